This design comes from an exercise in tuning for small area on the open sky130 flow, not from production work. At most, simulation tests tie the RTL to the original design; equivalence was not proved. Runs are listed by start time; runs that overlapped did not see each other's results, and the first one shown may already differ from the original design. Some runs may be left out. An edit can pass the tests and still lose a function that they never use. Only the layout flow was run in runs 3 to 6, 15, 16 and 21; the RTL was not checked for function there.

--- design/flow/config.mk ---
export PLATFORM = sky130hd
export DESIGN_NAME = MX_MAC_hybrid_BPE
export DESIGN_NICKNAME = MX_MAC_hybrid_BPE
export VERILOG_FILES = /design/flow/design.v
export SDC_FILE = /design/flow/constraint.sdc
export NUM_CORES = 4
export LEC_CHECK = 0
export CAP_MARGIN = 20
export CORE_MARGIN = 2
export CORE_UTILIZATION = 40
export SLEW_MARGIN = 20
--- design/flow/constraint.sdc ---
create_clock -name core_clock -period 30.0 [get_ports {clk_i}]
set_input_delay 6.0000 -clock core_clock [delete_from_list [all_inputs] [get_ports {clk_i}]]
set_output_delay 6.0000 -clock core_clock [all_outputs]
set_load 0.01 [all_outputs]
--- design/flow/design.v ---
module mul_2bit #()
(
  input  logic [1:0] in1,
  input  logic [1:0] in2,
  output logic [3:0] out
);
assign out = in1*in2;
endmodule
module L1 (
	input logic [3:0] mant0,
	input logic [5:0] exp0,
	input logic sign0,
	input logic [3:0] mant1,
	input logic [5:0] exp1,
	input logic sign1,
	input logic [3:0] mant2,
	input logic [5:0] exp2,
	input logic sign2,
	input logic [3:0] mant3,
	input logic [5:0] exp3,
	input logic sign3,
	input logic [1:0] prec_mode,
	output logic [9:0] added_mant,  
	output logic [5:0] added_exp,  
	output logic added_sign
);
logic [10:0] added_mant_signed;
logic signed [8:0] mant0_signed_shifted;
logic signed [8:0] mant1_signed_shifted;
logic signed [8:0] mant2_signed_shifted;
logic signed [8:0] mant3_signed_shifted;
logic [0:3][2:0] exp_shift;
assign exp_shift[0] = exp0[2:0]-2;
assign exp_shift[1] = exp1[2:0]-2;
assign exp_shift[2] = exp2[2:0]-2;
assign exp_shift[3] = exp3[2:0]-2;  
logic [0:3][4:0] mant_shift;
assign mant_shift[0] = {1'b0,mant0};
assign mant_shift[1] = {1'b0,mant1};
assign mant_shift[2] = {1'b0,mant2};
assign mant_shift[3] = {1'b0,mant3};
always_comb begin
mant0_signed_shifted = '0; mant1_signed_shifted = '0; mant2_signed_shifted = '0; mant3_signed_shifted = '0; added_mant_signed = '0;
if (prec_mode == 2'b11) begin  
	mant0_signed_shifted = (sign0) ? (-(mant_shift[0] << exp_shift[0])):(mant_shift[0] << exp_shift[0]);
	mant1_signed_shifted = (sign1) ? (-(mant_shift[1] << exp_shift[1])):(mant_shift[1] << exp_shift[1]);
	mant2_signed_shifted = (sign2) ? (-(mant_shift[2] << exp_shift[2])):(mant_shift[2] << exp_shift[2]);
	mant3_signed_shifted = (sign3) ? (-(mant_shift[3] << exp_shift[3])):(mant_shift[3] << exp_shift[3]);
	added_mant_signed = mant0_signed_shifted + mant1_signed_shifted + mant2_signed_shifted + mant3_signed_shifted;
	added_mant = (added_mant_signed[10]) ? (-added_mant_signed):(added_mant_signed);
	added_sign = added_mant_signed[10];
	added_exp = '0;  
end else begin  
	added_mant = mant0 + (mant1 << 2) + (mant2 << 2) + (mant3 << 4);
	added_exp  = exp0;
	added_sign = sign0;  
end
end
endmodule
module L2_hybrid #(
	parameter M_out_width = 16
)
(
	input  logic [9:0] mant0,
	input  logic [5:0]  exp0,
	input  logic        sign0,
	input  logic [9:0] mant1,
	input  logic [5:0]  exp1,
	input  logic        sign1,
	input  logic [9:0] mant2,
	input  logic [5:0]  exp2,
	input  logic        sign2,
	input  logic [9:0] mant3,
	input  logic [5:0]  exp3,
	input  logic        sign3,
	input  logic [1:0]  prec_mode,
	input  logic [1:0]  FP_mode,
	input  logic [M_out_width-1+9:0] accum_FP32,
	input  logic [7:0] shared_exp_added,
	output logic [M_out_width-1:0] out_mant,
	output logic [7:0]  out_exp,
	output logic        out_sign
);
logic [0:3][9:0] mants;
always_comb begin
if ((prec_mode == 2'b01) & (FP_mode == 2'b11)) begin
	mants[0] = mant0 << 4; mants[1] = mant1 << 4; mants[2] = mant2 << 4; mants[3] = mant3 << 4; 
end
else begin
	mants[0] = mant0; mants[1] = mant1; mants[2] = mant2; mants[3] = mant3; 
end
end
logic [M_out_width+2:0] mant0_ext, mant1_ext, mant2_ext, mant3_ext;
extend_v1_EA #(.M_out_width(M_out_width)) extend0 (.mant0(mants[0]), .mant1(mants[1]), .mant2(mants[2]), .mant3(mants[3]), .sign0(sign0), .sign1(sign1), .sign2(sign2), .sign3(sign3), .prec_mode(prec_mode), .mant0_ext(mant0_ext), .mant1_ext(mant1_ext), .mant2_ext(mant2_ext), .mant3_ext(mant3_ext));
logic [7:0] big_exp;
logic [7:0] exp_diff0, exp_diff1, exp_diff2, exp_diff3;
high_exp_v1_EA #(.M_out_width(M_out_width)) high_exp0 (.exp0_e(exp0), .exp1(exp1), .exp2(exp2), .exp3(exp3), .big_exp(big_exp), .exp_diff0(exp_diff0), .exp_diff1(exp_diff1), .exp_diff2(exp_diff2), .exp_diff3(exp_diff3));
logic signed [M_out_width+4:0] mant_to_FP_add;
logic sign_to_FP_add;
mant_add_v1_EA #(.M_out_width(M_out_width)) mant_add0 (.mant0_ext(mant0_ext), .mant1_ext(mant1_ext), .mant2_ext(mant2_ext), .mant3_ext(mant3_ext), .exp_diff0(exp_diff0), .exp_diff1(exp_diff1), .exp_diff2(exp_diff2), .exp_diff3(exp_diff3), .sign0(sign0), .prec_mode(prec_mode), .mant_to_FP_add(mant_to_FP_add), .sign_to_FP_add(sign_to_FP_add));
logic [7:0] exp_fp32;
exp_bias_v5_EA #(.M_out_width(M_out_width)) exp_bias0 (.big_exp(big_exp), .prec_mode(prec_mode), .FP_mode(FP_mode), .exp_fp32(exp_fp32));
logic [M_out_width+4+1+M_out_width+1:0] mant_to_normalize;  
logic [7:0]  exp_to_normalize;
logic        sign_to_normalize;
logic        accum_is_out;
accum_add_EA #(.M_out_width(M_out_width)) accum_add_EA0 (.mant_in(mant_to_FP_add), .exp_in(exp_fp32), .sign_in(sign_to_FP_add), .mant_accum(accum_FP32[M_out_width-1:0]), .exp_accum(accum_FP32[M_out_width+7:M_out_width]), .sign_accum(accum_FP32[M_out_width+8]), 
.shared_exp_added(shared_exp_added), .mant_to_normalize(mant_to_normalize), .exp_to_normalize(exp_to_normalize), .sign_to_normalize(sign_to_normalize), .accum_is_out(accum_is_out));
logic [M_out_width-1:0] normalized_mant;
logic [7:0] output_exp;
normalize_v1_EA #(.M_out_width(M_out_width)) normalize0 (.mant_to_normalize(mant_to_normalize), .exp_to_normalize(exp_to_normalize), .normalized_mant_out(normalized_mant), .output_exp(output_exp));
assign out_exp = output_exp;  
assign out_mant = (accum_is_out) ? accum_FP32[M_out_width-1:0]:normalized_mant;
assign out_sign = sign_to_normalize;
endmodule
module extend_v1_EA #(
	parameter M_out_width = 16
)
(
	input  logic [9:0] mant0,
	input  logic [9:0] mant1,
	input  logic [9:0] mant2,
	input  logic [9:0] mant3,
	input  logic sign0,
	input  logic sign1,
	input  logic sign2,
	input  logic sign3,
	input  logic [1:0] prec_mode,
	output logic [M_out_width+2:0] mant0_ext,
	output logic [M_out_width+2:0] mant1_ext,
	output logic [M_out_width+2:0] mant2_ext,
	output logic [M_out_width+2:0] mant3_ext
);
always_comb begin
if (prec_mode == 2'b00) begin
	mant0_ext = {1'b0,mant0, {(M_out_width-8){1'b0}}} >> 8;
	mant1_ext = {1'b0,mant1, {(M_out_width-8){1'b0}}} >> 4;
	mant2_ext = {1'b0,mant2, {(M_out_width-8){1'b0}}} >> 4;
	mant3_ext = {1'b0,mant3, {(M_out_width-8){1'b0}}};
end else begin
	mant0_ext = (sign0) ? (-({1'b0,mant0, {(M_out_width-8){1'b0}}})):({1'b0,mant0, {(M_out_width-8){1'b0}}});
	mant1_ext = (sign1) ? (-({1'b0,mant1, {(M_out_width-8){1'b0}}})):({1'b0,mant1, {(M_out_width-8){1'b0}}});
	mant2_ext = (sign2) ? (-({1'b0,mant2, {(M_out_width-8){1'b0}}})):({1'b0,mant2, {(M_out_width-8){1'b0}}});
	mant3_ext = (sign3) ? (-({1'b0,mant3, {(M_out_width-8){1'b0}}})):({1'b0,mant3, {(M_out_width-8){1'b0}}});
end
end
endmodule
module high_exp_v1_EA #(
	parameter M_out_width = 16
)
(
	input logic [5:0] exp0_e,
	input logic [5:0] exp1,
	input logic [5:0] exp2,
	input logic [5:0] exp3,
	output logic [7:0] big_exp,
	output logic [7:0] exp_diff0,
	output logic [7:0] exp_diff1,
	output logic [7:0] exp_diff2,
	output logic [7:0] exp_diff3
);
always_comb begin
if ((exp0_e >= exp1) & (exp0_e >= exp2) & (exp0_e >= exp3)) begin
	big_exp = exp0_e;
end else if ((exp1 >= exp0_e) & (exp1 >= exp2) & (exp1 >= exp3)) begin
	big_exp = exp1;
end else if ((exp2 >= exp0_e) & (exp2 >= exp1) & (exp2 >= exp3)) begin
	big_exp = exp2;
end else begin
	big_exp = exp3;
end
exp_diff0 = big_exp - exp0_e;
exp_diff1 = big_exp - exp1;
exp_diff2 = big_exp - exp2;
exp_diff3 = big_exp - exp3;
end
endmodule
module mant_add_v1_EA #(
	parameter M_out_width = 16
)
(
	input logic signed [M_out_width+2:0] mant0_ext,
	input logic signed [M_out_width+2:0] mant1_ext,
	input logic signed [M_out_width+2:0] mant2_ext,
	input logic signed [M_out_width+2:0] mant3_ext,
	input logic signed [7:0] exp_diff0, 
	input logic signed [7:0] exp_diff1,
	input logic signed [7:0] exp_diff2,
	input logic signed [7:0] exp_diff3,
	input logic sign0,
	input logic [1:0] prec_mode,
	output logic [M_out_width+4:0] mant_to_FP_add,
	output logic sign_to_FP_add
);
logic [M_out_width+4:0] added_mant;  
logic signed [M_out_width+2:0] shifted_mant0, shifted_mant1, shifted_mant2, shifted_mant3;
assign shifted_mant0 = mant0_ext >>> exp_diff0;
assign shifted_mant1 = mant1_ext >>> exp_diff1;
assign shifted_mant2 = mant2_ext >>> exp_diff2;
assign shifted_mant3 = mant3_ext >>> exp_diff3;
assign added_mant = shifted_mant0 + shifted_mant1 + shifted_mant2 + shifted_mant3;
assign mant_to_FP_add = ((prec_mode==2'b00) & (sign0)) ? -added_mant:added_mant;
assign sign_to_FP_add = (prec_mode==2'b00) ? sign0:added_mant[M_out_width+4];
endmodule
module exp_bias_v5_EA #(
	parameter M_out_width = 16
)
(
	input logic [7:0] big_exp,
	input logic [1:0] prec_mode,
	input logic [1:0] FP_mode,
	output logic [7:0] exp_fp32
);
always_comb begin
casez({prec_mode,FP_mode})
	4'b00??: begin  
		exp_fp32 = 127-1+8;
	end
	4'b0110: begin  
		exp_fp32 = big_exp + 119-1;
	end
	4'b0101: begin  
		exp_fp32 = big_exp + 129-1;
	end
	4'b0111: begin  
		exp_fp32 = big_exp + 101-1;
	end
	4'b0100: begin  
		exp_fp32 = big_exp + 127-1;
	end
	4'b11??: begin  
		exp_fp32 = 135-1+2;
	end
	default: begin
		exp_fp32 = 127;
	end
endcase
end
endmodule
module accum_add_EA #(
	parameter M_out_width = 16
)
(
	input  logic signed [M_out_width+4:0] mant_in,
	input  logic [7:0]  exp_in,
	input  logic        sign_in,
	input  logic [M_out_width-1:0] mant_accum,
	input  logic [7:0]  exp_accum,
	input  logic        sign_accum,
	input  logic [7:0] shared_exp_added,
	output logic [M_out_width+4+1+M_out_width+1:0] mant_to_normalize,
	output logic [7:0]  exp_to_normalize,
	output logic        sign_to_normalize,
	output logic        accum_is_out
);
logic [7:0] exp_tot_in;
assign exp_tot_in = exp_in + shared_exp_added - 127;
logic [M_out_width:0] mant_accum_full;
logic signed [M_out_width+4:0] mant_accum_2_comp;
assign mant_accum_full = (exp_accum == '0) ? {1'b0, mant_accum}:{1'b1, mant_accum};
assign mant_accum_2_comp = (sign_accum) ? -{1'b0, mant_accum_full, 3'd0}:{1'b0, mant_accum_full, 3'd0};
logic signed [M_out_width+4+1+M_out_width+1:0] mant_accum_ext;
logic signed [M_out_width+4+1+M_out_width+1:0] mant_in_ext;
logic signed [M_out_width+4+1+M_out_width+1:0] added_mants;
logic signed [8:0] exp_diff;
assign exp_diff = exp_accum - exp_tot_in;
localparam int signed MAX = M_out_width+1;  
localparam int signed MIN = M_out_width+1+4 + M_out_width+2;
localparam int PADD = M_out_width+2;
logic signed [M_out_width+4+1+M_out_width+1:0] temp;
always_comb begin
  accum_is_out = 1'b0;
  mant_in_ext = '0;
  mant_accum_ext = '0;
  added_mants = '0;
  temp = '0;
  if ((~exp_diff[8]) & (exp_diff < MAX)) begin
    mant_in_ext = (sign_in) ? {{PADD{1'b1}}, mant_in}:{{PADD{1'b0}}, mant_in};
    mant_accum_ext = mant_accum_2_comp << exp_diff;
    added_mants = mant_in_ext + mant_accum_ext;
    mant_to_normalize = (added_mants[M_out_width+4+1+M_out_width+1]) ? -added_mants:added_mants;
    exp_to_normalize = exp_accum;  
    sign_to_normalize = added_mants[M_out_width+4+1+M_out_width+1];
  end
  else if ((~exp_diff[8]) & (exp_diff >= MAX)) begin
    accum_is_out = 1'b1;
    mant_to_normalize = '0;
    exp_to_normalize = '0;
    sign_to_normalize = '0;
  end
  else if ((exp_diff[8]) & ((-exp_diff) < MIN)) begin
    mant_in_ext = {mant_in, {PADD{1'b0}}};  
    temp = {mant_accum_2_comp, {PADD{1'b0}}};
    mant_accum_ext = temp >>> (-exp_diff);  
    added_mants = mant_in_ext + mant_accum_ext;
    mant_to_normalize = (added_mants[M_out_width+4+1+M_out_width+1]) ? -added_mants:added_mants;
    exp_to_normalize = exp_tot_in;
    sign_to_normalize = added_mants[M_out_width+4+1+M_out_width+1];
  end
  else begin  
    mant_to_normalize = (sign_in) ? ({-mant_in, {PADD{1'b0}}}):{mant_in, {PADD{1'b0}}};
    exp_to_normalize = exp_tot_in;
    sign_to_normalize = sign_in;
  end
end
endmodule
module normalize_v1_EA #(
	parameter M_out_width = 16
)
(
	input logic [M_out_width+4+1+M_out_width+1:0] mant_to_normalize,
	input logic [7:0] exp_to_normalize,
	output logic [M_out_width-1:0] normalized_mant_out,
	output logic [7:0] output_exp
);
logic [M_out_width+4+1+M_out_width+1:0] normalized_mant;
assign normalized_mant_out = normalized_mant[M_out_width+4+1+M_out_width+1:M_out_width+4+1+M_out_width+1 - M_out_width + 1];
logic [$clog2(M_out_width+4+1+M_out_width+1 - 2)-1:0] leading_zeros;
always_comb begin
	leading_zeros = 0;
	for (int i=0; i<=(M_out_width+4+1+M_out_width+1); i++) begin
		if (mant_to_normalize[i]==1'b1) begin
			leading_zeros = (M_out_width+4+1+M_out_width+1)-i;
		end
	end
	normalized_mant = mant_to_normalize << (leading_zeros+1);
	output_exp = exp_to_normalize-leading_zeros+1;
end
endmodule
module normalize_v5_EA #(
	parameter M_out_width = 16
)
(
	input logic [52:0] mant_to_normalize,
	input logic [7:0] exp_to_normalize,
	output logic [22:0] normalized_mant_out,
	output logic [7:0] output_exp
);
logic [52:0] normalized_mant;
assign normalized_mant_out = normalized_mant[52:30];
always_comb begin
casez(mant_to_normalize)
	    53'b1????????????????????????????????????????????????????: begin 
			normalized_mant = mant_to_normalize << 1;
			output_exp = exp_to_normalize+1;
	    end
	    53'b01???????????????????????????????????????????????????: begin 
			normalized_mant = mant_to_normalize << 2;
			output_exp = exp_to_normalize-1+1;
	    end
	    53'b001??????????????????????????????????????????????????: begin 
			normalized_mant = mant_to_normalize << 3;
			output_exp = exp_to_normalize-2+1;
	    end
	    53'b0001?????????????????????????????????????????????????: begin 
			normalized_mant = mant_to_normalize << 4;
			output_exp = exp_to_normalize-3+1;
	    end
	    53'b00001????????????????????????????????????????????????: begin 
			normalized_mant = mant_to_normalize << 5;
			output_exp = exp_to_normalize-4+1;
	    end
	    53'b000001???????????????????????????????????????????????: begin 
			normalized_mant = mant_to_normalize << 6;
			output_exp = exp_to_normalize-5+1;
	    end
	    53'b0000001??????????????????????????????????????????????: begin 
			normalized_mant = mant_to_normalize << 7;
			output_exp = exp_to_normalize-6+1;
	    end
	    53'b00000001?????????????????????????????????????????????: begin 
			normalized_mant = mant_to_normalize << 8;
			output_exp = exp_to_normalize-7+1;
	    end
	    53'b000000001????????????????????????????????????????????: begin 
			normalized_mant = mant_to_normalize << 9;
			output_exp = exp_to_normalize-8+1;
	    end
	    53'b0000000001???????????????????????????????????????????: begin 
			normalized_mant = mant_to_normalize << 10;
			output_exp = exp_to_normalize-9+1;
	    end
	    53'b00000000001??????????????????????????????????????????: begin 
			normalized_mant = mant_to_normalize << 11;
			output_exp = exp_to_normalize-10+1;
	    end
	    53'b000000000001?????????????????????????????????????????: begin 
			normalized_mant = mant_to_normalize << 12;
			output_exp = exp_to_normalize-11+1;
	    end
	    53'b0000000000001????????????????????????????????????????: begin 
			normalized_mant = mant_to_normalize << 13;
			output_exp = exp_to_normalize-12+1;
	    end
	    53'b00000000000001???????????????????????????????????????: begin 
			normalized_mant = mant_to_normalize << 14;
			output_exp = exp_to_normalize-13+1;
	    end
	    53'b000000000000001??????????????????????????????????????: begin 
			normalized_mant = mant_to_normalize << 15;
			output_exp = exp_to_normalize-14+1;
	    end
	    53'b0000000000000001?????????????????????????????????????: begin 
			normalized_mant = mant_to_normalize << 16;
			output_exp = exp_to_normalize-15+1;
	    end
	    53'b00000000000000001????????????????????????????????????: begin 
			normalized_mant = mant_to_normalize << 17;
			output_exp = exp_to_normalize-16+1;
	    end
	    53'b000000000000000001???????????????????????????????????: begin 
			normalized_mant = mant_to_normalize << 18;
			output_exp = exp_to_normalize-17+1;
	    end
	    53'b0000000000000000001??????????????????????????????????: begin 
			normalized_mant = mant_to_normalize << 19;
			output_exp = exp_to_normalize-18+1;
	    end
	    53'b00000000000000000001?????????????????????????????????: begin 
			normalized_mant = mant_to_normalize << 20;
			output_exp = exp_to_normalize-19+1;
	    end
	    53'b000000000000000000001????????????????????????????????: begin 
			normalized_mant = mant_to_normalize << 21;
			output_exp = exp_to_normalize-20+1;
	    end
	    53'b0000000000000000000001???????????????????????????????: begin 
			normalized_mant = mant_to_normalize << 22;
			output_exp = exp_to_normalize-21+1;
	    end
	    53'b00000000000000000000001??????????????????????????????: begin 
			normalized_mant = mant_to_normalize << 23;
			output_exp = exp_to_normalize-22+1;
	    end
	    53'b000000000000000000000001?????????????????????????????: begin 
			normalized_mant = mant_to_normalize << 24;
			output_exp = exp_to_normalize-23+1;
	    end
	    53'b0000000000000000000000001????????????????????????????: begin 
			normalized_mant = mant_to_normalize << 25;
			output_exp = exp_to_normalize-24+1;
	    end
	    53'b00000000000000000000000001???????????????????????????: begin 
			normalized_mant = mant_to_normalize << 26;
			output_exp = exp_to_normalize-25+1;
	    end
	    53'b000000000000000000000000001??????????????????????????: begin 
			normalized_mant = mant_to_normalize << 27;
			output_exp = exp_to_normalize-26+1;
	    end
	    53'b0000000000000000000000000001?????????????????????????: begin 
			normalized_mant = mant_to_normalize << 28;
			output_exp = exp_to_normalize-27+1;
	    end
	    53'b00000000000000000000000000001????????????????????????: begin 
			normalized_mant = mant_to_normalize << 29;
			output_exp = exp_to_normalize-28+1;
	    end
	    53'b000000000000000000000000000001???????????????????????: begin 
			normalized_mant = mant_to_normalize << 30;
			output_exp = exp_to_normalize-29+1;
	    end
	    53'b0000000000000000000000000000001??????????????????????: begin 
			normalized_mant = mant_to_normalize << 31;
			output_exp = exp_to_normalize-30+1;
	    end
	    53'b00000000000000000000000000000001?????????????????????: begin 
			normalized_mant = mant_to_normalize << 32;
			output_exp = exp_to_normalize-31+1;
	    end
	    53'b000000000000000000000000000000001????????????????????: begin 
			normalized_mant = mant_to_normalize << 33;
			output_exp = exp_to_normalize-32+1;
	    end
	    53'b0000000000000000000000000000000001???????????????????: begin 
			normalized_mant = mant_to_normalize << 34;
			output_exp = exp_to_normalize-33+1;
	    end
	    53'b00000000000000000000000000000000001??????????????????: begin 
			normalized_mant = mant_to_normalize << 35;
			output_exp = exp_to_normalize-34+1;
	    end
	    53'b000000000000000000000000000000000001?????????????????: begin 
			normalized_mant = mant_to_normalize << 36;
			output_exp = exp_to_normalize-35+1;
	    end
	    53'b0000000000000000000000000000000000001????????????????: begin 
			normalized_mant = mant_to_normalize << 37;
			output_exp = exp_to_normalize-36+1;
	    end
	    53'b00000000000000000000000000000000000001???????????????: begin 
			normalized_mant = mant_to_normalize << 38;
			output_exp = exp_to_normalize-37+1;
	    end
	    53'b000000000000000000000000000000000000001??????????????: begin 
			normalized_mant = mant_to_normalize << 39;
			output_exp = exp_to_normalize-38+1;
	    end
	    53'b0000000000000000000000000000000000000001?????????????: begin 
			normalized_mant = mant_to_normalize << 40;
			output_exp = exp_to_normalize-39+1;
	    end
	    53'b00000000000000000000000000000000000000001????????????: begin 
			normalized_mant = mant_to_normalize << 41;
			output_exp = exp_to_normalize-40+1;
	    end
	    53'b000000000000000000000000000000000000000001???????????: begin 
			normalized_mant = mant_to_normalize << 42;
			output_exp = exp_to_normalize-41+1;
	    end
	    53'b0000000000000000000000000000000000000000001??????????: begin 
			normalized_mant = mant_to_normalize << 43;
			output_exp = exp_to_normalize-42+1;
	    end
	    53'b00000000000000000000000000000000000000000001?????????: begin 
			normalized_mant = mant_to_normalize << 44;
			output_exp = exp_to_normalize-43+1;
	    end
	    53'b000000000000000000000000000000000000000000001???????: begin 
			normalized_mant = mant_to_normalize << 45;
			output_exp = exp_to_normalize-44+1;
	    end
	    53'b0000000000000000000000000000000000000000000001??????: begin 
			normalized_mant = mant_to_normalize << 46;
			output_exp = exp_to_normalize-45+1;
	    end
	    53'b00000000000000000000000000000000000000000000001?????: begin 
			normalized_mant = mant_to_normalize << 47;
			output_exp = exp_to_normalize-46+1;
	    end
	    53'b000000000000000000000000000000000000000000000001????: begin 
			normalized_mant = mant_to_normalize << 48;
			output_exp = exp_to_normalize-47+1;
	    end
	    53'b0000000000000000000000000000000000000000000000001???: begin 
			normalized_mant = mant_to_normalize << 49;
			output_exp = exp_to_normalize-48+1;
	    end
	    53'b00000000000000000000000000000000000000000000000001??: begin 
			normalized_mant = mant_to_normalize << 50;
			output_exp = exp_to_normalize-49+1;
	    end
	    53'b000000000000000000000000000000000000000000000000001?: begin 
			normalized_mant = mant_to_normalize << 51;
			output_exp = exp_to_normalize-50+1;
	    end
	    53'b0000000000000000000000000000000000000000000000000001: begin 
			normalized_mant = mant_to_normalize << 52;
			output_exp = exp_to_normalize-51+1;
	    end
	    default: begin
		normalized_mant = '0;
		output_exp = '0;
	    end
endcase
end
endmodule
module ST_mul_hybrid #(
  parameter M_out_width = 16
)
(
  input  logic [7:0]  a_mant0,
  input  logic [7:0]  a_mant1,
  input  logic [7:0]  a_mant2,
  input  logic [7:0]  a_mant3,
  input  logic [7:0]  b_mant0,
  input  logic [7:0]  b_mant1,
  input  logic [7:0]  b_mant2,
  input  logic [7:0]  b_mant3,
  input  logic [9:0]  a_exp_in0,  
  input  logic [9:0]  a_exp_in1,
  input  logic [9:0]  a_exp_in2,
  input  logic [9:0]  a_exp_in3,
  input  logic [9:0]  b_exp_in0,
  input  logic [9:0]  b_exp_in1,
  input  logic [9:0]  b_exp_in2,
  input  logic [9:0]  b_exp_in3,
  input  logic [3:0]  a_sign_in0,  
  input  logic [3:0]  a_sign_in1,
  input  logic [3:0]  a_sign_in2,
  input  logic [3:0]  a_sign_in3,
  input  logic [3:0]  b_sign_in0,
  input  logic [3:0]  b_sign_in1,
  input  logic [3:0]  b_sign_in2,
  input  logic [3:0]  b_sign_in3,
  input  logic [1:0]  prec_mode,  
  input  logic [1:0]  FP_mode,  
  input  logic [7:0] shared_exp_added,
  input  logic [M_out_width-1+9:0] accum_FP32,
  output logic [M_out_width-1:0] out_mant,
  output logic [7:0]  out_exp,
  output logic        out_sign
);
logic [0:3][0:3][1:0] a;
logic [0:3][0:3][1:0] b;
logic [0:3][0:3][4:0] a_exp;
logic [0:3][0:3][4:0] b_exp;
logic [0:3][0:3] a_sign;
logic [0:3][0:3] b_sign;
preprocessing preprocessing0 (.a_mant0(a_mant0), .a_mant1(a_mant1), .a_mant2(a_mant2), .a_mant3(a_mant3), .b_mant0(b_mant0), .b_mant1(b_mant1), .b_mant2(b_mant2), .b_mant3(b_mant3), .a_exp_in0(a_exp_in0), .a_exp_in1(a_exp_in1), 
.a_exp_in2(a_exp_in2), .a_exp_in3(a_exp_in3), .b_exp_in0(b_exp_in0), .b_exp_in1(b_exp_in1), .b_exp_in2(b_exp_in2), .b_exp_in3(b_exp_in3), .a_sign_in0(a_sign_in0), .a_sign_in1(a_sign_in1), .a_sign_in2(a_sign_in2), .a_sign_in3(a_sign_in3), 
.b_sign_in0(b_sign_in0), .b_sign_in1(b_sign_in1), .b_sign_in2(b_sign_in2), .b_sign_in3(b_sign_in3), .prec_mode(prec_mode), .FP_mode(FP_mode), .a(a), .b(b), .a_exp(a_exp), .b_exp(b_exp), .a_sign(a_sign), .b_sign(b_sign));
logic [3:0] m00_o, m01_o, m02_o, m03_o, m10_o, m11_o, m12_o, m13_o, m20_o, m21_o, m22_o, m23_o, m30_o, m31_o, m32_o, m33_o; 
logic [0:3][0:3][5:0] exp_interm;
logic [0:3][0:3] sign_interm;
multiplication multiplication0 (.a(a), .b(b), .m00_o(m00_o), .m01_o(m01_o), .m02_o(m02_o), .m03_o(m03_o), .m10_o(m10_o), .m11_o(m11_o), .m12_o(m12_o), .m13_o(m13_o), .m20_o(m20_o), .m21_o(m21_o), .m22_o(m22_o), .m23_o(m23_o), .m30_o(m30_o), .m31_o(m31_o), .m32_o(m32_o), .m33_o(m33_o), .a_exp(a_exp), .b_exp(b_exp), .a_sign(a_sign), .b_sign(b_sign), .exp_interm(exp_interm), .sign_interm(sign_interm));
logic [9:0] added_mant0, added_mant1, added_mant2, added_mant3;
logic [5:0] added_exp0, added_exp1, added_exp2, added_exp3;
logic added_sign0, added_sign1, added_sign2, added_sign3;
lvl1_adders lvl1_adders0 (.m00_o(m00_o), .m01_o(m01_o), .m02_o(m02_o), .m03_o(m03_o), .m10_o(m10_o), .m11_o(m11_o), .m12_o(m12_o), .m13_o(m13_o), .m20_o(m20_o), .m21_o(m21_o), .m22_o(m22_o), .m23_o(m23_o), .m30_o(m30_o), .m31_o(m31_o), .m32_o(m32_o), .m33_o(m33_o), .exp_interm(exp_interm), .sign_interm(sign_interm), .prec_mode(prec_mode), 
.added_mant0(added_mant0), .added_mant1(added_mant1), .added_mant2(added_mant2), .added_mant3(added_mant3), .added_exp0(added_exp0), .added_exp1(added_exp1), .added_exp2(added_exp2), .added_exp3(added_exp3), .added_sign0(added_sign0), .added_sign1(added_sign1), .added_sign2(added_sign2), .added_sign3(added_sign3));
L2_hybrid #(.M_out_width(M_out_width)) L2_EA_0 (.mant0(added_mant0), .exp0(added_exp0), .sign0(added_sign0), .mant1(added_mant1), .exp1(added_exp1), .sign1(added_sign1), .mant2(added_mant2), .exp2(added_exp2), .sign2(added_sign2), .mant3(added_mant3), .exp3(added_exp3), .sign3(added_sign3), .prec_mode(prec_mode), .FP_mode(FP_mode), .out_mant(out_mant), .out_exp(out_exp), .out_sign(out_sign), .accum_FP32(accum_FP32), .shared_exp_added(shared_exp_added));
endmodule
module preprocessing (
	input logic [7:0] a_mant0,
	input logic [7:0] a_mant1,
	input logic [7:0] a_mant2,
	input logic [7:0] a_mant3,
	input logic [7:0] b_mant0,
	input logic [7:0] b_mant1,
	input logic [7:0] b_mant2,
	input logic [7:0] b_mant3,
	input logic [9:0] a_exp_in0,
	input logic [9:0] a_exp_in1,
	input logic [9:0] a_exp_in2,
	input logic [9:0] a_exp_in3,
	input logic [9:0] b_exp_in0,
	input logic [9:0] b_exp_in1,
	input logic [9:0] b_exp_in2,
	input logic [9:0] b_exp_in3,
	input logic [3:0] a_sign_in0,
	input logic [3:0] a_sign_in1,
	input logic [3:0] a_sign_in2,
	input logic [3:0] a_sign_in3,
	input logic [3:0] b_sign_in0,
	input logic [3:0] b_sign_in1,
	input logic [3:0] b_sign_in2,
	input logic [3:0] b_sign_in3,
	input logic [1:0] prec_mode,
	input logic [1:0] FP_mode,
	output logic [0:3][0:3][1:0] a,
	output logic [0:3][0:3][1:0] b,
	output logic [0:3][0:3][4:0] a_exp,
	output logic [0:3][0:3][4:0] b_exp,
	output logic [0:3][0:3] a_sign,
	output logic [0:3][0:3] b_sign
);		
logic [0:3][7:0] a_mant;
assign a_mant[0] = a_mant0; assign a_mant[1] = a_mant1; assign a_mant[2] = a_mant2; assign a_mant[3] = a_mant3;
logic [0:3][7:0] b_mant;
assign b_mant[0] = b_mant0; assign b_mant[1] = b_mant1; assign b_mant[2] = b_mant2; assign b_mant[3] = b_mant3;
logic [0:3][9:0] a_exp_in;
assign a_exp_in[0] = a_exp_in0; assign a_exp_in[1] = a_exp_in1; assign a_exp_in[2] = a_exp_in2; assign a_exp_in[3] = a_exp_in3; 
logic [0:3][9:0] b_exp_in;
assign b_exp_in[0] = b_exp_in0; assign b_exp_in[1] = b_exp_in1; assign b_exp_in[2] = b_exp_in2; assign b_exp_in[3] = b_exp_in3; 
logic [0:3][3:0] a_sign_in;
assign a_sign_in[0] = a_sign_in0; assign a_sign_in[1] = a_sign_in1; assign a_sign_in[2] = a_sign_in2; assign a_sign_in[3] = a_sign_in3; 
logic [0:3][3:0] b_sign_in;
assign b_sign_in[0] = b_sign_in0; assign b_sign_in[1] = b_sign_in1; assign b_sign_in[2] = b_sign_in2; assign b_sign_in[3] = b_sign_in3;
logic [0:3][7:0] a_mant_;
logic [0:3][7:0] b_mant_;
logic [0:3][9:0] a_exp_in_;
logic [0:3][9:0] b_exp_in_;
logic [0:3][3:0] a_sign_in_;
logic [0:3][3:0] b_sign_in_;
always_comb begin
  case (prec_mode)
    2'b00: begin  
	a_mant_ = a_mant;
	b_mant_ = b_mant;
	a_exp_in_ = a_exp_in;
	b_exp_in_ = b_exp_in;
	a_sign_in_ = a_sign_in;
	b_sign_in_ = b_sign_in;
    end
    2'b01: begin  
	a_mant_ = a_mant;
	b_mant_ = b_mant;
	a_exp_in_ = a_exp_in;
	b_exp_in_ = b_exp_in;
	a_sign_in_ = a_sign_in;
	b_sign_in_ = b_sign_in;
    end
    2'b11: begin  
	a_mant_[0] = {4'd0,a_mant[0][3:0]}; a_exp_in_[0] = {6'd0,a_exp_in[0][3:0]}; a_sign_in_[0] = a_sign_in[0];
	a_mant_[1] = {4'd0,a_mant[1][3:0]}; a_exp_in_[1] = {6'd0,a_exp_in[1][3:0]}; a_sign_in_[1] = a_sign_in[1];
	a_mant_[2] = {a_mant[2][7:4],4'd0}; a_exp_in_[2] = {a_exp_in[2][9:4],4'd0}; a_sign_in_[2] = a_sign_in[2];
	a_mant_[3] = {a_mant[3][7:4],4'd0}; a_exp_in_[3] = {a_exp_in[3][9:4],4'd0}; a_sign_in_[3] = a_sign_in[3];
	b_mant_[0] = {4'd0,b_mant[0][3:0]}; b_exp_in_[0] = {6'd0,b_exp_in[0][3:0]}; b_sign_in_[0] = b_sign_in[0];
	b_mant_[1] = {4'd0,b_mant[1][3:0]}; b_exp_in_[1] = {6'd0,b_exp_in[1][3:0]}; b_sign_in_[1] = b_sign_in[1];
	b_mant_[2] = {b_mant[2][7:4],4'd0}; b_exp_in_[2] = {b_exp_in[2][9:4],4'd0}; b_sign_in_[2] = b_sign_in[2];
	b_mant_[3] = {b_mant[3][7:4],4'd0}; b_exp_in_[3] = {b_exp_in[3][9:4],4'd0}; b_sign_in_[3] = b_sign_in[3];
    end
    default: begin
	a_mant_[0] = '0; a_exp_in_[0] = '0; a_sign_in_[0] = '0;
	a_mant_[1] = '0; a_exp_in_[1] = '0; a_sign_in_[1] = '0;
	a_mant_[2] = '0; a_exp_in_[2] = '0; a_sign_in_[2] = '0;
	a_mant_[3] = '0; a_exp_in_[3] = '0; a_sign_in_[3] = '0;
	b_mant_[0] = '0; b_exp_in_[0] = '0; b_sign_in_[0] = '0;
	b_mant_[1] = '0; b_exp_in_[1] = '0; b_sign_in_[1] = '0;
	b_mant_[2] = '0; b_exp_in_[2] = '0; b_sign_in_[2] = '0;
	b_mant_[3] = '0; b_exp_in_[3] = '0; b_sign_in_[3] = '0;
    end
  endcase
end
integer i,j;
always_comb begin
	j = 0;
	if (prec_mode == 2'b00) begin  
		{a[0][3],a[0][2],a[0][1],a[0][0]} = (a_mant_[0][7]) ? (~a_mant_[0])+1:a_mant_[0];
		{a[1][3],a[1][2],a[1][1],a[1][0]} = (a_mant_[0][7]) ? (~a_mant_[0])+1:a_mant_[0];
		{a[2][3],a[2][2],a[2][1],a[2][0]} = (a_mant_[0][7]) ? (~a_mant_[0])+1:a_mant_[0];
		{a[3][3],a[3][2],a[3][1],a[3][0]} = (a_mant_[0][7]) ? (~a_mant_[0])+1:a_mant_[0];
		{b[0][3],b[0][2],b[0][1],b[0][0]} = (b_mant_[0][7]) ? (~b_mant_[0])+1:b_mant_[0];
		{b[1][3],b[1][2],b[1][1],b[1][0]} = (b_mant_[0][7]) ? (~b_mant_[0])+1:b_mant_[0];
		{b[2][3],b[2][2],b[2][1],b[2][0]} = (b_mant_[0][7]) ? (~b_mant_[0])+1:b_mant_[0];
		{b[3][3],b[3][2],b[3][1],b[3][0]} = (b_mant_[0][7]) ? (~b_mant_[0])+1:b_mant_[0];
		for (i=0;i<4;i=i+1) begin
		for (j=0;j<4;j=j+1) begin
			a_exp[i][j] = '0;
			b_exp[i][j] = '0;
			a_sign[i][j] = a_mant_[0][7];
			b_sign[i][j] = b_mant_[0][7];
		end
		end
	end else if (prec_mode == 2'b01) begin
    		if (FP_mode[0]) begin  
			for (i=0;i<2;i=i+1) begin
			for (j=0;j<2;j=j+1) begin
				{a[i][3],a[i][2]} = (a_exp_in_[0][9:5] == 0) ? {2'b00,a_mant_[0][5:4]}:{2'b01,a_mant_[0][5:4]};
				{a[i][1],a[i][0]} = (a_exp_in_[0][4:0] == 0) ? {2'b00,a_mant_[0][1:0]}:{2'b01,a_mant_[0][1:0]};
      				a_exp[i][j+2] = (a_exp_in_[0][9:5] == 0) ? 5'd1:a_exp_in_[0][9:5];
      				a_exp[i][j] = (a_exp_in_[0][4:0] == 0) ? 5'd1:a_exp_in_[0][4:0];
				a_sign[i][j+2] = a_sign_in_[0][1];
				a_sign[i][j] = a_sign_in_[0][0];
				{a[i+2][3],a[i+2][2]} = (a_exp_in_[1][9:5] == 0) ? {2'b00,a_mant_[1][5:4]}:{2'b01,a_mant_[1][5:4]};
				{a[i+2][1],a[i+2][0]} = (a_exp_in_[1][4:0] == 0) ? {2'b00,a_mant_[1][1:0]}:{2'b01,a_mant_[1][1:0]};
      				a_exp[i+2][j+2] = (a_exp_in_[1][9:5] == 0) ? 5'd1:a_exp_in_[1][9:5];
      				a_exp[i+2][j] = (a_exp_in_[1][4:0] == 0) ? 5'd1:a_exp_in_[1][4:0];
				a_sign[i+2][j+2] = a_sign_in_[1][1];
				a_sign[i+2][j] = a_sign_in_[1][0];
				{b[i][3],b[i][2]} = (b_exp_in_[0][9:5] == 0) ? {2'b00,b_mant_[0][5:4]}:{2'b01,b_mant_[0][5:4]};
				{b[i][1],b[i][0]} = (b_exp_in_[0][4:0] == 0) ? {2'b00,b_mant_[0][1:0]}:{2'b01,b_mant_[0][1:0]};
      				b_exp[i][j+2] = (b_exp_in_[0][9:5] == 0) ? 5'd1:b_exp_in_[0][9:5];
      				b_exp[i][j] = (b_exp_in_[0][4:0] == 0) ? 5'd1:b_exp_in_[0][4:0];
				b_sign[i][j+2] = b_sign_in_[0][1];
				b_sign[i][j] = b_sign_in_[0][0];
				{b[i+2][3],b[i+2][2]} = (b_exp_in_[1][9:5] == 0) ? {2'b00,b_mant_[1][5:4]}:{2'b01,b_mant_[1][5:4]};
				{b[i+2][1],b[i+2][0]} = (b_exp_in_[1][4:0] == 0) ? {2'b00,b_mant_[1][1:0]}:{2'b01,b_mant_[1][1:0]};
      				b_exp[i+2][j+2] = (b_exp_in_[1][9:5] == 0) ? 5'd1:b_exp_in_[1][9:5];
      				b_exp[i+2][j] = (b_exp_in_[1][4:0] == 0) ? 5'd1:b_exp_in_[1][4:0];
				b_sign[i+2][j+2] = b_sign_in_[1][1];
				b_sign[i+2][j] = b_sign_in_[1][0];
			end
			end
    		end else begin  
			for (i=0;i<2;i=i+1) begin
			for (j=0;j<2;j=j+1) begin
				{a[i][3],a[i][2]} = (a_exp_in_[0][9:5] == 0) ? {1'b0,a_mant_[0][6:4]}:{1'b1,a_mant_[0][6:4]};
				{a[i][1],a[i][0]} = (a_exp_in_[0][4:0] == 0) ? {1'b0,a_mant_[0][2:0]}:{1'b1,a_mant_[0][2:0]};
      				a_exp[i][j+2] = (a_exp_in_[0][9:5] == 0) ? 5'd1:a_exp_in_[0][9:5];
      				a_exp[i][j] = (a_exp_in_[0][4:0] == 0) ? 5'd1:a_exp_in_[0][4:0];
				a_sign[i][j+2] = a_sign_in_[0][1];
				a_sign[i][j] = a_sign_in_[0][0];
				{a[i+2][3],a[i+2][2]} = (a_exp_in_[1][9:5] == 0) ? {1'b0,a_mant_[1][6:4]}:{1'b1,a_mant_[1][6:4]};
				{a[i+2][1],a[i+2][0]} = (a_exp_in_[1][4:0] == 0) ? {1'b0,a_mant_[1][2:0]}:{1'b1,a_mant_[1][2:0]};
      				a_exp[i+2][j+2] = (a_exp_in_[1][9:5] == 0) ? 5'd1:a_exp_in_[1][9:5];
      				a_exp[i+2][j] = (a_exp_in_[1][4:0] == 0) ? 5'd1:a_exp_in_[1][4:0];
				a_sign[i+2][j+2] = a_sign_in_[1][1];
				a_sign[i+2][j] = a_sign_in_[1][0];
				{b[i][3],b[i][2]} = (b_exp_in_[0][9:5] == 0) ? {1'b0,b_mant_[0][6:4]}:{1'b1,b_mant_[0][6:4]};
				{b[i][1],b[i][0]} = (b_exp_in_[0][4:0] == 0) ? {1'b0,b_mant_[0][2:0]}:{1'b1,b_mant_[0][2:0]};
      				b_exp[i][j+2] = (b_exp_in_[0][9:5] == 0) ? 5'd1:b_exp_in_[0][9:5];
      				b_exp[i][j] = (b_exp_in_[0][4:0] == 0) ? 5'd1:b_exp_in_[0][4:0];
				b_sign[i][j+2] = b_sign_in_[0][1];
				b_sign[i][j] = b_sign_in_[0][0];
				{b[i+2][3],b[i+2][2]} = (b_exp_in_[1][9:5] == 0) ? {1'b0,b_mant_[1][6:4]}:{1'b1,b_mant_[1][6:4]};
				{b[i+2][1],b[i+2][0]} = (b_exp_in_[1][4:0] == 0) ? {1'b0,b_mant_[1][2:0]}:{1'b1,b_mant_[1][2:0]};
      				b_exp[i+2][j+2] = (b_exp_in_[1][9:5] == 0) ? 5'd1:b_exp_in_[1][9:5];
      				b_exp[i+2][j] = (b_exp_in_[1][4:0] == 0) ? 5'd1:b_exp_in_[1][4:0];
				b_sign[i+2][j+2] = b_sign_in_[1][1];
				b_sign[i+2][j] = b_sign_in_[1][0];
			end
			end
		end
	end else if (prec_mode == 2'b11) begin
		for (i=0;i<2;i=i+1) begin
    			a[i][3] = '0;
    			a[i][2] = '0;
    			a[i][1] = (a_exp_in_[i][3:2] == 0) ? {1'b0,a_mant_[i][2]}:{1'b1,a_mant_[i][2]};
    			a[i][0] = (a_exp_in_[i][1:0] == 0) ? {1'b0,a_mant_[i][0]}:{1'b1,a_mant_[i][0]};
    			a_exp[i][3] = '0;
    			a_exp[i][2] = '0;
    			a_exp[i][1] = (a_exp_in_[i][3:2] == 0) ? 2'd1:a_exp_in_[i][3:2];
    			a_exp[i][0] = (a_exp_in_[i][1:0] == 0) ? 2'd1:a_exp_in_[i][1:0];
			a_sign[i][3] = a_sign_in_[i][3]; 
			a_sign[i][2] = a_sign_in_[i][2]; 
			a_sign[i][1] = a_sign_in_[i][1];
			a_sign[i][0] = a_sign_in_[i][0];
    			a[i+2][3] = (a_exp_in_[i+2][7:6] == 0) ? {1'b0,a_mant_[i+2][6]}:{1'b1,a_mant_[i+2][6]};
    			a[i+2][2] = (a_exp_in_[i+2][5:4] == 0) ? {1'b0,a_mant_[i+2][4]}:{1'b1,a_mant_[i+2][4]};
    			a[i+2][1] = '0;
    			a[i+2][0] = '0;
    			a_exp[i+2][3] = (a_exp_in_[i+2][7:6] == 0) ? 2'd1:a_exp_in_[i+2][7:6];
    			a_exp[i+2][2] = (a_exp_in_[i+2][5:4] == 0) ? 2'd1:a_exp_in_[i+2][5:4];
    			a_exp[i+2][1] = '0;
    			a_exp[i+2][0] = '0;
			a_sign[i+2][3] = a_sign_in_[i+2][3];
			a_sign[i+2][2] = a_sign_in_[i+2][2];
			a_sign[i+2][1] = a_sign_in_[i+2][1]; 
			a_sign[i+2][0] = a_sign_in_[i+2][0]; 
    			b[i][3] = '0;
    			b[i][2] = '0;
    			b[i][1] = (b_exp_in_[i][3:2] == 0) ? {1'b0,b_mant_[i][2]}:{1'b1,b_mant_[i][2]};
    			b[i][0] = (b_exp_in_[i][1:0] == 0) ? {1'b0,b_mant_[i][0]}:{1'b1,b_mant_[i][0]};
    			b_exp[i][3] = '0;
    			b_exp[i][2] = '0;
    			b_exp[i][1] = (b_exp_in_[i][3:2] == 0) ? 2'd1:b_exp_in_[i][3:2];
    			b_exp[i][0] = (b_exp_in_[i][1:0] == 0) ? 2'd1:b_exp_in_[i][1:0];
			b_sign[i][3] = b_sign_in_[i][3]; 
			b_sign[i][2] = b_sign_in_[i][2]; 
			b_sign[i][1] = b_sign_in_[i][1];
			b_sign[i][0] = b_sign_in_[i][0];
    			b[i+2][3] = (b_exp_in_[i+2][7:6] == 0) ? {1'b0,b_mant_[i+2][6]}:{1'b1,b_mant_[i+2][6]};
    			b[i+2][2] = (b_exp_in_[i+2][5:4] == 0) ? {1'b0,b_mant_[i+2][4]}:{1'b1,b_mant_[i+2][4]};
    			b[i+2][1] = '0;
    			b[i+2][0] = '0;
    			b_exp[i+2][3] = (b_exp_in_[i+2][7:6] == 0) ? 2'd1:b_exp_in_[i+2][7:6];
    			b_exp[i+2][2] = (b_exp_in_[i+2][5:4] == 0) ? 2'd1:b_exp_in_[i+2][5:4];
    			b_exp[i+2][1] = '0;
    			b_exp[i+2][0] = '0;
			b_sign[i+2][3] = b_sign_in_[i+2][3];
			b_sign[i+2][2] = b_sign_in_[i+2][2];
			b_sign[i+2][1] = b_sign_in_[i+2][1]; 
			b_sign[i+2][0] = b_sign_in_[i+2][0]; 
		end
	end else begin  
		for (i=0;i<4;i=i+1) begin
		for (j=0;j<4;j=j+1) begin
			a[i][j] = '0;
			b[i][j] = '0;
			a_exp[i][j] = '0;
			b_exp[i][j] = '0;
			a_sign[i][j] = '0;
			b_sign[i][j] = '0;
		end
		end
	end
end
endmodule
module multiplication (
	input wire [0:3][0:3][1:0] a,
	input wire [0:3][0:3][1:0] b,
	output logic [3:0] m00_o,
	output logic [3:0] m01_o,
	output logic [3:0] m02_o,
	output logic [3:0] m03_o,
	output logic [3:0] m10_o,
	output logic [3:0] m11_o,
	output logic [3:0] m12_o,
	output logic [3:0] m13_o,
	output logic [3:0] m20_o,
	output logic [3:0] m21_o,
	output logic [3:0] m22_o,
	output logic [3:0] m23_o,
	output logic [3:0] m30_o,
	output logic [3:0] m31_o,
	output logic [3:0] m32_o,
	output logic [3:0] m33_o,
	input  wire [0:3][0:3][4:0] a_exp,
	input  wire [0:3][0:3][4:0] b_exp,
	input  wire [0:3][0:3] a_sign,
	input  wire [0:3][0:3] b_sign,
	output logic [0:3][0:3][5:0] exp_interm,
	output logic [0:3][0:3] sign_interm
);
mul_2bit m00 (.in1(a[0][0]), .in2(b[0][0]), .out(m00_o));
mul_2bit m01 (.in1(a[1][0]), .in2(b[0][1]), .out(m01_o));
mul_2bit m02 (.in1(a[2][0]), .in2(b[0][2]), .out(m02_o));
mul_2bit m03 (.in1(a[3][0]), .in2(b[0][3]), .out(m03_o));
mul_2bit m10 (.in1(a[0][1]), .in2(b[1][0]), .out(m10_o));
mul_2bit m11 (.in1(a[1][1]), .in2(b[1][1]), .out(m11_o));
mul_2bit m12 (.in1(a[2][1]), .in2(b[1][2]), .out(m12_o));
mul_2bit m13 (.in1(a[3][1]), .in2(b[1][3]), .out(m13_o));
mul_2bit m20 (.in1(a[0][2]), .in2(b[2][0]), .out(m20_o));
mul_2bit m21 (.in1(a[1][2]), .in2(b[2][1]), .out(m21_o));
mul_2bit m22 (.in1(a[2][2]), .in2(b[2][2]), .out(m22_o));
mul_2bit m23 (.in1(a[3][2]), .in2(b[2][3]), .out(m23_o));
mul_2bit m30 (.in1(a[0][3]), .in2(b[3][0]), .out(m30_o));
mul_2bit m31 (.in1(a[1][3]), .in2(b[3][1]), .out(m31_o));
mul_2bit m32 (.in1(a[2][3]), .in2(b[3][2]), .out(m32_o));
mul_2bit m33 (.in1(a[3][3]), .in2(b[3][3]), .out(m33_o));
integer i1,j1;
always_comb begin
	for (i1=0;i1<4;i1=i1+1) begin
	for (j1=0;j1<4;j1=j1+1) begin
		exp_interm[i1][j1] = a_exp[j1][i1]+b_exp[i1][j1];
		sign_interm[i1][j1] = a_sign[j1][i1]+b_sign[i1][j1];
	end
	end
end
endmodule
module lvl1_adders (
	input logic [3:0] m00_o, 
	input logic [3:0] m01_o, 
	input logic [3:0] m02_o, 
	input logic [3:0] m03_o, 
	input logic [3:0] m10_o, 
	input logic [3:0] m11_o, 
	input logic [3:0] m12_o, 
	input logic [3:0] m13_o, 
	input logic [3:0] m20_o, 
	input logic [3:0] m21_o, 
	input logic [3:0] m22_o, 
	input logic [3:0] m23_o, 
	input logic [3:0] m30_o, 
	input logic [3:0] m31_o, 
	input logic [3:0] m32_o, 
	input logic [3:0] m33_o,
	input wire [0:3][0:3][5:0] exp_interm,
	input wire [0:3][0:3] sign_interm,
	input logic [1:0] prec_mode,
	output logic [9:0] added_mant0,
	output logic [9:0] added_mant1,
	output logic [9:0] added_mant2,
	output logic [9:0] added_mant3,
	output logic [5:0] added_exp0,
	output logic [5:0] added_exp1,
	output logic [5:0] added_exp2,
	output logic [5:0] added_exp3,
	output logic       added_sign0,
	output logic       added_sign1,
	output logic       added_sign2,
	output logic       added_sign3
);
L1 L1_0 (.mant0(m00_o), .exp0(exp_interm[0][0]), .sign0(sign_interm[0][0]), .mant1(m01_o), .exp1(exp_interm[0][1]), .sign1(sign_interm[0][1]), 
		      .mant2(m10_o), .exp2(exp_interm[1][0]), .sign2(sign_interm[1][0]), .mant3(m11_o), .exp3(exp_interm[1][1]), .sign3(sign_interm[1][1]), 
		      .prec_mode(prec_mode), .added_mant(added_mant0), .added_exp(added_exp0), .added_sign(added_sign0));
L1 L1_1 (.mant0(m20_o), .exp0(exp_interm[2][0]), .sign0(sign_interm[2][0]), .mant1(m21_o), .exp1(exp_interm[2][1]), .sign1(sign_interm[2][1]), 
		      .mant2(m30_o), .exp2(exp_interm[3][0]), .sign2(sign_interm[3][0]), .mant3(m31_o), .exp3(exp_interm[3][1]), .sign3(sign_interm[3][1]), 
		      .prec_mode(prec_mode), .added_mant(added_mant1), .added_exp(added_exp1), .added_sign(added_sign1));
L1 L1_2 (.mant0(m02_o), .exp0(exp_interm[0][2]), .sign0(sign_interm[0][2]), .mant1(m03_o), .exp1(exp_interm[0][3]), .sign1(sign_interm[0][3]), 
		      .mant2(m12_o), .exp2(exp_interm[1][2]), .sign2(sign_interm[1][2]), .mant3(m13_o), .exp3(exp_interm[1][3]), .sign3(sign_interm[1][3]), 
		      .prec_mode(prec_mode), .added_mant(added_mant2), .added_exp(added_exp2), .added_sign(added_sign2));
L1 L1_3 (.mant0(m22_o), .exp0(exp_interm[2][2]), .sign0(sign_interm[2][2]), .mant1(m23_o), .exp1(exp_interm[2][3]), .sign1(sign_interm[2][3]), 
		      .mant2(m32_o), .exp2(exp_interm[3][2]), .sign2(sign_interm[3][2]), .mant3(m33_o), .exp3(exp_interm[3][3]), .sign3(sign_interm[3][3]), 
		      .prec_mode(prec_mode), .added_mant(added_mant3), .added_exp(added_exp3), .added_sign(added_sign3));
endmodule
module MX_MAC_hybrid_BPE #(
	parameter M_out_width = 16
)
(
  	input  logic        clk_i,
  	input  logic        rstn,
  	input  logic [7:0]  a_mant0,
  	input  logic [7:0]  a_mant1,
  	input  logic [7:0]  a_mant2,
 	input  logic [7:0]  a_mant3,
  	input  logic [7:0]  b_mant0,
  	input  logic [7:0]  b_mant1,
  	input  logic [7:0]  b_mant2,
  	input  logic [7:0]  b_mant3,
  	input  logic [9:0]  a_exp_in0,  
  	input  logic [9:0]  a_exp_in1,
  	input  logic [9:0]  a_exp_in2,
  	input  logic [9:0]  a_exp_in3,
  	input  logic [9:0]  b_exp_in0,
  	input  logic [9:0]  b_exp_in1,
  	input  logic [9:0]  b_exp_in2,
	input  logic [9:0]  b_exp_in3,
  	input  logic [3:0]  a_sign_in0,  
	input  logic [3:0]  a_sign_in1,
	input  logic [3:0]  a_sign_in2,
	input  logic [3:0]  a_sign_in3,
  	input  logic [3:0]  b_sign_in0,
	input  logic [3:0]  b_sign_in1,
	input  logic [3:0]  b_sign_in2,
	input  logic [3:0]  b_sign_in3,
	input  logic [1:0]  prec_mode,  
	input  logic [1:0]  FP_mode,
	input  logic [7:0]  shared_exp_added,
	input  logic        A_valid,
	input  logic        B_valid,
	output logic [M_out_width-1:0] MAC_mant_out,
	output logic [7:0] MAC_exp_out,
	output logic MAC_sign_out
);
logic [M_out_width-1:0] out_mant;
logic [7:0]  out_exp;
logic        out_sign;
logic [M_out_width-1:0] accum_mant;
logic [7:0]  accum_exp;
logic        accum_sign;
logic [M_out_width-1+9:0] accum_FP32;
assign accum_FP32 = {accum_sign, accum_exp, accum_mant};
ST_mul_hybrid #(.M_out_width(M_out_width)) ST_mul_EA_0 (.a_mant0(a_mant0), .a_mant1(a_mant1), .a_mant2(a_mant2), .a_mant3(a_mant3), .b_mant0(b_mant0), .b_mant1(b_mant1), .b_mant2(b_mant2), .b_mant3(b_mant3), 
.a_exp_in0(a_exp_in0), .a_exp_in1(a_exp_in1), .a_exp_in2(a_exp_in2), .a_exp_in3(a_exp_in3), .b_exp_in0(b_exp_in0), .b_exp_in1(b_exp_in1), .b_exp_in2(b_exp_in2), .b_exp_in3(b_exp_in3), 
.a_sign_in0(a_sign_in0), .a_sign_in1(a_sign_in1), .a_sign_in2(a_sign_in2), .a_sign_in3(a_sign_in3), .b_sign_in0(b_sign_in0), .b_sign_in1(b_sign_in1), .b_sign_in2(b_sign_in2), .b_sign_in3(b_sign_in3), 
.prec_mode(prec_mode), .FP_mode(FP_mode), .shared_exp_added(shared_exp_added), .accum_FP32(accum_FP32), .out_mant(out_mant), .out_exp(out_exp), .out_sign(out_sign));
assign MAC_mant_out = accum_mant;
assign MAC_exp_out = accum_exp;
assign MAC_sign_out = accum_sign;
register #(.M_out_width(M_out_width)) reg0 (.clk_i(clk_i), .rstn(rstn), .output_mant(out_mant), .output_exp(out_exp), .output_sign(out_sign), .accum_mant(accum_mant), .accum_exp(accum_exp), .accum_sign(accum_sign), .A_valid(A_valid), .B_valid(B_valid));
endmodule
module register #(
	parameter M_out_width = 16
)
(
	input logic clk_i,
	input logic rstn,
	input logic [M_out_width-1:0] output_mant,
	input logic [7:0] output_exp,
	input logic output_sign,
	input logic A_valid,
	input logic B_valid,
	output logic [M_out_width-1:0] accum_mant,
	output logic [7:0] accum_exp,
	output logic accum_sign
);
always @(posedge clk_i or negedge rstn) begin
	if (~rstn) begin
		accum_mant <= '0; accum_exp <= '0; accum_sign <= '0;
	end else if (A_valid & B_valid) begin
		accum_mant <= output_mant; accum_exp <= output_exp; accum_sign <= output_sign;
	end else begin
		accum_mant <= accum_mant; accum_exp <= accum_exp; accum_sign <= accum_sign;
	end
end
endmodule
--- design/flow/run.sh ---
#!/bin/bash
# synth_recipe.tcl (not shown) runs the flow's synth.tcl, then flattens the netlist and writes it again
# the make line also repeats each setting of config.mk as NAME=value (left out here)
make -C /OpenROAD-flow-scripts/flow DESIGN_CONFIG=/design/flow/config.mk WORK_HOME=/design/flow/orfs CLKGATE_MAP_FILE= SYNTH_SCRIPT=/design/flow/synth_recipe.tcl finish
==> results.cfg, run 1 <==
[routing]
drt_wl_total_um = 182900
via_per_inst = 6.314
total_via_count_in_the_routed_design = 50630
wl_per_cell_um = 22.81
first_iter_violations = 5357
drt_first_pass_iters = 6
ant_nets = 0
route.detailed.drc = 0

[job]
drv_cap = 0

[floorplan]
row_count = 121
floorplan.initialDensity_pct = 40.15
chipHeight_um = 333.8
floorplan.io_pins = 217
core-area_sq_um = 108400
die-area_sq_um = 111400
die_width_um = 333.8

[timing]
period_share_pct = 94.78
setup_repair_after_global_routing_missed_its_margin = no
final-max-slew-violation-count = 0
hold_violations = 0
final_setup_skew_ns = 0.004361
worst_pin_slew_ns = 1.263
max_slew_margin_pct = 15.33
setup_viol = 0
fmaxAchievable_ghz = 0.03517
finalWorstPathRequiredPeriod_ns = 28.43

[global_routing]
grt-busiest-layer = met2
gr-usage-all-layers_pct = 31.30
grt_remaining_overflow = 0
grtUsageMet1_pct = 46.02
largest_net_degree_at_the_start_of_global_routing = 98
grt_pass1_wl_um = 277600
globalRouteMet2Util_pct = 47.59
global_route.usage.met3_pct = 4.036
antenna_found_initial = 2
via_count_of_the_first_global_routing_pass = 46160

[synth]
synthDistinctLibCells = 119
mappedNetlistArea_sq_um = 43520
synth_largest_area_cell = sky130_fd_sc_hd__ha_1
yosysWarningCount = 10
synth_fp_nets = 7308
post-synth-top-area-fraction_pct = 12.10
post_synth_main_area_contributors = sky130_fd_sc_hd__ha_1 12%, sky130_fd_sc_hd__xnor2_1 6.7%, sky130_fd_sc_hd__a21oi_1 6.4%, sky130_fd_sc_hd__nor2_1 6.0%, sky130_fd_sc_hd__nand2_1 5.6%
syn_avg_cell_area_sq_um = 6.602
postSynthRegisterBits = 25
synth_cells = 6592
synth_top_flop_cell = sky130_fd_sc_hd__dfrtp_1
synth-seq-area-share_pct = 1.438
synth_async_sr_flop_share_pct = 100.0
synth-edff-count = 0

[worst_setup_path]
slowest_delay_ns = 0.55
rr_worst_depth = 47
crit_arrival_ns = 28.58
timing.critical_path.slowest_stage_cell = sky130_fd_sc_hd__fa_1
end_kind = register
timing.rr.end = reg0.accum_exp[7]
cpLargestDelayFamily = compound AO/OA/AOI/OAI gates
crit_type = input port to register
rrSetupSlack_ns = 15.74
cpMostUsedCell = sky130_fd_sc_hd__a21oi_1
required_ns = 30.15
path_buf_inv = 9
maximum_fanout_encountered_on_the_critical_timing_path = 16
worst_setup_path_startpoint = b_exp_in0[1]
worstReg2RegStart = reg0.accum_exp[0]
startpoint_type = input port

[placement]
gp_routability_congestion = 1.033
placedInstanceArea_sq_um = 47010
detailed_place_hpwl_um = 152300
buffer_ports.inserted = 164

[clocking]
cts-root-buf = sky130_fd_sc_hd__clkbuf_16
cts_made_buffers = 3
cts.reportedPaths.clkPinSlew_ns = 0.07
cts.path.max_buffers = 2
clock_insertion_delay_worst_skew_ns = 0.26
cts_tree = done
cts.htree.levels = 1
numClockSinks = 25
cts_hold_buffers = 0

[run_status]
status = timing/DRC/antenna clean

[final_layout]
final_cell_area_sq_um = 47650
post_layout_nets = 7320
flow.area_growth_from_synthesis_pct = 9.500
final.fill_count = 11510
layout_cell_share_with_drive_strength_beyond_1_pct = 7.481

[hold_path]
end_point_of_the_most_critical_hold_path = reg0.accum_mant[7]
min-delay-start = reg0.accum_mant[7]
timing.hold.worst.class = register to register
min_delay_path_depth = 2
-- worst reg2reg max path, delay by kind of cell (launching register included) --
kind / cells / cell delay (ns)
AOI/OAI and AO/OA: 21 / 6.45
and+or+nand+nor: 10 / 2.81
adders and majority gates: 7 / 2.64
buffers and inverters: 4 / 0.76
xor gates and xnor gates: 3 / 0.55
DFF: 1 / 0.46
muxes: 2 / 0.46
-- through the flow --
stage / setup WS [ns] / utilization [%] / std cells / hold slack (ns) / setup TNS, ns
global placement: 0.1117 / 43.37 / 7998 / 0.5960 / 0
finish: 1.567 / 43.96 / 8019 / 0.6373 / 0
global route: 0.009290 / 43.96 / 8019 / 0.6792 / 0
detailed placement: -0.1949 / 43.37 / 7998 / 0.6064 / -1.305
CTS: 0.002327 / 43.45 / 8002 / 0.6186 / 0
floorplan: 1.485 / - / 6592 / 0.5746 / 0
-- final cells by class --
type	count	area, sq um	share of cell area (%)
diodes	2	5.005	0.01050
well taps	1414	1769	3.713
inverters	384	1449	3.041
flip-flops and latches	25	625.6	1.313
repair buffers	365	3174	6.661
clock inverters	1	7.507	0.01575
multi-input cells	5825	40550	85.09
clock buffers	3	75.07	0.1575
-- cells in the mapped netlist (35+ instances only) --
cell type / number
sky130_fd_sc_hd__nor3_1: 195
sky130_fd_sc_hd__ha_1: 421
sky130_fd_sc_hd__a211oi_1: 81
sky130_fd_sc_hd__o21a_1: 54
sky130_fd_sc_hd__nand3_1: 160
sky130_fd_sc_hd__a31oi_1: 135
sky130_fd_sc_hd__nor2_1: 697
sky130_fd_sc_hd__inv_1: 377
sky130_fd_sc_hd__a22oi_1: 39
sky130_fd_sc_hd__o22ai_1: 54
sky130_fd_sc_hd__and2_1: 85
sky130_fd_sc_hd__mux2_2: 71
sky130_fd_sc_hd__xnor2_1: 334
sky130_fd_sc_hd__and3_1: 68
sky130_fd_sc_hd__o211ai_1: 80
sky130_fd_sc_hd__nand4_1: 49
sky130_fd_sc_hd__nand2_1: 652
sky130_fd_sc_hd__a21oi_1: 559
sky130_fd_sc_hd__nand2b_1: 83
sky130_fd_sc_hd__o21bai_1: 56
sky130_fd_sc_hd__o21ai_0: 469
sky130_fd_sc_hd__buf_2: 45
sky130_fd_sc_hd__nor2b_1: 103
sky130_fd_sc_hd__a21o_1: 128
sky130_fd_sc_hd__clkbuf_1: 271
sky130_fd_sc_hd__xor2_1: 155
sky130_fd_sc_hd__fa_1: 103
sky130_fd_sc_hd__or2_2: 44
sky130_fd_sc_hd__mux2i_1: 179
sky130_fd_sc_hd__buf_1: 35
sky130_fd_sc_hd__or3_1: 80
sky130_fd_sc_hd__o31ai_1: 70
sky130_fd_sc_hd__nor4_1: 45
-- state kept, by name, indices dropped and copies added, names as in the netlist --
name             flops
reg0.accum_sign      1
reg0.accum_mant     16
reg0.accum_exp       8
-- layer usage --
metal	vias up	wire length, um
met3	237	15720
li1	24110	-
met5	-	0
met1	24080	85040
met2	2204	76630
met4	0	5549
-- kinds of logic after synthesis --
kind of cell	share of synthesized area, %
and+or+nand+nor	26.64
buffers and inverters	6.624
DFF	1.438
muxes	6.765
xor gates and xnor gates	9.934
adders and majority gates	16.84
AOI/OAI and AO/OA	31.76
-- worst max-delay path by stage --
| stage | end | cells after the start |
|---|---|---|
| after floorplan | reg0.accum_mant[4] | 111 |
| after global placement | reg0.accum_mant[14] | 99 |
| after detailed placement | reg0.accum_mant[14] | 99 |
| after CTS | reg0.accum_mant[14] | 99 |
| after global routing | reg0.accum_mant[15] | 103 |
| final | reg0.accum_mant[5] | 97 |
-- placed cells by master, fill, tap and decap left out, drive strengths merged, types with 54 or more instances in the layout --
master and count:
a21o 128, a211oi 87, o21ai 494, and3 68, nand2 652, nor2 699
fa 103, inv 379, nand3 161, a21oi 561, clkdlybuf4s50 162, buf 203
ha 421, o21a 54, or3 81, nor3 199, nor2b 104, mux2i 179
nand2b 83, o211ai 80, o31ai 72, xor2 156, o21bai 56, and2 88
o22ai 55, xnor2 334, a31oi 135, mux2 72
-- timing repair --
action / 4_1_cts / 5_1_grt
setup buffers: 0 / 15
endpoints found under the setup margin: 0 / 23
resized for setup: 0 / 85
hold endpoints to repair: 0 / 0
Power of run 1 is not shown: default switching activity piles up to over one toggle a cycle in this logic, so the estimate is an artifact.
==> inputs of run 2 (changes only) <==
==> design/flow/design.v (replaced) <==
module fp_lane (
	input  logic [3:0]  x,
	input  logic [3:0]  y,
	input  logic        s,
	input  logic [5:0]  d,
	input  logic        e5m2,
	output logic [20:0] term,
	output logic        cin
);
logic [7:0] p;
logic [17:0] v, mag;
logic sticky;
assign p = x * y;
assign v = e5m2 ? {p[5:0], 12'd0} : {2'b00, p, 8'd0};
assign mag = v >> d;
assign sticky = |(v & ~({18{1'b1}} << d));
assign term = {3'b000, mag} ^ {21{s}};
assign cin = s & ~sticky;
endmodule
module fp4_dot (
	input  logic        en,
	input  logic [7:0]  a_mant0, a_mant1, a_mant2, a_mant3,
	input  logic [7:0]  b_mant0, b_mant1, b_mant2, b_mant3,
	input  logic [9:0]  a_exp_in0, a_exp_in1, a_exp_in2, a_exp_in3,
	input  logic [9:0]  b_exp_in0, b_exp_in1, b_exp_in2, b_exp_in3,
	input  logic [3:0]  a_sign_in0, a_sign_in1, a_sign_in2, a_sign_in3,
	input  logic [3:0]  b_sign_in0, b_sign_in1, b_sign_in2, b_sign_in3,
	output logic signed [11:0] sum
);
function automatic [3:0] f4v(input m, input [1:0] ef);
	case (ef)
		2'd0: f4v = {3'b000, m};
		2'd1: f4v = {2'b00, 1'b1, m};
		2'd2: f4v = {1'b0, 1'b1, m, 1'b0};
		default: f4v = {1'b1, m, 2'b00};
	endcase
endfunction
function automatic signed [8:0] term(input en_, input ma, input [1:0] ea, input sa, input mb, input [1:0] eb, input sb);
	logic [7:0] pu;
	logic signed [8:0] p;
	pu = f4v(ma, ea) * f4v(mb, eb);
	p = {1'b0, pu};
	term = (en_ & (sa ^ sb)) ? -p : (en_ ? p : 9'sd0);
endfunction
assign sum = term(en, a_mant0[0], a_exp_in0[1:0], a_sign_in0[0], b_mant0[0], b_exp_in0[1:0], b_sign_in0[0])
           + term(en, a_mant1[0], a_exp_in1[1:0], a_sign_in1[0], b_mant0[2], b_exp_in0[3:2], b_sign_in0[1])
           + term(en, a_mant0[2], a_exp_in0[3:2], a_sign_in0[1], b_mant1[0], b_exp_in1[1:0], b_sign_in1[0])
           + term(en, a_mant1[2], a_exp_in1[3:2], a_sign_in1[1], b_mant1[2], b_exp_in1[3:2], b_sign_in1[1])
           + term(en, a_mant2[4], a_exp_in2[5:4], a_sign_in2[2], b_mant2[4], b_exp_in2[5:4], b_sign_in2[2])
           + term(en, a_mant3[4], a_exp_in3[5:4], a_sign_in3[2], b_mant2[6], b_exp_in2[7:6], b_sign_in2[3])
           + term(en, a_mant2[6], a_exp_in2[7:6], a_sign_in2[3], b_mant3[4], b_exp_in3[5:4], b_sign_in3[2])
           + term(en, a_mant3[6], a_exp_in3[7:6], a_sign_in3[3], b_mant3[6], b_exp_in3[7:6], b_sign_in3[3]);
endmodule
module front_end (
	input  logic [7:0]  a_mant0, a_mant1, a_mant2, a_mant3,
	input  logic [7:0]  b_mant0, b_mant1, b_mant2, b_mant3,
	input  logic [9:0]  a_exp_in0, a_exp_in1, a_exp_in2, a_exp_in3,
	input  logic [9:0]  b_exp_in0, b_exp_in1, b_exp_in2, b_exp_in3,
	input  logic [3:0]  a_sign_in0, a_sign_in1, a_sign_in2, a_sign_in3,
	input  logic [3:0]  b_sign_in0, b_sign_in1, b_sign_in2, b_sign_in3,
	input  logic [1:0]  prec_mode,
	input  logic [1:0]  FP_mode,
	output logic signed [20:0] x_sum,
	output logic        x_sign,
	output logic [7:0]  x_exp
);
logic int8, fp8, fp4, m3, e5m2;
assign int8 = (prec_mode == 2'b00);
assign fp8  = (prec_mode == 2'b01);
assign fp4  = (prec_mode == 2'b11);
assign m3   = ~FP_mode[0];
assign e5m2 = fp8 & (FP_mode == 2'b11);
logic [7:0] a_abs, b_abs;
logic s_int;
assign a_abs = a_mant0[7] ? (~a_mant0 + 8'd1) : a_mant0;
assign b_abs = b_mant0[7] ? (~b_mant0 + 8'd1) : b_mant0;
assign s_int = a_mant0[7] ^ b_mant0[7];
function automatic [3:0] f8m(input [2:0] bits, input [4:0] ef, input m3_);
	f8m = m3_ ? {|ef, bits} : {1'b0, |ef, bits[1:0]};
endfunction
function automatic [4:0] f8e(input [4:0] ef);
	f8e = (ef == 5'd0) ? 5'd1 : ef;
endfunction
logic [3:0] mA0l, mA0h, mA1l, mA1h, mB0l, mB0h, mB1l, mB1h;
assign mA0l = f8m(a_mant0[2:0], a_exp_in0[4:0], m3);
assign mA0h = f8m(a_mant0[6:4], a_exp_in0[9:5], m3);
assign mA1l = f8m(a_mant1[2:0], a_exp_in1[4:0], m3);
assign mA1h = f8m(a_mant1[6:4], a_exp_in1[9:5], m3);
assign mB0l = f8m(b_mant0[2:0], b_exp_in0[4:0], m3);
assign mB0h = f8m(b_mant0[6:4], b_exp_in0[9:5], m3);
assign mB1l = f8m(b_mant1[2:0], b_exp_in1[4:0], m3);
assign mB1h = f8m(b_mant1[6:4], b_exp_in1[9:5], m3);
logic [5:0] e0, e1, e2, e3;
assign e0 = f8e(a_exp_in0[4:0]) + f8e(b_exp_in0[4:0]);
assign e1 = f8e(a_exp_in0[9:5]) + f8e(b_exp_in1[4:0]);
assign e2 = f8e(a_exp_in1[4:0]) + f8e(b_exp_in0[9:5]);
assign e3 = f8e(a_exp_in1[9:5]) + f8e(b_exp_in1[9:5]);
logic [5:0] big01, big23, big;
assign big01 = (e0 >= e1) ? e0 : e1;
assign big23 = (e2 >= e3) ? e2 : e3;
assign big   = (big01 >= big23) ? big01 : big23;
logic [3:0] x0, x1, x2, x3, y0, y1, y2, y3;
logic s0, s1, s2, s3;
logic [5:0] d0, d1, d2, d3;
always_comb begin
	x0 = '0; x1 = '0; x2 = '0; x3 = '0; y0 = '0; y1 = '0; y2 = '0; y3 = '0;
	s0 = 1'b0; s1 = 1'b0; s2 = 1'b0; s3 = 1'b0;
	d0 = big - e0; d1 = big - e1; d2 = big - e2; d3 = big - e3;
	if (int8) begin
		x0 = a_abs[3:0]; y0 = b_abs[3:0];
		x1 = a_abs[7:4]; y1 = b_abs[3:0];
		x2 = a_abs[3:0]; y2 = b_abs[7:4];
		x3 = a_abs[7:4]; y3 = b_abs[7:4];
		s0 = s_int; s1 = s_int; s2 = s_int; s3 = s_int;
		d0 = 6'd8; d1 = 6'd4; d2 = 6'd4; d3 = 6'd0;
	end else if (fp8) begin
		x0 = mA0l; y0 = mB0l; s0 = a_sign_in0[0] ^ b_sign_in0[0];
		x1 = mA0h; y1 = mB1l; s1 = a_sign_in0[1] ^ b_sign_in1[0];
		x2 = mA1l; y2 = mB0h; s2 = a_sign_in1[0] ^ b_sign_in0[1];
		x3 = mA1h; y3 = mB1h; s3 = a_sign_in1[1] ^ b_sign_in1[1];
	end
end
logic [20:0] t0, t1, t2, t3;
logic c0, c1, c2, c3;
fp_lane ln0 (.x(x0), .y(y0), .s(s0), .d(d0), .e5m2(e5m2), .term(t0), .cin(c0));
fp_lane ln1 (.x(x1), .y(y1), .s(s1), .d(d1), .e5m2(e5m2), .term(t1), .cin(c1));
fp_lane ln2 (.x(x2), .y(y2), .s(s2), .d(d2), .e5m2(e5m2), .term(t2), .cin(c2));
fp_lane ln3 (.x(x3), .y(y3), .s(s3), .d(d3), .e5m2(e5m2), .term(t3), .cin(c3));
logic signed [11:0] f4sum;
fp4_dot f4 (.en(fp4),
	.a_mant0(a_mant0), .a_mant1(a_mant1), .a_mant2(a_mant2), .a_mant3(a_mant3),
	.b_mant0(b_mant0), .b_mant1(b_mant1), .b_mant2(b_mant2), .b_mant3(b_mant3),
	.a_exp_in0(a_exp_in0), .a_exp_in1(a_exp_in1), .a_exp_in2(a_exp_in2), .a_exp_in3(a_exp_in3),
	.b_exp_in0(b_exp_in0), .b_exp_in1(b_exp_in1), .b_exp_in2(b_exp_in2), .b_exp_in3(b_exp_in3),
	.a_sign_in0(a_sign_in0), .a_sign_in1(a_sign_in1), .a_sign_in2(a_sign_in2), .a_sign_in3(a_sign_in3),
	.b_sign_in0(b_sign_in0), .b_sign_in1(b_sign_in1), .b_sign_in2(b_sign_in2), .b_sign_in3(b_sign_in3),
	.sum(f4sum));
assign x_sum = t0 + t1 + t2 + t3 + {f4sum[11], f4sum, 8'd0} + c0 + c1 + c2 + c3;
assign x_sign = int8 ? s_int : x_sum[20];
always_comb begin
	case (prec_mode)
		2'b00: x_exp = 8'd134;
		2'b11: x_exp = 8'd136;
		2'b10: x_exp = 8'd127;
		default: case (FP_mode)
			2'b11: x_exp = {2'b00, big} + 8'd100;
			2'b10: x_exp = {2'b00, big} + 8'd118;
			2'b01: x_exp = {2'b00, big} + 8'd128;
			default: x_exp = {2'b00, big} + 8'd126;
		endcase
	endcase
end
endmodule
module accum_norm (
	input  logic signed [20:0] x_sum,
	input  logic        x_sign,
	input  logic [7:0]  x_exp,
	input  logic [7:0]  shared_exp_added,
	input  logic [24:0] accum_FP32,
	output logic [15:0] out_mant,
	output logic [7:0]  out_exp,
	output logic        out_sign
);
logic [15:0] ma;
logic [7:0]  ea;
logic        sa;
assign ma = accum_FP32[15:0];
assign ea = accum_FP32[23:16];
assign sa = accum_FP32[24];
logic [7:0] e_in;
assign e_in = x_exp + shared_exp_added - 8'd127;
logic [8:0] d;           
assign d = {1'b0, ea} - {1'b0, e_in};
logic dneg, case1, case2, case4;
assign dneg  = d[8];
assign case1 = ~dneg & (d < 9'd17);
assign case2 = ~dneg & ~case1;
logic signed [8:0] ds;
assign ds = d;
assign case4 = dneg & (ds <= -9'sd39);
logic [17:0] a18;
assign a18 = sa ? -{1'b0, |ea, ma} : {1'b0, |ea, ma};
logic [5:0] r;
assign r = (dneg ? 6'd2 : 6'd20) - d[5:0];
logic signed [40:0] qw;
logic signed [40:0] aw;
assign aw = {a18, 23'd0};
assign qw = aw >>> r;
logic [38:0] q;
assign q = case4 ? 39'd0 : qw[38:0];
logic [38:0] p;
assign p = case1 ? {{18{x_sign}}, x_sum} : {x_sum, 18'd0};
logic [38:0] y, m;
assign y = p + q;
assign m = y[38] ? -y : y;
logic [38:0] n0, n1, n2, n3, n4, n5;
logic [5:0] lz;
always_comb begin
	n0 = m; lz = 6'd0;
	if (n0[38:7]  == '0) begin n1 = n0 << 32; lz[5] = 1'b1; end else n1 = n0;
	if (n1[38:23] == '0) begin n2 = n1 << 16; lz[4] = 1'b1; end else n2 = n1;
	if (n2[38:31] == '0) begin n3 = n2 << 8;  lz[3] = 1'b1; end else n3 = n2;
	if (n3[38:35] == '0) begin n4 = n3 << 4;  lz[2] = 1'b1; end else n4 = n3;
	if (n4[38:37] == '0) begin n5 = n4 << 2;  lz[1] = 1'b1; end else n5 = n4;
	if (n5[38] == 1'b0)  begin lz[0] = 1'b1; end
end
logic [15:0] nm;
assign nm = lz[0] ? n5[36:21] : n5[37:22];
logic zero;
assign zero = (m == '0);
logic [7:0] en;
assign en = case1 ? ea : e_in;
always_comb begin
	if (case2) begin
		out_mant = ma; out_exp = 8'd1; out_sign = 1'b0;
	end else begin
		out_mant = nm;
		out_exp  = zero ? en + 8'd1 : en - {2'b00, lz} + 8'd1;
		out_sign = case4 ? x_sign : y[38];
	end
end
endmodule
module mac_core (
	input  logic [7:0]  a_mant0, a_mant1, a_mant2, a_mant3,
	input  logic [7:0]  b_mant0, b_mant1, b_mant2, b_mant3,
	input  logic [9:0]  a_exp_in0, a_exp_in1, a_exp_in2, a_exp_in3,
	input  logic [9:0]  b_exp_in0, b_exp_in1, b_exp_in2, b_exp_in3,
	input  logic [3:0]  a_sign_in0, a_sign_in1, a_sign_in2, a_sign_in3,
	input  logic [3:0]  b_sign_in0, b_sign_in1, b_sign_in2, b_sign_in3,
	input  logic [1:0]  prec_mode,
	input  logic [1:0]  FP_mode,
	input  logic [7:0]  shared_exp_added,
	input  logic [24:0] accum_FP32,
	output logic [15:0] out_mant,
	output logic [7:0]  out_exp,
	output logic        out_sign
);
logic signed [20:0] x_sum;    
logic               x_sign;   
logic [7:0]         x_exp;    
front_end fe0 (.a_mant0(a_mant0), .a_mant1(a_mant1), .a_mant2(a_mant2), .a_mant3(a_mant3),
	.b_mant0(b_mant0), .b_mant1(b_mant1), .b_mant2(b_mant2), .b_mant3(b_mant3),
	.a_exp_in0(a_exp_in0), .a_exp_in1(a_exp_in1), .a_exp_in2(a_exp_in2), .a_exp_in3(a_exp_in3),
	.b_exp_in0(b_exp_in0), .b_exp_in1(b_exp_in1), .b_exp_in2(b_exp_in2), .b_exp_in3(b_exp_in3),
	.a_sign_in0(a_sign_in0), .a_sign_in1(a_sign_in1), .a_sign_in2(a_sign_in2), .a_sign_in3(a_sign_in3),
	.b_sign_in0(b_sign_in0), .b_sign_in1(b_sign_in1), .b_sign_in2(b_sign_in2), .b_sign_in3(b_sign_in3),
	.prec_mode(prec_mode), .FP_mode(FP_mode), .x_sum(x_sum), .x_sign(x_sign), .x_exp(x_exp));
accum_norm an0 (.x_sum(x_sum), .x_sign(x_sign), .x_exp(x_exp), .shared_exp_added(shared_exp_added),
	.accum_FP32(accum_FP32), .out_mant(out_mant), .out_exp(out_exp), .out_sign(out_sign));
endmodule
module MX_MAC_hybrid_BPE #(
	parameter M_out_width = 16
)
(
	input  logic        clk_i,
	input  logic        rstn,
	input  logic [7:0]  a_mant0,
	input  logic [7:0]  a_mant1,
	input  logic [7:0]  a_mant2,
	input  logic [7:0]  a_mant3,
	input  logic [7:0]  b_mant0,
	input  logic [7:0]  b_mant1,
	input  logic [7:0]  b_mant2,
	input  logic [7:0]  b_mant3,
	input  logic [9:0]  a_exp_in0,
	input  logic [9:0]  a_exp_in1,
	input  logic [9:0]  a_exp_in2,
	input  logic [9:0]  a_exp_in3,
	input  logic [9:0]  b_exp_in0,
	input  logic [9:0]  b_exp_in1,
	input  logic [9:0]  b_exp_in2,
	input  logic [9:0]  b_exp_in3,
	input  logic [3:0]  a_sign_in0,
	input  logic [3:0]  a_sign_in1,
	input  logic [3:0]  a_sign_in2,
	input  logic [3:0]  a_sign_in3,
	input  logic [3:0]  b_sign_in0,
	input  logic [3:0]  b_sign_in1,
	input  logic [3:0]  b_sign_in2,
	input  logic [3:0]  b_sign_in3,
	input  logic [1:0]  prec_mode,
	input  logic [1:0]  FP_mode,
	input  logic [7:0]  shared_exp_added,
	input  logic        A_valid,
	input  logic        B_valid,
	output logic [M_out_width-1:0] MAC_mant_out,
	output logic [7:0] MAC_exp_out,
	output logic MAC_sign_out
);
logic [15:0] accum_mant;
logic [7:0]  accum_exp;
logic        accum_sign;
logic [15:0] out_mant;
logic [7:0]  out_exp;
logic        out_sign;
mac_core core0 (.a_mant0(a_mant0), .a_mant1(a_mant1), .a_mant2(a_mant2), .a_mant3(a_mant3),
	.b_mant0(b_mant0), .b_mant1(b_mant1), .b_mant2(b_mant2), .b_mant3(b_mant3),
	.a_exp_in0(a_exp_in0), .a_exp_in1(a_exp_in1), .a_exp_in2(a_exp_in2), .a_exp_in3(a_exp_in3),
	.b_exp_in0(b_exp_in0), .b_exp_in1(b_exp_in1), .b_exp_in2(b_exp_in2), .b_exp_in3(b_exp_in3),
	.a_sign_in0(a_sign_in0), .a_sign_in1(a_sign_in1), .a_sign_in2(a_sign_in2), .a_sign_in3(a_sign_in3),
	.b_sign_in0(b_sign_in0), .b_sign_in1(b_sign_in1), .b_sign_in2(b_sign_in2), .b_sign_in3(b_sign_in3),
	.prec_mode(prec_mode), .FP_mode(FP_mode), .shared_exp_added(shared_exp_added),
	.accum_FP32({accum_sign, accum_exp, accum_mant}),
	.out_mant(out_mant), .out_exp(out_exp), .out_sign(out_sign));
always @(posedge clk_i or negedge rstn) begin
	if (~rstn) begin
		accum_mant <= '0; accum_exp <= '0; accum_sign <= '0;
	end else if (A_valid & B_valid) begin
		accum_mant <= out_mant; accum_exp <= out_exp; accum_sign <= out_sign;
	end
end
assign MAC_mant_out = accum_mant;
assign MAC_exp_out = accum_exp;
assign MAC_sign_out = accum_sign;
endmodule
==> results.cfg, run 2 <==
[placement]
gp_routability_congestion = 0.9757
detailed_place_hpwl_um = 76370
post-place-ws_ns = 0.9954
buffer_ports.inserted = 148

[timing]
setup_repair_after_global_routing_missed_its_margin = no
fin_worst_hold_slack_ns = 0.5819
period_share_pct = 94.65
final-max-slew-violation-count = 0
hold_violations = 0
final_ws_setup_ns = 1.604
max_slew_margin_pct = 25.67
finalWorstPathRequiredPeriod_ns = 28.40
final_setup_skew_ns = 0.002462
setup_tns_ns = 0
setup_viol = 0
worst_pin_slew_ns = 1.114
fmaxAchievable_ghz = 0.03522

[run_status]
status = timing/DRC/antenna clean

[synth]
yosysWarningCount = 4
syn_avg_cell_area_sq_um = 6.943
postSynthRegisterBits = 25
synth-edff-count = 0
synth-seq-area-share_pct = 2.201
synth_top_flop_cell = sky130_fd_sc_hd__dfrtp_1
mappedNetlistArea_sq_um = 28420
synth_largest_area_cell = sky130_fd_sc_hd__ha_1
synth_async_sr_flop_share_pct = 100.0
post_synth_main_area_contributors = sky130_fd_sc_hd__ha_1 15%, sky130_fd_sc_hd__fa_1 12%, sky130_fd_sc_hd__xnor2_1 7.7%, sky130_fd_sc_hd__nor2_1 6.2%, sky130_fd_sc_hd__a21oi_1 6.0%
synthDistinctLibCells = 98
synth_cells = 4093
synth_fp_nets = 4791
post-synth-top-area-fraction_pct = 14.97
synth_common_cells = 471 x sky130_fd_sc_hd__nor2_1, 421 x sky130_fd_sc_hd__nand2_1, 343 x sky130_fd_sc_hd__a21oi_1
post-synth-top-count-cell = sky130_fd_sc_hd__nor2_1

[final_layout]
layout_commonest_cell = sky130_fd_sc_hd__nor2_1
registers_with_the_most_flip_flops = accum_mant (16), accum_exp (8), accum_sign (1)
number_of_flip_flops_in_the_largest_register = 16
most_flops_register = accum_mant
layout_cell_share_with_drive_strength_beyond_1_pct = 3.920
layout.cells.most_common_list = 469 x sky130_fd_sc_hd__nor2_1, 420 x sky130_fd_sc_hd__nand2_1, 338 x sky130_fd_sc_hd__ha_1, 337 x sky130_fd_sc_hd__a21oi_1, 318 x sky130_fd_sc_hd__inv_1
post_layout_nets = 4781
flow.area_growth_from_synthesis_pct = 8.079

[worst_setup_path]
end_kind = register
crit_arrival_ns = 28.59
required_ns = 30.19
slowest_delay_ns = 0.74
crit_type = input port to register
startpoint_type = input port
cpMostUsedCell = sky130_fd_sc_hd__a21oi_1
timing.critical_path.slowest_stage_cell = sky130_fd_sc_hd__or4_1
maximum_fanout_encountered_on_the_critical_timing_path = 22

[clocking]
cts-root-buf = sky130_fd_sc_hd__clkbuf_16
numClockSinks = 25
cts.reportedPaths.clkPinSlew_ns = 0.07
clock_insertion_delay_worst_skew_ns = 0.27
cts_made_buffers = 3
cts_tree = done
cts.htree.levels = 1
post_cts_repair_setup_buffers = 0
cts.path.max_buffers = 2

[job]
drv_cap = 0

[floorplan]
chipHeight_um = 270.5
row_count = 97
floorplan.initialDensity_pct = 40.51
die_width_um = 270.5
core-area_sq_um = 70150
floorplan.io_pins = 217
die-area_sq_um = 73190

[routing]
wl_per_cell_um = 17.84
ant_nets = 0
via_per_inst = 5.673
total_via_count_in_the_routed_design = 28490
drt_first_pass_iters = 6
drt_wl_total_um = 89630
route.detailed.drc = 0
first_iter_violations = 1934

[global_routing]
antenna_found_initial = 2
gr-usage-all-layers_pct = 23.80
via_count_of_the_first_global_routing_pass = 27290
grt_remaining_overflow = 0
largest_net_degree_at_the_start_of_global_routing = 74
grt_pass1_wl_um = 144100

[hold_path]
timing.hold.worst.class = register to register
## run 2: changes by cell type after synthesis, moves of 60 or more
cell	change
sky130_fd_sc_hd__clkbuf_1	-108
sky130_fd_sc_hd__o21ai_0	-219
sky130_fd_sc_hd__mux2i_1	-64
sky130_fd_sc_hd__fa_1	+63
sky130_fd_sc_hd__nand2_1	-231
sky130_fd_sc_hd__ha_1	-81
sky130_fd_sc_hd__xnor2_1	-85
sky130_fd_sc_hd__nor3_1	-111
sky130_fd_sc_hd__nand3_1	-60
sky130_fd_sc_hd__nor2_1	-226
sky130_fd_sc_hd__nor2b_1	-72
sky130_fd_sc_hd__a21oi_1	-216
sky130_fd_sc_hd__a31oi_1	-89
## run 2: layout make-up
type                       count  area (sq um)
clock buffer                   3         75.07
antenna                        1         2.502
timing repair buffer         191          1804
clock inverter                 1         7.507
inverter                     323          1217
fill                        7465         39440
tap                          940          1176
sequential                    25         625.6
multi-input combinational   3539         25800
## run 2: worst max-delay path: cells and delay by family
kind,cells,cell delay [ns]
compound gates,45,9.30
buf+inv,10,1.98
simple gates,22,4.79
xor+xnor,5,1.24
fa+ha+maj,14,4.71
mux,3,0.51
## run 2: worst paths after layout
check	startpoint	endpoint	slack (ns)	cells after the start
max reg2reg	accum_exp[0]	accum_exp[7]	16.36	52
max	a_exp_in1[2]	accum_exp[7]	1.60	99
min	accum_mant[11]	accum_mant[11]	0.58	2
min reg2reg	accum_mant[11]	accum_mant[11]	0.58	2
max in group asynchronous	rstn	accum_mant[1]	23.67	2
min in group asynchronous	rstn	accum_mant[8]	6.09	2
## run 2: per-layer routing
metal,part of all wire (%),GRT usage (%)
met5,0,0
met4,3.8,8.026
met3,4.1,1.065
met2,49,42.94
met1,44,30.19
## run 2: what timing repair did
item / CTS / global route
gates resized for setup: 0 / 3
endpoints found under the hold margin: 0 / 0
hold buffers: 0 / 0
endpoints found under the setup margin: 0 / 1
## run 2: cells by family (layout without fill, tap and decap cells)
logic type | Yosys count | in the layout | synth area share [%]
xor+xnor | 361 | 361 | 11.17
buf+inv | 529 | 518 | 7.159
compound gates | 1095 | 1095 | 24.34
fa+ha+maj | 508 | 508 | 26.73
simple gates | 1443 | 1443 | 23.67
other cells | 0 | 1 | 0
mux | 132 | 132 | 4.724
flops | 25 | 25 | 2.201
## run 2: metrics by stage
stage | util (%) | instance area [sq um] | std cells
finish | 43.78 | 30710 | 5023
global route | 43.78 | 30710 | 5022
CTS | 43.76 | 30700 | 5022
detailed placement | 43.65 | 30620 | 5018
global placement | 43.65 | 30620 | 5018
floorplan | - | 28420 | 4093
Power of run 2 is left out for the same reason.
==> inputs of run 3 (changes only) <==
==> design/flow/design.v (replaced) <==
module mul4x4 (
	input  logic [3:0] x,
	input  logic [3:0] y,
	output logic [7:0] p
);
logic [3:0] r0, r1, r2, r3;
assign r0 = x & {4{y[0]}};
assign r1 = x & {4{y[1]}};
assign r2 = x & {4{y[2]}};
assign r3 = x & {4{y[3]}};
logic [4:0] s1;
logic [3:0] c1;
assign s1[0] = r0[1] ^ r1[0];            assign c1[0] = r0[1] & r1[0];
assign s1[1] = r0[2] ^ r1[1] ^ c1[0];    assign c1[1] = (r0[2] & r1[1]) | (c1[0] & (r0[2] ^ r1[1]));
assign s1[2] = r0[3] ^ r1[2] ^ c1[1];    assign c1[2] = (r0[3] & r1[2]) | (c1[1] & (r0[3] ^ r1[2]));
assign s1[3] = r1[3] ^ c1[2];            assign c1[3] = r1[3] & c1[2];
assign s1[4] = c1[3];
logic [4:0] s2;
logic [3:0] c2;
assign s2[0] = s1[1] ^ r2[0];            assign c2[0] = s1[1] & r2[0];
assign s2[1] = s1[2] ^ r2[1] ^ c2[0];    assign c2[1] = (s1[2] & r2[1]) | (c2[0] & (s1[2] ^ r2[1]));
assign s2[2] = s1[3] ^ r2[2] ^ c2[1];    assign c2[2] = (s1[3] & r2[2]) | (c2[1] & (s1[3] ^ r2[2]));
assign s2[3] = s1[4] ^ r2[3] ^ c2[2];    assign c2[3] = (s1[4] & r2[3]) | (c2[2] & (s1[4] ^ r2[3]));
assign s2[4] = c2[3];
logic [4:0] s3;
logic [3:0] c3;
assign s3[0] = s2[1] ^ r3[0];            assign c3[0] = s2[1] & r3[0];
assign s3[1] = s2[2] ^ r3[1] ^ c3[0];    assign c3[1] = (s2[2] & r3[1]) | (c3[0] & (s2[2] ^ r3[1]));
assign s3[2] = s2[3] ^ r3[2] ^ c3[1];    assign c3[2] = (s2[3] & r3[2]) | (c3[1] & (s2[3] ^ r3[2]));
assign s3[3] = s2[4] ^ r3[3] ^ c3[2];    assign c3[3] = (s2[4] & r3[3]) | (c3[2] & (s2[4] ^ r3[3]));
assign s3[4] = c3[3];
assign p = {s3[4:0], s2[0], s1[0], r0[0]};
endmodule
module add_rc #(
	parameter W = 8
)
(
	input  logic [W-1:0] a,
	input  logic [W-1:0] b,
	input  logic         cin,
	output logic [W-1:0] s
);
logic [W:0] c;
assign c[0] = cin;
genvar i;
generate
	for (i = 0; i < W; i = i + 1) begin : g_bit
		assign s[i] = a[i] ^ b[i] ^ c[i];
		assign c[i+1] = (a[i] & b[i]) | (c[i] & (a[i] ^ b[i]));
	end
endgenerate
endmodule
module fp_lane (
	input  logic [3:0]  x,
	input  logic [3:0]  y,
	input  logic        s,
	input  logic [6:0]  d,
	output logic [18:0] term,
	output logic        cin
);
logic [7:0] p;
mul4x4 mul0 (.x(x), .y(y), .p(p));
logic [19:0] v, sh, mask;
assign v = {p, 12'd0};
assign sh = v >> d;
assign mask = ~({20{1'b1}} << d);
assign term = {~s, sh[17:0] ^ {18{s}}};
assign cin = s & ~(|(v & mask));
endmodule
module fp4_prod (
	input  logic       ma,
	input  logic [1:0] ea,
	input  logic       sa,
	input  logic       mb,
	input  logic [1:0] eb,
	input  logic       sb,
	output logic [7:0] mag,
	output logic       s
);
logic ha, hb;
assign ha = |ea;
assign hb = |eb;
logic [3:0] q;
assign q[0] = ma & mb;
assign q[1] = (ha & mb) ^ (ma & hb);
assign q[2] = (ha & hb) & ~(ma & mb);
assign q[3] = ha & hb & ma & mb;
logic [5:0] qa;
always_comb begin
	case (ea)
		2'd3: qa = {q, 2'b00};
		2'd2: qa = {1'b0, q, 1'b0};
		default: qa = {2'b00, q};
	endcase
	case (eb)
		2'd3: mag = {qa, 2'b00};
		2'd2: mag = {1'b0, qa, 1'b0};
		default: mag = {2'b00, qa};
	endcase
end
assign s = sa ^ sb;
endmodule
module front_end (
	input  logic [7:0]  a_mant0, a_mant1, a_mant2, a_mant3,
	input  logic [7:0]  b_mant0, b_mant1, b_mant2, b_mant3,
	input  logic [9:0]  a_exp_in0, a_exp_in1, a_exp_in2, a_exp_in3,
	input  logic [9:0]  b_exp_in0, b_exp_in1, b_exp_in2, b_exp_in3,
	input  logic [3:0]  a_sign_in0, a_sign_in1, a_sign_in2, a_sign_in3,
	input  logic [3:0]  b_sign_in0, b_sign_in1, b_sign_in2, b_sign_in3,
	input  logic [1:0]  prec_mode,
	input  logic [1:0]  FP_mode,
	input  logic [7:0]  shared_exp_added,
	output logic [20:0] x_sum,
	output logic        x_sign,
	output logic [7:0]  e_in
);
logic int8, fp8, fp4, m3, e5m2;
assign int8 = (prec_mode == 2'b00);
assign fp8  = (prec_mode == 2'b01);
assign fp4  = (prec_mode == 2'b11);
assign m3   = ~FP_mode[0];
assign e5m2 = (FP_mode == 2'b11);
logic [7:0] a_abs, b_abs;
logic s_int;
assign a_abs = a_mant0[7] ? (~a_mant0 + 8'd1) : a_mant0;
assign b_abs = b_mant0[7] ? (~b_mant0 + 8'd1) : b_mant0;
assign s_int = a_mant0[7] ^ b_mant0[7];
function automatic [3:0] f8m(input [2:0] bits, input [4:0] ef, input m3_);
	f8m = m3_ ? {|ef, bits} : {1'b0, |ef, bits[1:0]};
endfunction
function automatic [4:0] f8e(input [4:0] ef);
	f8e = {ef[4:1], ef[0] | ~(|ef[4:1])};
endfunction
function automatic [3:0] f4v(input m, input [1:0] ef);
	case (ef)
		2'd0: f4v = {3'b000, m};
		2'd1: f4v = {2'b00, 1'b1, m};
		2'd2: f4v = {1'b0, 1'b1, m, 1'b0};
		default: f4v = {1'b1, m, 2'b00};
	endcase
endfunction
logic [5:0] e0, e1, e2, e3;
assign e0 = f8e(a_exp_in0[4:0]) + f8e(b_exp_in0[4:0]);
assign e1 = f8e(a_exp_in0[9:5]) + f8e(b_exp_in1[4:0]);
assign e2 = f8e(a_exp_in1[4:0]) + f8e(b_exp_in0[9:5]);
assign e3 = f8e(a_exp_in1[9:5]) + f8e(b_exp_in1[9:5]);
logic [5:0] big01, big23, big;
assign big01 = (e0 >= e1) ? e0 : e1;
assign big23 = (e2 >= e3) ? e2 : e3;
assign big   = (big01 >= big23) ? big01 : big23;
logic [3:0] x0, x1, x2, x3, y0, y1, y2, y3;
logic s0, s1, s2, s3;
logic [6:0] d0, d1, d2, d3, bigp;
assign bigp = {1'b0, big} + {4'd0, ~e5m2, 2'b00};
always_comb begin
	x0 = '0; x1 = '0; x2 = '0; x3 = '0; y0 = '0; y1 = '0; y2 = '0; y3 = '0;
	s0 = 1'b0; s1 = 1'b0; s2 = 1'b0; s3 = 1'b0;
	d0 = 7'd4; d1 = 7'd4; d2 = 7'd4; d3 = 7'd4;
	if (int8) begin
		x0 = a_abs[3:0]; y0 = b_abs[3:0];
		x1 = a_abs[7:4]; y1 = b_abs[3:0];
		x2 = a_abs[3:0]; y2 = b_abs[7:4];
		x3 = a_abs[7:4]; y3 = b_abs[7:4];
		s0 = s_int; s1 = s_int; s2 = s_int; s3 = s_int;
		d0 = 7'd12; d1 = 7'd8; d2 = 7'd8; d3 = 7'd4;
	end else if (fp8) begin
		x0 = f8m(a_mant0[2:0], a_exp_in0[4:0], m3); y0 = f8m(b_mant0[2:0], b_exp_in0[4:0], m3);
		x1 = f8m(a_mant0[6:4], a_exp_in0[9:5], m3); y1 = f8m(b_mant1[2:0], b_exp_in1[4:0], m3);
		x2 = f8m(a_mant1[2:0], a_exp_in1[4:0], m3); y2 = f8m(b_mant0[6:4], b_exp_in0[9:5], m3);
		x3 = f8m(a_mant1[6:4], a_exp_in1[9:5], m3); y3 = f8m(b_mant1[6:4], b_exp_in1[9:5], m3);
		s0 = a_sign_in0[0] ^ b_sign_in0[0];
		s1 = a_sign_in0[1] ^ b_sign_in1[0];
		s2 = a_sign_in1[0] ^ b_sign_in0[1];
		s3 = a_sign_in1[1] ^ b_sign_in1[1];
		d0 = bigp - {1'b0, e0}; d1 = bigp - {1'b0, e1}; d2 = bigp - {1'b0, e2}; d3 = bigp - {1'b0, e3};
	end else if (fp4) begin
		x0 = f4v(a_mant0[0], a_exp_in0[1:0]); y0 = f4v(b_mant0[0], b_exp_in0[1:0]);
		x1 = f4v(a_mant1[0], a_exp_in1[1:0]); y1 = f4v(b_mant0[2], b_exp_in0[3:2]);
		x2 = f4v(a_mant0[2], a_exp_in0[3:2]); y2 = f4v(b_mant1[0], b_exp_in1[1:0]);
		x3 = f4v(a_mant1[2], a_exp_in1[3:2]); y3 = f4v(b_mant1[2], b_exp_in1[3:2]);
		s0 = a_sign_in0[0] ^ b_sign_in0[0];
		s1 = a_sign_in1[0] ^ b_sign_in0[1];
		s2 = a_sign_in0[1] ^ b_sign_in1[0];
		s3 = a_sign_in1[1] ^ b_sign_in1[1];
	end
end
logic [18:0] t0, t1, t2, t3;
logic c0, c1, c2, c3;
fp_lane ln0 (.x(x0), .y(y0), .s(s0), .d(d0), .term(t0), .cin(c0));
fp_lane ln1 (.x(x1), .y(y1), .s(s1), .d(d1), .term(t1), .cin(c1));
fp_lane ln2 (.x(x2), .y(y2), .s(s2), .d(d2), .term(t2), .cin(c2));
fp_lane ln3 (.x(x3), .y(y3), .s(s3), .d(d3), .term(t3), .cin(c3));
logic [7:0] u0, u1, u2, u3;
logic us0, us1, us2, us3;
fp4_prod fq0 (.ma(a_mant2[4]), .ea(a_exp_in2[5:4]), .sa(a_sign_in2[2]), .mb(b_mant2[4]), .eb(b_exp_in2[5:4]), .sb(b_sign_in2[2]), .mag(u0), .s(us0));
fp4_prod fq1 (.ma(a_mant3[4]), .ea(a_exp_in3[5:4]), .sa(a_sign_in3[2]), .mb(b_mant2[6]), .eb(b_exp_in2[7:6]), .sb(b_sign_in2[3]), .mag(u1), .s(us1));
fp4_prod fq2 (.ma(a_mant2[6]), .ea(a_exp_in2[7:6]), .sa(a_sign_in2[3]), .mb(b_mant3[4]), .eb(b_exp_in3[5:4]), .sb(b_sign_in3[2]), .mag(u2), .s(us2));
fp4_prod fq3 (.ma(a_mant3[6]), .ea(a_exp_in3[7:6]), .sa(a_sign_in3[3]), .mb(b_mant3[6]), .eb(b_exp_in3[7:6]), .sb(b_sign_in3[3]), .mag(u3), .s(us3));
logic [8:0] v0, v1, v2, v3;
assign v0 = {~(fp4 & us0), (u0 & {8{fp4}}) ^ {8{fp4 & us0}}};
assign v1 = {~(fp4 & us1), (u1 & {8{fp4}}) ^ {8{fp4 & us1}}};
assign v2 = {~(fp4 & us2), (u2 & {8{fp4}}) ^ {8{fp4 & us2}}};
assign v3 = {~(fp4 & us3), (u3 & {8{fp4}}) ^ {8{fp4 & us3}}};
logic [20:0] op [0:11];
assign op[0]  = {2'b00, t0};
assign op[1]  = {2'b00, t1};
assign op[2]  = {2'b00, t2};
assign op[3]  = {2'b00, t3};
assign op[4]  = {4'd0, v0, 8'd0};
assign op[5]  = {4'd0, v1, 8'd0};
assign op[6]  = {4'd0, v2, 8'd0};
assign op[7]  = {4'd0, v3, 8'd0};
assign op[8]  = {2'b01, 1'b1, 9'd0, fp4 & us0, 7'd0, c0};
assign op[9]  = {12'd0, fp4 & us1, 7'd0, c1};
assign op[10] = {12'd0, fp4 & us2, 7'd0, c2};
assign op[11] = {12'd0, fp4 & us3, 7'd0, c3};
function automatic [41:0] csa(input [20:0] a, input [20:0] b, input [20:0] c);
	logic [20:0] cy;
	cy = (a & b) | (a & c) | (b & c);
	csa = {a ^ b ^ c, cy[19:0], 1'b0};
endfunction
logic [20:0] l1 [0:7];
logic [20:0] l2 [0:5];
logic [20:0] l3 [0:3];
logic [20:0] l4 [0:2];
logic [20:0] l5 [0:1];
assign {l1[0], l1[1]} = csa(op[0], op[1], op[2]);
assign {l1[2], l1[3]} = csa(op[3], op[4], op[5]);
assign {l1[4], l1[5]} = csa(op[6], op[7], op[8]);
assign {l1[6], l1[7]} = csa(op[9], op[10], op[11]);
assign {l2[0], l2[1]} = csa(l1[0], l1[1], l1[2]);
assign {l2[2], l2[3]} = csa(l1[3], l1[4], l1[5]);
assign l2[4] = l1[6];
assign l2[5] = l1[7];
assign {l3[0], l3[1]} = csa(l2[0], l2[1], l2[2]);
assign {l3[2], l3[3]} = csa(l2[3], l2[4], l2[5]);
assign {l4[0], l4[1]} = csa(l3[0], l3[1], l3[2]);
assign l4[2] = l3[3];
assign {l5[0], l5[1]} = csa(l4[0], l4[1], l4[2]);
add_rc #(.W(21)) xadd (.a(l5[0]), .b(l5[1]), .cin(1'b0), .s(x_sum));
assign x_sign = int8 ? s_int : x_sum[20];
logic [7:0] ebias;
always_comb begin
	case (prec_mode)
		2'b00: ebias = 8'd7;
		2'b11: ebias = 8'd9;
		2'b10: ebias = 8'd0;
		default: case (FP_mode)
			2'b11: ebias = 8'd229;
			2'b10: ebias = 8'd247;
			2'b01: ebias = 8'd1;
			default: ebias = 8'd255;
		endcase
	endcase
end
assign e_in = shared_exp_added + ebias + (fp8 ? {2'b00, big} : 8'd0);
endmodule
module accum_norm (
	input  logic [20:0] x_sum,
	input  logic        x_sign,
	input  logic [7:0]  e_in,
	input  logic [24:0] accum_FP32,
	output logic [15:0] out_mant,
	output logic [7:0]  out_exp,
	output logic        out_sign
);
logic [15:0] ma;
logic [7:0]  ea;
logic        sa;
assign ma = accum_FP32[15:0];
assign ea = accum_FP32[23:16];
assign sa = accum_FP32[24];
logic [8:0] d;           
assign d = {1'b0, ea} - {1'b0, e_in};
logic dneg, case1, case2, case4;
assign dneg  = d[8];
assign case1 = ~dneg & (d[7:0] < 8'd17);
assign case2 = ~dneg & ~case1;
assign case4 = dneg & (d[7:0] <= 8'd217);    
logic [5:0] r;
assign r = (dneg ? 6'd2 : 6'd20) - d[5:0];
logic [39:0] fw, qs, qmask;
assign fw = {|ea, ma, 23'd0};
assign qs = fw >> r;
assign qmask = ~({40{1'b1}} << r);
logic q_sticky;
assign q_sticky = |(fw & qmask);
logic [38:0] q;
logic qcin;
assign q = case4 ? 39'd0 : (qs[38:0] ^ {39{sa}});
assign qcin = ~case4 & sa & ~q_sticky;
logic [38:0] p;
assign p = case1 ? {{18{x_sign}}, x_sum} : {x_sum, 18'd0};
logic [38:0] y, m;
add_rc #(.W(39)) yadd (.a(p), .b(q), .cin(qcin), .s(y));
assign m = (y ^ {39{y[38]}}) + {38'd0, y[38]};
logic [38:0] n1, n2, n3, n4, n5;
logic [5:0] lz;
always_comb begin
	lz = 6'd0;
	if (m[38:7]   == '0) begin n1 = m << 32;  lz[5] = 1'b1; end else n1 = m;
	if (n1[38:23] == '0) begin n2 = n1 << 16; lz[4] = 1'b1; end else n2 = n1;
	if (n2[38:31] == '0) begin n3 = n2 << 8;  lz[3] = 1'b1; end else n3 = n2;
	if (n3[38:35] == '0) begin n4 = n3 << 4;  lz[2] = 1'b1; end else n4 = n3;
	if (n4[38:37] == '0) begin n5 = n4 << 2;  lz[1] = 1'b1; end else n5 = n4;
	if (n5[38] == 1'b0)  begin lz[0] = 1'b1; end
end
logic [15:0] nm;
assign nm = lz[0] ? n5[36:21] : n5[37:22];
logic zero;
assign zero = ~(|m);
logic [7:0] en;
assign en = case1 ? ea : e_in;
always_comb begin
	if (case2) begin
		out_mant = ma; out_exp = 8'd1; out_sign = 1'b0;
	end else begin
		out_mant = nm;
		out_exp  = zero ? en + 8'd1 : en - {2'b00, lz} + 8'd1;
		out_sign = case4 ? x_sign : y[38];
	end
end
endmodule
module mac_core (
	input  logic [7:0]  a_mant0, a_mant1, a_mant2, a_mant3,
	input  logic [7:0]  b_mant0, b_mant1, b_mant2, b_mant3,
	input  logic [9:0]  a_exp_in0, a_exp_in1, a_exp_in2, a_exp_in3,
	input  logic [9:0]  b_exp_in0, b_exp_in1, b_exp_in2, b_exp_in3,
	input  logic [3:0]  a_sign_in0, a_sign_in1, a_sign_in2, a_sign_in3,
	input  logic [3:0]  b_sign_in0, b_sign_in1, b_sign_in2, b_sign_in3,
	input  logic [1:0]  prec_mode,
	input  logic [1:0]  FP_mode,
	input  logic [7:0]  shared_exp_added,
	input  logic [24:0] accum_FP32,
	output logic [15:0] out_mant,
	output logic [7:0]  out_exp,
	output logic        out_sign
);
logic [20:0] x_sum;    
logic        x_sign;   
logic [7:0]  e_in;     
front_end fe0 (.a_mant0(a_mant0), .a_mant1(a_mant1), .a_mant2(a_mant2), .a_mant3(a_mant3),
	.b_mant0(b_mant0), .b_mant1(b_mant1), .b_mant2(b_mant2), .b_mant3(b_mant3),
	.a_exp_in0(a_exp_in0), .a_exp_in1(a_exp_in1), .a_exp_in2(a_exp_in2), .a_exp_in3(a_exp_in3),
	.b_exp_in0(b_exp_in0), .b_exp_in1(b_exp_in1), .b_exp_in2(b_exp_in2), .b_exp_in3(b_exp_in3),
	.a_sign_in0(a_sign_in0), .a_sign_in1(a_sign_in1), .a_sign_in2(a_sign_in2), .a_sign_in3(a_sign_in3),
	.b_sign_in0(b_sign_in0), .b_sign_in1(b_sign_in1), .b_sign_in2(b_sign_in2), .b_sign_in3(b_sign_in3),
	.prec_mode(prec_mode), .FP_mode(FP_mode), .shared_exp_added(shared_exp_added),
	.x_sum(x_sum), .x_sign(x_sign), .e_in(e_in));
accum_norm an0 (.x_sum(x_sum), .x_sign(x_sign), .e_in(e_in),
	.accum_FP32(accum_FP32), .out_mant(out_mant), .out_exp(out_exp), .out_sign(out_sign));
endmodule
module MX_MAC_hybrid_BPE #(
	parameter M_out_width = 16
)
(
	input  logic        clk_i,
	input  logic        rstn,
	input  logic [7:0]  a_mant0,
	input  logic [7:0]  a_mant1,
	input  logic [7:0]  a_mant2,
	input  logic [7:0]  a_mant3,
	input  logic [7:0]  b_mant0,
	input  logic [7:0]  b_mant1,
	input  logic [7:0]  b_mant2,
	input  logic [7:0]  b_mant3,
	input  logic [9:0]  a_exp_in0,
	input  logic [9:0]  a_exp_in1,
	input  logic [9:0]  a_exp_in2,
	input  logic [9:0]  a_exp_in3,
	input  logic [9:0]  b_exp_in0,
	input  logic [9:0]  b_exp_in1,
	input  logic [9:0]  b_exp_in2,
	input  logic [9:0]  b_exp_in3,
	input  logic [3:0]  a_sign_in0,
	input  logic [3:0]  a_sign_in1,
	input  logic [3:0]  a_sign_in2,
	input  logic [3:0]  a_sign_in3,
	input  logic [3:0]  b_sign_in0,
	input  logic [3:0]  b_sign_in1,
	input  logic [3:0]  b_sign_in2,
	input  logic [3:0]  b_sign_in3,
	input  logic [1:0]  prec_mode,
	input  logic [1:0]  FP_mode,
	input  logic [7:0]  shared_exp_added,
	input  logic        A_valid,
	input  logic        B_valid,
	output logic [M_out_width-1:0] MAC_mant_out,
	output logic [7:0] MAC_exp_out,
	output logic MAC_sign_out
);
logic [15:0] accum_mant;
logic [7:0]  accum_exp;
logic        accum_sign;
logic [15:0] out_mant;
logic [7:0]  out_exp;
logic        out_sign;
mac_core core0 (.a_mant0(a_mant0), .a_mant1(a_mant1), .a_mant2(a_mant2), .a_mant3(a_mant3),
	.b_mant0(b_mant0), .b_mant1(b_mant1), .b_mant2(b_mant2), .b_mant3(b_mant3),
	.a_exp_in0(a_exp_in0), .a_exp_in1(a_exp_in1), .a_exp_in2(a_exp_in2), .a_exp_in3(a_exp_in3),
	.b_exp_in0(b_exp_in0), .b_exp_in1(b_exp_in1), .b_exp_in2(b_exp_in2), .b_exp_in3(b_exp_in3),
	.a_sign_in0(a_sign_in0), .a_sign_in1(a_sign_in1), .a_sign_in2(a_sign_in2), .a_sign_in3(a_sign_in3),
	.b_sign_in0(b_sign_in0), .b_sign_in1(b_sign_in1), .b_sign_in2(b_sign_in2), .b_sign_in3(b_sign_in3),
	.prec_mode(prec_mode), .FP_mode(FP_mode), .shared_exp_added(shared_exp_added),
	.accum_FP32({accum_sign, accum_exp, accum_mant}),
	.out_mant(out_mant), .out_exp(out_exp), .out_sign(out_sign));
always @(posedge clk_i or negedge rstn) begin
	if (~rstn) begin
		accum_mant <= '0; accum_exp <= '0; accum_sign <= '0;
	end else if (A_valid & B_valid) begin
		accum_mant <= out_mant; accum_exp <= out_exp; accum_sign <= out_sign;
	end
end
assign MAC_mant_out = accum_mant;
assign MAC_exp_out = accum_exp;
assign MAC_sign_out = accum_sign;
endmodule
==> results.cfg, run 3 <==
[final_layout]
layout_cell_share_with_drive_strength_beyond_1_pct = 31.34
final.fill_count = 5600
diodes = 0
layout_commonest_cell = sky130_fd_sc_hd__buf_4
registers_with_the_most_flip_flops = accum_mant (16), accum_exp (8), accum_sign (1)
layout.cells.most_common_list = 940 x sky130_fd_sc_hd__buf_4, 357 x sky130_fd_sc_hd__nor2_1, 323 x sky130_fd_sc_hd__nand2_1, 306 x sky130_fd_sc_hd__inv_1, 232 x sky130_fd_sc_hd__a21oi_1
flow.area_growth_from_synthesis_pct = 43.78
most_flops_register = accum_mant
post_layout_nets = 4828
number_of_flip_flops_in_the_largest_register = 16
final_cell_area_sq_um = 34060

[routing]
route.detailed.drc = 0
total_via_count_in_the_routed_design = 27870
drt_wl_total_um = 89520
wl_per_cell_um = 17.66
ant_nets = 0
drt_first_pass_iters = 6
first_iter_violations = 1965
via_per_inst = 5.500

[global_routing]
gr-usage-all-layers_pct = 28.46
via_count_of_the_first_global_routing_pass = 26750
grt_pass1_wl_um = 140700
grt_remaining_overflow = 0
antenna_found_initial = 1
largest_net_degree_at_the_start_of_global_routing = 43

[floorplan]
floorplan.io_pins = 217
core-area_sq_um = 58800
die-area_sq_um = 61180
row_count = 89
floorplan.initialDensity_pct = 40.29
chipHeight_um = 247.4
die_width_um = 247.4

[timing]
final_setup_skew_ns = 0.003058
period_share_pct = 116.0
setup_viol = 24
max_slew_margin_pct = 34.54
fmaxAchievable_ghz = 0.02873
final_ws_setup_ns = -4.809
final-max-slew-violation-count = 0
setup_repair_after_global_routing_missed_its_margin = yes
worst_pin_slew_ns = 0.9786
finalWorstPathRequiredPeriod_ns = 34.81
hold_violations = 0

[synth]
synth_area_in_xor_xnor_pct = 9.951
synthDistinctLibCells = 119
synth-edff-count = 0
synth_cells = 3388
synth_fa_ha_area_share_pct = 24.01
synth_largest_area_cell = sky130_fd_sc_hd__fa_1
post-synth-top-area-fraction_pct = 15.47
post_synth_main_area_contributors = sky130_fd_sc_hd__fa_1 15%, sky130_fd_sc_hd__ha_1 8.3%, sky130_fd_sc_hd__xnor2_1 7.2%, sky130_fd_sc_hd__nor2_1 5.9%, sky130_fd_sc_hd__a21oi_1 5.4%
synth_fp_nets = 3920
postSynthRegisterBits = 25
synth_compound_area_share_pct = 23.96
synth-seq-area-share_pct = 2.641
synth_common_cells = 370 x sky130_fd_sc_hd__nor2_1, 327 x sky130_fd_sc_hd__nand2_1, 321 x sky130_fd_sc_hd__inv_1
post-synth-top-count-cell = sky130_fd_sc_hd__nor2_1
synth.mux.area_fraction_pct = 5.255
synth_async_sr_flop_share_pct = 100.0
synthSimpleGateAreaFrac_pct = 24.72
largest_family_of_logic_cells_by_synthesized_area = simple AND/OR/NAND/NOR gates
syn_avg_cell_area_sq_um = 6.992
synth_top_flop_cell = sky130_fd_sc_hd__dfrtp_1
yosysWarningCount = 16
mappedNetlistArea_sq_um = 23690

[clocking]
clock_insertion_delay_worst_skew_ns = 0.26
cts.reportedPaths.clkPinSlew_ns = 0.06
cts_tree = done
cts.path.max_buffers = 2
cts_made_buffers = 3
cts-root-buf = sky130_fd_sc_hd__clkbuf_16
cts.htree.levels = 1
cts_hold_buffers = 0
numClockSinks = 25

[worst_setup_path]
end_kind = register
timing.critical_path.slowest_stage_cell = sky130_fd_sc_hd__or4b_4
crit_arrival_ns = 34.93
required_ns = 30.12
slowest_delay_ns = 0.58
crit_type = input port to register
startpoint_type = input port
maximum_fanout_encountered_on_the_critical_timing_path = 6
cpMostUsedCell = sky130_fd_sc_hd__fa_2

[placement]
buffer_ports.inserted = 148
placedInstanceArea_sq_um = 32360
gp_routability_congestion = 1.031
detailed_place_hpwl_um = 73870

[job]
drv_cap = 0

[run_status]
failing_layout_checks_criteria = negative setup slack
status = complete, but fails checks

[hold_path]
timing.hold.worst.class = register to register
run 3: changes by cell type after synthesis, moves of 38 or more:
cell                      change
sky130_fd_sc_hd__a21oi_1     -87
sky130_fd_sc_hd__ha_1       -183
sky130_fd_sc_hd__nand2_1     -94
sky130_fd_sc_hd__nor2_1     -101
sky130_fd_sc_hd__o21a_1      -38
sky130_fd_sc_hd__o21ai_0     -61
sky130_fd_sc_hd__xnor2_1     -53
sky130_fd_sc_hd__xor2_1      -46
run 3: layer usage:
metal | global-route usage [%] | part of all wire (%) | vias up
met1 | 37.18 | 43 | 13270
li1 | - | - | 13600
met5 | 0 | 0 | -
met4 | 8.647 | 3.4 | 0
met2 | 50.40 | 49 | 838
met3 | 1.503 | 4.7 | 169
run 3: critical path: cells and delay by family:
kind | cells | cell delay [ns]
buffers and inverters | 20 | 2.04
muxes | 2 | 0.58
AOI/OAI and AO/OA | 24 | 3.76
and+or+nand+nor | 18 | 4.01
adders and majority gates | 54 | 17.94
xor gates and xnor gates | 4 | 0.53
run 3: what timing repair did:
| item | in CTS | in global routing |
|---|---|---|
| pin swaps | 46 | 47 |
| setup endpoints to repair | 24 | 25 |
| resized for setup | 224 | 92 |
| endpoints found under the hold margin | 0 | 0 |
| buffers inserted | 65 | 23 |
run 3: path summary, 6_finish.rpt:
check	slack [ns]	depth (start not counted)	start	endpoint
worst min register to register	0.58	2	accum_exp[3]	accum_exp[3]
min in group asynchronous	5.72	1	rstn	accum_mant[11]
worst min-delay path	0.58	2	accum_exp[3]	accum_exp[3]
max in group asynchronous	23.91	1	rstn	accum_exp[0]
worst max-delay path	-4.81	122	b_exp_in0[1]	accum_exp[3]
worst max register to register	6.07	101	accum_exp[0]	accum_exp[3]
run 3: logic make-up after synthesis:
group | Yosys count
and+or+nand+nor | 1216
AOI/OAI and AO/OA | 866
buffers and inverters | 552
adders and majority gates | 346
xor gates and xnor gates | 265
muxes | 118
DFF | 25
run 3: layout make-up:
type	count	area, sq um	share of cell area (%)
multi-input cells	2811	22230	65.26
repair buffers	1124	8904	26.14
inverters	331	1255	3.685
well taps	773	967.2	2.840
flip-flops and latches	25	625.6	1.837
clock buffers	3	75.07	0.2204
clock inverters	1	7.507	0.02204
run 3: stage by stage:
| step | setup slack, ns | setup TNS (ns) | utilization, % | hold WS (ns) | std cells |
|---|---|---|---|---|---|
| 6_report | -4.809 | -98.15 | 57.93 | 0.5753 | 5068 |
| 5_1_grt | -5.755 | -120.15 | 57.93 | 0.6379 | 5068 |
| 4_1_cts | -4.496 | -88.48 | 57.11 | 0.5761 | 5048 |
| 3_5_place_dp | -5.993 | -119.38 | 55.03 | 0.5624 | 4980 |
| 3_3_place_gp | -5.640 | -111.52 | 55.04 | 0.5600 | 4980 |
| 2_1_floorplan | -4.835 | -86.24 | - | 0.5663 | 3388 |
Power of run 3 is left out for the same reason.
==> inputs of run 4 (changes only) <==
--- a/design/flow/design.v
+++ b/design/flow/design.v
@@ -202,41 +202,7 @@
 assign v2 = {~(fp4 & us2), (u2 & {8{fp4}}) ^ {8{fp4 & us2}}};
 assign v3 = {~(fp4 & us3), (u3 & {8{fp4}}) ^ {8{fp4 & us3}}};
-logic [20:0] op [0:11];
-assign op[0]  = {2'b00, t0};
-assign op[1]  = {2'b00, t1};
-assign op[2]  = {2'b00, t2};
-assign op[3]  = {2'b00, t3};
-assign op[4]  = {4'd0, v0, 8'd0};
-assign op[5]  = {4'd0, v1, 8'd0};
-assign op[6]  = {4'd0, v2, 8'd0};
-assign op[7]  = {4'd0, v3, 8'd0};
-assign op[8]  = {2'b01, 1'b1, 9'd0, fp4 & us0, 7'd0, c0};
-assign op[9]  = {12'd0, fp4 & us1, 7'd0, c1};
-assign op[10] = {12'd0, fp4 & us2, 7'd0, c2};
-assign op[11] = {12'd0, fp4 & us3, 7'd0, c3};
-function automatic [41:0] csa(input [20:0] a, input [20:0] b, input [20:0] c);
-	logic [20:0] cy;
-	cy = (a & b) | (a & c) | (b & c);
-	csa = {a ^ b ^ c, cy[19:0], 1'b0};
-endfunction
-logic [20:0] l1 [0:7];
-logic [20:0] l2 [0:5];
-logic [20:0] l3 [0:3];
-logic [20:0] l4 [0:2];
-logic [20:0] l5 [0:1];
-assign {l1[0], l1[1]} = csa(op[0], op[1], op[2]);
-assign {l1[2], l1[3]} = csa(op[3], op[4], op[5]);
-assign {l1[4], l1[5]} = csa(op[6], op[7], op[8]);
-assign {l1[6], l1[7]} = csa(op[9], op[10], op[11]);
-assign {l2[0], l2[1]} = csa(l1[0], l1[1], l1[2]);
-assign {l2[2], l2[3]} = csa(l1[3], l1[4], l1[5]);
-assign l2[4] = l1[6];
-assign l2[5] = l1[7];
-assign {l3[0], l3[1]} = csa(l2[0], l2[1], l2[2]);
-assign {l3[2], l3[3]} = csa(l2[3], l2[4], l2[5]);
-assign {l4[0], l4[1]} = csa(l3[0], l3[1], l3[2]);
-assign l4[2] = l3[3];
-assign {l5[0], l5[1]} = csa(l4[0], l4[1], l4[2]);
-add_rc #(.W(21)) xadd (.a(l5[0]), .b(l5[1]), .cin(1'b0), .s(x_sum));
+xsum xs0 (.t0(t0), .t1(t1), .t2(t2), .t3(t3), .v0(v0), .v1(v1), .v2(v2), .v3(v3),
+	.c0(c0), .c1(c1), .c2(c2), .c3(c3),
+	.u0(fp4 & us0), .u1(fp4 & us1), .u2(fp4 & us2), .u3(fp4 & us3), .s(x_sum));
 assign x_sign = int8 ? s_int : x_sum[20];
 logic [7:0] ebias;
@@ -256,4 +222,259 @@
 assign e_in = shared_exp_added + ebias + (fp8 ? {2'b00, big} : 8'd0);
 endmodule
+module xsum (
+	input  logic [18:0] t0, t1, t2, t3,
+	input  logic [8:0]  v0, v1, v2, v3,
+	input  logic        c0, c1, c2, c3,
+	input  logic        u0, u1, u2, u3,
+	output logic [20:0] s
+);
+logic n1, n2, n3, n4, n5, n6, n7, n8, n9, n10, n11, n12, n13, n14, n15, n16, n17, n18, n19, n20, n21, n22, n23, n24, n25, n26, n27, n28, n29, n30, n31, n32, n33, n34, n35, n36, n37, n38, n39, n40, n41, n42, n43, n44, n45, n46, n47, n48, n49, n50, n51, n52, n53, n54, n55, n56, n57, n58, n59, n60, n61, n62, n63, n64, n65, n66, n67, n68, n69, n70, n71, n72, n73, n74, n75, n76, n77, n78, n79, n80, n81, n82, n83, n84, n85, n86, n87, n88, n89, n90, n91, n92, n93, n94, n95, n96, n97, n98, n99, n100, n101, n102, n103, n104, n105, n106, n107, n108, n109, n110, n111, n112, n113, n114, n115, n116, n117, n118, n119, n120, n121, n122, n123, n124, n125, n126, n127, n128, n129, n130, n131, n132, n133, n134, n135, n136, n137, n138, n139, n140, n141, n142, n143, n144, n145, n146, n147, n148, n149, n150, n151, n152, n153, n154, n155, n156, n157, n158, n159, n160, n161, n162, n163, n164, n165, n166, n167, n168, n169, n170, n171, n172, n173, n174, n175, n176, n177, n178, n179, n180, n181, n182, n183, n184, n185, n186, n187, n188, n189, n190, n191, n192, n193, n194, n195, n196, n197, n198, n199, n200, n201, n202;
+assign n1 = t0[8] ^ v0[0] ^ u0;
+assign n2 = (t0[8] & v0[0]) | (u0 & (t0[8] ^ v0[0]));
+assign n3 = t1[8] ^ v1[0];
+assign n4 = t1[8] & v1[0];
+assign n5 = t0[9] ^ v0[1];
+assign n6 = t0[9] & v0[1];
+assign n7 = t0[0] ^ c0 ^ t1[0];
+assign n8 = (t0[0] & c0) | (t1[0] & (t0[0] ^ c0));
+assign n9 = u1 ^ t2[8] ^ v2[0];
+assign n10 = (u1 & t2[8]) | (v2[0] & (u1 ^ t2[8]));
+assign n11 = u2 ^ t3[8];
+assign n12 = u2 & t3[8];
+assign n13 = t1[9] ^ v1[1] ^ t2[9];
+assign n14 = (t1[9] & v1[1]) | (t2[9] & (t1[9] ^ v1[1]));
+assign n15 = v2[1] ^ t3[9] ^ v3[1];
+assign n16 = (v2[1] & t3[9]) | (v3[1] & (v2[1] ^ t3[9]));
+assign n17 = n5 ^ n2;
+assign n18 = n5 & n2;
+assign n19 = t0[10] ^ v0[2] ^ t1[10];
+assign n20 = (t0[10] & v0[2]) | (t1[10] & (t0[10] ^ v0[2]));
+assign n21 = v1[2] ^ t2[10] ^ v2[2];
+assign n22 = (v1[2] & t2[10]) | (v2[2] & (v1[2] ^ t2[10]));
+assign n23 = t3[10] ^ v3[2] ^ n6;
+assign n24 = (t3[10] & v3[2]) | (n6 & (t3[10] ^ v3[2]));
+assign n25 = t0[11] ^ v0[3] ^ t1[11];
+assign n26 = (t0[11] & v0[3]) | (t1[11] & (t0[11] ^ v0[3]));
+assign n27 = v1[3] ^ t2[11] ^ v2[3];
+assign n28 = (v1[3] & t2[11]) | (v2[3] & (v1[3] ^ t2[11]));
+assign n29 = t3[11] ^ v3[3];
+assign n30 = t3[11] & v3[3];
+assign n31 = t0[12] ^ v0[4] ^ t1[12];
+assign n32 = (t0[12] & v0[4]) | (t1[12] & (t0[12] ^ v0[4]));
+assign n33 = v1[4] ^ t2[12] ^ v2[4];
+assign n34 = (v1[4] & t2[12]) | (v2[4] & (v1[4] ^ t2[12]));
+assign n35 = t3[12] ^ v3[4];
+assign n36 = t3[12] & v3[4];
+assign n37 = t0[13] ^ v0[5] ^ t1[13];
+assign n38 = (t0[13] & v0[5]) | (t1[13] & (t0[13] ^ v0[5]));
+assign n39 = v1[5] ^ t2[13] ^ v2[5];
+assign n40 = (v1[5] & t2[13]) | (v2[5] & (v1[5] ^ t2[13]));
+assign n41 = t3[13] ^ v3[5];
+assign n42 = t3[13] & v3[5];
+assign n43 = t0[14] ^ v0[6] ^ t1[14];
+assign n44 = (t0[14] & v0[6]) | (t1[14] & (t0[14] ^ v0[6]));
+assign n45 = v1[6] ^ t2[14] ^ v2[6];
+assign n46 = (v1[6] & t2[14]) | (v2[6] & (v1[6] ^ t2[14]));
+assign n47 = t3[14] ^ v3[6];
+assign n48 = t3[14] & v3[6];
+assign n49 = t0[15] ^ v0[7] ^ t1[15];
+assign n50 = (t0[15] & v0[7]) | (t1[15] & (t0[15] ^ v0[7]));
+assign n51 = v1[7] ^ t2[15] ^ v2[7];
+assign n52 = (v1[7] & t2[15]) | (v2[7] & (v1[7] ^ t2[15]));
+assign n53 = t3[15] ^ v3[7];
+assign n54 = t3[15] & v3[7];
+assign n55 = t0[16] ^ v0[8] ^ t1[16];
+assign n56 = (t0[16] & v0[8]) | (t1[16] & (t0[16] ^ v0[8]));
+assign n57 = v1[8] ^ t2[16] ^ v2[8];
+assign n58 = (v1[8] & t2[16]) | (v2[8] & (v1[8] ^ t2[16]));
+assign n59 = t3[16] ^ v3[8];
+assign n60 = t3[16] & v3[8];
+assign n61 = t0[17] ^ t1[17];
+assign n62 = t0[17] & t1[17];
+assign n63 = c1 ^ t2[0] ^ c2;
+assign n64 = (c1 & t2[0]) | (c2 & (c1 ^ t2[0]));
+assign n65 = t0[1] ^ t1[1] ^ t2[1];
+assign n66 = (t0[1] & t1[1]) | (t2[1] & (t0[1] ^ t1[1]));
+assign n67 = t0[2] ^ t1[2];
+assign n68 = t0[2] & t1[2];
+assign n69 = t0[3] ^ t1[3];
+assign n70 = t0[3] & t1[3];
+assign n71 = t0[4] ^ t1[4];
+assign n72 = t0[4] & t1[4];
+assign n73 = t0[5] ^ t1[5];
+assign n74 = t0[5] & t1[5];
+assign n75 = t0[6] ^ t1[6];
+assign n76 = t0[6] & t1[6];
+assign n77 = t0[7] ^ t1[7];
+assign n78 = t0[7] & t1[7];
+assign n79 = v3[0] ^ u3 ^ n1;
+assign n80 = (v3[0] & u3) | (n1 & (v3[0] ^ u3));
+assign n81 = n3 ^ n9;
+assign n82 = n3 & n9;
+assign n83 = n4 ^ n13 ^ n15;
+assign n84 = (n4 & n13) | (n15 & (n4 ^ n13));
+assign n85 = n17 ^ n10 ^ n12;
+assign n86 = (n17 & n10) | (n12 & (n17 ^ n10));
+assign n87 = n19 ^ n21 ^ n23;
+assign n88 = (n19 & n21) | (n23 & (n19 ^ n21));
+assign n89 = n14 ^ n16 ^ n18;
+assign n90 = (n14 & n16) | (n18 & (n14 ^ n16));
+assign n91 = n25 ^ n27 ^ n29;
+assign n92 = (n25 & n27) | (n29 & (n25 ^ n27));
+assign n93 = n20 ^ n22 ^ n24;
+assign n94 = (n20 & n22) | (n24 & (n20 ^ n22));
+assign n95 = n31 ^ n33 ^ n35;
+assign n96 = (n31 & n33) | (n35 & (n31 ^ n33));
+assign n97 = n26 ^ n28 ^ n30;
+assign n98 = (n26 & n28) | (n30 & (n26 ^ n28));
+assign n99 = n37 ^ n39 ^ n41;
+assign n100 = (n37 & n39) | (n41 & (n37 ^ n39));
+assign n101 = n32 ^ n34 ^ n36;
+assign n102 = (n32 & n34) | (n36 & (n32 ^ n34));
+assign n103 = n43 ^ n45 ^ n47;
+assign n104 = (n43 & n45) | (n47 & (n43 ^ n45));
+assign n105 = n38 ^ n40 ^ n42;
+assign n106 = (n38 & n40) | (n42 & (n38 ^ n40));
+assign n107 = n49 ^ n51 ^ n53;
+assign n108 = (n49 & n51) | (n53 & (n49 ^ n51));
+assign n109 = n44 ^ n46 ^ n48;
+assign n110 = (n44 & n46) | (n48 & (n44 ^ n46));
+assign n111 = n55 ^ n57 ^ n59;
+assign n112 = (n55 & n57) | (n59 & (n55 ^ n57));
+assign n113 = n50 ^ n52 ^ n54;
+assign n114 = (n50 & n52) | (n54 & (n50 ^ n52));
+assign n115 = t2[17] ^ t3[17] ^ n61;
+assign n116 = (t2[17] & t3[17]) | (n61 & (t2[17] ^ t3[17]));
+assign n117 = n56 ^ n58 ^ n60;
+assign n118 = (n56 & n58) | (n60 & (n56 ^ n58));
+assign n119 = t0[18] ^ t1[18] ^ t2[18];
+assign n120 = (t0[18] & t1[18]) | (t2[18] & (t0[18] ^ t1[18]));
+assign n121 = t3[18] ^ 1'b1 ^ n62;
+assign n122 = (t3[18] & 1'b1) | (n62 & (t3[18] ^ 1'b1));
+assign n123 = t3[0] ^ c3;
+assign n124 = t3[0] & c3;
+assign n125 = t3[1] ^ n8 ^ n65;
+assign n126 = (t3[1] & n8) | (n65 & (t3[1] ^ n8));
+assign n127 = t2[2] ^ t3[2] ^ n67;
+assign n128 = (t2[2] & t3[2]) | (n67 & (t2[2] ^ t3[2]));
+assign n129 = t2[3] ^ t3[3] ^ n69;
+assign n130 = (t2[3] & t3[3]) | (n69 & (t2[3] ^ t3[3]));
+assign n131 = t2[4] ^ t3[4] ^ n71;
+assign n132 = (t2[4] & t3[4]) | (n71 & (t2[4] ^ t3[4]));
+assign n133 = t2[5] ^ t3[5] ^ n73;
+assign n134 = (t2[5] & t3[5]) | (n73 & (t2[5] ^ t3[5]));
+assign n135 = t2[6] ^ t3[6] ^ n75;
+assign n136 = (t2[6] & t3[6]) | (n75 & (t2[6] ^ t3[6]));
+assign n137 = t2[7] ^ t3[7] ^ n77;
+assign n138 = (t2[7] & t3[7]) | (n77 & (t2[7] ^ t3[7]));
+assign n139 = n11 ^ n79 ^ n81;
+assign n140 = (n11 & n79) | (n81 & (n11 ^ n79));
+assign n141 = n83 ^ n85 ^ n80;
+assign n142 = (n83 & n85) | (n80 & (n83 ^ n85));
+assign n143 = n87 ^ n89 ^ n84;
+assign n144 = (n87 & n89) | (n84 & (n87 ^ n89));
+assign n145 = n91 ^ n93 ^ n88;
+assign n146 = (n91 & n93) | (n88 & (n91 ^ n93));
+assign n147 = n95 ^ n97 ^ n92;
+assign n148 = (n95 & n97) | (n92 & (n95 ^ n97));
+assign n149 = n99 ^ n101 ^ n96;
+assign n150 = (n99 & n101) | (n96 & (n99 ^ n101));
+assign n151 = n103 ^ n105 ^ n100;
+assign n152 = (n103 & n105) | (n100 & (n103 ^ n105));
+assign n153 = n107 ^ n109 ^ n104;
+assign n154 = (n107 & n109) | (n104 & (n107 ^ n109));
+assign n155 = n111 ^ n113 ^ n108;
+assign n156 = (n111 & n113) | (n108 & (n111 ^ n113));
+assign n157 = n115 ^ n117 ^ n112;
+assign n158 = (n115 & n117) | (n112 & (n115 ^ n117));
+assign n159 = n119 ^ n121 ^ n116;
+assign n160 = (n119 & n121) | (n116 & (n119 ^ n121));
+assign n161 = 1'b1 ^ n120;
+assign n162 = 1'b1 & n120;
+assign n163 = n7 ^ n63;
+assign n164 = n7 & n63;
+assign n165 = n64 ^ n125 ^ n124;
+assign n166 = (n64 & n125) | (n124 & (n64 ^ n125));
+assign n167 = n66 ^ n127 ^ n126;
+assign n168 = (n66 & n127) | (n126 & (n66 ^ n127));
+assign n169 = n68 ^ n129 ^ n128;
+assign n170 = (n68 & n129) | (n128 & (n68 ^ n129));
+assign n171 = n70 ^ n131 ^ n130;
+assign n172 = (n70 & n131) | (n130 & (n70 ^ n131));
+assign n173 = n72 ^ n133 ^ n132;
+assign n174 = (n72 & n133) | (n132 & (n72 ^ n133));
+assign n175 = n74 ^ n135 ^ n134;
+assign n176 = (n74 & n135) | (n134 & (n74 ^ n135));
+assign n177 = n76 ^ n137 ^ n136;
+assign n178 = (n76 & n137) | (n136 & (n76 ^ n137));
+assign n179 = n78 ^ n139 ^ n138;
+assign n180 = (n78 & n139) | (n138 & (n78 ^ n139));
+assign n181 = n82 ^ n141 ^ n140;
+assign n182 = (n82 & n141) | (n140 & (n82 ^ n141));
+assign n183 = n86 ^ n143 ^ n142;
+assign n184 = (n86 & n143) | (n142 & (n86 ^ n143));
+assign n185 = n90 ^ n145 ^ n144;
+assign n186 = (n90 & n145) | (n144 & (n90 ^ n145));
+assign n187 = n94 ^ n147 ^ n146;
+assign n188 = (n94 & n147) | (n146 & (n94 ^ n147));
+assign n189 = n98 ^ n149 ^ n148;
+assign n190 = (n98 & n149) | (n148 & (n98 ^ n149));
+assign n191 = n102 ^ n151 ^ n150;
+assign n192 = (n102 & n151) | (n150 & (n102 ^ n151));
+assign n193 = n106 ^ n153 ^ n152;
+assign n194 = (n106 & n153) | (n152 & (n106 ^ n153));
+assign n195 = n110 ^ n155 ^ n154;
+assign n196 = (n110 & n155) | (n154 & (n110 ^ n155));
+assign n197 = n114 ^ n157 ^ n156;
+assign n198 = (n114 & n157) | (n156 & (n114 ^ n157));
+assign n199 = n118 ^ n159 ^ n158;
+assign n200 = (n118 & n159) | (n158 & (n118 ^ n159));
+assign n201 = n122 ^ n161 ^ n160;
+assign n202 = (n122 & n161) | (n160 & (n122 ^ n161));
+logic [20:0] ra, rb;
+assign ra[0] = n123;
+assign rb[0] = n163;
+assign ra[1] = n165;
+assign rb[1] = n164;
+assign ra[2] = n167;
+assign rb[2] = n166;
+assign ra[3] = n169;
+assign rb[3] = n168;
+assign ra[4] = n171;
+assign rb[4] = n170;
+assign ra[5] = n173;
+assign rb[5] = n172;
+assign ra[6] = n175;
+assign rb[6] = n174;
+assign ra[7] = n177;
+assign rb[7] = n176;
+assign ra[8] = n179;
+assign rb[8] = n178;
+assign ra[9] = n181;
+assign rb[9] = n180;
+assign ra[10] = n183;
+assign rb[10] = n182;
+assign ra[11] = n185;
+assign rb[11] = n184;
+assign ra[12] = n187;
+assign rb[12] = n186;
+assign ra[13] = n189;
+assign rb[13] = n188;
+assign ra[14] = n191;
+assign rb[14] = n190;
+assign ra[15] = n193;
+assign rb[15] = n192;
+assign ra[16] = n195;
+assign rb[16] = n194;
+assign ra[17] = n197;
+assign rb[17] = n196;
+assign ra[18] = n199;
+assign rb[18] = n198;
+assign ra[19] = n201;
+assign rb[19] = n200;
+assign ra[20] = n162;
+assign rb[20] = n202;
+assign s = ra + rb;
+endmodule
 module accum_norm (
 	input  logic [20:0] x_sum,
@@ -293,5 +514,7 @@
 assign p = case1 ? {{18{x_sign}}, x_sum} : {x_sum, 18'd0};
 logic [38:0] y, m;
-add_rc #(.W(39)) yadd (.a(p), .b(q), .cin(qcin), .s(y));
+logic [39:0] yw;
+assign yw = {p, 1'b1} + {q, qcin};
+assign y = yw[39:1];
 assign m = (y ^ {39{y[38]}}) + {38'd0, y[38]};
 logic [38:0] n1, n2, n3, n4, n5;
--- a/design/flow/config.mk
+++ b/design/flow/config.mk
@@ -6,4 +6,5 @@
 export NUM_CORES = 4
 export LEC_CHECK = 0
+export ABC_CLOCK_PERIOD_IN_PS = 20000
 export CAP_MARGIN = 20
 export CORE_MARGIN = 2
==> results.cfg, run 4 <==
[routing]
via_per_inst = 5.958
drt_first_pass_iters = 8
wl_per_cell_um = 19.23
ant_nets = 0
total_via_count_in_the_routed_design = 27630
first_iter_violations = 2471
drt_wl_total_um = 89180
route.detailed.drc = 0

[worst_setup_path]
crit_type = input port to register
end_kind = register
path_buf_inv = 12
startpoint_type = input port
maximum_fanout_encountered_on_the_critical_timing_path = 12
required_ns = 30.11
timing.critical_path.slowest_stage_cell = sky130_fd_sc_hd__a2111oi_0
cpLargestDelayFamily = compound AO/OA/AOI/OAI gates
slowest_delay_ns = 0.62
cpMostUsedCell = sky130_fd_sc_hd__a21oi_1
crit_arrival_ns = 28.36

[placement]
placedInstanceArea_sq_um = 27870
gp_routability_congestion = 0.9874
buffer_ports.inserted = 148
detailed_place_hpwl_um = 73980
place.detailed.instances = 4633

[timing]
fmaxAchievable_ghz = 0.03539
fin_worst_hold_slack_ns = 0.5761
setup_repair_after_global_routing_missed_its_margin = no
setup_tns_ns = 0
final-max-slew-violation-count = 0
hold_violations = 0
setup_viol = 0
period_share_pct = 94.18
max_slew_margin_pct = 33.55
final_setup_skew_ns = 0.007409
finalWorstPathRequiredPeriod_ns = 28.25
worst_pin_slew_ns = 0.9934

[synth]
synthDistinctLibCells = 112
synth_cells = 3757
synth_top_flop_cell = sky130_fd_sc_hd__dfrtp_1
postSynthRegisterBits = 25
synth_common_cells = 411 x sky130_fd_sc_hd__nand2_1, 391 x sky130_fd_sc_hd__nor2_1, 293 x sky130_fd_sc_hd__a21oi_1
yosysWarningCount = 4
synth-seq-area-share_pct = 2.459
synth_fp_nets = 4269
synth_async_sr_flop_share_pct = 100.0
mappedNetlistArea_sq_um = 25440
syn_avg_cell_area_sq_um = 6.771
post-synth-top-area-fraction_pct = 10.15
post_synth_main_area_contributors = sky130_fd_sc_hd__fa_1 10%, sky130_fd_sc_hd__ha_1 9.4%, sky130_fd_sc_hd__xnor2_1 7.5%, sky130_fd_sc_hd__nand2_1 6.1%, sky130_fd_sc_hd__nor2_1 5.8%
post-synth-top-count-cell = sky130_fd_sc_hd__nand2_1
synth_largest_area_cell = sky130_fd_sc_hd__fa_1
synth-edff-count = 0

[global_routing]
via_count_of_the_first_global_routing_pass = 25780
gr-usage-all-layers_pct = 26.20
largest_net_degree_at_the_start_of_global_routing = 60
antenna_found_initial = 0
grt_remaining_overflow = 0
grt_pass1_wl_um = 141800

[clocking]
cts-root-buf = sky130_fd_sc_hd__clkbuf_16
cts_tree = done
cts.reportedPaths.clkPinSlew_ns = 0.06
cts_hold_buffers = 0
numClockSinks = 25
cts.path.max_buffers = 2
clock_insertion_delay_worst_skew_ns = 0.26
cts_made_buffers = 3
cts.htree.levels = 1

[floorplan]
row_count = 92
die_width_um = 256.2
floorplan.initialDensity_pct = 40.40
core-area_sq_um = 62970
die-area_sq_um = 65630
chipHeight_um = 256.2
floorplan.io_pins = 217

[final_layout]
layout_cell_share_with_drive_strength_beyond_1_pct = 5.988
layout.cells.most_common_list = 411 x sky130_fd_sc_hd__nand2_1, 389 x sky130_fd_sc_hd__nor2_1, 291 x sky130_fd_sc_hd__a21oi_1, 265 x sky130_fd_sc_hd__inv_1, 244 x sky130_fd_sc_hd__o21ai_0
multi_input_area_sq_um = 23080
final_cell_area_sq_um = 28010
final.fill_count = 6615
diodes = 0
registers_with_the_most_flip_flops = accum_mant (16), accum_exp (8), accum_sign (1)
flow.area_growth_from_synthesis_pct = 10.10
most_flops_register = accum_mant
number_of_flip_flops_in_the_largest_register = 16
register_area_sq_um = 626.9
final_cell_count_no_fill = 4637
post_layout_nets = 4304
layout_commonest_cell = sky130_fd_sc_hd__nand2_1

[hold_path]
timing.hold.worst.class = register to register

[run_status]
status = timing/DRC/antenna clean

[job]
drv_cap = 0
==> run 4: kinds of logic (layout without fill, tap and decap cells) <==
| group | after synthesis | in the layout | share of synthesized area [%] |
|---|---|---|---|
| xor+xnor | 320 | 320 | 11.13 |
| buf+inv | 477 | 511 | 7.196 |
| mux | 103 | 103 | 4.338 |
| simple gates | 1410 | 1410 | 26.70 |
| fa+ha+maj | 326 | 326 | 19.78 |
| compound gates | 1096 | 1096 | 28.39 |
| flops | 25 | 25 | 2.459 |
==> run 4: worst paths after layout <==
path / cells after the start / endpoint / slack [ns] / from
max reg2reg: 50 / accum_exp[7] / 15.21 / accum_exp[0]
max: 93 / accum_exp[7] / 1.75 / b_exp_in1[3]
max in group asynchronous: 2 / accum_sign / 23.62 / rstn
min reg2reg: 2 / accum_exp[3] / 0.58 / accum_exp[3]
min: 2 / accum_exp[3] / 0.58 / accum_exp[3]
min in group asynchronous: 2 / accum_exp[4] / 6.09 / rstn
==> run 4: cell type report <==
cell class,instances,share of cell area [%]
repair buffers,237,7.649
well taps,846,3.780
clock inverters,1,0.01787
clock buffers,3,0.2681
flip-flops and latches,25,2.238
multi-input cells,3255,82.43
inverters,270,3.619
==> run 4: routing by layer <==
layer,up-vias,track usage [%],part of all wire [%]
li1,13550,-,-
met5,-,0,0
met4,0,9.974,4.1
met1,12900,34.88,44
met3,172,1.325,5.3
met2,1004,44.60,47
==> run 4: worst reg2reg max path: cells and delay by family (launching register included) <==
family / cells / cell delay [ns]
adders and majority gates: 7 / 2.10
muxes: 2 / 0.61
and+or+nand+nor: 10 / 3.45
buffers and inverters: 5 / 0.69
AOI/OAI and AO/OA: 22 / 6.12
xor gates and xnor gates: 4 / 1.26
DFF: 1 / 0.40
==> run 4: repair_timing <==
| item | in CTS | in global routing |
|---|---|---|
| buffers inserted | 0 | 0 |
| hold endpoints to repair | 0 | 0 |
| resized for setup | 0 | 10 |
| endpoints found under the setup margin | 0 | 1 |
==> run 4: stage by stage <==
step / worst slack [ns] / utilization [%]
after floorplan: 2.960 / -
after detailed placement: 1.482 / 44.27
after global routing: 0.03890 / 44.48
after CTS: 1.698 / 44.40
after global placement: 1.672 / 44.27
final: 1.747 / 44.48
Power of run 4 is left out for the same reason.
==> inputs of run 5 (changes only) <==
--- a/design/flow/config.mk
+++ b/design/flow/config.mk
@@ -6,5 +6,4 @@
 export NUM_CORES = 4
 export LEC_CHECK = 0
-export ABC_CLOCK_PERIOD_IN_PS = 20000
 export CAP_MARGIN = 20
 export CORE_MARGIN = 2
==> results.cfg, run 5 <==
[run_status]
status = timing/DRC/antenna clean

[timing]
final_setup_skew_ns = 0.007409
setup_viol = 0
fin_worst_hold_slack_ns = 0.5761
period_share_pct = 94.18
setup_tns_ns = 0
worst_pin_slew_ns = 0.9934
hold_violations = 0
finalWorstPathRequiredPeriod_ns = 28.25
setup_repair_after_global_routing_missed_its_margin = no
max_slew_margin_pct = 33.55
fmaxAchievable_ghz = 0.03539
final-max-slew-violation-count = 0

[worst_setup_path]
timing.rr.end = accum_exp[7]
crit_type = input port to register
required_ns = 30.11
maximum_fanout_encountered_on_the_critical_timing_path = 12
rr_worst_depth = 50
startpoint_type = input port
slowest_delay_ns = 0.62
cpMostUsedCell = sky130_fd_sc_hd__a21oi_1
worstReg2RegStart = accum_exp[0]
end_kind = register
rrSetupSlack_ns = 15.21
timing.critical_path.slowest_stage_cell = sky130_fd_sc_hd__a2111oi_0
crit_arrival_ns = 28.36

[routing]
route.detailed.drc = 0
via_per_inst = 5.958
ant_nets = 0
drt_first_pass_iters = 8
total_via_count_in_the_routed_design = 27630
drt_wl_total_um = 89180
first_iter_violations = 2471
wl_per_cell_um = 19.23

[clocking]
cts_made_buffers = 3
cts_tree = done
numClockSinks = 25
cts.path.max_buffers = 2
cts_hold_buffers = 0
cts-root-buf = sky130_fd_sc_hd__clkbuf_16
clock_insertion_delay_worst_skew_ns = 0.26
cts.htree.levels = 1
cts.reportedPaths.clkPinSlew_ns = 0.06

[synth]
synth_fp_nets = 4269
synth-seq-area-share_pct = 2.459
synth_cells = 3757
synth_async_sr_flop_share_pct = 100.0
post-synth-top-count-cell = sky130_fd_sc_hd__nand2_1
yosysWarningCount = 4
synth_top_flop_cell = sky130_fd_sc_hd__dfrtp_1
synth-edff-count = 0
post_synth_main_area_contributors = sky130_fd_sc_hd__fa_1 10%, sky130_fd_sc_hd__ha_1 9.4%, sky130_fd_sc_hd__xnor2_1 7.5%, sky130_fd_sc_hd__nand2_1 6.1%, sky130_fd_sc_hd__nor2_1 5.8%
post-synth-top-area-fraction_pct = 10.15
syn_avg_cell_area_sq_um = 6.771
synth_common_cells = 411 x sky130_fd_sc_hd__nand2_1, 391 x sky130_fd_sc_hd__nor2_1, 293 x sky130_fd_sc_hd__a21oi_1
postSynthRegisterBits = 25
synthDistinctLibCells = 112
mappedNetlistArea_sq_um = 25440
synth_largest_area_cell = sky130_fd_sc_hd__fa_1

[global_routing]
grt_remaining_overflow = 0
largest_net_degree_at_the_start_of_global_routing = 60
via_count_of_the_first_global_routing_pass = 25780
grt_pass1_wl_um = 141800
antenna_found_initial = 0
gr-usage-all-layers_pct = 26.20

[floorplan]
row_count = 92
core-area_sq_um = 62970
die-area_sq_um = 65630
chipHeight_um = 256.2
die_width_um = 256.2
floorplan.initialDensity_pct = 40.40
floorplan.io_pins = 217

[final_layout]
layout_commonest_cell = sky130_fd_sc_hd__nand2_1
number_of_flip_flops_in_the_largest_register = 16
final.fill_count = 6615
layout_cell_share_with_drive_strength_beyond_1_pct = 5.988
diodes = 0
flow.area_growth_from_synthesis_pct = 10.10
final_core_utilization_pct = 44.48
post_layout_nets = 4304
final_cell_area_sq_um = 28010
layout.cells.most_common_list = 411 x sky130_fd_sc_hd__nand2_1, 389 x sky130_fd_sc_hd__nor2_1, 291 x sky130_fd_sc_hd__a21oi_1, 265 x sky130_fd_sc_hd__inv_1, 244 x sky130_fd_sc_hd__o21ai_0
registers_with_the_most_flip_flops = accum_mant (16), accum_exp (8), accum_sign (1)
most_flops_register = accum_mant

[hold_path]
min-delay-start = accum_exp[3]
min_delay_path_depth = 2
timing.hold.worst.class = register to register
end_point_of_the_most_critical_hold_path = accum_exp[3]

[placement]
placedInstanceArea_sq_um = 27870
detailed_place_hpwl_um = 73980
buffer_ports.inserted = 148
gp_routability_congestion = 0.9874

[job]
drv_cap = 0
run 5: cell counts after synthesis:
Identical to the previous run, type by type.
run 5: kinds of logic after synthesis:
logic type / after synthesis / share of synthesized area, %
and+or+nand+nor: 1410 / 26.70
AOI/OAI and AO/OA: 1096 / 28.39
buffers and inverters: 477 / 7.196
adders and majority gates: 326 / 19.78
xor gates and xnor gates: 320 / 11.13
muxes: 103 / 4.338
DFF: 25 / 2.459
run 5: worst max-delay path, delay by kind of cell:
family | cells | cell delay, ns
xor gates and xnor gates | 5 | 1.05
buffers and inverters | 12 | 2.05
muxes | 4 | 0.96
AOI/OAI and AO/OA | 33 | 6.93
and+or+nand+nor | 23 | 5.74
adders and majority gates | 16 | 5.60
run 5: final cells by class:
type	count	area, sq um	share of cell area [%]
multi-input cells	3255	23080	82.43
repair buffers	237	2142	7.649
well taps	846	1059	3.780
inverters	270	1013	3.619
flip-flops and latches	25	626.9	2.238
clock buffers	3	75.07	0.2681
clock inverters	1	5.005	0.01787
run 5: worst max-delay path by stage:
stage / slack [ns] / cells after the start / startpoint / endpoint
final: 1.75 / 93 / b_exp_in1[3] / accum_exp[7]
after global routing: 0.04 / 104 / b_exp_in1[2] / accum_exp[7]
after CTS: 1.70 / 91 / b_exp_in0[1] / accum_exp[7]
after detailed placement: 1.48 / 100 / b_exp_in0[1] / accum_exp[7]
after global placement: 1.67 / 103 / b_exp_in0[1] / accum_exp[7]
after floorplan: 2.96 / 105 / a_exp_in1[6] / accum_exp[7]
run 5: per-stage QoR:
step | cells | setup WS, ns
2_1_floorplan | 3757 | 2.960
3_3_place_gp | 4633 | 1.672
3_5_place_dp | 4633 | 1.482
4_1_cts | 4637 | 1.698
5_1_grt | 4637 | 0.03890
6_report | 4637 | 1.747
run 5: timing repair:
action                                  in CTS  in global routing
buffers inserted                             0                  0
endpoints found under the setup margin       0                  1
gates resized for setup                      0                 10
endpoints found under the hold margin        0                  0
run 5: routing by layer:
metal / vias to the layer above / part of all wire, % / track usage (%) / routed length [um]
li1: 13550 / - / - / -
met1: 12900 / 44 / 34.88 / 38890
met2: 1004 / 47 / 44.60 / 41880
met3: 172 / 5.3 / 1.325 / 4705
met4: 0 / 4.1 / 9.974 / 3700
met5: - / 0 / 0 / 0
Power of run 5 is left out for the same reason.
==> inputs of run 6 (changes only) <==
--- a/design/flow/config.mk
+++ b/design/flow/config.mk
@@ -6,4 +6,5 @@
 export NUM_CORES = 4
 export LEC_CHECK = 0
+export ABC_AREA = 1
 export CAP_MARGIN = 20
 export CORE_MARGIN = 2
==> results.cfg, run 6 <==
[synth]
post-synth-top-area-fraction_pct = 16.54
synth_top_flop_cell = sky130_fd_sc_hd__dfrtp_1
synth-edff-count = 0
synth_cells = 4110
post-synth-top-count-cell = sky130_fd_sc_hd__nand2_1
postSynthRegisterBits = 25
mappedNetlistArea_sq_um = 23760
syn_avg_cell_area_sq_um = 5.781
synth_async_sr_flop_share_pct = 100.0
synth-seq-area-share_pct = 2.633
synth_common_cells = 1047 x sky130_fd_sc_hd__nand2_1, 660 x sky130_fd_sc_hd__inv_1, 459 x sky130_fd_sc_hd__nor2_1
yosysWarningCount = 4
synth_largest_area_cell = sky130_fd_sc_hd__nand2_1
synthDistinctLibCells = 69
post_synth_main_area_contributors = sky130_fd_sc_hd__nand2_1 17%, sky130_fd_sc_hd__fa_1 11%, sky130_fd_sc_hd__inv_1 10%, sky130_fd_sc_hd__ha_1 10%, sky130_fd_sc_hd__nor2_1 7.3%
synth_fp_nets = 4622

[job]
drv_cap = 0

[final_layout]
diodes = 0
registers_with_the_most_flip_flops = accum_mant (16), accum_exp (8), accum_sign (1)
final_core_utilization_pct = 44.06
layout.cells.most_common_list = 1047 x sky130_fd_sc_hd__nand2_1, 660 x sky130_fd_sc_hd__inv_1, 458 x sky130_fd_sc_hd__nor2_1, 326 x sky130_fd_sc_hd__o21ai_0, 208 x sky130_fd_sc_hd__nand3_1
final_cell_area_sq_um = 25960
layout_commonest_cell = sky130_fd_sc_hd__nand2_1
layout_cell_share_with_drive_strength_beyond_1_pct = 4.838
most_flops_register = accum_mant
final.fill_count = 6494
number_of_flip_flops_in_the_largest_register = 16
flow.area_growth_from_synthesis_pct = 9.247
post_layout_nets = 4688

[worst_setup_path]
worstSetupPathDepth = 122
timing.critical_path.slowest_stage_cell = sky130_fd_sc_hd__fa_1
worst_setup_path_startpoint = a_exp_in1[6]
end_kind = register
maximum_fanout_encountered_on_the_critical_timing_path = 36
crit_type = input port to register
startpoint_type = input port
timing.rr.end = accum_exp[7]
required_ns = 30.14
path_buf_inv = 14
rrSetupSlack_ns = 16.00
crit_arrival_ns = 28.13
slowest_delay_ns = 0.60
rr_worst_depth = 78
worstReg2RegStart = accum_exp[0]
crit_path_end = accum_exp[7]
cpLargestDelayFamily = simple AND/OR/NAND/NOR gates
cpMostUsedCell = sky130_fd_sc_hd__nand2_1

[global_routing]
gr-usage-all-layers_pct = 25.46
largest_net_degree_at_the_start_of_global_routing = 44
antenna_found_initial = 0
grt_remaining_overflow = 0
via_count_of_the_first_global_routing_pass = 24590
grt_pass1_wl_um = 126800

[routing]
ant_nets = 0
first_iter_violations = 1828
wl_per_cell_um = 15.96
via_per_inst = 5.242
route.detailed.drc = 0
drt_first_pass_iters = 8
total_via_count_in_the_routed_design = 25940
drt_wl_total_um = 78970

[timing]
fin_worst_hold_slack_ns = 0.5908
fmaxAchievable_ghz = 0.03573
max_slew_margin_pct = 32.70
setup_tns_ns = 0
finalWorstPathRequiredPeriod_ns = 27.99
period_share_pct = 93.29
hold_violations = 0
final-max-slew-violation-count = 0
setup_viol = 0
final_setup_skew_ns = 0.005570
setup_repair_after_global_routing_missed_its_margin = no
worst_pin_slew_ns = 0.9841

[clocking]
cts_tree = done
cts_hold_buffers = 0
cts-resized-gates = 0
post_cts_repair_setup_buffers = 0
cts.reportedPaths.clkPinSlew_ns = 0.07
cts.path.max_buffers = 2
clock_insertion_delay_worst_skew_ns = 0.26
cts_made_buffers = 3
cts.htree.levels = 1
cts-root-buf = sky130_fd_sc_hd__clkbuf_16
numClockSinks = 25

[hold_path]
timing.hold.worst.class = register to register

[floorplan]
core-area_sq_um = 58910
chipHeight_um = 247.7
floorplan.initialDensity_pct = 40.33
die_width_um = 247.7
die-area_sq_um = 61360
row_count = 89
floorplan.io_pins = 217

[placement]
detailed_place_hpwl_um = 67490
gp_routability_congestion = 0.9371
buffer_ports.inserted = 148
placedInstanceArea_sq_um = 25820

[run_status]
status = timing/DRC/antenna clean
run 6: cell types whose count changed after synthesis, sizes merged, moves of 51 or more:
cell | before | now
o21ai | 252 | 342
xor2 | 100 | 182
nor3 | 91 | 40
xnor2 | 219 | 29
clkbuf | 157 | 77
nand2 | 411 | 1099
a21oi | 294 | 196
mux2i | 84 | 18
nor2 | 392 | 499
nand3 | 117 | 228
inv | 270 | 688
a21o | 61 | 7
run 6: layer usage:
layer,track usage (%),routed length [um],vias to the layer above
met4,8.049,2784,0
li1,-,-,13360
met5,0,0,-
met2,45.83,37600,732
met1,32.62,34950,11720
met3,1.103,3636,120
run 6: area by class of cell:
type	instances	area (sq um)	share of cell area, %
Multi-Input combinational cell	3278	20000	77.06
Inverter	700	2630	10.13
Timing Repair Buffer	168	1652	6.363
Tap cell	773	967.2	3.726
Sequential cell	25	625.6	2.410
Clock buffer	3	75.07	0.2892
Clock inverter	1	5.005	0.01928
run 6: cell families (layout without fill, tap and decap cells):
family	after synthesis	after routing	share of synthesized area (%)
AOI/OAI and AO/OA	774	774	18.92
buffers and inverters	807	872	13.31
DFF	25	25	2.633
and+or+nand+nor	1955	1955	35.64
xor gates and xnor gates	211	211	7.810
muxes	18	18	0.7583
adders and majority gates	320	320	20.93
run 6: how the worst min path moves through the flow:
stage	start	endpoint	slack, ns	cells after the start
finish	accum_exp[0]	accum_exp[0]	0.59	2
global route	accum_mant[1]	accum_mant[1]	0.62	2
CTS	accum_mant[1]	accum_mant[1]	0.59	2
detailed placement	accum_mant[1]	accum_mant[1]	0.57	2
global placement	accum_exp[0]	accum_exp[0]	0.56	2
floorplan	accum_mant[5]	accum_mant[5]	0.55	2
run 6: worst reg2reg max path, delay by kind of cell, from the launching register on:
| kind | cells | cell delay (ns) |
|---|---|---|
| and+or+nand+nor | 41 | 5.93 |
| AOI/OAI and AO/OA | 17 | 3.37 |
| adders and majority gates | 8 | 2.36 |
| buffers and inverters | 10 | 1.53 |
| DFF | 1 | 0.42 |
| xor gates and xnor gates | 2 | 0.28 |
run 6: metrics by stage:
| stage | setup slack, ns | std cells |
|---|---|---|
| 2_1_floorplan | 6.279 | 4110 |
| 3_3_place_gp | 1.572 | 4943 |
| 3_5_place_dp | 1.518 | 4943 |
| 4_1_cts | 1.717 | 4947 |
| 5_1_grt | 0.007415 | 4948 |
| 6_report | 2.014 | 4948 |
Power of run 6 is left out for the same reason.
==> inputs of run 7 (changes only) <==
--- a/design/flow/design.v
+++ b/design/flow/design.v
@@ -482,7 +482,8 @@
 	input  logic [7:0]  e_in,
 	input  logic [24:0] accum_FP32,
-	output logic [15:0] out_mant,
+	output logic [15:0] out_mant,    
 	output logic [7:0]  out_exp,
-	output logic        out_sign
+	output logic        out_sign,
+	output logic        keep_mant    
 );
 logic [15:0] ma;
@@ -535,9 +536,10 @@
 logic [7:0] en;
 assign en = case1 ? ea : e_in;
+assign keep_mant = case2;
+assign out_mant = nm;
 always_comb begin
 	if (case2) begin
-		out_mant = ma; out_exp = 8'd1; out_sign = 1'b0;
+		out_exp = 8'd1; out_sign = 1'b0;
 	end else begin
-		out_mant = nm;
 		out_exp  = zero ? en + 8'd1 : en - {2'b00, lz} + 8'd1;
 		out_sign = case4 ? x_sign : y[38];
@@ -558,5 +560,6 @@
 	output logic [15:0] out_mant,
 	output logic [7:0]  out_exp,
-	output logic        out_sign
+	output logic        out_sign,
+	output logic        keep_mant
 );
 logic [20:0] x_sum;    
@@ -572,5 +575,5 @@
 	.x_sum(x_sum), .x_sign(x_sign), .e_in(e_in));
 accum_norm an0 (.x_sum(x_sum), .x_sign(x_sign), .e_in(e_in),
-	.accum_FP32(accum_FP32), .out_mant(out_mant), .out_exp(out_exp), .out_sign(out_sign));
+	.accum_FP32(accum_FP32), .out_mant(out_mant), .out_exp(out_exp), .out_sign(out_sign), .keep_mant(keep_mant));
 endmodule
 module MX_MAC_hybrid_BPE #(
@@ -619,4 +622,5 @@
 logic [7:0]  out_exp;
 logic        out_sign;
+logic        keep_mant;
 mac_core core0 (.a_mant0(a_mant0), .a_mant1(a_mant1), .a_mant2(a_mant2), .a_mant3(a_mant3),
 	.b_mant0(b_mant0), .b_mant1(b_mant1), .b_mant2(b_mant2), .b_mant3(b_mant3),
@@ -627,10 +631,11 @@
 	.prec_mode(prec_mode), .FP_mode(FP_mode), .shared_exp_added(shared_exp_added),
 	.accum_FP32({accum_sign, accum_exp, accum_mant}),
-	.out_mant(out_mant), .out_exp(out_exp), .out_sign(out_sign));
+	.out_mant(out_mant), .out_exp(out_exp), .out_sign(out_sign), .keep_mant(keep_mant));
 always @(posedge clk_i or negedge rstn) begin
 	if (~rstn) begin
 		accum_mant <= '0; accum_exp <= '0; accum_sign <= '0;
 	end else if (A_valid & B_valid) begin
-		accum_mant <= out_mant; accum_exp <= out_exp; accum_sign <= out_sign;
+		if (~keep_mant) accum_mant <= out_mant;
+		accum_exp <= out_exp; accum_sign <= out_sign;
 	end
 end
==> results.cfg, run 7 <==
[global_routing]
grt_remaining_overflow = 0
grt_pass1_wl_um = 127400
gr-usage-all-layers_pct = 25.70
via_count_of_the_first_global_routing_pass = 24590
largest_net_degree_at_the_start_of_global_routing = 39
antenna_found_initial = 0

[synth]
post-synth-top-count-cell = sky130_fd_sc_hd__nand2_1
synth-seq-area-share_pct = 2.629
postSynthRegisterBits = 25
synth_cells = 4136
mappedNetlistArea_sq_um = 23800
post-synth-top-area-fraction_pct = 17.02
synth_top_flop_cell = sky130_fd_sc_hd__dfrtp_1
synth_async_sr_flop_share_pct = 100.0
synth_fp_nets = 4648
syn_avg_cell_area_sq_um = 5.753
yosysWarningCount = 4
synthDistinctLibCells = 67
post_synth_main_area_contributors = sky130_fd_sc_hd__nand2_1 17%, sky130_fd_sc_hd__fa_1 11%, sky130_fd_sc_hd__inv_1 11%, sky130_fd_sc_hd__ha_1 10%, sky130_fd_sc_hd__nor2_1 7.4%
synth_common_cells = 1079 x sky130_fd_sc_hd__nand2_1, 666 x sky130_fd_sc_hd__inv_1, 472 x sky130_fd_sc_hd__nor2_1
synth_largest_area_cell = sky130_fd_sc_hd__nand2_1
synth-edff-count = 0

[floorplan]
die_width_um = 247.9
die-area_sq_um = 61450
row_count = 89
chipHeight_um = 247.9
floorplan.io_pins = 217
floorplan.initialDensity_pct = 40.39
core-area_sq_um = 58910

[timing]
period_share_pct = 92.87
hold_violations = 0
finalWorstPathRequiredPeriod_ns = 27.86
setup_viol = 0
setup_repair_after_global_routing_missed_its_margin = no
fin_worst_hold_slack_ns = 0.5705
max_slew_margin_pct = 34.72
final-max-slew-violation-count = 0
fmaxAchievable_ghz = 0.03589
setup_tns_ns = 0
worst_pin_slew_ns = 0.9666
final_ws_setup_ns = 2.139
final_setup_skew_ns = 0.003667

[worst_setup_path]
required_ns = 30.15
cpMostUsedCell = sky130_fd_sc_hd__nand2_1
timing.critical_path.slowest_stage_cell = sky130_fd_sc_hd__nand2_2
startpoint_type = input port
crit_type = input port to register
maximum_fanout_encountered_on_the_critical_timing_path = 38
rrSetupSlack_ns = 16.52
worstReg2RegStart = accum_exp[0]
slowest_delay_ns = 0.55
timing.rr.end = accum_exp[7]
crit_arrival_ns = 28.01
end_kind = register
rr_worst_depth = 73

[clocking]
numClockSinks = 25
cts.path.max_buffers = 2
clock_insertion_delay_worst_skew_ns = 0.27
cts-root-buf = sky130_fd_sc_hd__clkbuf_16
cts.reportedPaths.clkPinSlew_ns = 0.07
cts_tree = done
cts_made_buffers = 3
cts.htree.levels = 1
cts_hold_buffers = 0

[final_layout]
layout.cells.most_common_list = 1079 x sky130_fd_sc_hd__nand2_1, 666 x sky130_fd_sc_hd__inv_1, 472 x sky130_fd_sc_hd__nor2_1, 331 x sky130_fd_sc_hd__o21ai_0, 196 x sky130_fd_sc_hd__xor2_1
final.fill_count = 6487
registers_with_the_most_flip_flops = accum_mant (16), accum_exp (8), accum_sign (1)
post_layout_nets = 4715
final_core_utilization_pct = 44.10
diodes = 0
most_flops_register = accum_mant
number_of_flip_flops_in_the_largest_register = 16
layout_cell_share_with_drive_strength_beyond_1_pct = 4.783
layout_commonest_cell = sky130_fd_sc_hd__nand2_1
flow.area_growth_from_synthesis_pct = 9.186

[hold_path]
end_point_of_the_most_critical_hold_path = accum_exp[0]
min-delay-start = accum_exp[0]
min_delay_path_depth = 2
timing.hold.worst.class = register to register

[placement]
detailed_place_hpwl_um = 67780
buffer_ports.inserted = 148
gp_routability_congestion = 0.9298
post-place-ws_ns = 1.758

[routing]
drt_first_pass_iters = 6
first_iter_violations = 2007
via_per_inst = 5.198
wl_per_cell_um = 15.96
drt_wl_total_um = 79380
route.detailed.drc = 0
total_via_count_in_the_routed_design = 25860
ant_nets = 0

[run_status]
status = timing/DRC/antenna clean

[job]
drv_cap = 0
[run 7: how the worst max path moves through the flow]
| stage | to | slack, ns | cells past startpoint | start |
|---|---|---|---|---|
| final | accum_exp[7] | 2.14 | 120 | a_exp_in1[6] |
| after global routing | accum_exp[7] | 0.29 | 127 | a_exp_in1[6] |
| after CTS | accum_exp[7] | 2.00 | 120 | a_exp_in1[6] |
| after detailed placement | accum_exp[7] | 1.76 | 120 | a_exp_in1[6] |
| after global placement | accum_exp[7] | 1.89 | 120 | a_exp_in1[6] |
| after floorplan | accum_exp[7] | 6.21 | 119 | a_exp_in1[6] |
[run 7: final cells by class]
class	count	area (sq um)	share of cell area [%]
Clock inverter	1	7.507	0.02889
Inverter	706	2653	10.21
Clock buffer	3	75.07	0.2889
Sequential cell	25	625.6	2.408
Tap cell	773	967.2	3.723
Timing Repair Buffer	167	1624	6.251
Multi-Input combinational cell	3300	20030	77.09
[run 7: layer usage]
| metal | global-route usage [%] | share of wire [%] | vias to the layer above |
|---|---|---|---|
| met1 | 33.79 | 46 | 11680 |
| li1 | - | - | 13420 |
| met3 | 0.6812 | 3.7 | 120 |
| met4 | 6.833 | 2.9 | 0 |
| met2 | 46.06 | 48 | 647 |
| met5 | 0 | 0 | - |
[run 7: cell families (layout without fill, tap and decap cells)]
kind of cell / Yosys count / count (layout) / synth area share [%]
adder cells (fa/ha/maj): 320 / 320 / 20.90
AO/OA/AOI/OAI: 755 / 755 / 18.41
AND/OR/NAND/NOR: 1988 / 1988 / 35.95
buffers and inverters: 811 / 877 / 13.27
flip-flops: 25 / 25 / 2.629
XOR/XNOR: 220 / 220 / 8.129
multiplexers: 17 / 17 / 0.7151
[run 7: repair_timing]
| item | in CTS | in global routing |
|---|---|---|
| endpoints found under the setup margin | 0 | 1 |
| setup buffers | 0 | 0 |
| resized for setup | 0 | 1 |
[run 7: metrics by stage]
step	cells	instance area, sq um
after global routing	4975	25980
after global placement	4971	25880
after floorplan	4136	23800
after CTS	4975	25960
after detailed placement	4971	25880
final	4975	25980
[run 7: worst max-delay path, delay by kind of cell]
kind	cells	cell delay, ns
xor gates and xnor gates	4	1.11
adders and majority gates	18	5.90
and+or+nand+nor	58	8.72
buffers and inverters	16	1.93
AOI/OAI and AO/OA	24	4.31
Power of run 7 is left out for the same reason.
==> inputs of run 8 (changes only) <==
--- a/design/flow/design.v
+++ b/design/flow/design.v
@@ -101,4 +101,52 @@
 assign s = sa ^ sb;
 endmodule
+module add_bk #(
+	parameter W = 8
+)
+(
+	input  logic [W-1:0] a,
+	input  logic [W-1:0] b,
+	input  logic         cin,
+	output logic [W-1:0] s
+);
+logic [W-1:0] g, p, G, P;
+integer l, i;
+always_comb begin
+	g = a & b;
+	p = a ^ b;
+	G = g;
+	P = p;
+	G[0] = g[0] | (p[0] & cin);
+	for (l = 0; (1 << l) < W; l = l + 1)
+		for (i = (2 << l) - 1; i < W; i = i + (2 << l)) begin
+			G[i] = G[i] | (P[i] & G[i - (1 << l)]);
+			P[i] = P[i] & P[i - (1 << l)];
+		end
+	for (l = 5; l >= 0; l = l - 1)
+		for (i = (3 << l) - 1; i < W; i = i + (2 << l)) begin
+			G[i] = G[i] | (P[i] & G[i - (1 << l)]);
+			P[i] = P[i] & P[i - (1 << l)];
+		end
+end
+assign s = p ^ {G[W-2:0], cin};
+endmodule
+module prefix_or #(
+	parameter W = 8
+)
+(
+	input  logic [W-1:0] a,
+	output logic [W-1:0] o
+);
+integer l, i;
+always_comb begin
+	o = a;
+	for (l = 0; (1 << l) < W; l = l + 1)
+		for (i = (2 << l) - 1; i < W; i = i + (2 << l))
+			o[i] = o[i] | o[i - (1 << l)];
+	for (l = 5; l >= 0; l = l - 1)
+		for (i = (3 << l) - 1; i < W; i = i + (2 << l))
+			o[i] = o[i] | o[i - (1 << l)];
+end
+endmodule
 module front_end (
 	input  logic [7:0]  a_mant0, a_mant1, a_mant2, a_mant3,
@@ -475,5 +523,5 @@
 assign ra[20] = n162;
 assign rb[20] = n202;
-assign s = ra + rb;
+add_bk #(.W(21)) cpa (.a(ra), .b(rb), .cin(1'b0), .s(s));
 endmodule
 module accum_norm (
@@ -515,8 +563,8 @@
 assign p = case1 ? {{18{x_sign}}, x_sum} : {x_sum, 18'd0};
 logic [38:0] y, m;
-logic [39:0] yw;
-assign yw = {p, 1'b1} + {q, qcin};
-assign y = yw[39:1];
-assign m = (y ^ {39{y[38]}}) + {38'd0, y[38]};
+add_bk #(.W(39)) yadd (.a(p), .b(q), .cin(qcin), .s(y));
+logic [38:0] ylow;    
+prefix_or #(.W(39)) por (.a({y[37:0], 1'b0}), .o(ylow));
+assign m = y ^ (ylow & {39{y[38]}});
 logic [38:0] n1, n2, n3, n4, n5;
 logic [5:0] lz;
==> results.cfg, run 8 <==
[synth]
post_synth_main_area_contributors = sky130_fd_sc_hd__nand2_1 16%, sky130_fd_sc_hd__fa_1 14%, sky130_fd_sc_hd__ha_1 11%, sky130_fd_sc_hd__inv_1 11%, sky130_fd_sc_hd__o21ai_0 7.3%
synth_cells = 3712
post-synth-top-area-fraction_pct = 15.51
synth_top_flop_cell = sky130_fd_sc_hd__dfrtp_1
synth_async_sr_flop_share_pct = 100.0
synth_common_cells = 909 x sky130_fd_sc_hd__nand2_1, 620 x sky130_fd_sc_hd__inv_1, 398 x sky130_fd_sc_hd__nor2_1
synth-edff-count = 0
post-synth-top-count-cell = sky130_fd_sc_hd__nand2_1
synth_largest_area_cell = sky130_fd_sc_hd__nand2_1
synth_fp_nets = 4248
syn_avg_cell_area_sq_um = 5.926
synth-seq-area-share_pct = 2.844
postSynthRegisterBits = 25
yosysWarningCount = 7
synthDistinctLibCells = 65
mappedNetlistArea_sq_um = 22000

[final_layout]
layout.cells.most_common_list = 909 x sky130_fd_sc_hd__nand2_1, 620 x sky130_fd_sc_hd__inv_1, 398 x sky130_fd_sc_hd__nor2_1, 320 x sky130_fd_sc_hd__o21ai_0, 237 x sky130_fd_sc_hd__nand3_1
most_flops_register = accum_mant
final.fill_count = 5882
multi_input_area_sq_um = 18470
diodes = 0
layout_cell_share_with_drive_strength_beyond_1_pct = 3.222
register_area_sq_um = 625.6
layout_commonest_cell = sky130_fd_sc_hd__nand2_1
registers_with_the_most_flip_flops = accum_mant (16), accum_exp (8), accum_sign (1)
flow.area_growth_from_synthesis_pct = 9.715
number_of_flip_flops_in_the_largest_register = 16
post_layout_nets = 4324

[clocking]
cts_made_buffers = 3
numClockSinks = 25
cts_hold_buffers = 0
cts.htree.levels = 1
cts-root-buf = sky130_fd_sc_hd__clkbuf_16
post_cts_repair_setup_buffers = 0
cts.reportedPaths.clkPinSlew_ns = 0.07
cts_tree = done
cts.path.max_buffers = 2
cts-resized-gates = 0
clock_insertion_delay_worst_skew_ns = 0.27

[global_routing]
gr-usage-all-layers_pct = 24.67
via_count_of_the_first_global_routing_pass = 21620
grt_remaining_overflow = 0
largest_net_degree_at_the_start_of_global_routing = 56
grt_pass1_wl_um = 113700
antenna_found_initial = 0

[worst_setup_path]
timing.rr.end = accum_exp[7]
cpMostUsedCell = sky130_fd_sc_hd__nand2_1
rr_worst_depth = 78
rrSetupSlack_ns = 16.41
worst_setup_path_startpoint = a_exp_in1[1]
worstReg2RegStart = accum_exp[0]
maximum_fanout_encountered_on_the_critical_timing_path = 28
end_kind = register
timing.critical_path.slowest_stage_cell = sky130_fd_sc_hd__fa_1
required_ns = 30.16
crit_arrival_ns = 26.89
crit_type = input port to register
cpLargestDelayFamily = simple AND/OR/NAND/NOR gates
path_buf_inv = 14
slowest_delay_ns = 0.65
startpoint_type = input port
worstSetupPathDepth = 115
crit_path_end = accum_exp[7]

[routing]
first_iter_violations = 1833
wl_per_cell_um = 15.91
via_per_inst = 5.282
ant_nets = 0
drt_wl_total_um = 71310
drt_first_pass_iters = 6
route.detailed.drc = 0
total_via_count_in_the_routed_design = 23680

[timing]
fmaxAchievable_ghz = 0.03741
setup_viol = 0
setup_tns_ns = 0
finalWorstPathRequiredPeriod_ns = 26.73
worst_pin_slew_ns = 0.9452
max_slew_margin_pct = 36.91
period_share_pct = 89.10
hold_violations = 0
final-max-slew-violation-count = 0
setup_repair_after_global_routing_missed_its_margin = no
final_setup_skew_ns = 0.003014

[hold_path]
timing.hold.worst.class = register to register

[placement]
detailed_place_hpwl_um = 61190
gp_routability_congestion = 0.9550
buffer_ports.inserted = 148

[floorplan]
floorplan.initialDensity_pct = 40.63
row_count = 85
core-area_sq_um = 54130
die_width_um = 238.5
floorplan.io_pins = 217
die-area_sq_um = 56880
chipHeight_um = 238.5

[run_status]
status = timing/DRC/antenna clean

[job]
drv_cap = 0
==> run 8: worst min-delay path, stage by stage, from the launching register on <==
cell                      delay (ns)
sky130_fd_sc_hd__dfrtp_1        0.38
sky130_fd_sc_hd__nand2_1        0.07
sky130_fd_sc_hd__nand2_1        0.06
==> run 8: per-layer routing <==
metal	vias to the layer above	routed length, um	track usage, %
li1	12100	-	-
met3	90	3516	1.293
met5	-	0	0
met2	700	33570	43.22
met4	0	1705	5.663
met1	10800	32510	33.34
==> run 8: layout make-up <==
| cell class | instances | share of cell area [%] |
|---|---|---|
| tap | 696 | 3.608 |
| clock buffer | 3 | 0.3111 |
| timing repair buffer | 173 | 6.916 |
| multi-input combinational | 2942 | 76.52 |
| inverter | 643 | 10.02 |
| sequential | 25 | 2.592 |
| clock inverter | 1 | 0.03111 |
==> run 8: metrics by stage <==
stage                     cells  hold WS [ns]  worst slack (ns)  utilization (%)  cell area, sq um
final                      4483        0.5338             3.271            44.58             24130
after global routing       4483        0.5740             1.080            44.58             24130
after CTS                  4483        0.5449             3.403            44.57             24130
after detailed placement   4479        0.5263             3.164            44.42             24040
after global placement     4479        0.5241             3.356            44.42             24040
after floorplan            3712        0.5338             6.649                -             22000
==> run 8: worst min-delay path by stage <==
stage / from / endpoint / cells after the start
after floorplan: accum_mant[10] / accum_mant[10] / 2
after global placement: accum_mant[8] / accum_mant[8] / 2
after detailed placement: accum_mant[8] / accum_mant[8] / 2
after CTS: accum_mant[8] / accum_mant[8] / 2
after global routing: accum_mant[8] / accum_mant[8] / 2
final: accum_mant[8] / accum_mant[8] / 2
==> run 8: cells by family after synthesis <==
logic type,Yosys count,share of synthesized area [%]
buffers and inverters,745,13.23
AND/OR/NAND/NOR,1726,33.53
adder cells (fa/ha/maj),344,24.93
flip-flops,25,2.844
XOR/XNOR,171,6.843
multiplexers,19,0.8646
AO/OA/AOI/OAI,682,17.76
Power of run 8 is left out for the same reason.
==> inputs of run 9 (changes only) <==
--- a/design/flow/design.v
+++ b/design/flow/design.v
@@ -188,9 +188,13 @@
 	endcase
 endfunction
-logic [5:0] e0, e1, e2, e3;
-assign e0 = f8e(a_exp_in0[4:0]) + f8e(b_exp_in0[4:0]);
-assign e1 = f8e(a_exp_in0[9:5]) + f8e(b_exp_in1[4:0]);
-assign e2 = f8e(a_exp_in1[4:0]) + f8e(b_exp_in0[9:5]);
-assign e3 = f8e(a_exp_in1[9:5]) + f8e(b_exp_in1[9:5]);
+logic [5:0] f0, f1, f2, f3, e0, e1, e2, e3;
+assign f0 = f8e(a_exp_in0[4:0]) + f8e(b_exp_in0[4:0]);
+assign f1 = f8e(a_exp_in0[9:5]) + f8e(b_exp_in1[4:0]);
+assign f2 = f8e(a_exp_in1[4:0]) + f8e(b_exp_in0[9:5]);
+assign f3 = f8e(a_exp_in1[9:5]) + f8e(b_exp_in1[9:5]);
+assign e0 = fp8 ? f0 : 6'd0;
+assign e1 = fp8 ? f1 : {3'd0, int8, 2'd0};
+assign e2 = fp8 ? f2 : {3'd0, int8, 2'd0};
+assign e3 = fp8 ? f3 : {2'd0, int8, 3'd0};
 logic [5:0] big01, big23, big;
 assign big01 = (e0 >= e1) ? e0 : e1;
@@ -200,9 +204,12 @@
 logic s0, s1, s2, s3;
 logic [6:0] d0, d1, d2, d3, bigp;
-assign bigp = {1'b0, big} + {4'd0, ~e5m2, 2'b00};
+assign bigp = {1'b0, big} + {4'd0, ~(fp8 & e5m2), 2'b00};
+assign d0 = bigp - {1'b0, e0};
+assign d1 = bigp - {1'b0, e1};
+assign d2 = bigp - {1'b0, e2};
+assign d3 = bigp - {1'b0, e3};
 always_comb begin
 	x0 = '0; x1 = '0; x2 = '0; x3 = '0; y0 = '0; y1 = '0; y2 = '0; y3 = '0;
 	s0 = 1'b0; s1 = 1'b0; s2 = 1'b0; s3 = 1'b0;
-	d0 = 7'd4; d1 = 7'd4; d2 = 7'd4; d3 = 7'd4;
 	if (int8) begin
 		x0 = a_abs[3:0]; y0 = b_abs[3:0];
@@ -211,5 +218,4 @@
 		x3 = a_abs[7:4]; y3 = b_abs[7:4];
 		s0 = s_int; s1 = s_int; s2 = s_int; s3 = s_int;
-		d0 = 7'd12; d1 = 7'd8; d2 = 7'd8; d3 = 7'd4;
 	end else if (fp8) begin
 		x0 = f8m(a_mant0[2:0], a_exp_in0[4:0], m3); y0 = f8m(b_mant0[2:0], b_exp_in0[4:0], m3);
@@ -221,5 +227,4 @@
 		s2 = a_sign_in1[0] ^ b_sign_in0[1];
 		s3 = a_sign_in1[1] ^ b_sign_in1[1];
-		d0 = bigp - {1'b0, e0}; d1 = bigp - {1'b0, e1}; d2 = bigp - {1'b0, e2}; d3 = bigp - {1'b0, e3};
 	end else if (fp4) begin
 		x0 = f4v(a_mant0[0], a_exp_in0[1:0]); y0 = f4v(b_mant0[0], b_exp_in0[1:0]);
@@ -241,21 +246,21 @@
 logic [7:0] u0, u1, u2, u3;
 logic us0, us1, us2, us3;
-fp4_prod fq0 (.ma(a_mant2[4]), .ea(a_exp_in2[5:4]), .sa(a_sign_in2[2]), .mb(b_mant2[4]), .eb(b_exp_in2[5:4]), .sb(b_sign_in2[2]), .mag(u0), .s(us0));
-fp4_prod fq1 (.ma(a_mant3[4]), .ea(a_exp_in3[5:4]), .sa(a_sign_in3[2]), .mb(b_mant2[6]), .eb(b_exp_in2[7:6]), .sb(b_sign_in2[3]), .mag(u1), .s(us1));
-fp4_prod fq2 (.ma(a_mant2[6]), .ea(a_exp_in2[7:6]), .sa(a_sign_in2[3]), .mb(b_mant3[4]), .eb(b_exp_in3[5:4]), .sb(b_sign_in3[2]), .mag(u2), .s(us2));
-fp4_prod fq3 (.ma(a_mant3[6]), .ea(a_exp_in3[7:6]), .sa(a_sign_in3[3]), .mb(b_mant3[6]), .eb(b_exp_in3[7:6]), .sb(b_sign_in3[3]), .mag(u3), .s(us3));
+fp4_prod fq0 (.ma(fp4 & a_mant2[4]), .ea(a_exp_in2[5:4] & {2{fp4}}), .sa(fp4 & a_sign_in2[2]), .mb(b_mant2[4]), .eb(b_exp_in2[5:4]), .sb(fp4 & b_sign_in2[2]), .mag(u0), .s(us0));
+fp4_prod fq1 (.ma(fp4 & a_mant3[4]), .ea(a_exp_in3[5:4] & {2{fp4}}), .sa(fp4 & a_sign_in3[2]), .mb(b_mant2[6]), .eb(b_exp_in2[7:6]), .sb(fp4 & b_sign_in2[3]), .mag(u1), .s(us1));
+fp4_prod fq2 (.ma(fp4 & a_mant2[6]), .ea(a_exp_in2[7:6] & {2{fp4}}), .sa(fp4 & a_sign_in2[3]), .mb(b_mant3[4]), .eb(b_exp_in3[5:4]), .sb(fp4 & b_sign_in3[2]), .mag(u2), .s(us2));
+fp4_prod fq3 (.ma(fp4 & a_mant3[6]), .ea(a_exp_in3[7:6] & {2{fp4}}), .sa(fp4 & a_sign_in3[3]), .mb(b_mant3[6]), .eb(b_exp_in3[7:6]), .sb(fp4 & b_sign_in3[3]), .mag(u3), .s(us3));
 logic [8:0] v0, v1, v2, v3;
-assign v0 = {~(fp4 & us0), (u0 & {8{fp4}}) ^ {8{fp4 & us0}}};
-assign v1 = {~(fp4 & us1), (u1 & {8{fp4}}) ^ {8{fp4 & us1}}};
-assign v2 = {~(fp4 & us2), (u2 & {8{fp4}}) ^ {8{fp4 & us2}}};
-assign v3 = {~(fp4 & us3), (u3 & {8{fp4}}) ^ {8{fp4 & us3}}};
+assign v0 = {~us0, u0 ^ {8{us0}}};
+assign v1 = {~us1, u1 ^ {8{us1}}};
+assign v2 = {~us2, u2 ^ {8{us2}}};
+assign v3 = {~us3, u3 ^ {8{us3}}};
 xsum xs0 (.t0(t0), .t1(t1), .t2(t2), .t3(t3), .v0(v0), .v1(v1), .v2(v2), .v3(v3),
 	.c0(c0), .c1(c1), .c2(c2), .c3(c3),
-	.u0(fp4 & us0), .u1(fp4 & us1), .u2(fp4 & us2), .u3(fp4 & us3), .s(x_sum));
+	.u0(us0), .u1(us1), .u2(us2), .u3(us3), .s(x_sum));
 assign x_sign = int8 ? s_int : x_sum[20];
 logic [7:0] ebias;
 always_comb begin
 	case (prec_mode)
-		2'b00: ebias = 8'd7;
+		2'b00: ebias = 8'd255;    
 		2'b11: ebias = 8'd9;
 		2'b10: ebias = 8'd0;
@@ -268,5 +273,5 @@
 	endcase
 end
-assign e_in = shared_exp_added + ebias + (fp8 ? {2'b00, big} : 8'd0);
+assign e_in = shared_exp_added + ebias + {2'b00, big};
 endmodule
 module xsum (
==> design/flow/flow/run.sh (new file) <==
#!/bin/bash
# Standard layout (standard.sh) with two changes to how it is made:
#  - ABC's area script replaced by flow/abc_area.script (choice computation
#    and area-oriented mapping); synthesis is otherwise unchanged;
#  - port buffers made from the smallest buffer cell.
set -e
rm -rf scripts_mod
cp -r "$FLOW_HOME/scripts" scripts_mod
cp flow/abc_area.script scripts_mod/abc_area.script
export SCRIPTS_DIR="$PWD/scripts_mod"
export BUFFER_PORTS_ARGS="-buffer_cell sky130_fd_sc_hd__buf_1"
bash standard.sh > standard.log 2>&1
==> design/flow/flow/abc_area.script (new file) <==
strash
dch -f
map -a -B 0.9
topo
stime -c
buffer -c
upsize -c
dnsize -c
==> design/flow/standard.sh (new file) <==
#!/bin/bash
# synth_recipe.tcl (not shown) runs the flow's synth.tcl, then flattens the netlist and writes it again
# the make line also repeats each setting of config.mk as NAME=value (left out here)
make -C /OpenROAD-flow-scripts/flow DESIGN_CONFIG=/design/flow/config.mk WORK_HOME=/design/flow/orfs CLKGATE_MAP_FILE= SYNTH_SCRIPT=/design/flow/synth_recipe.tcl "${@:-finish}"
removed: design/flow/run.sh
==> results.cfg, run 9 <==
[clocking]
cts_tree = done
cts-root-buf = sky130_fd_sc_hd__clkbuf_16
cts.htree.levels = 1
cts.reportedPaths.clkPinSlew_ns = 0.07
cts_made_buffers = 3
numClockSinks = 25
cts_hold_buffers = 0
clock_insertion_delay_worst_skew_ns = 0.27
cts.path.max_buffers = 2

[worst_setup_path]
end_kind = register
rr_worst_depth = 92
worstSetupPathDepth = 110
cpLargestDelayFamily = compound AO/OA/AOI/OAI gates
crit_type = input port to register
slowest_delay_ns = 0.54
cpMostUsedCell = sky130_fd_sc_hd__nand2_1
timing.rr.end = accum_exp[7]
required_ns = 30.15
timing.critical_path.slowest_stage_cell = sky130_fd_sc_hd__fa_1
worstReg2RegStart = accum_exp[0]
maximum_fanout_encountered_on_the_critical_timing_path = 31
crit_arrival_ns = 28.18
path_buf_inv = 17
rrSetupSlack_ns = 13.67
startpoint_type = input port

[final_layout]
post_layout_nets = 4076
layout.cells.most_common_list = 618 x sky130_fd_sc_hd__inv_1, 593 x sky130_fd_sc_hd__nand2_1, 431 x sky130_fd_sc_hd__nor2_1, 340 x sky130_fd_sc_hd__o21ai_0, 218 x sky130_fd_sc_hd__a21oi_1
registers_with_the_most_flip_flops = accum_mant (16), accum_exp (8), accum_sign (1)
flow.area_growth_from_synthesis_pct = 6.056
layout_commonest_cell = sky130_fd_sc_hd__inv_1
diodes = 0
most_flops_register = accum_mant
number_of_flip_flops_in_the_largest_register = 16
layout_cell_share_with_drive_strength_beyond_1_pct = 3.457

[hold_path]
min_delay_path_depth = 2
end_point_of_the_most_critical_hold_path = accum_exp[4]
timing.hold.worst.class = register to register
min-delay-start = accum_exp[4]

[floorplan]
chipHeight_um = 234.0
die-area_sq_um = 54750
core-area_sq_um = 52450
die_width_um = 234.0
row_count = 84
floorplan.io_pins = 217
floorplan.initialDensity_pct = 40.34

[global_routing]
largest_net_degree_at_the_start_of_global_routing = 58
grtUsageMet1_pct = 31.66
globalRouteMet2Util_pct = 43.24
grt_remaining_overflow = 0
via_count_of_the_first_global_routing_pass = 20600
gr-usage-all-layers_pct = 23.91
grt_pass1_wl_um = 106000
global_route.usage.met3_pct = 0.6080
grt-busiest-layer = met2
antenna_found_initial = 0

[synth]
post-synth-top-area-fraction_pct = 14.86
synthSimpleGateAreaFrac_pct = 25.03
synth_async_sr_flop_share_pct = 100.0
postSynthRegisterBits = 25
syn_avg_cell_area_sq_um = 6.122
synth_fa_ha_area_share_pct = 26.51
synth_common_cells = 618 x sky130_fd_sc_hd__inv_1, 594 x sky130_fd_sc_hd__nand2_1, 432 x sky130_fd_sc_hd__nor2_1
synth_cells = 3456
largest_family_of_logic_cells_by_synthesized_area = adder cells
synth_compound_area_share_pct = 22.15
post_synth_main_area_contributors = sky130_fd_sc_hd__fa_1 15%, sky130_fd_sc_hd__ha_1 12%, sky130_fd_sc_hd__inv_1 11%, sky130_fd_sc_hd__nand2_1 11%, sky130_fd_sc_hd__o21ai_0 8.1%
mappedNetlistArea_sq_um = 21160
post-synth-top-count-cell = sky130_fd_sc_hd__inv_1
synth-seq-area-share_pct = 2.957
yosysWarningCount = 7
synth_largest_area_cell = sky130_fd_sc_hd__fa_1
synth.mux.area_fraction_pct = 0.2839
synthDistinctLibCells = 72
synth_fp_nets = 4002
synth-edff-count = 0
synth_top_flop_cell = sky130_fd_sc_hd__dfrtp_1
synth_area_in_xor_xnor_pct = 9.415

[placement]
gp_routability_congestion = 0.9343
detailed_place_hpwl_um = 57300
buffer_ports.inserted = 148

[timing]
period_share_pct = 93.45
final-max-slew-violation-count = 0
hold_violations = 0
setup_tns_ns = 0
max_slew_margin_pct = 35.34
finalWorstPathRequiredPeriod_ns = 28.04
fmaxAchievable_ghz = 0.03567
worst_pin_slew_ns = 0.9634
setup_viol = 0
setup_repair_after_global_routing_missed_its_margin = no
final_setup_skew_ns = 0.004175

[job]
drv_cap = 0

[routing]
wl_per_cell_um = 15.70
route.detailed.drc = 0
total_via_count_in_the_routed_design = 21870
drt_first_pass_iters = 6
drt_wl_total_um = 66210
first_iter_violations = 1650
ant_nets = 0
via_per_inst = 5.187

[run_status]
status = timing/DRC/antenna clean
## run 9: changes by cell type after synthesis, sizes merged, moves of 11 or more
cell	change
nand2	-333
nand3	-156
a21oi	+67
o21ai	+49
xor2	+35
nor2	+24
o22ai	+22
xnor2	+18
clkbuf	+17
a31oi	+13
mux2i	-13
buf	-11
## run 9: how the worst max path moves through the flow
stage,slack [ns],end,start
after global placement,1.05,accum_exp[7],a_exp_in1[1]
after CTS,1.26,accum_exp[7],a_exp_in1[1]
after detailed placement,1.01,accum_exp[7],a_exp_in1[1]
after global routing,0.01,accum_exp[7],a_exp_in1[1]
final,1.96,accum_exp[7],b_exp_in1[1]
after floorplan,5.31,accum_exp[7],prec_mode[1]
## run 9: tightest hold or removal path, cell delays in order, from the launching register on
cell                      delay (ns)
sky130_fd_sc_hd__dfrtp_1        0.45
sky130_fd_sc_hd__nand2_1        0.08
sky130_fd_sc_hd__nand2_1        0.06
## run 9: cells by family after synthesis
family          count (synthesis)
simple gates                 1276
compound gates                817
buf+inv                       754
fa+ha+maj                     354
xor+xnor                      224
flops                          25
mux                             6
## run 9: timing repair
action | in CTS | in global routing
gates resized for setup | 0 | 6
setup buffers | 0 | 3
setup endpoints to repair | 0 | 6
## run 9: metrics by stage
stage | worst slack [ns] | area [sq um] | hold WS (ns) | util, % | std cells
after global routing | 0.01291 | 22440 | 0.6624 | 42.78 | 4217
after global placement | 1.052 | 22300 | 0.6012 | 42.53 | 4209
after floorplan | 5.307 | 21160 | 0.5557 | - | 3456
final | 1.964 | 22440 | 0.6171 | 42.78 | 4217
after CTS | 1.257 | 22390 | 0.6231 | 42.69 | 4213
after detailed placement | 1.009 | 22300 | 0.6060 | 42.53 | 4209
## run 9: final cells by class
class / instances / area [sq um]
fill: 5805 / 30010
multi-input combinational: 2678 / 17670
inverter: 646 / 2430
tap: 688 / 860.8
timing repair buffer: 176 / 765.7
sequential: 25 / 625.6
clock buffer: 3 / 75.07
clock inverter: 1 / 7.507
## run 9: layer usage
layer	vias to the layer above	part of all wire [%]
li1	11330	-
met3	84	3.7
met1	9948	46
met4	0	2.3
met2	513	48
met5	-	0
Power of run 9 is left out for the same reason.
==> inputs of run 10 (changes only) <==
==> design/flow/design.v: back to that of run 8 <==
==> design/flow/flow/run.sh (replaced) <==
#!/bin/bash
# Standard layout, with the port buffers made from the smallest buffer cell.
cp standard.sh standard.sh.txt
export BUFFER_PORTS_ARGS="-buffer_cell sky130_fd_sc_hd__buf_1"
bash standard.sh > standard.log 2>&1
removed: design/flow/flow/abc_area.script
==> results.cfg, run 10 <==
[run_status]
status = timing/DRC/antenna clean

[final_layout]
flow.area_growth_from_synthesis_pct = 5.392
layout_cell_share_with_drive_strength_beyond_1_pct = 3.145
final_cell_area_sq_um = 23180
layout.cells.most_common_list = 909 x sky130_fd_sc_hd__nand2_1, 620 x sky130_fd_sc_hd__inv_1, 398 x sky130_fd_sc_hd__nor2_1, 320 x sky130_fd_sc_hd__o21ai_0, 237 x sky130_fd_sc_hd__nand3_1
number_of_flip_flops_in_the_largest_register = 16
layout_commonest_cell = sky130_fd_sc_hd__nand2_1
most_flops_register = accum_mant
registers_with_the_most_flip_flops = accum_mant (16), accum_exp (8), accum_sign (1)
post_layout_nets = 4321
diodes = 0

[floorplan]
floorplan.initialDensity_pct = 40.63
chipHeight_um = 238.5
die_width_um = 238.5
floorplan.io_pins = 217
die-area_sq_um = 56880
row_count = 85
core-area_sq_um = 54130

[worst_setup_path]
worstReg2RegStart = accum_exp[0]
rrSetupSlack_ns = 16.42
rr_worst_depth = 78
crit_type = input port to register
required_ns = 30.15
end_kind = register
cpMostUsedCell = sky130_fd_sc_hd__nand2_1
timing.rr.end = accum_exp[7]
timing.critical_path.slowest_stage_cell = sky130_fd_sc_hd__fa_1
maximum_fanout_encountered_on_the_critical_timing_path = 22
worst_setup_path_startpoint = a_exp_in1[6]
slowest_delay_ns = 0.62
startpoint_type = input port
crit_arrival_ns = 26.41

[placement]
placedInstanceArea_sq_um = 23100
gp_routability_congestion = 0.9362
buffer_ports.inserted = 148
detailed_place_hpwl_um = 60460

[synth]
post-synth-top-count-cell = sky130_fd_sc_hd__nand2_1
post-synth-top-area-fraction_pct = 15.51
yosysWarningCount = 7
synth_common_cells = 909 x sky130_fd_sc_hd__nand2_1, 620 x sky130_fd_sc_hd__inv_1, 398 x sky130_fd_sc_hd__nor2_1
synthDistinctLibCells = 65
synth_async_sr_flop_share_pct = 100.0
mappedNetlistArea_sq_um = 22000
synth_top_flop_cell = sky130_fd_sc_hd__dfrtp_1
syn_avg_cell_area_sq_um = 5.926
synth_largest_area_cell = sky130_fd_sc_hd__nand2_1
synth_cells = 3712
synth_fp_nets = 4248
postSynthRegisterBits = 25
synth-edff-count = 0
post_synth_main_area_contributors = sky130_fd_sc_hd__nand2_1 16%, sky130_fd_sc_hd__fa_1 14%, sky130_fd_sc_hd__ha_1 11%, sky130_fd_sc_hd__inv_1 11%, sky130_fd_sc_hd__o21ai_0 7.3%
synth-seq-area-share_pct = 2.844

[clocking]
cts_hold_buffers = 0
cts_tree = done
cts_made_buffers = 3
clock_insertion_delay_worst_skew_ns = 0.26
post_cts_repair_setup_buffers = 0
cts.path.max_buffers = 2
cts-resized-gates = 0
cts-root-buf = sky130_fd_sc_hd__clkbuf_16
cts.reportedPaths.clkPinSlew_ns = 0.06
cts.htree.levels = 1
numClockSinks = 25

[routing]
wl_per_cell_um = 15.79
drt_first_pass_iters = 8
via_per_inst = 5.247
ant_nets = 0
drt_wl_total_um = 70750
total_via_count_in_the_routed_design = 23510
first_iter_violations = 1764
route.detailed.drc = 0

[hold_path]
end_point_of_the_most_critical_hold_path = accum_mant[8]
min-delay-start = accum_mant[8]
min_delay_path_depth = 2
timing.hold.worst.class = register to register

[global_routing]
gr-usage-all-layers_pct = 24.54
via_count_of_the_first_global_routing_pass = 21950
grt_remaining_overflow = 0
antenna_found_initial = 0
grt_pass1_wl_um = 113500
largest_net_degree_at_the_start_of_global_routing = 56

[timing]
final-max-slew-violation-count = 0
setup_viol = 0
hold_violations = 0
finalWorstPathRequiredPeriod_ns = 26.26
setup_tns_ns = 0
max_slew_margin_pct = 30.11
period_share_pct = 87.52
setup_repair_after_global_routing_missed_its_margin = no
final_setup_skew_ns = 0.002451
worst_pin_slew_ns = 1.044
fmaxAchievable_ghz = 0.03809

[job]
drv_cap = 0
==> run 10: through the flow <==
step           util, %  cells  hold slack (ns)  setup slack (ns)
6_report         42.82   4480           0.5446             3.744
5_1_grt          42.82   4480           0.5837             1.288
2_1_floorplan        -   3712           0.5338             6.649
3_5_place_dp     42.67   4476           0.5267             3.653
3_3_place_gp     42.67   4476           0.5239             3.616
4_1_cts          42.82   4480           0.5450             3.866
==> run 10: critical path, delay by kind of cell <==
kind | cells | cell delay [ns]
buf+inv | 14 | 1.99
xor+xnor | 2 | 0.54
compound gates | 26 | 4.31
fa+ha+maj | 17 | 6.21
simple gates | 56 | 7.31
==> run 10: how the worst max path moves through the flow <==
stage | to | slack [ns] | depth (start not counted)
after floorplan | accum_exp[7] | 6.65 | 115
after global placement | accum_exp[7] | 3.62 | 114
after detailed placement | accum_exp[7] | 3.65 | 115
after CTS | accum_exp[7] | 3.87 | 115
after global routing | accum_exp[7] | 1.29 | 115
final | accum_exp[7] | 3.74 | 115
==> run 10: cell families (layout without fill, tap and decap cells) <==
| kind of cell | Yosys count | count (layout) | synth area share [%] |
|---|---|---|---|
| AOI/OAI and AO/OA | 682 | 682 | 17.76 |
| xor gates and xnor gates | 171 | 171 | 6.843 |
| adders and majority gates | 344 | 344 | 24.93 |
| buffers and inverters | 745 | 817 | 13.23 |
| DFF | 25 | 25 | 2.844 |
| muxes | 19 | 19 | 0.8646 |
| and+or+nand+nor | 1726 | 1726 | 33.53 |
==> run 10: layout make-up <==
class                           instances  area (sq um)
Fill cell                            6004         30950
Multi-Input combinational cell       2942         18460
Inverter                              643          2419
Tap cell                              696         870.8
Timing Repair Buffer                  170         720.7
Sequential cell                        25         625.6
Clock buffer                            3         75.07
Clock inverter                          1         7.507
==> run 10: layer usage <==
layer	vias to the layer above	track usage, %	wire [um]
met5	-	0	0
met4	0	6.023	1799
met3	84	1.270	3115
met2	631	43.03	33020
met1	10700	33.02	32820
li1	12090	-	-
Power of run 10 is left out for the same reason.
==> inputs of run 11 (changes only) <==
==> design/flow/design.v: back to that of run 9 <==
==> design/flow/flow/run.sh (replaced) <==
#!/bin/bash
# Standard layout (standard.sh) with two changes to how it is made:
#  - ABC's area script replaced by flow/abc_area.script (choice computation
#    and area-oriented mapping); synthesis is otherwise unchanged;
#  - port buffers made from the smallest buffer cell.
set -e
rm -rf scripts_mod
cp -r "$FLOW_HOME/scripts" scripts_mod
cp flow/abc_area.script scripts_mod/abc_area.script
export SCRIPTS_DIR="$PWD/scripts_mod"
export BUFFER_PORTS_ARGS="-buffer_cell sky130_fd_sc_hd__buf_1"
bash standard.sh > standard.log 2>&1
==> design/flow/flow/abc_area.script (new file) <==
strash
&get -n
&dch -f
&nf -R 1000 -p
&st
&dch -f
&nf -R 1000 -p
&put
topo
stime -c
buffer -c
upsize -c
dnsize -c
==> results.cfg, run 11 <==
[run_status]
status = timing/DRC/antenna clean

[synth]
post-synth-top-count-cell = sky130_fd_sc_hd__nor2_1
yosysWarningCount = 7
synth.mux.area_fraction_pct = 3.725
post-synth-top-area-fraction_pct = 15.41
synth_cells = 2913
synth_compound_area_share_pct = 24.18
largest_family_of_logic_cells_by_synthesized_area = adder cells
synthSimpleGateAreaFrac_pct = 23.47
synth_area_in_xor_xnor_pct = 10.78
synth_fa_ha_area_share_pct = 27.55
synth_top_flop_cell = sky130_fd_sc_hd__dfrtp_1
synthDistinctLibCells = 95
postSynthRegisterBits = 25
synth_fp_nets = 3459
syn_avg_cell_area_sq_um = 7.000
mappedNetlistArea_sq_um = 20390
synth-edff-count = 0
post_synth_main_area_contributors = sky130_fd_sc_hd__fa_1 15%, sky130_fd_sc_hd__ha_1 12%, sky130_fd_sc_hd__a21oi_1 7.1%, sky130_fd_sc_hd__xnor2_1 6.4%, sky130_fd_sc_hd__nor2_1 6.0%
synth-seq-area-share_pct = 3.068
synth_async_sr_flop_share_pct = 100.0
synth_common_cells = 324 x sky130_fd_sc_hd__nor2_1, 314 x sky130_fd_sc_hd__nand2_1, 288 x sky130_fd_sc_hd__a21oi_1
synth_largest_area_cell = sky130_fd_sc_hd__fa_1

[clocking]
cts.reportedPaths.clkPinSlew_ns = 0.07
cts-root-buf = sky130_fd_sc_hd__clkbuf_16
clock_insertion_delay_worst_skew_ns = 0.26
numClockSinks = 25
cts_made_buffers = 3
cts.path.max_buffers = 2
cts.htree.levels = 1
cts_hold_buffers = 0
cts_tree = done

[placement]
post-place-ws_ns = -0.1302
detailed_place_hpwl_um = 58100
buffer_ports.inserted = 148
gp_routability_congestion = 0.9400

[routing]
first_iter_violations = 1637
wl_per_cell_um = 18.56
via_per_inst = 5.668
total_via_count_in_the_routed_design = 20800
route.detailed.drc = 0
ant_nets = 0
drt_first_pass_iters = 5
drt_wl_total_um = 68100

[global_routing]
gr-usage-all-layers_pct = 25.19
grt_remaining_overflow = 0
via_count_of_the_first_global_routing_pass = 20330
grt_pass1_wl_um = 108700
grt-busiest-layer = met2
antenna_found_initial = 0
grtUsageMet1_pct = 32.56
globalRouteMet2Util_pct = 46.63
largest_net_degree_at_the_start_of_global_routing = 53
global_route.usage.met3_pct = 0.6820

[floorplan]
floorplan.initialDensity_pct = 40.56
die-area_sq_um = 52800
die_width_um = 229.8
floorplan.io_pins = 217
chipHeight_um = 229.8
core-area_sq_um = 50270
row_count = 82

[worst_setup_path]
timing.critical_path.slowest_stage_cell = sky130_fd_sc_hd__or4_1
path_buf_inv = 12
end_kind = register
rrSetupSlack_ns = 14.02
worstReg2RegStart = accum_exp[0]
rr_worst_depth = 75
timing.rr.end = accum_exp[7]
cpLargestDelayFamily = compound AO/OA/AOI/OAI gates
startpoint_type = input port
required_ns = 30.16
crit_arrival_ns = 28.52
crit_type = input port to register
maximum_fanout_encountered_on_the_critical_timing_path = 21
slowest_delay_ns = 0.64
cpMostUsedCell = sky130_fd_sc_hd__ha_1

[timing]
fmaxAchievable_ghz = 0.03526
final-max-slew-violation-count = 0
setup_repair_after_global_routing_missed_its_margin = no
max_slew_margin_pct = 29.22
worst_pin_slew_ns = 1.058
setup_viol = 0
period_share_pct = 94.55
final_setup_skew_ns = 0.003181
hold_violations = 0
setup_tns_ns = 0
final_ws_setup_ns = 1.636
finalWorstPathRequiredPeriod_ns = 28.36

[hold_path]
timing.hold.worst.class = register to register
min-delay-start = accum_mant[12]
end_point_of_the_most_critical_hold_path = accum_mant[12]
min_delay_path_depth = 2

[job]
drv_cap = 0

[final_layout]
registers_with_the_most_flip_flops = accum_mant (16), accum_exp (8), accum_sign (1)
final.fill_count = 5290
layout_commonest_cell = sky130_fd_sc_hd__nor2_1
diodes = 0
layout_cell_share_with_drive_strength_beyond_1_pct = 5.170
most_flops_register = accum_mant
final_core_utilization_pct = 43.62
flow.area_growth_from_synthesis_pct = 7.541
post_layout_nets = 3545
layout.cells.most_common_list = 318 x sky130_fd_sc_hd__nor2_1, 314 x sky130_fd_sc_hd__nand2_1, 287 x sky130_fd_sc_hd__a21oi_1, 258 x sky130_fd_sc_hd__inv_1, 201 x sky130_fd_sc_hd__o21ai_0
number_of_flip_flops_in_the_largest_register = 16
-- run 11: cell types whose count changed after synthesis, sizes merged, moves of 34 or more --
| cell | previous run | this run |
|---|---|---|
| a21o | 10 | 59 |
| a21oi | 157 | 288 |
| inv | 632 | 261 |
| mux2i | 19 | 53 |
| nand2 | 930 | 316 |
| nand2b | 0 | 51 |
| nand3 | 245 | 61 |
| nor2 | 415 | 330 |
| nor2b | 0 | 43 |
| o21ai | 332 | 210 |
| xnor2 | 27 | 149 |
| xor2 | 144 | 102 |
-- run 11: worst max-delay path by stage --
stage	start	to	slack (ns)	cells after the start
final	b_exp_in1[1]	accum_exp[7]	1.64	104
after global routing	a_exp_in1[3]	accum_exp[7]	0.05	105
after CTS	b_exp_in1[1]	accum_exp[7]	0.03	102
after detailed placement	b_exp_in1[1]	accum_exp[7]	-0.13	101
after global placement	b_exp_in1[1]	accum_exp[7]	0.58	102
after floorplan	prec_mode[1]	accum_exp[7]	3.47	105
-- run 11: area by class of cell --
class	instances	area (sq um)	area share, %
clock buffers	3	75.07	0.3423
repair buffers	198	930.9	4.245
inverters	262	985.9	4.496
flip-flops and latches	25	625.6	2.853
multi-input cells	2509	18460	84.19
well taps	672	840.8	3.834
clock inverters	1	7.507	0.03423
-- run 11: tightest hold or removal path, cell delays in order, from the launching register on --
cell and delay [ns]:
sky130_fd_sc_hd__dfrtp_1 0.41, sky130_fd_sc_hd__nand2_1 0.07, sky130_fd_sc_hd__o31ai_1 0.06
-- run 11: routing by layer --
metal | up-vias | wire length, um
met5 | - | 0
met4 | 0 | 1607
met3 | 97 | 2297
met2 | 549 | 33710
met1 | 9926 | 30490
li1 | 10230 | -
-- run 11: logic make-up (layout without fill, tap and decap cells) --
group                    count (synthesis)  after routing
AO/OA/AOI/OAI                          806            806
XOR/XNOR                               251            251
adder cells (fa/ha/maj)                355            355
buffers and inverters                  380            464
flip-flops                              25             25
multiplexers                            73             73
AND/OR/NAND/NOR                       1023           1024
-- run 11: stage by stage --
step	cell area, sq um	std cells	hold WS, ns
6_report	21930	3670	0.5807
5_1_grt	21930	3670	0.6268
4_1_cts	21780	3668	0.5833
3_5_place_dp	21700	3664	0.5687
3_3_place_gp	21700	3664	0.5621
2_1_floorplan	20390	2913	0.5620
-- run 11: what timing repair did --
item                                    CTS  global route
buffers inserted                          0             1
resized for setup                         0            19
endpoints found under the setup margin    0            24
Power of run 11 is left out for the same reason.
==> inputs of run 12 (changes only) <==
--- a/design/flow/flow/run.sh
+++ b/design/flow/flow/run.sh
@@ -3,4 +3,5 @@
 #  - ABC's area script replaced by flow/abc_area.script (choice computation
 #    and area-oriented mapping); synthesis is otherwise unchanged;
+#  - no full/half-adder cell extraction before ABC (ADDER_MAP_FILE empty);
 #  - port buffers made from the smallest buffer cell.
 set -e
@@ -9,4 +10,5 @@
 cp flow/abc_area.script scripts_mod/abc_area.script
 export SCRIPTS_DIR="$PWD/scripts_mod"
+export ADDER_MAP_FILE=
 export BUFFER_PORTS_ARGS="-buffer_cell sky130_fd_sc_hd__buf_1"
 bash standard.sh > standard.log 2>&1
==> results.cfg, run 12 <==
[hold_path]
timing.hold.worst.class = register to register

[floorplan]
chipHeight_um = 228.4
die-area_sq_um = 52140
die_width_um = 228.4
floorplan.initialDensity_pct = 40.29
core-area_sq_um = 49970
row_count = 82
floorplan.io_pins = 217

[worst_setup_path]
end_kind = register
crit_type = input port to register
crit_arrival_ns = 28.32
timing.critical_path.slowest_stage_cell = sky130_fd_sc_hd__or4_1
slowest_delay_ns = 0.59
startpoint_type = input port
maximum_fanout_encountered_on_the_critical_timing_path = 34
cpMostUsedCell = sky130_fd_sc_hd__nor2_1
required_ns = 30.20
rrSetupSlack_ns = 12.20

[synth]
synth_top_flop_cell = sky130_fd_sc_hd__dfrtp_1
yosysWarningCount = 7
post_synth_main_area_contributors = sky130_fd_sc_hd__xnor2_1 17%, sky130_fd_sc_hd__xor2_1 9.7%, sky130_fd_sc_hd__nor2_1 7.8%, sky130_fd_sc_hd__nand2_1 7.7%, sky130_fd_sc_hd__a21oi_1 5.6%
synth_largest_area_cell = sky130_fd_sc_hd__xnor2_1
synth_cells = 3163
postSynthRegisterBits = 25
post-synth-top-area-fraction_pct = 16.53
post-synth-top-count-cell = sky130_fd_sc_hd__nor2_1
synth_fp_nets = 3355
synth-seq-area-share_pct = 3.107
synth-edff-count = 0
synth_common_cells = 420 x sky130_fd_sc_hd__nor2_1, 414 x sky130_fd_sc_hd__nand2_1, 380 x sky130_fd_sc_hd__xnor2_1
synthDistinctLibCells = 105
syn_avg_cell_area_sq_um = 6.365
mappedNetlistArea_sq_um = 20130
synth_async_sr_flop_share_pct = 100.0

[clocking]
cts_tree = done
cts.htree.levels = 1
cts_hold_buffers = 0
clock_insertion_delay_worst_skew_ns = 0.26
cts_made_buffers = 3
cts.path.max_buffers = 2
numClockSinks = 25
cts-root-buf = sky130_fd_sc_hd__clkbuf_16
cts.reportedPaths.clkPinSlew_ns = 0.07

[routing]
route.detailed.drc = 0
total_via_count_in_the_routed_design = 21370
drt_first_pass_iters = 5
via_per_inst = 5.464
wl_per_cell_um = 16.43
first_iter_violations = 1448
drt_wl_total_um = 64270
ant_nets = 0

[placement]
post-place-ws_ns = 1.088
buffer_ports.inserted = 148
gp_routability_congestion = 0.9345
place.detailed.instances = 3907
detailed_place_hpwl_um = 53970

[global_routing]
grt_remaining_overflow = 0
gr-usage-all-layers_pct = 23.78
largest_net_degree_at_the_start_of_global_routing = 61
antenna_found_initial = 0
grt_pass1_wl_um = 103300
via_count_of_the_first_global_routing_pass = 19550

[final_layout]
final.fill_count = 5509
post_layout_nets = 3433
layout_commonest_cell = sky130_fd_sc_hd__nor2_1
layout_cell_share_with_drive_strength_beyond_1_pct = 5.340
layout.cells.most_common_list = 419 x sky130_fd_sc_hd__nor2_1, 414 x sky130_fd_sc_hd__nand2_1, 379 x sky130_fd_sc_hd__xnor2_1, 224 x sky130_fd_sc_hd__a21oi_1, 222 x sky130_fd_sc_hd__xor2_1
registers_with_the_most_flip_flops = accum_mant (16), accum_exp (8), accum_sign (1)
most_flops_register = accum_mant
final_core_utilization_pct = 42.95
final_cell_count_no_fill = 3912
number_of_flip_flops_in_the_largest_register = 16
diodes = 0
flow.area_growth_from_synthesis_pct = 6.581

[run_status]
status = timing/DRC/antenna clean

[timing]
period_share_pct = 93.72
worst_pin_slew_ns = 1.059
setup_repair_after_global_routing_missed_its_margin = no
final_ws_setup_ns = 1.883
setup_tns_ns = 0
max_slew_margin_pct = 28.74
fmaxAchievable_ghz = 0.03557
final_setup_skew_ns = 0.006106
finalWorstPathRequiredPeriod_ns = 28.12
final-max-slew-violation-count = 0
hold_violations = 0
setup_viol = 0

[job]
drv_cap = 0
-- run 12: path summary, 6_finish.rpt --
kind / startpoint / endpoint / cells after the start
min in group asynchronous: rstn / accum_mant[10] / 2
hold reg to reg: accum_mant[11] / accum_mant[11] / 2
max in group asynchronous: rstn / accum_sign / 2
hold / removal: accum_mant[11] / accum_mant[11] / 2
setup reg to reg: accum_exp[0] / accum_exp[7] / 80
setup / recovery: b_exp_in1[3] / accum_exp[7] / 102
-- run 12: metrics by stage --
step | hold slack, ns | instance area (sq um)
floorplan | 0.5632 | 20130
global placement | 0.5979 | 21360
detailed placement | 0.6023 | 21360
CTS | 0.6179 | 21440
global route | 0.6495 | 21460
finish | 0.6049 | 21460
-- run 12: cells by family (layout without fill, tap and decap cells) --
logic type,Yosys count,in the layout,synth area share [%]
and+or+nand+nor,1350,1350,31.84
AOI/OAI and AO/OA,745,745,22.52
xor gates and xnor gates,611,611,27.08
buffers and inverters,217,294,4.586
muxes,128,128,6.482
adders and majority gates,87,87,4.388
DFF,25,25,3.107
-- run 12: per-layer routing --
metal | vias to the layer above | global-route usage (%) | part of all wire, %
met5 | - | 0 | 0
met4 | 0 | 5.556 | 2.5
met3 | 86 | 0.9356 | 4.2
met2 | 572 | 42.01 | 47
met1 | 9666 | 31.89 | 46
li1 | 11050 | - | -
-- run 12: critical path: cells and delay by family --
kind | cells | cell delay (ns)
xor gates and xnor gates | 8 | 2.17
muxes | 3 | 1.13
AOI/OAI and AO/OA | 29 | 5.63
buffers and inverters | 6 | 1.31
adders and majority gates | 11 | 3.98
and+or+nand+nor | 45 | 8.06
-- run 12: cell type report --
type                    count  area [sq um]  area share [%]
clock buffers               3         75.07          0.3499
clock inverters             1         7.507         0.03499
inverters                  86         322.8           1.504
multi-input cells        2921         18610           86.72
flip-flops and latches     25         626.9           2.921
well taps                 672         840.8           3.918
repair buffers            204         977.2           4.554
-- run 12: what timing repair did --
item	CTS	global route
buffers inserted	0	1
setup endpoints to repair	0	7
gates resized for setup	0	4
Power of run 12 is left out for the same reason.
==> inputs of run 13 (changes only) <==
==> design/flow/flow/run.sh (replaced) <==
#!/bin/bash
# Standard layout (standard.sh) with these changes to how it is made:
#  - ABC's area script replaced by flow/abc_area.script (AIG optimisation
#    with &deepsyn, choice computation and area-oriented mapping);
#    synthesis is otherwise unchanged;
#  - no full/half-adder cell extraction before ABC (ADDER_MAP_FILE empty);
#  - port buffers made from the smallest buffer cell.
set -e
rm -rf scripts_mod
cp -r "$FLOW_HOME/scripts" scripts_mod
cp flow/abc_area.script scripts_mod/abc_area.script
export SCRIPTS_DIR="$PWD/scripts_mod"
export ADDER_MAP_FILE=
export BUFFER_PORTS_ARGS="-buffer_cell sky130_fd_sc_hd__buf_1"
bash standard.sh > standard.log 2>&1
==> design/flow/flow/abc_area.script (replaced) <==
strash
&get -n
&deepsyn -T 90
&dch -f
&nf -R 1000 -p
&st
&dch -f
&nf -R 1000 -p
&put
topo
stime -c
buffer -c
upsize -c
dnsize -c
==> results.cfg, run 13 <==
[clocking]
cts-root-buf = sky130_fd_sc_hd__clkbuf_16
cts.path.max_buffers = 2
clock_insertion_delay_worst_skew_ns = 0.26
cts.htree.levels = 1
cts.reportedPaths.clkPinSlew_ns = 0.07
cts_made_buffers = 3
numClockSinks = 25
cts_tree = done

[hold_path]
timing.hold.worst.class = register to register
min-delay-start = accum_mant[8]
min_delay_path_depth = 2
end_point_of_the_most_critical_hold_path = accum_mant[8]

[final_layout]
layout_commonest_cell = sky130_fd_sc_hd__xnor2_1
post_layout_nets = 3321
layout_cell_share_with_drive_strength_beyond_1_pct = 13.97
diodes = 0
most_flops_register = accum_mant
number_of_flip_flops_in_the_largest_register = 16
registers_with_the_most_flip_flops = accum_mant (16), accum_exp (8), accum_sign (1)
flow.area_growth_from_synthesis_pct = 16.75
layout.cells.most_common_list = 365 x sky130_fd_sc_hd__xnor2_1, 328 x sky130_fd_sc_hd__nand2_1, 294 x sky130_fd_sc_hd__nor2_1, 221 x sky130_fd_sc_hd__o21ai_0, 194 x sky130_fd_sc_hd__buf_4

[worst_setup_path]
required_ns = 30.16
cpMostUsedCell = sky130_fd_sc_hd__maj3_2
crit_type = input port to register
timing.critical_path.slowest_stage_cell = sky130_fd_sc_hd__maj3_4
slowest_delay_ns = 0.40
startpoint_type = input port
maximum_fanout_encountered_on_the_critical_timing_path = 7
worstReg2RegStart = accum_exp[0]
rr_worst_depth = 114
path_buf_inv = 11
rrSetupSlack_ns = 10.16
cpLargestDelayFamily = adder cells
timing.rr.end = accum_exp[6]
crit_arrival_ns = 29.07
end_kind = register

[timing]
setup_tns_ns = 0
worst_pin_slew_ns = 1.024
final_setup_skew_ns = 0.005688
period_share_pct = 96.37
finalWorstPathRequiredPeriod_ns = 28.91
setup_viol = 0
hold_violations = 0
fmaxAchievable_ghz = 0.03459
final-max-slew-violation-count = 0
max_slew_margin_pct = 31.45

[synth]
synth_cells = 2894
post_synth_main_area_contributors = sky130_fd_sc_hd__xnor2_1 17%, sky130_fd_sc_hd__mux2i_1 8.9%, sky130_fd_sc_hd__xor2_1 8.6%, sky130_fd_sc_hd__nand2_1 6.5%, sky130_fd_sc_hd__o21ai_0 6.1%
synth_fp_nets = 3086
post-synth-top-count-cell = sky130_fd_sc_hd__xnor2_1
synth-seq-area-share_pct = 3.290
mappedNetlistArea_sq_um = 19010
synth_top_flop_cell = sky130_fd_sc_hd__dfrtp_1
synth_common_cells = 379 x sky130_fd_sc_hd__xnor2_1, 331 x sky130_fd_sc_hd__nand2_1, 302 x sky130_fd_sc_hd__nor2_1
syn_avg_cell_area_sq_um = 6.570
synth_async_sr_flop_share_pct = 100.0
synth-edff-count = 0
synth_largest_area_cell = sky130_fd_sc_hd__xnor2_1
post-synth-top-area-fraction_pct = 17.46
yosysWarningCount = 7
postSynthRegisterBits = 25
synthDistinctLibCells = 94

[floorplan]
floorplan.io_pins = 217
die_width_um = 222.0
core-area_sq_um = 46750
chipHeight_um = 222.0
die-area_sq_um = 49290
row_count = 79
floorplan.initialDensity_pct = 40.67

[routing]
total_via_count_in_the_routed_design = 21090
first_iter_violations = 1620
drt_wl_total_um = 67130
wl_per_cell_um = 17.97
ant_nets = 0
drt_first_pass_iters = 7
via_per_inst = 5.647
route.detailed.drc = 0

[global_routing]
via_count_of_the_first_global_routing_pass = 19570
grt_remaining_overflow = 0
gr-usage-all-layers_pct = 25.44
grt_pass1_wl_um = 103100
largest_net_degree_at_the_start_of_global_routing = 30
antenna_found_initial = 0

[placement]
buffer_ports.inserted = 148
detailed_place_hpwl_um = 55790
gp_routability_congestion = 0.9878

[run_status]
status = timing/DRC/antenna clean

[job]
drv_cap = 0
[run 13: changes by cell type in the layout (fill, tap and decap cells not counted), sizes merged, moves of 17 or more]
cell | before | now
mux2i | 109 | 170
xor2 | 223 | 189
o21ai | 247 | 270
buf | 203 | 347
o31ai | 29 | 12
a21oi | 227 | 208
nor3 | 63 | 46
nor2 | 423 | 309
nand2 | 417 | 338
[run 13: per-stage QoR]
| step | instances | setup slack (ns) | util [%] | cell area [sq um] | hold WS (ns) |
|---|---|---|---|---|---|
| floorplan | 2894 | 1.628 | - | 19010 | 0.5641 |
| global placement | 3676 | -0.2841 | 44.77 | 20930 | 0.5930 |
| detailed placement | 3676 | -0.5609 | 44.77 | 20930 | 0.6095 |
| CTS | 3680 | 0.04576 | 45.04 | 21060 | 0.6258 |
| global route | 3735 | -0.3704 | 47.48 | 22200 | 0.6754 |
| finish | 3735 | 1.088 | 47.48 | 22200 | 0.6160 |
[run 13: how the worst max path moves through the flow]
stage            startpoint           end  slack (ns)  cells past startpoint
2_1_floorplan  a_exp_in0[3]  accum_exp[6]        1.63                    135
3_3_place_gp   a_exp_in0[4]  accum_exp[6]       -0.28                    131
3_5_place_dp   b_exp_in1[9]  accum_exp[6]       -0.56                    132
4_1_cts        b_exp_in1[9]  accum_exp[6]        0.05                    135
5_1_grt        a_exp_in1[9]  accum_exp[6]       -0.37                    138
6_report       a_exp_in0[1]  accum_exp[6]        1.09                    136
[run 13: final cells by class]
class,instances,area [sq um]
fillers,4880,24550
multi-input cells,2656,18270
repair buffers,348,2098
clock inverters,1,5.005
well taps,607,759.5
flip-flops and latches,25,625.6
clock buffers,3,75.07
inverters,95,369.1
[run 13: cells by family (layout without fill, tap and decap cells)]
family / after synthesis / count (layout) / synth area share [%]
AND/OR/NAND/NOR: 1073 / 1075 / 27.07
AO/OA/AOI/OAI: 731 / 731 / 23.41
XOR/XNOR: 570 / 570 / 26.51
buffers and inverters: 215 / 447 / 4.639
multiplexers: 193 / 193 / 10.31
adder cells (fa/ha/maj): 87 / 87 / 4.764
flip-flops: 25 / 25 / 3.290
[run 13: what timing repair did]
| action | in CTS | in global routing |
|---|---|---|
| pin swaps | 0 | 52 |
| resized for setup | 11 | 136 |
| setup buffers | 0 | 52 |
| cloned | 0 | 3 |
| endpoints found under the setup margin | 2 | 24 |
| hold buffers | 0 | 0 |
[run 13: tightest hold or removal path, stage by stage, from the launching register on]
cell	delay [ns]
sky130_fd_sc_hd__dfrtp_1	0.45
sky130_fd_sc_hd__nand2_1	0.06
sky130_fd_sc_hd__o21ai_0	0.07
[run 13: layer usage]
| layer | up-vias | wire, um | GRT usage [%] |
|---|---|---|---|
| met3 | 95 | 2639 | 0.9276 |
| met4 | 0 | 2025 | 6.386 |
| met5 | - | 0 | 0 |
| li1 | 10510 | - | - |
| met1 | 9858 | 29230 | 32.22 |
| met2 | 624 | 33230 | 47.07 |
Power of run 13 is left out for the same reason.
==> inputs of run 14 (changes only) <==
--- a/design/flow/flow/run.sh
+++ b/design/flow/flow/run.sh
@@ -1,7 +1,6 @@
 #!/bin/bash
 # Standard layout (standard.sh) with these changes to how it is made:
-#  - ABC's area script replaced by flow/abc_area.script (AIG optimisation
-#    with &deepsyn, choice computation and area-oriented mapping);
-#    synthesis is otherwise unchanged;
+#  - ABC's area script replaced by flow/abc_area.script (choice computation
+#    and area-oriented mapping); synthesis is otherwise unchanged;
 #  - no full/half-adder cell extraction before ABC (ADDER_MAP_FILE empty);
 #  - port buffers made from the smallest buffer cell.
==> design/flow/flow/abc_area.script (replaced) <==
strash
&get -n
&dch -f
&nf -R 1000 -p
&st
&dch -f
&nf -R 1000 -p
&put
topo
stime -c
buffer -c
upsize -c
dnsize -c
==> results.cfg, run 14 <==
[synth]
synth_common_cells = 420 x sky130_fd_sc_hd__nor2_1, 414 x sky130_fd_sc_hd__nand2_1, 380 x sky130_fd_sc_hd__xnor2_1
synth_cells = 3163
post-synth-top-count-cell = sky130_fd_sc_hd__nor2_1
synth_largest_area_cell = sky130_fd_sc_hd__xnor2_1
post_synth_main_area_contributors = sky130_fd_sc_hd__xnor2_1 17%, sky130_fd_sc_hd__xor2_1 9.7%, sky130_fd_sc_hd__nor2_1 7.8%, sky130_fd_sc_hd__nand2_1 7.7%, sky130_fd_sc_hd__a21oi_1 5.6%
synth_fp_nets = 3355
synth_async_sr_flop_share_pct = 100.0
mappedNetlistArea_sq_um = 20130
synthDistinctLibCells = 105
synth-seq-area-share_pct = 3.107
synth_top_flop_cell = sky130_fd_sc_hd__dfrtp_1
syn_avg_cell_area_sq_um = 6.365
post-synth-top-area-fraction_pct = 16.53
yosysWarningCount = 7
postSynthRegisterBits = 25
synth-edff-count = 0

[timing]
final-max-slew-violation-count = 0
final_ws_setup_ns = 1.883
fmaxAchievable_ghz = 0.03557
final_setup_skew_ns = 0.006106
max_slew_margin_pct = 28.74
setup_repair_after_global_routing_missed_its_margin = no
worst_pin_slew_ns = 1.059
setup_tns_ns = 0
finalWorstPathRequiredPeriod_ns = 28.12
setup_viol = 0
hold_violations = 0
period_share_pct = 93.72

[routing]
route.detailed.drc = 0
ant_nets = 0
drt_wl_total_um = 64270
via_per_inst = 5.464
wl_per_cell_um = 16.43
total_via_count_in_the_routed_design = 21370
drt_first_pass_iters = 5
first_iter_violations = 1448

[clocking]
cts.reportedPaths.clkPinSlew_ns = 0.07
cts_hold_buffers = 0
cts.path.max_buffers = 2
cts_made_buffers = 3
clock_insertion_delay_worst_skew_ns = 0.26
cts.htree.levels = 1
cts_tree = done
cts-root-buf = sky130_fd_sc_hd__clkbuf_16
numClockSinks = 25

[placement]
buffer_ports.inserted = 148
detailed_place_hpwl_um = 53970
gp_routability_congestion = 0.9345
post-place-ws_ns = 1.088

[worst_setup_path]
timing.critical_path.slowest_stage_cell = sky130_fd_sc_hd__or4_1
end_kind = register
maximum_fanout_encountered_on_the_critical_timing_path = 34
slowest_delay_ns = 0.59
startpoint_type = input port
timing.rr.end = accum_exp[7]
worstReg2RegStart = accum_exp[0]
rrSetupSlack_ns = 12.20
crit_arrival_ns = 28.32
required_ns = 30.20
crit_type = input port to register
cpMostUsedCell = sky130_fd_sc_hd__nor2_1
rr_worst_depth = 80

[floorplan]
die-area_sq_um = 52140
floorplan.initialDensity_pct = 40.29
core-area_sq_um = 49970
row_count = 82
chipHeight_um = 228.4
floorplan.io_pins = 217
die_width_um = 228.4

[final_layout]
flow.area_growth_from_synthesis_pct = 6.581
post_layout_nets = 3433
layout.cells.most_common_list = 419 x sky130_fd_sc_hd__nor2_1, 414 x sky130_fd_sc_hd__nand2_1, 379 x sky130_fd_sc_hd__xnor2_1, 224 x sky130_fd_sc_hd__a21oi_1, 222 x sky130_fd_sc_hd__xor2_1
layout_commonest_cell = sky130_fd_sc_hd__nor2_1
diodes = 0
number_of_flip_flops_in_the_largest_register = 16
registers_with_the_most_flip_flops = accum_mant (16), accum_exp (8), accum_sign (1)
final.fill_count = 5509
most_flops_register = accum_mant
layout_cell_share_with_drive_strength_beyond_1_pct = 5.340

[global_routing]
grt_remaining_overflow = 0
grt_pass1_wl_um = 103300
antenna_found_initial = 0
via_count_of_the_first_global_routing_pass = 19550
gr-usage-all-layers_pct = 23.78
largest_net_degree_at_the_start_of_global_routing = 61

[hold_path]
end_point_of_the_most_critical_hold_path = accum_mant[11]
min_delay_path_depth = 2
min-delay-start = accum_mant[11]
timing.hold.worst.class = register to register

[run_status]
status = timing/DRC/antenna clean

[job]
drv_cap = 0
-- run 14: changes by cell type in the layout (fill, tap and decap cells not counted), moves of 36 or more --
cell,change
sky130_fd_sc_hd__buf_4,-138
sky130_fd_sc_hd__nor2_1,+125
sky130_fd_sc_hd__nand2_1,+86
sky130_fd_sc_hd__mux2i_1,-60
sky130_fd_sc_hd__xor2_1,+48
sky130_fd_sc_hd__a21oi_1,+36
-- run 14: cell type report --
| cell class | instances | area [sq um] | share of cell area, % |
|---|---|---|---|
| repair buffers | 204 | 977.2 | 4.554 |
| flip-flops and latches | 25 | 626.9 | 2.921 |
| well taps | 672 | 840.8 | 3.918 |
| inverters | 86 | 322.8 | 1.504 |
| clock buffers | 3 | 75.07 | 0.3499 |
| clock inverters | 1 | 7.507 | 0.03499 |
| multi-input cells | 2921 | 18610 | 86.72 |
-- run 14: worst max-delay path by stage --
| stage | start | cells after the start | end |
|---|---|---|---|
| after global routing | b_exp_in1[3] | 104 | accum_exp[7] |
| after detailed placement | b_exp_in1[3] | 102 | accum_exp[7] |
| after floorplan | b_exp_in1[3] | 105 | accum_exp[7] |
| after CTS | b_exp_in1[3] | 102 | accum_exp[7] |
| after global placement | b_exp_in1[3] | 102 | accum_exp[7] |
| final | b_exp_in1[3] | 102 | accum_exp[7] |
-- run 14: per-stage QoR --
step	hold WS (ns)	cells	cell area, sq um	utilization [%]
floorplan	0.5632	3163	20130	-
global placement	0.5979	3907	21360	42.75
detailed placement	0.6023	3907	21360	42.75
CTS	0.6179	3911	21440	42.91
global route	0.6495	3912	21460	42.95
finish	0.6049	3912	21460	42.95
-- run 14: cell families after synthesis --
family,share of synthesized area (%)
adder cells (fa/ha/maj),4.388
AND/OR/NAND/NOR,31.84
buffers and inverters,4.586
flip-flops,3.107
AO/OA/AOI/OAI,22.52
multiplexers,6.482
XOR/XNOR,27.08
-- run 14: repair_timing --
item,in CTS,in global routing
resized for setup,0,4
endpoints found under the setup margin,0,7
buffers inserted,0,1
-- run 14: routing by layer --
metal / part of all wire [%] / GRT usage (%) / vias up
li1: - / - / 11050
met1: 46 / 31.89 / 9666
met2: 47 / 42.01 / 572
met3: 4.2 / 0.9356 / 86
met4: 2.5 / 5.556 / 0
met5: 0 / 0 / -
-- run 14: worst max-delay path, delay by kind of cell --
family	cells	cell delay (ns)
AO/OA/AOI/OAI	29	5.63
AND/OR/NAND/NOR	45	8.06
adder cells (fa/ha/maj)	11	3.98
multiplexers	3	1.13
XOR/XNOR	8	2.17
buffers and inverters	6	1.31
Power of run 14 is left out for the same reason.
==> inputs of run 15 (changes only) <==
--- a/design/flow/design.v
+++ b/design/flow/design.v
@@ -159,6 +159,7 @@
 	input  logic [1:0]  FP_mode,
 	input  logic [7:0]  shared_exp_added,
-	output logic [20:0] x_sum,
-	output logic        x_sign,
+	output logic [21:0] x_ra,       
+	output logic [21:0] x_rb,
+	output logic        x_z,        
 	output logic [7:0]  e_in
 );
@@ -255,8 +256,8 @@
 assign v2 = {~us2, u2 ^ {8{us2}}};
 assign v3 = {~us3, u3 ^ {8{us3}}};
-xsum xs0 (.t0(t0), .t1(t1), .t2(t2), .t3(t3), .v0(v0), .v1(v1), .v2(v2), .v3(v3),
+xrows xr0 (.t0(t0), .t1(t1), .t2(t2), .t3(t3), .v0(v0), .v1(v1), .v2(v2), .v3(v3),
 	.c0(c0), .c1(c1), .c2(c2), .c3(c3),
-	.u0(us0), .u1(us1), .u2(us2), .u3(us3), .s(x_sum));
-assign x_sign = int8 ? s_int : x_sum[20];
+	.u0(us0), .u1(us1), .u2(us2), .u3(us3), .ra(x_ra), .rb(x_rb));
+assign x_z = int8 & s_int & ((a_mant0 == 8'd0) | (b_mant0 == 8'd0));
 logic [7:0] ebias;
 always_comb begin
@@ -275,12 +276,12 @@
 assign e_in = shared_exp_added + ebias + {2'b00, big};
 endmodule
-module xsum (
+module xrows (
 	input  logic [18:0] t0, t1, t2, t3,
 	input  logic [8:0]  v0, v1, v2, v3,
 	input  logic        c0, c1, c2, c3,
 	input  logic        u0, u1, u2, u3,
-	output logic [20:0] s
+	output logic [21:0] ra, rb
 );
-logic n1, n2, n3, n4, n5, n6, n7, n8, n9, n10, n11, n12, n13, n14, n15, n16, n17, n18, n19, n20, n21, n22, n23, n24, n25, n26, n27, n28, n29, n30, n31, n32, n33, n34, n35, n36, n37, n38, n39, n40, n41, n42, n43, n44, n45, n46, n47, n48, n49, n50, n51, n52, n53, n54, n55, n56, n57, n58, n59, n60, n61, n62, n63, n64, n65, n66, n67, n68, n69, n70, n71, n72, n73, n74, n75, n76, n77, n78, n79, n80, n81, n82, n83, n84, n85, n86, n87, n88, n89, n90, n91, n92, n93, n94, n95, n96, n97, n98, n99, n100, n101, n102, n103, n104, n105, n106, n107, n108, n109, n110, n111, n112, n113, n114, n115, n116, n117, n118, n119, n120, n121, n122, n123, n124, n125, n126, n127, n128, n129, n130, n131, n132, n133, n134, n135, n136, n137, n138, n139, n140, n141, n142, n143, n144, n145, n146, n147, n148, n149, n150, n151, n152, n153, n154, n155, n156, n157, n158, n159, n160, n161, n162, n163, n164, n165, n166, n167, n168, n169, n170, n171, n172, n173, n174, n175, n176, n177, n178, n179, n180, n181, n182, n183, n184, n185, n186, n187, n188, n189, n190, n191, n192, n193, n194, n195, n196, n197, n198, n199, n200, n201, n202;
+logic n1, n2, n3, n4, n5, n6, n7, n8, n9, n10, n11, n12, n13, n14, n15, n16, n17, n18, n19, n20, n21, n22, n23, n24, n25, n26, n27, n28, n29, n30, n31, n32, n33, n34, n35, n36, n37, n38, n39, n40, n41, n42, n43, n44, n45, n46, n47, n48, n49, n50, n51, n52, n53, n54, n55, n56, n57, n58, n59, n60, n61, n62, n63, n64, n65, n66, n67, n68, n69, n70, n71, n72, n73, n74, n75, n76, n77, n78, n79, n80, n81, n82, n83, n84, n85, n86, n87, n88, n89, n90, n91, n92, n93, n94, n95, n96, n97, n98, n99, n100, n101, n102, n103, n104, n105, n106, n107, n108, n109, n110, n111, n112, n113, n114, n115, n116, n117, n118, n119, n120, n121, n122, n123, n124, n125, n126, n127, n128, n129, n130, n131, n132, n133, n134, n135, n136, n137, n138, n139, n140, n141, n142, n143, n144, n145, n146, n147, n148, n149, n150, n151, n152, n153, n154, n155, n156, n157, n158, n159, n160, n161, n162, n163, n164, n165, n166, n167, n168, n169, n170, n171, n172, n173, n174, n175, n176, n177, n178, n179, n180, n181, n182, n183, n184, n185, n186, n187, n188, n189, n190, n191, n192, n193, n194, n195, n196, n197, n198, n199, n200;
 assign n1 = t0[8] ^ v0[0] ^ u0;
 assign n2 = (t0[8] & v0[0]) | (u0 & (t0[8] ^ v0[0]));
@@ -403,6 +404,6 @@
 assign n119 = t0[18] ^ t1[18] ^ t2[18];
 assign n120 = (t0[18] & t1[18]) | (t2[18] & (t0[18] ^ t1[18]));
-assign n121 = t3[18] ^ 1'b1 ^ n62;
-assign n122 = (t3[18] & 1'b1) | (n62 & (t3[18] ^ 1'b1));
+assign n121 = t3[18] ^ n62;
+assign n122 = t3[18] & n62;
 assign n123 = t3[0] ^ c3;
 assign n124 = t3[0] & c3;
@@ -443,94 +444,93 @@
 assign n159 = n119 ^ n121 ^ n116;
 assign n160 = (n119 & n121) | (n116 & (n119 ^ n121));
-assign n161 = 1'b1 ^ n120;
-assign n162 = 1'b1 & n120;
-assign n163 = n7 ^ n63;
-assign n164 = n7 & n63;
-assign n165 = n64 ^ n125 ^ n124;
-assign n166 = (n64 & n125) | (n124 & (n64 ^ n125));
-assign n167 = n66 ^ n127 ^ n126;
-assign n168 = (n66 & n127) | (n126 & (n66 ^ n127));
-assign n169 = n68 ^ n129 ^ n128;
-assign n170 = (n68 & n129) | (n128 & (n68 ^ n129));
-assign n171 = n70 ^ n131 ^ n130;
-assign n172 = (n70 & n131) | (n130 & (n70 ^ n131));
-assign n173 = n72 ^ n133 ^ n132;
-assign n174 = (n72 & n133) | (n132 & (n72 ^ n133));
-assign n175 = n74 ^ n135 ^ n134;
-assign n176 = (n74 & n135) | (n134 & (n74 ^ n135));
-assign n177 = n76 ^ n137 ^ n136;
-assign n178 = (n76 & n137) | (n136 & (n76 ^ n137));
-assign n179 = n78 ^ n139 ^ n138;
-assign n180 = (n78 & n139) | (n138 & (n78 ^ n139));
-assign n181 = n82 ^ n141 ^ n140;
-assign n182 = (n82 & n141) | (n140 & (n82 ^ n141));
-assign n183 = n86 ^ n143 ^ n142;
-assign n184 = (n86 & n143) | (n142 & (n86 ^ n143));
-assign n185 = n90 ^ n145 ^ n144;
-assign n186 = (n90 & n145) | (n144 & (n90 ^ n145));
-assign n187 = n94 ^ n147 ^ n146;
-assign n188 = (n94 & n147) | (n146 & (n94 ^ n147));
-assign n189 = n98 ^ n149 ^ n148;
-assign n190 = (n98 & n149) | (n148 & (n98 ^ n149));
-assign n191 = n102 ^ n151 ^ n150;
-assign n192 = (n102 & n151) | (n150 & (n102 ^ n151));
-assign n193 = n106 ^ n153 ^ n152;
-assign n194 = (n106 & n153) | (n152 & (n106 ^ n153));
-assign n195 = n110 ^ n155 ^ n154;
-assign n196 = (n110 & n155) | (n154 & (n110 ^ n155));
-assign n197 = n114 ^ n157 ^ n156;
-assign n198 = (n114 & n157) | (n156 & (n114 ^ n157));
-assign n199 = n118 ^ n159 ^ n158;
-assign n200 = (n118 & n159) | (n158 & (n118 ^ n159));
-assign n201 = n122 ^ n161 ^ n160;
-assign n202 = (n122 & n161) | (n160 & (n122 ^ n161));
-logic [20:0] ra, rb;
+assign n161 = n7 ^ n63;
+assign n162 = n7 & n63;
+assign n163 = n64 ^ n125 ^ n124;
+assign n164 = (n64 & n125) | (n124 & (n64 ^ n125));
+assign n165 = n66 ^ n127 ^ n126;
+assign n166 = (n66 & n127) | (n126 & (n66 ^ n127));
+assign n167 = n68 ^ n129 ^ n128;
+assign n168 = (n68 & n129) | (n128 & (n68 ^ n129));
+assign n169 = n70 ^ n131 ^ n130;
+assign n170 = (n70 & n131) | (n130 & (n70 ^ n131));
+assign n171 = n72 ^ n133 ^ n132;
+assign n172 = (n72 & n133) | (n132 & (n72 ^ n133));
+assign n173 = n74 ^ n135 ^ n134;
+assign n174 = (n74 & n135) | (n134 & (n74 ^ n135));
+assign n175 = n76 ^ n137 ^ n136;
+assign n176 = (n76 & n137) | (n136 & (n76 ^ n137));
+assign n177 = n78 ^ n139 ^ n138;
+assign n178 = (n78 & n139) | (n138 & (n78 ^ n139));
+assign n179 = n82 ^ n141 ^ n140;
+assign n180 = (n82 & n141) | (n140 & (n82 ^ n141));
+assign n181 = n86 ^ n143 ^ n142;
+assign n182 = (n86 & n143) | (n142 & (n86 ^ n143));
+assign n183 = n90 ^ n145 ^ n144;
+assign n184 = (n90 & n145) | (n144 & (n90 ^ n145));
+assign n185 = n94 ^ n147 ^ n146;
+assign n186 = (n94 & n147) | (n146 & (n94 ^ n147));
+assign n187 = n98 ^ n149 ^ n148;
+assign n188 = (n98 & n149) | (n148 & (n98 ^ n149));
+assign n189 = n102 ^ n151 ^ n150;
+assign n190 = (n102 & n151) | (n150 & (n102 ^ n151));
+assign n191 = n106 ^ n153 ^ n152;
+assign n192 = (n106 & n153) | (n152 & (n106 ^ n153));
+assign n193 = n110 ^ n155 ^ n154;
+assign n194 = (n110 & n155) | (n154 & (n110 ^ n155));
+assign n195 = n114 ^ n157 ^ n156;
+assign n196 = (n114 & n157) | (n156 & (n114 ^ n157));
+assign n197 = n118 ^ n159 ^ n158;
+assign n198 = (n118 & n159) | (n158 & (n118 ^ n159));
+assign n199 = n120 ^ n122 ^ n160;
+assign n200 = (n120 & n122) | (n160 & (n120 ^ n122));
 assign ra[0] = n123;
-assign rb[0] = n163;
-assign ra[1] = n165;
-assign rb[1] = n164;
-assign ra[2] = n167;
-assign rb[2] = n166;
-assign ra[3] = n169;
-assign rb[3] = n168;
-assign ra[4] = n171;
-assign rb[4] = n170;
-assign ra[5] = n173;
-assign rb[5] = n172;
-assign ra[6] = n175;
-assign rb[6] = n174;
-assign ra[7] = n177;
-assign rb[7] = n176;
-assign ra[8] = n179;
-assign rb[8] = n178;
-assign ra[9] = n181;
-assign rb[9] = n180;
-assign ra[10] = n183;
-assign rb[10] = n182;
-assign ra[11] = n185;
-assign rb[11] = n184;
-assign ra[12] = n187;
-assign rb[12] = n186;
-assign ra[13] = n189;
-assign rb[13] = n188;
-assign ra[14] = n191;
-assign rb[14] = n190;
-assign ra[15] = n193;
-assign rb[15] = n192;
-assign ra[16] = n195;
-assign rb[16] = n194;
-assign ra[17] = n197;
-assign rb[17] = n196;
-assign ra[18] = n199;
-assign rb[18] = n198;
-assign ra[19] = n201;
-assign rb[19] = n200;
-assign ra[20] = n162;
-assign rb[20] = n202;
-add_bk #(.W(21)) cpa (.a(ra), .b(rb), .cin(1'b0), .s(s));
+assign rb[0] = n161;
+assign ra[1] = n163;
+assign rb[1] = n162;
+assign ra[2] = n165;
+assign rb[2] = n164;
+assign ra[3] = n167;
+assign rb[3] = n166;
+assign ra[4] = n169;
+assign rb[4] = n168;
+assign ra[5] = n171;
+assign rb[5] = n170;
+assign ra[6] = n173;
+assign rb[6] = n172;
+assign ra[7] = n175;
+assign rb[7] = n174;
+assign ra[8] = n177;
+assign rb[8] = n176;
+assign ra[9] = n179;
+assign rb[9] = n178;
+assign ra[10] = n181;
+assign rb[10] = n180;
+assign ra[11] = n183;
+assign rb[11] = n182;
+assign ra[12] = n185;
+assign rb[12] = n184;
+assign ra[13] = n187;
+assign rb[13] = n186;
+assign ra[14] = n189;
+assign rb[14] = n188;
+assign ra[15] = n191;
+assign rb[15] = n190;
+assign ra[16] = n193;
+assign rb[16] = n192;
+assign ra[17] = n195;
+assign rb[17] = n194;
+assign ra[18] = n197;
+assign rb[18] = n196;
+assign ra[19] = n199;
+assign rb[19] = n198;
+assign ra[20] = n200;
+assign rb[20] = 1'b0;
+assign ra[21] = 1'b0;
+assign rb[21] = 1'b0;
 endmodule
 module accum_norm (
-	input  logic [20:0] x_sum,
-	input  logic        x_sign,
+	input  logic [21:0] x_ra,
+	input  logic [21:0] x_rb,
+	input  logic        x_z,
 	input  logic [7:0]  e_in,
 	input  logic [24:0] accum_FP32,
@@ -565,8 +565,14 @@
 assign q = case4 ? 39'd0 : (qs[38:0] ^ {39{sa}});
 assign qcin = ~case4 & sa & ~q_sticky;
-logic [38:0] p;
-assign p = case1 ? {{18{x_sign}}, x_sum} : {x_sum, 18'd0};
-logic [38:0] y, m;
-add_bk #(.W(39)) yadd (.a(p), .b(q), .cin(qcin), .s(y));
+logic [38:0] pa, pb, kc;
+assign pa = case1 ? {17'd0, x_ra} : {x_ra[20:0], 18'd0};
+assign pb = case1 ? {17'd0, x_rb} : {x_rb[20:0], 18'd0};
+assign kc = case1 ? (x_z ? 39'h7FFFCC0000 : 39'h7FFFEC0000) : 39'h3000000000;
+logic [38:0] s1, c1, s2, c2, y, m;
+assign s1 = pa ^ pb ^ q;
+assign c1 = {((pa[37:0] & pb[37:0]) | (pa[37:0] & q[37:0]) | (pb[37:0] & q[37:0])), 1'b0};
+assign s2 = s1 ^ c1 ^ kc;
+assign c2 = {((s1[37:0] & c1[37:0]) | (s1[37:0] & kc[37:0]) | (c1[37:0] & kc[37:0])), 1'b0};
+add_bk #(.W(39)) yadd (.a(s2), .b(c2), .cin(qcin), .s(y));
 logic [38:0] ylow;    
 prefix_or #(.W(39)) por (.a({y[37:0], 1'b0}), .o(ylow));
@@ -596,5 +602,5 @@
 	end else begin
 		out_exp  = zero ? en + 8'd1 : en - {2'b00, lz} + 8'd1;
-		out_sign = case4 ? x_sign : y[38];
+		out_sign = y[38] | (case4 & x_z);
 	end
 end
@@ -616,6 +622,6 @@
 	output logic        keep_mant
 );
-logic [20:0] x_sum;    
-logic        x_sign;   
+logic [21:0] x_ra, x_rb;   
+logic        x_z;          
 logic [7:0]  e_in;     
 front_end fe0 (.a_mant0(a_mant0), .a_mant1(a_mant1), .a_mant2(a_mant2), .a_mant3(a_mant3),
@@ -626,6 +632,6 @@
 	.b_sign_in0(b_sign_in0), .b_sign_in1(b_sign_in1), .b_sign_in2(b_sign_in2), .b_sign_in3(b_sign_in3),
 	.prec_mode(prec_mode), .FP_mode(FP_mode), .shared_exp_added(shared_exp_added),
-	.x_sum(x_sum), .x_sign(x_sign), .e_in(e_in));
-accum_norm an0 (.x_sum(x_sum), .x_sign(x_sign), .e_in(e_in),
+	.x_ra(x_ra), .x_rb(x_rb), .x_z(x_z), .e_in(e_in));
+accum_norm an0 (.x_ra(x_ra), .x_rb(x_rb), .x_z(x_z), .e_in(e_in),
 	.accum_FP32(accum_FP32), .out_mant(out_mant), .out_exp(out_exp), .out_sign(out_sign), .keep_mant(keep_mant));
 endmodule
==> results.cfg, run 15 <==
[run_status]
status = timing/DRC/antenna clean

[floorplan]
floorplan.initialDensity_pct = 40.46
die-area_sq_um = 53830
floorplan.io_pins = 217
chipHeight_um = 232.0
die_width_um = 232.0
core-area_sq_um = 51410
row_count = 83

[synth]
synth_fp_nets = 3500
post-synth-top-area-fraction_pct = 16.68
post-synth-top-count-cell = sky130_fd_sc_hd__nor2_1
synth_top_flop_cell = sky130_fd_sc_hd__dfrtp_1
synth_cells = 3308
postSynthRegisterBits = 25
synth-seq-area-share_pct = 3.008
post_synth_main_area_contributors = sky130_fd_sc_hd__xnor2_1 17%, sky130_fd_sc_hd__xor2_1 10%, sky130_fd_sc_hd__nor2_1 8.1%, sky130_fd_sc_hd__nand2_1 7.8%, sky130_fd_sc_hd__o21ai_0 6.0%
synth-edff-count = 0
synthDistinctLibCells = 97
yosysWarningCount = 6
syn_avg_cell_area_sq_um = 6.287
mappedNetlistArea_sq_um = 20800
synth_common_cells = 446 x sky130_fd_sc_hd__nor2_1, 434 x sky130_fd_sc_hd__nand2_1, 396 x sky130_fd_sc_hd__xnor2_1
synth_largest_area_cell = sky130_fd_sc_hd__xnor2_1
synth_async_sr_flop_share_pct = 100.0

[routing]
wl_per_cell_um = 16.23
first_iter_violations = 1560
route.detailed.drc = 0
via_per_inst = 5.458
total_via_count_in_the_routed_design = 22160
drt_first_pass_iters = 6
ant_nets = 0
drt_wl_total_um = 65910

[final_layout]
layout_commonest_cell = sky130_fd_sc_hd__nor2_1
diodes = 0
layout_cell_share_with_drive_strength_beyond_1_pct = 5.355
flow.area_growth_from_synthesis_pct = 6.588
number_of_flip_flops_in_the_largest_register = 16
final_cell_area_sq_um = 22170
most_flops_register = accum_mant
post_layout_nets = 3573
registers_with_the_most_flip_flops = accum_mant (16), accum_exp (8), accum_sign (1)
layout.cells.most_common_list = 444 x sky130_fd_sc_hd__nor2_1, 434 x sky130_fd_sc_hd__nand2_1, 395 x sky130_fd_sc_hd__xnor2_1, 251 x sky130_fd_sc_hd__o21ai_0, 248 x sky130_fd_sc_hd__xor2_1

[timing]
final_ws_setup_ns = 1.901
worst_pin_slew_ns = 1.007
setup_tns_ns = 0
hold_violations = 0
max_slew_margin_pct = 32.61
setup_viol = 0
fmaxAchievable_ghz = 0.03559
setup_repair_after_global_routing_missed_its_margin = no
final-max-slew-violation-count = 0
final_setup_skew_ns = 0.004969
finalWorstPathRequiredPeriod_ns = 28.10
period_share_pct = 93.66

[clocking]
cts_tree = done
clock_insertion_delay_worst_skew_ns = 0.26
cts.path.max_buffers = 2
cts_made_buffers = 3
cts.reportedPaths.clkPinSlew_ns = 0.07
cts-root-buf = sky130_fd_sc_hd__clkbuf_16
numClockSinks = 25
post_cts_repair_setup_buffers = 0
cts.htree.levels = 1
cts_hold_buffers = 0

[worst_setup_path]
end_kind = register
crit_arrival_ns = 28.25
slowest_delay_ns = 0.69
required_ns = 30.15
cpMostUsedCell = sky130_fd_sc_hd__maj3_2
crit_type = input port to register
maximum_fanout_encountered_on_the_critical_timing_path = 39
startpoint_type = input port
timing.critical_path.slowest_stage_cell = sky130_fd_sc_hd__or4_1

[global_routing]
largest_net_degree_at_the_start_of_global_routing = 52
antenna_found_initial = 0
via_count_of_the_first_global_routing_pass = 20200
gr-usage-all-layers_pct = 23.80
grt_remaining_overflow = 0
grt_pass1_wl_um = 105500

[job]
drv_cap = 0

[placement]
gp_routability_congestion = 0.9422
detailed_place_hpwl_um = 55430
post-place-ws_ns = 1.600
buffer_ports.inserted = 148
placedInstanceArea_sq_um = 22070

[hold_path]
timing.hold.worst.class = register to register
run 15: per-stage QoR:
stage,instances,hold slack (ns),util [%]
final,4060,0.5585,43.12
after global routing,4060,0.5901,43.12
after CTS,4059,0.5629,43.09
after detailed placement,4055,0.5468,42.93
after global placement,4055,0.5510,42.93
after floorplan,3308,0.5349,-
run 15: cell type report:
cell class | count | area (sq um)
repair buffers | 201 | 954.7
multi-input cells | 3071 | 19350
flip-flops and latches | 25 | 626.9
inverters | 79 | 296.5
clock buffers | 3 | 75.07
clock inverters | 1 | 7.507
well taps | 680 | 850.8
fillers | 5629 | 29240
run 15: critical path, delay by kind of cell:
| kind | cells | cell delay (ns) |
|---|---|---|
| AND/OR/NAND/NOR | 44 | 8.07 |
| AO/OA/AOI/OAI | 26 | 5.58 |
| adder cells (fa/ha/maj) | 10 | 3.45 |
| XOR/XNOR | 10 | 2.26 |
| buffers and inverters | 11 | 2.14 |
| multiplexers | 1 | 0.62 |
run 15: path summary, 6_finish.rpt:
path                            slack [ns]              to           start  cells past startpoint
worst max-delay path                  1.90    accum_exp[6]    b_exp_in0[3]                    102
worst min-delay path                  0.56  accum_mant[11]  accum_mant[11]                      2
worst max register to register       12.59    accum_exp[6]    accum_exp[0]                     78
worst min register to register        0.56  accum_mant[11]  accum_mant[11]                      2
max in group asynchronous            24.00      accum_sign            rstn                      2
min in group asynchronous             5.72  accum_mant[10]            rstn                      2
run 15: per-layer routing:
| layer | up-vias | GRT usage (%) | wire, um |
|---|---|---|---|
| met1 | 10020 | 31.27 | 30000 |
| met4 | 0 | 5.709 | 1816 |
| met5 | - | 0 | 0 |
| li1 | 11540 | - | - |
| met2 | 516 | 42.77 | 31680 |
| met3 | 89 | 0.7122 | 2413 |
run 15: cells by family (layout without fill, tap and decap cells):
| family | Yosys count | after routing | share of synthesized area, % |
|---|---|---|---|
| compound gates | 789 | 789 | 22.61 |
| simple gates | 1415 | 1416 | 31.93 |
| xor+xnor | 653 | 653 | 27.92 |
| mux | 127 | 127 | 6.257 |
| flops | 25 | 25 | 3.008 |
| fa+ha+maj | 86 | 86 | 4.200 |
| buf+inv | 213 | 284 | 4.073 |
run 15: repair_timing:
item | CTS | global route
hold endpoints to repair | 0 | 0
endpoints found under the setup margin | 0 | 3
gates resized for setup | 0 | 1
Power of run 15 is left out for the same reason.
==> inputs of run 16 (changes only) <==
--- a/design/flow/flow/run.sh
+++ b/design/flow/flow/run.sh
@@ -1,6 +1,7 @@
 #!/bin/bash
 # Standard layout (standard.sh) with these changes to how it is made:
-#  - ABC's area script replaced by flow/abc_area.script (choice computation
-#    and area-oriented mapping); synthesis is otherwise unchanged;
+#  - ABC's area script replaced by flow/abc_area.script (AIG optimisation
+#    with &deepsyn, choice computation and area-oriented mapping);
+#    synthesis is otherwise unchanged;
 #  - no full/half-adder cell extraction before ABC (ADDER_MAP_FILE empty);
 #  - port buffers made from the smallest buffer cell.
==> design/flow/flow/abc_area.script (replaced) <==
strash
&get -n
&deepsyn -T 90
&dch -f
&nf -R 1000 -p
&st
&dch -f
&nf -R 1000 -p
&put
topo
stime -c
buffer -c
upsize -c
dnsize -c
==> results.cfg, run 16 <==
[run_status]
status = timing/DRC/antenna clean

[worst_setup_path]
cpMostUsedCell = sky130_fd_sc_hd__maj3_2
crit_arrival_ns = 28.93
end_kind = register
maximum_fanout_encountered_on_the_critical_timing_path = 10
required_ns = 30.16
slowest_delay_ns = 0.55
timing.critical_path.slowest_stage_cell = sky130_fd_sc_hd__or4_4
startpoint_type = input port
crit_type = input port to register

[final_layout]
most_flops_register = accum_mant
diodes = 0
registers_with_the_most_flip_flops = accum_mant (16), accum_exp (8), accum_sign (1)
layout.cells.most_common_list = 378 x sky130_fd_sc_hd__nand2_1, 377 x sky130_fd_sc_hd__xnor2_1, 341 x sky130_fd_sc_hd__nor2_1, 224 x sky130_fd_sc_hd__a21oi_1, 207 x sky130_fd_sc_hd__o21ai_0
layout_commonest_cell = sky130_fd_sc_hd__nand2_1
flow.area_growth_from_synthesis_pct = 12.54
final.fill_count = 5251
layout_cell_share_with_drive_strength_beyond_1_pct = 12.49
number_of_flip_flops_in_the_largest_register = 16
final_cell_count_no_fill = 3890
post_layout_nets = 3419

[timing]
worst_pin_slew_ns = 1.030
fin_worst_hold_slack_ns = 0.6275
finalWorstPathRequiredPeriod_ns = 28.77
fmaxAchievable_ghz = 0.03476
max_slew_margin_pct = 31.11
final_setup_skew_ns = 0.001773
final-max-slew-violation-count = 0
setup_viol = 0
period_share_pct = 95.88
hold_violations = 0

[routing]
wl_per_cell_um = 16.58
route.detailed.drc = 0
m1WireLength_um = 29300
first_iter_violations = 1366
drt_first_pass_iters = 5
highest_signal_layer = met4
total_via_count_in_the_routed_design = 21150
route.met3.wl_um = 2348
ant_nets = 0
drt_wl_total_um = 64500
dr_wl_met2_um = 30320
via_per_inst = 5.438

[placement]
detailed_place_hpwl_um = 54710
buffer_ports.inserted = 148
gp_routability_congestion = 0.9561
place.detailed.instances = 3858

[clocking]
cts.reportedPaths.clkPinSlew_ns = 0.07
numClockSinks = 25
cts_hold_buffers = 0
cts-root-buf = sky130_fd_sc_hd__clkbuf_16
clock_insertion_delay_worst_skew_ns = 0.27
cts.path.max_buffers = 2
cts_made_buffers = 3
cts_tree = done
cts.htree.levels = 1

[synth]
postSynthRegisterBits = 25
synth-edff-count = 0
synth_common_cells = 386 x sky130_fd_sc_hd__xnor2_1, 381 x sky130_fd_sc_hd__nand2_1, 349 x sky130_fd_sc_hd__nor2_1
yosysWarningCount = 6
synth_top_flop_cell = sky130_fd_sc_hd__dfrtp_1
mappedNetlistArea_sq_um = 19980
synthDistinctLibCells = 106
synth-seq-area-share_pct = 3.131
synth_async_sr_flop_share_pct = 100.0
post-synth-top-count-cell = sky130_fd_sc_hd__xnor2_1
post-synth-top-area-fraction_pct = 16.92
post_synth_main_area_contributors = sky130_fd_sc_hd__xnor2_1 17%, sky130_fd_sc_hd__xor2_1 9.0%, sky130_fd_sc_hd__nand2_1 7.2%, sky130_fd_sc_hd__mux2i_1 7.0%, sky130_fd_sc_hd__nor2_1 6.6%
syn_avg_cell_area_sq_um = 6.559
synth_largest_area_cell = sky130_fd_sc_hd__xnor2_1
synth_cells = 3046
synth_fp_nets = 3238

[global_routing]
largest_net_degree_at_the_start_of_global_routing = 57
gr-usage-all-layers_pct = 24.28
via_count_of_the_first_global_routing_pass = 19200
grt_remaining_overflow = 0
antenna_found_initial = 0
grt_pass1_wl_um = 101300

[floorplan]
die_width_um = 227.5
floorplan.initialDensity_pct = 40.65
chipHeight_um = 227.5
floorplan.io_pins = 217
row_count = 81
core-area_sq_um = 49150
die-area_sq_um = 51750

[hold_path]
timing.hold.worst.class = register to register

[job]
drv_cap = 0
-- run 16: cell types whose count changed after synthesis, sizes merged, moves of 36 or more --
cell	change
mux2i	+36
nand2	-52
nand3	-38
nor2	-91
o21ai	-45
xor2	-40
-- run 16: through the flow --
stage | util, % | setup slack [ns] | setup TNS, ns | instance area (sq um)
final | 45.74 | 1.235 | 0 | 22480
after global routing | 45.74 | -0.2206 | -0.2421 | 22480
after CTS | 44.35 | 0.2252 | 0 | 21800
after detailed placement | 44.18 | 0.01408 | 0 | 21720
after global placement | 44.18 | 0.2394 | 0 | 21720
after floorplan | - | 1.813 | 0 | 19980
-- run 16: area by class of cell --
cell class / instances / area (sq um) / share of cell area, %
inverter: 90 / 345.3 / 1.536
clock buffer: 3 / 75.07 / 0.3339
clock inverter: 1 / 7.507 / 0.03339
tap: 664 / 830.8 / 3.695
multi-input combinational: 2809 / 18870 / 83.91
sequential: 25 / 625.6 / 2.782
timing repair buffer: 298 / 1733 / 7.707
-- run 16: cells by family after synthesis --
group | share of synthesized area, %
AO/OA/AOI/OAI | 24.25
XOR/XNOR | 27.41
adder cells (fa/ha/maj) | 4.691
buffers and inverters | 4.791
flip-flops | 3.131
multiplexers | 7.928
AND/OR/NAND/NOR | 27.80
-- run 16: path summary, 6_finish.rpt --
kind | end | start | slack [ns] | cells past startpoint
worst max-delay path | accum_exp[7] | b_exp_in1[6] | 1.23 | 130
worst min-delay path | accum_mant[15] | accum_mant[15] | 0.63 | 2
min in group asynchronous | accum_mant[8] | rstn | 5.72 | 2
max in group asynchronous | accum_exp[3] | rstn | 24.03 | 2
worst max register to register | accum_exp[7] | accum_exp[0] | 10.75 | 106
worst min register to register | accum_mant[15] | accum_mant[15] | 0.63 | 2
-- run 16: layer usage --
layer,vias to the layer above,global-route usage [%]
li1,10900,-
met1,9611,31.89
met2,534,42.68
met3,107,0.9422
met4,0,7.780
met5,-,0
-- run 16: repair_timing --
action,CTS,global route
buffers inserted,0,26
setup endpoints to repair,0,24
resized for setup,0,108
-- run 16: critical path, delay by kind of cell --
family / cells / cell delay, ns
adders and majority gates: 23 / 7.06
AOI/OAI and AO/OA: 41 / 6.16
and+or+nand+nor: 34 / 5.07
xor gates and xnor gates: 11 / 1.95
buffers and inverters: 17 / 1.74
muxes: 4 / 0.89
Power of run 16 is left out for the same reason.
==> inputs of run 17 (changes only) <==
==> design/flow/design.v: back to that of run 9 <==
--- a/design/flow/flow/run.sh
+++ b/design/flow/flow/run.sh
@@ -1,7 +1,6 @@
 #!/bin/bash
 # Standard layout (standard.sh) with these changes to how it is made:
-#  - ABC's area script replaced by flow/abc_area.script (AIG optimisation
-#    with &deepsyn, choice computation and area-oriented mapping);
-#    synthesis is otherwise unchanged;
+#  - ABC's area script replaced by flow/abc_area.script (choice computation
+#    and area-oriented mapping); synthesis is otherwise unchanged;
 #  - no full/half-adder cell extraction before ABC (ADDER_MAP_FILE empty);
 #  - port buffers made from the smallest buffer cell.
==> design/flow/flow/abc_area.script (replaced) <==
strash
&get -n
&dch -f
&nf -R 1000 -p
&st
&dch -f
&nf -R 1000 -p
&put
topo
stime -c
==> results.cfg, run 17 <==
[routing]
via_per_inst = 5.538
drt_first_pass_iters = 5
first_iter_violations = 1522
total_via_count_in_the_routed_design = 21450
drt_wl_total_um = 63720
ant_nets = 0
wl_per_cell_um = 16.46
route.detailed.drc = 0

[timing]
period_share_pct = 94.10
hold_violations = 0
final-max-slew-violation-count = 0
setup_viol = 0
fmaxAchievable_ghz = 0.03542
finalWorstPathRequiredPeriod_ns = 28.23
worst_pin_slew_ns = 1.036
max_slew_margin_pct = 30.47
final_setup_skew_ns = 0.003274

[synth]
yosysWarningCount = 7
postSynthRegisterBits = 25
synth_top_flop_cell = sky130_fd_sc_hd__dfrtp_1
synth_common_cells = 423 x sky130_fd_sc_hd__nor2_1, 417 x sky130_fd_sc_hd__nand2_1, 383 x sky130_fd_sc_hd__xnor2_1
synth_cells = 3032
synth_async_sr_flop_share_pct = 100.0
synth-seq-area-share_pct = 3.256
post-synth-top-count-cell = sky130_fd_sc_hd__nor2_1
synth_largest_area_cell = sky130_fd_sc_hd__xnor2_1
post_synth_main_area_contributors = sky130_fd_sc_hd__xnor2_1 17%, sky130_fd_sc_hd__xor2_1 10%, sky130_fd_sc_hd__nor2_1 8.3%, sky130_fd_sc_hd__nand2_1 8.1%, sky130_fd_sc_hd__o21ai_0 6.4%
mappedNetlistArea_sq_um = 19210
synthDistinctLibCells = 62
synth-edff-count = 0
synth_fp_nets = 3224
syn_avg_cell_area_sq_um = 6.337
post-synth-top-area-fraction_pct = 17.46

[clocking]
cts.reportedPaths.clkPinSlew_ns = 0.07
cts_made_buffers = 3
cts.path.max_buffers = 2
cts_hold_buffers = 0
cts.htree.levels = 1
cts_tree = done
cts-root-buf = sky130_fd_sc_hd__clkbuf_16
clock_insertion_delay_worst_skew_ns = 0.26
numClockSinks = 25

[global_routing]
grt_pass1_wl_um = 100900
grt_remaining_overflow = 0
antenna_found_initial = 1
gr-usage-all-layers_pct = 24.56
via_count_of_the_first_global_routing_pass = 19260
largest_net_degree_at_the_start_of_global_routing = 60

[floorplan]
core-area_sq_um = 47550
die-area_sq_um = 49800
floorplan.io_pins = 217
die_width_um = 223.2
row_count = 80
chipHeight_um = 223.2
floorplan.initialDensity_pct = 40.41

[final_layout]
final_core_utilization_pct = 45.03
number_of_flip_flops_in_the_largest_register = 16
registers_with_the_most_flip_flops = accum_mant (16), accum_exp (8), accum_sign (1)
diodes = 0
final.fill_count = 5183
layout_commonest_cell = sky130_fd_sc_hd__nor2_1
flow.area_growth_from_synthesis_pct = 11.42
layout_cell_share_with_drive_strength_beyond_1_pct = 3.439
post_layout_nets = 3450
final_cell_area_sq_um = 21410
most_flops_register = accum_mant
layout.cells.most_common_list = 421 x sky130_fd_sc_hd__nor2_1, 416 x sky130_fd_sc_hd__nand2_1, 376 x sky130_fd_sc_hd__xnor2_1, 245 x sky130_fd_sc_hd__o21ai_0, 225 x sky130_fd_sc_hd__a21oi_1

[placement]
detailed_place_hpwl_um = 53100
gp_routability_congestion = 0.9472
buffer_ports.inserted = 148
placedInstanceArea_sq_um = 21130

[hold_path]
timing.hold.worst.class = register to register
min-delay-start = accum_sign

[run_status]
status = timing/DRC/antenna clean

[worst_setup_path]
timing.critical_path.slowest_stage_cell = sky130_fd_sc_hd__or4_1
worstReg2RegStart = accum_exp[0]
end_kind = register
required_ns = 30.15
worst_setup_path_startpoint = b_exp_in1[1]
crit_arrival_ns = 28.38
startpoint_type = input port
maximum_fanout_encountered_on_the_critical_timing_path = 26
crit_type = input port to register
slowest_delay_ns = 0.55

[job]
drv_cap = 0
[run 17: cell types whose count changed after synthesis, moves of 38 or more]
cell / delta
sky130_fd_sc_hd__clkbuf_1: -71
sky130_fd_sc_hd__clkinv_1: +86
sky130_fd_sc_hd__nor2_1: +74
sky130_fd_sc_hd__o21ai_0: +38
sky130_fd_sc_hd__and2_0: +45
sky130_fd_sc_hd__inv_1: -80
sky130_fd_sc_hd__and2_1: -43
[run 17: stage by stage]
step                std cells  hold slack (ns)  setup TNS, ns  setup slack, ns
floorplan                3032           0.5632              0          0.09774
global placement         3862           0.4719              0           0.4215
detailed placement       3862           0.4755              0           0.1980
CTS                      3866           0.4913              0           0.3699
global route             3872           0.5221       -0.06159         -0.06159
finish                   3872           0.4875              0            1.770
[run 17: cell type report]
class / count / area (sq um) / share of cell area (%)
multi-input cells: 2922 / 18500 / 86.41
flip-flops and latches: 25 / 626.9 / 2.928
inverters: 86 / 326.6 / 1.525
well taps: 615 / 769.5 / 3.594
clock inverters: 1 / 7.507 / 0.03507
clock buffers: 3 / 75.07 / 0.3507
repair buffers: 220 / 1105 / 5.161
[run 17: critical path: cells and delay by family]
family                     cells  cell delay, ns
and+or+nand+nor               43            7.43
AOI/OAI and AO/OA             32            6.24
adders and majority gates     10            4.13
buffers and inverters         11            2.29
xor gates and xnor gates       8            1.71
muxes                          3            0.53
[run 17: kinds of logic (layout without fill, tap and decap cells)]
| kind of cell | after synthesis | in the layout | synth area share (%) |
|---|---|---|---|
| mux | 128 | 128 | 6.792 |
| compound gates | 745 | 745 | 22.97 |
| flops | 25 | 25 | 3.256 |
| xor+xnor | 611 | 611 | 28.22 |
| fa+ha+maj | 87 | 87 | 4.532 |
| simple gates | 1350 | 1351 | 32.55 |
| buf+inv | 86 | 310 | 1.680 |
[run 17: routing by layer]
layer,routed length [um],up-vias,global-route usage (%),share of wire [%]
met3,2396,69,0.7770,3.8
met5,0,-,0,0
met4,1305,0,4.936,2.0
met1,29390,9760,32.61,46
li1,-,11100,-,-
met2,30630,512,44.30,48
[run 17: path summary, 6_finish.rpt]
kind | endpoint | slack (ns) | cells past startpoint
max in group asynchronous | accum_sign | 24.00 | 2
max | accum_exp[7] | 1.77 | 107
min reg2reg | accum_sign | 0.49 | 2
min | accum_sign | 0.49 | 2
max reg2reg | accum_exp[7] | 11.85 | 82
min in group asynchronous | accum_mant[12] | 5.72 | 2
[run 17: timing repair]
| action | in CTS | in global routing |
|---|---|---|
| setup endpoints to repair | 0 | 24 |
| resized for setup | 0 | 30 |
| buffers inserted | 0 | 5 |
Power of run 17 is left out for the same reason.
==> inputs of run 18 (changes only) <==
--- a/design/flow/config.mk
+++ b/design/flow/config.mk
@@ -10,3 +10,4 @@
 export CORE_MARGIN = 2
 export CORE_UTILIZATION = 40
+export GPL_TIMING_DRIVEN = 0
 export SLEW_MARGIN = 20
==> results.cfg, run 18 <==
[clocking]
cts_tree = done
cts.htree.levels = 1
cts.reportedPaths.clkPinSlew_ns = 0.06
cts.path.max_buffers = 2
cts_made_buffers = 3
cts-root-buf = sky130_fd_sc_hd__clkbuf_16
numClockSinks = 25
clock_insertion_delay_worst_skew_ns = 0.26

[synth]
yosysWarningCount = 7
synth_largest_area_cell = sky130_fd_sc_hd__xnor2_1
mappedNetlistArea_sq_um = 19210
synth_fp_nets = 3224
syn_avg_cell_area_sq_um = 6.337
postSynthRegisterBits = 25
synth-edff-count = 0
post-synth-top-count-cell = sky130_fd_sc_hd__nor2_1
synthDistinctLibCells = 62
synth_common_cells = 423 x sky130_fd_sc_hd__nor2_1, 417 x sky130_fd_sc_hd__nand2_1, 383 x sky130_fd_sc_hd__xnor2_1
synth_async_sr_flop_share_pct = 100.0
synth_cells = 3032
post_synth_main_area_contributors = sky130_fd_sc_hd__xnor2_1 17%, sky130_fd_sc_hd__xor2_1 10%, sky130_fd_sc_hd__nor2_1 8.3%, sky130_fd_sc_hd__nand2_1 8.1%, sky130_fd_sc_hd__o21ai_0 6.4%
synth-seq-area-share_pct = 3.256
post-synth-top-area-fraction_pct = 17.46
synth_top_flop_cell = sky130_fd_sc_hd__dfrtp_1

[worst_setup_path]
rrSetupSlack_ns = 11.66
timing.critical_path.slowest_stage_cell = sky130_fd_sc_hd__or4_1
maximum_fanout_encountered_on_the_critical_timing_path = 27
startpoint_type = input port
slowest_delay_ns = 0.55
cpMostUsedCell = sky130_fd_sc_hd__nand2_1
required_ns = 30.20
crit_type = input port to register
crit_arrival_ns = 28.77
end_kind = register

[global_routing]
grt_remaining_overflow = 0
largest_net_degree_at_the_start_of_global_routing = 43
gr-usage-all-layers_pct = 24.62
via_count_of_the_first_global_routing_pass = 19370
antenna_found_initial = 0
grt_pass1_wl_um = 101400

[routing]
drt_wl_total_um = 64490
first_iter_violations = 1760
via_per_inst = 5.631
drt_first_pass_iters = 6
wl_per_cell_um = 16.78
total_via_count_in_the_routed_design = 21650
ant_nets = 0
route.detailed.drc = 0

[timing]
finalWorstPathRequiredPeriod_ns = 28.57
final-max-slew-violation-count = 0
max_slew_margin_pct = 8.510
setup_tns_ns = 0
hold_violations = 0
setup_viol = 0
fin_worst_hold_slack_ns = 0.6176
worst_pin_slew_ns = 1.363
period_share_pct = 95.23
fmaxAchievable_ghz = 0.03500
final_setup_skew_ns = 0.004538
final_ws_setup_ns = 1.431

[final_layout]
number_of_flip_flops_in_the_largest_register = 16
layout_commonest_cell = sky130_fd_sc_hd__nor2_1
layout_cell_share_with_drive_strength_beyond_1_pct = 4.274
flow.area_growth_from_synthesis_pct = 13.17
most_flops_register = accum_mant
post_layout_nets = 3422
diodes = 0
final_cell_area_sq_um = 21740
layout.cells.most_common_list = 417 x sky130_fd_sc_hd__nor2_1, 413 x sky130_fd_sc_hd__nand2_1, 365 x sky130_fd_sc_hd__xnor2_1, 242 x sky130_fd_sc_hd__o21ai_0, 224 x sky130_fd_sc_hd__a21oi_1
registers_with_the_most_flip_flops = accum_mant (16), accum_exp (8), accum_sign (1)

[floorplan]
row_count = 80
floorplan.io_pins = 217
core-area_sq_um = 47550
floorplan.initialDensity_pct = 40.41
die_width_um = 223.2
die-area_sq_um = 49800
chipHeight_um = 223.2

[placement]
detailed_place_hpwl_um = 52470
post-place-ws_ns = -5.077
placedInstanceArea_sq_um = 20930
gp_routability_congestion = 0.9385
buffer_ports.inserted = 148

[hold_path]
timing.hold.worst.class = register to register

[run_status]
status = timing/DRC/antenna clean

[job]
drv_cap = 0
==> run 18: cell counts after synthesis <==
No cell type changed its count.
==> run 18: worst paths after layout <==
| check | from | to | depth (start not counted) |
|---|---|---|---|
| min in group asynchronous | rstn | accum_mant[13] | 1 |
| setup reg to reg | accum_exp[0] | accum_exp[7] | 82 |
| hold / removal | accum_exp[7] | accum_exp[7] | 1 |
| hold reg to reg | accum_exp[7] | accum_exp[7] | 1 |
| setup / recovery | prec_mode[0] | accum_exp[7] | 103 |
| max in group asynchronous | rstn | accum_sign | 1 |
==> run 18: kinds of logic (layout without fill, tap and decap cells) <==
group	after synthesis	count (layout)	share of synthesized area, %
simple gates	1350	1353	32.55
buf+inv	86	276	1.680
xor+xnor	611	615	28.22
fa+ha+maj	87	87	4.532
flops	25	25	3.256
compound gates	745	745	22.97
mux	128	128	6.792
==> run 18: area by class of cell <==
class | instances | area, sq um
clock buffers | 3 | 75.07
clock inverters | 1 | 7.507
fillers | 5094 | 25800
inverters | 86 | 331.6
multi-input cells | 2928 | 18980
flip-flops and latches | 25 | 626.9
well taps | 615 | 769.5
repair buffers | 185 | 948.4
repair inverters | 1 | 5.005
==> run 18: what timing repair did <==
action | in CTS | in global routing
setup endpoints to repair | 24 | 24
buffers inserted | 11 | 14
gates cloned | 3 | 5
gates resized for setup | 34 | 50
pin swaps | 6 | 6
hold buffers | 0 | 0
==> run 18: critical path, delay by kind of cell <==
| kind | cells | cell delay [ns] |
|---|---|---|
| and+or+nand+nor | 46 | 8.32 |
| xor gates and xnor gates | 8 | 1.54 |
| adders and majority gates | 12 | 4.87 |
| AOI/OAI and AO/OA | 29 | 5.96 |
| buffers and inverters | 8 | 1.97 |
==> run 18: per-stage QoR <==
step / utilization [%] / instances
floorplan: - / 3032
global placement: 43.34 / 3795
detailed placement: 44.03 / 3807
CTS: 44.87 / 3825
global route: 45.73 / 3844
finish: 45.73 / 3844
==> run 18: routing by layer <==
metal  up-vias  wire, um  GRT usage (%)
li1      11060         -              -
met1      9883     29330          32.82
met2       606     30910          43.94
met3        92      2621         0.5531
met4         0      1628          6.019
met5         -         0              0
Power of run 18 is left out for the same reason.
==> inputs of run 19 (changes only) <==
==> design/flow/flow/abc_area.script (replaced) <==
strash
&get -n
&dch -f
&nf -R 30 -p
&st
&dch -f
&nf -R 30 -p
&put
topo
stime -c
--- a/design/flow/config.mk
+++ b/design/flow/config.mk
@@ -10,4 +10,3 @@
 export CORE_MARGIN = 2
 export CORE_UTILIZATION = 40
-export GPL_TIMING_DRIVEN = 0
 export SLEW_MARGIN = 20
==> results.cfg, run 19 <==
[worst_setup_path]
end_kind = register
startpoint_type = input port
timing.critical_path.slowest_stage_cell = sky130_fd_sc_hd__or4_1
slowest_delay_ns = 0.65
crit_arrival_ns = 28.14
required_ns = 30.14
cpMostUsedCell = sky130_fd_sc_hd__maj3_1
maximum_fanout_encountered_on_the_critical_timing_path = 26
crit_type = input port to register

[synth]
synth_async_sr_flop_share_pct = 100.0
synth_fp_nets = 3260
synth-edff-count = 0
post-synth-top-area-fraction_pct = 17.34
mappedNetlistArea_sq_um = 20160
postSynthRegisterBits = 25
synth_cells = 3068
synth_common_cells = 399 x sky130_fd_sc_hd__xnor2_1, 389 x sky130_fd_sc_hd__nor2_1, 377 x sky130_fd_sc_hd__nand2_1
post-synth-top-count-cell = sky130_fd_sc_hd__xnor2_1
syn_avg_cell_area_sq_um = 6.570
synthDistinctLibCells = 71
synth_largest_area_cell = sky130_fd_sc_hd__xnor2_1
synth_top_flop_cell = sky130_fd_sc_hd__dfrtp_1
post_synth_main_area_contributors = sky130_fd_sc_hd__xnor2_1 17%, sky130_fd_sc_hd__xor2_1 9.3%, sky130_fd_sc_hd__nor2_1 7.2%, sky130_fd_sc_hd__nand2_1 7.0%, sky130_fd_sc_hd__mux2i_1 5.9%
synth-seq-area-share_pct = 3.103
yosysWarningCount = 7

[clocking]
cts.htree.levels = 1
numClockSinks = 25
cts_hold_buffers = 0
clock_insertion_delay_worst_skew_ns = 0.25
cts_tree = done
cts_made_buffers = 3
cts-root-buf = sky130_fd_sc_hd__clkbuf_16
cts.path.max_buffers = 2
cts.reportedPaths.clkPinSlew_ns = 0.06

[global_routing]
antenna_found_initial = 0
via_count_of_the_first_global_routing_pass = 20660
largest_net_degree_at_the_start_of_global_routing = 43
grt_pass1_wl_um = 111000
grt_remaining_overflow = 0
gr-usage-all-layers_pct = 25.56

[final_layout]
most_flops_register = accum_mant
final_core_utilization_pct = 44.83
post_layout_nets = 3491
registers_with_the_most_flip_flops = accum_mant (16), accum_exp (8), accum_sign (1)
layout_commonest_cell = sky130_fd_sc_hd__xnor2_1
layout_cell_share_with_drive_strength_beyond_1_pct = 3.305
diodes = 0
flow.area_growth_from_synthesis_pct = 11.13
number_of_flip_flops_in_the_largest_register = 16
layout.cells.most_common_list = 396 x sky130_fd_sc_hd__xnor2_1, 387 x sky130_fd_sc_hd__nor2_1, 377 x sky130_fd_sc_hd__nand2_1, 211 x sky130_fd_sc_hd__xor2_1, 211 x sky130_fd_sc_hd__a21oi_1

[timing]
setup_tns_ns = 0
period_share_pct = 93.34
worst_pin_slew_ns = 1.040
hold_violations = 0
fmaxAchievable_ghz = 0.03571
finalWorstPathRequiredPeriod_ns = 28.00
final-max-slew-violation-count = 0
max_slew_margin_pct = 30.40
setup_viol = 0
final_setup_skew_ns = 0.004042
fin_worst_hold_slack_ns = 0.6044
setup_repair_after_global_routing_missed_its_margin = no

[floorplan]
chipHeight_um = 228.5
die-area_sq_um = 52210
floorplan.io_pins = 217
die_width_um = 228.5
floorplan.initialDensity_pct = 40.34
core-area_sq_um = 49970
row_count = 82

[routing]
first_iter_violations = 1468
total_via_count_in_the_routed_design = 22610
wl_per_cell_um = 17.52
ant_nets = 0
via_per_inst = 5.694
drt_first_pass_iters = 5
route.detailed.drc = 0
drt_wl_total_um = 69570

[run_status]
status = timing/DRC/antenna clean

[placement]
gp_routability_congestion = 0.9606
buffer_ports.inserted = 148
detailed_place_hpwl_um = 58160

[hold_path]
timing.hold.worst.class = register to register

[job]
drv_cap = 0
## run 19: cell count changes after synthesis, moves of 16 or more
cell                       change
sky130_fd_sc_hd__a21oi_1      -16
sky130_fd_sc_hd__o21ai_0      -39
sky130_fd_sc_hd__xnor2_1      +16
sky130_fd_sc_hd__o31ai_1      +18
sky130_fd_sc_hd__nor2_1       -34
sky130_fd_sc_hd__clkinv_1     -16
sky130_fd_sc_hd__nand2_1      -40
sky130_fd_sc_hd__nand3_1      +16
## run 19: logic make-up (layout without fill, tap and decap cells)
| kind of cell | Yosys count | count (layout) | synth area share, % |
|---|---|---|---|
| xor gates and xnor gates | 625 | 626 | 27.93 |
| muxes | 137 | 137 | 7.144 |
| buffers and inverters | 70 | 299 | 1.303 |
| DFF | 25 | 25 | 3.103 |
| and+or+nand+nor | 1308 | 1308 | 30.53 |
| AOI/OAI and AO/OA | 827 | 827 | 26.22 |
| adders and majority gates | 76 | 76 | 3.774 |
## run 19: area by class of cell
class                           instances  area [sq um]
Fill cell                            5392         27560
Multi-Input combinational cell       2974         19460
Inverter                               70         262.8
Sequential cell                        25         625.6
Tap cell                              672         840.8
Clock buffer                            3         75.07
Clock inverter                          1         5.005
Timing Repair Buffer                  225          1134
## run 19: metal layers
metal  GRT usage (%)  up-vias  routed length (um)
met1           34.64    10320               31820
met3           1.073       86                3457
met5               0        -                   0
met4           5.821        0                1701
li1                -    11520                   -
met2           44.66      677               32600
## run 19: path summary, 6_finish.rpt
check                               from             end  slack [ns]  cells past startpoint
max                         b_exp_in0[3]    accum_exp[7]        2.00                     85
min in group asynchronous           rstn  accum_mant[12]        5.73                      2
max reg2reg                 accum_exp[0]    accum_exp[7]       11.95                     71
max in group asynchronous           rstn    accum_exp[4]       24.04                      2
min                        accum_mant[8]   accum_mant[8]        0.60                      2
min reg2reg                accum_mant[8]   accum_mant[8]        0.60                      2
## run 19: stage by stage
step,cell area [sq um],setup slack (ns),cells
6_report,22400,1.998,3970
5_1_grt,22400,0.05102,3970
3_3_place_gp,22200,0.1402,3961
4_1_cts,22280,0.3451,3965
2_1_floorplan,20230,0.2616,3068
3_5_place_dp,22200,0.1328,3961
## run 19: timing repair
| action | in CTS | in global routing |
|---|---|---|
| endpoints found under the setup margin | 0 | 24 |
| setup buffers | 0 | 4 |
| resized for setup | 0 | 13 |
| endpoints found under the hold margin | 0 | 0 |
## run 19: critical path: cells and delay by family
family,cells,cell delay (ns)
compound gates,28,7.27
buf+inv,6,1.48
simple gates,31,6.43
mux,5,1.62
fa+ha+maj,8,3.35
xor+xnor,7,1.97
Power of run 19 is left out for the same reason.
==> inputs of run 20 (changes only) <==
==> design/flow/flow/abc_area.script (replaced) <==
strash
&get -n
&dch -f
&nf -R 60 -p
&st
&dch -f
&nf -R 60 -p
&put
topo
stime -c
==> results.cfg, run 20 <==
[placement]
detailed_place_hpwl_um = 53710
gp_routability_congestion = 0.9749
placedInstanceArea_sq_um = 21250
buffer_ports.inserted = 148

[worst_setup_path]
end_kind = register
worstReg2RegStart = accum_exp[0]
cpMostUsedCell = sky130_fd_sc_hd__maj3_1
crit_arrival_ns = 28.71
required_ns = 30.15
slowest_delay_ns = 0.50
crit_type = input port to register
rr_worst_depth = 83
startpoint_type = input port
timing.rr.end = accum_exp[7]
maximum_fanout_encountered_on_the_critical_timing_path = 29
rrSetupSlack_ns = 11.56
timing.critical_path.slowest_stage_cell = sky130_fd_sc_hd__maj3_1

[synth]
synth.mux.area_fraction_pct = 6.754
synth-edff-count = 0
synth_cells = 3031
largest_family_of_logic_cells_by_synthesized_area = simple AND/OR/NAND/NOR gates
synthSimpleGateAreaFrac_pct = 32.55
synth_common_cells = 412 x sky130_fd_sc_hd__nor2_1, 406 x sky130_fd_sc_hd__nand2_1, 391 x sky130_fd_sc_hd__xnor2_1
post_synth_main_area_contributors = sky130_fd_sc_hd__xnor2_1 18%, sky130_fd_sc_hd__xor2_1 9.6%, sky130_fd_sc_hd__nor2_1 8.0%, sky130_fd_sc_hd__nand2_1 7.9%, sky130_fd_sc_hd__o21ai_0 6.5%
synth_fp_nets = 3223
yosysWarningCount = 7
synthDistinctLibCells = 64
synth-seq-area-share_pct = 3.250
postSynthRegisterBits = 25
mappedNetlistArea_sq_um = 19250
post-synth-top-count-cell = sky130_fd_sc_hd__nor2_1
synth_largest_area_cell = sky130_fd_sc_hd__xnor2_1
syn_avg_cell_area_sq_um = 6.351
synth_fa_ha_area_share_pct = 4.316
synth_async_sr_flop_share_pct = 100.0
synth_area_in_xor_xnor_pct = 28.03
post-synth-top-area-fraction_pct = 17.79
synth_top_flop_cell = sky130_fd_sc_hd__dfrtp_1
synth_compound_area_share_pct = 23.42

[hold_path]
min_delay_path_depth = 2
timing.hold.worst.class = register to register
end_point_of_the_most_critical_hold_path = accum_mant[12]
min-delay-start = accum_mant[12]

[clocking]
numClockSinks = 25
cts-root-buf = sky130_fd_sc_hd__clkbuf_16
cts_tree = done
cts.reportedPaths.clkPinSlew_ns = 0.07
cts.htree.levels = 1
cts_made_buffers = 3
clock_insertion_delay_worst_skew_ns = 0.26
cts_hold_buffers = 0
cts.path.max_buffers = 2

[timing]
final-max-slew-violation-count = 0
setup_viol = 0
fmaxAchievable_ghz = 0.03501
finalWorstPathRequiredPeriod_ns = 28.56
worst_pin_slew_ns = 1.013
period_share_pct = 95.20
final_setup_skew_ns = 0.003492
hold_violations = 0
max_slew_margin_pct = 32.00

[routing]
first_iter_violations = 1585
wl_per_cell_um = 16.66
via_per_inst = 5.554
ant_nets = 0
drt_wl_total_um = 64710
drt_first_pass_iters = 6
route.detailed.drc = 0
total_via_count_in_the_routed_design = 21580

[global_routing]
gr-usage-all-layers_pct = 24.79
grt_remaining_overflow = 0
antenna_found_initial = 1
largest_net_degree_at_the_start_of_global_routing = 61
via_count_of_the_first_global_routing_pass = 19650
grt_pass1_wl_um = 102400

[final_layout]
most_flops_register = accum_mant
layout_commonest_cell = sky130_fd_sc_hd__nor2_1
layout_cell_share_with_drive_strength_beyond_1_pct = 3.945
registers_with_the_most_flip_flops = accum_mant (16), accum_exp (8), accum_sign (1)
post_layout_nets = 3463
flow.area_growth_from_synthesis_pct = 12.38
number_of_flip_flops_in_the_largest_register = 16
diodes = 0
final.fill_count = 5239
layout.cells.most_common_list = 410 x sky130_fd_sc_hd__nor2_1, 405 x sky130_fd_sc_hd__nand2_1, 386 x sky130_fd_sc_hd__xnor2_1, 249 x sky130_fd_sc_hd__o21ai_0, 231 x sky130_fd_sc_hd__a21oi_1
final_cell_area_sq_um = 21630

[floorplan]
die-area_sq_um = 49890
die_width_um = 223.4
floorplan.io_pins = 217
chipHeight_um = 223.4
floorplan.initialDensity_pct = 40.40
core-area_sq_um = 47650
row_count = 80

[run_status]
status = timing/DRC/antenna clean

[job]
drv_cap = 0
[run 20: cell types whose count changed after synthesis, moves of 11 or more]
cell and change:
sky130_fd_sc_hd__o31ai_1 -14, sky130_fd_sc_hd__o21ai_0 +43, sky130_fd_sc_hd__clkinv_1 +16, sky130_fd_sc_hd__nor2_1 +23, sky130_fd_sc_hd__a211oi_1 -14, sky130_fd_sc_hd__a311oi_1 -11, sky130_fd_sc_hd__nand2b_1 +12, sky130_fd_sc_hd__a21oi_1 +21
sky130_fd_sc_hd__nand3_1 -16, sky130_fd_sc_hd__a21o_1 -13, sky130_fd_sc_hd__nand2_1 +29
[run 20: worst max-delay path: cells and delay by family]
| kind | cells | cell delay [ns] |
|---|---|---|
| mux | 3 | 0.94 |
| fa+ha+maj | 9 | 3.82 |
| xor+xnor | 9 | 1.61 |
| buf+inv | 8 | 1.73 |
| compound gates | 36 | 6.81 |
| simple gates | 40 | 7.75 |
[run 20: final cells by class]
cell class                      instances  area (sq um)  area share (%)
Clock inverter                          1         7.507         0.03470
Clock buffer                            3         75.07          0.3470
Timing Repair Buffer                  232          1191           5.506
Sequential cell                        25         626.9           2.898
Multi-Input combinational cell       2923         18640           86.16
Inverter                               86         322.8           1.492
Tap cell                              615         769.5           3.557
[run 20: through the flow]
stage,setup TNS [ns],setup WS [ns],cells,utilization [%],hold slack [ns]
final,0,1.440,3885,45.40,0.6196
after global routing,-0.09168,-0.09168,3885,45.40,0.6361
after CTS,0,0.1078,3878,44.84,0.6307
after detailed placement,-0.3321,-0.3321,3873,44.61,0.6149
after global placement,-0.2486,-0.2486,3873,44.61,0.6006
after floorplan,0,0.2056,3031,-,0.5650
[run 20: worst max-delay path by stage]
stage,startpoint,end,slack [ns],depth (start not counted)
global route,b_exp_in0[8],accum_exp[7],-0.09,109
floorplan,b_exp_in0[9],accum_exp[7],0.21,100
finish,a_exp_in0[9],accum_exp[7],1.44,105
global placement,b_exp_in1[4],accum_exp[7],-0.25,106
detailed placement,b_exp_in1[4],accum_exp[7],-0.33,105
CTS,b_exp_in1[2],accum_exp[7],0.11,105
[run 20: per-layer routing]
metal / track usage (%) / up-vias / share of wire, % / wire length [um]
met5: 0 / - / 0 / 0
li1: - / 11150 / - / -
met4: 4.839 / 0 / 2.0 / 1320
met1: 32.76 / 9805 / 46 / 29600
met2: 44.79 / 545 / 48 / 31100
met3: 1.119 / 74 / 4.2 / 2694
[run 20: kinds of logic (layout without fill, tap and decap cells)]
logic type | after synthesis | count (layout)
AOI/OAI and AO/OA | 758 | 758
xor gates and xnor gates | 608 | 610
adders and majority gates | 83 | 83
buffers and inverters | 86 | 322
DFF | 25 | 25
muxes | 128 | 128
and+or+nand+nor | 1343 | 1344
[run 20: what timing repair did]
action                     4_1_cts  5_1_grt
resized for setup                2       36
setup buffers                    0        5
gates cloned                     1        2
pin swaps                        1        4
setup endpoints to repair        1       24
Power of run 20 is left out for the same reason.
==> inputs of run 21 (changes only) <==
--- a/design/flow/design.v
+++ b/design/flow/design.v
@@ -197,8 +197,18 @@
 assign e2 = fp8 ? f2 : {3'd0, int8, 2'd0};
 assign e3 = fp8 ? f3 : {2'd0, int8, 3'd0};
-logic [5:0] big01, big23, big;
-assign big01 = (e0 >= e1) ? e0 : e1;
-assign big23 = (e2 >= e3) ? e2 : e3;
-assign big   = (big01 >= big23) ? big01 : big23;
+logic g01, g02, g03, g12, g13, g23;
+assign g01 = (e0 >= e1);
+assign g02 = (e0 >= e2);
+assign g03 = (e0 >= e3);
+assign g12 = (e1 >= e2);
+assign g13 = (e1 >= e3);
+assign g23 = (e2 >= e3);
+logic w0, w1, w2, w3;
+assign w0 = g01 & g02 & g03;
+assign w1 = ~g01 & g12 & g13;
+assign w2 = ~g02 & ~g12 & g23;
+assign w3 = ~g03 & ~g13 & ~g23;
+logic [5:0] big;
+assign big = ({6{w0}} & e0) | ({6{w1 & ~w0}} & e1) | ({6{w2 & ~w0 & ~w1}} & e2) | ({6{w3 & ~w0 & ~w1 & ~w2}} & e3);
 logic [3:0] x0, x1, x2, x3, y0, y1, y2, y3;
 logic s0, s1, s2, s3;
@@ -587,6 +597,8 @@
 logic zero;
 assign zero = ~(|m);
-logic [7:0] en;
+logic [7:0] en, en1, en_lz1;
 assign en = case1 ? ea : e_in;
+assign en1 = en + 8'd1;
+assign en_lz1 = en1 - {2'b00, lz[5:1], 1'b0};
 assign keep_mant = case2;
 assign out_mant = nm;
@@ -595,5 +607,5 @@
 		out_exp = 8'd1; out_sign = 1'b0;
 	end else begin
-		out_exp  = zero ? en + 8'd1 : en - {2'b00, lz} + 8'd1;
+		out_exp  = zero ? en1 : (lz[0] ? en_lz1 - 8'd1 : en_lz1);
 		out_sign = case4 ? x_sign : y[38];
 	end
==> design/flow/flow/abc_area.script (replaced) <==
strash
&get -n
&dch -f
&nf -R 1000 -p
&st
&dch -f
&nf -R 1000 -p
&put
topo
stime -c
buffer -c
upsize -c
dnsize -c
==> results.cfg, run 21 <==
[timing]
period_share_pct = 92.29
final_setup_skew_ns = 0.004532
finalWorstPathRequiredPeriod_ns = 27.69
max_slew_margin_pct = 25.98
setup_repair_after_global_routing_missed_its_margin = no
setup_tns_ns = 0
final_ws_setup_ns = 2.314
worst_pin_slew_ns = 1.106
final-max-slew-violation-count = 0
setup_viol = 0
hold_violations = 0
fmaxAchievable_ghz = 0.03612

[global_routing]
via_count_of_the_first_global_routing_pass = 19670
gr-usage-all-layers_pct = 23.96
global_route.usage.met3_pct = 1.060
antenna_found_initial = 0
grtUsageMet1_pct = 32.31
globalRouteMet2Util_pct = 41.89
grt_remaining_overflow = 0
grt_pass1_wl_um = 104500
largest_net_degree_at_the_start_of_global_routing = 68
grt-busiest-layer = met2

[worst_setup_path]
timing.rr.end = accum_exp[7]
worstReg2RegStart = accum_exp[1]
crit_arrival_ns = 27.90
rr_worst_depth = 77
timing.critical_path.slowest_stage_cell = sky130_fd_sc_hd__nand2b_1
startpoint_type = input port
maximum_fanout_encountered_on_the_critical_timing_path = 36
required_ns = 30.21
crit_type = input port to register
path_buf_inv = 7
end_kind = register
slowest_delay_ns = 0.62
cpMostUsedCell = sky130_fd_sc_hd__nand2_1
cpLargestDelayFamily = simple AND/OR/NAND/NOR gates
rrSetupSlack_ns = 12.43

[synth]
synth_largest_area_cell = sky130_fd_sc_hd__xnor2_1
synth-seq-area-share_pct = 3.099
post-synth-top-area-fraction_pct = 15.97
synth_top_flop_cell = sky130_fd_sc_hd__dfrtp_1
synth-edff-count = 0
synth_common_cells = 406 x sky130_fd_sc_hd__nor2_1, 390 x sky130_fd_sc_hd__nand2_1, 368 x sky130_fd_sc_hd__xnor2_1
synth_cells = 3165
postSynthRegisterBits = 25
synth_async_sr_flop_share_pct = 100.0
yosysWarningCount = 7
mappedNetlistArea_sq_um = 20190
synthDistinctLibCells = 108
syn_avg_cell_area_sq_um = 6.378
post-synth-top-count-cell = sky130_fd_sc_hd__nor2_1
synth_fp_nets = 3357
post_synth_main_area_contributors = sky130_fd_sc_hd__xnor2_1 16%, sky130_fd_sc_hd__xor2_1 9.8%, sky130_fd_sc_hd__nor2_1 7.5%, sky130_fd_sc_hd__nand2_1 7.3%, sky130_fd_sc_hd__a21oi_1 6.0%

[final_layout]
most_flops_register = accum_mant
final_cell_count_no_fill = 3895
post_layout_nets = 3416
registers_with_the_most_flip_flops = accum_mant (16), accum_exp (8), accum_sign (1)
number_of_flip_flops_in_the_largest_register = 16
layout_commonest_cell = sky130_fd_sc_hd__nor2_1
layout.cells.most_common_list = 405 x sky130_fd_sc_hd__nor2_1, 390 x sky130_fd_sc_hd__nand2_1, 368 x sky130_fd_sc_hd__xnor2_1, 238 x sky130_fd_sc_hd__a21oi_1, 223 x sky130_fd_sc_hd__xor2_1
final_core_utilization_pct = 43.02
layout_cell_share_with_drive_strength_beyond_1_pct = 5.616
diodes = 0
flow.area_growth_from_synthesis_pct = 6.490
final.fill_count = 5450

[job]
drv_cap = 0

[clocking]
cts.htree.levels = 1
clock_insertion_delay_worst_skew_ns = 0.27
post_cts_repair_setup_buffers = 0
cts.reportedPaths.clkPinSlew_ns = 0.07
cts-resized-gates = 0
numClockSinks = 25
cts_hold_buffers = 0
cts-root-buf = sky130_fd_sc_hd__clkbuf_16
cts_made_buffers = 3
cts_tree = done
cts.path.max_buffers = 2

[floorplan]
chipHeight_um = 228.7
floorplan.initialDensity_pct = 40.40
floorplan.io_pins = 217
core-area_sq_um = 49970
row_count = 82
die_width_um = 228.7
die-area_sq_um = 52280

[routing]
route.detailed.drc = 0
via_per_inst = 5.542
drt_first_pass_iters = 7
drt_wl_total_um = 65030
wl_per_cell_um = 16.70
total_via_count_in_the_routed_design = 21590
first_iter_violations = 1587
ant_nets = 0

[hold_path]
min_delay_path_depth = 2
end_point_of_the_most_critical_hold_path = accum_mant[4]
timing.hold.worst.class = register to register
min-delay-start = accum_mant[4]

[placement]
post-place-ws_ns = 2.078
gp_routability_congestion = 0.9562
place.detailed.instances = 3889
detailed_place_hpwl_um = 54070
buffer_ports.inserted = 148

[run_status]
status = timing/DRC/antenna clean
run 21: changes by cell type after synthesis, sizes merged, moves of 18 or more:
| cell | previous run | this run |
|---|---|---|
| o22ai | 25 | 43 |
| buf | 0 | 51 |
| clkbuf | 0 | 83 |
| inv | 0 | 90 |
| xor2 | 212 | 231 |
| clkinv | 86 | 2 |
run 21: worst max-delay path by stage:
stage	from	to	cells after the start
finish	a_exp_in0[1]	accum_exp[7]	94
global route	a_exp_in0[3]	accum_exp[7]	95
CTS	b_exp_in0[3]	accum_exp[7]	93
detailed placement	b_exp_in0[3]	accum_exp[7]	93
global placement	b_exp_in0[3]	accum_exp[7]	91
floorplan	a_exp_in0[3]	accum_exp[7]	102
run 21: metal layers:
metal	wire length, um	vias to the layer above	share of wire (%)
li1	-	11080	-
met5	0	-	0
met3	3066	99	4.7
met4	1493	0	2.3
met2	30700	657	47
met1	29770	9751	46
run 21: area by class of cell:
cell class,count,area [sq um],share of cell area [%]
Clock inverter,1,7.507,0.03492
Multi-Input combinational cell,2914,18740,87.16
Clock buffer,3,75.07,0.3492
Tap cell,672,840.8,3.911
Inverter,92,345.3,1.606
Timing Repair Buffer,188,864.6,4.022
Sequential cell,25,626.9,2.916
run 21: cell families after synthesis:
logic type / after synthesis / synth area share [%]
DFF: 25 / 3.099
muxes: 112 / 5.653
buffers and inverters: 226 / 4.444
xor gates and xnor gates: 612 / 27.57
adders and majority gates: 80 / 4.060
and+or+nand+nor: 1310 / 30.92
AOI/OAI and AO/OA: 800 / 24.25
run 21: tightest hold or removal path, delay by kind of cell (launching register included):
kind	cells	cell delay, ns
flip-flops	1	0.44
AND/OR/NAND/NOR	2	0.13
run 21: metrics by stage:
| stage | hold slack, ns | instance area (sq um) |
|---|---|---|
| 2_1_floorplan | 0.5553 | 20190 |
| 3_3_place_gp | 0.5773 | 21380 |
| 3_5_place_dp | 0.5819 | 21380 |
| 4_1_cts | 0.6044 | 21460 |
| 5_1_grt | 0.6304 | 21500 |
| 6_report | 0.5997 | 21500 |
Power of run 21 is left out for the same reason.
==> inputs of run 22 (changes only) <==
--- a/design/flow/design.v
+++ b/design/flow/design.v
@@ -197,18 +197,8 @@
 assign e2 = fp8 ? f2 : {3'd0, int8, 2'd0};
 assign e3 = fp8 ? f3 : {2'd0, int8, 3'd0};
-logic g01, g02, g03, g12, g13, g23;
-assign g01 = (e0 >= e1);
-assign g02 = (e0 >= e2);
-assign g03 = (e0 >= e3);
-assign g12 = (e1 >= e2);
-assign g13 = (e1 >= e3);
-assign g23 = (e2 >= e3);
-logic w0, w1, w2, w3;
-assign w0 = g01 & g02 & g03;
-assign w1 = ~g01 & g12 & g13;
-assign w2 = ~g02 & ~g12 & g23;
-assign w3 = ~g03 & ~g13 & ~g23;
-logic [5:0] big;
-assign big = ({6{w0}} & e0) | ({6{w1 & ~w0}} & e1) | ({6{w2 & ~w0 & ~w1}} & e2) | ({6{w3 & ~w0 & ~w1 & ~w2}} & e3);
+logic [5:0] big01, big23, big;
+assign big01 = (e0 >= e1) ? e0 : e1;
+assign big23 = (e2 >= e3) ? e2 : e3;
+assign big   = (big01 >= big23) ? big01 : big23;
 logic [3:0] x0, x1, x2, x3, y0, y1, y2, y3;
 logic s0, s1, s2, s3;
@@ -597,8 +587,6 @@
 logic zero;
 assign zero = ~(|m);
-logic [7:0] en, en1, en_lz1;
+logic [7:0] en;
 assign en = case1 ? ea : e_in;
-assign en1 = en + 8'd1;
-assign en_lz1 = en1 - {2'b00, lz[5:1], 1'b0};
 assign keep_mant = case2;
 assign out_mant = nm;
@@ -607,5 +595,5 @@
 		out_exp = 8'd1; out_sign = 1'b0;
 	end else begin
-		out_exp  = zero ? en1 : (lz[0] ? en_lz1 - 8'd1 : en_lz1);
+		out_exp  = zero ? en + 8'd1 : en - {2'b00, lz} + 8'd1;
 		out_sign = case4 ? x_sign : y[38];
 	end
--- a/design/flow/config.mk
+++ b/design/flow/config.mk
@@ -9,4 +9,4 @@
 export CAP_MARGIN = 20
 export CORE_MARGIN = 2
-export CORE_UTILIZATION = 40
+export CORE_UTILIZATION = 65
 export SLEW_MARGIN = 20
==> results.cfg, run 22 <==
[final_layout]
multi_input_area_sq_um = 18660
flow.area_growth_from_synthesis_pct = 4.779
most_flops_register = accum_mant
layout.cells.most_common_list = 418 x sky130_fd_sc_hd__nor2_1, 414 x sky130_fd_sc_hd__nand2_1, 378 x sky130_fd_sc_hd__xnor2_1, 224 x sky130_fd_sc_hd__a21oi_1, 222 x sky130_fd_sc_hd__xor2_1
registers_with_the_most_flip_flops = accum_mant (16), accum_exp (8), accum_sign (1)
post_layout_nets = 3424
layout_commonest_cell = sky130_fd_sc_hd__nor2_1
number_of_flip_flops_in_the_largest_register = 16
layout_cell_share_with_drive_strength_beyond_1_pct = 5.138
diodes = 0
final.fill_count = 2719
register_area_sq_um = 626.9
final_cell_count_no_fill = 3627

[timing]
fmaxAchievable_ghz = 0.03522
worst_pin_slew_ns = 1.033
final_setup_skew_ns = 0.003393
final-max-slew-violation-count = 0
setup_repair_after_global_routing_missed_its_margin = no
hold_violations = 0
period_share_pct = 94.63
finalWorstPathRequiredPeriod_ns = 28.39
max_slew_margin_pct = 30.89
setup_viol = 0
setup_tns_ns = 0

[placement]
place.detailed.instances = 3620
detailed_place_hpwl_um = 53580
gp_routability_congestion = 1.017
buffer_ports.inserted = 148

[run_status]
status = timing/DRC/antenna clean

[global_routing]
via_count_of_the_first_global_routing_pass = 20960
grt_pass1_wl_um = 102400
grt_remaining_overflow = 0
largest_net_degree_at_the_start_of_global_routing = 61
gr-usage-all-layers_pct = 37.55
antenna_found_initial = 0

[synth]
post-synth-top-area-fraction_pct = 16.53
largest_family_of_logic_cells_by_synthesized_area = simple AND/OR/NAND/NOR gates
synth.mux.area_fraction_pct = 6.482
post_synth_main_area_contributors = sky130_fd_sc_hd__xnor2_1 17%, sky130_fd_sc_hd__xor2_1 9.7%, sky130_fd_sc_hd__nor2_1 7.8%, sky130_fd_sc_hd__nand2_1 7.7%, sky130_fd_sc_hd__a21oi_1 5.6%
synth-edff-count = 0
synth_cells = 3163
synth_top_flop_cell = sky130_fd_sc_hd__dfrtp_1
synth-seq-area-share_pct = 3.107
synth_fa_ha_area_share_pct = 4.388
synth_common_cells = 420 x sky130_fd_sc_hd__nor2_1, 414 x sky130_fd_sc_hd__nand2_1, 380 x sky130_fd_sc_hd__xnor2_1
synth_async_sr_flop_share_pct = 100.0
mappedNetlistArea_sq_um = 20130
synthSimpleGateAreaFrac_pct = 31.84
synth_area_in_xor_xnor_pct = 27.08
synth_largest_area_cell = sky130_fd_sc_hd__xnor2_1
post-synth-top-count-cell = sky130_fd_sc_hd__nor2_1
yosysWarningCount = 7
postSynthRegisterBits = 25
synth_fp_nets = 3355
synth_compound_area_share_pct = 22.52
synthDistinctLibCells = 105
syn_avg_cell_area_sq_um = 6.365

[floorplan]
floorplan.initialDensity_pct = 65.99
floorplan.io_pins = 217
die_width_um = 180.0
core-area_sq_um = 30510
row_count = 64
chipHeight_um = 180.0
die-area_sq_um = 32400

[worst_setup_path]
timing.critical_path.slowest_stage_cell = sky130_fd_sc_hd__or4_1
worstReg2RegStart = accum_exp[0]
timing.rr.end = accum_exp[7]
worst_setup_path_startpoint = b_exp_in1[3]
crit_type = input port to register
maximum_fanout_encountered_on_the_critical_timing_path = 34
slowest_delay_ns = 0.55
rrSetupSlack_ns = 11.96
required_ns = 30.15
end_kind = register
rr_worst_depth = 83
startpoint_type = input port
crit_arrival_ns = 28.54

[clocking]
clock_insertion_delay_worst_skew_ns = 0.26
cts.path.max_buffers = 2
numClockSinks = 25
cts.reportedPaths.clkPinSlew_ns = 0.06
cts.htree.levels = 1
cts_hold_buffers = 0
cts_tree = done
cts_made_buffers = 3
cts-root-buf = sky130_fd_sc_hd__clkbuf_16

[hold_path]
end_point_of_the_most_critical_hold_path = accum_mant[11]
timing.hold.worst.class = register to register
min-delay-start = accum_mant[11]
min_delay_path_depth = 2

[routing]
drt_first_pass_iters = 13
first_iter_violations = 2240
total_via_count_in_the_routed_design = 22750
ant_nets = 0
route.detailed.drc = 0
drt_wl_total_um = 64620
wl_per_cell_um = 17.81
via_per_inst = 6.273

[job]
drv_cap = 0
run 22: worst max-delay path by stage:
stage | slack [ns] | endpoint | cells past startpoint
2_1_floorplan | 5.68 | accum_exp[7] | 105
3_3_place_gp | 1.13 | accum_exp[7] | 104
3_5_place_dp | 0.63 | accum_exp[7] | 104
4_1_cts | 0.84 | accum_exp[7] | 104
5_1_grt | 0.02 | accum_exp[7] | 108
6_report | 1.61 | accum_exp[7] | 108
run 22: cell families after synthesis:
family | Yosys count
AND/OR/NAND/NOR | 1350
AO/OA/AOI/OAI | 745
XOR/XNOR | 611
buffers and inverters | 217
multiplexers | 128
adder cells (fa/ha/maj) | 87
flip-flops | 25
run 22: timing repair:
action | 4_1_cts | 5_1_grt
setup endpoints to repair | 0 | 24
gates resized for setup | 0 | 8
buffers inserted | 0 | 2
run 22: layer usage:
layer  GRT usage (%)  wire length, um
met1           44.53            25410
met2           67.98            31160
met3           2.208             4357
met4           19.51             3687
met5               0                0
run 22: through the flow:
| stage | setup slack [ns] | utilization, % | instance area, sq um | hold slack (ns) |
|---|---|---|---|---|
| 6_report | 1.610 | 69.14 | 21100 | 0.6102 |
| 5_1_grt | 0.01587 | 69.14 | 21100 | 0.6312 |
| 4_1_cts | 0.8357 | 68.86 | 21010 | 0.5987 |
| 3_5_place_dp | 0.6306 | 68.60 | 20930 | 0.5841 |
| 3_3_place_gp | 1.132 | 68.60 | 20930 | 0.5620 |
| 2_1_floorplan | 5.682 | - | 20130 | 0.5632 |
run 22: area by class of cell:
type | count | share of cell area, %
clock buffer | 4 | 0.3737
timing repair buffer | 194 | 4.330
multi-input combinational | 2922 | 88.45
inverter | 86 | 1.530
tap | 396 | 2.349
sequential | 25 | 2.972
run 22: worst max-delay path, delay by kind of cell:
| kind | cells | cell delay [ns] |
|---|---|---|
| AND/OR/NAND/NOR | 48 | 9.19 |
| AO/OA/AOI/OAI | 33 | 6.10 |
| adder cells (fa/ha/maj) | 10 | 3.05 |
| buffers and inverters | 8 | 1.79 |
| XOR/XNOR | 7 | 1.59 |
| multiplexers | 2 | 0.74 |
Power of run 22 is left out for the same reason.

[separate check: timing with driven ports]
Ports are ideal in the flow. The routed layouts listed here were re-timed in OpenROAD. Step 1, drivers: a clkbuf_16 drives clk_i and a buf_2 each remaining input, both assumed. Step 2 moves the port delays by t, midway between the first and last clock arrival at a register: inputs arrive t later, outputs are due t later. That takes back most of the time a late clock gives input paths. a / b / c = no drivers / after step 1 / after step 2; a / b = the first two.
run	shift t [ns]	slack for setup (ns)	worst setup path at the end
run 1	0.309	1.567 / 1.575 / 1.265	input to register
run 2	0.295	1.604 / 1.607 / 1.312	input to register
run 3	0.291	-4.809 / -4.810 / -5.101	input to register
run 4	0.284	1.747 / 1.751 / 1.467	input to register
run 5	0.284	1.747 / 1.751 / 1.467	input to register
run 6	0.291	2.014 / 2.025 / 1.734	input to register
run 7	0.299	2.139 / 2.147 / 1.848	input to register
run 8	0.295	3.271 / 3.269 / 2.973	input to register
run 9	0.297	1.964 / 1.974 / 1.677	input to register
run 10	0.293	3.744 / 3.757 / 3.464	input to register
run 11	0.292	1.636 / 1.643 / 1.351	input to register
run 12	0.294	1.883 / 1.886 / 1.592	input to register
run 13	0.289	1.088 / 1.094 / 0.805	input to register
run 14	0.294	1.883 / 1.886 / 1.592	input to register
run 15	0.284	1.901 / 1.909 / 1.625	input to register
run 16	0.296	1.235 / 1.239 / 0.943	input to register
run 17	0.287	1.770 / 1.776 / 1.488	input to register
run 18	0.286	1.431 / 1.435 / 1.148	input to register
run 19	0.276	1.998 / 2.004 / 1.728	input to register
run 20	0.284	1.440 / 1.448 / 1.163	input to register
run 21	0.296	2.314 / 2.326 / 2.030	input to register
run 22	0.291	1.610 / 1.616 / 1.325	input to register
The setup slack of run 1, which loses most, moves by +0.008 ns with the drivers and by -0.302 ns with both steps.
